Source: an optimization exercise on an open RTL-to-GDS flow (aim: small area and a short achievable clock period). Production flows keep margins and buffers that such runs may drop.
Where RTL was checked, it was by simulation tests only, not by an equivalence proof against the original.
The runs stand in the order in which they began. Some may have run side by side, so a run need not build on the results above it, and the first need not be the original design.
Not every run is shown, and edits may drop behaviour that the tests do not exercise.
Only the layout flow was run in runs 2 to 10, 12, 20, 21, 23 to 25, 27 to 33, 37 to 39, 41 to 48, 50, 51 and 54; the RTL was not checked for function there.
Power and IR drop assume default switching activity.

$ cat run.sh
#!/bin/bash
# synth_recipe.tcl (not shown) runs the flow's synth.tcl, then flattens the netlist and writes it again
# the make line also repeats each setting of config.mk as NAME=value (left out here)
make -C /OpenROAD-flow-scripts/flow DESIGN_CONFIG=/design/flow/config.mk WORK_HOME=/design/flow/orfs CLKGATE_MAP_FILE= SYNTH_SCRIPT=/design/flow/synth_recipe.tcl finish
$ cat config.mk
export PLATFORM = sky130hd
export DESIGN_NAME = mac_array
export DESIGN_NICKNAME = mac_array
export VERILOG_FILES = /design/flow/design.v
export SDC_FILE = /design/flow/constraint.sdc
export NUM_CORES = 4
export LEC_CHECK = 0
export CAP_MARGIN = 20
export CORE_MARGIN = 2
export CORE_UTILIZATION = 40
export SLEW_MARGIN = 20
$ cat constraint.sdc
create_clock -name core_clock -period 8.5 [get_ports {clk}]
set_input_delay 1.7000 -clock core_clock [delete_from_list [all_inputs] [get_ports {clk}]]
set_output_delay 1.7000 -clock core_clock [all_outputs]
set_load 0.01 [all_outputs]
$ cat design.v
module vedic_2x2 (
    input  [1:0] a,
    input  [1:0] b,
    output [3:0] product
);
    wire [3:0] partial;
    wire c1, c2;
    assign partial[0] = a[0] & b[0];
    assign partial[1] = a[1] & b[0];
    assign partial[2] = a[0] & b[1];
    assign partial[3] = a[1] & b[1];
    assign product[0] = partial[0];
    assign {c1, product[1]} = partial[1] + partial[2];
    assign {c2, product[2]} = partial[3] + c1;
    assign product[3] = c2;
endmodule
module vedic_mult #(
    parameter WIDTH = 8
)(
    input  [WIDTH-1:0] a,
    input  [WIDTH-1:0] b,
    output [2*WIDTH-1:0] product
);
    generate
        if (WIDTH == 2) begin : base_case
            vedic_2x2 v2x2 (
                .a(a),
                .b(b),
                .product(product)
            );
        end else begin : recursive_case
            localparam HALF_WIDTH = WIDTH / 2;
            wire [WIDTH-1:0] q0, q1, q2, q3;
            wire [2*WIDTH-1:0] aligned_q0, aligned_q1, aligned_q2, aligned_q3;
            wire [2*WIDTH-1:0] temp1, temp2;
            vedic_mult #(HALF_WIDTH) m0 (
                .a(a[HALF_WIDTH-1:0]),
                .b(b[HALF_WIDTH-1:0]),
                .product(q0)
            );
            vedic_mult #(HALF_WIDTH) m1 (
                .a(a[WIDTH-1:HALF_WIDTH]),
                .b(b[HALF_WIDTH-1:0]),
                .product(q1)
            );
            vedic_mult #(HALF_WIDTH) m2 (
                .a(a[HALF_WIDTH-1:0]),
                .b(b[WIDTH-1:HALF_WIDTH]),
                .product(q2)
            );
            vedic_mult #(HALF_WIDTH) m3 (
                .a(a[WIDTH-1:HALF_WIDTH]),
                .b(b[WIDTH-1:HALF_WIDTH]),
                .product(q3)
            );
            assign aligned_q0 = {{WIDTH{1'b0}}, q0};
            assign aligned_q1 = {{HALF_WIDTH{1'b0}}, q1, {HALF_WIDTH{1'b0}}};
            assign aligned_q2 = {{HALF_WIDTH{1'b0}}, q2, {HALF_WIDTH{1'b0}}};
            assign aligned_q3 = {q3, {WIDTH{1'b0}}};
            assign temp1 = aligned_q0 + aligned_q1;
            assign temp2 = temp1 + aligned_q2;
            assign product = temp2 + aligned_q3;
        end
    endgenerate
endmodule
module sigmoid_activation #(
    parameter WIDTH = 16,
    parameter FRAC_BITS = 11
)(
    input  signed [WIDTH-1:0] x,
    output [WIDTH-1:0] y
);
    localparam signed [WIDTH-1:0] NEG_THRESHOLD = -(4 << FRAC_BITS);
    localparam signed [WIDTH-1:0] POS_THRESHOLD = (4 << FRAC_BITS);
    localparam [WIDTH-1:0] ZERO_VAL = {WIDTH{1'b0}};
    localparam [WIDTH-1:0] HALF_VAL = (1 << (WIDTH-1));
    localparam [WIDTH-1:0] ONE_VAL  = {WIDTH{1'b1}};
    reg [WIDTH-1:0] y_reg;
    always @(*) begin
        if ($signed(x) < NEG_THRESHOLD)
            y_reg = ZERO_VAL;
        else if ($signed(x) > POS_THRESHOLD)
            y_reg = ONE_VAL;
        else
            y_reg = HALF_VAL + {{3{x[WIDTH-1]}}, x[WIDTH-1:3]};
    end
    assign y = y_reg;
endmodule
module mac_unit #(
    parameter DATA_WIDTH = 8,
    parameter ACCUM_WIDTH = 32,
    parameter OUTPUT_WIDTH = 16,
    parameter USE_SQRT_CSLA = 1,
    parameter ENABLE_ACTIVATION = 1,
    parameter FRAC_BITS = 11
)(
    input  clk,
    input  rst_n,
    input  enable,
    input  clear_acc,
    input  [DATA_WIDTH-1:0] input_data,
    input  [DATA_WIDTH-1:0] weight,
    output [OUTPUT_WIDTH-1:0] mac_out,
    output [OUTPUT_WIDTH-1:0] activated_out,
    output valid,
    output overflow
);
    localparam MULT_WIDTH = 2 * DATA_WIDTH;
    wire [MULT_WIDTH-1:0] mult_result;
    reg [ACCUM_WIDTH-1:0] accumulator;
    reg [ACCUM_WIDTH-1:0] next_acc;
    wire [ACCUM_WIDTH:0] acc_sum;
    reg overflow_reg;
    reg valid_reg;
    vedic_mult #(
        .WIDTH(DATA_WIDTH)
    ) multiplier (
        .a(input_data),
        .b(weight),
        .product(mult_result)
    );
    assign acc_sum = {1'b0, accumulator} + {{(ACCUM_WIDTH-MULT_WIDTH+1){1'b0}}, mult_result};
    always @(*) begin
        if (enable) begin
            if (clear_acc) begin
                next_acc = {{(ACCUM_WIDTH-MULT_WIDTH){1'b0}}, mult_result};
            end else begin
                next_acc = acc_sum[ACCUM_WIDTH-1:0];
            end
        end else if (clear_acc) begin
            next_acc = {ACCUM_WIDTH{1'b0}};
        end else begin
            next_acc = accumulator;
        end
    end
    always @(posedge clk or negedge rst_n) begin
        if (!rst_n)
            accumulator <= {ACCUM_WIDTH{1'b0}};
        else
            accumulator <= next_acc;
    end
    always @(posedge clk or negedge rst_n) begin
        if (!rst_n)
            overflow_reg <= 1'b0;
        else if (clear_acc)
            overflow_reg <= 1'b0;
        else if (enable && acc_sum[ACCUM_WIDTH])
            overflow_reg <= 1'b1;
    end
    assign overflow = overflow_reg;
    assign mac_out = accumulator[OUTPUT_WIDTH-1:0];
    generate
        if (ENABLE_ACTIVATION) begin : gen_activation
            sigmoid_activation #(
                .WIDTH(OUTPUT_WIDTH),
                .FRAC_BITS(FRAC_BITS)
            ) activation (
                .x(mac_out),
                .y(activated_out)
            );
        end else begin : no_activation
            assign activated_out = mac_out;
        end
    endgenerate
    always @(posedge clk or negedge rst_n) begin
        if (!rst_n)
            valid_reg <= 1'b0;
        else
            valid_reg <= enable;
    end
    assign valid = valid_reg;
endmodule
module mac_array #(
    parameter NUM_CHANNELS = 4,
    parameter DATA_WIDTH = 8,
    parameter ACCUM_WIDTH = 32,
    parameter OUTPUT_WIDTH = 16
)(
    input  clk,
    input  rst_n,
    input  [NUM_CHANNELS-1:0] enable,
    input  [NUM_CHANNELS-1:0] clear_acc,
    input  [DATA_WIDTH*NUM_CHANNELS-1:0] input_data,
    input  [DATA_WIDTH*NUM_CHANNELS-1:0] weight,
    output [OUTPUT_WIDTH*NUM_CHANNELS-1:0] mac_out,
    output [OUTPUT_WIDTH*NUM_CHANNELS-1:0] activated_out,
    output [NUM_CHANNELS-1:0] valid,
    output [NUM_CHANNELS-1:0] overflow
);
    genvar i;
    generate
        for (i = 0; i < NUM_CHANNELS; i = i + 1) begin : mac_channels
            mac_unit #(
                .DATA_WIDTH(DATA_WIDTH),
                .ACCUM_WIDTH(ACCUM_WIDTH),
                .OUTPUT_WIDTH(OUTPUT_WIDTH)
            ) mac_inst (
                .clk(clk),
                .rst_n(rst_n),
                .enable(enable[i]),
                .clear_acc(clear_acc[i]),
                .input_data(input_data[DATA_WIDTH*(i+1)-1:DATA_WIDTH*i]),
                .weight(weight[DATA_WIDTH*(i+1)-1:DATA_WIDTH*i]),
                .mac_out(mac_out[OUTPUT_WIDTH*(i+1)-1:OUTPUT_WIDTH*i]),
                .activated_out(activated_out[OUTPUT_WIDTH*(i+1)-1:OUTPUT_WIDTH*i]),
                .valid(valid[i]),
                .overflow(overflow[i])
            );
        end
    endgenerate
endmodule
==> metrics.yaml, run 1 <==
seq_area_sq_um: 3403
synth-edff-count: 0
cp-end-kind: "flop"
wl_microns: 53600
dieArea_sq_um: 55150
critical_path_required_ns: 8.83
path_buf_inv: 2
whs_ns: 0.5018
port_buffers: 209
drt_first_iter_violations: 742
clk_pin_slew_ns: 0.06
setup_viol: 0
ys_warn_count: 2
tightest_slew_ns: 1.056
die-width_microns: 234.9
place_worst_setup_slack_ns: -0.4495
mostFrequentLayoutCell: "ha_1"
ys.flop_type: "dfrtp_1"
largest_register_ffs: 128
clockBufferDepth: 2
reg2reg_slack_ns: 5.47
skew_ns: 0.008690
rsz0062_at_grt: "true"
avgSynthCellArea_sq_um: 8.439
multi_input_area_sq_um: 16350
htree_levels: 4
slew_viol_final: 0
root_buffer: "clkbuf_16"
synth.top_cell.area_share: 0.2137
coreArea_sq_um: 52660
dr.pass1.iters: 5
crit_type: "in -> reg"
r2r_end: "mac_channels[3].mac_inst.accumulator[22]"
holdPathStages: 2
p_clk_frac: 0.086
p_seq_frac: 0.112
row_count: 84
ant_nets: 0
min_from: "mac_channels[1].mac_inst.overflow_reg"
most-common-layout-cells: "ha_1 (360), inv_1 (266), and2_1 (260)"
status: "no timing/DRC/antenna violations"
power.switching_mw: 4.063
yosys.area.top_type: "ha_1"
finalCriticalPeriod_ns: 8.226
crit_top_cell: "ha_1"
wl_per_cell_microns: 15.16
fin_ws_ns: 0.2736
fin_area_sq_um: 25850
switching_share: 0.4585
synthTopCellsByArea: "ha_1 (21%), dfrtp_1 (16%), fa_1 (9.8%), and2_1 (7.6%), inv_1 (4.7%)"
crit_path_start_kind: "input pin"
hold_viol_final: 0
grt_use_total: 0.1940
yosysSeqAreaShare: 0.1597
cts_sinks: 136
vdd.ir_drop.worst_uv: 249.8
via_count: 18280
hp-class: "reg -> reg"
fin_nets: 3378
worstPathArrival_ns: 8.55
num_antenna_cells: 0
area_growth_pct: 21.27
cts_made_buffers: 17
antenna_found_initial: 0
synthCells: 2526
crit_fanout: 5
power_density_nw_per_um2: 342.8
p_total_mw: 8.861
fillCellCount: 4999
grt_pass1_wl_microns: 90710
start_util: 0.4048
max_stage_delay_ns: 0.56
clock.fmax_ghz: 0.1216
crit_family: "adder cells"
ioPinCount: 210
slew_headroom: 0.2932
grt_start_max_net_pins: 82
cts_tree: "done"
hpwl_microns: 43270
drv_cap: 0
grt-ovfl-total: 0
drive_gt1_frac: 0.1026
synth_seq_cells: 136
timing.rr.start: "mac_channels[3].mac_inst.accumulator[0]"
combPwrFrac: 0.801
grt_pass1_vias: 18650
utilization: 0.4909
place_area_sq_um: 25040
vias_per_cell: 5.172
gp_congestion: 0.8776
yosysUniqueCellTypes: 67
die_height_microns: 234.9
period_share: 0.9678
drc: 0
postSynth.asyncResetShare: 1.000
clock_latency_ns: 0.44
slowest_stage: "fa_1"
power.leakage_nw: 13.24
synth_area_sq_um: 21320
intPower_mw: 4.798
syn_nets: 3068
whs_endpoint: "mac_channels[1].mac_inst.overflow_reg"
r2r_cells: 10
-- per-stage QoR --
stage | setup TNS [ns] | std cells
3_3_place_gp | -10.12 | 3503
5_1_grt | -0.07880 | 3535
3_5_place_dp | -13.86 | 3503
6_report | 0 | 3535
2_1_floorplan | 0 | 2526
4_1_cts | 0 | 3533
-- timing repair --
action | in CTS | in global routing
endpoints found under the setup margin | 0 | 54
endpoints found under the hold margin | 0 | 0
hold buffers | 0 | 0
gates resized for setup | 0 | 42
buffers inserted | 0 | 2
-- worst reg2reg max path, cell delays in order (launching register included) --
cell and delay [ns]:
dfrtp_1 0.42, ha_1 0.23, inv_1 0.06, fa_1 0.41, nor2b_1 0.16, o31a_1 0.24, o21ai_0 0.19, a2111oi_4 0.49
nor3_4 0.09, nor4_1 0.26, mux2_2 0.37
-- final cells by class --
class | instances | area share
Clock inverter | 12 | 0.006002
Inverter | 267 | 0.03877
Tap cell | 688 | 0.03330
Timing Repair Buffer | 414 | 0.1410
Multi-Input combinational cell | 2000 | 0.6327
Clock buffer | 18 | 0.01660
Sequential cell | 136 | 0.1317
-- kinds of logic after synthesis --
| logic type | share of synthesized area |
|---|---|
| and+or+nand+nor | 0.1927 |
| AOI/OAI and AO/OA | 0.1509 |
| adders and majority gates | 0.3118 |
| buffers and inverters | 0.08311 |
| xor gates and xnor gates | 0.07971 |
| DFF | 0.1597 |
| muxes | 0.02213 |
-- synthesized netlist by cell type, types with 5 or more instances --
master	n
ha_1	364
inv_1	266
and2_1	260
nand2_1	217
a21oi_1	149
dfrtp_1	136
nor2_1	111
fa_1	104
xor2_1	101
o21ai_0	94
xnor2_1	93
buf_4	80
a21o_1	75
nand3_1	38
mux2i_1	37
clkbuf_1	35
nor2b_1	35
o21a_1	28
and3_1	24
nand4_1	22
nor3_1	18
a211oi_1	16
o31ai_1	15
nor4_1	14
o211ai_1	14
o22ai_1	14
a31oi_1	12
or3_1	12
o2111ai_1	11
or4_1	11
nand2b_1	10
mux2_2	9
nor3b_1	9
o21bai_1	9
buf_1	7
a21bo_2	6
a211o_1	5
a21boi_0	5
a22oi_1	5
o31a_1	5
-- power groups by stage --
stage                     Clock (mW)  Sequential, mW  Combinational [mW]
final                          0.766           0.995                7.10
after global routing           0.811            1.02                7.90
after CTS                      0.788           0.995                6.94
after detailed placement           0            1.00                6.89
after global placement             0            1.00                6.81
after floorplan                    0           0.913                4.47
-- metal layers --
layer	routed length (microns)	up-vias	track usage
met5	0	-	0
met2	25370	274	0.3296
li1	-	9174	-
met4	645	0	0.03644
met1	25700	8789	0.2599
met3	1881	46	0.03266
-- worst max path at each step --
stage	start	to	slack, ns	depth (start not counted)
global placement	input_data[25]	mac_channels[3].mac_inst.accumulator[25]	-0.43	29
CTS	input_data[25]	mac_channels[3].mac_inst.accumulator[21]	0.007	29
floorplan	input_data[17]	mac_channels[2].mac_inst.accumulator[28]	0.18	27
global route	input_data[8]	mac_channels[1].mac_inst.accumulator[26]	-0.03	29
finish	input_data[25]	mac_channels[3].mac_inst.accumulator[22]	0.27	28
detailed placement	input_data[25]	mac_channels[3].mac_inst.accumulator[21]	-0.45	29
==> run 2: changes to the inputs <==
--- a/design.v
+++ b/design.v
@@ -67,108 +67,60 @@
     parameter WIDTH = 16,
     parameter FRAC_BITS = 11
 )(
-    input  signed [WIDTH-1:0] x,
-    output [WIDTH-1:0] y
+    input  [15:0] x,
+    output [15:0] y
 );
-    localparam signed [WIDTH-1:0] NEG_THRESHOLD = -(4 << FRAC_BITS);
-    localparam signed [WIDTH-1:0] POS_THRESHOLD = (4 << FRAC_BITS);
-    localparam [WIDTH-1:0] ZERO_VAL = {WIDTH{1'b0}};
-    localparam [WIDTH-1:0] HALF_VAL = (1 << (WIDTH-1));
-    localparam [WIDTH-1:0] ONE_VAL  = {WIDTH{1'b1}};
-    reg [WIDTH-1:0] y_reg;
-    always @(*) begin
-        if ($signed(x) < NEG_THRESHOLD)
-            y_reg = ZERO_VAL;
-        else if ($signed(x) > POS_THRESHOLD)
-            y_reg = ONE_VAL;
-        else
-            y_reg = HALF_VAL + {{3{x[WIDTH-1]}}, x[WIDTH-1:3]};
-    end
-    assign y = y_reg;
+    wire neg_sat = x[15] & ~(x[14] & x[13]);
+    wire pos_sat = ~x[15] & (x[14] | (x[13] & (|x[12:0])));
+    wire [15:0] lin = {~x[15], x[15], x[15], x[15:3]};
+    assign y = pos_sat ? 16'hFFFF : (neg_sat ? 16'h0000 : lin);
 endmodule
 module mac_unit #(
     parameter DATA_WIDTH = 8,
     parameter ACCUM_WIDTH = 32,
-    parameter OUTPUT_WIDTH = 16,
-    parameter USE_SQRT_CSLA = 1,
-    parameter ENABLE_ACTIVATION = 1,
-    parameter FRAC_BITS = 11
+    parameter OUTPUT_WIDTH = 16
 )(
     input  clk,
     input  rst_n,
     input  enable,
     input  clear_acc,
-    input  [DATA_WIDTH-1:0] input_data,
-    input  [DATA_WIDTH-1:0] weight,
-    output [OUTPUT_WIDTH-1:0] mac_out,
-    output [OUTPUT_WIDTH-1:0] activated_out,
+    input  [7:0] input_data,
+    input  [7:0] weight,
+    output [15:0] mac_out,
+    output [15:0] activated_out,
     output valid,
     output overflow
 );
-    localparam MULT_WIDTH = 2 * DATA_WIDTH;
-    wire [MULT_WIDTH-1:0] mult_result;
-    reg [ACCUM_WIDTH-1:0] accumulator;
-    reg [ACCUM_WIDTH-1:0] next_acc;
-    wire [ACCUM_WIDTH:0] acc_sum;
+    reg [15:0] acc_lo;
+    reg [15:0] acc_hi;
     reg overflow_reg;
     reg valid_reg;
-    vedic_mult #(
-        .WIDTH(DATA_WIDTH)
-    ) multiplier (
-        .a(input_data),
-        .b(weight),
-        .product(mult_result)
-    );
-    assign acc_sum = {1'b0, accumulator} + {{(ACCUM_WIDTH-MULT_WIDTH+1){1'b0}}, mult_result};
-    always @(*) begin
-        if (enable) begin
-            if (clear_acc) begin
-                next_acc = {{(ACCUM_WIDTH-MULT_WIDTH){1'b0}}, mult_result};
-            end else begin
-                next_acc = acc_sum[ACCUM_WIDTH-1:0];
-            end
-        end else if (clear_acc) begin
-            next_acc = {ACCUM_WIDTH{1'b0}};
+    wire [7:0] a = input_data & {8{enable}};
+    wire [15:0] lo_m = acc_lo & {16{~clear_acc}};
+    wire [16:0] s = lo_m + a * weight;
+    wire [15:0] hi_m = acc_hi & {16{~clear_acc}};
+    wire [15:0] hi_n = s[16] ? hi_m + 16'd1 : hi_m;
+    wire c32 = s[16] & (&acc_hi);
+    always @(posedge clk or negedge rst_n) begin
+        if (!rst_n) begin
+            acc_lo <= 16'd0;
+            acc_hi <= 16'd0;
+            overflow_reg <= 1'b0;
+            valid_reg <= 1'b0;
         end else begin
-            next_acc = accumulator;
+            acc_lo <= s[15:0];
+            acc_hi <= hi_n;
+            overflow_reg <= ~clear_acc & (overflow_reg | c32);
+            valid_reg <= enable;
         end
     end
-    always @(posedge clk or negedge rst_n) begin
-        if (!rst_n)
-            accumulator <= {ACCUM_WIDTH{1'b0}};
-        else
-            accumulator <= next_acc;
-    end
-    always @(posedge clk or negedge rst_n) begin
-        if (!rst_n)
-            overflow_reg <= 1'b0;
-        else if (clear_acc)
-            overflow_reg <= 1'b0;
-        else if (enable && acc_sum[ACCUM_WIDTH])
-            overflow_reg <= 1'b1;
-    end
     assign overflow = overflow_reg;
-    assign mac_out = accumulator[OUTPUT_WIDTH-1:0];
-    generate
-        if (ENABLE_ACTIVATION) begin : gen_activation
-            sigmoid_activation #(
-                .WIDTH(OUTPUT_WIDTH),
-                .FRAC_BITS(FRAC_BITS)
-            ) activation (
-                .x(mac_out),
-                .y(activated_out)
-            );
-        end else begin : no_activation
-            assign activated_out = mac_out;
-        end
-    endgenerate
-    always @(posedge clk or negedge rst_n) begin
-        if (!rst_n)
-            valid_reg <= 1'b0;
-        else
-            valid_reg <= enable;
-    end
     assign valid = valid_reg;
+    assign mac_out = acc_lo;
+    sigmoid_activation activation (
+        .x(acc_lo),
+        .y(activated_out)
+    );
 endmodule
 module mac_array #(
     parameter NUM_CHANNELS = 4,
==> run 2 against run 1 <==
Sequential cell count unchanged. Non-clock buffer count down 190. Sequential share of layout area up 3.4 points. Design area down 21%. First-iteration DRC count up 13%. Synthesized cell count down 22%. Count of clock-buffer cells in the layout down 1. Combinational power down 57%. Register-to-register slack worse by 0.26 ns. Setup slack better by 0.35 ns. Cell count down 22%. Clock skew up 0.00097 ns. Largest power group unchanged.
==> metrics.yaml, run 2 <==
p_clk_frac: 0.157  # +0.071
postSynth.asyncResetShare: 1.000  # unchanged
intPower_mw: 2.756  # -43%
synthCells: 1980  # -22%
crit_fanout: 23  # +18
synth-edff-count: 0  # unchanged
status: "no timing/DRC/antenna violations"
ioPinCount: 210  # unchanged
yosysMostFrequentCell: "inv_1"
power.leakage_nw: 10.53  # -20%
port_buffers: 209  # unchanged
tightest_slew_ns: 0.8301  # -0.2262 ns
wl_microns: 41930  # -22%
avgSynthCellArea_sq_um: 8.744  # +3.6%
ys_top_cells_by_count: "inv_1 (233), and3_1 (231), ha_1 (212)"
hold_viol_final: 0  # unchanged
mostFrequentLayoutCell: "inv_1"
area_growth_pct: 18.57
final_cells: 2753  # -22%
setup_viol: 0  # unchanged
synth_area_sq_um: 17310  # -19%
clock_latency_ns: 0.45  # about the same
slew_headroom: 0.4393  # +0.1461
slew_viol_final: 0  # unchanged
cp-end-kind: "flop"
cts_resized: 0  # unchanged
dr.pass1.iters: 7  # +2
cts_setup_buffers: 0  # unchanged
synthSimpleGateAreaFrac: 0.2405  # +0.04782
slowest_stage: "clkdlybuf4s50_1"
power.switching_mw: 2.088  # -49%
synth_seq_cells: 136  # unchanged
clock.fmax_ghz: 0.1269  # +4.4%
cp-startpoint: "enable[3]"
ys_warn_count: 1  # -1
rsz0062_at_grt: "false"
whs_ns: 0.5070  # +0.005136 ns
start_util: 0.4037  # -0.001140
worstPathArrival_ns: 8.24  # -0.31 ns
synth_top_family_by_area: "adder cells"
clockBufferDepth: 2  # unchanged
vias_per_cell: 5.215  # +0.83%
wl_per_cell_microns: 15.23  # +0.46%
grt_pass1_wl_microns: 71380  # -21%
finalCriticalPeriod_ns: 7.881  # -0.3452 ns
cts_tree: "done"
ctsHoldBuffers: 0  # unchanged
grt_start_max_net_pins: 80  # -2.4%
antenna_found_initial: 0  # unchanged
timing.rr.start: "mac_channels[3].mac_inst.acc_lo[0]"
drive_gt1_frac: 0.03090  # -0.07166
hpwl_microns: 32440  # -25%
holdPathStages: 2  # unchanged
p_total_mw: 4.844  # -45%
most-common-layout-cells: "inv_1 (233), and3_1 (231), ha_1 (212)"
htree_levels: 4  # unchanged
yosysUniqueCellTypes: 66  # -1.5%
cts_sinks: 136  # unchanged
critical_path_required_ns: 8.86  # +0.03 ns
switching_share: 0.4310  # -0.02750
skew_ns: 0.009659  # +0.0009686 ns
die-width_microns: 212.0  # -9.7%
synth_compound_area_frac: 0.09359  # -0.05732
post-place-cells: 2721  # -22%
min_from: "mac_channels[1].mac_inst.overflow_reg"
synthTopCellsByArea: "dfrtp_1 (20%), fa_1 (17%), ha_1 (15%), and3_1 (8.3%), inv_1 (5.1%)"
crit_path_start_kind: "input pin"
crit_type: "in -> reg"
dieArea_sq_um: 44960  # -18%
synth_mux_area_frac: 0.003180  # -0.01895
vdd.ir_drop.worst_uv: 288.9  # +16%
clk_pin_slew_ns: 0.07  # about the same
max_stage_delay_ns: 0.73  # +0.17 ns
drv_cap: 0  # unchanged
coreArea_sq_um: 42890  # -19%
combPwrFrac: 0.635  # -0.166
via_count: 14360  # -21%
die_height_microns: 212.0  # -9.7%
gp_congestion: 0.8439  # -3.8%
power_density_nw_per_um2: 236.0  # -31%
row_count: 76  # -9.5%
synth-xor-area-share: 0.07234  # -0.007367
yosysSeqAreaShare: 0.1966  # +0.03692
root_buffer: "clkbuf_16"
p_seq_frac: 0.208  # +0.096
ant_nets: 0  # unchanged
num_antenna_cells: 0  # unchanged
synth_fa_ha_area_frac: 0.3249  # +0.01313
r2r_cells: 11  # +1
ys.flop_type: "dfrtp_1"
yosys.area.top_type: "dfrtp_1"
hp-class: "reg -> reg"
period_share: 0.9272  # -0.04061
reg2reg_slack_ns: 5.21  # -0.26 ns
setup_tns_ns: 0  # unchanged
cts_made_buffers: 17  # unchanged
fin_nets: 2589  # -23%
drc: 0  # unchanged
syn_nets: 2414  # -21%
synth.top_cell.area_share: 0.1966  # -0.01708
grt_pass1_vias: 14610  # -22%
drt_first_iter_violations: 836  # +13%
grt_use_total: 0.1940  # about the same
grt-ovfl-total: 0  # unchanged
==> run 2: cell types whose count changed after synthesis, moves of 42 or more <==
cell	before	now
buf_4	80	16
fa_1	104	148
xor2_1	101	46
nor2_1	111	191
nand2_1	217	68
a21o_1	75	33
o21ai_0	94	31
a21oi_1	149	96
nor2b_1	35	96
and3_1	24	231
ha_1	364	212
and2_1	260	7
==> run 2: metrics by stage <==
step	instance area [sq um]	setup WS (ns)	util
finish	20530	0.6188	0.4787
global route	20530	0.1745	0.4787
CTS	20530	0.6543	0.4787
detailed placement	19950	0.1692	0.4651
global placement	19950	0.3854	0.4651
floorplan	17310	1.001	-
==> run 2: worst max-delay path: cells and delay by family <==
family	cells	cell delay (ns)
AND/OR/NAND/NOR	5	0.68
adder cells (fa/ha/maj)	6	2.26
multiplexers	1	0.19
XOR/XNOR	1	0.25
AO/OA/AOI/OAI	8	2.00
buffers and inverters	4	1.15
==> run 2: routing by layer <==
layer  global-route usage  wire length (microns)  up-vias
met5                    0                      0        -
met4              0.05148                    654        0
met3              0.02733                   1660       34
met2               0.3257                  19920      290
met1               0.2622                  19700     6967
li1                     -                      -     7066
==> run 2: layout make-up <==
type / instances / area, sq um
fillers: 4118 / 22360
multi-input cells: 1543 / 12720
flip-flops and latches: 136 / 3403
repair buffers: 224 / 2218
inverters: 233 / 874.6
well taps: 585 / 732.0
clock buffers: 17 / 425.4
clock inverters: 15 / 157.7
==> run 2: power groups by stage <==
| stage | sequential (mW) | clock, mW | combinational, mW |
|---|---|---|---|
| 4_1_cts | 1.01 | 0.786 | 3.10 |
| 6_report | 1.01 | 0.759 | 3.08 |
| 5_1_grt | 1.03 | 0.812 | 3.42 |
| 3_3_place_gp | 1.01 | 0 | 3.04 |
| 2_1_floorplan | 0.992 | 0 | 1.88 |
| 3_5_place_dp | 1.02 | 0 | 3.08 |
==> run 2: final timing paths <==
path                                                         endpoint
worst min-delay path            mac_channels[1].mac_inst.overflow_reg
worst min register to register  mac_channels[1].mac_inst.overflow_reg
worst max-delay path              mac_channels[3].mac_inst.acc_hi[15]
max in group asynchronous         mac_channels[0].mac_inst.acc_hi[13]
worst max register to register    mac_channels[3].mac_inst.acc_hi[11]
min in group asynchronous          mac_channels[1].mac_inst.valid_reg
==> run 3: changes to the inputs <==
--- a/config.mk
+++ b/config.mk
@@ -5,7 +5,9 @@
 export SDC_FILE = /design/flow/constraint.sdc
 export NUM_CORES = 4
 export LEC_CHECK = 0
+export ABC_CLOCK_PERIOD_IN_PS = 2000
 export CAP_MARGIN = 20
 export CORE_MARGIN = 2
 export CORE_UTILIZATION = 40
+export SETUP_SLACK_MARGIN = 4.5
 export SLEW_MARGIN = 20
==> run 3 against run 2 <==
Routed wire length up 12%. Design area up 20%. Count of clock-buffer cells in the layout up 4. Setup slack better by 1.1 ns. Clock skew up 0.0086 ns. Combinational power up 34%. Register-to-register slack better by 0.16 ns. Largest cell class unchanged. Non-clock buffer count up 153. Die area unchanged.
==> metrics.yaml, run 3 <==
clock_latency_ns: 0.46  # about the same
grt_pass1_wl_microns: 76000  # +6.5%
post-place-cells: 2717  # -0.15%
setup_tns_ns: 0  # unchanged
holdPathStages: 2  # unchanged
reg2reg_slack_ns: 5.37  # +0.16 ns
coreArea_sq_um: 42890  # unchanged
yosys.area.top_type: "dfrtp_1"
seq_area_sq_um: 3410  # +0.18%
grt-ovfl-total: 0  # unchanged
hpwl_microns: 32010  # -1.3%
syn_nets: 2414  # unchanged
r2r_cells: 12  # +1
via_count: 15330  # +6.8%
combPwrFrac: 0.687  # +0.052
cts_made_buffers: 17  # unchanged
avgSynthCellArea_sq_um: 8.744  # unchanged
synth_compound_area_frac: 0.09359  # unchanged
grt_use_total: 0.2064  # +0.01248
r2r_end: "mac_channels[2].mac_inst.acc_hi[1]"
cp-end-kind: "flop"
ctsHoldBuffers: 0  # unchanged
hp-class: "reg -> reg"
htree_levels: 4  # unchanged
clock.fmax_ghz: 0.1485  # +17%
multi_input_area_sq_um: 15170  # +19%
clk_pin_slew_ns: 0.06  # about the same
die-width_microns: 212.0  # unchanged
skew_ns: 0.01823  # +0.008572 ns
cts_tree: "done"
vias_per_cell: 5.275  # +1.1%
synthSimpleGateAreaFrac: 0.2405  # unchanged
synth_fa_ha_area_frac: 0.3249  # unchanged
fillCellCount: 3678  # -11%
yosysUniqueCellTypes: 66  # unchanged
dr.pass1.iters: 5  # -2
fin_nets: 2742  # +5.9%
intPower_mw: 3.513  # +27%
synth_seq_cells: 136  # unchanged
area_growth_pct: 42.87
yosysMostFrequentCell: "inv_1"
drv_cap: 0  # unchanged
yosysSeqAreaShare: 0.1966  # unchanged
worstPathArrival_ns: 7.07  # -1.17 ns
p_seq_frac: 0.167  # -0.041
wl_per_cell_microns: 16.20  # +6.3%
grt_pass1_vias: 15520  # +6.3%
crit_fanout: 8  # -65%
cp-startpoint: "enable[0]"
wl_microns: 47070  # +12%
drive_gt1_frac: 0.2895  # +0.2586
p_seq_mw: 1.01  # about the same
maxPowerGroup: "combinational logic"
postSynth.asyncResetShare: 1.000  # unchanged
most-common-layout-cells: "inv_1 (210), and3_1 (189), nor2_1 (168)"
root_buffer: "clkbuf_16"
synth_area_sq_um: 17310  # unchanged
synthCells: 1980  # unchanged
grt_start_max_net_pins: 73  # -8.8%
drc: 0  # unchanged
powerComb_mw: 4.14  # +34%
ant_nets: 0  # unchanged
status: "no timing/DRC/antenna violations"
hold_viol_final: 0  # unchanged
timing.rr.start: "mac_channels[2].mac_inst.acc_lo[0]"
ys_top_cells_by_count: "inv_1 (233), and3_1 (231), ha_1 (212)"
synth_mux_area_frac: 0.003180  # unchanged
powerClk_mw: 0.879  # +16%
synth.top_cell.area_share: 0.1966  # unchanged
finalCriticalPeriod_ns: 6.736  # -1.145 ns
clockBufferDepth: 2  # unchanged
start_util: 0.4037  # unchanged
vdd.ir_drop.worst_uv: 182.7  # -37%
setup_viol: 0  # unchanged
power.switching_mw: 2.514  # +20%
whs_endpoint: "mac_channels[0].mac_inst.overflow_reg"
port_buffers: 209  # unchanged
mostFrequentLayoutCell: "inv_1"
drt_first_iter_violations: 605  # -28%
synth-edff-count: 0  # unchanged
min_from: "mac_channels[0].mac_inst.overflow_reg"
slew_headroom: 0.4139  # -0.02540
ioPinCount: 210  # unchanged
cts_sinks: 136  # unchanged
utilization: 0.5768  # +0.09809
gp_congestion: 0.8320  # -1.4%
antenna_found_initial: 0  # unchanged
row_count: 76  # unchanged
crit_path_start_kind: "input pin"
ys.flop_type: "dfrtp_1"
final_cells: 2906  # +5.6%
ys_warn_count: 1  # unchanged
p_clk_frac: 0.146  # -0.011
rsz0062_at_grt: "true"
critical_path_required_ns: 8.84  # -0.02 ns
power_density_nw_per_um2: 243.7  # +3.3%
die_height_microns: 212.0  # unchanged
synth-xor-area-share: 0.07234  # unchanged
switching_share: 0.4171  # -0.01396
slew_viol_final: 0  # unchanged
tightest_slew_ns: 0.8791  # +0.04897 ns
synthTopCellsByArea: "dfrtp_1 (20%), fa_1 (17%), ha_1 (15%), and3_1 (8.3%), inv_1 (5.1%)"
period_share: 0.7925  # -0.1347
synth_top_family_by_area: "adder cells"
num_antenna_cells: 0  # unchanged
dieArea_sq_um: 44960  # unchanged
crit_type: "in -> reg"
power.leakage_nw: 12.09  # +15%
run 3: cell counts after synthesis:
Identical to the previous run, type by type.
run 3: final cells by class:
class | instances | share of cell area
clock buffers | 21 | 0.01861
clock inverters | 11 | 0.008802
inverters | 233 | 0.03536
multi-input cells | 1543 | 0.6135
flip-flops and latches | 136 | 0.1378
well taps | 585 | 0.02959
repair buffers | 377 | 0.1563
run 3: logic make-up (layout without fill, tap and decap cells):
kind of cell	count (synthesis)	after routing
buffers and inverters	301	642
flip-flops	136	136
AND/OR/NAND/NOR	785	785
multiplexers	5	5
adder cells (fa/ha/maj)	361	361
XOR/XNOR	143	143
AO/OA/AOI/OAI	249	249
run 3: worst max-delay path by stage:
stage                                         endpoint  slack (ns)
floorplan           mac_channels[0].mac_inst.acc_hi[5]        1.56
global placement    mac_channels[0].mac_inst.acc_hi[1]        0.66
detailed placement  mac_channels[0].mac_inst.acc_hi[1]        0.50
CTS                 mac_channels[0].mac_inst.acc_hi[1]        1.80
global route        mac_channels[0].mac_inst.acc_hi[7]        1.57
finish              mac_channels[0].mac_inst.acc_hi[1]        1.76
run 3: layer usage:
layer	up-vias	global-route usage	part of all wire
li1	7377	-	-
met1	7596	0.2668	0.44
met2	293	0.3612	0.51
met3	63	0.02984	0.036
met4	0	0.05391	0.017
met5	-	0	0
run 3: critical path, stage by stage:
cell     delay [ns]
buf_12         0.12
buf_16         0.13
nand3_1        0.11
fa_1           0.49
fa_1           0.49
inv_1          0.06
fa_1           0.50
inv_2          0.04
fa_1           0.50
inv_2          0.05
ha_4           0.27
inv_2          0.03
o21ai_2        0.16
a21o_1         0.15
a21oi_2        0.07
o21ai_2        0.16
nor2_1         0.08
xnor2_1        0.12
ha_1           0.34
nand3_2        0.14
nor2_4         0.04
and3_4         0.16
or4_4          0.42
a21oi_4        0.23
buf_12         0.15
nor2_4         0.04
mux2_4         0.30
run 3: timing repair:
action,4_1_cts,5_1_grt
gates cloned,20,3
endpoints found under the setup margin,177,147
pin swaps,182,147
gates resized for setup,553,228
endpoints found under the hold margin,0,0
setup buffers,102,32
run 3: stage by stage:
stage               power (mW)  worst slack, ns  area, sq um  hold WS, ns
floorplan                3.123            1.562        18480       0.4637
global placement         4.267           0.6574        20820       0.4869
detailed placement       4.312           0.5023        20820       0.4932
CTS                      5.623            1.796        23580       0.5085
global route             6.451            1.570        24740       0.5275
finish                   6.027            1.764        24740       0.4997
--- run 4: outline of the changes from run 3 ---
design.v: 163 -> 344 lines; modules unchanged: 3
  mac_unit: edited, 47 -> 237 lines, shown in part
  mac_array: edited, 39 -> 30 lines, not shown
==> module mac_unit, changes in run 4, first 26 of 237 lines <==
@@ -1,8 +1,4 @@
-module mac_unit #(
-    parameter DATA_WIDTH = 8,
-    parameter ACCUM_WIDTH = 32,
-    parameter OUTPUT_WIDTH = 16
-)(
+module mac_unit (
     input  clk,
     input  rst_n,
     input  enable,
@@ -16,24 +12,218 @@
 );
     reg [15:0] acc_lo;
     reg [15:0] acc_hi;
-    reg overflow_reg;
-    reg valid_reg;
+    reg        hi_cin;      
+    reg        overflow_reg;
+    reg        valid_reg;
     wire [7:0] a = input_data & {8{enable}};
+    wire [63:0] pp;
+    genvar gi, gj;
+    generate
+        for (gi = 0; gi < 8; gi = gi + 1) begin : g_pp_i
+            for (gj = 0; gj < 8; gj = gj + 1) begin : g_pp_j
+                assign pp[gi*8+gj] = a[gi] & weight[gj];
--- a/config.mk
+++ b/config.mk
@@ -5,9 +5,7 @@
 export SDC_FILE = /design/flow/constraint.sdc
 export NUM_CORES = 4
 export LEC_CHECK = 0
-export ABC_CLOCK_PERIOD_IN_PS = 2000
 export CAP_MARGIN = 20
 export CORE_MARGIN = 2
 export CORE_UTILIZATION = 40
-export SETUP_SLACK_MARGIN = 4.5
 export SLEW_MARGIN = 20
==> run 4 against run 3 <==
Critical path type unchanged. Largest cell class unchanged. Count of clock-buffer cells in the layout is 3 lower. Fmax is 3.3% higher. Design area is 27% lower. Clock skew is 0.0023 ns lower. Critical endpoint is now mac_channels[0].mac_inst.overflow_reg. Setup slack better by 0.22 ns. Utilization is 9.1 points lower. Sequential share of layout area is 5.5 points higher. Worst hold slack better by 0.018 ns. Sequential power hardly changed. Critical path depth is 12 lower. Routed wire length is 20% lower.
==> metrics.yaml, run 4 <==
status: "no timing/DRC/antenna violations"
drc: 0  # unchanged
syn_nets: 1958  # -19%
path_buf_inv: 4  # -3
vias_per_cell: 5.102  # -3.3%
wl_per_cell_microns: 16.58  # +2.4%
clk_pin_slew_ns: 0.06  # about the same
r2r_cells: 13  # +1
synth_seq_cells: 140  # +2.9%
timing.rr.start: "mac_channels[0].mac_inst.acc_lo[6]"
crit_chain: "clkdlybuf4s50_1 -> buf_4 -> and3_1 -> fa_1 -> inv_1 -> fa_1 -> inv_1 -> fa_1 -> fa_1 -> ha_1 -> nand4_1 -> or2_2 -> o21a_1 -> or3b_2 -> o21ai_1"
final_cells: 2274  # -22%
drive_gt1_frac: 0.03063  # -0.2589
fin_nets: 2132  # -22%
slew_headroom: 0.3020  # -0.1120
synthCells: 1576  # -20%
ys_warn_count: 1  # unchanged
worstSetupPathDepth: 15  # -44%
yosys.area.top_type: "fa_1"
synthTopCellsByArea: "fa_1 (28%), dfrtp_1 (23%), and3_1 (8.6%), ha_1 (8.3%), inv_1 (5.8%)"
hpwl_microns: 29460  # -8.0%
skew_ns: 0.01588  # -0.002347 ns
htree_levels: 4  # unchanged
cp-startpoint: "enable[0]"
worstPathArrival_ns: 6.88  # -0.19 ns
clock.fmax_ghz: 0.1534  # +3.3%
wl_microns: 37710  # -20%
antenna_found_initial: 0  # unchanged
root_buffer: "clkbuf_16"
fin_area_sq_um: 18170  # -27%
max_stage_delay_ns: 0.93  # +0.43 ns
tightest_slew_ns: 1.047  # +0.1679 ns
cp-end-kind: "flop"
via_count: 11600  # -24%
crit_end: "mac_channels[0].mac_inst.overflow_reg"
crit_family: "adder cells"
mostFrequentLayoutCell: "inv_1"
synth_area_sq_um: 15080  # -13%
drt_first_iter_violations: 578  # -4.5%
cts_tree: "done"
post-place-cells: 2242  # -17%
cts_resized: 0  # -100%
ys.flop_type: "dfrtp_1"
hp-class: "reg -> reg"
finalCriticalPeriod_ns: 6.521  # -0.2154 ns
die_height_microns: 198.2  # -6.6%
yosysUniqueCellTypes: 47  # -29%
num_antenna_cells: 0  # unchanged
utilization: 0.4859  # -0.09089
crit_fanout: 34  # +26
grt_use_total: 0.1973  # -0.009134
critical_path_required_ns: 8.86  # +0.02 ns
port_buffers: 209  # unchanged
yosysSeqAreaShare: 0.2323  # +0.03577
slew_viol_final: 0  # unchanged
cts_setup_buffers: 0  # -100%
clockBufferDepth: 2  # unchanged
ctsHoldBuffers: 0  # unchanged
grt-ovfl-total: 0  # unchanged
postSynth.asyncResetShare: 1.000  # unchanged
clock_latency_ns: 0.43  # -0.03 ns
row_count: 71  # -6.6%
start_util: 0.4032  # -0.0005287
whs_ns: 0.5182  # +0.01850 ns
yosysMostFrequentCell: "inv_1"
place_area_sq_um: 17580  # -16%
slowest_stage: "clkdlybuf4s50_1"
synth.top_cell.area_share: 0.2762  # +0.07959
rsz0062_at_grt: "false"
most-common-layout-cells: "inv_1 (234), fa_1 (208), and3_1 (207)"
setup_viol: 0  # unchanged
dr.pass1.iters: 4  # -1
reg2reg_slack_ns: 4.19  # -1.18 ns
grt_pass1_wl_microns: 61740  # -19%
gp_congestion: 0.8907  # +7.1%
grt_start_max_net_pins: 74  # +1.4%
dieArea_sq_um: 39270  # -13%
power_density_nw_per_um2: 255.8  # +5.0%
area_growth_pct: 20.51
crit_type: "in -> reg"
setup_tns_ns: 0  # unchanged
power.leakage_nw: 9.180  # -24%
ys_top_cells_by_count: "inv_1 (234), fa_1 (208), and3_1 (207)"
cts_sinks: 140  # +2.9%
die-width_microns: 198.2  # -6.6%
ant_nets: 0  # unchanged
drv_cap: 0  # unchanged
crit_path_start_kind: "input pin"
grt_pass1_vias: 11790  # -24%
r2r_end: "mac_channels[0].mac_inst.overflow_reg"
cts_made_buffers: 17  # unchanged
vdd.ir_drop.worst_uv: 142.4  # -22%
hold_viol_final: 0  # unchanged
period_share: 0.7671  # -0.02534
ioPinCount: 210  # unchanged
coreArea_sq_um: 37400  # -13%
crit_top_cell: "fa_1"
synth-edff-count: 0  # unchanged
avgSynthCellArea_sq_um: 9.567  # +9.4%
==> run 4: worst min-delay path by stage <==
| stage | startpoint | cells after the start | slack [ns] | end |
|---|---|---|---|---|
| 6_report | mac_channels[3].mac_inst.overflow_reg | 1 | 0.52 | mac_channels[3].mac_inst.overflow_reg |
| 5_1_grt | mac_channels[3].mac_inst.overflow_reg | 1 | 0.54 | mac_channels[3].mac_inst.overflow_reg |
| 4_1_cts | mac_channels[0].mac_inst.overflow_reg | 2 | 0.53 | mac_channels[0].mac_inst.overflow_reg |
| 3_5_place_dp | mac_channels[0].mac_inst.overflow_reg | 2 | 0.51 | mac_channels[0].mac_inst.overflow_reg |
| 3_3_place_gp | mac_channels[0].mac_inst.overflow_reg | 2 | 0.49 | mac_channels[0].mac_inst.overflow_reg |
| 2_1_floorplan | mac_channels[1].mac_inst.overflow_reg | 1 | 0.46 | mac_channels[1].mac_inst.overflow_reg |
==> run 4: cells by family after synthesis <==
logic type                 Yosys count  synth area share
buffers and inverters              299           0.07842
AOI/OAI and AO/OA                  161           0.06780
DFF                                140            0.2323
adders and majority gates          311            0.3611
and+or+nand+nor                    583            0.2127
xor gates and xnor gates            82           0.04763
==> run 4: power breakdown <==
group,total (mW),switching [mW],internal (mW)
Clock,0.752,0.315,0.437
Combinational,2.87,1.40,1.47
Sequential,1.02,0.201,0.823
Total,4.65,1.92,2.73
==> run 4: final cells by class <==
cell class / count / area [sq um]
clock buffers: 18 / 429.2
clock inverters: 14 / 157.7
fillers: 3513 / 19230
inverters: 234 / 878.3
multi-input cells: 1137 / 10400
flip-flops and latches: 140 / 3503
well taps: 511 / 639.4
repair buffers: 220 / 2166
==> run 4: routing by layer <==
layer	global-route usage	wire length, microns	part of all wire	up-vias
li1	-	-	-	5513
met4	0.04901	571	0.015	0
met5	0	0	0	-
met1	0.2748	17730	0.47	5836
met3	0.02589	1218	0.032	38
met2	0.3261	18190	0.48	214
==> run 4: stage by stage <==
stage               total power [mW]  setup slack [ns]
floorplan                      2.691             2.743
global placement               3.889             1.647
detailed placement             3.927             1.607
CTS                            4.709             2.044
global route                   5.064             1.696
finish                         4.648             1.979
==> run 5: changes to the inputs <==
--- a/design.v
+++ b/design.v
@@ -218,74 +218,7 @@
     assign tc112 = (lo_m[14] & pp[63]) | (lo_m[14] & tc84) | (pp[63] & tc84);
     wire [15:0] row_a = {lo_m[15], ts111, ts109, tc106, tc104, tc102, tc100, tc98, tc96, tc94, tc92, tc90, tc88, tc86, pp[8], lo_m[0]};
     wire [15:0] row_b = {tc112, tc110, tc108, ts107, ts105, ts103, ts101, ts99, ts97, ts95, ts93, ts91, ts89, ts87, ts85, pp[0]};
-    wire [15:0] g0 = row_a & row_b;
-    wire [15:0] p0 = row_a ^ row_b;
-    wire gl1_1 = g0[1] | (p0[1] & g0[0]);
-    wire pl1_1 = p0[1] & p0[0];
-    wire gl1_3 = g0[3] | (p0[3] & g0[2]);
-    wire pl1_3 = p0[3] & p0[2];
-    wire gl1_5 = g0[5] | (p0[5] & g0[4]);
-    wire pl1_5 = p0[5] & p0[4];
-    wire gl1_7 = g0[7] | (p0[7] & g0[6]);
-    wire pl1_7 = p0[7] & p0[6];
-    wire gl1_9 = g0[9] | (p0[9] & g0[8]);
-    wire pl1_9 = p0[9] & p0[8];
-    wire gl1_11 = g0[11] | (p0[11] & g0[10]);
-    wire pl1_11 = p0[11] & p0[10];
-    wire gl1_13 = g0[13] | (p0[13] & g0[12]);
-    wire pl1_13 = p0[13] & p0[12];
-    wire gl1_15 = g0[15] | (p0[15] & g0[14]);
-    wire pl1_15 = p0[15] & p0[14];
-    wire gl2_2 = g0[2] | (p0[2] & gl1_1);
-    wire pl2_2 = p0[2] & pl1_1;
-    wire gl2_3 = gl1_3 | (pl1_3 & gl1_1);
-    wire pl2_3 = pl1_3 & pl1_1;
-    wire gl2_6 = g0[6] | (p0[6] & gl1_5);
-    wire pl2_6 = p0[6] & pl1_5;
-    wire gl2_7 = gl1_7 | (pl1_7 & gl1_5);
-    wire pl2_7 = pl1_7 & pl1_5;
-    wire gl2_10 = g0[10] | (p0[10] & gl1_9);
-    wire pl2_10 = p0[10] & pl1_9;
-    wire gl2_11 = gl1_11 | (pl1_11 & gl1_9);
-    wire pl2_11 = pl1_11 & pl1_9;
-    wire gl2_14 = g0[14] | (p0[14] & gl1_13);
-    wire pl2_14 = p0[14] & pl1_13;
-    wire gl2_15 = gl1_15 | (pl1_15 & gl1_13);
-    wire pl2_15 = pl1_15 & pl1_13;
-    wire gl3_4 = g0[4] | (p0[4] & gl2_3);
-    wire pl3_4 = p0[4] & pl2_3;
-    wire gl3_5 = gl1_5 | (pl1_5 & gl2_3);
-    wire pl3_5 = pl1_5 & pl2_3;
-    wire gl3_6 = gl2_6 | (pl2_6 & gl2_3);
-    wire pl3_6 = pl2_6 & pl2_3;
-    wire gl3_7 = gl2_7 | (pl2_7 & gl2_3);
-    wire pl3_7 = pl2_7 & pl2_3;
-    wire gl3_12 = g0[12] | (p0[12] & gl2_11);
-    wire pl3_12 = p0[12] & pl2_11;
-    wire gl3_13 = gl1_13 | (pl1_13 & gl2_11);
-    wire pl3_13 = pl1_13 & pl2_11;
-    wire gl3_14 = gl2_14 | (pl2_14 & gl2_11);
-    wire pl3_14 = pl2_14 & pl2_11;
-    wire gl3_15 = gl2_15 | (pl2_15 & gl2_11);
-    wire pl3_15 = pl2_15 & pl2_11;
-    wire gl4_8 = g0[8] | (p0[8] & gl3_7);
-    wire pl4_8 = p0[8] & pl3_7;
-    wire gl4_9 = gl1_9 | (pl1_9 & gl3_7);
-    wire pl4_9 = pl1_9 & pl3_7;
-    wire gl4_10 = gl2_10 | (pl2_10 & gl3_7);
-    wire pl4_10 = pl2_10 & pl3_7;
-    wire gl4_11 = gl2_11 | (pl2_11 & gl3_7);
-    wire pl4_11 = pl2_11 & pl3_7;
-    wire gl4_12 = gl3_12 | (pl3_12 & gl3_7);
-    wire pl4_12 = pl3_12 & pl3_7;
-    wire gl4_13 = gl3_13 | (pl3_13 & gl3_7);
-    wire pl4_13 = pl3_13 & pl3_7;
-    wire gl4_14 = gl3_14 | (pl3_14 & gl3_7);
-    wire pl4_14 = pl3_14 & pl3_7;
-    wire gl4_15 = gl3_15 | (pl3_15 & gl3_7);
-    wire pl4_15 = pl3_15 & pl3_7;
-    wire [15:0] cg = {gl4_15, gl4_14, gl4_13, gl4_12, gl4_11, gl4_10, gl4_9, gl4_8, gl3_7, gl3_6, gl3_5, gl3_4, gl2_3, gl2_2, gl1_1, g0[0]};
-    wire [16:0] lo_sum = {cg[15], p0 ^ {cg[14:0], 1'b0}};
+    wire [16:0] lo_sum = row_a + row_b;
     wire c16 = lo_sum[16];
     wire hi_ones = hi_cin ? (acc_hi == 16'hFFFE) : (acc_hi == 16'hFFFF);
     wire [15:0] hi_n = (acc_hi + {15'd0, hi_cin}) & {16{~clear_acc}};
==> run 5 against run 4 <==
Largest cell class unchanged. Non-clock buffer count unchanged. Synthesized cell count grew 5.4%. Global-route usage up 0.55 points. Clock power about the same. Still clean on timing, DRC and antenna. First-iteration DRC count fell by 8.7%. Critical endpoint is now mac_channels[0].mac_inst.acc_lo[15]. Register-to-register slack got worse by 0.16 ns. Setup slack got worse by 0.00083 ns.
==> metrics.yaml, run 5 <==
status: "no timing/DRC/antenna violations"
cp-end-kind: "flop"
ioPinCount: 210  # unchanged
synth.top_cell.area_share: 0.2525  # -0.02366
num_antenna_cells: 0  # unchanged
synth-edff-count: 0  # unchanged
ys_warn_count: 1  # unchanged
syn_nets: 2035  # +3.9%
cts_setup_buffers: 0  # unchanged
skew_ns: 0.01430  # -0.001587 ns
yosysMostFrequentCell: "inv_1"
grt_pass1_vias: 13160  # +12%
drc: 0  # unchanged
gp_congestion: 0.8819  # -0.99%
tightest_slew_ns: 1.020  # -0.02692 ns
setup_tns_ns: 0  # unchanged
postSynth.asyncResetShare: 1.000  # unchanged
p_total_mw: 4.970  # +6.9%
wl_met3_microns: 1966  # +61%
cts_sinks: 140  # unchanged
port_buffers: 209  # unchanged
grt_use_met3: 0.03563  # +0.009743
post-place-cells: 2336  # +4.2%
drt_first_iter_violations: 528  # -8.7%
die-width_microns: 201.1  # +1.5%
setup_viol: 0  # unchanged
dr.max_layer_used: "met4"
grt-ovfl-total: 0  # unchanged
cts_made_buffers: 17  # unchanged
synth_area_sq_um: 15540  # +3.1%
place_worst_setup_slack_ns: 1.593  # -0.01374 ns
period_share: 0.7672  # about the same
worstPathArrival_ns: 6.82  # -0.06 ns
grt_start_max_net_pins: 73  # -1.4%
ys.flop_type: "dfrtp_1"
start_util: 0.4040  # +0.0008164
ctsHoldBuffers: 0  # unchanged
vdd.ir_drop.worst_uv: 219.4  # +54%
drv_cap: 0  # unchanged
rsz0062_at_grt: "false"
place_area_sq_um: 18070  # +2.7%
clock_latency_ns: 0.42  # about the same
crit_fanout: 37  # +8.8%
power_density_nw_per_um2: 266.4  # +4.2%
hpwl_microns: 30810  # +4.6%
drive_gt1_frac: 0.03351  # +0.002884
power.leakage_nw: 9.342  # +1.8%
fin_nets: 2211  # +3.7%
finalCriticalPeriod_ns: 6.521  # +0.0008300 ns
synthTopCellsByArea: "fa_1 (25%), dfrtp_1 (23%), and3_1 (8.9%), ha_1 (8.4%), inv_1 (5.7%)"
grt_busiest_layer: "met2"
synthCells: 1661  # +5.4%
yosysSeqAreaShare: 0.2254  # -0.006903
yosys.area.top_type: "fa_1"
wl_met2_microns: 18430  # +1.3%
die_height_microns: 201.1  # +1.5%
mostFrequentLayoutCell: "inv_1"
cts_resized: 0  # unchanged
clk_pin_slew_ns: 0.07  # about the same
root_buffer: "clkbuf_16"
wl_microns: 39240  # +4.0%
ant_nets: 0  # unchanged
grt_use_total: 0.2028  # +0.005531
crit_path_start_kind: "input pin"
critical_path_required_ns: 8.80  # -0.06 ns
most-common-layout-cells: "inv_1 (237), and3_1 (221), clkdlybuf4s50_1 (207)"
area_growth_pct: 20.03
fin_ws_ns: 1.979  # -0.0008300 ns
use_met2: 0.3318  # +0.005753
row_count: 72  # +1.4%
hp-class: "reg -> reg"
htree_levels: 4  # unchanged
dr.pass1.iters: 5  # +1
yosysUniqueCellTypes: 62  # +32%
slew_viol_final: 0  # unchanged
hold_viol_final: 0  # unchanged
fin_area_sq_um: 18650  # +2.7%
fillCellCount: 3653  # +4.0%
cts_tree: "done"
vias_per_cell: 5.217  # +2.3%
avgSynthCellArea_sq_um: 9.356  # -2.2%
dieArea_sq_um: 40440  # +3.0%
antenna_found_initial: 0  # unchanged
synth_seq_cells: 140  # unchanged
ys_top_cells_by_count: "inv_1 (237), and3_1 (221), fa_1 (196)"
slew_headroom: 0.3178  # +0.01582
clock.fmax_ghz: 0.1533  # about the same
clockBufferDepth: 2  # unchanged
coreArea_sq_um: 38470  # +2.9%
met1_length_microns: 18200  # +2.7%
utilization: 0.4849  # -0.0009570
whs_ns: 0.5417  # +0.02352 ns
crit_type: "in -> reg"
use_met1: 0.2823  # +0.007557
wl_per_cell_microns: 16.57  # about the same
grt_pass1_wl_microns: 67390  # +9.2%
final_cells: 2368  # +4.1%
via_count: 12360  # +6.5%
==> run 5: cell count changes after synthesis, sizes merged, moves of 5 or more <==
cell	before	now
a21oi	43	58
nand2b	14	20
nor3	12	19
nor2	95	107
nand3	79	84
and3	207	221
nand4	23	13
xnor2	35	42
a21o	14	23
fa	208	196
==> run 5: critical path, cell delays in order <==
cell and delay, ns:
clkdlybuf4s50_1 0.88, buf_4 0.45, and3_1 0.19, fa_1 0.53, inv_1 0.05, fa_1 0.44
fa_1 0.46, fa_1 0.51, inv_1 0.04, ha_1 0.35, and3_1 0.26, and3_1 0.17
nand3_1 0.11, a31oi_1 0.34, a221oi_1 0.17, xnor2_1 0.15
==> run 5: kinds of logic after synthesis <==
group                      count (synthesis)  share of synthesized area
DFF                                      140                     0.2254
muxes                                      1                  0.0006441
adders and majority gates                302                     0.3375
xor gates and xnor gates                  90                    0.05072
buffers and inverters                    300                    0.07633
and+or+nand+nor                          628                     0.2216
AOI/OAI and AO/OA                        200                    0.08776
==> run 5: area by class of cell <==
class / instances / area, sq um / area share
clock buffers: 19 / 452.9 / 0.02428
repair buffers: 220 / 2171 / 0.1164
clock inverters: 13 / 132.6 / 0.007110
multi-input cells: 1221 / 10860 / 0.5820
well taps: 518 / 648.1 / 0.03475
inverters: 237 / 889.6 / 0.04769
flip-flops and latches: 140 / 3503 / 0.1878
==> run 5: worst paths after layout <==
kind / to / from / cells after the start / slack [ns]
worst min register to register: mac_channels[0].mac_inst.acc_hi[11] / mac_channels[0].mac_inst.acc_hi[11] / 2 / 0.54
worst max register to register: mac_channels[3].mac_inst.overflow_reg / mac_channels[3].mac_inst.acc_lo[6] / 15 / 4.03
min in group asynchronous: mac_channels[0].mac_inst.acc_lo[12] / rst_n / 1 / 1.26
worst min-delay path: mac_channels[0].mac_inst.acc_hi[11] / mac_channels[0].mac_inst.acc_hi[11] / 2 / 0.54
max in group asynchronous: mac_channels[3].mac_inst.acc_hi[7] / rst_n / 2 / 5.86
worst max-delay path: mac_channels[0].mac_inst.acc_lo[15] / enable[0] / 16 / 1.98
==> run 5: power breakdown <==
part / internal [mW] / leakage [nW] / total [mW] / switching (mW)
clock: 0.425 / 0.275 / 0.751 / 0.326
combinational: 1.60 / 7.24 / 3.16 / 1.56
sequential: 0.825 / 1.83 / 1.06 / 0.233
==> run 6: changes to the inputs <==
==> design.v: back to that of run 4 <==
--- a/config.mk
+++ b/config.mk
@@ -8,4 +8,5 @@
 export CAP_MARGIN = 20
 export CORE_MARGIN = 2
 export CORE_UTILIZATION = 40
+export SETUP_SLACK_MARGIN = 3.0
 export SLEW_MARGIN = 20
==> run 6 against run 5 <==
Count of clock-buffer cells in the layout unchanged. Cell count is 3.9% lower. Utilization increased by 0.57 points. Sequential cell count is the same. Global-route usage shrank 0.73 points. Setup slack gained 1.1 ns. Register-to-register slack improved by 0.33 ns. Clock power grew 4.3%. Critical path depth fell by 2. Combinational power is 7.6% lower. Total power down 4.5%. Largest power group unchanged.
==> metrics.yaml, run 6 <==
slew_headroom: 0.3711  # +0.05326
slew_viol_final: 0  # unchanged
ys_top_cells_by_count: "inv_1 (234), fa_1 (208), and3_1 (207)"
ys.flop_type: "dfrtp_1"
drv_cap: 0  # unchanged
ctsHoldBuffers: 0  # unchanged
cts_sinks: 140  # unchanged
ant_nets: 0  # unchanged
crit_fanout: 8  # -78%
yosysMostFrequentCell: "inv_1"
start_util: 0.4032  # -0.0008164
r2r_cells: 14  # -1
postSynth.asyncResetShare: 1.000  # unchanged
vias_per_cell: 5.169  # -0.93%
synth_compound_area_frac: 0.06780  # -0.01997
gp_congestion: 0.8489  # -3.7%
holdPathStages: 1  # -1
setup_tns_ns: 0  # unchanged
p_seq_frac: 0.220  # +0.007
multi_input_area_sq_um: 10510  # -3.2%
synth.top_cell.area_share: 0.2762  # +0.02366
synth_mux_area_frac: 0  # -0.0006441
most-common-layout-cells: "inv_1 (234), fa_1 (207), and3_1 (203)"
status: "no timing/DRC/antenna violations"
period_share: 0.6331  # -0.1341
cts_made_buffers: 17  # unchanged
drc: 0  # unchanged
drive_gt1_frac: 0.04873  # +0.01521
die-width_microns: 198.2  # -1.5%
switching_share: 0.4074  # -0.01888
crit_path_start_kind: "input pin"
clockBufferDepth: 2  # unchanged
worstPathArrival_ns: 5.73  # -1.09 ns
fillCellCount: 3538  # -3.1%
crit_type: "in -> reg"
synth_fa_ha_area_frac: 0.3611  # +0.02361
antenna_found_initial: 0  # unchanged
area_growth_pct: 21.70
p_clk_frac: 0.165  # +0.014
synthSimpleGateAreaFrac: 0.2127  # -0.008899
clk_pin_slew_ns: 0.06  # about the same
power_density_nw_per_um2: 258.7  # -2.9%
synth_top_family_by_area: "adder cells"
clock_latency_ns: 0.42  # about the same
synth_area_sq_um: 15080  # -3.0%
root_buffer: "clkbuf_16"
htree_levels: 4  # unchanged
ioPinCount: 210  # unchanged
tightest_slew_ns: 0.9434  # -0.07669 ns
num_antenna_cells: 0  # unchanged
yosysUniqueCellTypes: 47  # -24%
via_count: 11770  # -4.8%
dr.pass1.iters: 5  # unchanged
grt_use_total: 0.1956  # -0.007272
die_height_microns: 198.2  # -1.5%
row_count: 71  # -1.4%
intPower_mw: 2.814  # -1.3%
skew_ns: 0.006945  # -0.007351 ns
powerComb_mw: 2.92  # -7.6%
dieArea_sq_um: 39270  # -2.9%
syn_nets: 1958  # -3.8%
reg2reg_slack_ns: 4.36  # +0.33 ns
cts_tree: "done"
hpwl_microns: 29000  # -5.9%
synth_seq_cells: 140  # unchanged
powerClk_mw: 0.783  # +4.3%
cp-end-kind: "flop"
yosys.area.top_type: "fa_1"
hold_viol_final: 0  # unchanged
grt_pass1_vias: 11830  # -10%
drt_first_iter_violations: 524  # -0.76%
synthTopCellsByArea: "fa_1 (28%), dfrtp_1 (23%), and3_1 (8.6%), ha_1 (8.3%), inv_1 (5.8%)"
critical_path_required_ns: 8.85  # +0.05 ns
setup_viol: 0  # unchanged
utilization: 0.4906  # +0.005741
finalCriticalPeriod_ns: 5.381  # -1.140 ns
wl_per_cell_microns: 16.33  # -1.4%
synth-edff-count: 0  # unchanged
power.leakage_nw: 9.554  # +2.3%
grt_start_max_net_pins: 73  # unchanged
ys_warn_count: 1  # unchanged
yosysSeqAreaShare: 0.2323  # +0.006903
p_seq_mw: 1.05  # about the same
power.switching_mw: 1.934  # -8.7%
synth-xor-area-share: 0.04763  # -0.003094
mostFrequentLayoutCell: "inv_1"
rsz0062_at_grt: "true"
vdd.ir_drop.worst_uv: 180.6  # -18%
coreArea_sq_um: 37400  # -2.8%
seq_area_sq_um: 3503  # unchanged
maxPowerGroup: "combinational logic"
port_buffers: 209  # unchanged
clock.fmax_ghz: 0.1858  # +21%
synthCells: 1576  # -5.1%
avgSynthCellArea_sq_um: 9.567  # +2.3%
grt_pass1_wl_microns: 60840  # -9.7%
wl_microns: 37170  # -5.3%
combPwrFrac: 0.615  # -0.021
grt-ovfl-total: 0  # unchanged
fin_nets: 2134  # -3.5%
hp-class: "reg -> reg"
## run 6: cells by family (layout without fill, tap and decap cells)
family | Yosys count | after routing
simple gates | 583 | 583
buf+inv | 299 | 488
xor+xnor | 82 | 82
flops | 140 | 140
compound gates | 161 | 161
fa+ha+maj | 311 | 311
## run 6: per-layer routing
layer  vias to the layer above  GRT usage  share of wire
met2                       260     0.3290           0.50
met3                        37    0.03049          0.045
li1                       5517          -              -
met5                         -          0              0
met4                         0    0.04205          0.014
met1                      5951     0.2669           0.44
## run 6: cell type report
type	count	share of cell area
inverters	234	0.04787
multi-input cells	1137	0.5725
repair buffers	222	0.1203
flip-flops and latches	140	0.1909
well taps	511	0.03484
clock buffers	19	0.02468
clock inverters	13	0.008864
## run 6: what timing repair did
action                     in CTS  in global routing
buffers inserted                1                  0
hold endpoints to repair        0                  0
gates resized for setup        59                 77
pin swaps                       0                  3
setup endpoints to repair      43                 27
## run 6: path summary, 6_finish.rpt
check | end | startpoint
setup / recovery | mac_channels[0].mac_inst.overflow_reg | input_data[2]
hold / removal | mac_channels[1].mac_inst.overflow_reg | mac_channels[1].mac_inst.overflow_reg
setup reg to reg | mac_channels[1].mac_inst.overflow_reg | mac_channels[1].mac_inst.acc_lo[7]
hold reg to reg | mac_channels[1].mac_inst.overflow_reg | mac_channels[1].mac_inst.overflow_reg
max in group asynchronous | mac_channels[0].mac_inst.acc_hi[0] | rst_n
min in group asynchronous | mac_channels[0].mac_inst.valid_reg | rst_n
## run 6: worst max-delay path: stages
cell	delay (ns)
dlygate4sd2_1	0.36
and3_1	0.26
fa_1	0.53
inv_1	0.06
fa_1	0.41
inv_1	0.09
fa_1	0.41
fa_1	0.50
ha_4	0.32
nand4_1	0.06
or2_2	0.29
o21a_1	0.23
or3b_4	0.39
o21ai_1	0.13
## run 6: through the flow
stage | cells | hold WS, ns | cell area [sq um] | power, mW | worst slack (ns)
final | 2276 | 0.5000 | 18350 | 4.748 | 3.119
after CTS | 2276 | 0.4996 | 18270 | 4.818 | 2.989
after global routing | 2276 | 0.5282 | 18350 | 5.149 | 2.955
after floorplan | 1576 | 0.4644 | 15220 | 2.741 | 3.005
after global placement | 2243 | 0.4786 | 17680 | 3.953 | 1.640
after detailed placement | 2243 | 0.4899 | 17680 | 3.998 | 1.515
==> run 7: changes to the inputs <==
--- a/config.mk
+++ b/config.mk
@@ -8,5 +8,5 @@
 export CAP_MARGIN = 20
 export CORE_MARGIN = 2
 export CORE_UTILIZATION = 40
-export SETUP_SLACK_MARGIN = 3.0
+export SETUP_SLACK_MARGIN = 3.7
 export SLEW_MARGIN = 20
==> run 7 against run 6 <==
Highest routed layer unchanged. Critical endpoint unchanged. Synthesized cell count unchanged. Largest power group unchanged. Synthesized area unchanged. Via count up 2.6%. Clock skew increased by 0.0043 ns. Sequential share of layout area fell by 1.6 points.
==> metrics.yaml, run 7 <==
drv_cap: 0  # unchanged
tightest_slew_ns: 1.062  # +0.1187 ns
mostFrequentLayoutCell: "inv_1"
slowest_stage: "fa_1"
via_count: 12070  # +2.6%
power_density_nw_per_um2: 271.7  # +5.0%
dieArea_sq_um: 39270  # unchanged
use_met1: 0.2875  # +0.02060
row_count: 71  # unchanged
synthTopCellsByArea: "fa_1 (28%), dfrtp_1 (23%), and3_1 (8.6%), ha_1 (8.3%), inv_1 (5.8%)"
max_stage_delay_ns: 0.55  # +0.02 ns
hold_viol_final: 0  # unchanged
combPwrFrac: 0.667  # +0.052
grt_busiest_layer: "met2"
power.switching_mw: 2.217  # +15%
wl_microns: 40780  # +9.7%
die-width_microns: 198.2  # unchanged
slew_headroom: 0.2919  # -0.07913
status: "no timing/DRC/antenna violations"
fin_area_sq_um: 19990  # +9.0%
fillCellCount: 3377  # -4.6%
synth-edff-count: 0  # unchanged
setup_tns_ns: 0  # unchanged
vdd.ir_drop.worst_uv: 197.4  # +9.3%
ys_warn_count: 1  # unchanged
grt_pass1_vias: 12490  # +5.6%
worstPathArrival_ns: 5.41  # -0.32 ns
drive_gt1_frac: 0.1991  # +0.1504
htree_levels: 4  # unchanged
ant_nets: 0  # unchanged
crit_fanout: 8  # unchanged
p_clk_frac: 0.144  # -0.021
coreArea_sq_um: 37400  # unchanged
intPower_mw: 3.215  # +14%
ys.flop_type: "dfrtp_1"
crit_chain: "buf_16 -> buf_12 -> and3_4 -> fa_1 -> inv_2 -> fa_2 -> inv_2 -> fa_1 -> fa_1 -> ha_4 -> nand4_1 -> or2_4 -> o21a_4 -> or3b_4 -> o21ai_2"
grt_pass1_wl_microns: 65850  # +8.2%
crit_type: "in -> reg"
num_antenna_cells: 0  # unchanged
die_height_microns: 198.2  # unchanged
postSynth.asyncResetShare: 1.000  # unchanged
wl_per_cell_microns: 17.44  # +6.8%
p_seq_frac: 0.190  # -0.030
synth_seq_cells: 140  # unchanged
yosysSeqAreaShare: 0.2323  # unchanged
crit_top_cell: "fa_1"
cp-end-kind: "flop"
vias_per_cell: 5.160  # -0.18%
grt-ovfl-total: 0  # unchanged
whs_ns: 0.4988  # -0.001201 ns
synth_area_sq_um: 15080  # unchanged
grt_start_max_net_pins: 72  # -1.4%
yosys.area.top_type: "fa_1"
clock_latency_ns: 0.44  # +0.02 ns
ioPinCount: 210  # unchanged
root_buffer: "clkbuf_16"
yosysUniqueCellTypes: 47  # unchanged
hp-class: "reg -> reg"
crit_path_start_kind: "input pin"
syn_nets: 1958  # unchanged
area_growth_pct: 32.59
cts_made_buffers: 17  # unchanged
synthCells: 1576  # unchanged
antenna_found_initial: 0  # unchanged
place_area_sq_um: 18010  # +1.8%
dr.pass1.iters: 5  # unchanged
slew_viol_final: 0  # unchanged
rsz0062_at_grt: "true"
start_util: 0.4032  # unchanged
use_met2: 0.3544  # +0.02534
critical_path_required_ns: 8.86  # about the same
hpwl_microns: 29520  # +1.8%
power.leakage_nw: 9.798  # +2.6%
ys_top_cells_by_count: "inv_1 (234), fa_1 (208), and3_1 (207)"
drc: 0  # unchanged
period_share: 0.5940  # -0.03910
ctsHoldBuffers: 0  # unchanged
port_buffers: 209  # unchanged
clockBufferDepth: 2  # unchanged
path_buf_inv: 4  # +1
finalCriticalPeriod_ns: 5.049  # -0.3324 ns
yosysMostFrequentCell: "inv_1"
synth.top_cell.area_share: 0.2762  # unchanged
cts_sinks: 140  # unchanged
setup_viol: 0  # unchanged
avgSynthCellArea_sq_um: 9.567  # unchanged
crit_family: "adder cells"
grt_use_total: 0.2130  # +0.01738
gp_congestion: 0.8675  # +2.2%
cts_tree: "done"
clock.fmax_ghz: 0.1981  # +6.6%
fin_nets: 2197  # +3.0%
grt_use_met3: 0.03441  # +0.003918
drt_first_iter_violations: 534  # +1.9%
switching_share: 0.4081  # +0.0007639
skew_ns: 0.01121  # +0.004267 ns
clk_pin_slew_ns: 0.06  # about the same
p_total_mw: 5.432  # +14%
most-common-layout-cells: "inv_1 (211), fa_1 (178), and3_1 (167)"
==> run 7: repair_timing <==
| action | 4_1_cts | 5_1_grt |
|---|---|---|
| endpoints found under the setup margin | 56 | 37 |
| gates resized for setup | 441 | 85 |
| buffers inserted | 33 | 15 |
| cloned | 17 | 0 |
| pin swaps | 92 | 78 |
==> run 7: final timing paths <==
path,startpoint,cells past startpoint,slack [ns],to
hold reg to reg,mac_channels[0].mac_inst.overflow_reg,2,0.50,mac_channels[0].mac_inst.overflow_reg
min in group asynchronous,rst_n,1,1.25,mac_channels[2].mac_inst.acc_lo[4]
setup / recovery,enable[0],15,3.45,mac_channels[0].mac_inst.overflow_reg
max in group asynchronous,rst_n,2,5.79,mac_channels[1].mac_inst.acc_lo[0]
hold / removal,mac_channels[0].mac_inst.overflow_reg,2,0.50,mac_channels[0].mac_inst.overflow_reg
setup reg to reg,mac_channels[1].mac_inst.acc_lo[8],14,4.51,mac_channels[1].mac_inst.overflow_reg
==> run 7: metrics by stage <==
stage | setup WS (ns) | instances | utilization
floorplan | 3.135 | 1576 | -
global placement | 1.880 | 2242 | 0.4812
detailed placement | 1.742 | 2242 | 0.4815
CTS | 3.455 | 2324 | 0.5258
global route | 3.384 | 2339 | 0.5346
finish | 3.451 | 2339 | 0.5346
==> run 7: cells by family after synthesis <==
group | count (synthesis) | synth area share
and+or+nand+nor | 583 | 0.2127
DFF | 140 | 0.2323
buffers and inverters | 299 | 0.07842
adders and majority gates | 311 | 0.3611
xor gates and xnor gates | 82 | 0.04763
AOI/OAI and AO/OA | 161 | 0.06780
==> run 7: final cells by class <==
type,instances,area [sq um],share of cell area
multi-input combinational,1137,11320,0.5664
clock buffer,17,425.4,0.02128
clock inverter,15,176.4,0.008824
timing repair buffer,285,3045,0.1523
inverter,234,878.3,0.04393
tap,511,639.4,0.03198
sequential,140,3503,0.1752
==> run 7: power by group through the flow <==
stage / sequential (mW) / clock (mW) / combinational (mW)
after floorplan: 1.01 / 0 / 1.87
after global placement: 1.04 / 0 / 3.05
after detailed placement: 1.04 / 0 / 3.09
after CTS: 1.03 / 0.804 / 3.41
after global routing: 1.05 / 0.833 / 3.96
final: 1.03 / 0.780 / 3.62
==> run 7: routing by layer <==
metal  share of wire  wire length (microns)
met1            0.45                  18230
met5               0                      0
met2            0.50                  20410
met3           0.039                   1587
met4           0.014                    560
--- run 8: outline of the changes from run 7 ---
design.v: 344 -> 257 lines; modules unchanged: 2
  csa_fa: new, 10 lines, not shown
  csa_ha: new, 9 lines
  csa_han: new, 9 lines
  mac_unit: edited, 237 -> 187 lines, shown in part
  removed: vedic_2x2, vedic_mult
==> module csa_ha as of run 8 <==
module csa_ha (
    input  a,
    input  b,
    output s,
    output co
);
    assign s = a ^ b;
    assign co = a & b;
endmodule
==> module csa_han as of run 8 <==
module csa_han (
    input  a,
    input  b,
    output s,
    output co
);
    assign s = ~(a ^ b);
    assign co = a | b;
endmodule
==> module mac_unit, changes in run 8, first 15 of 234 lines <==
@@ -12,135 +12,82 @@
 );
     reg [15:0] acc_lo;
     reg [15:0] acc_hi;
-    reg        hi_cin;      
-    reg        overflow_reg;
+    reg        hi_cin;        
+    reg        hi_ones;       
+    reg        overflow_reg;  
     reg        valid_reg;
-    wire [7:0] a = input_data & {8{enable}};
-    wire [63:0] pp;
+    wire [7:0] a_g = input_data & {8{enable}};
+    wire [15:0] lo_m = acc_lo & {16{~clear_acc}};
+    wire [63:0] ppn;
--- a/config.mk
+++ b/config.mk
@@ -8,5 +8,6 @@
 export CAP_MARGIN = 20
 export CORE_MARGIN = 2
 export CORE_UTILIZATION = 40
-export SETUP_SLACK_MARGIN = 3.7
+export SETUP_SLACK_MARGIN = 3.0
 export SLEW_MARGIN = 20
+export SYNTH_HIERARCHICAL = 1
==> run 8 against run 7 <==
Utilization down 4.1 points. Count of clock-buffer cells in the layout up 6. Non-clock buffer count down 60. Clock skew down 0.0026 ns. Still clean on timing, DRC and antenna. Sequential cell count up 4. Register-to-register slack better by 0.04 ns. Combinational power down 21%. Critical endpoint is now mac_channels[3].mac_inst.acc_lo[13]. Largest power group unchanged.
==> metrics.yaml, run 8 <==
status: "no timing/DRC/antenna violations"
grt_use_total: 0.2029  # -0.01005
tightest_slew_ns: 0.9182  # -0.1439 ns
intPower_mw: 2.852  # -11%
fin_area_sq_um: 18440  # -7.8%
ys_top_cells_by_count: "and3_1 (280), fa_1 (208), dfrtp_1 (144)"
slowest_stage: "clkdlybuf4s50_1"
r2r_cells: 10  # -4
clk_pin_slew_ns: 0.06  # about the same
skew_ns: 0.008609  # -0.002603 ns
drc: 0  # unchanged
clockBufferDepth: 2  # unchanged
avgSynthCellArea_sq_um: 10.64  # +11%
power.switching_mw: 1.967  # -11%
synth_seq_cells: 144  # +2.9%
ioPinCount: 210  # unchanged
ys_warn_count: 7  # +6
timing.rr.start: "mac_channels[0].mac_inst.acc_lo[8]"
ctsHoldBuffers: 0  # unchanged
yosysUniqueCellTypes: 42  # -11%
yosys.area.top_type: "fa_1"
gp_congestion: 0.8149  # -6.1%
switching_share: 0.4081  # about the same
period_share: 0.6328  # +0.03879
num_antenna_cells: 0  # unchanged
root_buffer: "clkbuf_16"
port_buffers: 209  # unchanged
clock.fmax_ghz: 0.1859  # -6.1%
start_util: 0.4027  # -0.0005018
finalCriticalPeriod_ns: 5.379  # +0.3297 ns
wl_per_cell_microns: 17.75  # +1.8%
combPwrFrac: 0.594  # -0.073
coreArea_sq_um: 37400  # unchanged
antenna_found_initial: 0  # unchanged
vdd.ir_drop.worst_uv: 207.4  # +5.1%
area_growth_pct: 22.46
powerComb_mw: 2.86  # -21%
die_height_microns: 198.0  # about the same
cts_made_buffers: 17  # unchanged
drt_first_iter_violations: 630  # +18%
dieArea_sq_um: 39220  # -0.13%
synth-edff-count: 0  # unchanged
hold_viol_final: 0  # unchanged
power_density_nw_per_um2: 261.3  # -3.8%
holdPathStages: 2  # unchanged
grt-ovfl-total: 0  # unchanged
wl_microns: 37830  # -7.2%
ant_nets: 0  # unchanged
p_seq_frac: 0.223  # +0.033
place_area_sq_um: 17630  # -2.1%
grt_start_max_net_pins: 74  # +2.8%
min_from: "mac_channels[1].mac_inst.acc_hi[13]"
drive_gt1_frac: 0.05737  # -0.1418
reg2reg_slack_ns: 4.55  # +0.04 ns
whs_endpoint: "mac_channels[1].mac_inst.acc_hi[13]"
crit_fanout: 8  # unchanged
setup_viol: 0  # unchanged
drv_cap: 0  # unchanged
clock_latency_ns: 0.43  # about the same
crit_path_start_kind: "input pin"
vias_per_cell: 5.419  # +5.0%
powerClk_mw: 0.882  # +13%
via_count: 11550  # -4.3%
die-width_microns: 198.0  # about the same
crit_top_cell: "fa_1"
crit_type: "in -> reg"
power.leakage_nw: 9.453  # -3.5%
grt_pass1_wl_microns: 63110  # -4.1%
worstPathArrival_ns: 5.69  # +0.28 ns
crit_chain: "clkdlybuf4s50_1 -> and3_1 -> fa_1 -> fa_1 -> fa_1 -> fa_1 -> ha_1 -> a21oi_1 -> o21a_1 -> o21ai_1 -> or4_1 -> o311ai_1"
cts_tree: "done"
synth_area_sq_um: 15060  # -0.12%
synth.top_cell.area_share: 0.2765  # +0.0003442
syn_nets: 1798  # -8.2%
cp-end-kind: "flop"
fin_nets: 1990  # -9.4%
postSynth.asyncResetShare: 1.000  # unchanged
slew_headroom: 0.3878  # +0.09592
p_clk_frac: 0.183  # +0.039
yosysSeqAreaShare: 0.2393  # +0.006936
maxPowerGroup: "combinational logic"
mostFrequentLayoutCell: "and3_1"
setup_tns_ns: 0  # unchanged
dr.pass1.iters: 4  # -1
grt_pass1_vias: 12190  # -2.4%
rsz0062_at_grt: "true"
synthTopCellsByArea: "fa_1 (28%), dfrtp_1 (24%), and3_1 (12%), ha_1 (8.3%), nor2b_1 (3.3%)"
hpwl_microns: 29370  # -0.53%
yosysMostFrequentCell: "and3_1"
max_stage_delay_ns: 0.57  # +0.02 ns
cts_sinks: 144  # +2.9%
slew_viol_final: 0  # unchanged
ys.flop_type: "dfrtp_1"
synthCells: 1416  # -10%
critical_path_required_ns: 8.81  # -0.05 ns
hp-class: "reg -> reg"
row_count: 71  # unchanged
p_seq_mw: 1.08  # +5%
most-common-layout-cells: "and3_1 (280), fa_1 (208), clkdlybuf4s50_1 (166)"
r2r_end: "mac_channels[0].mac_inst.acc_lo[14]"
htree_levels: 4  # unchanged
[run 8: routing by layer]
layer  global-route usage  share of wire
met2               0.3237           0.48
met5                    0              0
met3              0.03390          0.039
met1               0.2898           0.47
met4              0.04651          0.012
[run 8: worst max-delay path by stage]
stage                   startpoint                                  end  slack (ns)  cells after the start
floorplan             clear_acc[0]  mac_channels[0].mac_inst.acc_lo[13]        3.31                     12
global placement         enable[3]  mac_channels[3].mac_inst.acc_lo[11]        2.06                     13
detailed placement       enable[3]  mac_channels[3].mac_inst.acc_lo[11]        1.94                     13
CTS                      enable[3]  mac_channels[3].mac_inst.acc_lo[11]        3.04                     13
global route        input_data[10]  mac_channels[1].mac_inst.acc_lo[14]        2.95                     11
finish              input_data[28]  mac_channels[3].mac_inst.acc_lo[13]        3.12                     12
[run 8: worst max-delay path, delay by kind of cell]
family	cells	cell delay [ns]
adder cells (fa/ha/maj)	5	2.18
buffers and inverters	1	0.57
AND/OR/NAND/NOR	2	0.70
AO/OA/AOI/OAI	4	0.53
[run 8: final cells by class]
type,instances,area [sq um]
Inverter,52,195.2
Fill cell,3424,18960
Clock inverter,9,200.2
Multi-Input combinational cell,1168,11020
Clock buffer,23,498.0
Timing Repair Buffer,225,2288
Sequential cell,144,3603
Tap cell,511,639.4
[run 8: through the flow]
step           cells  setup WS, ns  power, mW  utilization  hold WS [ns]
6_report        2132         3.121      4.819       0.4931        0.5355
3_3_place_gp    2097         2.060      3.915       0.4714        0.5204
3_5_place_dp    2097         1.936      3.942       0.4714        0.5198
2_1_floorplan   1416         3.315      2.799            -        0.4971
4_1_cts         2129         3.041      4.859       0.4902        0.5362
5_1_grt         2132         2.955      5.250       0.4931        0.5662
[run 8: cell families after synthesis]
group           after synthesis  synth area share
compound gates              192           0.09970
xor+xnor                     80           0.04653
fa+ha+maj                   308            0.3596
simple gates                588            0.2247
buf+inv                     104           0.03024
flops                       144            0.2393
[run 8: Yosys stat by module (local to each module, per instance), excerpt]
module,cells,times used,flops+latches,cell area [sq um]
mac_unit,272,4,36,2524
sigmoid_activation,26,4,0,180.2
csa_ha,1,32,0,12.51
csa_fa,1,192,0,20.02
[run 8: timing repair]
item                       4_1_cts  5_1_grt
resized for setup               23       57
setup endpoints to repair       37       26
setup buffers                    0        3
pin swaps                        0        7
--- run 9: outline of the changes from run 8 ---
design.v: 257 -> 257 lines; modules unchanged: 5
  mac_unit: edited, 187 -> 187 lines, shown in part
==> module mac_unit, changes in run 9, first 11 of 65 lines <==
@@ -24,27 +24,27 @@
     generate
         for (gi = 0; gi < 8; gi = gi + 1) begin : g_pp_i
             for (gj = 0; gj < 8; gj = gj + 1) begin : g_pp_j
-                assign ppn[gi*8+gj] = (a_g[gi] & weight[gj]);
+                assign ppn[gi*8+gj] = ~(a_g[gi] & weight[gj]);
             end
         end
     endgenerate
-    assign accn = lo_m;
+    assign accn = ~lo_m;
==> run 9 against run 8 <==
Fmax down 0.37%. Clock power down 8.3%. Non-clock buffer count up 25. Setup slack worse by 0.020 ns. Routed wire length up 2.5%. Cell count up 14%. Critical path depth up 3. Highest routed layer unchanged. Global-route usage down 0.70 points. Largest cell class unchanged. Count of clock-buffer cells in the layout down 4.
==> metrics.yaml, run 9 <==
status: "no timing/DRC/antenna violations"
die_height_microns: 201.0  # +1.5%
crit_path_start_kind: "input pin"
hp-class: "reg -> reg"
ys.flop_type: "dfrtp_1"
num_antenna_cells: 0  # unchanged
worstPathArrival_ns: 5.70  # about the same
dieArea_sq_um: 40420  # +3.1%
period_share: 0.6351  # +0.002328
holdPathStages: 2  # unchanged
ys_top_cells_by_count: "nand2_1 (312), inv_1 (264), fa_1 (208)"
slew_viol_final: 0  # unchanged
dr.pass1.iters: 5  # +1
drv_cap: 0  # unchanged
crit_chain: "clkdlybuf4s50_1 -> and2_4 -> nand2_1 -> fa_1 -> fa_1 -> fa_1 -> fa_1 -> inv_1 -> ha_4 -> nand4_1 -> nor2_1 -> o211ai_2 -> nand2_2 -> mux2_2 -> xnor2_2"
drc: 0  # unchanged
synth.top_cell.area_share: 0.2681  # -0.008376
path_buf_inv: 2  # +1
fin_nets: 2275  # +14%
drt_first_iter_violations: 565  # -10%
yosysUniqueCellTypes: 44  # +4.8%
hpwl_microns: 29330  # -0.12%
synthCells: 1716  # +21%
gp_congestion: 0.8984  # +10%
skew_ns: 0.01512  # +0.006508 ns
crit_top_cell: "fa_1"
cp-end-kind: "flop"
root_buffer: "clkbuf_16"
post-place-cells: 2359  # +12%
cts_sinks: 144  # unchanged
slowest_stage: "fa_1"
slew_headroom: 0.3480  # -0.03988
setup_tns_ns: 0  # unchanged
die-width_microns: 201.0  # +1.5%
clk_pin_slew_ns: 0.06  # about the same
clockBufferDepth: 2  # unchanged
finalCriticalPeriod_ns: 5.399  # +0.01979 ns
clock_latency_ns: 0.43  # about the same
row_count: 72  # +1.4%
dr.max_layer_used: "met4"
synth_seq_cells: 144  # unchanged
postSynth.asyncResetShare: 1.000  # unchanged
grt_pass1_vias: 12620  # +3.5%
wl_microns: 38760  # +2.5%
start_util: 0.4037  # +0.001058
place_worst_setup_slack_ns: 2.172  # +0.2361 ns
fin_area_sq_um: 19300  # +4.7%
yosys.area.top_type: "fa_1"
hold_viol_final: 0  # unchanged
fin_ws_ns: 3.101  # -0.01979 ns
wl_met2_microns: 19370  # +6.7%
via_count: 12080  # +4.6%
synth_area_sq_um: 15530  # +3.1%
crit_family: "adder cells"
port_buffers: 209  # unchanged
grt_use_total: 0.1959  # -0.007017
setup_viol: 0  # unchanged
fillCellCount: 3645  # +6.5%
worstSetupPathDepth: 15  # +3
syn_nets: 2098  # +17%
drive_gt1_frac: 0.1007  # +0.04336
synthTopCellsByArea: "fa_1 (27%), dfrtp_1 (23%), ha_1 (8.1%), nand2_1 (7.5%), inv_1 (6.4%)"
vdd.ir_drop.worst_uv: 215.0  # +3.6%
ant_nets: 0  # unchanged
area_growth_pct: 24.31
max_stage_delay_ns: 0.54  # -0.03 ns
grt_pass1_wl_microns: 64250  # +1.8%
rsz0062_at_grt: "false"
p_total_mw: 5.142  # +6.7%
yosysSeqAreaShare: 0.2320  # -0.007249
yosysMostFrequentCell: "nand2_1"
place_area_sq_um: 17920  # +1.7%
multi_input_area_sq_um: 10880  # -1.3%
vias_per_cell: 4.984  # -8.0%
met1_length_microns: 17180  # -3.1%
critical_path_required_ns: 8.80  # about the same
cts_made_buffers: 17  # unchanged
grt_use_met3: 0.03084  # -0.003051
ioPinCount: 210  # unchanged
antenna_found_initial: 0  # unchanged
cts_tree: "done"
grt-ovfl-total: 0  # unchanged
final_cells: 2424  # +14%
wl_per_cell_microns: 15.99  # -9.9%
wl_met3_microns: 1831  # +23%
crit_fanout: 8  # unchanged
grt_busiest_layer: "met2"
seq_area_sq_um: 3603  # unchanged
use_met2: 0.3355  # +0.01183
coreArea_sq_um: 38470  # +2.9%
synth-edff-count: 0  # unchanged
utilization: 0.5019  # +0.008762
clock.fmax_ghz: 0.1852  # -0.37%
power.leakage_nw: 8.745  # -7.5%
grt_start_max_net_pins: 74  # unchanged
whs_ns: 0.5398  # +0.004308 ns
avgSynthCellArea_sq_um: 9.050  # -15%
htree_levels: 4  # unchanged
power_density_nw_per_um2: 266.3  # +1.9%
crit_type: "in -> reg"
most-common-layout-cells: "nand2_1 (311), inv_1 (263), fa_1 (195)"
use_met1: 0.2635  # -0.02628
ys_warn_count: 7  # unchanged
tightest_slew_ns: 0.9781  # +0.05982 ns
r2r_cells: 13  # +3
mostFrequentLayoutCell: "nand2_1"
[run 9: cell count changes after synthesis, moves of 16 or more]
cell	previous run	this run
nand3_1	40	20
inv_1	52	264
nor2b_1	80	32
and2_1	0	32
o21ai_1	0	20
o21ai_0	40	24
nand2_1	36	312
and3_1	280	8
nand2b_1	4	72
buf_1	0	28
[run 9: logic make-up after synthesis]
group,synth area share
adder cells (fa/ha/maj),0.3487
AO/OA/AOI/OAI,0.07090
AND/OR/NAND/NOR,0.2072
XOR/XNOR,0.04286
multiplexers,0.008057
buffers and inverters,0.09023
flip-flops,0.2320
[run 9: power by group]
group | total [mW] | switching [mW] | internal (mW)
combinational | 3.26 | 1.60 | 1.66
sequential | 1.07 | 0.230 | 0.844
clock | 0.809 | 0.324 | 0.485
[run 9: final timing paths]
| kind | start | endpoint | slack [ns] |
|---|---|---|---|
| min in group asynchronous | rst_n | mac_channels[3].mac_inst.overflow_reg | 1.32 |
| worst max register to register | mac_channels[2].mac_inst.acc_lo[8] | mac_channels[2].mac_inst.acc_lo[14] | 4.54 |
| worst min register to register | mac_channels[3].mac_inst.acc_hi[15] | mac_channels[3].mac_inst.hi_ones | 0.54 |
| worst max-delay path | input_data[17] | mac_channels[2].mac_inst.acc_lo[14] | 3.10 |
| max in group asynchronous | rst_n | mac_channels[1].mac_inst.overflow_reg | 5.74 |
| worst min-delay path | mac_channels[3].mac_inst.acc_hi[15] | mac_channels[3].mac_inst.hi_ones | 0.54 |
[run 9: layout make-up]
type / instances / share of cell area
timing repair buffer: 250 / 0.1326
clock inverter: 13 / 0.008944
inverter: 264 / 0.05133
sequential: 144 / 0.1867
tap: 518 / 0.03357
clock buffer: 19 / 0.02346
multi-input combinational: 1216 / 0.5634
[run 9: timing repair]
action,in CTS,in global routing
setup endpoints to repair,36,29
setup buffers,0,29
hold endpoints to repair,0,0
hold buffers,0,0
pin swaps,3,38
cloned,2,2
gates resized for setup,76,81
[run 9: per-module statistics from Yosys (local to each module, per instance), excerpt]
module | area (sq um) | flops+latches | times used | cells inside
mac_unit | 2521 | 36 | 4 | 315
sigmoid_activation | 180.2 | 0 | 4 | 26
csa_han | 27.53 | 0 | 32 | 5
csa_fa | 20.02 | 0 | 192 | 1
==> run 10: changes to the inputs <==
==> design.v: back to that of run 8 <==
==> flow/run.sh (new file) <==
#!/bin/bash
# Standard layout, with the port buffers made from the smallest buffer cell
# instead of the resizer's default pick; timing repair upsizes them as needed.
cp standard.sh standard_sh.txt
export BUFFER_PORTS_ARGS="-buffer_cell sky130_fd_sc_hd__buf_1"
bash standard.sh > standard.log 2>&1
==> standard.sh (new file) <==
#!/bin/bash
# synth_recipe.tcl (not shown) runs the flow's synth.tcl, then flattens the netlist and writes it again
# the make line also repeats each setting of config.mk as NAME=value (left out here)
make -C /OpenROAD-flow-scripts/flow DESIGN_CONFIG=/design/flow/config.mk WORK_HOME=/design/flow/orfs CLKGATE_MAP_FILE= SYNTH_SCRIPT=/design/flow/synth_recipe.tcl "${@:-finish}"
removed: run.sh
==> run 10 against run 9 <==
Via count shrank 4.0%. Sequential cell count is the same. First-iteration DRC count grew 32%. Synthesized area shrank 3.0%. Global-route usage shrank 0.20 points. Highest routed layer unchanged. Register-to-register slack lost 0.09 ns. Largest cell class unchanged. Count of clock-buffer cells in the layout grew 1. Cell count shrank 12%. Design area shrank 12%.
==> metrics.yaml, run 10 <==
slew_headroom: 0.3634  # +0.01545
mostFrequentLayoutCell: "and3_1"
htree_levels: 4  # unchanged
grt_pass1_wl_microns: 60610  # -5.7%
synthCells: 1416  # -17%
via_count: 11600  # -4.0%
rsz0062_at_grt: "true"
setup_tns_ns: 0  # unchanged
drv_cap: 0  # unchanged
crit_fanout: 33  # +25
n_clock_buffer: 20  # +1
drive_gt1_frac: 0.04768  # -0.05306
row_count: 71  # -1.4%
grt-ovfl-total: 0  # unchanged
place_worst_setup_slack_ns: 2.387  # +0.2155 ns
max_stage_delay_ns: 0.53  # about the same
slew_viol_final: 0  # unchanged
ys_top_cells_by_count: "and3_1 (280), fa_1 (208), dfrtp_1 (144)"
synth_seq_cells: 144  # unchanged
synthSimpleGateAreaFrac: 0.2247  # +0.01744
most-common-layout-cells: "and3_1 (280), fa_1 (208), buf_1 (205)"
crit_chain: "buf_1 -> buf_4 -> nor2b_1 -> fa_1 -> fa_1 -> fa_1 -> fa_1 -> ha_1 -> nand4_1 -> o21ai_0 -> nor2_1 -> o311ai_1"
crit_top_cell: "fa_1"
area_growth_pct: 12.51
drt_first_iter_violations: 748  # +32%
clk_pin_slew_ns: 0.06  # about the same
cts_made_buffers: 17  # unchanged
multi_input_gates: 1168  # -3.9%
ant_nets: 0  # unchanged
nonClockBufferCount: 221  # -12%
start_util: 0.4027  # -0.001058
crit_type: "in -> reg"
dominant_cells: "multi-input gates"
synth_fa_ha_area_frac: 0.3596  # +0.01089
power.leakage_nw: 8.495  # -2.8%
clockBufferDepth: 2  # unchanged
seq_area_sq_um: 3603  # unchanged
drc: 0  # unchanged
postSynth.asyncResetShare: 1.000  # unchanged
hold_viol_final: 0  # unchanged
yosysSeqAreaShare: 0.2393  # +0.007249
cts_tree: "done"
fin_nets: 1986  # -13%
root_buffer: "clkbuf_16"
critical_path_required_ns: 8.80  # about the same
ys_warn_count: 7  # unchanged
nWellTaps: 511  # -1.4%
clock.fmax_ghz: 0.1896  # +2.3%
coreArea_sq_um: 37400  # -2.8%
yosysUniqueCellTypes: 42  # -4.5%
hpwl_microns: 28360  # -3.3%
antenna_found_initial: 0  # unchanged
num_antenna_cells: 0  # unchanged
synth_mux_area_frac: 0  # -0.008057
vias_per_cell: 5.455  # +9.4%
clock_area_frac: 0.03508  # +0.002670
synth.top_cell.area_share: 0.2765  # +0.008376
n_sequential_cell: 144  # unchanged
synth-edff-count: 0  # unchanged
finalCriticalPeriod_ns: 5.275  # -0.1237 ns
wl_per_cell_microns: 17.07  # +6.7%
cp-end-kind: "flop"
dr.pass1.iters: 7  # +2
p_total_mw: 4.268  # -17%
seq_share: 0.2127  # +0.02601
slowest_stage: "fa_1"
reg2reg_slack_ns: 4.45  # -0.09 ns
ioPinCount: 210  # unchanged
dieArea_sq_um: 39220  # -3.0%
period_share: 0.6206  # -0.01455
fin_ws_ns: 3.225  # +0.1237 ns
synth_top_family_by_area: "adder cells"
ys.flop_type: "dfrtp_1"
syn_nets: 1798  # -14%
grt_pass1_vias: 11870  # -6.0%
grt_use_total: 0.1939  # -0.002016
port_buffers: 209  # unchanged
synth_area_sq_um: 15060  # -3.0%
path_buf_inv: 2  # unchanged
yosys.area.top_type: "fa_1"
worstPathArrival_ns: 5.57  # -0.13 ns
cts_sinks: 144  # unchanged
skew_ns: 0.008391  # -0.006726 ns
avgSynthCellArea_sq_um: 10.64  # +18%
setup_viol: 0  # unchanged
status: "no timing/DRC/antenna violations"
die_height_microns: 198.0  # -1.5%
wl_microns: 36290  # -6.4%
synth_compound_area_frac: 0.09970  # +0.02880
tightest_slew_ns: 0.9549  # -0.02318 ns
multi_input_area_sq_um: 11000  # +1.1%
clock_latency_ns: 0.42  # about the same
multi_input_area_share: 0.6492  # +0.08582
vdd.ir_drop.worst_uv: 207.2  # -3.6%
gp_congestion: 0.8682  # -3.4%
nonClkBufAreaFrac: 0.05376  # -0.07885
die-width_microns: 198.0  # -1.5%
fillCellCount: 3581  # -1.8%
synth-xor-area-share: 0.04653  # +0.003665
crit_family: "adder cells"
yosysMostFrequentCell: "and3_1"
crit_path_start_kind: "input pin"
synthTopCellsByArea: "fa_1 (28%), dfrtp_1 (24%), and3_1 (12%), ha_1 (8.3%), nor2b_1 (3.3%)"
grt_start_max_net_pins: 78  # +5.4%
hp-class: "reg -> reg"
power_density_nw_per_um2: 251.9  # -5.4%
inverters: 52  # -80%
## run 10: cell count changes after synthesis, moves of 28 or more
cell,previous run,this run
nand2b_1,72,4
inv_1,264,52
and3_1,8,280
nand2_1,312,36
buf_1,28,0
and2_1,32,0
nor2b_1,32,80
## run 10: repair_timing
action,CTS,global route
gates resized for setup,3,13
hold buffers,0,0
pin swaps,0,2
cloned,0,0
buffers inserted,0,2
endpoints found under the setup margin,4,12
## run 10: per-layer routing
metal,global-route usage,part of all wire,routed length [microns]
met1,0.2696,0.45,16480
met2,0.3179,0.49,17650
met3,0.02998,0.043,1574
met4,0.04818,0.016,575
met5,0,0,0
## run 10: through the flow
stage	cell area, sq um	utilization	instances	hold WS [ns]
after floorplan	15060	-	1416	0.4971
after global placement	16300	0.4359	2094	0.5174
after detailed placement	16300	0.4359	2094	0.5198
after CTS	16910	0.4520	2124	0.5385
after global routing	16940	0.4530	2126	0.5579
final	16940	0.4530	2126	0.5371
## run 10: per-module statistics from Yosys, one instance, submodules excluded, excerpt
| module | cell area [sq um] | flip-flops and latches |
|---|---|---|
| csa_fa | 20.02 | 0 |
| csa_ha | 12.51 | 0 |
| mac_unit | 2524 | 36 |
| sigmoid_activation | 180.2 | 0 |
## run 10: worst paths after layout
| path | from | endpoint | cells after the start |
|---|---|---|---|
| setup / recovery | clear_acc[3] | mac_channels[3].mac_inst.acc_lo[14] | 12 |
| hold / removal | mac_channels[1].mac_inst.acc_hi[13] | mac_channels[1].mac_inst.acc_hi[13] | 2 |
| setup reg to reg | mac_channels[3].mac_inst.acc_lo[8] | mac_channels[3].mac_inst.acc_lo[14] | 10 |
| hold reg to reg | mac_channels[1].mac_inst.acc_hi[13] | mac_channels[1].mac_inst.acc_hi[13] | 2 |
| max in group asynchronous | rst_n | mac_channels[0].mac_inst.acc_hi[12] | 2 |
| min in group asynchronous | rst_n | mac_channels[3].mac_inst.acc_lo[12] | 1 |
## run 10: report_power, final
group / internal [mW] / switching, mW / total [mW]
logic: 1.02 / 1.42 / 2.44
clock network: 0.473 / 0.282 / 0.754
registers: 0.844 / 0.233 / 1.08
## run 10: kinds of logic after synthesis
family	Yosys count
AOI/OAI and AO/OA	192
and+or+nand+nor	588
adders and majority gates	308
buffers and inverters	104
xor gates and xnor gates	80
DFF	144
==> run 11: too many edits to list; what changed since run 10 <==
design.v: 257 -> 237 lines; modules unchanged: 5
  mac_unit: edited, 187 -> 167 lines, not shown
==> run 11 against run 10 <==
Still clean. Register-to-register slack better by 0.39 ns. Total power is 18% higher. Synthesized cell count is 1.1% lower. First-iteration DRC count is 12% lower. Count of clock-buffer cells in the layout is 1 higher. Sequential cell count is 28 higher. Critical path type is now reg -> out. Highest routed layer unchanged.
==> metrics.yaml, run 11 <==
critical_path_required_ns: 6.80  # -2.00 ns
port_buffers: 209  # unchanged
cp-startpoint: "mac_channels[3].mac_inst.up_s[0]"
yosys.area.top_type: "fa_1"
setup_viol: 0  # unchanged
area_growth_pct: 11.45
rsz0062_at_grt: "false"
hpwl_microns: 28030  # -1.2%
drt_first_iter_violations: 660  # -12%
start_util: 0.4075  # +0.004796
path_buf_inv: 3  # +1
ant_nets: 0  # unchanged
cts_made_buffers: 17  # unchanged
avgSynthCellArea_sq_um: 11.01  # +3.6%
grt_pass1_vias: 11500  # -3.1%
fillCellCount: 3643  # +1.7%
synth_fa_ha_area_frac: 0.3603  # +0.0006847
synthCells: 1400  # -1.1%
wl_per_cell_microns: 17.32  # +1.5%
synthTopCellsByArea: "fa_1 (29%), dfrtp_1 (28%), and3_1 (11%), ha_1 (7.5%), xor2_1 (3.2%)"
synth_seq_cells: 172  # +19%
syn_nets: 1786  # -0.67%
cts_sinks: 172  # +19%
largest-register: "mac_channels.mac_inst.acc_hi"
power.leakage_nw: 8.843  # +4.1%
dr.pass1.iters: 4  # -3
postSynth.asyncResetShare: 1.000  # unchanged
worstPathArrival_ns: 3.57  # -2.00 ns
crit_path_start_kind: "flop"
vias_per_cell: 5.329  # -2.3%
grt_use_total: 0.1870  # -0.006868
grt_pass1_wl_microns: 61260  # +1.1%
synth_compound_area_frac: 0.07141  # -0.02830
timing.rr.start: "mac_channels[3].mac_inst.up_s[0]"
synth_area_sq_um: 15420  # +2.4%
period_share: 0.6206  # about the same
clock_latency_ns: 0.44  # +0.02 ns
antenna_found_initial: 0  # unchanged
ys_warn_count: 7  # unchanged
setup_tns_ns: 0  # unchanged
synth-xor-area-share: 0.03862  # -0.007903
gp_congestion: 0.8448  # -2.7%
ys_top_cells_by_count: "and3_1 (264), fa_1 (220), dfrtp_1 (172)"
clockBufferDepth: 2  # unchanged
num_antenna_cells: 0  # unchanged
slew_headroom: 0.4611  # +0.09769
root_buffer: "clkbuf_16"
crit_top_cell: "fa_1"
crit_fanout: 12  # -64%
mostFrequentLayoutCell: "and3_1"
cts_tree: "done"
clock.fmax_ghz: 0.1896  # about the same
slew_viol_final: 0  # unchanged
crit_type: "reg -> out"
synth.top_cell.area_share: 0.2856  # +0.009118
utilization: 0.4541  # +0.001064
ctsHoldBuffers: 0  # unchanged
die_height_microns: 200.3  # +1.2%
yosysSeqAreaShare: 0.2791  # +0.03985
power_density_nw_per_um2: 293.8  # +17%
min_from: "mac_channels[2].mac_inst.overflow_reg"
max_stage_delay_ns: 0.55  # +0.02 ns
vdd.ir_drop.worst_uv: 165.1  # -20%
grt-ovfl-total: 0  # unchanged
drv_cap: 0  # unchanged
grt_start_max_net_pins: 78  # unchanged
wl_microns: 36350  # +0.18%
synth_mux_area_frac: 0  # unchanged
slowest_stage: "fa_1"
finalCriticalPeriod_ns: 5.275  # -0.0002400 ns
reg2reg_slack_ns: 4.84  # +0.39 ns
hp-class: "reg -> reg"
yosysUniqueCellTypes: 40  # -4.8%
most-common-layout-cells: "and3_1 (264), fa_1 (220), buf_1 (208)"
status: "no timing/DRC/antenna violations"
synthSimpleGateAreaFrac: 0.2100  # -0.01466
synth_top_family_by_area: "adder cells"
largest_register_ffs: 64
ys.flop_type: "dfrtp_1"
hold_viol_final: 0  # unchanged
coreArea_sq_um: 37840  # +1.2%
ioPinCount: 210  # unchanged
htree_levels: 4  # unchanged
cp-end-kind: "output pin"
drc: 0  # unchanged
dieArea_sq_um: 40140  # +2.3%
crit_family: "adder cells"
crit_chain: "fa_1 -> inv_1 -> fa_1 -> nand2b_1 -> nand2b_1 -> a21oi_1 -> fa_1 -> inv_1 -> nor4_1 -> and4_1 -> o21ai_0 -> buf_1"
clk_pin_slew_ns: 0.07  # about the same
skew_ns: 0.01250  # +0.004107 ns
drive_gt1_frac: 0.03526  # -0.01241
fin_nets: 1961  # -1.3%
tightest_slew_ns: 0.8084  # -0.1465 ns
synth-edff-count: 0  # unchanged
yosysMostFrequentCell: "and3_1"
cts_setup_buffers: 0  # unchanged
row_count: 71  # unchanged
via_count: 11190  # -3.5%
p_total_mw: 5.049  # +18%
die-width_microns: 200.3  # +1.2%
run 11: cell count changes in the layout (fill, tap and decap cells not counted), moves of 20 or more:
cell     change
nor2b_1     -36
dfrtp_1     +28
xnor2_1     -28
inv_1       +24
nand3_1     -24
nand4_1     +24
or3_1       +20
run 11: power by group:
part | leakage, nW | internal (mW) | switching [mW] | total, mW
clock network | 0.264 | 0.423 | 0.347 | 0.770
registers | 2.27 | 1.02 | 0.137 | 1.16
logic | 6.31 | 1.20 | 1.92 | 3.12
run 11: logic make-up after synthesis:
kind of cell             after synthesis
AND/OR/NAND/NOR                      552
adder cells (fa/ha/maj)              312
flip-flops                           172
AO/OA/AOI/OAI                        156
buffers and inverters                140
XOR/XNOR                              68
run 11: final cells by class:
cell class                      instances  area [sq um]  share of cell area
Clock buffer                           21         460.4             0.02679
Sequential cell                       172          4304              0.2505
Inverter                               76         285.3             0.01660
Tap cell                              511         639.4             0.03720
Timing Repair Buffer                  220         890.9             0.05184
Multi-Input combinational cell       1088         10500              0.6107
Clock inverter                         11         110.1            0.006407
run 11: path summary, 6_finish.rpt:
| path | end | cells after the start |
|---|---|---|
| max | activated_out[60] | 12 |
| min | mac_channels[2].mac_inst.overflow_reg | 1 |
| max reg2reg | mac_channels[3].mac_inst.up_c[4] | 11 |
| min reg2reg | mac_channels[2].mac_inst.overflow_reg | 1 |
| max in group asynchronous | mac_channels[2].mac_inst.lo_l[2] | 2 |
| min in group asynchronous | mac_channels[1].mac_inst.lo_l[5] | 1 |
run 11: stage by stage:
step / cells / setup slack (ns) / instance area (sq um) / hold WS (ns)
2_1_floorplan: 1400 / 3.740 / 15420 / 0.4809
3_3_place_gp: 2066 / 3.580 / 16580 / 0.4964
3_5_place_dp: 2066 / 3.382 / 16580 / 0.4988
4_1_cts: 2098 / 3.018 / 17150 / 0.5172
5_1_grt: 2099 / 3.003 / 17190 / 0.5287
6_report: 2099 / 3.225 / 17190 / 0.5162
run 11: metal layers:
layer  global-route usage  vias up  part of all wire
met5                    0        -                 0
met4              0.04206        0             0.011
met3              0.02896       27             0.040
met2               0.3034      233              0.48
met1               0.2653     5710              0.47
li1                     -     5216                 -
run 11: what timing repair did:
item | 4_1_cts | 5_1_grt
pin swaps | 0 | 0
gates resized for setup | 1 | 2
endpoints found under the hold margin | 0 | 0
setup endpoints to repair | 4 | 16
==> run 12: changes to the inputs <==
==> design.v: back to that of run 8 <==
--- a/config.mk
+++ b/config.mk
@@ -8,6 +8,7 @@
 export CAP_MARGIN = 20
 export CORE_MARGIN = 2
 export CORE_UTILIZATION = 40
+export CTS_BUF_LIST = sky130_fd_sc_hd__clkbuf_4 sky130_fd_sc_hd__clkbuf_8
 export SETUP_SLACK_MARGIN = 3.0
 export SLEW_MARGIN = 20
 export SYNTH_HIERARCHICAL = 1
==> run 12 against run 11 <==
Critical path depth stayed put. Synthesized cell count is 1.1% higher. Synthesized area is 2.3% lower. Sequential share of layout area is 3.5 points lower. Design area is 2.6% lower. Still clean on timing, DRC and antenna.
==> metrics.yaml, run 12 <==
status: "no timing/DRC/antenna violations"
gp_congestion: 0.8682  # +2.8%
num_antenna_cells: 0  # unchanged
crit_path_start_kind: "input pin"
avgSynthCellArea_sq_um: 10.64  # -3.4%
mostFrequentLayoutCell: "and3_1"
cts_sinks: 144  # -16%
use_met1: 0.2685  # +0.003228
setup_viol: 0  # unchanged
critical_path_required_ns: 8.84  # +2.04 ns
drv_cap: 0  # unchanged
synth_mux_area_frac: 0  # unchanged
p_clk_frac: 0.139  # -0.013
place_worst_setup_slack_ns: 2.387  # -0.9947 ns
cts_setup_buffers: 0  # unchanged
htree_levels: 4  # unchanged
cts_resized: 3  # +2
fin_nets: 1984  # +1.2%
clockBufferDepth: 2  # unchanged
dieArea_sq_um: 39220  # -2.3%
finalCriticalPeriod_ns: 5.260  # -0.01476 ns
postSynth.asyncResetShare: 1.000  # unchanged
row_count: 71  # unchanged
slew_viol_final: 0  # unchanged
wl_met2_microns: 17710  # +1.7%
synthSimpleGateAreaFrac: 0.2247  # +0.01466
grt_use_total: 0.1939  # +0.006919
cp-end-kind: "flop"
wl_microns: 36350  # about the same
skew_ns: 0.01141  # -0.001088 ns
crit_chain: "buf_2 -> buf_4 -> nor2b_1 -> fa_1 -> fa_1 -> fa_1 -> fa_1 -> ha_1 -> nand4_1 -> nor3b_2 -> nor2_1 -> o311ai_1"
area_growth_pct: 11.09
combPwrFrac: 0.597  # -0.021
hold_viol_final: 0  # unchanged
slew_headroom: 0.3662  # -0.09493
die-width_microns: 198.0  # -1.2%
cts_tree: "done"
synth_area_sq_um: 15060  # -2.3%
crit_type: "in -> reg"
synth_fa_ha_area_frac: 0.3596  # -0.0006847
synth_seq_cells: 144  # -16%
path_buf_inv: 2  # -1
synthCells: 1416  # +1.1%
drc: 0  # unchanged
grt_pass1_wl_microns: 60520  # -1.2%
coreArea_sq_um: 37400  # -1.2%
wl_per_cell_microns: 17.12  # -1.2%
vdd.ir_drop.worst_uv: 199.3  # +21%
setup_tns_ns: 0  # unchanged
period_share: 0.6188  # -0.001736
ant_nets: 0  # unchanged
worstPathArrival_ns: 5.60  # +2.03 ns
max_stage_delay_ns: 0.51  # -0.04 ns
grt-ovfl-total: 0  # unchanged
slowest_stage: "fa_1"
most-common-layout-cells: "and3_1 (280), fa_1 (208), buf_1 (206)"
die_height_microns: 198.0  # -1.2%
hp-class: "reg -> reg"
vias_per_cell: 5.482  # +2.9%
synth-edff-count: 0  # unchanged
ys_top_cells_by_count: "and3_1 (280), fa_1 (208), dfrtp_1 (144)"
via_count: 11640  # +4.1%
antenna_found_initial: 0  # unchanged
use_met2: 0.3190  # +0.01554
power.leakage_nw: 8.397  # -5.0%
synth_top_family_by_area: "adder cells"
power_density_nw_per_um2: 243.4  # -17%
synth-xor-area-share: 0.04653  # +0.007903
synth.top_cell.area_share: 0.2765  # -0.009118
crit_family: "adder cells"
grt_start_max_net_pins: 78  # unchanged
yosysUniqueCellTypes: 42  # +5.0%
cts_made_buffers: 17  # unchanged
grt_pass1_vias: 11880  # +3.3%
dr.pass1.iters: 7  # +3
met1_length_microns: 16330  # -4.2%
intPower_mw: 2.159  # -18%
ctsHoldBuffers: 0  # unchanged
p_total_mw: 4.073  # -19%
fillCellCount: 3600  # -1.2%
grt_busiest_layer: "met2"
port_buffers: 209  # unchanged
synth_compound_area_frac: 0.09970  # +0.02830
grt_use_met3: 0.02998  # +0.001016
yosys.area.top_type: "fa_1"
ys_warn_count: 7  # unchanged
dr.max_layer_used: "met4"
crit_fanout: 18  # +6
start_util: 0.4027  # -0.004796
yosysSeqAreaShare: 0.2393  # -0.03985
clk_pin_slew_ns: 0.08  # about the same
wl_met3_microns: 1708  # +16%
hpwl_microns: 28360  # +1.2%
synthTopCellsByArea: "fa_1 (28%), dfrtp_1 (24%), and3_1 (12%), ha_1 (8.3%), nor2b_1 (3.3%)"
fin_ws_ns: 3.240  # +0.01476 ns
drt_first_iter_violations: 721  # +9.2%
drive_gt1_frac: 0.04650  # +0.01123
syn_nets: 1798  # +0.67%
ys.flop_type: "dfrtp_1"
clock.fmax_ghz: 0.1901  # +0.28%
ioPinCount: 210  # unchanged
p_seq_frac: 0.264  # +0.035
yosysMostFrequentCell: "and3_1"
rsz0062_at_grt: "true"
switching_share: 0.4698  # -0.006708
power.switching_mw: 1.913  # -20%
tightest_slew_ns: 0.9508  # +0.1424 ns
clock_latency_ns: 0.45  # about the same
root_buffer: "clkbuf_8"
crit_top_cell: "fa_1"
[run 12: changes by cell type after synthesis, sizes merged, moves of 16 or more]
cell and delta:
xor2 -16, nor3 +16, or3 -20, nor2b +36
buf -20, xnor2 +28, nand3 +16, inv -24
and3 +16, and2 -16, dfrtp -28, nand4 -24
[run 12: per-module statistics from Yosys, one instance, submodules excluded, a selection]
module	copies in the design	cells	flops+latches	cell area, sq um
csa_fa	192	1	0	20.02
csa_ha	32	1	0	12.51
mac_unit	4	272	36	2524
sigmoid_activation	4	26	0	180.2
[run 12: worst paths after layout]
check | startpoint | endpoint | slack, ns | depth (start not counted)
hold reg to reg | mac_channels[1].mac_inst.acc_hi[13] | mac_channels[1].mac_inst.acc_hi[13] | 0.54 | 2
min in group asynchronous | rst_n | mac_channels[3].mac_inst.acc_lo[12] | 1.39 | 1
max in group asynchronous | rst_n | mac_channels[0].mac_inst.acc_hi[2] | 5.86 | 2
setup / recovery | clear_acc[2] | mac_channels[2].mac_inst.acc_lo[14] | 3.24 | 12
hold / removal | mac_channels[1].mac_inst.acc_hi[13] | mac_channels[1].mac_inst.acc_hi[13] | 0.54 | 2
setup reg to reg | mac_channels[3].mac_inst.acc_lo[8] | mac_channels[3].mac_inst.acc_lo[14] | 4.45 | 10
[run 12: metrics by stage]
stage                     cells  hold slack (ns)  utilization  area (sq um)
final                      2124           0.5418       0.4473         16730
after global routing       2124           0.5767       0.4473         16730
after CTS                  2124           0.5413       0.4470         16720
after detailed placement   2094           0.5198       0.4359         16300
after global placement     2094           0.5174       0.4359         16300
after floorplan            1416           0.4971            -         15060
[run 12: power by group through the flow]
| stage | Sequential, mW | Clock [mW] | Combinational [mW] |
|---|---|---|---|
| 2_1_floorplan | 1.03 | 0 | 1.77 |
| 3_3_place_gp | 1.09 | 0 | 2.40 |
| 3_5_place_dp | 1.08 | 0 | 2.44 |
| 4_1_cts | 1.08 | 0.587 | 2.45 |
| 5_1_grt | 1.09 | 0.617 | 2.76 |
| 6_report | 1.08 | 0.566 | 2.43 |
[run 12: area by class of cell]
type	count	area, sq um	area share
Sequential cell	144	3603	0.2154
Clock inverter	10	137.6	0.008227
Inverter	52	195.2	0.01167
Timing Repair Buffer	219	884.6	0.05288
Clock buffer	20	269.0	0.01608
Multi-Input combinational cell	1168	11000	0.6575
Tap cell	511	639.4	0.03822
==> run 13: changes to the inputs <==
==> design.v: back to that of run 11 <==
--- a/config.mk
+++ b/config.mk
@@ -9,6 +9,6 @@
 export CORE_MARGIN = 2
 export CORE_UTILIZATION = 40
 export CTS_BUF_LIST = sky130_fd_sc_hd__clkbuf_4 sky130_fd_sc_hd__clkbuf_8
-export SETUP_SLACK_MARGIN = 3.0
+export SETUP_SLACK_MARGIN = 4.0
 export SLEW_MARGIN = 20
 export SYNTH_HIERARCHICAL = 1
==> run 13 against run 12 <==
Still clean on timing, DRC and antenna. Critical path depth fell by 1. Design area increased by 10%. Via count fell by 1.1%. Utilization up 4.1 points. Sequential power up 8%. Sequential cell count up 28. Critical path type is now reg -> out. Highest routed layer unchanged.
==> metrics.yaml, run 13 <==
utilization: 0.4881  # +0.04074
synth_area_sq_um: 15420  # +2.4%
post-place-cells: 2069  # -1.2%
power.leakage_nw: 9.405  # +12%
wl_per_cell_microns: 17.85  # +4.3%
hpwl_microns: 27970  # -1.4%
cts_tree: "done"
die-width_microns: 200.3  # +1.2%
grt_start_max_net_pins: 71  # -9.0%
use_met2: 0.3089  # -0.01008
largest_register_ffs: 64
slew_headroom: 0.3882  # +0.02205
most-common-layout-cells: "and3_1 (260), fa_1 (204), dfrtp_1 (172)"
synthTopCellsByArea: "fa_1 (29%), dfrtp_1 (28%), and3_1 (11%), ha_1 (7.5%), xor2_1 (3.2%)"
area_growth_pct: 19.78
status: "no timing/DRC/antenna violations"
grt-ovfl-total: 0  # unchanged
whs_ns: 0.5218  # -0.02003 ns
setup_viol: 0  # unchanged
wl_microns: 38270  # +5.3%
syn_nets: 1786  # -0.67%
slew_viol_final: 0  # unchanged
worstPathArrival_ns: 3.19  # -2.41 ns
hold_viol_final: 0  # unchanged
clock_latency_ns: 0.48  # +0.03 ns
largest-register: "mac_channels.mac_inst.acc_hi"
mostFrequentLayoutCell: "and3_1"
clock.fmax_ghz: 0.2046  # +7.6%
die_height_microns: 200.3  # +1.2%
ioPinCount: 210  # unchanged
drv_cap: 0  # unchanged
setup_tns_ns: 0  # unchanged
yosysMostFrequentCell: "and3_1"
fin_area_sq_um: 18470  # +10%
dieArea_sq_um: 40140  # +2.3%
hp-class: "reg -> reg"
period_share: 0.5749  # -0.04388
crit_fanout: 6  # -12
crit_top_cell: "fa_2"
ys_warn_count: 7  # unchanged
grt_use_total: 0.1919  # -0.001975
gp_congestion: 0.8075  # -7.0%
place_area_sq_um: 16630  # +2.0%
critical_path_required_ns: 6.80  # -2.04 ns
dr.pass1.iters: 5  # -2
vias_per_cell: 5.369  # -2.1%
yosys.area.top_type: "fa_1"
postSynth.asyncResetShare: 1.000  # unchanged
rsz0062_at_grt: "true"
synth-edff-count: 0  # unchanged
crit_type: "reg -> out"
ys.flop_type: "dfrtp_1"
clockBufferDepth: 2  # unchanged
finalCriticalPeriod_ns: 4.887  # -0.3730 ns
fin_ws_ns: 3.613  # +0.3730 ns
htree_levels: 4  # unchanged
tightest_slew_ns: 0.9177  # -0.03307 ns
drive_gt1_frac: 0.1843  # +0.1378
start_util: 0.4075  # +0.004796
grt_use_met3: 0.03075  # +0.0007739
grt_pass1_wl_microns: 62650  # +3.5%
place_worst_setup_slack_ns: 3.547  # +1.160 ns
crit_chain: "fa_2 -> inv_2 -> fa_2 -> nand2b_4 -> a21oi_4 -> or3_4 -> and2_4 -> nor4_4 -> and4_4 -> o21ai_4 -> buf_2"
synth_seq_cells: 172  # +19%
max_stage_delay_ns: 0.40  # -0.11 ns
num_antenna_cells: 0  # unchanged
ant_nets: 0  # unchanged
cts_sinks: 172  # +19%
avgSynthCellArea_sq_um: 11.01  # +3.6%
power_density_nw_per_um2: 339.4  # +39%
antenna_found_initial: 0  # unchanged
port_buffers: 209  # unchanged
yosysSeqAreaShare: 0.2791  # +0.03985
vdd.ir_drop.worst_uv: 207.2  # +4.0%
coreArea_sq_um: 37840  # +1.2%
via_count: 11510  # -1.1%
ctsHoldBuffers: 0  # unchanged
use_met1: 0.2709  # +0.002416
cp-end-kind: "output pin"
synthCells: 1400  # -1.1%
grt_pass1_vias: 11970  # +0.73%
ys_top_cells_by_count: "and3_1 (264), fa_1 (220), dfrtp_1 (172)"
slowest_stage: "dfrtp_1"
p_total_mw: 6.270  # +54%
synth.top_cell.area_share: 0.2856  # +0.009118
root_buffer: "clkbuf_8"
grt_busiest_layer: "met2"
skew_ns: 0.02080  # +0.009389 ns
cts_made_buffers: 17  # unchanged
row_count: 71  # unchanged
final_cells: 2144  # +0.94%
crit_path_start_kind: "flop"
drt_first_iter_violations: 521  # -28%
path_buf_inv: 2  # unchanged
yosysUniqueCellTypes: 40  # -4.8%
drc: 0  # unchanged
clk_pin_slew_ns: 0.09  # about the same
crit_family: "simple AND/OR/NAND/NOR gates"
fin_nets: 2007  # +1.2%
[run 13: per-module statistics from Yosys, one instance, submodules excluded, a selection]
module	flops+latches	cells	cell area [sq um]	copies in the design
csa_ha	0	1	12.51	32
csa_fa	0	1	20.02	192
mac_unit	43	268	2614	4
sigmoid_activation	0	26	180.2	4
[run 13: power breakdown]
group	switching (mW)	total (mW)	internal, mW
sequential	0.153	1.17	1.02
combinational	2.43	4.50	2.07
clock	0.331	0.598	0.267
total	2.92	6.27	3.35
[run 13: worst paths after layout]
kind / from / endpoint / slack (ns) / depth (start not counted)
max: mac_channels[0].mac_inst.up_s[0] / activated_out[13] / 3.61 / 11
min: mac_channels[2].mac_inst.overflow_reg / mac_channels[2].mac_inst.overflow_reg / 0.52 / 1
max reg2reg: mac_channels[0].mac_inst.up_s[0] / mac_channels[0].mac_inst.up_c[4] / 4.72 / 12
min reg2reg: mac_channels[2].mac_inst.overflow_reg / mac_channels[2].mac_inst.overflow_reg / 0.52 / 1
max in group asynchronous: rst_n / mac_channels[3].mac_inst.acc_hi[4] / 5.93 / 3
min in group asynchronous: rst_n / mac_channels[1].mac_inst.lo_l[6] / 1.42 / 2
[run 13: repair_timing]
| action | CTS | global route |
|---|---|---|
| hold endpoints to repair | 0 | 0 |
| setup endpoints to repair | 69 | 82 |
| cloned | 6 | 1 |
| resized for setup | 181 | 126 |
| pin swaps | 38 | 31 |
| buffers inserted | 27 | 10 |
[run 13: kinds of logic (layout without fill, tap and decap cells)]
group | after synthesis | count (layout) | synth area share
xor+xnor | 68 | 68 | 0.03862
compound gates | 156 | 157 | 0.07141
fa+ha+maj | 312 | 312 | 0.3603
buf+inv | 140 | 368 | 0.04057
simple gates | 552 | 556 | 0.2100
flops | 172 | 172 | 0.2791
[run 13: routing by layer]
metal / part of all wire / vias up / wire [microns]
met5: 0 / - / 0
met4: 0.015 / 0 / 561
met3: 0.036 / 34 / 1394
met2: 0.48 / 243 / 18460
met1: 0.47 / 5896 / 17850
li1: - / 5338 / -
[run 13: layout make-up]
| class | instances | area (sq um) |
|---|---|---|
| timing repair buffer | 261 | 1448 |
| multi-input combinational | 1093 | 11390 |
| fill | 3508 | 19370 |
| clock buffer | 17 | 234.0 |
| inverter | 76 | 290.3 |
| tap | 511 | 639.4 |
| sequential | 172 | 4304 |
| clock inverter | 14 | 161.4 |
==> run 14: changes to the inputs <==
--- a/config.mk
+++ b/config.mk
@@ -9,6 +9,6 @@
 export CORE_MARGIN = 2
 export CORE_UTILIZATION = 40
 export CTS_BUF_LIST = sky130_fd_sc_hd__clkbuf_4 sky130_fd_sc_hd__clkbuf_8
-export SETUP_SLACK_MARGIN = 4.0
+export SETUP_SLACK_MARGIN = 4.5
 export SLEW_MARGIN = 20
 export SYNTH_HIERARCHICAL = 1
==> run 14 against run 13 <==
Synthesized area unchanged. Global-route usage increased by 1.1 points. Cell count increased by 2.8%. Critical endpoint is now activated_out[50].
==> metrics.yaml, run 14 <==
grt_pass1_wl_microns: 66110  # +5.5%
dr.pass1.iters: 5  # unchanged
cp-end-kind: "output pin"
row_count: 71  # unchanged
drc: 0  # unchanged
hpwl_microns: 27790  # -0.63%
power.leakage_nw: 10.05  # +6.9%
ys_warn_count: 7  # unchanged
area_growth_pct: 31.71
power_density_nw_per_um2: 338.4  # -0.32%
ant_nets: 0  # unchanged
clockBufferDepth: 2  # unchanged
power.switching_mw: 3.095  # +6.0%
p_seq_mw: 1.18  # about the same
crit_path_start_kind: "flop"
place_area_sq_um: 17210  # +3.5%
maxPowerGroup: "combinational logic"
synth_area_sq_um: 15420  # unchanged
synthTopCellsByArea: "fa_1 (29%), dfrtp_1 (28%), and3_1 (11%), ha_1 (7.5%), xor2_1 (3.2%)"
cts_made_buffers: 17  # unchanged
wl_microns: 40270  # +5.2%
cts_tree: "done"
synth-edff-count: 0  # unchanged
combPwrFrac: 0.741  # +0.023
intPower_mw: 3.777  # +13%
via_count: 11950  # +3.8%
finalCriticalPeriod_ns: 4.891  # +0.004230 ns
r2r_cells: 11  # -1
clock.fmax_ghz: 0.2045  # about the same
clock_latency_ns: 0.49  # about the same
root_buffer: "clkbuf_8"
htree_levels: 4  # unchanged
ctsHoldBuffers: 0  # unchanged
fin_area_sq_um: 20310  # +10%
period_share: 0.5754  # about the same
gp_congestion: 0.8403  # +4.1%
cts_sinks: 172  # unchanged
grt_pass1_vias: 12530  # +4.8%
status: "no timing/DRC/antenna violations"
worstPathArrival_ns: 3.19  # about the same
hp-class: "reg -> reg"
coreArea_sq_um: 37840  # unchanged
grt-ovfl-total: 0  # unchanged
mostFrequentLayoutCell: "and3_1"
synth.top_cell.area_share: 0.2856  # unchanged
largest_register_ffs: 64  # unchanged
start_util: 0.4075  # unchanged
setup_tns_ns: 0  # unchanged
vias_per_cell: 5.424  # +1.0%
p_seq_frac: 0.171  # -0.016
antenna_found_initial: 0  # unchanged
die-width_microns: 200.3  # unchanged
crit_top_cell: "fa_2"
tightest_slew_ns: 0.8876  # -0.03009 ns
avgSynthCellArea_sq_um: 11.01  # unchanged
yosysSeqAreaShare: 0.2791  # unchanged
worstSetupPathDepth: 11  # unchanged
synthCells: 1400  # unchanged
fin_ws_ns: 3.609  # -0.004230 ns
slew_headroom: 0.4083  # +0.02006
skew_ns: 0.01489  # -0.005905 ns
grt_start_max_net_pins: 70  # -1.4%
holdPathStages: 1  # unchanged
p_clk_frac: 0.088  # -0.007
crit_chain: "fa_2 -> inv_2 -> fa_2 -> nand2b_4 -> a21oi_4 -> or3_4 -> and2_4 -> nor4_4 -> and4_4 -> o2bb2ai_2 -> buf_2"
ys.flop_type: "dfrtp_1"
clk_pin_slew_ns: 0.10  # about the same
max_stage_delay_ns: 0.40  # about the same
ioPinCount: 210  # unchanged
num_antenna_cells: 0  # unchanged
setup_viol: 0  # unchanged
crit_type: "reg -> out"
switching_share: 0.4504  # -0.01513
grt_use_total: 0.2026  # +0.01063
path_buf_inv: 2  # unchanged
yosysMostFrequentCell: "and3_1"
slowest_stage: "dfrtp_1"
synth_seq_cells: 172  # unchanged
crit_family: "simple AND/OR/NAND/NOR gates"
die_height_microns: 200.3  # unchanged
largest-register: "mac_channels.mac_inst.acc_hi"
hold_viol_final: 0  # unchanged
rsz0062_at_grt: "true"
powerClk_mw: 0.604  # +1%
yosysUniqueCellTypes: 40  # unchanged
drv_cap: 0  # unchanged
most-common-layout-cells: "and3_1 (233), fa_1 (175), dfrtp_1 (172)"
wl_per_cell_microns: 18.28  # +2.4%
crit_fanout: 6  # unchanged
syn_nets: 1786  # unchanged
yosys.area.top_type: "fa_1"
postSynth.asyncResetShare: 1.000  # unchanged
port_buffers: 209  # unchanged
dieArea_sq_um: 40140  # unchanged
powerComb_mw: 5.09  # +13%
slew_viol_final: 0  # unchanged
drt_first_iter_violations: 704  # +35%
critical_path_required_ns: 6.80  # about the same
vdd.ir_drop.worst_uv: 167.1  # -19%
place_worst_setup_slack_ns: 3.548  # +0.0009700 ns
ys_top_cells_by_count: "and3_1 (264), fa_1 (220), dfrtp_1 (172)"
p_total_mw: 6.872  # +9.6%
fin_nets: 2065  # +2.9%
drive_gt1_frac: 0.3121  # +0.1277
-- run 14: cell count changes in the layout (fill, tap and decap cells not counted), moves of 9 or more --
cell,previous run,this run
nor2b_1,44,35
fa_1,204,175
ha_1,92,70
buf_1,140,86
buf_4,26,64
fa_2,16,45
clkbuf_2,9,44
and3_4,4,31
ha_4,0,18
buf_12,2,17
and3_1,260,233
bufbuf_16,0,10
-- run 14: per-module statistics from Yosys (local to each module, per instance), a selection --
module / area [sq um] / times used / flip-flops and latches
mac_unit: 2614 / 4 / 43
sigmoid_activation: 180.2 / 4 / 0
csa_fa: 20.02 / 192 / 0
csa_ha: 12.51 / 32 / 0
-- run 14: area by class of cell --
type	instances	area [sq um]
fillers	3274	17530
repair buffers	320	2572
clock inverters	15	165.2
clock buffers	17	234.0
multi-input cells	1092	12100
inverters	76	297.8
flip-flops and latches	172	4304
well taps	511	639.4
-- run 14: per-layer routing --
layer	global-route usage	vias to the layer above	wire (microns)
met5	0	-	0
met4	0.05476	0	677
met3	0.02864	45	1427
met2	0.3292	243	19840
met1	0.2852	6202	18320
li1	-	5458	-
-- run 14: what timing repair did --
action | CTS | global route
endpoints found under the setup margin | 104 | 109
setup buffers | 55 | 31
resized for setup | 234 | 170
gates cloned | 17 | 2
pin swaps | 85 | 61
-- run 14: through the flow --
step | hold WS [ns] | std cells | utilization
floorplan | 0.4809 | 1400 | -
CTS | 0.5262 | 2170 | 0.5130
detailed placement | 0.5021 | 2066 | 0.4548
finish | 0.5249 | 2203 | 0.5367
global placement | 0.4940 | 2066 | 0.4548
global route | 0.5522 | 2203 | 0.5367
-- run 14: worst paths after layout --
path	start	end	slack, ns
min	mac_channels[2].mac_inst.overflow_reg	mac_channels[2].mac_inst.overflow_reg	0.52
max	mac_channels[3].mac_inst.up_s[0]	activated_out[50]	3.61
min in group asynchronous	rst_n	mac_channels[1].mac_inst.valid_reg	1.23
max reg2reg	mac_channels[0].mac_inst.up_s[0]	mac_channels[0].mac_inst.up_c[3]	4.74
max in group asynchronous	rst_n	mac_channels[1].mac_inst.up_c[5]	5.91
min reg2reg	mac_channels[2].mac_inst.overflow_reg	mac_channels[2].mac_inst.overflow_reg	0.52
-- run 14: cells by family after synthesis --
kind of cell | synth area share
and+or+nand+nor | 0.2100
adders and majority gates | 0.3603
DFF | 0.2791
AOI/OAI and AO/OA | 0.07141
buffers and inverters | 0.04057
xor gates and xnor gates | 0.03862
==> run 15: changes to the inputs <==
==> flow/run.sh (replaced) <==
#!/bin/bash
# Layout flow: the standard ORFS flow with two changes.
#  1. Synthesis extracts full/half adder cells only inside the carry-save
#     cells (csa_fa, csa_ha); the other adders are left to ABC, so their
#     carry chains are not built from slow full-adder cells.  Registers are
#     untouched, so they match the standard synthesis.
#  2. The port buffers use the smallest buffer cell; timing repair upsizes
#     the ones on critical paths.
set -euo pipefail
HERE=$PWD
sed 's/^\(  extract_fa {\*}\[dont_use_extract_fa_args\]\)$/\1 csa_fa csa_ha/' \
  "$FLOW_HOME/scripts/synth.tcl" > "$HERE/synth_sel.tcl"
grep -q 'dont_use_extract_fa_args\] csa_fa csa_ha' "$HERE/synth_sel.tcl"
sed "s#^source \$::env(SCRIPTS_DIR)/synth.tcl\$#source $HERE/synth_sel.tcl#" \
  "$HERE/synth_recipe.tcl" > "$HERE/synth_recipe_sel.tcl"
grep -q "source $HERE/synth_sel.tcl" "$HERE/synth_recipe_sel.tcl"
export BUFFER_PORTS_ARGS="-buffer_cell sky130_fd_sc_hd__buf_1"
bash standard.sh SYNTH_SCRIPT="$HERE/synth_recipe_sel.tcl" finish > standard.log 2>&1
--- a/config.mk
+++ b/config.mk
@@ -9,6 +9,6 @@
 export CORE_MARGIN = 2
 export CORE_UTILIZATION = 40
 export CTS_BUF_LIST = sky130_fd_sc_hd__clkbuf_4 sky130_fd_sc_hd__clkbuf_8
-export SETUP_SLACK_MARGIN = 4.5
+export SETUP_SLACK_MARGIN = 4.3
 export SLEW_MARGIN = 20
 export SYNTH_HIERARCHICAL = 1
==> run 15 against run 14 <==
Still clean. Total power fell by 1.5%. Via count rose by 7.9%. Die area rose by 3.8%. Largest cell class unchanged.
==> metrics.yaml, run 15 <==
finalCriticalPeriod_ns: 4.419  # -0.4723 ns
p_total_mw: 6.767  # -1.5%
port_buffers: 209  # unchanged
cts_sinks: 172  # unchanged
row_count: 73  # +2.8%
met1_length_microns: 19170  # +4.6%
synth-edff-count: 0  # unchanged
setup_tns_ns: 0  # unchanged
cts_tree: "done"
cp-end-kind: "output pin"
antenna_found_initial: 0  # unchanged
dr.pass1.iters: 5  # unchanged
drive_gt1_frac: 0.2659  # -0.04616
drt_first_iter_violations: 768  # +9.1%
whs_ns: 0.5618  # +0.03684 ns
switching_share: 0.4707  # +0.02031
die-width_microns: 204.1  # +1.9%
clock.fmax_ghz: 0.2263  # +11%
hp-class: "reg -> reg"
p_seq_mw: 1.30  # +10%
via_count: 12900  # +7.9%
grt_use_total: 0.2032  # +0.0006204
skew_ns: 0.01524  # +0.0003518 ns
synth_area_sq_um: 16020  # +3.9%
root_buffer: "clkbuf_8"
synthCells: 1552  # +11%
wl_met2_microns: 20730  # +4.5%
clk_pin_slew_ns: 0.09  # about the same
status: "no timing/DRC/antenna violations"
worstPathArrival_ns: 2.72  # -0.47 ns
synth_seq_cells: 172  # unchanged
dieArea_sq_um: 41650  # +3.8%
power_density_nw_per_um2: 338.0  # -0.11%
postSynth.asyncResetShare: 1.000  # unchanged
cts_made_buffers: 17  # unchanged
fin_nets: 2098  # +1.6%
power.switching_mw: 3.185  # +2.9%
largest-register: "mac_channels.mac_inst.acc_hi"
wl_met3_microns: 1650  # +16%
tightest_slew_ns: 0.8662  # -0.02136 ns
start_util: 0.4040  # -0.003444
area_growth_pct: 25.02
fin_area_sq_um: 20020  # -1.4%
yosys.area.top_type: "dfrtp_1"
coreArea_sq_um: 39640  # +4.7%
critical_path_required_ns: 6.80  # about the same
most-common-layout-cells: "and3_1 (256), fa_1 (188), dfrtp_1 (153)"
yosysSeqAreaShare: 0.2688  # -0.01038
htree_levels: 4  # unchanged
slew_headroom: 0.4225  # +0.01424
ys_warn_count: 7  # unchanged
reg2reg_slack_ns: 4.96  # +0.22 ns
yosysUniqueCellTypes: 51  # +28%
place_area_sq_um: 17360  # +0.88%
maxPowerGroup: "combinational logic"
synthTopCellsByArea: "dfrtp_1 (27%), fa_1 (24%), and3_1 (10%), xnor2_1 (6.3%), nor2b_1 (3.4%)"
mostFrequentLayoutCell: "and3_1"
intPower_mw: 3.582  # -5.2%
synth.top_cell.area_share: 0.2688  # -0.01687
p_clk_frac: 0.092  # +0.004
clockBufferDepth: 2  # unchanged
drv_cap: 0  # unchanged
power.leakage_nw: 9.145  # -9.0%
powerComb_mw: 4.84  # -4.9%
ioPinCount: 210  # unchanged
slew_viol_final: 0  # unchanged
hold_viol_final: 0  # unchanged
rsz0062_at_grt: "true"
grt_pass1_vias: 13070  # +4.3%
gp_congestion: 0.8329  # -0.88%
post-place-cells: 2212  # +7.1%
yosysMostFrequentCell: "and3_1"
crit_type: "reg -> out"
hpwl_microns: 29040  # +4.5%
avgSynthCellArea_sq_um: 10.32  # -6.3%
syn_nets: 1850  # +3.6%
dr.max_layer_used: "met4"
grt_pass1_wl_microns: 67990  # +2.8%
wl_per_cell_microns: 18.07  # -1.2%
die_height_microns: 204.1  # +1.9%
grt-ovfl-total: 0  # unchanged
setup_viol: 0  # unchanged
p_seq_frac: 0.192  # +0.021
ys_top_cells_by_count: "and3_1 (268), fa_1 (192), dfrtp_1 (172)"
powerClk_mw: 0.624  # +3%
grt_start_max_net_pins: 68  # -2.9%
num_antenna_cells: 0  # unchanged
crit_fanout: 7  # +1
crit_path_start_kind: "flop"
vdd.ir_drop.worst_uv: 177.5  # +6.2%
wl_microns: 42170  # +4.7%
final_cells: 2334  # +5.9%
vias_per_cell: 5.525  # +1.9%
ant_nets: 0  # unchanged
combPwrFrac: 0.716  # -0.025
clock_latency_ns: 0.49  # about the same
drc: 0  # unchanged
largest_register_ffs: 64  # unchanged
period_share: 0.5199  # -0.05557
ctsHoldBuffers: 0  # unchanged
ys.flop_type: "dfrtp_1"
==> run 15: metrics by stage <==
stage | util | setup slack [ns]
after floorplan | - | 3.989
after global placement | 0.4380 | 3.436
after detailed placement | 0.4380 | 3.333
after CTS | 0.4908 | 4.058
after global routing | 0.5051 | 3.978
final | 0.5051 | 4.081
==> run 15: logic make-up (layout without fill, tap and decap cells) <==
kind of cell             after synthesis  after routing  share of synthesized area
AND/OR/NAND/NOR                      620            628                     0.2269
multiplexers                          24             24                    0.01688
adder cells (fa/ha/maj)              244            244                     0.2775
XOR/XNOR                             136            136                    0.07437
AO/OA/AOI/OAI                        236            240                     0.1003
buffers and inverters                120            365                    0.03531
flip-flops                           172            172                     0.2688
==> run 15: repair_timing <==
item,in CTS,in global routing
gates resized for setup,253,111
cloned,12,2
pin swaps,64,57
setup buffers,57,23
setup endpoints to repair,87,88
==> run 15: area by class of cell <==
type | instances | area [sq um]
fillers | 3589 | 19620
multi-input cells | 1272 | 12690
flip-flops and latches | 172 | 4328
repair buffers | 297 | 1787
well taps | 525 | 656.9
clock buffers | 20 | 256.5
inverters | 40 | 152.6
clock inverters | 8 | 146.4
==> run 15: worst max-delay path: stages, from the launching register on <==
cell,delay (ns)
dfrtp_1,0.43
o22ai_2,0.13
o221ai_2,0.21
nand3_2,0.12
o211a_4,0.18
maj3_2,0.36
xnor2_4,0.27
inv_2,0.12
o21ai_4,0.15
o2bb2ai_2,0.11
buf_2,0.15
==> run 15: routing by layer <==
| layer | vias up | track usage |
|---|---|---|
| li1 | 6017 | - |
| met1 | 6583 | 0.2753 |
| met2 | 253 | 0.3374 |
| met3 | 43 | 0.03221 |
| met4 | 0 | 0.05797 |
| met5 | - | 0 |
==> run 15: worst paths after layout <==
check,from,end,cells past startpoint
worst min-delay path,mac_channels[2].mac_inst.acc_hi[14],mac_channels[2].mac_inst.acc_hi[14],2
max in group asynchronous,rst_n,mac_channels[1].mac_inst.up_s[5],2
worst min register to register,mac_channels[2].mac_inst.acc_hi[14],mac_channels[2].mac_inst.acc_hi[14],2
worst max register to register,mac_channels[1].mac_inst.up_c[0],mac_channels[1].mac_inst.up_c[2],7
worst max-delay path,mac_channels[1].mac_inst.up_s[0],activated_out[25],10
min in group asynchronous,rst_n,mac_channels[0].mac_inst.up_ci,1
==> run 16: changes to the inputs <==
--- a/config.mk
+++ b/config.mk
@@ -9,6 +9,6 @@
 export CORE_MARGIN = 2
 export CORE_UTILIZATION = 40
 export CTS_BUF_LIST = sky130_fd_sc_hd__clkbuf_4 sky130_fd_sc_hd__clkbuf_8
-export SETUP_SLACK_MARGIN = 4.3
+export SETUP_SLACK_MARGIN = 4.6
 export SLEW_MARGIN = 20
 export SYNTH_HIERARCHICAL = 1
==> run 16 against run 15 <==
Count of clock-buffer cells in the layout decreased by 1. Sequential share of layout area decreased by 1.9 points. Synthesized cell count unchanged. Setup slack got worse by 0.12 ns. Still clean. Die area unchanged. Critical path type unchanged. First-iteration DRC count increased by 0.65%. Sequential power about the same. Worst hold slack got worse by 0.0012 ns. Synthesized area unchanged. Combinational power increased by 19%. Routed wire length increased by 4.9%. Clock power decreased by 1%.
==> metrics.yaml, run 16 <==
postSynth.asyncResetShare: 1.000  # unchanged
yosysUniqueCellTypes: 51  # unchanged
synthTopCellsByArea: "dfrtp_1 (27%), fa_1 (24%), and3_1 (10%), xnor2_1 (6.3%), nor2b_1 (3.4%)"
setup_viol: 0  # unchanged
clock_latency_ns: 0.54  # +0.05 ns
mostFrequentLayoutCell: "and3_1"
tightest_slew_ns: 0.9448  # +0.07860 ns
root_buffer: "clkbuf_8"
largest-register: "mac_channels.mac_inst.acc_hi"
avgSynthCellArea_sq_um: 10.32  # unchanged
r2r_end: "mac_channels[3].mac_inst.up_c[1]"
htree_levels: 4  # unchanged
vdd.ir_drop.worst_uv: 433.8  # +140%
grt-ovfl-total: 0  # unchanged
setup_tns_ns: 0  # unchanged
min_from: "mac_channels[0].mac_inst.acc_hi[14]"
coreArea_sq_um: 39640  # unchanged
power.leakage_nw: 9.911  # +8.4%
cp-startpoint: "mac_channels[1].mac_inst.up_s[0]"
ys.flop_type: "dfrtp_1"
clk_pin_slew_ns: 0.09  # about the same
port_buffers: 209  # unchanged
crit_family: "compound AO/OA/AOI/OAI gates"
rsz0062_at_grt: "true"
yosys.area.top_type: "dfrtp_1"
hold_viol_final: 0  # unchanged
drc: 0  # unchanged
cts_tree: "done"
crit_chain: "a21oi_4 -> o221ai_2 -> and2_4 -> maj3_2 -> xnor2_4 -> o21ai_4 -> clkbuf_16 -> o2bb2ai_2 -> buf_2"
ys_warn_count: 7  # unchanged
gp_congestion: 0.8180  # -1.8%
dr.pass1.iters: 5  # unchanged
grt_pass1_vias: 13590  # +4.0%
max_stage_delay_ns: 0.49  # +0.06 ns
hp-class: "reg -> reg"
synth_area_sq_um: 16020  # unchanged
fin_nets: 2166  # +3.2%
die-width_microns: 204.1  # unchanged
power_density_nw_per_um2: 348.9  # +3.2%
synthCells: 1552  # unchanged
dieArea_sq_um: 41650  # unchanged
utilization: 0.5551  # +0.05006
syn_nets: 1850  # unchanged
whs_endpoint: "mac_channels[0].mac_inst.acc_hi[14]"
path_buf_inv: 2  # unchanged
synth.top_cell.area_share: 0.2688  # unchanged
critical_path_required_ns: 6.80  # about the same
slew_headroom: 0.3701  # -0.05240
period_share: 0.5338  # +0.01396
holdPathStages: 2  # unchanged
reg2reg_slack_ns: 4.97  # about the same
cp-end-kind: "output pin"
wl_microns: 44230  # +4.9%
crit_type: "reg -> out"
ys_top_cells_by_count: "and3_1 (268), fa_1 (192), dfrtp_1 (172)"
vias_per_cell: 5.554  # +0.53%
drive_gt1_frac: 0.3822  # +0.1164
finalCriticalPeriod_ns: 4.538  # +0.1186 ns
die_height_microns: 204.1  # unchanged
start_util: 0.4040  # unchanged
drt_first_iter_violations: 773  # +0.65%
r2r_cells: 9  # +2
worstSetupPathDepth: 9  # -1
crit_end: "activated_out[18]"
status: "no timing/DRC/antenna violations"
crit_fanout: 5  # -2
largest_register_ffs: 64  # unchanged
via_count: 13360  # +3.6%
hpwl_microns: 28700  # -1.2%
num_antenna_cells: 0  # unchanged
worstPathArrival_ns: 2.84  # +0.12 ns
ioPinCount: 210  # unchanged
slowest_stage: "dfrtp_2"
most-common-layout-cells: "and3_1 (235), dfrtp_1 (150), fa_1 (141)"
area_growth_pct: 37.41
synth_seq_cells: 172  # unchanged
timing.rr.start: "mac_channels[3].mac_inst.up_s[0]"
synth-edff-count: 0  # unchanged
ant_nets: 0  # unchanged
grt_pass1_wl_microns: 70390  # +3.5%
fillCellCount: 3353  # -6.6%
yosysMostFrequentCell: "and3_1"
cts_made_buffers: 17  # unchanged
drv_cap: 0  # unchanged
clock.fmax_ghz: 0.2204  # -2.6%
crit_path_start_kind: "flop"
row_count: 73  # unchanged
cts_sinks: 172  # unchanged
yosysSeqAreaShare: 0.2688  # unchanged
skew_ns: 0.01733  # +0.002083 ns
clockBufferDepth: 2  # unchanged
slew_viol_final: 0  # unchanged
grt_use_total: 0.2119  # +0.008731
antenna_found_initial: 0  # unchanged
grt_start_max_net_pins: 111  # +63%
wl_per_cell_microns: 18.38  # +1.7%
## run 16: cell counts after synthesis
Identical to the previous run, type by type.
## run 16: metrics by stage
| step | std cells | setup WS (ns) | instance area (sq um) | hold WS [ns] | total power, mW |
|---|---|---|---|---|---|
| 2_1_floorplan | 1552 | 3.989 | 17190 | 0.5157 | 4.070 |
| 3_3_place_gp | 2210 | 3.390 | 17990 | 0.5315 | 4.883 |
| 3_5_place_dp | 2210 | 3.329 | 17990 | 0.5414 | 4.947 |
| 4_1_cts | 2353 | 3.985 | 20880 | 0.5598 | 6.909 |
| 5_1_grt | 2406 | 3.840 | 22010 | 0.5951 | 8.182 |
| 6_report | 2406 | 3.962 | 22010 | 0.5606 | 7.679 |
## run 16: routing by layer
metal,track usage,vias to the layer above,share of wire
met5,0,-,0
met4,0.07350,0,0.020
met3,0.04018,75,0.043
met2,0.3502,332,0.51
met1,0.2792,6812,0.43
li1,-,6145,-
## run 16: report_power, final
part / switching (mW) / internal (mW)
Combinational: 2.78 / 2.96
Sequential: 0.299 / 1.02
Clock: 0.340 / 0.277
Total: 3.42 / 4.26
## run 16: worst min-delay path, delay by kind of cell (launching register included)
family	cells	cell delay (ns)
flip-flops	1	0.40
AO/OA/AOI/OAI	2	0.13
## run 16: repair_timing
action	CTS	global route
gates cloned	20	4
resized for setup	353	160
endpoints found under the setup margin	130	102
pin swaps	106	79
buffers inserted	91	49
hold buffers	0	0
## run 16: kinds of logic (layout without fill, tap and decap cells)
kind of cell	Yosys count	count (layout)	synth area share
muxes	24	24	0.01688
and+or+nand+nor	620	628	0.2269
AOI/OAI and AO/OA	236	236	0.1003
buffers and inverters	120	441	0.03531
adders and majority gates	244	244	0.2775
xor gates and xnor gates	136	136	0.07437
DFF	172	172	0.2688
## run 16: layout make-up
type,count,area (sq um),share of cell area
Clock buffer,19,261.5,0.01188
Clock inverter,13,141.4,0.006425
Inverter,40,150.1,0.006823
Multi-Input combinational cell,1268,13410,0.6093
Sequential cell,172,4332,0.1968
Tap cell,525,656.9,0.02985
Timing Repair Buffer,369,3057,0.1389
## run 16: modules after synthesis, one instance, submodules excluded, a selection
module,cells,area (sq um)
csa_fa,1,20.02
csa_ha,1,12.51
mac_unit,306,2763
sigmoid_activation,26,180.2
==> run 17: changes to the inputs <==
--- a/config.mk
+++ b/config.mk
@@ -9,6 +9,6 @@
 export CORE_MARGIN = 2
 export CORE_UTILIZATION = 40
 export CTS_BUF_LIST = sky130_fd_sc_hd__clkbuf_4 sky130_fd_sc_hd__clkbuf_8
-export SETUP_SLACK_MARGIN = 4.6
+export SETUP_SLACK_MARGIN = 4.0
 export SLEW_MARGIN = 20
 export SYNTH_HIERARCHICAL = 1
==> run 17 against run 16 <==
Non-clock buffer count fell by 114. Cell count shrank 4.8%. Synthesized cell count did not move.
==> metrics.yaml, run 17 <==
status: "no timing/DRC/antenna violations"
power.leakage_nw: 8.657  # -13%
synthTopCellsByArea: "dfrtp_1 (27%), fa_1 (24%), and3_1 (10%), xnor2_1 (6.3%), nor2b_1 (3.4%)"
fillCellCount: 3694  # +10%
dieArea_sq_um: 41650  # unchanged
power_density_nw_per_um2: 324.5  # -7.0%
crit_path_start_kind: "flop"
grt_pass1_vias: 12390  # -8.8%
synth-edff-count: 0  # unchanged
most-common-layout-cells: "and3_1 (264), fa_1 (192), buf_1 (172)"
postSynth.asyncResetShare: 1.000  # unchanged
avgSynthCellArea_sq_um: 10.32  # unchanged
start_util: 0.4040  # unchanged
vias_per_cell: 5.525  # -0.53%
num_antenna_cells: 0  # unchanged
die_height_microns: 204.1  # unchanged
max_stage_delay_ns: 0.59  # +0.10 ns
slowest_stage: "xnor2_1"
drt_first_iter_violations: 677  # -12%
area_growth_pct: 18.78
r2r_cells: 8  # -1
ys.flop_type: "dfrtp_1"
antenna_found_initial: 0  # unchanged
synth.top_cell.area_share: 0.2688  # unchanged
slew_headroom: 0.4335  # +0.06340
dr.pass1.iters: 5  # unchanged
yosysUniqueCellTypes: 51  # unchanged
hold_viol_final: 0  # unchanged
synth_seq_cells: 172  # unchanged
setup_tns_ns: 0  # unchanged
ioPinCount: 210  # unchanged
place_area_sq_um: 17230  # -4.2%
worstPathArrival_ns: 2.82  # -0.02 ns
gp_congestion: 0.8371  # +2.3%
reg2reg_slack_ns: 4.75  # -0.22 ns
setup_viol: 0  # unchanged
hp-class: "reg -> reg"
cp-end-kind: "output pin"
fin_ws_ns: 3.984  # +0.02138 ns
crit_type: "reg -> out"
drc: 0  # unchanged
cts_tree: "done"
yosysSeqAreaShare: 0.2688  # unchanged
vdd.ir_drop.worst_uv: 163.2  # -62%
ant_nets: 0  # unchanged
root_buffer: "clkbuf_8"
wl_per_cell_microns: 17.35  # -5.6%
crit_chain: "buf_4 -> maj3_1 -> xnor2_1 -> nor4_2 -> and4_4 -> o21ai_4 -> buf_6"
fin_area_sq_um: 19020  # -14%
path_buf_inv: 2  # unchanged
cts_made_buffers: 17  # unchanged
yosysMostFrequentCell: "and3_1"
worstSetupPathDepth: 7  # -2
period_share: 0.5313  # -0.002515
largest_register_ffs: 64  # unchanged
crit_fanout: 6  # +1
port_buffers: 209  # unchanged
holdPathStages: 2  # unchanged
tightest_slew_ns: 0.8497  # -0.09510 ns
row_count: 73  # unchanged
largest-register: "mac_channels.mac_inst.acc_hi"
via_count: 12660  # -5.3%
critical_path_required_ns: 6.80  # about the same
grt_use_total: 0.1900  # -0.02197
clock_latency_ns: 0.50  # -0.04 ns
multi_input_area_sq_um: 12210  # -8.9%
coreArea_sq_um: 39640  # unchanged
synth_area_sq_um: 16020  # unchanged
hpwl_microns: 28920  # +0.75%
grt-ovfl-total: 0  # unchanged
drive_gt1_frac: 0.1795  # -0.2027
rsz0062_at_grt: "true"
grt_start_max_net_pins: 68  # -39%
seq_area_sq_um: 4323  # -0.20%
clk_pin_slew_ns: 0.10  # about the same
htree_levels: 4  # unchanged
finalCriticalPeriod_ns: 4.516  # -0.02138 ns
ys_warn_count: 7  # unchanged
clockBufferDepth: 2  # unchanged
yosys.area.top_type: "dfrtp_1"
place_worst_setup_slack_ns: 3.376  # +0.04708 ns
final_cells: 2291  # -4.8%
syn_nets: 1850  # unchanged
mostFrequentLayoutCell: "and3_1"
grt_pass1_wl_microns: 63810  # -9.3%
ys_top_cells_by_count: "and3_1 (268), fa_1 (192), dfrtp_1 (172)"
cts_sinks: 172  # unchanged
wl_microns: 39750  # -10%
slew_viol_final: 0  # unchanged
crit_family: "XOR/XNOR gates"
clock.fmax_ghz: 0.2214  # +0.47%
skew_ns: 0.01573  # -0.001593 ns
drv_cap: 0  # unchanged
fin_nets: 2051  # -5.3%
post-place-cells: 2213  # +0.14%
die-width_microns: 204.1  # unchanged
synthCells: 1552  # unchanged
-- run 17: final timing paths --
kind / startpoint / to
max: mac_channels[0].mac_inst.up_c[0] / activated_out[13]
min: mac_channels[1].mac_inst.acc_hi[14] / mac_channels[1].mac_inst.acc_hi[14]
max reg2reg: mac_channels[0].mac_inst.up_c[0] / mac_channels[0].mac_inst.up_c[2]
min reg2reg: mac_channels[1].mac_inst.acc_hi[14] / mac_channels[1].mac_inst.acc_hi[14]
max in group asynchronous: rst_n / mac_channels[1].mac_inst.up_c[4]
min in group asynchronous: rst_n / mac_channels[0].mac_inst.lo_l[7]
-- run 17: power by group --
part / internal, mW / leakage [nW] / switching, mW
clock network: 0.312 / 0.202 / 0.319
logic: 1.89 / 6.21 / 2.37
registers: 1.02 / 2.25 / 0.266
total: 3.22 / 8.66 / 2.96
-- run 17: cells by family after synthesis --
| family | share of synthesized area |
|---|---|
| buffers and inverters | 0.03531 |
| multiplexers | 0.01688 |
| adder cells (fa/ha/maj) | 0.2775 |
| AO/OA/AOI/OAI | 0.1003 |
| XOR/XNOR | 0.07437 |
| AND/OR/NAND/NOR | 0.2269 |
| flip-flops | 0.2688 |
-- run 17: metal layers --
layer | global-route usage | routed length, microns | up-vias
li1 | - | - | 5895
met1 | 0.2640 | 18360 | 6477
met2 | 0.3102 | 19370 | 243
met3 | 0.02647 | 1336 | 43
met4 | 0.05461 | 680 | 0
met5 | 0 | 0 | -
-- run 17: what timing repair did --
item,CTS,global route
setup buffers,18,21
hold endpoints to repair,0,0
gates cloned,5,2
gates resized for setup,137,86
pin swaps,19,25
setup endpoints to repair,67,66
hold buffers,0,0
-- run 17: cell type report --
| cell class | instances | area share |
|---|---|---|
| Timing Repair Buffer | 255 | 0.06571 |
| Clock buffer | 20 | 0.01414 |
| Tap cell | 525 | 0.03453 |
| Clock inverter | 12 | 0.008550 |
| Sequential cell | 172 | 0.2272 |
| Multi-Input combinational cell | 1267 | 0.6419 |
| Inverter | 40 | 0.007893 |
-- run 17: metrics by stage --
step | hold slack [ns] | util | total power [mW]
after floorplan | 0.5157 | - | 3.610
after global placement | 0.5274 | 0.4346 | 4.535
after detailed placement | 0.5498 | 0.4346 | 4.588
after CTS | 0.5623 | 0.4664 | 5.789
after global routing | 0.5810 | 0.4799 | 6.636
final | 0.5589 | 0.4799 | 6.172
==> run 18: changes to the inputs <==
--- a/config.mk
+++ b/config.mk
@@ -5,6 +5,7 @@
 export SDC_FILE = /design/flow/constraint.sdc
 export NUM_CORES = 4
 export LEC_CHECK = 0
+export ABC_CLOCK_PERIOD_IN_PS = 3500
 export CAP_MARGIN = 20
 export CORE_MARGIN = 2
 export CORE_UTILIZATION = 40
==> run 18 against run 17 <==
Still clean on timing, DRC and antenna. Synthesized area unchanged. Clock power about the same. Design area unchanged. Register-to-register slack about the same. Via count unchanged. Die area unchanged. Global-route usage unchanged. Fmax unchanged. Sequential power about the same. Total power unchanged. Clock skew unchanged. Combinational power about the same. Critical path type unchanged. Highest routed layer unchanged.
==> metrics.yaml, run 18 <==
status: "no timing/DRC/antenna violations"
holdPathStages: 2  # unchanged
setup_viol: 0  # unchanged
multi_input_area_sq_um: 12210  # unchanged
tightest_slew_ns: 0.8497  # unchanged
grt_start_max_net_pins: 68  # unchanged
most-common-layout-cells: "and3_1 (264), fa_1 (192), buf_1 (172)"
clockBufferDepth: 2  # unchanged
die-width_microns: 204.1  # unchanged
dieArea_sq_um: 41650  # unchanged
nWellTaps: 525  # unchanged
cts_tree: "done"
nonClockBufferCount: 255  # unchanged
drt_first_iter_violations: 677  # unchanged
vdd.ir_drop.worst_uv: 163.2  # unchanged
fin_ws_ns: 3.984  # unchanged
htree_levels: 4  # unchanged
synth_top_family_by_area: "adder cells"
clock_area_frac: 0.02269  # unchanged
hp-class: "reg -> reg"
coreArea_sq_um: 39640  # unchanged
fin_nets: 2051  # unchanged
postSynth.asyncResetShare: 1.000  # unchanged
vias_per_cell: 5.525  # unchanged
root_buffer: "clkbuf_8"
crit_chain: "buf_4 -> maj3_1 -> xnor2_1 -> nor4_2 -> and4_4 -> o21ai_4 -> buf_6"
drc: 0  # unchanged
slew_viol_final: 0  # unchanged
synth-edff-count: 0  # unchanged
synthTopCellsByArea: "dfrtp_1 (27%), fa_1 (24%), and3_1 (10%), xnor2_1 (6.3%), nor2b_1 (3.4%)"
max_stage_delay_ns: 0.59  # about the same
via_count: 12660  # unchanged
nonClkBufAreaFrac: 0.06571  # unchanged
crit_type: "reg -> out"
rsz0062_at_grt: "true"
num_antenna_cells: 0  # unchanged
synthSimpleGateAreaFrac: 0.2269  # unchanged
port_buffers: 209  # unchanged
timing.rr.start: "mac_channels[0].mac_inst.up_c[0]"
yosys.area.top_type: "dfrtp_1"
period_share: 0.5313  # unchanged
largest-register: "mac_channels.mac_inst.acc_hi"
clock_latency_ns: 0.50  # about the same
fillCellCount: 3694  # unchanged
seq_share: 0.2272  # unchanged
cp-end-kind: "output pin"
clk_pin_slew_ns: 0.10  # about the same
skew_ns: 0.01573  # unchanged
area_growth_pct: 18.78  # unchanged
grt_pass1_wl_microns: 63810  # unchanged
syn_nets: 1850  # unchanged
dominant_cells: "multi-input gates"
antenna_found_initial: 0  # unchanged
inverters: 40  # unchanged
synth_area_sq_um: 16020  # unchanged
ant_nets: 0  # unchanged
synth_compound_area_frac: 0.1003  # unchanged
synthCells: 1552  # unchanged
grt-ovfl-total: 0  # unchanged
synth_seq_cells: 172  # unchanged
wl_microns: 39750  # unchanged
mostFrequentLayoutCell: "and3_1"
dr.pass1.iters: 5  # unchanged
crit_fanout: 6  # unchanged
multi_input_gates: 1267  # unchanged
finalCriticalPeriod_ns: 4.516  # unchanged
reg2reg_slack_ns: 4.75  # about the same
synth.top_cell.area_share: 0.2688  # unchanged
synth_fa_ha_area_frac: 0.2775  # unchanged
gp_congestion: 0.8371  # unchanged
seq_area_sq_um: 4323  # unchanged
grt_use_total: 0.1900  # unchanged
n_clock_buffer: 20  # unchanged
hold_viol_final: 0  # unchanged
r2r_end: "mac_channels[0].mac_inst.up_c[2]"
synth-xor-area-share: 0.07438  # unchanged
wl_per_cell_microns: 17.35  # unchanged
ys.flop_type: "dfrtp_1"
cts_sinks: 172  # unchanged
yosysUniqueCellTypes: 51  # unchanged
avgSynthCellArea_sq_um: 10.32  # unchanged
row_count: 73  # unchanged
n_sequential_cell: 172  # unchanged
crit_path_start_kind: "flop"
ys_top_cells_by_count: "and3_1 (268), fa_1 (192), dfrtp_1 (172)"
whs_endpoint: "mac_channels[1].mac_inst.acc_hi[14]"
ctsHoldBuffers: 0  # unchanged
clock.fmax_ghz: 0.2214  # unchanged
yosysMostFrequentCell: "and3_1"
grt_pass1_vias: 12390  # unchanged
multi_input_area_share: 0.6419  # unchanged
place_worst_setup_slack_ns: 3.376  # unchanged
ioPinCount: 210  # unchanged
slowest_stage: "xnor2_1"
worstPathArrival_ns: 2.82  # about the same
drive_gt1_frac: 0.1795  # unchanged
largest_register_ffs: 64  # unchanged
utilization: 0.4799  # unchanged
ys_warn_count: 7  # unchanged
slew_headroom: 0.4335  # unchanged
r2r_cells: 8  # unchanged
drv_cap: 0  # unchanged
die_height_microns: 204.1  # unchanged
yosysSeqAreaShare: 0.2688  # unchanged
hpwl_microns: 28920  # unchanged
critical_path_required_ns: 6.80  # about the same
cts_made_buffers: 17  # unchanged
synth_mux_area_frac: 0.01688  # unchanged
min_from: "mac_channels[1].mac_inst.acc_hi[14]"
power_density_nw_per_um2: 324.5  # unchanged
power.leakage_nw: 8.657  # unchanged
setup_tns_ns: 0  # unchanged
start_util: 0.4040  # unchanged
[run 18: cell counts in the layout (fill, tap and decap cells not counted)]
Identical to the previous run, type by type.
[run 18: power by group]
part / internal [mW] / switching, mW
registers: 1.02 / 0.266
clock network: 0.312 / 0.319
logic: 1.89 / 2.37
total: 3.22 / 2.96
[run 18: worst max path at each step]
stage | slack, ns | end | cells after the start | from
final | 3.98 | activated_out[13] | 7 | mac_channels[0].mac_inst.up_c[0]
after global placement | 3.45 | mac_channels[0].mac_inst.lo_l[6] | 10 | enable[0]
after detailed placement | 3.38 | mac_channels[0].mac_inst.lo_l[7] | 10 | enable[0]
after global routing | 3.89 | activated_out[13] | 7 | mac_channels[0].mac_inst.up_c[0]
after CTS | 3.98 | activated_out[6] | 10 | mac_channels[0].mac_inst.up_s[1]
after floorplan | 3.99 | mac_channels[0].mac_inst.lo_l[6] | 11 | enable[0]
[run 18: worst max-delay path, delay by kind of cell (launching register included)]
kind	cells	cell delay, ns
buf+inv	2	0.29
simple gates	2	0.42
xor+xnor	1	0.59
compound gates	1	0.21
fa+ha+maj	1	0.36
flops	1	0.45
[run 18: kinds of logic after synthesis]
family                   Yosys count
AND/OR/NAND/NOR                  620
adder cells (fa/ha/maj)          244
AO/OA/AOI/OAI                    236
flip-flops                       172
XOR/XNOR                         136
buffers and inverters            120
multiplexers                      24
[run 18: timing repair]
action	CTS	global route
buffers inserted	18	21
hold endpoints to repair	0	0
endpoints found under the setup margin	67	66
cloned	5	2
gates resized for setup	137	86
pin swaps	19	25
[run 18: routing by layer]
metal | track usage | vias up | share of wire
met5 | 0 | - | 0
met4 | 0.05461 | 0 | 0.017
met3 | 0.02647 | 43 | 0.034
met2 | 0.3102 | 243 | 0.49
met1 | 0.2640 | 6477 | 0.46
li1 | - | 5895 | -
[run 18: stage by stage]
stage / instance area [sq um] / hold WS (ns) / total power [mW] / cells
after detailed placement: 17230 / 0.5498 / 4.588 / 2213
final: 19020 / 0.5589 / 6.172 / 2291
after CTS: 18490 / 0.5623 / 5.789 / 2268
after global routing: 19020 / 0.5810 / 6.636 / 2291
after global placement: 17230 / 0.5274 / 4.535 / 2213
after floorplan: 16280 / 0.5157 / 3.610 / 1552
==> run 19: changes to the inputs <==
--- a/flow/run.sh
+++ b/flow/run.sh
@@ -15,4 +15,4 @@
   "$HERE/synth_recipe.tcl" > "$HERE/synth_recipe_sel.tcl"
 grep -q "source $HERE/synth_sel.tcl" "$HERE/synth_recipe_sel.tcl"
 export BUFFER_PORTS_ARGS="-buffer_cell sky130_fd_sc_hd__buf_1"
-bash standard.sh SYNTH_SCRIPT="$HERE/synth_recipe_sel.tcl" finish > standard.log 2>&1
+bash standard.sh SYNTH_SCRIPT="$HERE/synth_recipe_sel.tcl" RECOVER_POWER=100 finish > standard.log 2>&1
--- a/config.mk
+++ b/config.mk
@@ -5,7 +5,6 @@
 export SDC_FILE = /design/flow/constraint.sdc
 export NUM_CORES = 4
 export LEC_CHECK = 0
-export ABC_CLOCK_PERIOD_IN_PS = 3500
 export CAP_MARGIN = 20
 export CORE_MARGIN = 2
 export CORE_UTILIZATION = 40
==> run 19 against run 18 <==
Now fails the layout checks on capacitance limit, slew limit. Non-clock buffer count stayed put. Combinational power shrank 9.6%. Clock power about the same. Routed wire length rose by 0.41%. Sequential cell count stayed put. Largest cell class unchanged. Register-to-register slack about the same. Global-route usage is the same. First-iteration DRC count is 0.15% higher. Sequential share of layout area up 0.77 points. Synthesized cell count stayed put. Sequential power hardly changed.
==> metrics.yaml, run 19 <==
status: "finished with violations"
violations: "capacitance limit, slew limit"
synth.top_cell.area_share: 0.2688  # unchanged
htree_levels: 4  # unchanged
grt_pass1_wl_microns: 63810  # unchanged
drive_gt1_frac: 0.1189  # -0.06059
setup_viol: 0  # unchanged
p_seq_mw: 1.28  # about the same
crit_path_start_kind: "flop"
whs_ns: 0.5605  # +0.001632 ns
ioPinCount: 210  # unchanged
cts_tree: "done"
yosys.area.top_type: "dfrtp_1"
crit_type: "reg -> out"
post-place-cells: 2213  # unchanged
synth-edff-count: 0  # unchanged
place_area_sq_um: 17230  # unchanged
cts_sinks: 172  # unchanged
powerClk_mw: 0.631  # about the same
power.leakage_nw: 8.394  # -3.0%
powerComb_mw: 3.85  # -9.6%
avgSynthCellArea_sq_um: 10.32  # unchanged
row_count: 73  # unchanged
drt_first_iter_violations: 678  # +0.15%
drc: 0  # unchanged
drv_cap: 9  # +9
tightest_slew_ns: 2.564  # +1.715 ns
yosysMostFrequentCell: "and3_1"
clock_latency_ns: 0.50  # about the same
setup_tns_ns: 0  # unchanged
antenna_found_initial: 0  # unchanged
slew_headroom: -0.7095  # -1.143
power_density_nw_per_um2: 313.2  # -3.5%
via_count: 12700  # +0.34%
intPower_mw: 2.956  # -8.1%
ys_top_cells_by_count: "and3_1 (268), fa_1 (192), dfrtp_1 (172)"
finalCriticalPeriod_ns: 5.735  # +1.218 ns
port_buffers: 209  # unchanged
slew_viol_final: 486  # +486
synth_seq_cells: 172  # unchanged
cp-end-kind: "output pin"
start_util: 0.4040  # unchanged
most-common-layout-cells: "and3_1 (268), fa_1 (192), buf_1 (172)"
ys_warn_count: 7  # unchanged
ys.flop_type: "dfrtp_1"
maxPowerGroup: "combinational logic"
dr.pass1.iters: 5  # unchanged
grt_pass1_vias: 12390  # unchanged
postSynth.asyncResetShare: 1.000  # unchanged
syn_nets: 1850  # unchanged
synth_area_sq_um: 16020  # unchanged
clk_pin_slew_ns: 0.10  # about the same
clockBufferDepth: 2  # unchanged
hp-class: "reg -> reg"
hpwl_microns: 28920  # unchanged
area_growth_pct: 14.81
switching_share: 0.4869  # +0.008100
ant_nets: 0  # unchanged
cts_made_buffers: 17  # unchanged
fillCellCount: 3796  # +2.8%
combPwrFrac: 0.669  # -0.021
fin_area_sq_um: 18390  # -3.3%
gp_congestion: 0.8371  # unchanged
num_antenna_cells: 0  # unchanged
place_worst_setup_slack_ns: 3.376  # unchanged
fin_nets: 2051  # unchanged
wl_per_cell_microns: 17.42  # +0.41%
fin_ws_ns: 2.765  # -1.218 ns
rsz0062_at_grt: "true"
wl_microns: 39910  # +0.41%
synthTopCellsByArea: "dfrtp_1 (27%), fa_1 (24%), and3_1 (10%), xnor2_1 (6.3%), nor2b_1 (3.4%)"
hold_viol_final: 0  # unchanged
clock.fmax_ghz: 0.1744  # -21%
yosysSeqAreaShare: 0.2688  # unchanged
root_buffer: "clkbuf_8"
p_clk_frac: 0.110  # +0.008
p_seq_frac: 0.222  # +0.014
die-width_microns: 204.1  # unchanged
grt_use_total: 0.1900  # unchanged
synthCells: 1552  # unchanged
skew_ns: 0.01432  # -0.001416 ns
largest_register_ffs: 64  # unchanged
yosysUniqueCellTypes: 51  # unchanged
period_share: 0.6747  # +0.1434
dieArea_sq_um: 41650  # unchanged
die_height_microns: 204.1  # unchanged
crit_fanout: 13  # +7
mostFrequentLayoutCell: "and3_1"
p_total_mw: 5.760  # -6.7%
vdd.ir_drop.worst_uv: 146.2  # -10%
largest-register: "mac_channels.mac_inst.acc_hi"
vias_per_cell: 5.544  # +0.34%
coreArea_sq_um: 39640  # unchanged
worstPathArrival_ns: 4.03  # +1.21 ns
critical_path_required_ns: 6.80  # about the same
final_cells: 2291  # unchanged
grt_start_max_net_pins: 68  # unchanged
ctsHoldBuffers: 0  # unchanged
utilization: 0.4639  # -0.01603
grt-ovfl-total: 0  # unchanged
power.switching_mw: 2.804  # -5.1%
run 19: cell families after synthesis:
| logic type | share of synthesized area |
|---|---|
| AO/OA/AOI/OAI | 0.1003 |
| XOR/XNOR | 0.07437 |
| adder cells (fa/ha/maj) | 0.2775 |
| buffers and inverters | 0.03531 |
| flip-flops | 0.2688 |
| multiplexers | 0.01688 |
| AND/OR/NAND/NOR | 0.2269 |
run 19: per-layer routing:
layer  vias up  routed length, microns  GRT usage
li1       5895                       -          -
met1      6477                   18540     0.2640
met2       283                   19250     0.3102
met3        46                    1437    0.02647
met4         0                     676    0.05461
met5         -                       0          0
run 19: layout make-up:
cell class | instances | area (sq um) | share of cell area
repair buffers | 255 | 1139 | 0.06192
well taps | 525 | 656.9 | 0.03572
clock inverters | 12 | 162.7 | 0.008846
flip-flops and latches | 172 | 4319 | 0.2349
multi-input cells | 1267 | 11690 | 0.6358
clock buffers | 20 | 269.0 | 0.01463
inverters | 40 | 150.1 | 0.008166
run 19: path summary, 6_finish.rpt:
check,startpoint,endpoint,slack (ns),cells past startpoint
max reg2reg,mac_channels[0].mac_inst.up_s[0],mac_channels[0].mac_inst.up_c[3],4.74,8
min in group asynchronous,rst_n,mac_channels[0].mac_inst.up_ci,1.99,1
min reg2reg,mac_channels[2].mac_inst.acc_hi[14],mac_channels[2].mac_inst.acc_hi[14],0.56,2
max in group asynchronous,rst_n,mac_channels[1].mac_inst.up_c[4],4.51,2
min,mac_channels[2].mac_inst.acc_hi[14],mac_channels[2].mac_inst.acc_hi[14],0.56,2
max,mac_channels[0].mac_inst.up_s[0],activated_out[13],2.77,11
run 19: modules after synthesis (local to each module, per instance), a selection:
module              copies in the design  area (sq um)
csa_ha                                32         12.51
sigmoid_activation                     4         180.2
mac_unit                               4          2763
csa_fa                               192         20.02
run 19: worst max-delay path, cell delays in order, from the launching register on:
cell	delay (ns)
dfrtp_1	0.42
a21oi_1	0.12
o221ai_1	0.39
nand3_2	0.14
o211a_4	0.17
maj3_2	0.32
xnor2_1	0.39
clkinv_1	0.25
o21ai_4	0.09
clkbuf_1	0.56
o21ai_0	0.32
clkdlybuf4s25_1	0.37
run 19: what timing repair did:
action	in CTS	in global routing
setup buffers	18	21
gates resized for setup	137	86
pin swaps	19	25
cloned	5	2
endpoints found under the setup margin	67	66
## Run 20: large edit since run 19, in outline
design.v: 237 -> 242 lines; modules unchanged: 5
  mac_unit: edited, 167 -> 172 lines, shown in part
==> module mac_unit, changes in run 20, first 20 of 153 lines <==
@@ -11,13 +11,14 @@
     output overflow
 );
     reg [7:0] lo_l;
-    reg [7:0] up_s;
+    reg [7:0] up_s;    
     reg [7:0] up_c;
     reg        up_ci;
     reg [15:0] acc_hi;
     reg        hi_p;
     reg        overflow_reg;
     reg        valid_reg;
+    reg        alive;
     wire [7:0] ur_g = up_s & up_c;
     wire [7:0] ur_p = up_s ^ up_c;
     wire ur_g0c = ur_g[0] | (ur_p[0] & up_ci);
@@ -43,52 +44,53 @@
     wire [15:0] acc = {ur_s, lo_l};
     wire hi_inc = hi_p | ur_co;
     wire ovf = overflow_reg | (hi_inc & (&acc_hi));
--- a/flow/run.sh
+++ b/flow/run.sh
@@ -15,4 +15,4 @@
   "$HERE/synth_recipe.tcl" > "$HERE/synth_recipe_sel.tcl"
 grep -q "source $HERE/synth_sel.tcl" "$HERE/synth_recipe_sel.tcl"
 export BUFFER_PORTS_ARGS="-buffer_cell sky130_fd_sc_hd__buf_1"
-bash standard.sh SYNTH_SCRIPT="$HERE/synth_recipe_sel.tcl" RECOVER_POWER=100 finish > standard.log 2>&1
+bash standard.sh SYNTH_SCRIPT="$HERE/synth_recipe_sel.tcl" finish > standard.log 2>&1
==> run 20 against run 19 <==
The run now finishes clean. Critical path depth did not move. Clock power fell by 12%. Non-clock buffer count rose by 45. Via count rose by 1.7%. Fmax rose by 23%. Count of clock-buffer cells in the layout rose by 1. Design area rose by 4.2%. Cell count rose by 1.2%. Synthesized cell count fell by 1.3%.
==> metrics.yaml, run 20 <==
ys_warn_count: 7  # unchanged
worstPathArrival_ns: 2.98  # -1.05 ns
grt-ovfl-total: 0  # unchanged
yosys.area.top_type: "fa_1"
ioPinCount: 210  # unchanged
final_cells: 2319  # +1.2%
syn_nets: 1830  # -1.1%
clock_latency_ns: 0.50  # about the same
slew_headroom: 0.4386  # +1.148
switching_share: 0.4732  # -0.01364
setup_viol: 0  # unchanged
power.leakage_nw: 8.644  # +3.0%
mostFrequentLayoutCell: "and3_1"
slew_viol_final: 0  # -100%
fin_ws_ns: 3.820  # +1.055 ns
slowest_stage: "a222oi_1"
cts_made_buffers: 17  # unchanged
postSynth.asyncResetShare: 0.6364  # -0.3636
combPwrFrac: 0.723  # +0.054
drv_cap: 0  # -9
tightest_slew_ns: 0.8422  # -1.722 ns
largest_register_ffs: 64  # unchanged
power.switching_mw: 3.197  # +14%
skew_ns: 0.01241  # -0.001905 ns
use_met2: 0.3355  # +0.02532
synth-edff-count: 0  # unchanged
synth_seq_cells: 176  # +2.3%
rsz0062_at_grt: "true"
drt_first_iter_violations: 816  # +20%
finalCriticalPeriod_ns: 4.680  # -1.055 ns
p_total_mw: 6.755  # +17%
drive_gt1_frac: 0.2049  # +0.08597
port_buffers: 209  # unchanged
vdd.ir_drop.worst_uv: 256.9  # +76%
synthCells: 1532  # -1.3%
grt_busiest_layer: "met2"
cts_sinks: 176  # +2.3%
htree_levels: 4  # unchanged
setup_tns_ns: 0  # unchanged
dieArea_sq_um: 40920  # -1.8%
clock.fmax_ghz: 0.2137  # +23%
ant_nets: 0  # unchanged
p_seq_mw: 1.32  # +3%
intPower_mw: 3.558  # +20%
status: "no timing/DRC/antenna violations"
via_count: 12920  # +1.7%
post-place-cells: 2199  # -0.63%
yosysSeqAreaShare: 0.2597  # -0.009043
grt_pass1_vias: 12730  # +2.8%
grt_use_total: 0.1990  # +0.009060
met1_length_microns: 18700  # +0.86%
wl_microns: 41620  # +4.3%
area_growth_pct: 21.81
grt_start_max_net_pins: 69  # +1.5%
synthTopCellsByArea: "fa_1 (24%), dfrtp_1 (18%), and3_1 (10%), dfxtp_1 (8.1%), xnor2_1 (5.6%)"
crit_type: "reg -> out"
num_antenna_cells: 0  # unchanged
whs_ns: 0.4866  # -0.07390 ns
grt_pass1_wl_microns: 65850  # +3.2%
powerComb_mw: 4.88  # +27%
vias_per_cell: 5.573  # +0.52%
crit_chain: "a222oi_1 -> buf_4 -> buf_6 -> o21a_4 -> nor2_2 -> maj3_2 -> xor2_4 -> o21ai_2 -> buf_6 -> o21ai_4 -> buf_6"
largest-register: "mac_channels.mac_inst.acc_hi"
fin_area_sq_um: 19150  # +4.2%
crit_fanout: 6  # -7
maxPowerGroup: "combinational logic"
hold_viol_final: 0  # unchanged
clk_pin_slew_ns: 0.10  # about the same
critical_path_required_ns: 6.80  # about the same
crit_path_start_kind: "flop"
avgSynthCellArea_sq_um: 10.26  # -0.53%
drc: 0  # unchanged
antenna_found_initial: 0  # unchanged
utilization: 0.4945  # +0.03062
p_seq_frac: 0.195  # -0.027
row_count: 72  # -1.4%
fin_nets: 2086  # +1.7%
coreArea_sq_um: 38740  # -2.3%
use_met1: 0.2666  # +0.002568
period_share: 0.5506  # -0.1241
grt_use_met3: 0.02483  # -0.001636
dr.max_layer_used: "met4"
place_area_sq_um: 16930  # -1.7%
die-width_microns: 202.3  # -0.89%
ys_top_cells_by_count: "and3_1 (256), fa_1 (192), dfrtp_1 (112)"
crit_top_cell: "buf_6"
hpwl_microns: 29300  # +1.3%
cp-end-kind: "output pin"
cts_tree: "done"
place_worst_setup_slack_ns: 3.368  # -0.007640 ns
max_stage_delay_ns: 0.45  # -0.11 ns
wl_met3_microns: 1493  # +3.9%
dr.pass1.iters: 5  # unchanged
ctsHoldBuffers: 0  # unchanged
gp_congestion: 0.8347  # -0.29%
start_util: 0.4059  # +0.001928
ys.flop_type: "dfrtp_1"
clockBufferDepth: 2  # unchanged
synth.top_cell.area_share: 0.2444  # -0.02432
p_clk_frac: 0.082  # -0.028
wl_per_cell_microns: 17.95  # +3.0%
hp-class: "reg -> reg"
most-common-layout-cells: "and3_1 (253), fa_1 (192), buf_1 (150)"
root_buffer: "clkbuf_8"
yosysMostFrequentCell: "and3_1"
synth_area_sq_um: 15730  # -1.8%
power_density_nw_per_um2: 352.7  # +13%
wl_met2_microns: 20660  # +7.3%
yosysUniqueCellTypes: 54  # +5.9%
die_height_microns: 202.3  # -0.89%
powerClk_mw: 0.555  # -12%
==> run 20: changes by cell type after synthesis, moves of 16 or more <==
cell      delta
dfxtp_1     +64
dfrtp_1     -60
inv_1       -28
nand2_1     +24
mux2_2      -20
o211ai_1    +20
a21oi_1     -16
nor2b_1     -16
xnor2_1     -16
==> run 20: cells by family after synthesis <==
| group | synth area share |
|---|---|
| fa+ha+maj | 0.2826 |
| xor+xnor | 0.08148 |
| simple gates | 0.2155 |
| flops | 0.2597 |
| mux | 0.002546 |
| other cells | 0.0009545 |
| buf+inv | 0.02546 |
| compound gates | 0.1318 |
==> run 20: critical path: cells and delay by family, from the launching register on <==
kind                       cells  cell delay (ns)
AOI/OAI and AO/OA              4             0.86
xor gates and xnor gates       1             0.25
adders and majority gates      1             0.35
buffers and inverters          4             0.56
DFF                            1             0.42
and+or+nand+nor                1             0.04
==> run 20: repair_timing <==
action,in CTS,in global routing
buffers inserted,53,27
hold endpoints to repair,0,0
gates cloned,4,3
resized for setup,162,118
setup endpoints to repair,64,66
pin swaps,48,46
==> run 20: modules after synthesis (local to each module, per instance), a selection <==
| module | cells inside | copies in the design | flops+latches |
|---|---|---|---|
| csa_ha | 1 | 32 | 0 |
| mac_unit | 301 | 4 | 44 |
| csa_fa | 1 | 192 | 0 |
| sigmoid_activation | 26 | 4 | 0 |
==> run 20: layout make-up <==
type | instances | area, sq um
repair buffers | 300 | 1758
multi-input cells | 1281 | 12260
fillers | 3514 | 19580
clock inverters | 11 | 81.33
inverters | 12 | 45.04
well taps | 518 | 648.1
clock buffers | 21 | 276.5
flip-flops and latches | 176 | 4089
==> run 20: path summary, 6_finish.rpt <==
kind | startpoint | to | slack [ns] | cells past startpoint
setup / recovery | mac_channels[2].mac_inst.up_s[3] | activated_out[46] | 3.82 | 11
min in group asynchronous | rst_n | mac_channels[3].mac_inst.valid_reg | 1.25 | 1
setup reg to reg | mac_channels[3].mac_inst.up_c[0] | mac_channels[3].mac_inst.up_c[2] | 4.99 | 7
hold / removal | mac_channels[2].mac_inst.acc_hi[12] | mac_channels[2].mac_inst.acc_hi[12] | 0.49 | 2
hold reg to reg | mac_channels[2].mac_inst.acc_hi[12] | mac_channels[2].mac_inst.acc_hi[12] | 0.49 | 2
max in group asynchronous | rst_n | mac_channels[0].mac_inst.up_c[2] | 5.84 | 2
--- run 21: outline of the changes from run 20 ---
design.v: 242 -> 234 lines; modules unchanged: 5
  mac_unit: edited, 172 -> 164 lines, not shown
==> run 21 against run 20 <==
Synthesized area shrank 0.29%. Cell count decreased by 3.1%. Sequential power about the same. Highest routed layer is now met5. Critical path type unchanged.
==> metrics.yaml, run 21 <==
hp-class: "reg -> reg"
rsz0062_at_grt: "true"
r2r_cells: 10  # +3
drc: 0  # unchanged
synthSimpleGateAreaFrac: 0.2180  # +0.002534
wl_microns: 40120  # -3.6%
cts_made_buffers: 17  # unchanged
postSynth.asyncResetShare: 1.000  # +0.3636
worstPathArrival_ns: 3.13  # +0.15 ns
fin_nets: 2014  # -3.5%
whs_endpoint: "mac_channels[2].mac_inst.acc_hi[1]"
max_stage_delay_ns: 0.49  # +0.04 ns
synth_fa_ha_area_frac: 0.2898  # +0.007196
crit_end: "activated_out[16]"
clk_pin_slew_ns: 0.10  # about the same
yosysUniqueCellTypes: 41  # -24%
setup_viol: 0  # unchanged
place_worst_setup_slack_ns: 3.478  # +0.1097 ns
synth.top_cell.area_share: 0.2873  # +0.04283
vdd.ir_drop.worst_uv: 246.5  # -4.1%
synth_compound_area_frac: 0.07022  # -0.06154
ys_top_cells_by_count: "and3_1 (256), fa_1 (192), dfrtp_1 (180)"
row_count: 72  # unchanged
gp_congestion: 0.8234  # -1.4%
grt-ovfl-total: 0  # unchanged
slowest_stage: "nor4_1"
htree_levels: 4  # unchanged
ant_nets: 0  # unchanged
syn_nets: 1782  # -2.6%
start_util: 0.4057  # about the same
fin_area_sq_um: 18720  # -2.2%
dieArea_sq_um: 40800  # -0.28%
synth-edff-count: 0  # unchanged
wl_per_cell_microns: 17.85  # -0.56%
area_growth_pct: 19.41
setup_tns_ns: 0  # unchanged
crit_chain: "o22ai_2 -> nor2_1 -> a21oi_1 -> maj3_1 -> xnor2_1 -> nor4_1 -> and4_2 -> o2bb2ai_1 -> buf_2"
p_total_mw: 6.302  # -6.7%
period_share: 0.5678  # +0.01720
crit_path_start_kind: "flop"
hpwl_microns: 28890  # -1.4%
place_area_sq_um: 16860  # -0.41%
synth_mux_area_frac: 0.003830  # +0.001284
avgSynthCellArea_sq_um: 10.57  # +2.9%
mostFrequentLayoutCell: "and3_1"
critical_path_required_ns: 6.80  # about the same
finalCriticalPeriod_ns: 4.826  # +0.1462 ns
yosysSeqAreaShare: 0.2873  # +0.02756
ioPinCount: 210  # unchanged
skew_ns: 0.01674  # +0.004330 ns
die_height_microns: 202.0  # -0.14%
tightest_slew_ns: 0.9627  # +0.1205 ns
timing.rr.start: "mac_channels[1].mac_inst.up_s[0]"
grt_start_max_net_pins: 69  # unchanged
grt_use_total: 0.1980  # -0.001022
slew_viol_final: 0  # unchanged
synth-xor-area-share: 0.1050  # +0.02353
fillCellCount: 3522  # +0.23%
synth_seq_cells: 180  # +2.3%
vias_per_cell: 5.400  # -3.1%
largest_register_ffs: 64  # unchanged
synth_area_sq_um: 15680  # -0.29%
drive_gt1_frac: 0.1689  # -0.03600
clock_latency_ns: 0.50  # about the same
slew_headroom: 0.3582  # -0.08033
drv_cap: 0  # unchanged
yosysMostFrequentCell: "and3_1"
die-width_microns: 202.0  # -0.14%
power_density_nw_per_um2: 336.6  # -4.6%
antenna_found_initial: 5  # +5
clock.fmax_ghz: 0.2072  # -3.0%
hold_viol_final: 0  # unchanged
r2r_end: "mac_channels[1].mac_inst.up_c[4]"
synthTopCellsByArea: "dfrtp_1 (29%), fa_1 (25%), and3_1 (10%), xnor2_1 (6.0%), xor2_1 (4.5%)"
ys_warn_count: 7  # unchanged
post-place-cells: 2153  # -2.1%
cts_sinks: 180  # +2.3%
holdPathStages: 2  # unchanged
dr.pass1.iters: 5  # unchanged
most-common-layout-cells: "and3_1 (256), fa_1 (192), dfrtp_1 (176)"
clockBufferDepth: 2  # unchanged
reg2reg_slack_ns: 4.60  # -0.39 ns
crit_type: "reg -> out"
power.leakage_nw: 8.862  # +2.5%
utilization: 0.4845  # -0.009985
port_buffers: 209  # unchanged
ys.flop_type: "dfrtp_1"
via_count: 12140  # -6.1%
drt_first_iter_violations: 620  # -24%
grt_pass1_vias: 12360  # -3.0%
coreArea_sq_um: 38650  # -0.23%
yosys.area.top_type: "dfrtp_1"
synth_top_family_by_area: "adder cells"
synthCells: 1484  # -3.1%
cts_tree: "done"
largest-register: "mac_channels.mac_inst.acc_hi"
root_buffer: "clkbuf_8"
final_cells: 2248  # -3.1%
grt_pass1_wl_microns: 65430  # -0.64%
status: "no timing/DRC/antenna violations"
whs_ns: 0.5463  # +0.05971 ns
cp-startpoint: "mac_channels[1].mac_inst.up_s[0]"
cp-end-kind: "output pin"
min_from: "mac_channels[2].mac_inst.acc_hi[1]"
crit_fanout: 6  # unchanged
fin_ws_ns: 3.674  # -0.1462 ns
[run 21: cell types whose count changed after synthesis, sizes merged, moves of 16 or more]
| cell | previous run | this run |
|---|---|---|
| xor2 | 36 | 80 |
| dfxtp | 64 | 0 |
| nor2 | 60 | 92 |
| nand2 | 88 | 72 |
| o211ai | 28 | 8 |
| o21ai | 60 | 36 |
| nand2b | 16 | 0 |
| dfrtp | 112 | 180 |
| a31o | 20 | 0 |
[run 21: per-layer routing]
| metal | track usage | part of all wire | vias to the layer above |
|---|---|---|---|
| met3 | 0.03015 | 0.032 | 49 |
| met2 | 0.3263 | 0.50 | 205 |
| met5 | 0 | 0.0014 | - |
| li1 | - | - | 5622 |
| met1 | 0.2715 | 0.46 | 6256 |
| met4 | 0.05699 | 0.014 | 8 |
[run 21: power breakdown]
| part | total, mW | internal [mW] | switching [mW] |
|---|---|---|---|
| Sequential | 1.33 | 1.06 | 0.263 |
| Clock | 0.674 | 0.335 | 0.339 |
| Combinational | 4.30 | 1.86 | 2.44 |
[run 21: what timing repair did]
action,4_1_cts,5_1_grt
hold buffers,0,0
gates cloned,11,0
gates resized for setup,177,56
endpoints found under the setup margin,65,72
setup buffers,31,20
pin swaps,61,32
[run 21: final cells by class]
type / count / area (sq um) / share of cell area
Multi-Input combinational cell: 1227 / 11670 / 0.6233
Sequential cell: 180 / 4509 / 0.2408
Timing Repair Buffer: 270 / 1369 / 0.07310
Tap cell: 518 / 648.1 / 0.03461
Clock buffer: 19 / 255.2 / 0.01363
Clock inverter: 13 / 195.2 / 0.01042
Inverter: 20 / 75.07 / 0.004009
Antenna cell: 1 / 2.502 / 0.0001336
[run 21: cell families (layout without fill, tap and decap cells)]
logic type               count (synthesis)  in the layout
other                                    0              1
flip-flops                             180            180
AO/OA/AOI/OAI                          164            168
multiplexers                             4              4
adder cells (fa/ha/maj)                252            252
buffers and inverters                   88            322
AND/OR/NAND/NOR                        608            615
XOR/XNOR                               188            188
[run 21: worst max-delay path: cells and delay by family (launching register included)]
kind	cells	cell delay (ns)
XOR/XNOR	1	0.25
AO/OA/AOI/OAI	3	0.33
flip-flops	1	0.43
buffers and inverters	1	0.16
AND/OR/NAND/NOR	3	1.07
adder cells (fa/ha/maj)	1	0.38
==> run 22: changes to the inputs <==
==> design.v: back to that of run 11 <==
--- a/config.mk
+++ b/config.mk
@@ -7,8 +7,9 @@
 export LEC_CHECK = 0
 export CAP_MARGIN = 20
 export CORE_MARGIN = 2
-export CORE_UTILIZATION = 40
+export CORE_UTILIZATION = 65
 export CTS_BUF_LIST = sky130_fd_sc_hd__clkbuf_4 sky130_fd_sc_hd__clkbuf_8
+export PLACE_DENSITY = 0.75
 export SETUP_SLACK_MARGIN = 4.0
 export SLEW_MARGIN = 20
 export SYNTH_HIERARCHICAL = 1
==> run 22 against run 21 <==
Total power grew 1.8%. Utilization rose by 30 points. Worst hold slack improved by 0.0070 ns. Sequential share of layout area decreased by 1.3 points. Sequential power is essentially flat. Critical path type unchanged. Largest power group unchanged. Highest routed layer is now met4.
==> metrics.yaml, run 22 <==
die-width_microns: 161.0  # -20%
ys.flop_type: "dfrtp_1"
skew_ns: 0.02103  # +0.004291 ns
ioPinCount: 210  # unchanged
synth_compound_area_frac: 0.1003  # +0.03009
clock_latency_ns: 0.49  # about the same
fin_area_sq_um: 19030  # +1.6%
port_buffers: 209  # unchanged
fin_nets: 2071  # +2.8%
synth-edff-count: 0  # unchanged
synth-xor-area-share: 0.07438  # -0.03064
num_antenna_cells: 0  # -1
clockBufferDepth: 2  # unchanged
antenna_found_initial: 0  # -5
drv_cap: 0  # unchanged
yosysMostFrequentCell: "and3_1"
r2r_cells: 8  # -2
place_worst_setup_slack_ns: 3.096  # -0.3818 ns
synthTopCellsByArea: "dfrtp_1 (27%), fa_1 (24%), and3_1 (10%), xnor2_1 (6.3%), nor2b_1 (3.4%)"
clk_pin_slew_ns: 0.09  # about the same
grt_pass1_wl_microns: 63510  # -2.9%
drc: 0  # unchanged
status: "no timing/DRC/antenna violations"
power.leakage_nw: 8.785  # -0.86%
timing.rr.start: "mac_channels[1].mac_inst.up_c[0]"
power.switching_mw: 3.120  # +2.5%
most-common-layout-cells: "and3_1 (264), fa_1 (192), buf_1 (167)"
die_height_microns: 161.0  # -20%
hold_viol_final: 0  # unchanged
vdd.ir_drop.worst_uv: 406.2  # +65%
cts_made_buffers: 17  # unchanged
hpwl_microns: 27590  # -4.5%
fillCellCount: 1599  # -55%
postSynth.asyncResetShare: 1.000  # unchanged
setup_viol: 0  # unchanged
avgSynthCellArea_sq_um: 10.32  # -2.3%
final_cells: 2109  # -6.2%
gp_congestion: 0.8589  # +4.3%
htree_levels: 4  # unchanged
syn_nets: 1850  # +3.8%
synthSimpleGateAreaFrac: 0.2269  # +0.008873
grt_use_total: 0.3038  # +0.1058
wl_microns: 41920  # +4.5%
ant_nets: 0  # unchanged
drive_gt1_frac: 0.1989  # +0.03000
utilization: 0.7848  # +0.3003
holdPathStages: 2  # unchanged
yosysUniqueCellTypes: 51  # +24%
clock.fmax_ghz: 0.2154  # +4.0%
drt_first_iter_violations: 1190  # +92%
dieArea_sq_um: 25910  # -36%
hp-class: "reg -> reg"
crit_fanout: 6  # unchanged
yosysSeqAreaShare: 0.2688  # -0.01851
synth_mux_area_frac: 0.01688  # +0.01304
grt_start_max_net_pins: 78  # +13%
wl_per_cell_microns: 19.88  # +11%
synth.top_cell.area_share: 0.2688  # -0.01851
cp-end-kind: "output pin"
crit_path_start_kind: "flop"
power_density_nw_per_um2: 337.1  # +0.17%
worstPathArrival_ns: 2.94  # -0.19 ns
switching_share: 0.4864  # +0.003123
place_area_sq_um: 17020  # +0.92%
dr.pass1.iters: 6  # +1
maxPowerGroup: "combinational logic"
rsz0062_at_grt: "true"
grt_pass1_vias: 12690  # +2.7%
post-place-cells: 2018  # -6.3%
cts_tree: "done"
combPwrFrac: 0.705  # +0.022
intPower_mw: 3.295  # +1.2%
reg2reg_slack_ns: 4.80  # +0.20 ns
mostFrequentLayoutCell: "and3_1"
largest-register: "mac_channels.mac_inst.acc_hi"
grt-ovfl-total: 0  # unchanged
min_from: "mac_channels[3].mac_inst.acc_hi[14]"
synthCells: 1552  # +4.6%
slew_headroom: 0.3524  # -0.005830
tightest_slew_ns: 0.9714  # +0.008745 ns
ys_warn_count: 7  # unchanged
cts_sinks: 172  # -4.4%
p_clk_frac: 0.092  # -0.015
p_seq_mw: 1.30  # about the same
fin_ws_ns: 3.858  # +0.1845 ns
critical_path_required_ns: 6.80  # about the same
powerComb_mw: 4.53  # +5.3%
synth_fa_ha_area_frac: 0.2775  # -0.01232
ctsHoldBuffers: 0  # unchanged
root_buffer: "clkbuf_8"
finalCriticalPeriod_ns: 4.642  # -0.1845 ns
powerClk_mw: 0.589  # -13%
setup_tns_ns: 0  # unchanged
yosys.area.top_type: "dfrtp_1"
synth_top_family_by_area: "adder cells"
crit_type: "reg -> out"
period_share: 0.5461  # -0.02171
synth_area_sq_um: 16020  # +2.1%
p_seq_frac: 0.203  # -0.007
whs_endpoint: "mac_channels[3].mac_inst.acc_hi[14]"
area_growth_pct: 18.83
start_util: 0.6605  # +0.2548
ys_top_cells_by_count: "and3_1 (268), fa_1 (192), dfrtp_1 (172)"
largest_register_ffs: 64  # unchanged
vias_per_cell: 6.340  # +17%
via_count: 13370  # +10%
synth_seq_cells: 172  # -4.4%
coreArea_sq_um: 24250  # -37%
r2r_end: "mac_channels[1].mac_inst.up_c[2]"
slew_viol_final: 0  # unchanged
row_count: 57  # -21%
[run 22: final cells by class]
cell class	instances	area, sq um	area share
inverters	40	150.1	0.007890
well taps	324	405.4	0.02130
repair buffers	275	1464	0.07692
flip-flops and latches	172	4329	0.2275
clock buffers	20	269.0	0.01414
clock inverters	11	120.1	0.006312
multi-input cells	1267	12290	0.6460
[run 22: metrics by stage]
| step | hold slack [ns] | total power [mW] |
|---|---|---|
| floorplan | 0.5157 | 3.610 |
| global placement | 0.5344 | 4.499 |
| detailed placement | 0.5418 | 4.592 |
| CTS | 0.5540 | 5.515 |
| global route | 0.5709 | 6.801 |
| finish | 0.5534 | 6.416 |
[run 22: timing repair]
item                       CTS  global route
setup endpoints to repair   63            68
buffers inserted            18            32
gates cloned                 3             7
pin swaps                   15            46
resized for setup          100           189
[run 22: critical path, stage by stage, from the launching register on]
cell	delay, ns
dfrtp_1	0.43
nand2_1	0.11
a31oi_2	0.29
nand3_1	0.17
o211a_4	0.19
maj3_2	0.37
xnor2_4	0.29
inv_2	0.11
o21ai_4	0.09
buf_6	0.18
o2bb2ai_1	0.09
clkbuf_2	0.13
[run 22: routing by layer]
layer / track usage / up-vias / wire [microns]
li1: - / 5935 / -
met3: 0.04417 / 122 / 2706
met4: 0.09334 / 0 / 1058
met1: 0.4272 / 6753 / 17220
met2: 0.4967 / 561 / 20940
met5: 0 / - / 0
[run 22: cell families (layout without fill, tap and decap cells)]
family | Yosys count | after routing
adder cells (fa/ha/maj) | 244 | 244
XOR/XNOR | 136 | 136
AND/OR/NAND/NOR | 620 | 626
flip-flops | 172 | 172
AO/OA/AOI/OAI | 236 | 237
buffers and inverters | 120 | 346
multiplexers | 24 | 24
[run 22: worst max-delay path by stage]
| stage | cells past startpoint | slack, ns | end | startpoint |
|---|---|---|---|---|
| 2_1_floorplan | 11 | 3.99 | mac_channels[0].mac_inst.lo_l[6] | enable[0] |
| 3_3_place_gp | 11 | 3.21 | mac_channels[0].mac_inst.lo_l[7] | clear_acc[0] |
| 3_5_place_dp | 11 | 3.10 | mac_channels[0].mac_inst.lo_l[7] | clear_acc[0] |
| 4_1_cts | 11 | 4.00 | activated_out[35] | mac_channels[2].mac_inst.up_c[0] |
| 5_1_grt | 11 | 3.79 | activated_out[22] | mac_channels[1].mac_inst.up_c[3] |
| 6_report | 11 | 3.86 | activated_out[22] | mac_channels[1].mac_inst.up_c[3] |
## Run 23: large edit since run 22, in outline
design.v: 237 -> 238 lines; modules unchanged: 5
  mac_unit: edited, 167 -> 168 lines, shown in part
==> module mac_unit, changes in run 23, first 22 of 150 lines <==
@@ -11,15 +11,15 @@
     output overflow
 );
     reg [7:0] lo_l;
-    reg [7:0] up_s;
-    reg [7:0] up_c;
+    reg [7:0] up_p;    
+    reg [7:0] up_g;    
     reg        up_ci;
     reg [15:0] acc_hi;
     reg        hi_p;
     reg        overflow_reg;
     reg        valid_reg;
-    wire [7:0] ur_g = up_s & up_c;
-    wire [7:0] ur_p = up_s ^ up_c;
+    wire [7:0] ur_g = up_g;
+    wire [7:0] ur_p = up_p;
     wire ur_g0c = ur_g[0] | (ur_p[0] & up_ci);
     wire ur_g1_1 = ur_g[1] | (ur_p[1] & ur_g0c);
     wire ur_g1_3 = ur_g[3] | (ur_p[3] & ur_g[2]);
@@ -46,49 +46,50 @@
     wire [15:0] hi_n = (acc_hi + {15'd0, hi_inc}) & {16{~clear_acc}};
--- a/config.mk
+++ b/config.mk
@@ -7,9 +7,8 @@
 export LEC_CHECK = 0
 export CAP_MARGIN = 20
 export CORE_MARGIN = 2
-export CORE_UTILIZATION = 65
+export CORE_UTILIZATION = 40
 export CTS_BUF_LIST = sky130_fd_sc_hd__clkbuf_4 sky130_fd_sc_hd__clkbuf_8
-export PLACE_DENSITY = 0.75
 export SETUP_SLACK_MARGIN = 4.0
 export SLEW_MARGIN = 20
 export SYNTH_HIERARCHICAL = 1
==> run 23 against run 22 <==
Utilization down 29 points. Sequential cell count did not move. Die area grew 64%. Design area is 5.7% higher. Clock power up 5.6%. Synthesized cell count increased by 2.6%. Cell count up 12%. Critical path type unchanged.
==> metrics.yaml, run 23 <==
cts_tree: "done"
p_total_mw: 6.555  # +2.2%
start_util: 0.4031  # -0.2573
vdd.ir_drop.worst_uv: 443.8  # +9.2%
yosys.area.top_type: "dfrtp_1"
grt-ovfl-total: 0  # unchanged
slew_viol_final: 0  # unchanged
postSynth.asyncResetShare: 1.000  # unchanged
largest_register_ffs: 64  # unchanged
crit_chain: "a21oi_4 -> nand4b_1 -> nand2_2 -> a21oi_1 -> xnor2_1 -> nand2_1 -> nand2_4 -> o2bb2ai_4 -> buf_6"
fin_nets: 2124  # +2.6%
htree_levels: 4  # unchanged
period_share: 0.5401  # -0.005939
worstPathArrival_ns: 2.89  # -0.05 ns
drc: 0  # unchanged
row_count: 74  # +30%
wl_microns: 43100  # +2.8%
place_area_sq_um: 17560  # +3.2%
yosysMostFrequentCell: "and3_1"
ys_top_cells_by_count: "and3_1 (260), fa_1 (192), dfrtp_1 (172)"
dr.pass1.iters: 7  # +1
yosysUniqueCellTypes: 54  # +5.9%
area_growth_pct: 22.82
synth_area_sq_um: 16390  # +2.3%
grt_use_total: 0.2006  # -0.1032
clk_pin_slew_ns: 0.11  # +0.02 ns
num_antenna_cells: 0  # unchanged
coreArea_sq_um: 40650  # +68%
post-place-cells: 2248  # +11%
fillCellCount: 3690  # +130%
gp_congestion: 0.8332  # -3.0%
grt_pass1_wl_microns: 67190  # +5.8%
cts_made_buffers: 17  # unchanged
ioPinCount: 210  # unchanged
setup_tns_ns: 0  # unchanged
synth_seq_cells: 172  # unchanged
status: "no timing/DRC/antenna violations"
utilization: 0.4951  # -0.2897
fin_area_sq_um: 20120  # +5.7%
power_density_nw_per_um2: 325.7  # -3.4%
tightest_slew_ns: 0.6890  # -0.2824 ns
grt_pass1_vias: 12570  # -0.95%
reg2reg_slack_ns: 4.83  # +0.03 ns
clock.fmax_ghz: 0.2178  # +1.1%
largest-register: "mac_channels.mac_inst.acc_hi"
slew_headroom: 0.5364  # +0.1840
grt_start_max_net_pins: 173  # +120%
skew_ns: 0.01734  # -0.003691 ns
syn_nets: 1890  # +2.2%
path_buf_inv: 1  # -2
crit_fanout: 10  # +4
crit_path_start_kind: "flop"
ctsHoldBuffers: 0  # unchanged
hpwl_microns: 28680  # +3.9%
yosysSeqAreaShare: 0.2627  # -0.006074
cp-end-kind: "output pin"
ys.flop_type: "dfrtp_1"
crit_family: "simple AND/OR/NAND/NOR gates"
fin_ws_ns: 3.909  # +0.05048 ns
drv_cap: 0  # unchanged
synth.top_cell.area_share: 0.2627  # -0.006074
via_count: 13160  # -1.6%
die_height_microns: 206.4  # +28%
clockBufferDepth: 2  # unchanged
ys_warn_count: 7  # unchanged
ant_nets: 0  # unchanged
whs_ns: 0.5446  # -0.008788 ns
root_buffer: "clkbuf_8"
cts_sinks: 172  # unchanged
slowest_stage: "xnor2_1"
mostFrequentLayoutCell: "and3_1"
drt_first_iter_violations: 844  # -29%
final_cells: 2371  # +12%
max_stage_delay_ns: 0.45  # +0.02 ns
critical_path_required_ns: 6.80  # about the same
place_worst_setup_slack_ns: 2.778  # -0.3182 ns
most-common-layout-cells: "and3_1 (254), fa_1 (186), dfrtp_1 (172)"
clock_latency_ns: 0.56  # +0.07 ns
setup_viol: 0  # unchanged
port_buffers: 209  # unchanged
hold_viol_final: 0  # unchanged
synthCells: 1592  # +2.6%
power.leakage_nw: 9.697  # +10%
avgSynthCellArea_sq_um: 10.29  # -0.26%
vias_per_cell: 5.550  # -12%
crit_type: "reg -> out"
rsz0062_at_grt: "true"
wl_per_cell_microns: 18.18  # -8.6%
finalCriticalPeriod_ns: 4.591  # -0.05048 ns
dieArea_sq_um: 42600  # +64%
synthTopCellsByArea: "dfrtp_1 (26%), fa_1 (23%), and3_1 (9.9%), xor2_1 (5.8%), xnor2_1 (3.4%)"
die-width_microns: 206.4  # +28%
synth-edff-count: 0  # unchanged
drive_gt1_frac: 0.2191  # +0.02026
hp-class: "reg -> reg"
antenna_found_initial: 0  # unchanged
run 23: cell count changes in the layout (fill, tap and decap cells not counted), moves of 28 or more:
cell      delta
o211ai_1    +28
xnor2_1     -36
nor2_1      +47
xor2_1      +80
a21oi_1     -51
and2_1      +40
buf_1       -50
run 23: logic make-up (layout without fill, tap and decap cells):
group | count (synthesis) | count (layout) | synth area share
fa+ha+maj | 224 | 224 | 0.2590
flops | 172 | 172 | 0.2627
compound gates | 232 | 234 | 0.1173
buf+inv | 116 | 357 | 0.03177
xor+xnor | 172 | 172 | 0.09194
simple gates | 676 | 680 | 0.2373
run 23: final timing paths:
kind | start | to | depth (start not counted)
max | mac_channels[2].mac_inst.up_ci | activated_out[32] | 9
min | mac_channels[3].mac_inst.acc_hi[4] | mac_channels[3].mac_inst.acc_hi[4] | 2
max reg2reg | mac_channels[3].mac_inst.up_ci | mac_channels[3].mac_inst.up_g[2] | 13
min reg2reg | mac_channels[3].mac_inst.acc_hi[4] | mac_channels[3].mac_inst.acc_hi[4] | 2
max in group asynchronous | rst_n | mac_channels[2].mac_inst.acc_hi[13] | 3
min in group asynchronous | rst_n | mac_channels[0].mac_inst.lo_l[0] | 2
run 23: layout make-up:
type                       count  area, sq um  share of cell area
sequential                   172         4304              0.2139
multi-input combinational   1310        12550              0.6238
tap                          532        665.6             0.03308
inverter                      20        77.57            0.003855
clock inverter                13        137.6            0.006839
clock buffer                  19        261.5             0.01299
timing repair buffer         305         2123              0.1055
run 23: routing by layer:
| layer | global-route usage | vias to the layer above | routed length [microns] |
|---|---|---|---|
| met5 | 0 | - | 0 |
| met4 | 0.06173 | 0 | 791 |
| met3 | 0.03343 | 52 | 1860 |
| met2 | 0.3190 | 319 | 21290 |
| met1 | 0.2799 | 6687 | 19160 |
| li1 | - | 6100 | - |
run 23: where the power goes:
part / internal, mW / switching [mW] / total (mW)
Combinational: 2.16 / 2.49 / 4.66
Sequential: 1.02 / 0.258 / 1.27
Clock: 0.277 / 0.346 / 0.622
run 23: tightest hold or removal path, delay by kind of cell (launching register included):
| kind | cells | cell delay [ns] |
|---|---|---|
| xor+xnor | 1 | 0.07 |
| flops | 1 | 0.37 |
| simple gates | 1 | 0.07 |
run 23: repair_timing:
item                       CTS  global route
gates cloned                 6            13
resized for setup          140           207
pin swaps                   25            48
setup buffers               34            37
setup endpoints to repair   66            67
==> run 24: changes to the inputs <==
--- a/design.v
+++ b/design.v
@@ -51,15 +51,15 @@
     output overflow
 );
     reg [7:0] lo_l;
-    reg [7:0] up_p;    
-    reg [7:0] up_g;    
+    reg [7:0] up_s;    
+    reg [7:0] up_c;
     reg        up_ci;
     reg [15:0] acc_hi;
     reg        hi_p;
     reg        overflow_reg;
     reg        valid_reg;
-    wire [7:0] ur_g = up_g;
-    wire [7:0] ur_p = up_p;
+    wire [7:0] ur_g = up_s & up_c;
+    wire [7:0] ur_p = up_s ^ up_c;
     wire ur_g0c = ur_g[0] | (ur_p[0] & up_ci);
     wire ur_g1_1 = ur_g[1] | (ur_p[1] & ur_g0c);
     wire ur_g1_3 = ur_g[3] | (ur_p[3] & ur_g[2]);
@@ -180,8 +180,8 @@
     always @(posedge clk or negedge rst_n) begin
         if (!rst_n) begin
             lo_l <= 8'd0;
-            up_p <= 8'd0;
-            up_g <= 8'd0;
+            up_s <= 8'd0;
+            up_c <= 8'd0;
             up_ci <= 1'b0;
             acc_hi <= 16'd0;
             hi_p <= 1'b0;
@@ -189,8 +189,8 @@
             valid_reg <= 1'b0;
         end else begin
             lo_l <= lr_s;
-            up_p <= row_a[15:8] ^ row_b[15:8];
-            up_g <= row_b[15:8] & row_a[15:8];
+            up_s <= row_a[15:8];
+            up_c <= row_b[15:8];
             up_ci <= lr_co;
             acc_hi <= hi_n;
             hi_p <= c16;
--- a/config.mk
+++ b/config.mk
@@ -9,6 +9,6 @@
 export CORE_MARGIN = 2
 export CORE_UTILIZATION = 40
 export CTS_BUF_LIST = sky130_fd_sc_hd__clkbuf_4 sky130_fd_sc_hd__clkbuf_8
-export SETUP_SLACK_MARGIN = 4.0
+export SETUP_SLACK_MARGIN = 3.7
 export SLEW_MARGIN = 20
 export SYNTH_HIERARCHICAL = 1
==> run 24 against run 23 <==
Non-clock buffer count decreased by 76. Largest power group unchanged. Worst hold slack gained 0.013 ns. Count of clock-buffer cells in the layout up 1. Routed wire length shrank 10%. Sequential power hardly changed. Sequential share of layout area rose by 2.5 points.
==> metrics.yaml, run 24 <==
die-width_microns: 204.1  # -1.1%
mostFrequentLayoutCell: "and3_1"
yosysMostFrequentCell: "and3_1"
fin_nets: 2019  # -4.9%
largest-register: "mac_channels.mac_inst.acc_hi"
postSynth.asyncResetShare: 1.000  # unchanged
root_buffer: "clkbuf_8"
synthCells: 1552  # -2.5%
power.leakage_nw: 8.284  # -15%
num_antenna_cells: 0  # unchanged
yosys.area.top_type: "dfrtp_1"
crit_fanout: 13  # +3
clock.fmax_ghz: 0.2156  # -1.0%
p_total_mw: 5.479  # -16%
die_height_microns: 204.1  # -1.1%
drc: 0  # unchanged
yosysUniqueCellTypes: 51  # -5.6%
grt-ovfl-total: 0  # unchanged
yosysSeqAreaShare: 0.2688  # +0.006074
synth-edff-count: 0  # unchanged
clockBufferDepth: 2  # unchanged
ctsHoldBuffers: 0  # unchanged
synth_area_sq_um: 16020  # -2.3%
grt_pass1_wl_microns: 63360  # -5.7%
final_cells: 2259  # -4.7%
whs_ns: 0.5580  # +0.01341 ns
largest_register_ffs: 64  # unchanged
grt_use_total: 0.1895  # -0.01102
place_area_sq_um: 17150  # -2.3%
crit_path_start_kind: "flop"
slew_viol_final: 0  # unchanged
use_met1: 0.2715  # -0.008404
slowest_stage: "dfrtp_1"
max_stage_delay_ns: 0.43  # -0.02 ns
gp_congestion: 0.8684  # +4.2%
fin_area_sq_um: 18000  # -11%
clk_pin_slew_ns: 0.09  # -0.02 ns
drive_gt1_frac: 0.09631  # -0.1228
post-place-cells: 2220  # -1.2%
synth.top_cell.area_share: 0.2688  # +0.006074
grt_pass1_vias: 12110  # -3.7%
status: "no timing/DRC/antenna violations"
fin_ws_ns: 3.861  # -0.04821 ns
wl_microns: 38680  # -10%
drv_cap: 0  # unchanged
ys.flop_type: "dfrtp_1"
setup_viol: 0  # unchanged
syn_nets: 1850  # -2.1%
tightest_slew_ns: 0.8795  # +0.1905 ns
hpwl_microns: 29230  # +1.9%
synthTopCellsByArea: "dfrtp_1 (27%), fa_1 (24%), and3_1 (10%), xnor2_1 (6.3%), nor2b_1 (3.4%)"
finalCriticalPeriod_ns: 4.639  # +0.04821 ns
path_buf_inv: 2  # +1
cts_tree: "done"
wl_per_cell_microns: 17.12  # -5.8%
ant_nets: 0  # unchanged
rsz0062_at_grt: "true"
slew_headroom: 0.4137  # -0.1227
avgSynthCellArea_sq_um: 10.32  # +0.26%
htree_levels: 4  # unchanged
power_density_nw_per_um2: 304.3  # -6.6%
skew_ns: 0.01244  # -0.004899 ns
grt_busiest_layer: "met2"
area_growth_pct: 12.41
worstPathArrival_ns: 2.94  # +0.05 ns
dr.pass1.iters: 5  # -2
dieArea_sq_um: 41650  # -2.2%
antenna_found_initial: 0  # unchanged
utilization: 0.4542  # -0.04094
use_met2: 0.2953  # -0.02376
period_share: 0.5458  # +0.005672
drt_first_iter_violations: 639  # -24%
cts_setup_buffers: 0  # -100%
via_count: 12380  # -5.9%
row_count: 73  # -1.4%
crit_family: "compound AO/OA/AOI/OAI gates"
critical_path_required_ns: 6.80  # about the same
vdd.ir_drop.worst_uv: 187.5  # -58%
grt_start_max_net_pins: 71  # -59%
ys_warn_count: 7  # unchanged
hold_viol_final: 0  # unchanged
synth_seq_cells: 172  # unchanged
setup_tns_ns: 0  # unchanged
crit_chain: "a22oi_1 -> o221ai_1 -> and2_2 -> maj3_1 -> xnor2_2 -> o21ai_0 -> buf_4 -> o2bb2ai_1 -> buf_1"
grt_use_met3: 0.02695  # -0.006483
ioPinCount: 210  # unchanged
vias_per_cell: 5.480  # -1.2%
place_worst_setup_slack_ns: 3.172  # +0.3938 ns
cts_sinks: 172  # unchanged
most-common-layout-cells: "and3_1 (268), buf_1 (199), fa_1 (192)"
ys_top_cells_by_count: "and3_1 (268), fa_1 (192), dfrtp_1 (172)"
clock_latency_ns: 0.50  # -0.06 ns
coreArea_sq_um: 39640  # -2.5%
port_buffers: 209  # unchanged
start_util: 0.4040  # +0.0008874
crit_type: "reg -> out"
cts_made_buffers: 17  # unchanged
cts_resized: 36  # -74%
cp-end-kind: "output pin"
hp-class: "reg -> reg"
==> run 24: changes by cell type in the layout (fill, tap and decap cells not counted), sizes merged, moves of 24 or more <==
| cell | before | now |
|---|---|---|
| xor2 | 108 | 20 |
| xnor2 | 64 | 116 |
| nor2 | 104 | 60 |
| buf | 261 | 219 |
| a21oi | 24 | 64 |
| and2 | 44 | 12 |
| clkbuf | 62 | 30 |
| o211ai | 36 | 4 |
| mux2 | 0 | 24 |
==> run 24: layout make-up <==
type	instances	area, sq um
repair buffers	229	952.2
clock buffers	20	269.0
well taps	525	656.9
clock inverters	12	136.4
inverters	40	150.1
fillers	3832	21640
flip-flops and latches	172	4305
multi-input cells	1261	11530
==> run 24: kinds of logic after synthesis <==
logic type      after synthesis  share of synthesized area
compound gates              236                     0.1003
flops                       172                     0.2688
mux                          24                    0.01688
fa+ha+maj                   244                     0.2775
buf+inv                     120                    0.03531
simple gates                620                     0.2269
xor+xnor                    136                    0.07437
==> run 24: per-module statistics from Yosys, one instance, submodules excluded, a selection <==
module / flops+latches / cell area, sq um / times used
sigmoid_activation: 0 / 180.2 / 4
mac_unit: 43 / 2763 / 4
csa_ha: 0 / 12.51 / 32
csa_fa: 0 / 20.02 / 192
==> run 24: metal layers <==
metal  wire length (microns)  share of wire  vias up
li1                        -              -     5816
met1                   18050           0.47     6259
met2                   18190           0.47      254
met3                    1584          0.041       51
met4                     854          0.022        0
met5                       0              0        -
==> run 24: worst min-delay path: cells and delay by family, from the launching register on <==
kind               cells  cell delay, ns
AOI/OAI and AO/OA      2            0.14
DFF                    1            0.39
==> run 24: power by group <==
group	internal (mW)	switching (mW)
Combinational	1.50	2.13
Clock	0.281	0.318
Sequential	1.01	0.238
Total	2.79	2.68
==> run 24: final timing paths <==
path	startpoint	to	slack, ns	cells past startpoint
max	mac_channels[3].mac_inst.up_s[3]	activated_out[55]	3.86	9
max reg2reg	mac_channels[3].mac_inst.up_ci	mac_channels[3].mac_inst.up_c[2]	5.01	7
min reg2reg	mac_channels[0].mac_inst.acc_hi[13]	mac_channels[0].mac_inst.acc_hi[13]	0.56	2
min	mac_channels[0].mac_inst.acc_hi[13]	mac_channels[0].mac_inst.acc_hi[13]	0.56	2
min in group asynchronous	rst_n	mac_channels[0].mac_inst.up_s[0]	1.26	1
max in group asynchronous	rst_n	mac_channels[3].mac_inst.up_s[0]	5.83	2
==> run 25: changes to the inputs <==
--- a/config.mk
+++ b/config.mk
@@ -9,6 +9,6 @@
 export CORE_MARGIN = 2
 export CORE_UTILIZATION = 40
 export CTS_BUF_LIST = sky130_fd_sc_hd__clkbuf_4 sky130_fd_sc_hd__clkbuf_8
-export SETUP_SLACK_MARGIN = 3.7
+export SETUP_SLACK_MARGIN = 3.85
 export SLEW_MARGIN = 20
 export SYNTH_HIERARCHICAL = 1
==> run 25 against run 24 <==
Via count rose by 3.9%. Still clean. Critical path depth decreased by 1. Global-route usage increased by 1.7 points. Non-clock buffer count rose by 23. Sequential power is 4% higher. Design area up 3.7%. Cell count up 1.3%. First-iteration DRC count rose by 4.4%. Critical endpoint is now activated_out[27].
==> metrics.yaml, run 25 <==
worstPathArrival_ns: 2.82  # -0.12 ns
drt_first_iter_violations: 667  # +4.4%
critical_path_required_ns: 6.80  # about the same
wl_per_cell_microns: 18.53  # +8.2%
period_share: 0.5321  # -0.01368
crit_path_start_kind: "flop"
power_density_nw_per_um2: 319.1  # +4.9%
postSynth.asyncResetShare: 1.000  # unchanged
max_stage_delay_ns: 0.47  # +0.04 ns
p_total_mw: 5.958  # +8.8%
yosysMostFrequentCell: "and3_1"
root_buffer: "clkbuf_8"
dr.pass1.iters: 5  # unchanged
grt_pass1_vias: 12810  # +5.8%
utilization: 0.4710  # +0.01682
wl_microns: 42420  # +9.7%
area_growth_pct: 16.58
hpwl_microns: 29740  # +1.7%
cts_made_buffers: 17  # unchanged
coreArea_sq_um: 39640  # unchanged
finalCriticalPeriod_ns: 4.523  # -0.1162 ns
setup_viol: 0  # unchanged
crit_family: "simple AND/OR/NAND/NOR gates"
most-common-layout-cells: "and3_1 (268), fa_1 (192), buf_1 (167)"
largest_register_ffs: 64  # unchanged
clk_pin_slew_ns: 0.09  # about the same
ioPinCount: 210  # unchanged
die-width_microns: 204.1  # unchanged
start_util: 0.4040  # unchanged
synth_area_sq_um: 16020  # unchanged
num_antenna_cells: 0  # unchanged
fin_ws_ns: 3.977  # +0.1162 ns
drive_gt1_frac: 0.1661  # +0.06979
avgSynthCellArea_sq_um: 10.32  # unchanged
clockBufferDepth: 2  # unchanged
ys_top_cells_by_count: "and3_1 (268), fa_1 (192), dfrtp_1 (172)"
die_height_microns: 204.1  # unchanged
place_area_sq_um: 17120  # -0.17%
place_worst_setup_slack_ns: 3.244  # +0.07224 ns
clock.fmax_ghz: 0.2211  # +2.6%
cts_tree: "done"
ys_warn_count: 7  # unchanged
antenna_found_initial: 0  # unchanged
grt_start_max_net_pins: 68  # -4.2%
crit_chain: "o22ai_4 -> o21ai_1 -> maj3_1 -> xnor2_4 -> nor4_4 -> and4_4 -> o21ai_0 -> buf_2"
grt_use_total: 0.2063  # +0.01677
dieArea_sq_um: 41650  # unchanged
setup_tns_ns: 0  # unchanged
synth_seq_cells: 172  # unchanged
slowest_stage: "dfrtp_2"
seq_area_sq_um: 4337  # +0.73%
yosys.area.top_type: "dfrtp_1"
slew_viol_final: 0  # unchanged
mostFrequentLayoutCell: "and3_1"
fillCellCount: 3765  # -1.7%
fin_nets: 2049  # +1.5%
multi_input_area_sq_um: 11930  # +3.4%
synth.top_cell.area_share: 0.2688  # unchanged
grt-ovfl-total: 0  # unchanged
crit_type: "reg -> out"
yosysSeqAreaShare: 0.2688  # unchanged
ys.flop_type: "dfrtp_1"
via_count: 12860  # +3.9%
port_buffers: 209  # unchanged
skew_ns: 0.01674  # +0.004296 ns
syn_nets: 1850  # unchanged
yosysUniqueCellTypes: 51  # unchanged
largest-register: "mac_channels.mac_inst.acc_hi"
gp_congestion: 0.8382  # -3.5%
vias_per_cell: 5.617  # +2.5%
reg2reg_slack_ns: 4.78  # -0.23 ns
rsz0062_at_grt: "true"
crit_fanout: 6  # -7
path_buf_inv: 1  # -1
slew_headroom: 0.4144  # +0.0006750
fin_area_sq_um: 18670  # +3.7%
clock_latency_ns: 0.54  # +0.04 ns
ctsHoldBuffers: 0  # unchanged
vdd.ir_drop.worst_uv: 219.8  # +17%
tightest_slew_ns: 0.8784  # -0.001013 ns
synthTopCellsByArea: "dfrtp_1 (27%), fa_1 (24%), and3_1 (10%), xnor2_1 (6.3%), nor2b_1 (3.4%)"
hold_viol_final: 0  # unchanged
cts_sinks: 172  # unchanged
row_count: 73  # unchanged
drv_cap: 0  # unchanged
synthCells: 1552  # unchanged
grt_pass1_wl_microns: 67650  # +6.8%
drc: 0  # unchanged
power.leakage_nw: 8.581  # +3.6%
synth-edff-count: 0  # unchanged
cp-end-kind: "output pin"
status: "no timing/DRC/antenna violations"
hp-class: "reg -> reg"
ant_nets: 0  # unchanged
htree_levels: 4  # unchanged
==> run 25: cell counts after synthesis <==
Identical to the previous run, type by type.
==> run 25: worst paths after layout <==
check,startpoint,to,cells after the start
max,mac_channels[1].mac_inst.up_c[1],activated_out[27],8
min,mac_channels[2].mac_inst.acc_hi[13],mac_channels[2].mac_inst.acc_hi[13],2
max reg2reg,mac_channels[1].mac_inst.up_c[0],mac_channels[1].mac_inst.up_c[3],8
min reg2reg,mac_channels[2].mac_inst.acc_hi[13],mac_channels[2].mac_inst.acc_hi[13],2
max in group asynchronous,rst_n,mac_channels[2].mac_inst.up_c[1],2
min in group asynchronous,rst_n,mac_channels[0].mac_inst.lo_l[4],1
==> run 25: routing by layer <==
metal,global-route usage,routed length (microns)
met5,0,0
met4,0.06858,789
met3,0.03683,1810
met2,0.3351,20800
met1,0.2793,19020
==> run 25: logic make-up (layout without fill, tap and decap cells) <==
logic type	after synthesis	in the layout	synth area share
buffers and inverters	120	324	0.03531
AND/OR/NAND/NOR	620	627	0.2269
adder cells (fa/ha/maj)	244	244	0.2775
AO/OA/AOI/OAI	236	237	0.1003
flip-flops	172	172	0.2688
XOR/XNOR	136	136	0.07437
multiplexers	24	24	0.01688
==> run 25: through the flow <==
step,hold WS [ns],cells
2_1_floorplan,0.5157,1552
3_3_place_gp,0.5309,2216
3_5_place_dp,0.5505,2216
4_1_cts,0.5638,2271
5_1_grt,0.5916,2289
6_report,0.5608,2289
==> run 25: area by class of cell <==
type / count / share of cell area
inverter: 40 / 0.008042
multi-input combinational: 1268 / 0.6389
timing repair buffer: 252 / 0.06286
tap: 525 / 0.03518
clock buffer: 22 / 0.01521
clock inverter: 10 / 0.007506
sequential: 172 / 0.2323
==> run 25: modules after synthesis (local to each module, per instance), excerpt <==
module	cells inside	times used	flops+latches	cell area (sq um)
mac_unit	306	4	43	2763
sigmoid_activation	26	4	0	180.2
csa_ha	1	32	0	12.51
csa_fa	1	192	0	20.02
==> run 25: where the power goes <==
group	switching, mW	internal (mW)
logic	2.29	1.73
clock network	0.329	0.315
registers	0.273	1.02
==> run 25: timing repair <==
action	4_1_cts	5_1_grt
buffers inserted	18	12
setup endpoints to repair	61	65
hold endpoints to repair	0	0
resized for setup	100	124
pin swaps	15	21
gates cloned	5	6
==> run 26: changes to the inputs <==
--- a/design.v
+++ b/design.v
@@ -50,36 +50,28 @@
     output valid,
     output overflow
 );
-    reg [7:0] lo_l;
-    reg [7:0] up_s;    
-    reg [7:0] up_c;
+    reg [9:0] lo_l;
+    reg [5:0] up_s;    
+    reg [5:0] up_c;
     reg        up_ci;
     reg [15:0] acc_hi;
     reg        hi_p;
     reg        overflow_reg;
     reg        valid_reg;
-    wire [7:0] ur_g = up_s & up_c;
-    wire [7:0] ur_p = up_s ^ up_c;
+    wire [5:0] ur_g = up_s & up_c;
+    wire [5:0] ur_p = up_s ^ up_c;
     wire ur_g0c = ur_g[0] | (ur_p[0] & up_ci);
     wire ur_g1_1 = ur_g[1] | (ur_p[1] & ur_g0c);
     wire ur_g1_3 = ur_g[3] | (ur_p[3] & ur_g[2]);
     wire ur_p1_3 = ur_p[3] & ur_p[2];
     wire ur_g1_5 = ur_g[5] | (ur_p[5] & ur_g[4]);
     wire ur_p1_5 = ur_p[5] & ur_p[4];
-    wire ur_g1_7 = ur_g[7] | (ur_p[7] & ur_g[6]);
-    wire ur_p1_7 = ur_p[7] & ur_p[6];
     wire ur_g2_2 = ur_g[2] | (ur_p[2] & ur_g1_1);
     wire ur_g2_3 = ur_g1_3 | (ur_p1_3 & ur_g1_1);
-    wire ur_g2_6 = ur_g[6] | (ur_p[6] & ur_g1_5);
-    wire ur_p2_6 = ur_p[6] & ur_p1_5;
-    wire ur_g2_7 = ur_g1_7 | (ur_p1_7 & ur_g1_5);
-    wire ur_p2_7 = ur_p1_7 & ur_p1_5;
     wire ur_g3_4 = ur_g[4] | (ur_p[4] & ur_g2_3);
     wire ur_g3_5 = ur_g1_5 | (ur_p1_5 & ur_g2_3);
-    wire ur_g3_6 = ur_g2_6 | (ur_p2_6 & ur_g2_3);
-    wire ur_g3_7 = ur_g2_7 | (ur_p2_7 & ur_g2_3);
-    wire [7:0] ur_s = ur_p ^ {ur_g3_6, ur_g3_5, ur_g3_4, ur_g2_3, ur_g2_2, ur_g1_1, ur_g0c, up_ci};
-    wire ur_co = ur_g3_7;
+    wire [5:0] ur_s = ur_p ^ {ur_g3_4, ur_g2_3, ur_g2_2, ur_g1_1, ur_g0c, up_ci};
+    wire ur_co = ur_g3_5;
     wire [15:0] acc = {ur_s, lo_l};
     wire hi_inc = hi_p | ur_co;
     wire ovf = overflow_reg | (hi_inc & (&acc_hi));
@@ -155,8 +147,8 @@
     csa_fa u_ts111 (.a(acct[14]), .b(ppt[63]), .c(tc84), .s(ts111), .co(tc112));
     wire [15:0] row_a = {acct[15], ts111, ts109, tc106, tc104, tc102, tc100, tc98, tc96, tc94, tc92, tc90, tc88, tc86, ppt[8], acct[0]};
     wire [15:0] row_b = {tc112, tc110, tc108, ts107, ts105, ts103, ts101, ts99, ts97, ts95, ts93, ts91, ts89, ts87, ts85, ppt[0]};
-    wire [7:0] lr_g = row_a[7:0] & row_b[7:0];
-    wire [7:0] lr_p = row_a[7:0] ^ row_b[7:0];
+    wire [9:0] lr_g = row_a[9:0] & row_b[9:0];
+    wire [9:0] lr_p = row_a[9:0] ^ row_b[9:0];
     wire lr_g1_1 = lr_g[1] | (lr_p[1] & lr_g[0]);
     wire lr_g1_3 = lr_g[3] | (lr_p[3] & lr_g[2]);
     wire lr_p1_3 = lr_p[3] & lr_p[2];
@@ -164,6 +156,8 @@
     wire lr_p1_5 = lr_p[5] & lr_p[4];
     wire lr_g1_7 = lr_g[7] | (lr_p[7] & lr_g[6]);
     wire lr_p1_7 = lr_p[7] & lr_p[6];
+    wire lr_g1_9 = lr_g[9] | (lr_p[9] & lr_g[8]);
+    wire lr_p1_9 = lr_p[9] & lr_p[8];
     wire lr_g2_2 = lr_g[2] | (lr_p[2] & lr_g1_1);
     wire lr_g2_3 = lr_g1_3 | (lr_p1_3 & lr_g1_1);
     wire lr_g2_6 = lr_g[6] | (lr_p[6] & lr_g1_5);
@@ -174,14 +168,16 @@
     wire lr_g3_5 = lr_g1_5 | (lr_p1_5 & lr_g2_3);
     wire lr_g3_6 = lr_g2_6 | (lr_p2_6 & lr_g2_3);
     wire lr_g3_7 = lr_g2_7 | (lr_p2_7 & lr_g2_3);
-    wire [7:0] lr_s = lr_p ^ {lr_g3_6, lr_g3_5, lr_g3_4, lr_g2_3, lr_g2_2, lr_g1_1, lr_g[0], 1'b0};
-    wire lr_co = lr_g3_7;
+    wire lr_g4_8 = lr_g[8] | (lr_p[8] & lr_g3_7);
+    wire lr_g4_9 = lr_g1_9 | (lr_p1_9 & lr_g3_7);
+    wire [9:0] lr_s = lr_p ^ {lr_g4_8, lr_g3_7, lr_g3_6, lr_g3_5, lr_g3_4, lr_g2_3, lr_g2_2, lr_g1_1, lr_g[0], 1'b0};
+    wire lr_co = lr_g4_9;
     wire c16 = 1'b0;
     always @(posedge clk or negedge rst_n) begin
         if (!rst_n) begin
-            lo_l <= 8'd0;
-            up_s <= 8'd0;
-            up_c <= 8'd0;
+            lo_l <= 10'd0;
+            up_s <= 6'd0;
+            up_c <= 6'd0;
             up_ci <= 1'b0;
             acc_hi <= 16'd0;
             hi_p <= 1'b0;
@@ -189,8 +185,8 @@
             valid_reg <= 1'b0;
         end else begin
             lo_l <= lr_s;
-            up_s <= row_a[15:8];
-            up_c <= row_b[15:8];
+            up_s <= row_a[15:10];
+            up_c <= row_b[15:10];
             up_ci <= lr_co;
             acc_hi <= hi_n;
             hi_p <= c16;
--- a/config.mk
+++ b/config.mk
@@ -9,6 +9,6 @@
 export CORE_MARGIN = 2
 export CORE_UTILIZATION = 40
 export CTS_BUF_LIST = sky130_fd_sc_hd__clkbuf_4 sky130_fd_sc_hd__clkbuf_8
-export SETUP_SLACK_MARGIN = 3.85
+export SETUP_SLACK_MARGIN = 4.0
 export SLEW_MARGIN = 20
 export SYNTH_HIERARCHICAL = 1
==> run 26 against run 25 <==
Still clean on timing, DRC and antenna. Fmax is 1.6% higher. Die area is 3.8% lower. Synthesized cell count is 4.1% lower. Clock power is 16% lower. First-iteration DRC count is 11% higher. Critical path depth is 2 higher. Count of clock-buffer cells in the layout is 4 lower. Routed wire length is 7.2% lower. Sequential power is 8% lower. Global-route usage is 0.90 points lower. Largest power group unchanged.
==> metrics.yaml, run 26 <==
cts_sinks: 164  # -4.7%
hold_viol_final: 0  # unchanged
wl_microns: 39380  # -7.2%
fin_nets: 2008  # -2.0%
fin_ws_ns: 4.047  # +0.06977 ns
yosys.area.top_type: "dfrtp_1"
synthTopCellsByArea: "dfrtp_1 (27%), fa_1 (25%), and3_1 (10%), xnor2_1 (9.1%), nor2b_1 (2.8%)"
place_worst_setup_slack_ns: 3.005  # -0.2394 ns
seq_area_sq_um: 4104  # -5.4%
switching_share: 0.4748  # -0.009951
ioPinCount: 210  # unchanged
yosysUniqueCellTypes: 46  # -9.8%
crit_top_cell: "fa_1"
synth.top_cell.area_share: 0.2665  # -0.002257
antenna_found_initial: 0  # unchanged
final_cells: 2234  # -2.4%
status: "no timing/DRC/antenna violations"
fillCellCount: 3512  # -6.7%
root_buffer: "clkbuf_8"
slowest_stage: "fa_1"
clock_latency_ns: 0.49  # -0.05 ns
htree_levels: 4  # unchanged
utilization: 0.4859  # +0.01491
clockBufferDepth: 2  # unchanged
dieArea_sq_um: 40080  # -3.8%
p_total_mw: 5.788  # -2.9%
dr.pass1.iters: 7  # +2
clock.fmax_ghz: 0.2246  # +1.6%
gp_congestion: 0.8586  # +2.4%
yosysSeqAreaShare: 0.2665  # -0.002257
area_growth_pct: 19.13
wl_per_cell_microns: 17.63  # -4.9%
ctsHoldBuffers: 0  # unchanged
rsz0062_at_grt: "true"
combPwrFrac: 0.701  # +0.027
power.switching_mw: 2.748  # -4.9%
synth_seq_cells: 164  # -4.7%
slew_viol_final: 0  # unchanged
synth_area_sq_um: 15400  # -3.8%
tightest_slew_ns: 0.9139  # +0.03542 ns
power.leakage_nw: 8.532  # -0.57%
ant_nets: 0  # unchanged
p_seq_frac: 0.206  # -0.012
die-width_microns: 200.2  # -1.9%
multi_input_area_sq_um: 11650  # -2.4%
power_density_nw_per_um2: 315.5  # -1.1%
setup_viol: 0  # unchanged
synthCells: 1488  # -4.1%
post-place-cells: 2148  # -3.1%
largest_register_ffs: 64  # unchanged
cp-end-kind: "flop"
clk_pin_slew_ns: 0.09  # about the same
syn_nets: 1786  # -3.5%
crit_family: "adder cells"
worstPathArrival_ns: 4.85  # +2.03 ns
hp-class: "reg -> reg"
min_from: "mac_channels[3].mac_inst.acc_hi[14]"
drt_first_iter_violations: 742  # +11%
ys_top_cells_by_count: "and3_1 (256), fa_1 (192), dfrtp_1 (164)"
period_share: 0.5239  # -0.008208
avgSynthCellArea_sq_um: 10.35  # +0.29%
mostFrequentLayoutCell: "and3_1"
critical_path_required_ns: 8.90  # +2.10 ns
ys.flop_type: "dfrtp_1"
timing.rr.start: "mac_channels[2].mac_inst.lo_l[6]"
via_count: 12290  # -4.4%
num_antenna_cells: 0  # unchanged
largest-register: "mac_channels.mac_inst.acc_hi"
row_count: 71  # -2.7%
synth-edff-count: 0  # unchanged
grt_start_max_net_pins: 74  # +8.8%
yosysMostFrequentCell: "and3_1"
hpwl_microns: 27760  # -6.6%
max_stage_delay_ns: 0.56  # +0.09 ns
finalCriticalPeriod_ns: 4.453  # -0.06977 ns
grt-ovfl-total: 0  # unchanged
crit_chain: "buf_1 -> and3_4 -> fa_1 -> fa_2 -> fa_1 -> fa_1 -> and2_4 -> maj3_2 -> nor2_2 -> xnor2_1"
crit_type: "in -> reg"
whs_ns: 0.5468  # -0.01405 ns
drc: 0  # unchanged
cts_tree: "done"
skew_ns: 0.01763  # +0.0008901 ns
grt_pass1_vias: 12170  # -5.0%
drive_gt1_frac: 0.1770  # +0.01092
crit_path_start_kind: "input pin"
crit_fanout: 8  # +2
die_height_microns: 200.2  # -1.9%
vias_per_cell: 5.502  # -2.0%
postSynth.asyncResetShare: 1.000  # unchanged
setup_tns_ns: 0  # unchanged
vdd.ir_drop.worst_uv: 405.6  # +85%
grt_pass1_wl_microns: 64430  # -4.8%
slew_headroom: 0.3908  # -0.02361
ys_warn_count: 7  # unchanged
start_util: 0.4079  # +0.003872
grt_use_total: 0.1973  # -0.008965
path_buf_inv: 1  # unchanged
cp-startpoint: "weight[4]"
cts_made_buffers: 17  # unchanged
most-common-layout-cells: "and3_1 (248), fa_1 (188), dfrtp_1 (164)"
intPower_mw: 3.039  # -0.99%
fin_area_sq_um: 18350  # -1.7%
p_clk_frac: 0.093  # -0.015
port_buffers: 209  # unchanged
place_area_sq_um: 16620  # -3.0%
coreArea_sq_um: 37760  # -4.8%
drv_cap: 0  # unchanged
## run 26: cell count changes after synthesis, sizes merged, moves of 16 or more
cell	change
a21oi	-28
a31o	-16
inv	-20
mux2	-24
nor2	+16
nor2b	-20
nor3	+16
xnor2	+44
## run 26: Yosys stat by module, one instance, submodules excluded, a selection
module	flip-flops and latches	cells inside
mac_unit	41	290
csa_fa	0	1
sigmoid_activation	0	26
csa_ha	0	1
## run 26: what timing repair did
| item | CTS | global route |
|---|---|---|
| setup buffers | 19 | 24 |
| pin swaps | 23 | 42 |
| gates resized for setup | 98 | 198 |
| setup endpoints to repair | 76 | 67 |
| gates cloned | 7 | 4 |
## run 26: power groups by stage
stage / Combinational [mW] / Clock [mW] / Sequential [mW]
5_1_grt: 4.42 / 0.599 / 1.22
2_1_floorplan: 2.19 / 0 / 1.15
3_3_place_gp: 2.99 / 0 / 1.19
3_5_place_dp: 3.03 / 0 / 1.20
6_report: 4.05 / 0.539 / 1.19
4_1_cts: 3.45 / 0.562 / 1.18
## run 26: layout make-up
cell class / count / area share
timing repair buffer: 263 / 0.08253
tap: 511 / 0.03485
multi-input combinational: 1244 / 0.6348
clock inverter: 14 / 0.006411
sequential: 164 / 0.2237
inverter: 20 / 0.004501
clock buffer: 18 / 0.01316
## run 26: logic make-up after synthesis
| logic type | count (synthesis) | share of synthesized area |
|---|---|---|
| and+or+nand+nor | 608 | 0.2223 |
| adders and majority gates | 244 | 0.2889 |
| AOI/OAI and AO/OA | 212 | 0.09685 |
| xor gates and xnor gates | 172 | 0.09782 |
| DFF | 164 | 0.2665 |
| buffers and inverters | 88 | 0.02762 |
## run 26: worst paths after layout
path | end | cells past startpoint | slack, ns
min in group asynchronous | mac_channels[1].mac_inst.up_s[2] | 1 | 1.17
worst min-delay path | mac_channels[3].mac_inst.acc_hi[14] | 2 | 0.55
worst min register to register | mac_channels[3].mac_inst.acc_hi[14] | 2 | 0.55
max in group asynchronous | mac_channels[2].mac_inst.up_s[0] | 2 | 6.04
worst max register to register | mac_channels[2].mac_inst.lo_l[9] | 9 | 5.08
worst max-delay path | mac_channels[0].mac_inst.lo_l[9] | 10 | 4.05
## run 26: per-layer routing
metal  GRT usage  part of all wire  up-vias
li1            -                 -     5699
met1      0.2758              0.45     6254
met2      0.3242              0.49      312
met3     0.03384             0.048       27
met4     0.03865             0.011        0
met5           0                 0        -
==> run 27: changes to the inputs <==
--- a/design.v
+++ b/design.v
@@ -50,28 +50,24 @@
     output valid,
     output overflow
 );
-    reg [9:0] lo_l;
-    reg [5:0] up_s;    
-    reg [5:0] up_c;
+    reg [11:0] lo_l;
+    reg [3:0] up_s;    
+    reg [3:0] up_c;
     reg        up_ci;
     reg [15:0] acc_hi;
     reg        hi_p;
     reg        overflow_reg;
     reg        valid_reg;
-    wire [5:0] ur_g = up_s & up_c;
-    wire [5:0] ur_p = up_s ^ up_c;
+    wire [3:0] ur_g = up_s & up_c;
+    wire [3:0] ur_p = up_s ^ up_c;
     wire ur_g0c = ur_g[0] | (ur_p[0] & up_ci);
     wire ur_g1_1 = ur_g[1] | (ur_p[1] & ur_g0c);
     wire ur_g1_3 = ur_g[3] | (ur_p[3] & ur_g[2]);
     wire ur_p1_3 = ur_p[3] & ur_p[2];
-    wire ur_g1_5 = ur_g[5] | (ur_p[5] & ur_g[4]);
-    wire ur_p1_5 = ur_p[5] & ur_p[4];
     wire ur_g2_2 = ur_g[2] | (ur_p[2] & ur_g1_1);
     wire ur_g2_3 = ur_g1_3 | (ur_p1_3 & ur_g1_1);
-    wire ur_g3_4 = ur_g[4] | (ur_p[4] & ur_g2_3);
-    wire ur_g3_5 = ur_g1_5 | (ur_p1_5 & ur_g2_3);
-    wire [5:0] ur_s = ur_p ^ {ur_g3_4, ur_g2_3, ur_g2_2, ur_g1_1, ur_g0c, up_ci};
-    wire ur_co = ur_g3_5;
+    wire [3:0] ur_s = ur_p ^ {ur_g2_2, ur_g1_1, ur_g0c, up_ci};
+    wire ur_co = ur_g2_3;
     wire [15:0] acc = {ur_s, lo_l};
     wire hi_inc = hi_p | ur_co;
     wire ovf = overflow_reg | (hi_inc & (&acc_hi));
@@ -147,8 +143,8 @@
     csa_fa u_ts111 (.a(acct[14]), .b(ppt[63]), .c(tc84), .s(ts111), .co(tc112));
     wire [15:0] row_a = {acct[15], ts111, ts109, tc106, tc104, tc102, tc100, tc98, tc96, tc94, tc92, tc90, tc88, tc86, ppt[8], acct[0]};
     wire [15:0] row_b = {tc112, tc110, tc108, ts107, ts105, ts103, ts101, ts99, ts97, ts95, ts93, ts91, ts89, ts87, ts85, ppt[0]};
-    wire [9:0] lr_g = row_a[9:0] & row_b[9:0];
-    wire [9:0] lr_p = row_a[9:0] ^ row_b[9:0];
+    wire [11:0] lr_g = row_a[11:0] & row_b[11:0];
+    wire [11:0] lr_p = row_a[11:0] ^ row_b[11:0];
     wire lr_g1_1 = lr_g[1] | (lr_p[1] & lr_g[0]);
     wire lr_g1_3 = lr_g[3] | (lr_p[3] & lr_g[2]);
     wire lr_p1_3 = lr_p[3] & lr_p[2];
@@ -158,26 +154,34 @@
     wire lr_p1_7 = lr_p[7] & lr_p[6];
     wire lr_g1_9 = lr_g[9] | (lr_p[9] & lr_g[8]);
     wire lr_p1_9 = lr_p[9] & lr_p[8];
+    wire lr_g1_11 = lr_g[11] | (lr_p[11] & lr_g[10]);
+    wire lr_p1_11 = lr_p[11] & lr_p[10];
     wire lr_g2_2 = lr_g[2] | (lr_p[2] & lr_g1_1);
     wire lr_g2_3 = lr_g1_3 | (lr_p1_3 & lr_g1_1);
     wire lr_g2_6 = lr_g[6] | (lr_p[6] & lr_g1_5);
     wire lr_p2_6 = lr_p[6] & lr_p1_5;
     wire lr_g2_7 = lr_g1_7 | (lr_p1_7 & lr_g1_5);
     wire lr_p2_7 = lr_p1_7 & lr_p1_5;
+    wire lr_g2_10 = lr_g[10] | (lr_p[10] & lr_g1_9);
+    wire lr_p2_10 = lr_p[10] & lr_p1_9;
+    wire lr_g2_11 = lr_g1_11 | (lr_p1_11 & lr_g1_9);
+    wire lr_p2_11 = lr_p1_11 & lr_p1_9;
     wire lr_g3_4 = lr_g[4] | (lr_p[4] & lr_g2_3);
     wire lr_g3_5 = lr_g1_5 | (lr_p1_5 & lr_g2_3);
     wire lr_g3_6 = lr_g2_6 | (lr_p2_6 & lr_g2_3);
     wire lr_g3_7 = lr_g2_7 | (lr_p2_7 & lr_g2_3);
     wire lr_g4_8 = lr_g[8] | (lr_p[8] & lr_g3_7);
     wire lr_g4_9 = lr_g1_9 | (lr_p1_9 & lr_g3_7);
-    wire [9:0] lr_s = lr_p ^ {lr_g4_8, lr_g3_7, lr_g3_6, lr_g3_5, lr_g3_4, lr_g2_3, lr_g2_2, lr_g1_1, lr_g[0], 1'b0};
-    wire lr_co = lr_g4_9;
+    wire lr_g4_10 = lr_g2_10 | (lr_p2_10 & lr_g3_7);
+    wire lr_g4_11 = lr_g2_11 | (lr_p2_11 & lr_g3_7);
+    wire [11:0] lr_s = lr_p ^ {lr_g4_10, lr_g4_9, lr_g4_8, lr_g3_7, lr_g3_6, lr_g3_5, lr_g3_4, lr_g2_3, lr_g2_2, lr_g1_1, lr_g[0], 1'b0};
+    wire lr_co = lr_g4_11;
     wire c16 = 1'b0;
     always @(posedge clk or negedge rst_n) begin
         if (!rst_n) begin
-            lo_l <= 10'd0;
-            up_s <= 6'd0;
-            up_c <= 6'd0;
+            lo_l <= 12'd0;
+            up_s <= 4'd0;
+            up_c <= 4'd0;
             up_ci <= 1'b0;
             acc_hi <= 16'd0;
             hi_p <= 1'b0;
@@ -185,8 +189,8 @@
             valid_reg <= 1'b0;
         end else begin
             lo_l <= lr_s;
-            up_s <= row_a[15:10];
-            up_c <= row_b[15:10];
+            up_s <= row_a[15:12];
+            up_c <= row_b[15:12];
             up_ci <= lr_co;
             acc_hi <= hi_n;
             hi_p <= c16;
==> run 27 against run 26 <==
Critical path type unchanged. Via count is 5.1% higher. Count of clock-buffer cells in the layout is 1 lower. Register-to-register slack got worse by 0.25 ns. Routed wire length up 8.1%. Design area is 5.3% higher. Clock skew shrank 0.0045 ns. Critical path depth rose by 4. Sequential share of layout area fell by 2.2 points.
==> metrics.yaml, run 27 <==
combPwrFrac: 0.689  # -0.012
p_clk_frac: 0.110  # +0.017
rsz0062_at_grt: "true"
powerComb_mw: 3.81  # -5.9%
antenna_found_initial: 0  # unchanged
slew_headroom: 0.3794  # -0.01135
clk_pin_slew_ns: 0.10  # about the same
die_height_microns: 201.3  # +0.52%
vias_per_cell: 5.667  # +3.0%
yosys.area.top_type: "dfrtp_1"
grt_use_total: 0.2081  # +0.01077
synth_area_sq_um: 15560  # +1.1%
power.switching_mw: 2.627  # -4.4%
hpwl_microns: 29090  # +4.8%
synth-edff-count: 0  # unchanged
root_buffer: "clkbuf_8"
status: "no timing/DRC/antenna violations"
drc: 0  # unchanged
slowest_stage: "fa_1"
whs_ns: 0.5392  # -0.007629 ns
gp_congestion: 0.8556  # -0.35%
crit_path_start_kind: "input pin"
min_from: "mac_channels[0].mac_inst.acc_hi[8]"
ys_warn_count: 7  # unchanged
wl_microns: 42580  # +8.1%
ys_top_cells_by_count: "and3_1 (256), fa_1 (192), dfrtp_1 (156)"
slew_viol_final: 0  # unchanged
most-common-layout-cells: "and3_1 (234), dfrtp_1 (156), fa_1 (151)"
reg2reg_slack_ns: 4.83  # -0.25 ns
die-width_microns: 201.3  # +0.52%
cts_setup_buffers: 24  # +5
cts_tree: "done"
dieArea_sq_um: 40510  # +1.1%
tightest_slew_ns: 0.9309  # +0.01702 ns
hp-class: "reg -> reg"
grt_start_max_net_pins: 72  # -2.7%
via_count: 12910  # +5.1%
num_antenna_cells: 0  # unchanged
ctsHoldBuffers: 0  # unchanged
p_seq_frac: 0.200  # -0.006
coreArea_sq_um: 38560  # +2.1%
crit_type: "in -> reg"
timing.rr.start: "mac_channels[2].mac_inst.lo_l[6]"
synth_seq_cells: 156  # -4.9%
yosysMostFrequentCell: "and3_1"
vdd.ir_drop.worst_uv: 278.9  # -31%
synth.top_cell.area_share: 0.2508  # -0.01569
start_util: 0.4037  # -0.004201
setup_viol: 0  # unchanged
p_total_mw: 5.534  # -4.4%
cts_sinks: 156  # -4.9%
clockBufferDepth: 2  # unchanged
clock.fmax_ghz: 0.2187  # -2.6%
port_buffers: 209  # unchanged
wl_per_cell_microns: 18.69  # +6.0%
grt_pass1_wl_microns: 67770  # +5.2%
drive_gt1_frac: 0.2402  # +0.06319
fin_nets: 2046  # +1.9%
r2r_end: "mac_channels[2].mac_inst.lo_l[9]"
synthCells: 1524  # +2.4%
skew_ns: 0.01310  # -0.004528 ns
switching_share: 0.4747  # about the same
area_growth_pct: 24.10
largest_register_ffs: 64  # unchanged
ant_nets: 0  # unchanged
holdPathStages: 2  # unchanged
postSynth.asyncResetShare: 1.000  # unchanged
clock_latency_ns: 0.51  # +0.02 ns
cp-end-kind: "flop"
power.leakage_nw: 8.860  # +3.8%
drt_first_iter_violations: 849  # +14%
crit_chain: "buf_12 -> buf_12 -> buf_8 -> and3_4 -> ha_4 -> fa_2 -> fa_1 -> fa_2 -> a221oi_2 -> o2bb2a_4 -> o41ai_4 -> buf_6 -> maj3_2 -> xnor2_1"
power_density_nw_per_um2: 286.5  # -9.2%
syn_nets: 1822  # +2.0%
p_seq_mw: 1.11  # -7%
largest-register: "mac_channels.mac_inst.acc_hi"
mostFrequentLayoutCell: "and3_1"
powerClk_mw: 0.611  # +13%
worstPathArrival_ns: 4.97  # +0.12 ns
maxPowerGroup: "combinational logic"
htree_levels: 4  # unchanged
whs_endpoint: "mac_channels[0].mac_inst.acc_hi[8]"
max_stage_delay_ns: 0.51  # -0.05 ns
ys.flop_type: "dfrtp_1"
grt_pass1_vias: 12810  # +5.3%
intPower_mw: 2.907  # -4.4%
cts_resized: 181  # +85%
setup_tns_ns: 0  # unchanged
critical_path_required_ns: 8.90  # about the same
avgSynthCellArea_sq_um: 10.21  # -1.3%
hold_viol_final: 0  # unchanged
ioPinCount: 210  # unchanged
period_share: 0.5380  # +0.01404
row_count: 72  # +1.4%
crit_fanout: 8  # unchanged
dr.pass1.iters: 5  # -2
drv_cap: 0  # unchanged
cts_made_buffers: 17  # unchanged
yosysSeqAreaShare: 0.2508  # -0.01569
r2r_cells: 11  # +2
grt-ovfl-total: 0  # unchanged
finalCriticalPeriod_ns: 4.573  # +0.1193 ns
yosysUniqueCellTypes: 49  # +6.5%
synthTopCellsByArea: "dfrtp_1 (25%), fa_1 (25%), and3_1 (10%), xnor2_1 (5.9%), xor2_1 (3.4%)"
run 27: changes by cell type in the layout (fill, tap and decap cells not counted), moves of 18 or more:
cell | previous run | this run
buf_1 | 124 | 101
buf_2 | 26 | 58
clkbuf_2 | 46 | 28
fa_1 | 188 | 151
fa_2 | 4 | 41
nand3_1 | 24 | 55
xnor2_1 | 148 | 88
xor2_1 | 12 | 52
run 27: layout make-up:
| type | instances | area [sq um] |
|---|---|---|
| tap | 518 | 648.1 |
| fill | 3549 | 19240 |
| timing repair buffer | 286 | 1972 |
| inverter | 12 | 50.05 |
| clock buffer | 17 | 234.0 |
| multi-input combinational | 1275 | 12320 |
| sequential | 156 | 3904 |
| clock inverter | 15 | 183.9 |
run 27: kinds of logic after synthesis:
group / after synthesis / share of synthesized area
AO/OA/AOI/OAI: 236 / 0.1174
XOR/XNOR: 164 / 0.09228
adder cells (fa/ha/maj): 244 / 0.2855
buffers and inverters: 96 / 0.02797
flip-flops: 156 / 0.2508
AND/OR/NAND/NOR: 628 / 0.2260
run 27: worst max-delay path by stage:
stage	cells past startpoint	endpoint	from	slack (ns)
2_1_floorplan	13	mac_channels[0].mac_inst.lo_l[11]	enable[0]	3.56
3_3_place_gp	11	mac_channels[1].mac_inst.lo_l[11]	clear_acc[1]	2.81
3_5_place_dp	11	mac_channels[1].mac_inst.lo_l[11]	clear_acc[1]	2.75
4_1_cts	12	mac_channels[1].mac_inst.lo_l[11]	clear_acc[1]	3.96
5_1_grt	11	mac_channels[1].mac_inst.lo_l[11]	clear_acc[1]	3.91
6_report	14	mac_channels[3].mac_inst.lo_l[9]	enable[3]	3.93
run 27: routing by layer:
layer | wire (microns) | global-route usage
met1 | 19180 | 0.2873
met3 | 1890 | 0.03677
met5 | 0 | 0
met4 | 949 | 0.06145
met2 | 20560 | 0.3365
run 27: worst max-delay path: cells and delay by family:
family	cells	cell delay [ns]
xor+xnor	1	0.12
simple gates	1	0.17
fa+ha+maj	5	1.89
buf+inv	4	0.53
compound gates	3	0.54
run 27: through the flow:
step	worst slack [ns]	utilization	cell area, sq um	instances
6_report	3.927	0.5010	19320	2279
3_5_place_dp	2.753	0.4428	17070	2176
3_3_place_gp	2.806	0.4428	17070	2176
4_1_cts	3.961	0.4768	18380	2243
2_1_floorplan	3.562	-	16240	1524
5_1_grt	3.910	0.5010	19320	2279
==> run 28: changes to the inputs <==
--- a/design.v
+++ b/design.v
@@ -58,6 +58,7 @@
     reg        hi_p;
     reg        overflow_reg;
     reg        valid_reg;
+    reg        alive;
     wire [3:0] ur_g = up_s & up_c;
     wire [3:0] ur_p = up_s ^ up_c;
     wire ur_g0c = ur_g[0] | (ur_p[0] & up_ci);
@@ -71,7 +72,7 @@
     wire [15:0] acc = {ur_s, lo_l};
     wire hi_inc = hi_p | ur_co;
     wire ovf = overflow_reg | (hi_inc & (&acc_hi));
-    wire [15:0] hi_n = (acc_hi + {15'd0, hi_inc}) & {16{~clear_acc}};
+    wire [15:0] hi_n = (acc_hi + {15'd0, hi_inc}) & {16{~clear_acc & alive}};
     wire [7:0] a_g = input_data & {8{enable}};
     wire [15:0] lo_m = acc & {16{~clear_acc}};
     wire [63:0] ppt;
@@ -183,7 +184,7 @@
             up_s <= 4'd0;
             up_c <= 4'd0;
             up_ci <= 1'b0;
-            acc_hi <= 16'd0;
+            alive <= 1'b0;
             hi_p <= 1'b0;
             overflow_reg <= 1'b0;
             valid_reg <= 1'b0;
@@ -192,11 +193,14 @@
             up_s <= row_a[15:12];
             up_c <= row_b[15:12];
             up_ci <= lr_co;
-            acc_hi <= hi_n;
+            alive <= 1'b1;
             hi_p <= c16;
             overflow_reg <= ~clear_acc & ovf;
             valid_reg <= enable;
         end
+    end
+    always @(posedge clk) begin
+        acc_hi <= hi_n;
     end
     assign overflow = ovf;
     assign valid = valid_reg;
==> run 28 against run 27 <==
Routed wire length is 1.0% higher. Still clean. Global-route usage rose by 0.055 points. Clock power increased by 1%. Critical endpoint is now mac_channels[1].mac_inst.lo_l[9].
==> metrics.yaml, run 28 <==
clock_area_frac: 0.02236  # +0.0007209
yosysMostFrequentCell: "and3_1"
dieArea_sq_um: 41110  # +1.5%
synth-edff-count: 0  # unchanged
drive_gt1_frac: 0.1787  # -0.06146
synth_seq_cells: 160  # +2.6%
gp_congestion: 0.8299  # -3.0%
most-common-layout-cells: "and3_1 (233), fa_1 (176), buf_1 (144)"
multi_input_gates: 1312  # +2.9%
coreArea_sq_um: 38830  # +0.70%
holdPathStages: 2  # unchanged
setup_viol: 0  # unchanged
grt-ovfl-total: 0  # unchanged
wl_microns: 43020  # +1.0%
setup_tns_ns: 0  # unchanged
area_growth_pct: 21.14
inverters: 56  # +44
timing.rr.start: "mac_channels[3].mac_inst.lo_l[6]"
cp-end-kind: "flop"
min_from: "mac_channels[2].mac_inst.acc_hi[14]"
synthSimpleGateAreaFrac: 0.2230  # -0.003049
synthTopCellsByArea: "fa_1 (24%), dfrtp_1 (15%), and3_1 (9.8%), xnor2_1 (8.4%), dfxtp_1 (8.1%)"
clock.fmax_ghz: 0.2153  # -1.6%
largest_register_ffs: 64  # unchanged
slowest_stage: "fa_2"
fin_nets: 2148  # +5.0%
ioPinCount: 210  # unchanged
r2r_cells: 11  # unchanged
die_height_microns: 202.7  # +0.74%
synthCells: 1620  # +6.3%
powerComb_mw: 3.69  # -3%
htree_levels: 4  # unchanged
fin_area_sq_um: 19140  # -0.91%
drc: 0  # unchanged
cts_made_buffers: 17  # unchanged
root_buffer: "clkbuf_8"
critical_path_required_ns: 8.89  # about the same
num_antenna_cells: 0  # unchanged
period_share: 0.5465  # +0.008564
yosysSeqAreaShare: 0.2331  # -0.01767
skew_ns: 0.01676  # +0.003656 ns
crit_fanout: 6  # -2
cts_sinks: 160  # +2.6%
synth.top_cell.area_share: 0.2433  # -0.007535
rsz0062_at_grt: "true"
ctsHoldBuffers: 0  # unchanged
yosys.area.top_type: "fa_1"
utilization: 0.4930  # -0.007999
hold_viol_final: 0  # unchanged
place_worst_setup_slack_ns: 2.623  # -0.1294 ns
whs_endpoint: "mac_channels[2].mac_inst.acc_hi[15]"
synth_area_sq_um: 15800  # +1.5%
wl_per_cell_microns: 18.07  # -3.3%
crit_type: "in -> reg"
seq_share: 0.1924  # -0.009656
worstPathArrival_ns: 5.04  # +0.07 ns
nonClockBufferCount: 303  # +5.9%
start_util: 0.4069  # +0.003248
crit_path_start_kind: "input pin"
slew_headroom: 0.4277  # +0.04827
vias_per_cell: 5.564  # -1.8%
nonClkBufAreaFrac: 0.1061  # +0.004006
grt_use_total: 0.2087  # +0.0005531
powerClk_mw: 0.620  # +1%
crit_chain: "clkbuf_16 -> and3_4 -> fa_1 -> fa_2 -> fa_1 -> fa_2 -> buf_12 -> xor2_4 -> nand4b_1 -> buf_4 -> o21ai_4 -> maj3_2 -> xnor2_1"
synth_fa_ha_area_frac: 0.2711  # -0.01439
ant_nets: 0  # unchanged
grt_start_max_net_pins: 61  # -15%
place_area_sq_um: 17080  # about the same
fillCellCount: 3593  # +1.2%
p_seq_mw: 1.15  # +4%
postSynth.asyncResetShare: 0.6000  # -0.4000
row_count: 72  # unchanged
clockBufferDepth: 2  # unchanged
drt_first_iter_violations: 846  # -0.35%
p_seq_frac: 0.211  # +0.011
hp-class: "reg -> reg"
via_count: 13250  # +2.6%
reg2reg_slack_ns: 4.70  # -0.13 ns
slew_viol_final: 0  # unchanged
syn_nets: 1918  # +5.3%
power.switching_mw: 2.569  # -2.2%
max_stage_delay_ns: 0.61  # +0.10 ns
p_total_mw: 5.461  # -1.3%
die-width_microns: 202.7  # +0.74%
status: "no timing/DRC/antenna violations"
cts_tree: "done"
power.leakage_nw: 8.173  # -7.7%
intPower_mw: 2.893  # -0.49%
n_clock_buffer: 23  # +6
synth_mux_area_frac: 0  # unchanged
multi_input_area_share: 0.6343  # -0.003771
synth-xor-area-share: 0.09756  # +0.005278
finalCriticalPeriod_ns: 4.645  # +0.07279 ns
vdd.ir_drop.worst_uv: 245.9  # -12%
synth_compound_area_frac: 0.1343  # +0.01694
maxPowerGroup: "combinational logic"
clock_latency_ns: 0.48  # -0.03 ns
seq_area_sq_um: 3684  # -5.6%
port_buffers: 209  # unchanged
n_sequential_cell: 160  # +2.6%
antenna_found_initial: 0  # unchanged
==> run 28: cell types whose count changed in the layout (fill, tap and decap cells not counted), sizes merged, moves of 24 or more <==
| cell | change |
|---|---|
| nor2 | +24 |
| xor2 | -36 |
| nand3 | -24 |
| a211oi | +44 |
| inv | +41 |
| xnor2 | +48 |
| dfrtp | -60 |
| buf | +38 |
| dfxtp | +64 |
==> run 28: Yosys stat by module (local to each module, per instance), a selection <==
module,cells,copies in the design
csa_ha,1,32
mac_unit,323,4
sigmoid_activation,26,4
csa_fa,1,192
==> run 28: repair_timing <==
action / 4_1_cts / 5_1_grt
setup buffers: 40 / 31
setup endpoints to repair: 40 / 84
pin swaps: 42 / 29
cloned: 13 / 3
resized for setup: 147 / 92
==> run 28: metrics by stage <==
step / instances / hold WS [ns]
finish: 2381 / 0.5255
global route: 2381 / 0.5528
CTS: 2347 / 0.5241
detailed placement: 2262 / 0.5057
global placement: 2262 / 0.4960
floorplan: 1620 / 0.4840
==> run 28: worst max-delay path, delay by kind of cell <==
kind	cells	cell delay, ns
buf+inv	3	0.45
xor+xnor	2	0.25
fa+ha+maj	5	2.10
compound gates	1	0.19
simple gates	2	0.34
==> run 28: layer usage <==
| metal | track usage | wire length (microns) | share of wire | vias up |
|---|---|---|---|---|
| met5 | 0 | 0 | 0 | - |
| met4 | 0.04901 | 559 | 0.013 | 0 |
| met3 | 0.03114 | 2228 | 0.052 | 38 |
| met2 | 0.3456 | 21020 | 0.49 | 357 |
| met1 | 0.2887 | 19220 | 0.45 | 6673 |
| li1 | - | - | - | 6181 |
==> run 28: kinds of logic (layout without fill, tap and decap cells) <==
kind of cell               after synthesis  after routing
AOI/OAI and AO/OA                      276            276
xor gates and xnor gates               176            176
adders and majority gates              228            228
buffers and inverters                  148            391
DFF                                    160            160
other                                    4              4
and+or+nand+nor                        628            628
==> run 28: worst max-delay path by stage <==
stage                          start                                 to  depth (start not counted)
final                      enable[1]   mac_channels[1].mac_inst.lo_l[9]                         13
after floorplan            enable[0]   mac_channels[0].mac_inst.lo_l[9]                         13
after global routing      weight[15]  mac_channels[1].mac_inst.lo_l[11]                         10
after detailed placement   enable[1]  mac_channels[1].mac_inst.lo_l[11]                         11
after CTS                  weight[4]   mac_channels[0].mac_inst.lo_l[9]                         12
after global placement     enable[0]   mac_channels[0].mac_inst.lo_l[9]                         12
==> run 29: changes to the inputs <==
==> design.v: back to that of run 20 <==
--- a/config.mk
+++ b/config.mk
@@ -9,6 +9,6 @@
 export CORE_MARGIN = 2
 export CORE_UTILIZATION = 40
 export CTS_BUF_LIST = sky130_fd_sc_hd__clkbuf_4 sky130_fd_sc_hd__clkbuf_8
-export SETUP_SLACK_MARGIN = 4.0
+export SETUP_SLACK_MARGIN = 3.85
 export SLEW_MARGIN = 20
 export SYNTH_HIERARCHICAL = 1
==> run 29 against run 28 <==
Die area fell by 0.46%. Sequential share of layout area rose by 3.0 points. Routed wire length fell by 5.8%. Non-clock buffer count fell by 45. Setup slack improved by 0.034 ns. Utilization fell by 1.9 points. Critical endpoint is now activated_out[3]. Largest cell class unchanged.
==> metrics.yaml, run 29 <==
fin_area_sq_um: 18360  # -4.1%
slew_headroom: 0.3731  # -0.05460
grt_use_total: 0.1964  # -0.01229
wl_microns: 40540  # -5.8%
use_met2: 0.3273  # -0.01835
most-common-layout-cells: "and3_1 (256), fa_1 (192), buf_1 (162)"
crit_type: "reg -> out"
drt_first_iter_violations: 645  # -24%
syn_nets: 1830  # -4.6%
vias_per_cell: 5.564  # about the same
vdd.ir_drop.worst_uv: 287.3  # +17%
crit_fanout: 6  # unchanged
met1_length_microns: 18860  # -1.8%
dr.max_layer_used: "met4"
die-width_microns: 202.3  # -0.23%
tightest_slew_ns: 0.9404
grt_pass1_wl_microns: 65150
yosys.area.top_type: "fa_1"
grt_start_max_net_pins: 69  # +13%
utilization: 0.4740  # -0.01901
avgSynthCellArea_sq_um: 10.26
crit_chain: "o22ai_1 -> o21ai_0 -> maj3_1 -> xnor2_2 -> nor4_4 -> and4_4 -> o2bb2ai_2 -> buf_2"
ys.flop_type: "dfrtp_1"
gp_congestion: 0.8404  # +1.3%
cts_tree: "done"
postSynth.asyncResetShare: 0.6364  # +0.03636
wl_per_cell_microns: 17.77  # -1.6%
yosysSeqAreaShare: 0.2597  # +0.02657
synth.top_cell.area_share: 0.2444  # +0.001161
ioPinCount: 210  # unchanged
row_count: 72  # unchanged
max_stage_delay_ns: 0.43  # -0.18 ns
grt-ovfl-total: 0  # unchanged
root_buffer: "clkbuf_8"
path_buf_inv: 1  # -2
cp-end-kind: "output pin"
synthTopCellsByArea: "fa_1 (24%), dfrtp_1 (18%), and3_1 (10%), dfxtp_1 (8.1%), xnor2_1 (5.6%)"
antenna_found_initial: 0  # unchanged
drc: 0  # unchanged
period_share: 0.5425  # -0.003974
coreArea_sq_um: 38740  # -0.23%
clock.fmax_ghz: 0.2168  # +0.73%
yosysMostFrequentCell: "and3_1"
finalCriticalPeriod_ns: 4.612  # -0.03378 ns
hold_viol_final: 0  # unchanged
clockBufferDepth: 2  # unchanged
start_util: 0.4059  # -0.0009916
setup_tns_ns: 0  # unchanged
wl_met2_microns: 19730  # -6.1%
clock_latency_ns: 0.50  # +0.02 ns
area_growth_pct: 16.76
setup_viol: 0  # unchanged
ant_nets: 0  # unchanged
cts_made_buffers: 17  # unchanged
power_density_nw_per_um2: 334.5
place_area_sq_um: 16870  # -1.3%
cts_sinks: 176  # +10%
grt_pass1_vias: 12610
slew_viol_final: 0  # unchanged
via_count: 12690  # -4.2%
fin_nets: 2048  # -4.7%
die_height_microns: 202.3  # -0.23%
yosysUniqueCellTypes: 54
worstPathArrival_ns: 2.91  # -2.13 ns
reg2reg_slack_ns: 4.84  # +0.14 ns
mostFrequentLayoutCell: "and3_1"
dr.pass1.iters: 5
crit_family: "simple AND/OR/NAND/NOR gates"
grt_use_met3: 0.02757  # -0.003568
synth_area_sq_um: 15730  # -0.48%
grt_busiest_layer: "met2"
ys_top_cells_by_count: "and3_1 (256), fa_1 (192), dfrtp_1 (112)"
status: "no timing/DRC/antenna violations"
hpwl_microns: 29160
rsz0062_at_grt: "true"
ys_warn_count: 7
dieArea_sq_um: 40920  # -0.46%
port_buffers: 209  # unchanged
wl_met3_microns: 1460  # -34%
synth-edff-count: 0  # unchanged
htree_levels: 4  # unchanged
power.leakage_nw: 8.281  # +1.3%
synth_seq_cells: 176  # +10%
slowest_stage: "dfrtp_1"
hp-class: "reg -> reg"
clk_pin_slew_ns: 0.09
crit_path_start_kind: "flop"
critical_path_required_ns: 6.80  # -2.09 ns
drive_gt1_frac: 0.1577  # -0.02106
drv_cap: 0
largest-register: "mac_channels.mac_inst.acc_hi"
fillCellCount: 3628  # +0.97%
use_met1: 0.2696  # -0.01905
skew_ns: 0.02206  # +0.005305 ns
synthCells: 1532  # -5.4%
largest_register_ffs: 64  # unchanged
num_antenna_cells: 0  # unchanged
## run 29: worst paths after layout
check | from | cells past startpoint | end
worst min-delay path | mac_channels[2].mac_inst.acc_hi[12] | 2 | mac_channels[2].mac_inst.acc_hi[12]
worst min register to register | mac_channels[2].mac_inst.acc_hi[12] | 2 | mac_channels[2].mac_inst.acc_hi[12]
min in group asynchronous | rst_n | 1 | mac_channels[0].mac_inst.valid_reg
worst max-delay path | mac_channels[0].mac_inst.up_c[1] | 8 | activated_out[3]
worst max register to register | mac_channels[2].mac_inst.up_c[0] | 7 | mac_channels[2].mac_inst.up_c[2]
max in group asynchronous | rst_n | 2 | mac_channels[2].mac_inst.up_s[3]
## run 29: per-stage QoR
stage                     power [mW]  std cells  setup WS, ns  hold slack (ns)
after detailed placement       4.681       2199         3.401           0.4741
after floorplan                3.654       1532         3.864           0.4522
after global placement         4.625       2199         3.462           0.4613
final                          6.142       2281         3.888           0.4900
after CTS                      5.546       2250         3.838           0.4900
after global routing           6.626       2281         3.729           0.5146
## run 29: report_power, final
part           leakage [nW]  internal [mW]  switching, mW
sequential             1.93           1.03          0.277
clock                 0.197          0.234          0.341
combinational          6.16           1.87           2.39
total                  8.28           3.14           3.01
## run 29: per-module statistics from Yosys, one instance, submodules excluded, excerpt
module	area (sq um)	cells
mac_unit	2690	301
sigmoid_activation	180.2	26
csa_fa	20.02	1
csa_ha	12.51	1
## run 29: cells by family after synthesis
kind of cell / synth area share
simple gates: 0.2155
compound gates: 0.1318
fa+ha+maj: 0.2826
flops: 0.2597
xor+xnor: 0.08148
buf+inv: 0.02546
other cells: 0.0009545
mux: 0.002546
## run 29: worst register-to-register path, delay by kind of cell, from the launching register on
kind                     cells  cell delay [ns]
XOR/XNOR                     1             0.66
adder cells (fa/ha/maj)      5             2.16
flip-flops                   1             0.46
AND/OR/NAND/NOR              1             0.27
## run 29: what timing repair did
item                                    CTS  global route
setup buffers                            15            24
hold buffers                              0             0
gates cloned                              4             7
endpoints found under the setup margin   60            66
resized for setup                        61           160
pin swaps                                18            44
## run 29: final cells by class
class	count	area, sq um	share of cell area
flip-flops and latches	176	4089	0.2227
clock inverters	11	95.09	0.005179
inverters	12	45.04	0.002453
multi-input cells	1285	11930	0.6495
clock buffers	21	276.5	0.01506
well taps	518	648.1	0.03530
repair buffers	258	1281	0.06978
==> run 30: changes to the inputs <==
--- a/design.v
+++ b/design.v
@@ -50,37 +50,29 @@
     output valid,
     output overflow
 );
-    reg [7:0] lo_l;
-    reg [7:0] up_s;    
-    reg [7:0] up_c;
+    reg [9:0] lo_l;
+    reg [5:0] up_s;    
+    reg [5:0] up_c;
     reg        up_ci;
     reg [15:0] acc_hi;
     reg        hi_p;
     reg        overflow_reg;
     reg        valid_reg;
     reg        alive;
-    wire [7:0] ur_g = up_s & up_c;
-    wire [7:0] ur_p = up_s ^ up_c;
+    wire [5:0] ur_g = up_s & up_c;
+    wire [5:0] ur_p = up_s ^ up_c;
     wire ur_g0c = ur_g[0] | (ur_p[0] & up_ci);
     wire ur_g1_1 = ur_g[1] | (ur_p[1] & ur_g0c);
     wire ur_g1_3 = ur_g[3] | (ur_p[3] & ur_g[2]);
     wire ur_p1_3 = ur_p[3] & ur_p[2];
     wire ur_g1_5 = ur_g[5] | (ur_p[5] & ur_g[4]);
     wire ur_p1_5 = ur_p[5] & ur_p[4];
-    wire ur_g1_7 = ur_g[7] | (ur_p[7] & ur_g[6]);
-    wire ur_p1_7 = ur_p[7] & ur_p[6];
     wire ur_g2_2 = ur_g[2] | (ur_p[2] & ur_g1_1);
     wire ur_g2_3 = ur_g1_3 | (ur_p1_3 & ur_g1_1);
-    wire ur_g2_6 = ur_g[6] | (ur_p[6] & ur_g1_5);
-    wire ur_p2_6 = ur_p[6] & ur_p1_5;
-    wire ur_g2_7 = ur_g1_7 | (ur_p1_7 & ur_g1_5);
-    wire ur_p2_7 = ur_p1_7 & ur_p1_5;
     wire ur_g3_4 = ur_g[4] | (ur_p[4] & ur_g2_3);
     wire ur_g3_5 = ur_g1_5 | (ur_p1_5 & ur_g2_3);
-    wire ur_g3_6 = ur_g2_6 | (ur_p2_6 & ur_g2_3);
-    wire ur_g3_7 = ur_g2_7 | (ur_p2_7 & ur_g2_3);
-    wire [7:0] ur_s = ur_p ^ {ur_g3_6, ur_g3_5, ur_g3_4, ur_g2_3, ur_g2_2, ur_g1_1, ur_g0c, up_ci};
-    wire ur_co = ur_g3_7;
+    wire [5:0] ur_s = ur_p ^ {ur_g3_4, ur_g2_3, ur_g2_2, ur_g1_1, ur_g0c, up_ci};
+    wire ur_co = ur_g3_5;
     wire [15:0] acc = {ur_s, lo_l};
     wire hi_inc = hi_p | ur_co;
     wire ovf = overflow_reg | (hi_inc & (&acc_hi));
@@ -156,8 +148,8 @@
     csa_fa u_ts111 (.a(acct[14]), .b(ppt[63]), .c(tc84), .s(ts111), .co(tc112));
     wire [15:0] row_a = {acct[15], ts111, ts109, tc106, tc104, tc102, tc100, tc98, tc96, tc94, tc92, tc90, tc88, tc86, ppt[8], acct[0]};
     wire [15:0] row_b = {tc112, tc110, tc108, ts107, ts105, ts103, ts101, ts99, ts97, ts95, ts93, ts91, ts89, ts87, ts85, ppt[0]};
-    wire [7:0] lr_g = row_a[7:0] & row_b[7:0];
-    wire [7:0] lr_p = row_a[7:0] ^ row_b[7:0];
+    wire [9:0] lr_g = row_a[9:0] & row_b[9:0];
+    wire [9:0] lr_p = row_a[9:0] ^ row_b[9:0];
     wire lr_g1_1 = lr_g[1] | (lr_p[1] & lr_g[0]);
     wire lr_g1_3 = lr_g[3] | (lr_p[3] & lr_g[2]);
     wire lr_p1_3 = lr_p[3] & lr_p[2];
@@ -165,6 +157,8 @@
     wire lr_p1_5 = lr_p[5] & lr_p[4];
     wire lr_g1_7 = lr_g[7] | (lr_p[7] & lr_g[6]);
     wire lr_p1_7 = lr_p[7] & lr_p[6];
+    wire lr_g1_9 = lr_g[9] | (lr_p[9] & lr_g[8]);
+    wire lr_p1_9 = lr_p[9] & lr_p[8];
     wire lr_g2_2 = lr_g[2] | (lr_p[2] & lr_g1_1);
     wire lr_g2_3 = lr_g1_3 | (lr_p1_3 & lr_g1_1);
     wire lr_g2_6 = lr_g[6] | (lr_p[6] & lr_g1_5);
@@ -175,14 +169,16 @@
     wire lr_g3_5 = lr_g1_5 | (lr_p1_5 & lr_g2_3);
     wire lr_g3_6 = lr_g2_6 | (lr_p2_6 & lr_g2_3);
     wire lr_g3_7 = lr_g2_7 | (lr_p2_7 & lr_g2_3);
-    wire [7:0] lr_s = lr_p ^ {lr_g3_6, lr_g3_5, lr_g3_4, lr_g2_3, lr_g2_2, lr_g1_1, lr_g[0], 1'b0};
-    wire lr_co = lr_g3_7;
+    wire lr_g4_8 = lr_g[8] | (lr_p[8] & lr_g3_7);
+    wire lr_g4_9 = lr_g1_9 | (lr_p1_9 & lr_g3_7);
+    wire [9:0] lr_s = lr_p ^ {lr_g4_8, lr_g3_7, lr_g3_6, lr_g3_5, lr_g3_4, lr_g2_3, lr_g2_2, lr_g1_1, lr_g[0], 1'b0};
+    wire lr_co = lr_g4_9;
     wire c16 = 1'b0;
     always @(posedge clk or negedge rst_n) begin
         if (!rst_n) begin
-            lo_l <= 8'd0;
-            up_s <= 8'd0;
-            up_c <= 8'd0;
+            lo_l <= 10'd0;
+            up_s <= 6'd0;
+            up_c <= 6'd0;
             up_ci <= 1'b0;
             alive <= 1'b0;
             hi_p <= 1'b0;
@@ -190,8 +186,8 @@
             valid_reg <= 1'b0;
         end else begin
             lo_l <= lr_s;
-            up_s <= row_a[15:8];
-            up_c <= row_b[15:8];
+            up_s <= row_a[15:10];
+            up_c <= row_b[15:10];
             up_ci <= lr_co;
             alive <= 1'b1;
             hi_p <= c16;
--- a/config.mk
+++ b/config.mk
@@ -9,6 +9,6 @@
 export CORE_MARGIN = 2
 export CORE_UTILIZATION = 40
 export CTS_BUF_LIST = sky130_fd_sc_hd__clkbuf_4 sky130_fd_sc_hd__clkbuf_8
-export SETUP_SLACK_MARGIN = 3.85
+export SETUP_SLACK_MARGIN = 4.0
 export SLEW_MARGIN = 20
 export SYNTH_HIERARCHICAL = 1
==> run 30 against run 29 <==
First-iteration DRC count grew 20%. Clock power is 8.2% higher. Still clean. Total power fell by 2.9%. Worst hold slack worse by 0.0016 ns.
==> metrics.yaml, run 30 <==
status: "no timing/DRC/antenna violations"
synthTopCellsByArea: "fa_1 (25%), dfrtp_1 (17%), and3_1 (10%), dfxtp_1 (8.2%), xnor2_1 (6.5%)"
p_seq_frac: 0.201  # -0.012
area_growth_pct: 26.26
finalCriticalPeriod_ns: 4.582  # -0.02958 ns
ioPinCount: 210  # unchanged
p_clk_frac: 0.104  # +0.010
ctsHoldBuffers: 0  # unchanged
setup_viol: 0  # unchanged
dominant_cells: "multi-input gates"
multi_input_gates: 1279  # -0.47%
die_height_microns: 201.9  # -0.17%
clk_pin_slew_ns: 0.12  # +0.03 ns
hp-class: "reg -> reg"
p_total_mw: 5.963  # -2.9%
grt_pass1_wl_microns: 66950  # +2.8%
slew_viol_final: 0  # unchanged
slowest_stage: "fa_2"
wl_microns: 41130  # +1.4%
n_sequential_cell: 168  # -4.5%
multi_input_area_share: 0.6414  # -0.008083
clock.fmax_ghz: 0.2182  # +0.65%
critical_path_required_ns: 8.91  # +2.11 ns
synth_mux_area_frac: 0.002874  # +0.0003283
cp-end-kind: "flop"
grt_pass1_vias: 13100  # +3.9%
clock_latency_ns: 0.52  # +0.02 ns
post-place-cells: 2187  # -0.55%
nonClockBufferCount: 300  # +16%
wl_per_cell_microns: 17.78  # about the same
intPower_mw: 3.151  # +0.48%
synth.top_cell.area_share: 0.2453  # +0.0008587
crit_fanout: 5  # -1
grt-ovfl-total: 0  # unchanged
fin_nets: 2080  # +1.6%
synthSimpleGateAreaFrac: 0.2181  # +0.002673
switching_share: 0.4716  # -0.01783
rsz0062_at_grt: "true"
largest-register: "mac_channels.mac_inst.acc_hi"
synth_area_sq_um: 15670  # -0.35%
crit_path_start_kind: "input pin"
start_util: 0.4055  # -0.0004783
largest_register_ffs: 64  # unchanged
synth_fa_ha_area_frac: 0.2913  # +0.008658
dr.pass1.iters: 6  # +1
drive_gt1_frac: 0.2791  # +0.1214
slew_headroom: 0.4683  # +0.09521
root_buffer: "clkbuf_8"
gp_congestion: 0.8521  # +1.4%
vdd.ir_drop.worst_uv: 263.5  # -8.3%
seq_share: 0.1963  # -0.02641
yosysSeqAreaShare: 0.2478  # -0.01186
setup_tns_ns: 0  # unchanged
hold_viol_final: 0  # unchanged
power_density_nw_per_um2: 301.4  # -9.9%
nonClkBufAreaFrac: 0.1050  # +0.03519
power.switching_mw: 2.812  # -6.4%
crit_type: "in -> reg"
cts_tree: "done"
hpwl_microns: 27850  # -4.5%
die-width_microns: 201.9  # -0.17%
synth_top_family_by_area: "adder cells"
synth-edff-count: 0  # unchanged
clock_area_frac: 0.02150  # +0.001261
grt_use_total: 0.2017  # +0.005361
crit_chain: "buf_12 -> bufbuf_16 -> and3_1 -> fa_1 -> fa_2 -> fa_2 -> fa_2 -> xor2_4 -> or3_1 -> o211ai_1 -> nor3_1"
path_buf_inv: 2  # +1
nWellTaps: 518  # unchanged
postSynth.asyncResetShare: 0.6190  # -0.01732
avgSynthCellArea_sq_um: 10.20  # -0.61%
row_count: 72  # unchanged
port_buffers: 209  # unchanged
htree_levels: 4  # unchanged
drc: 0  # unchanged
num_antenna_cells: 0  # unchanged
mostFrequentLayoutCell: "and3_1"
worstPathArrival_ns: 4.99  # +2.08 ns
skew_ns: 0.01661  # -0.005450 ns
via_count: 12910  # +1.7%
syn_nets: 1834  # +0.22%
max_stage_delay_ns: 0.56  # +0.13 ns
yosysUniqueCellTypes: 57  # +5.6%
power.leakage_nw: 8.751  # +5.7%
cts_sinks: 168  # -4.5%
synthCells: 1536  # +0.26%
n_clock_buffer: 17  # -19%
yosys.area.top_type: "fa_1"
synth_compound_area_frac: 0.1242  # -0.007522
synth_seq_cells: 168  # -4.5%
ys.flop_type: "dfrtp_1"
drt_first_iter_violations: 772  # +20%
period_share: 0.5391  # -0.003480
final_cells: 2313  # +1.4%
synth-xor-area-share: 0.08719  # +0.005716
dieArea_sq_um: 40770  # -0.35%
crit_family: "adder cells"
ys_warn_count: 7  # unchanged
tightest_slew_ns: 0.7976  # -0.1428 ns
inverters: 16  # +4
fillCellCount: 3482  # -4.0%
ant_nets: 0  # unchanged
multi_input_area_sq_um: 12690  # +6.4%
==> run 30: routing by layer <==
| metal | share of wire | track usage |
|---|---|---|
| met1 | 0.44 | 0.2793 |
| met2 | 0.49 | 0.3227 |
| met3 | 0.050 | 0.03096 |
| met4 | 0.018 | 0.07038 |
| met5 | 0 | 0 |
==> run 30: what timing repair did <==
action                                  4_1_cts  5_1_grt
setup buffers                                46       27
cloned                                       17        4
pin swaps                                    82       79
endpoints found under the setup margin       89       75
resized for setup                           251      183
==> run 30: worst reg2reg max path, cell delays in order (launching register included) <==
cell	delay, ns
dfrtp_1	0.50
nor2b_2	0.24
ha_4	0.22
fa_2	0.34
fa_1	0.53
fa_2	0.49
maj3_2	0.32
maj3_2	0.36
or3_1	0.31
o211ai_1	0.19
nor3_1	0.09
==> run 30: stage by stage <==
stage	area, sq um	hold slack (ns)	setup slack, ns
floorplan	15990	0.4539	3.422
global placement	16960	0.4622	2.776
detailed placement	16960	0.4739	2.645
CTS	18890	0.4900	3.949
global route	19790	0.5108	3.880
finish	19790	0.4884	3.918
==> run 30: power by group through the flow <==
stage                     combinational [mW]  sequential [mW]  clock [mW]
after floorplan                         2.31             1.15           0
after global placement                  3.00             1.19           0
after detailed placement                3.06             1.19           0
after CTS                               3.61             1.18       0.649
after global routing                    4.49             1.22       0.678
final                                   4.14             1.20       0.622
==> run 30: worst paths after layout <==
check                                              startpoint                            endpoint  slack [ns]  cells after the start
hold / removal             mac_channels[0].mac_inst.acc_hi[5]  mac_channels[0].mac_inst.acc_hi[5]        0.49                      2
setup / recovery                                    enable[1]    mac_channels[1].mac_inst.lo_l[9]        3.92                     11
min in group asynchronous                               rst_n    mac_channels[1].mac_inst.lo_l[3]        1.25                      1
hold reg to reg            mac_channels[0].mac_inst.acc_hi[5]  mac_channels[0].mac_inst.acc_hi[5]        0.49                      2
max in group asynchronous                               rst_n    mac_channels[3].mac_inst.lo_l[1]        5.97                      2
setup reg to reg             mac_channels[1].mac_inst.lo_l[5]    mac_channels[1].mac_inst.lo_l[9]        4.80                     10
==> run 30: per-module statistics from Yosys, one instance, submodules excluded, excerpt <==
module | area [sq um] | flops+latches | cells inside
mac_unit | 2676 | 42 | 302
sigmoid_activation | 180.2 | 0 | 26
csa_fa | 20.02 | 0 | 1
csa_ha | 12.51 | 0 | 1
==> run 31: changes to the inputs <==
--- a/config.mk
+++ b/config.mk
@@ -9,6 +9,6 @@
 export CORE_MARGIN = 2
 export CORE_UTILIZATION = 40
 export CTS_BUF_LIST = sky130_fd_sc_hd__clkbuf_4 sky130_fd_sc_hd__clkbuf_8
-export SETUP_SLACK_MARGIN = 4.0
+export SETUP_SLACK_MARGIN = 3.85
 export SLEW_MARGIN = 20
 export SYNTH_HIERARCHICAL = 1
==> run 31 against run 30 <==
Largest cell class unchanged. Clock power decreased by 0.6%. Critical path type unchanged. Design area decreased by 6.7%. Largest power group unchanged. Sequential power about the same. Routed wire length decreased by 4.5%. Sequential share of layout area increased by 1.4 points. Utilization decreased by 3.4 points. Sequential cell count unchanged.
==> metrics.yaml, run 31 <==
power.leakage_nw: 8.198  # -6.3%
switching_share: 0.4831  # +0.01158
multi_input_area_sq_um: 12010  # -5.4%
whs_ns: 0.4899  # +0.001546 ns
synth.top_cell.area_share: 0.2453  # unchanged
synthTopCellsByArea: "fa_1 (25%), dfrtp_1 (17%), and3_1 (10%), dfxtp_1 (8.2%), xnor2_1 (6.5%)"
crit_family: "adder cells"
finalCriticalPeriod_ns: 4.671  # +0.08870 ns
intPower_mw: 2.711  # -14%
min_from: "mac_channels[0].mac_inst.acc_hi[5]"
crit_path_start_kind: "input pin"
dieArea_sq_um: 40770  # unchanged
syn_nets: 1834  # unchanged
reg2reg_slack_ns: 4.80  # about the same
skew_ns: 0.01512  # -0.001492 ns
row_count: 72  # unchanged
synth-xor-area-share: 0.08719  # unchanged
synth-edff-count: 0  # unchanged
grt_start_max_net_pins: 70
vias_per_cell: 5.568
hold_viol_final: 0  # unchanged
ys_top_cells_by_count: "and3_1 (260), fa_1 (192), xnor2_1 (116)"
cts_made_buffers: 17
wl_per_cell_microns: 17.41  # -2.1%
ctsHoldBuffers: 0  # unchanged
fin_nets: 2024  # -2.7%
synth_compound_area_frac: 0.1242  # unchanged
antenna_found_initial: 0
period_share: 0.5495  # +0.01044
htree_levels: 4  # unchanged
synth_fa_ha_area_frac: 0.2913  # unchanged
slowest_stage: "fa_1"
die-width_microns: 201.9  # unchanged
vdd.ir_drop.worst_uv: 197.8  # -25%
yosysUniqueCellTypes: 57  # unchanged
holdPathStages: 2  # unchanged
synth_mux_area_frac: 0.002874  # unchanged
drc: 0  # unchanged
gp_congestion: 0.8521  # unchanged
coreArea_sq_um: 38650
synthCells: 1536  # unchanged
wl_microns: 39300  # -4.5%
grt_pass1_vias: 12600  # -3.8%
p_seq_frac: 0.226  # +0.025
cts_sinks: 168  # unchanged
postSynth.asyncResetShare: 0.6190  # unchanged
slew_headroom: 0.4712  # +0.002915
dr.pass1.iters: 6  # unchanged
cts_tree: "done"
worstPathArrival_ns: 5.11  # +0.12 ns
crit_top_cell: "fa_1"
synth_area_sq_um: 15670  # unchanged
synthSimpleGateAreaFrac: 0.2181  # unchanged
timing.rr.start: "mac_channels[1].mac_inst.lo_l[5]"
r2r_end: "mac_channels[1].mac_inst.lo_l[9]"
utilization: 0.4775
crit_type: "in -> reg"
most-common-layout-cells: "and3_1 (249), fa_1 (178), buf_1 (147)"
power_density_nw_per_um2: 284.2  # -5.7%
clockBufferDepth: 2
via_count: 12570  # -2.7%
r2r_cells: 10  # unchanged
ioPinCount: 210  # unchanged
grt-ovfl-total: 0  # unchanged
max_stage_delay_ns: 0.70  # +0.14 ns
path_buf_inv: 2  # unchanged
drv_cap: 0
clock_latency_ns: 0.51  # about the same
status: "no timing/DRC/antenna violations"
p_clk_frac: 0.118  # +0.014
rsz0062_at_grt: "true"
largest_register_ffs: 64  # unchanged
start_util: 0.4055  # unchanged
clock.fmax_ghz: 0.2141  # -1.9%
fillCellCount: 3634  # +4.4%
cp-end-kind: "flop"
mostFrequentLayoutCell: "and3_1"
yosysSeqAreaShare: 0.2478  # unchanged
hp-class: "reg -> reg"
seq_area_sq_um: 3884
tightest_slew_ns: 0.7932  # -0.004372 ns
ys_warn_count: 7  # unchanged
critical_path_required_ns: 8.94  # +0.03 ns
die_height_microns: 201.9  # unchanged
yosys.area.top_type: "fa_1"
yosysMostFrequentCell: "and3_1"
grt_use_total: 0.1932  # -0.008527
grt_pass1_wl_microns: 64200  # -4.1%
synth_top_family_by_area: "adder cells"
power.switching_mw: 2.534  # -9.9%
crit_chain: "buf_2 -> buf_12 -> and3_1 -> fa_1 -> fa_1 -> fa_1 -> fa_1 -> xor2_1 -> or3_1 -> o211ai_1 -> nor3_1"
num_antenna_cells: 0  # unchanged
ys.flop_type: "dfrtp_1"
combPwrFrac: 0.657
whs_endpoint: "mac_channels[0].mac_inst.acc_hi[5]"
ant_nets: 0  # unchanged
drt_first_iter_violations: 675  # -13%
largest-register: "mac_channels.mac_inst.acc_hi"
clk_pin_slew_ns: 0.12  # about the same
p_total_mw: 5.245  # -12%
root_buffer: "clkbuf_8"
slew_viol_final: 0  # unchanged
port_buffers: 209  # unchanged
setup_tns_ns: 0  # unchanged
crit_fanout: 35  # +30
avgSynthCellArea_sq_um: 10.20  # unchanged
setup_viol: 0  # unchanged
area_growth_pct: 17.77
hpwl_microns: 27850  # unchanged
drive_gt1_frac: 0.1691  # -0.1100
synth_seq_cells: 168  # unchanged
-- run 31: through the flow --
step                area [sq um]  worst slack, ns  instances
CTS                        17950            3.850       2236
finish                     18450            3.829       2257
detailed placement         16960            2.645       2187
global route               18450            3.726       2257
global placement           16960            2.776       2187
floorplan                  15990            3.422       1536
-- run 31: power groups by stage --
stage / logic [mW] / registers (mW) / clock network, mW
after floorplan: 2.31 / 1.15 / 0
after global placement: 3.00 / 1.19 / 0
after detailed placement: 3.06 / 1.19 / 0
after CTS: 3.30 / 1.18 / 0.649
after global routing: 3.79 / 1.21 / 0.678
final: 3.44 / 1.18 / 0.618
-- run 31: modules after synthesis, one instance, submodules excluded, a selection --
module              area (sq um)  flip-flops and latches  cells
mac_unit                    2676                      42    302
csa_ha                     12.51                       0      1
sigmoid_activation         180.2                       0     26
csa_fa                     20.02                       0      1
-- run 31: kinds of logic (layout without fill, tap and decap cells) --
family          Yosys count  count (layout)
simple gates            592             593
fa+ha+maj               256             256
other cells               4               4
flops                   168             168
xor+xnor                156             156
compound gates          260             263
mux                       4               4
buf+inv                  96             295
-- run 31: worst max-delay path by stage --
stage	start	to	slack (ns)	cells after the start
after detailed placement	enable[2]	mac_channels[2].mac_inst.lo_l[9]	2.64	12
final	enable[1]	mac_channels[1].mac_inst.lo_l[9]	3.83	11
after global placement	enable[2]	mac_channels[2].mac_inst.lo_l[9]	2.78	12
after global routing	enable[1]	mac_channels[1].mac_inst.lo_l[9]	3.73	12
after CTS	weight[28]	mac_channels[3].mac_inst.lo_l[9]	3.85	11
after floorplan	enable[0]	mac_channels[0].mac_inst.lo_l[9]	3.42	12
-- run 31: per-layer routing --
layer,global-route usage,routed length (microns),vias up
li1,-,-,5876
met1,0.2689,17820,6297
met2,0.3068,18880,339
met3,0.03096,1864,55
met4,0.06644,733,0
met5,0,0,-
-- run 31: tightest hold or removal path, cell delays in order, from the launching register on --
cell	delay, ns
dfxtp_1	0.33
o21ai_0	0.07
a21oi_1	0.05
-- run 31: final cells by class --
class                      instances  share of cell area
tap                              518             0.03512
inverter                          16            0.003254
multi-input combinational       1276              0.6508
clock inverter                    15             0.01037
timing repair buffer             247             0.07736
clock buffer                      17             0.01268
sequential                       168              0.2105
-- run 31: timing repair --
item | CTS | global route
buffers inserted | 13 | 12
cloned | 4 | 9
setup endpoints to repair | 77 | 66
pin swaps | 15 | 28
gates resized for setup | 123 | 79
==> run 32: changes to the inputs <==
--- a/design.v
+++ b/design.v
@@ -50,17 +50,16 @@
     output valid,
     output overflow
 );
-    reg [9:0] lo_l;
-    reg [5:0] up_s;    
-    reg [5:0] up_c;
+    reg [8:0] lo_l;
+    reg [6:0] up_s;    
+    reg [6:0] up_c;
     reg        up_ci;
     reg [15:0] acc_hi;
     reg        hi_p;
     reg        overflow_reg;
     reg        valid_reg;
-    reg        alive;
-    wire [5:0] ur_g = up_s & up_c;
-    wire [5:0] ur_p = up_s ^ up_c;
+    wire [6:0] ur_g = up_s & up_c;
+    wire [6:0] ur_p = up_s ^ up_c;
     wire ur_g0c = ur_g[0] | (ur_p[0] & up_ci);
     wire ur_g1_1 = ur_g[1] | (ur_p[1] & ur_g0c);
     wire ur_g1_3 = ur_g[3] | (ur_p[3] & ur_g[2]);
@@ -69,14 +68,17 @@
     wire ur_p1_5 = ur_p[5] & ur_p[4];
     wire ur_g2_2 = ur_g[2] | (ur_p[2] & ur_g1_1);
     wire ur_g2_3 = ur_g1_3 | (ur_p1_3 & ur_g1_1);
+    wire ur_g2_6 = ur_g[6] | (ur_p[6] & ur_g1_5);
+    wire ur_p2_6 = ur_p[6] & ur_p1_5;
     wire ur_g3_4 = ur_g[4] | (ur_p[4] & ur_g2_3);
     wire ur_g3_5 = ur_g1_5 | (ur_p1_5 & ur_g2_3);
-    wire [5:0] ur_s = ur_p ^ {ur_g3_4, ur_g2_3, ur_g2_2, ur_g1_1, ur_g0c, up_ci};
-    wire ur_co = ur_g3_5;
+    wire ur_g3_6 = ur_g2_6 | (ur_p2_6 & ur_g2_3);
+    wire [6:0] ur_s = ur_p ^ {ur_g3_5, ur_g3_4, ur_g2_3, ur_g2_2, ur_g1_1, ur_g0c, up_ci};
+    wire ur_co = ur_g3_6;
     wire [15:0] acc = {ur_s, lo_l};
     wire hi_inc = hi_p | ur_co;
     wire ovf = overflow_reg | (hi_inc & (&acc_hi));
-    wire [15:0] hi_n = (acc_hi + {15'd0, hi_inc}) & {16{~clear_acc & alive}};
+    wire [15:0] hi_n = (acc_hi + {15'd0, hi_inc}) & {16{~clear_acc}};
     wire [7:0] a_g = input_data & {8{enable}};
     wire [15:0] lo_m = acc & {16{~clear_acc}};
     wire [63:0] ppt;
@@ -148,8 +150,8 @@
     csa_fa u_ts111 (.a(acct[14]), .b(ppt[63]), .c(tc84), .s(ts111), .co(tc112));
     wire [15:0] row_a = {acct[15], ts111, ts109, tc106, tc104, tc102, tc100, tc98, tc96, tc94, tc92, tc90, tc88, tc86, ppt[8], acct[0]};
     wire [15:0] row_b = {tc112, tc110, tc108, ts107, ts105, ts103, ts101, ts99, ts97, ts95, ts93, ts91, ts89, ts87, ts85, ppt[0]};
-    wire [9:0] lr_g = row_a[9:0] & row_b[9:0];
-    wire [9:0] lr_p = row_a[9:0] ^ row_b[9:0];
+    wire [8:0] lr_g = row_a[8:0] & row_b[8:0];
+    wire [8:0] lr_p = row_a[8:0] ^ row_b[8:0];
     wire lr_g1_1 = lr_g[1] | (lr_p[1] & lr_g[0]);
     wire lr_g1_3 = lr_g[3] | (lr_p[3] & lr_g[2]);
     wire lr_p1_3 = lr_p[3] & lr_p[2];
@@ -157,8 +159,6 @@
     wire lr_p1_5 = lr_p[5] & lr_p[4];
     wire lr_g1_7 = lr_g[7] | (lr_p[7] & lr_g[6]);
     wire lr_p1_7 = lr_p[7] & lr_p[6];
-    wire lr_g1_9 = lr_g[9] | (lr_p[9] & lr_g[8]);
-    wire lr_p1_9 = lr_p[9] & lr_p[8];
     wire lr_g2_2 = lr_g[2] | (lr_p[2] & lr_g1_1);
     wire lr_g2_3 = lr_g1_3 | (lr_p1_3 & lr_g1_1);
     wire lr_g2_6 = lr_g[6] | (lr_p[6] & lr_g1_5);
@@ -170,33 +170,29 @@
     wire lr_g3_6 = lr_g2_6 | (lr_p2_6 & lr_g2_3);
     wire lr_g3_7 = lr_g2_7 | (lr_p2_7 & lr_g2_3);
     wire lr_g4_8 = lr_g[8] | (lr_p[8] & lr_g3_7);
-    wire lr_g4_9 = lr_g1_9 | (lr_p1_9 & lr_g3_7);
-    wire [9:0] lr_s = lr_p ^ {lr_g4_8, lr_g3_7, lr_g3_6, lr_g3_5, lr_g3_4, lr_g2_3, lr_g2_2, lr_g1_1, lr_g[0], 1'b0};
-    wire lr_co = lr_g4_9;
+    wire [8:0] lr_s = lr_p ^ {lr_g3_7, lr_g3_6, lr_g3_5, lr_g3_4, lr_g2_3, lr_g2_2, lr_g1_1, lr_g[0], 1'b0};
+    wire lr_co = lr_g4_8;
     wire c16 = 1'b0;
     always @(posedge clk or negedge rst_n) begin
         if (!rst_n) begin
-            lo_l <= 10'd0;
-            up_s <= 6'd0;
-            up_c <= 6'd0;
+            lo_l <= 9'd0;
+            up_s <= 7'd0;
+            up_c <= 7'd0;
             up_ci <= 1'b0;
-            alive <= 1'b0;
+            acc_hi <= 16'd0;
             hi_p <= 1'b0;
             overflow_reg <= 1'b0;
             valid_reg <= 1'b0;
         end else begin
             lo_l <= lr_s;
-            up_s <= row_a[15:10];
-            up_c <= row_b[15:10];
+            up_s <= row_a[15:9];
+            up_c <= row_b[15:9];
             up_ci <= lr_co;
-            alive <= 1'b1;
+            acc_hi <= hi_n;
             hi_p <= c16;
             overflow_reg <= ~clear_acc & ovf;
             valid_reg <= enable;
         end
-    end
-    always @(posedge clk) begin
-        acc_hi <= hi_n;
     end
     assign overflow = ovf;
     assign valid = valid_reg;
--- a/config.mk
+++ b/config.mk
@@ -9,6 +9,6 @@
 export CORE_MARGIN = 2
 export CORE_UTILIZATION = 40
 export CTS_BUF_LIST = sky130_fd_sc_hd__clkbuf_4 sky130_fd_sc_hd__clkbuf_8
-export SETUP_SLACK_MARGIN = 3.85
+export SETUP_SLACK_MARGIN = 4.0
 export SLEW_MARGIN = 20
 export SYNTH_HIERARCHICAL = 1
==> run 32 against run 31 <==
Still clean. Sequential share of layout area up 1.5 points. Worst hold slack gained 0.050 ns. Die area down 1.2%. Clock power is 13% lower. Synthesized cell count down 4.2%. Combinational power up 28%. Count of clock-buffer cells in the layout grew 2. Utilization grew 0.87 points. Design area increased by 1.1%. Sequential power about the same. First-iteration DRC count fell by 3.3%. Critical endpoint is now activated_out[12].
==> metrics.yaml, run 32 <==
worstPathArrival_ns: 3.28  # -1.83 ns
fin_nets: 1988  # -1.8%
p_total_mw: 6.136  # +17%
cts_sinks: 168  # unchanged
via_count: 12200  # -3.0%
synth-xor-area-share: 0.09479  # +0.007599
p_clk_frac: 0.087  # -0.031
power.leakage_nw: 8.765  # +6.9%
synthTopCellsByArea: "dfrtp_1 (27%), fa_1 (25%), and3_1 (11%), xnor2_1 (6.8%), nor2b_1 (3.2%)"
p_seq_frac: 0.195  # -0.031
whs_endpoint: "mac_channels[0].mac_inst.acc_hi[6]"
ctsHoldBuffers: 0  # unchanged
power_density_nw_per_um2: 328.8  # +16%
wl_microns: 39340  # +0.12%
slew_headroom: 0.4427  # -0.02852
synth_area_sq_um: 15470  # -1.3%
dr.pass1.iters: 7  # +1
cts_tree: "done"
crit_top_cell: "maj3_2"
period_share: 0.5860  # +0.03650
crit_path_start_kind: "flop"
cts_made_buffers: 17  # unchanged
ys_top_cells_by_count: "and3_1 (260), fa_1 (192), dfrtp_1 (168)"
combPwrFrac: 0.717  # +0.060
clk_pin_slew_ns: 0.09  # -0.03 ns
max_stage_delay_ns: 0.41  # -0.29 ns
start_util: 0.4031  # -0.002361
hpwl_microns: 27640  # -0.75%
setup_tns_ns: 0  # unchanged
tightest_slew_ns: 0.8360  # +0.04278 ns
critical_path_required_ns: 6.80  # -2.14 ns
maxPowerGroup: "combinational logic"
ioPinCount: 210  # unchanged
slew_viol_final: 0  # unchanged
timing.rr.start: "mac_channels[2].mac_inst.up_ci"
skew_ns: 0.01747  # +0.002345 ns
rsz0062_at_grt: "true"
die-width_microns: 200.7  # -0.63%
grt_use_total: 0.1977  # +0.004435
mostFrequentLayoutCell: "and3_1"
coreArea_sq_um: 38380  # -0.70%
gp_congestion: 0.8365  # -1.8%
holdPathStages: 2  # unchanged
htree_levels: 4  # unchanged
grt-ovfl-total: 0  # unchanged
synth_mux_area_frac: 0.008735  # +0.005861
ant_nets: 0  # unchanged
synth_seq_cells: 168  # unchanged
post-place-cells: 2128  # -2.7%
status: "no timing/DRC/antenna violations"
powerClk_mw: 0.536  # -13%
reg2reg_slack_ns: 4.70  # -0.10 ns
grt_pass1_wl_microns: 64820  # +0.97%
crit_family: "adder cells"
yosysSeqAreaShare: 0.2718  # +0.02391
cp-end-kind: "output pin"
synth-edff-count: 0  # unchanged
crit_type: "reg -> out"
antenna_found_initial: 0  # unchanged
area_growth_pct: 20.62
wl_per_cell_microns: 17.72  # +1.8%
final_cells: 2220  # -1.6%
root_buffer: "clkbuf_8"
row_count: 72  # unchanged
largest-register: "mac_channels.mac_inst.acc_hi"
synthSimpleGateAreaFrac: 0.2268  # +0.008646
drt_first_iter_violations: 653  # -3.3%
die_height_microns: 200.7  # -0.63%
clock.fmax_ghz: 0.2008  # -6.2%
power.switching_mw: 2.886  # +14%
synthCells: 1472  # -4.2%
slowest_stage: "dfrtp_1"
crit_chain: "maj3_2 -> a221o_2 -> a21o_4 -> maj3_2 -> maj3_2 -> xnor2_4 -> inv_2 -> o21ai_4 -> buf_6 -> o21ai_4 -> buf_2"
finalCriticalPeriod_ns: 4.981  # +0.3103 ns
grt_pass1_vias: 12370  # -1.8%
ys.flop_type: "dfrtp_1"
yosysMostFrequentCell: "and3_1"
syn_nets: 1770  # -3.5%
switching_share: 0.4704  # -0.01279
dieArea_sq_um: 40260  # -1.2%
grt_start_max_net_pins: 70  # unchanged
r2r_end: "mac_channels[2].mac_inst.up_c[3]"
avgSynthCellArea_sq_um: 10.51  # +3.0%
setup_viol: 0  # unchanged
clock_latency_ns: 0.47  # -0.04 ns
hold_viol_final: 0  # unchanged
postSynth.asyncResetShare: 1.000  # +0.3810
clockBufferDepth: 2  # unchanged
yosysUniqueCellTypes: 47  # -18%
synth_top_family_by_area: "adder cells"
path_buf_inv: 3  # +1
hp-class: "reg -> reg"
p_seq_mw: 1.20  # about the same
yosys.area.top_type: "dfrtp_1"
drive_gt1_frac: 0.2121  # +0.04304
powerComb_mw: 4.40  # +28%
vdd.ir_drop.worst_uv: 198.6  # +0.41%
ys_warn_count: 7  # unchanged
drc: 0  # unchanged
largest_register_ffs: 64  # unchanged
r2r_cells: 8  # -2
synth_compound_area_frac: 0.07862  # -0.04563
-- run 32: cell count changes after synthesis, moves of 12 or more --
cell	before	now
nand3_1	8	52
nor2b_1	68	80
nand4_1	4	24
nor3_1	24	8
o21ai_1	12	0
o211ai_2	12	0
dfxtp_1	64	0
o2111ai_1	20	0
a21oi_1	36	12
dfrtp_1	104	168
maj3_1	32	12
or3_1	24	0
o21ai_0	40	28
maj3_2	0	12
-- run 32: cells by family after synthesis --
group / after synthesis
and+or+nand+nor: 620
buffers and inverters: 100
DFF: 168
xor gates and xnor gates: 164
adders and majority gates: 248
AOI/OAI and AO/OA: 160
muxes: 12
-- run 32: area by class of cell --
class | count | area [sq um]
Multi-Input combinational cell | 1211 | 11740
Fill cell | 3544 | 19720
Clock buffer | 19 | 249.0
Timing Repair Buffer | 272 | 1644
Tap cell | 518 | 648.1
Sequential cell | 168 | 4204
Clock inverter | 12 | 96.34
Inverter | 20 | 77.57
-- run 32: per-stage QoR --
stage | area, sq um | util | hold WS, ns | setup WS [ns]
after floorplan | 16000 | - | 0.4966 | 3.790
after global placement | 16940 | 0.4415 | 0.5151 | 3.174
after detailed placement | 16940 | 0.4415 | 0.5198 | 3.083
after CTS | 18180 | 0.4738 | 0.5465 | 3.490
after global routing | 18660 | 0.4862 | 0.5661 | 3.374
final | 18660 | 0.4862 | 0.5397 | 3.519
-- run 32: worst max path at each step --
| stage | end | start | cells after the start | slack, ns |
|---|---|---|---|---|
| 2_1_floorplan | mac_channels[0].mac_inst.up_ci | enable[0] | 11 | 3.79 |
| 3_3_place_gp | mac_channels[1].mac_inst.up_ci | enable[1] | 10 | 3.17 |
| 3_5_place_dp | mac_channels[1].mac_inst.up_ci | enable[1] | 10 | 3.08 |
| 4_1_cts | activated_out[29] | mac_channels[1].mac_inst.up_s[0] | 10 | 3.49 |
| 5_1_grt | activated_out[12] | mac_channels[0].mac_inst.up_s[0] | 11 | 3.37 |
| 6_report | activated_out[12] | mac_channels[0].mac_inst.up_s[0] | 11 | 3.52 |
-- run 32: layer usage --
metal,wire length [microns],global-route usage
met1,17670,0.2725
met2,19450,0.3240
met3,1693,0.03312
met4,528,0.05370
met5,0,0
-- run 32: what timing repair did --
action,4_1_cts,5_1_grt
resized for setup,168,84
gates cloned,9,1
buffers inserted,37,14
pin swaps,72,15
endpoints found under the setup margin,87,82
hold endpoints to repair,0,0
==> run 33: changes to the inputs <==
--- a/design.v
+++ b/design.v
@@ -50,31 +50,25 @@
     output valid,
     output overflow
 );
-    reg [8:0] lo_l;
-    reg [6:0] up_s;    
-    reg [6:0] up_c;
+    reg [10:0] lo_l;
+    reg [4:0] up_s;    
+    reg [4:0] up_c;
     reg        up_ci;
     reg [15:0] acc_hi;
     reg        hi_p;
     reg        overflow_reg;
     reg        valid_reg;
-    wire [6:0] ur_g = up_s & up_c;
-    wire [6:0] ur_p = up_s ^ up_c;
+    wire [4:0] ur_g = up_s & up_c;
+    wire [4:0] ur_p = up_s ^ up_c;
     wire ur_g0c = ur_g[0] | (ur_p[0] & up_ci);
     wire ur_g1_1 = ur_g[1] | (ur_p[1] & ur_g0c);
     wire ur_g1_3 = ur_g[3] | (ur_p[3] & ur_g[2]);
     wire ur_p1_3 = ur_p[3] & ur_p[2];
-    wire ur_g1_5 = ur_g[5] | (ur_p[5] & ur_g[4]);
-    wire ur_p1_5 = ur_p[5] & ur_p[4];
     wire ur_g2_2 = ur_g[2] | (ur_p[2] & ur_g1_1);
     wire ur_g2_3 = ur_g1_3 | (ur_p1_3 & ur_g1_1);
-    wire ur_g2_6 = ur_g[6] | (ur_p[6] & ur_g1_5);
-    wire ur_p2_6 = ur_p[6] & ur_p1_5;
     wire ur_g3_4 = ur_g[4] | (ur_p[4] & ur_g2_3);
-    wire ur_g3_5 = ur_g1_5 | (ur_p1_5 & ur_g2_3);
-    wire ur_g3_6 = ur_g2_6 | (ur_p2_6 & ur_g2_3);
-    wire [6:0] ur_s = ur_p ^ {ur_g3_5, ur_g3_4, ur_g2_3, ur_g2_2, ur_g1_1, ur_g0c, up_ci};
-    wire ur_co = ur_g3_6;
+    wire [4:0] ur_s = ur_p ^ {ur_g2_3, ur_g2_2, ur_g1_1, ur_g0c, up_ci};
+    wire ur_co = ur_g3_4;
     wire [15:0] acc = {ur_s, lo_l};
     wire hi_inc = hi_p | ur_co;
     wire ovf = overflow_reg | (hi_inc & (&acc_hi));
@@ -150,8 +144,8 @@
     csa_fa u_ts111 (.a(acct[14]), .b(ppt[63]), .c(tc84), .s(ts111), .co(tc112));
     wire [15:0] row_a = {acct[15], ts111, ts109, tc106, tc104, tc102, tc100, tc98, tc96, tc94, tc92, tc90, tc88, tc86, ppt[8], acct[0]};
     wire [15:0] row_b = {tc112, tc110, tc108, ts107, ts105, ts103, ts101, ts99, ts97, ts95, ts93, ts91, ts89, ts87, ts85, ppt[0]};
-    wire [8:0] lr_g = row_a[8:0] & row_b[8:0];
-    wire [8:0] lr_p = row_a[8:0] ^ row_b[8:0];
+    wire [10:0] lr_g = row_a[10:0] & row_b[10:0];
+    wire [10:0] lr_p = row_a[10:0] ^ row_b[10:0];
     wire lr_g1_1 = lr_g[1] | (lr_p[1] & lr_g[0]);
     wire lr_g1_3 = lr_g[3] | (lr_p[3] & lr_g[2]);
     wire lr_p1_3 = lr_p[3] & lr_p[2];
@@ -159,25 +153,31 @@
     wire lr_p1_5 = lr_p[5] & lr_p[4];
     wire lr_g1_7 = lr_g[7] | (lr_p[7] & lr_g[6]);
     wire lr_p1_7 = lr_p[7] & lr_p[6];
+    wire lr_g1_9 = lr_g[9] | (lr_p[9] & lr_g[8]);
+    wire lr_p1_9 = lr_p[9] & lr_p[8];
     wire lr_g2_2 = lr_g[2] | (lr_p[2] & lr_g1_1);
     wire lr_g2_3 = lr_g1_3 | (lr_p1_3 & lr_g1_1);
     wire lr_g2_6 = lr_g[6] | (lr_p[6] & lr_g1_5);
     wire lr_p2_6 = lr_p[6] & lr_p1_5;
     wire lr_g2_7 = lr_g1_7 | (lr_p1_7 & lr_g1_5);
     wire lr_p2_7 = lr_p1_7 & lr_p1_5;
+    wire lr_g2_10 = lr_g[10] | (lr_p[10] & lr_g1_9);
+    wire lr_p2_10 = lr_p[10] & lr_p1_9;
     wire lr_g3_4 = lr_g[4] | (lr_p[4] & lr_g2_3);
     wire lr_g3_5 = lr_g1_5 | (lr_p1_5 & lr_g2_3);
     wire lr_g3_6 = lr_g2_6 | (lr_p2_6 & lr_g2_3);
     wire lr_g3_7 = lr_g2_7 | (lr_p2_7 & lr_g2_3);
     wire lr_g4_8 = lr_g[8] | (lr_p[8] & lr_g3_7);
-    wire [8:0] lr_s = lr_p ^ {lr_g3_7, lr_g3_6, lr_g3_5, lr_g3_4, lr_g2_3, lr_g2_2, lr_g1_1, lr_g[0], 1'b0};
-    wire lr_co = lr_g4_8;
+    wire lr_g4_9 = lr_g1_9 | (lr_p1_9 & lr_g3_7);
+    wire lr_g4_10 = lr_g2_10 | (lr_p2_10 & lr_g3_7);
+    wire [10:0] lr_s = lr_p ^ {lr_g4_9, lr_g4_8, lr_g3_7, lr_g3_6, lr_g3_5, lr_g3_4, lr_g2_3, lr_g2_2, lr_g1_1, lr_g[0], 1'b0};
+    wire lr_co = lr_g4_10;
     wire c16 = 1'b0;
     always @(posedge clk or negedge rst_n) begin
         if (!rst_n) begin
-            lo_l <= 9'd0;
-            up_s <= 7'd0;
-            up_c <= 7'd0;
+            lo_l <= 11'd0;
+            up_s <= 5'd0;
+            up_c <= 5'd0;
             up_ci <= 1'b0;
             acc_hi <= 16'd0;
             hi_p <= 1'b0;
@@ -185,8 +185,8 @@
             valid_reg <= 1'b0;
         end else begin
             lo_l <= lr_s;
-            up_s <= row_a[15:9];
-            up_c <= row_b[15:9];
+            up_s <= row_a[15:11];
+            up_c <= row_b[15:11];
             up_ci <= lr_co;
             acc_hi <= hi_n;
             hi_p <= c16;
==> run 33 against run 32 <==
Critical endpoint is now activated_out[52]. Still clean. Worst hold slack better by 0.0081 ns. Global-route usage up 1.1 points. Critical path depth down 2. Design area up 2.8%. Highest routed layer unchanged. Non-clock buffer count up 30. Critical path type unchanged. Combinational power down 13%. Fmax up 7.5%.
==> metrics.yaml, run 33 <==
synthSimpleGateAreaFrac: 0.2285  # +0.001746
avgSynthCellArea_sq_um: 10.61  # +0.98%
grt-ovfl-total: 0  # unchanged
mostFrequentLayoutCell: "and3_1"
syn_nets: 1726  # -2.5%
seq_share: 0.2088  # -0.01650
ys_warn_count: 7  # unchanged
antenna_found_initial: 0  # unchanged
synth-edff-count: 0  # unchanged
setup_tns_ns: 0  # unchanged
cts_tree: "done"
power.leakage_nw: 8.953  # +2.2%
largest-register: "mac_channels.mac_inst.acc_hi"
p_clk_frac: 0.106  # +0.019
dr.pass1.iters: 5  # -2
cts_made_buffers: 17  # unchanged
gp_congestion: 0.8844  # +5.7%
clk_pin_slew_ns: 0.09  # about the same
inverters: 8  # -60%
dieArea_sq_um: 39460  # -2.0%
ctsHoldBuffers: 0  # unchanged
fin_nets: 1989  # +0.050%
grt_use_total: 0.2088  # +0.01117
hp-class: "reg -> reg"
p_seq_frac: 0.208  # +0.013
vdd.ir_drop.worst_uv: 183.9  # -7.4%
nWellTaps: 511  # -1.4%
clockBufferDepth: 2  # unchanged
multi_input_area_share: 0.6243  # -0.004910
status: "no timing/DRC/antenna violations"
drive_gt1_frac: 0.2617  # +0.04963
skew_ns: 0.01868  # +0.001209 ns
critical_path_required_ns: 6.80  # about the same
row_count: 71  # -1.4%
grt_pass1_wl_microns: 64870  # about the same
synth_top_family_by_area: "adder cells"
tightest_slew_ns: 1.025  # +0.1892 ns
power.switching_mw: 2.589  # -10%
grt_pass1_vias: 12100  # -2.2%
fillCellCount: 3387  # -4.4%
synth_seq_cells: 160  # -4.8%
n_sequential_cell: 160  # -4.8%
largest_register_ffs: 64  # unchanged
setup_viol: 0  # unchanged
slew_viol_final: 0  # unchanged
n_clock_buffer: 17  # -2
crit_family: "adder cells"
clock.fmax_ghz: 0.2157  # +7.5%
seq_area_sq_um: 4004  # -4.8%
area_growth_pct: 26.54
switching_share: 0.4604  # -0.009934
wl_microns: 40640  # +3.3%
crit_chain: "maj3_2 -> a311oi_4 -> nor2_2 -> maj3_2 -> xnor2_4 -> inv_2 -> o21ai_4 -> o2bb2ai_4 -> buf_2"
die_height_microns: 198.6  # -1.0%
slowest_stage: "dfrtp_1"
multi_input_area_sq_um: 11970  # +2.0%
fin_ws_ns: 3.865  # +0.3458 ns
clock_latency_ns: 0.48  # about the same
yosysSeqAreaShare: 0.2642  # -0.007556
wl_per_cell_microns: 18.35  # +3.5%
worstPathArrival_ns: 2.94  # -0.34 ns
coreArea_sq_um: 37490  # -2.3%
slew_headroom: 0.3120  # -0.1307
grt_start_max_net_pins: 67  # -4.3%
combPwrFrac: 0.685  # -0.032
power_density_nw_per_um2: 293.3  # -11%
hold_viol_final: 0  # unchanged
ys_top_cells_by_count: "and3_1 (268), fa_1 (192), dfrtp_1 (160)"
place_worst_setup_slack_ns: 2.775  # -0.3078 ns
synthCells: 1428  # -3.0%
root_buffer: "clkbuf_8"
path_buf_inv: 2  # -1
max_stage_delay_ns: 0.43  # +0.02 ns
multi_input_gates: 1202  # -0.74%
yosys.area.top_type: "dfrtp_1"
synth_mux_area_frac: 0  # -0.008735
htree_levels: 4  # unchanged
synthTopCellsByArea: "dfrtp_1 (26%), fa_1 (25%), and3_1 (11%), xnor2_1 (7.4%), xor2_1 (3.2%)"
clock_area_frac: 0.02127  # +0.002765
synth_area_sq_um: 15150  # -2.0%
drc: 0  # unchanged
utilization: 0.5115  # +0.02527
crit_top_cell: "maj3_2"
yosysUniqueCellTypes: 43  # -8.5%
die-width_microns: 198.6  # -1.0%
cts_setup_buffers: 47  # +27%
synth_compound_area_frac: 0.07629  # -0.002327
dominant_cells: "multi-input gates"
start_util: 0.4042  # +0.001142
postSynth.asyncResetShare: 1.000  # unchanged
period_share: 0.5453  # -0.04068
hpwl_microns: 27750  # +0.38%
ys.flop_type: "dfrtp_1"
cts_sinks: 160  # -4.8%
synth-xor-area-share: 0.1063  # +0.01155
nonClockBufferCount: 302  # +11%
crit_type: "reg -> out"
cp-end-kind: "output pin"
yosysMostFrequentCell: "and3_1"
via_count: 12060  # -1.1%
ioPinCount: 210  # unchanged
drt_first_iter_violations: 684  # +4.7%
## run 33: changes by cell type after synthesis, moves of 12 or more
cell	change
xor2_1	+16
mux2_2	-12
and4_1	+12
nand3_1	-16
inv_1	-12
o211ai_1	-12
a21o_1	+12
## run 33: worst paths after layout
kind,endpoint,cells past startpoint,start,slack [ns]
max in group asynchronous,mac_channels[3].mac_inst.acc_hi[2],2,rst_n,5.84
min in group asynchronous,mac_channels[1].mac_inst.lo_l[1],1,rst_n,1.26
setup / recovery,activated_out[52],9,mac_channels[3].mac_inst.up_ci,3.86
setup reg to reg,mac_channels[2].mac_inst.up_ci,10,mac_channels[2].mac_inst.lo_l[6],4.81
hold / removal,mac_channels[2].mac_inst.acc_hi[7],2,mac_channels[2].mac_inst.acc_hi[7],0.55
hold reg to reg,mac_channels[2].mac_inst.acc_hi[7],2,mac_channels[2].mac_inst.acc_hi[7],0.55
## run 33: per-module statistics from Yosys (local to each module, per instance), excerpt
| module | times used | cell area, sq um | flip-flops and latches | cells inside |
|---|---|---|---|---|
| csa_ha | 32 | 12.51 | 0 | 1 |
| sigmoid_activation | 4 | 180.2 | 0 | 26 |
| mac_unit | 4 | 2547 | 40 | 275 |
| csa_fa | 192 | 20.02 | 0 | 1 |
## run 33: per-stage QoR
stage / total power [mW] / instance area [sq um] / instances / hold slack [ns]
3_3_place_gp: 4.013 / 16500 / 2094 / 0.5160
5_1_grt: 6.050 / 19180 / 2215 / 0.5703
6_report: 5.623 / 19180 / 2215 / 0.5478
4_1_cts: 5.337 / 18530 / 2188 / 0.5510
2_1_floorplan: 3.262 / 15470 / 1428 / 0.4971
3_5_place_dp: 4.082 / 16510 / 2095 / 0.5249
## run 33: power by group through the flow
stage	Sequential (mW)	Clock, mW	Combinational [mW]
floorplan	1.11	0	2.15
detailed placement	1.16	0	2.92
CTS	1.16	0.618	3.56
finish	1.17	0.597	3.85
global route	1.19	0.654	4.20
global placement	1.15	0	2.86
## run 33: routing by layer
metal | up-vias | share of wire | global-route usage
met3 | 34 | 0.045 | 0.03069
li1 | 5553 | - | -
met1 | 6161 | 0.46 | 0.2937
met2 | 310 | 0.48 | 0.3379
met5 | - | 0 | 0
met4 | 0 | 0.014 | 0.05583
## run 33: cells by family (layout without fill, tap and decap cells)
family          Yosys count  after routing
simple gates            604            607
compound gates          152            155
flops                   160            160
fa+ha+maj               256            256
xor+xnor                184            184
buf+inv                  72            342
==> run 34: changes to the inputs <==
==> design.v: back to that of run 26 <==
--- a/config.mk
+++ b/config.mk
@@ -9,6 +9,6 @@
 export CORE_MARGIN = 2
 export CORE_UTILIZATION = 40
 export CTS_BUF_LIST = sky130_fd_sc_hd__clkbuf_4 sky130_fd_sc_hd__clkbuf_8
-export SETUP_SLACK_MARGIN = 4.0
+export SETUP_SLACK_MARGIN = 4.2
 export SLEW_MARGIN = 20
 export SYNTH_HIERARCHICAL = 1
==> run 34 against run 33 <==
Still clean on timing, DRC and antenna. Total power grew 18%. Synthesized cell count grew 4.2%. Critical path depth is the same. Sequential share of layout area shrank 0.42 points. Synthesized area grew 1.6%. Sequential cell count grew 4. Worst hold slack is essentially flat. Routed wire length grew 5.3%. Combinational power grew 26%. Clock skew shrank 0.0063 ns. Highest routed layer unchanged.
==> metrics.yaml, run 34 <==
p_total_mw: 6.631  # +18%
postSynth.asyncResetShare: 1.000  # unchanged
utilization: 0.5312  # +0.01972
drt_first_iter_violations: 770  # +13%
setup_viol: 0  # unchanged
ys_top_cells_by_count: "and3_1 (256), fa_1 (192), dfrtp_1 (164)"
reg2reg_slack_ns: 5.11  # +0.30 ns
crit_type: "reg -> out"
cp-startpoint: "mac_channels[3].mac_inst.up_ci"
die_height_microns: 200.2  # +0.79%
ys_warn_count: 7  # unchanged
drc: 0  # unchanged
num_antenna_cells: 0
synth_compound_area_frac: 0.09685  # +0.02056
ant_nets: 0
setup_tns_ns: 0  # unchanged
post-place-cells: 2149  # +2.6%
status: "no timing/DRC/antenna violations"
finalCriticalPeriod_ns: 4.428
clock.fmax_ghz: 0.2258  # +4.7%
mostFrequentLayoutCell: "and3_1"
grt_pass1_wl_microns: 67560  # +4.2%
crit_path_start_kind: "flop"
fin_ws_ns: 4.072  # +0.2071 ns
fin_area_sq_um: 20060  # +4.6%
dr.pass1.iters: 5  # unchanged
critical_path_required_ns: 6.80  # about the same
grt_use_total: 0.2076  # -0.001196
fin_nets: 2076  # +4.4%
syn_nets: 1786  # +3.5%
grt_start_max_net_pins: 77  # +15%
synth_area_sq_um: 15400  # +1.6%
synth-edff-count: 0  # unchanged
worstPathArrival_ns: 2.73  # -0.21 ns
most-common-layout-cells: "and3_1 (238), fa_1 (169), dfrtp_1 (164)"
power.leakage_nw: 9.267  # +3.5%
synth_top_family_by_area: "adder cells"
gp_congestion: 0.8680  # -1.9%
wl_microns: 42800  # +5.3%
wl_per_cell_microns: 18.59  # +1.3%
ys.flop_type: "dfrtp_1"
min_from: "mac_channels[1].mac_inst.acc_hi[15]"
row_count: 71  # unchanged
yosysMostFrequentCell: "and3_1"
grt-ovfl-total: 0  # unchanged
yosys.area.top_type: "dfrtp_1"
rsz0062_at_grt: "true"
clk_pin_slew_ns: 0.09  # about the same
cts_made_buffers: 17  # unchanged
yosysSeqAreaShare: 0.2665  # +0.002293
crit_end: "activated_out[56]"
grt_pass1_vias: 12800  # +5.8%
clock_latency_ns: 0.48  # about the same
vdd.ir_drop.worst_uv: 497.3  # +170%
cts_tree: "done"
htree_levels: 4  # unchanged
slew_headroom: 0.3582  # +0.04616
place_area_sq_um: 16620  # +0.70%
synth_fa_ha_area_frac: 0.2889
synthTopCellsByArea: "dfrtp_1 (27%), fa_1 (25%), and3_1 (10%), xnor2_1 (9.1%), nor2b_1 (2.8%)"
hpwl_microns: 27850  # +0.35%
whs_ns: 0.5479  # +0.0001320 ns
coreArea_sq_um: 37760  # +0.71%
largest-register: "mac_channels.mac_inst.acc_hi"
root_buffer: "clkbuf_8"
start_util: 0.4079  # +0.003642
cp-end-kind: "output pin"
synth.top_cell.area_share: 0.2665
ioPinCount: 210  # unchanged
skew_ns: 0.01238  # -0.006293 ns
place_worst_setup_slack_ns: 2.983  # +0.2081 ns
via_count: 12760  # +5.8%
synth_seq_cells: 164  # +2.5%
avgSynthCellArea_sq_um: 10.35  # -2.5%
hp-class: "reg -> reg"
period_share: 0.5210  # -0.02436
timing.rr.start: "mac_channels[0].mac_inst.lo_l[5]"
final_cells: 2302  # +3.9%
die-width_microns: 200.2  # +0.79%
power_density_nw_per_um2: 330.6  # +13%
synthCells: 1488  # +4.2%
crit_fanout: 4
clockBufferDepth: 2  # unchanged
largest_register_ffs: 64  # unchanged
synth-xor-area-share: 0.09782  # -0.008518
area_growth_pct: 30.24
hold_viol_final: 0  # unchanged
tightest_slew_ns: 0.9628  # -0.06236 ns
synth_mux_area_frac: 0  # unchanged
r2r_cells: 9  # -1
vias_per_cell: 5.542
synthSimpleGateAreaFrac: 0.2223  # -0.006239
slew_viol_final: 0  # unchanged
drive_gt1_frac: 0.2797  # +0.01799
antenna_found_initial: 0  # unchanged
dieArea_sq_um: 40080  # +1.6%
ctsHoldBuffers: 0  # unchanged
r2r_end: "mac_channels[0].mac_inst.lo_l[8]"
port_buffers: 209
yosysUniqueCellTypes: 46  # +7.0%
drv_cap: 0
cts_sinks: 164  # +2.5%
[run 34: cell types whose count changed in the layout (fill, tap and decap cells not counted), sizes merged, moves of 16 or more]
cell / previous run / this run
nor4: 12 / 28
xor2: 56 / 12
nand4: 20 / 4
nor3: 4 / 24
buf: 267 / 301
xnor2: 128 / 160
a21oi: 12 / 36
nand2: 53 / 80
[run 34: layout make-up]
type                            instances  area [sq um]
Fill cell                            3244         17700
Clock inverter                         12         97.59
Clock buffer                           20         269.0
Timing Repair Buffer                  331          2525
Inverter                               20         77.57
Sequential cell                       164          4104
Tap cell                              511         639.4
Multi-Input combinational cell       1244         12340
[run 34: how the worst min path moves through the flow]
stage,end,slack [ns],depth (start not counted)
final,mac_channels[1].mac_inst.acc_hi[15],0.55,2
after global routing,mac_channels[0].mac_inst.acc_hi[15],0.57,2
after CTS,mac_channels[1].mac_inst.acc_hi[15],0.55,2
after detailed placement,mac_channels[1].mac_inst.acc_hi[14],0.53,2
after global placement,mac_channels[1].mac_inst.acc_hi[13],0.53,2
after floorplan,mac_channels[0].mac_inst.acc_hi[12],0.51,2
[run 34: worst max-delay path, stage by stage, from the launching register on]
cell and delay [ns]:
dfrtp_1 0.41, buf_4 0.14, buf_4 0.12, xnor2_1 0.12, xnor2_1 0.27, nor4_1 0.49, and4_4 0.36, buf_4 0.16
o2bb2ai_4 0.05, buf_2 0.13
[run 34: timing repair]
action	in CTS	in global routing
gates resized for setup	296	180
pin swaps	86	73
buffers inserted	54	43
setup endpoints to repair	80	78
cloned	16	8
[run 34: per-layer routing]
| metal | part of all wire | vias to the layer above | global-route usage | routed length, microns |
|---|---|---|---|---|
| met1 | 0.43 | 6442 | 0.2793 | 18340 |
| met5 | 0 | - | 0 | 0 |
| met3 | 0.053 | 62 | 0.03889 | 2282 |
| met2 | 0.50 | 397 | 0.3410 | 21290 |
| met4 | 0.021 | 0 | 0.06263 | 891 |
| li1 | - | 5856 | - | - |
[run 34: cells by family (layout without fill, tap and decap cells)]
| logic type | after synthesis | after routing |
|---|---|---|
| xor+xnor | 172 | 172 |
| flops | 164 | 164 |
| buf+inv | 88 | 383 |
| compound gates | 212 | 212 |
| fa+ha+maj | 244 | 244 |
| simple gates | 608 | 616 |
[run 34: report_power, final]
part           internal, mW  switching [mW]  total, mW
Combinational          2.39            2.49       4.87
Sequential            0.960           0.249       1.21
Clock                 0.225           0.323      0.548
==> run 35: changes to the inputs <==
--- a/config.mk
+++ b/config.mk
@@ -9,6 +9,6 @@
 export CORE_MARGIN = 2
 export CORE_UTILIZATION = 40
 export CTS_BUF_LIST = sky130_fd_sc_hd__clkbuf_4 sky130_fd_sc_hd__clkbuf_8
-export SETUP_SLACK_MARGIN = 4.2
+export SETUP_SLACK_MARGIN = 3.7
 export SLEW_MARGIN = 20
 export SYNTH_HIERARCHICAL = 1
==> run 35 against run 34 <==
Die area unchanged. Synthesized cell count unchanged. Still clean. Total power down 28%. Register-to-register slack got worse by 0.08 ns. Critical path type is now in -> reg. Combinational power decreased by 38%. Cell count decreased by 5.3%. Clock skew increased by 0.0029 ns.
==> metrics.yaml, run 35 <==
status: "no timing/DRC/antenna violations"
port_buffers: 209  # unchanged
root_buffer: "clkbuf_8"
cp-end-kind: "flop"
hpwl_microns: 27570  # -1.0%
max_stage_delay_ns: 0.58  # +0.09 ns
ys_warn_count: 7  # unchanged
synth-edff-count: 0  # unchanged
coreArea_sq_um: 37760  # unchanged
start_util: 0.4079  # unchanged
r2r_end: "mac_channels[2].mac_inst.lo_l[9]"
min_from: "mac_channels[2].mac_inst.acc_hi[13]"
rsz0062_at_grt: "false"
utilization: 0.4507  # -0.08056
grt_pass1_vias: 11880  # -7.1%
p_total_mw: 4.773  # -28%
finalCriticalPeriod_ns: 4.637  # +0.2084 ns
most-common-layout-cells: "and3_1 (256), buf_1 (204), fa_1 (192)"
final_cells: 2180  # -5.3%
combPwrFrac: 0.628  # -0.107
vias_per_cell: 5.405  # -2.5%
cts_setup_buffers: 0  # -100%
power.switching_mw: 2.309  # -25%
clockBufferDepth: 2  # unchanged
clk_pin_slew_ns: 0.09  # about the same
drt_first_iter_violations: 758  # -1.6%
switching_share: 0.4837  # +0.02222
power_density_nw_per_um2: 280.5  # -15%
crit_top_cell: "fa_1"
htree_levels: 4  # unchanged
syn_nets: 1786  # unchanged
num_antenna_cells: 0  # unchanged
crit_chain: "buf_4 -> and3_1 -> fa_1 -> fa_1 -> fa_1 -> fa_1 -> o21ai_0 -> a221oi_1 -> nor2_1 -> xnor2_1"
critical_path_required_ns: 8.86  # +2.06 ns
grt_pass1_wl_microns: 62130  # -8.0%
area_growth_pct: 10.49
postSynth.asyncResetShare: 1.000  # unchanged
crit_fanout: 69  # +65
wl_per_cell_microns: 16.99  # -8.6%
timing.rr.start: "mac_channels[2].mac_inst.lo_l[7]"
holdPathStages: 2  # unchanged
drv_cap: 0  # unchanged
whs_endpoint: "mac_channels[2].mac_inst.acc_hi[13]"
place_worst_setup_slack_ns: 3.043  # +0.05972 ns
hold_viol_final: 0  # unchanged
die-width_microns: 200.2  # unchanged
row_count: 71  # unchanged
slew_headroom: 0.4262  # +0.06799
setup_tns_ns: 0  # unchanged
grt_use_met3: 0.02522  # -0.01367
mostFrequentLayoutCell: "and3_1"
worstPathArrival_ns: 5.00  # +2.27 ns
hp-class: "reg -> reg"
synthTopCellsByArea: "dfrtp_1 (27%), fa_1 (25%), and3_1 (10%), xnor2_1 (9.1%), nor2b_1 (2.8%)"
use_met2: 0.3123  # -0.02877
fin_nets: 1954  # -5.9%
grt_busiest_layer: "met2"
dieArea_sq_um: 40080  # unchanged
avgSynthCellArea_sq_um: 10.35  # unchanged
ys_top_cells_by_count: "and3_1 (256), fa_1 (192), dfrtp_1 (164)"
drc: 0  # unchanged
grt_use_total: 0.1900  # -0.01768
synth_seq_cells: 164  # unchanged
whs_ns: 0.5501  # +0.002226 ns
largest_register_ffs: 64  # unchanged
slew_viol_final: 0  # unchanged
yosysUniqueCellTypes: 46  # unchanged
power.leakage_nw: 7.794  # -16%
reg2reg_slack_ns: 5.03  # -0.08 ns
die_height_microns: 200.2  # unchanged
clock.fmax_ghz: 0.2157  # -4.5%
ant_nets: 0  # unchanged
p_clk_frac: 0.123  # +0.040
synth.top_cell.area_share: 0.2665  # unchanged
fin_ws_ns: 3.863  # -0.2084 ns
yosysMostFrequentCell: "and3_1"
use_met1: 0.2654  # -0.01386
drive_gt1_frac: 0.04733  # -0.2324
antenna_found_initial: 0  # unchanged
dr.pass1.iters: 5  # unchanged
wl_microns: 37040  # -13%
crit_path_start_kind: "input pin"
clock_latency_ns: 0.48  # about the same
tightest_slew_ns: 0.8608  # -0.1020 ns
fin_area_sq_um: 17020  # -15%
post-place-cells: 2148  # -0.047%
skew_ns: 0.01525  # +0.002870 ns
period_share: 0.5455  # +0.02451
cts_sinks: 164  # unchanged
yosys.area.top_type: "dfrtp_1"
intPower_mw: 2.465  # -31%
largest-register: "mac_channels.mac_inst.acc_hi"
ioPinCount: 210  # unchanged
ys.flop_type: "dfrtp_1"
synthCells: 1488  # unchanged
slowest_stage: "fa_1"
p_seq_frac: 0.249  # +0.067
vdd.ir_drop.worst_uv: 355.5  # -29%
gp_congestion: 0.8684  # about the same
yosysSeqAreaShare: 0.2665  # unchanged
crit_type: "in -> reg"
r2r_cells: 9  # unchanged
run 35: cell counts after synthesis:
No cell type changed its count.
run 35: worst max path at each step:
stage	from	end	slack, ns
2_1_floorplan	enable[0]	mac_channels[0].mac_inst.lo_l[9]	3.71
3_3_place_gp	enable[2]	mac_channels[2].mac_inst.lo_l[9]	3.16
3_5_place_dp	enable[2]	mac_channels[2].mac_inst.lo_l[9]	3.04
4_1_cts	mac_channels[1].mac_inst.up_ci	activated_out[29]	3.70
5_1_grt	mac_channels[1].mac_inst.up_ci	activated_out[29]	3.70
6_report	enable[2]	mac_channels[2].mac_inst.lo_l[9]	3.86
run 35: per-layer routing:
| layer | wire length (microns) | vias up | part of all wire |
|---|---|---|---|
| met2 | 17840 | 267 | 0.48 |
| met3 | 1642 | 30 | 0.044 |
| li1 | - | 5555 | - |
| met1 | 17130 | 5930 | 0.46 |
| met5 | 0 | - | 0 |
| met4 | 434 | 0 | 0.012 |
run 35: logic make-up (layout without fill, tap and decap cells):
| family | after synthesis | after routing | share of synthesized area |
|---|---|---|---|
| and+or+nand+nor | 608 | 608 | 0.2223 |
| xor gates and xnor gates | 172 | 172 | 0.09782 |
| adders and majority gates | 244 | 244 | 0.2889 |
| AOI/OAI and AO/OA | 212 | 212 | 0.09685 |
| buffers and inverters | 88 | 269 | 0.02762 |
| DFF | 164 | 164 | 0.2665 |
run 35: critical path, delay by kind of cell:
kind	cells	cell delay [ns]
compound gates	2	0.47
xor+xnor	1	0.13
fa+ha+maj	4	1.91
buf+inv	1	0.39
simple gates	2	0.37
run 35: layout make-up:
class	instances	area, sq um
Clock buffer	18	241.5
Tap cell	511	639.4
Inverter	20	75.07
Sequential cell	164	4104
Multi-Input combinational cell	1236	10940
Clock inverter	14	152.6
Timing Repair Buffer	217	864.6
Fill cell	3643	20740
run 35: repair_timing:
action / CTS / global route
hold buffers: 0 / 0
endpoints found under the setup margin: 58 / 45
endpoints found under the hold margin: 0 / 0
pin swaps: 0 / 3
gates resized for setup: 14 / 15
run 35: power groups by stage:
| stage | Clock, mW | Sequential [mW] | Combinational [mW] |
|---|---|---|---|
| after floorplan | 0 | 1.15 | 2.16 |
| after global placement | 0 | 1.20 | 2.94 |
| after detailed placement | 0 | 1.20 | 2.98 |
| after CTS | 0.609 | 1.19 | 3.02 |
| after global routing | 0.645 | 1.21 | 3.35 |
| final | 0.586 | 1.19 | 3.00 |
==> run 36: changes to the inputs <==
--- a/flow/run.sh
+++ b/flow/run.sh
@@ -14,5 +14,5 @@
 sed "s#^source \$::env(SCRIPTS_DIR)/synth.tcl\$#source $HERE/synth_sel.tcl#" \
   "$HERE/synth_recipe.tcl" > "$HERE/synth_recipe_sel.tcl"
 grep -q "source $HERE/synth_sel.tcl" "$HERE/synth_recipe_sel.tcl"
-export BUFFER_PORTS_ARGS="-buffer_cell sky130_fd_sc_hd__buf_1"
+export BUFFER_PORTS_ARGS="-buffer_cell sky130_fd_sc_hd__buf_2"
 bash standard.sh SYNTH_SCRIPT="$HERE/synth_recipe_sel.tcl" finish > standard.log 2>&1
==> run 36 against run 35 <==
Die area stayed put. Global-route usage is 0.23 points higher. Sequential share of layout area is 0.43 points lower. Highest routed layer unchanged. Total power is 4.4% higher. Critical path type is now reg -> out.
==> metrics.yaml, run 36 <==
wl_per_cell_microns: 17.08  # +0.53%
slew_headroom: 0.3520  # -0.07418
start_util: 0.4079  # unchanged
die_height_microns: 200.2  # unchanged
largest_register_ffs: 64  # unchanged
hold_viol_final: 0  # unchanged
post-place-cells: 2144  # -0.19%
port_buffers: 209  # unchanged
crit_fanout: 10  # -86%
rsz0062_at_grt: "false"
combPwrFrac: 0.637  # +0.009
gp_congestion: 0.8416  # -3.1%
ys_top_cells_by_count: "and3_1 (256), fa_1 (192), dfrtp_1 (164)"
area_growth_pct: 12.48
final_cells: 2179  # -0.046%
root_buffer: "clkbuf_8"
powerClk_mw: 0.621  # +6.0%
clock_latency_ns: 0.49  # about the same
yosysSeqAreaShare: 0.2665  # unchanged
htree_levels: 4  # unchanged
postSynth.asyncResetShare: 1.000  # unchanged
crit_chain: "maj3_2 -> a21o_1 -> maj3_1 -> xnor2_1 -> nand2_1 -> nand2_1 -> o2bb2ai_1 -> buf_2"
switching_share: 0.4616  # -0.02211
place_worst_setup_slack_ns: 3.127  # +0.08359 ns
num_antenna_cells: 0  # unchanged
clk_pin_slew_ns: 0.09  # about the same
dieArea_sq_um: 40080  # unchanged
wl_microns: 37220  # +0.48%
via_count: 11900
cp-end-kind: "output pin"
most-common-layout-cells: "and3_1 (256), buf_2 (202), fa_1 (192)"
setup_tns_ns: 0  # unchanged
intPower_mw: 2.683  # +8.9%
hp-class: "reg -> reg"
synth-edff-count: 0  # unchanged
power.leakage_nw: 8.348  # +7.1%
p_clk_frac: 0.125  # +0.002
crit_family: "adder cells"
row_count: 71  # unchanged
cts_sinks: 164  # unchanged
drt_first_iter_violations: 678  # -11%
crit_top_cell: "nand2_1"
yosysMostFrequentCell: "and3_1"
slew_viol_final: 0  # unchanged
clockBufferDepth: 2  # unchanged
fin_ws_ns: 3.882  # +0.01814 ns
utilization: 0.4588  # +0.008119
die-width_microns: 200.2  # unchanged
slowest_stage: "dfrtp_1"
max_stage_delay_ns: 0.41  # -0.17 ns
skew_ns: 0.01068  # -0.004576 ns
grt_use_total: 0.1922  # +0.002263
ys.flop_type: "dfrtp_1"
fin_area_sq_um: 17320  # +1.8%
powerComb_mw: 3.18  # +6%
setup_viol: 0
grt-ovfl-total: 0
dr.pass1.iters: 5  # unchanged
ctsHoldBuffers: 0  # unchanged
crit_path_start_kind: "flop"
period_share: 0.5433  # -0.002134
vias_per_cell: 5.463  # +1.1%
clock.fmax_ghz: 0.2165  # +0.39%
grt_start_max_net_pins: 98
status: "no timing/DRC/antenna violations"
power_density_nw_per_um2: 287.7  # +2.5%
path_buf_inv: 1  # unchanged
mostFrequentLayoutCell: "and3_1"
synthCells: 1488  # unchanged
fin_nets: 1953  # -0.051%
cts_tree: "done"
place_area_sq_um: 16770
largest-register: "mac_channels.mac_inst.acc_hi"
yosys.area.top_type: "dfrtp_1"
ys_warn_count: 7  # unchanged
hpwl_microns: 27780  # +0.76%
syn_nets: 1786  # unchanged
finalCriticalPeriod_ns: 4.618  # -0.01814 ns
vdd.ir_drop.worst_uv: 354.0  # -0.40%
coreArea_sq_um: 37760  # unchanged
grt_pass1_vias: 12110  # +1.9%
yosysUniqueCellTypes: 46  # unchanged
ant_nets: 0  # unchanged
crit_type: "reg -> out"
grt_pass1_wl_microns: 63070  # +1.5%
critical_path_required_ns: 6.80  # -2.06 ns
antenna_found_initial: 0  # unchanged
synth.top_cell.area_share: 0.2665  # unchanged
cts_made_buffers: 17
maxPowerGroup: "combinational logic"
drv_cap: 0  # unchanged
p_total_mw: 4.983  # +4.4%
drive_gt1_frac: 0.1709  # +0.1235
tightest_slew_ns: 0.9720  # +0.1113 ns
p_seq_frac: 0.238  # -0.011
worstPathArrival_ns: 2.92  # -2.08 ns
drc: 0  # unchanged
synth_area_sq_um: 15400
avgSynthCellArea_sq_um: 10.35  # unchanged
power.switching_mw: 2.300  # -0.38%
whs_ns: 0.5537  # +0.003537 ns
synth_seq_cells: 164  # unchanged
p_seq_mw: 1.19  # about the same
synthTopCellsByArea: "dfrtp_1 (27%), fa_1 (25%), and3_1 (10%), xnor2_1 (9.1%), nor2b_1 (2.8%)"
ioPinCount: 210  # unchanged
==> run 36: cell count changes in the layout (fill, tap and decap cells not counted), sizes merged <==
cell,previous run,this run
clkbuf,21,25
inv,24,21
buf,214,212
bufinv,2,3
clkinv,4,3
==> run 36: what timing repair did <==
action | CTS | global route
endpoints found under the setup margin | 53 | 50
setup buffers | 0 | 3
pin swaps | 0 | 4
resized for setup | 13 | 21
==> run 36: path summary, 6_finish.rpt <==
check | slack (ns) | depth (start not counted) | endpoint | start
max | 3.88 | 8 | activated_out[9] | mac_channels[0].mac_inst.up_ci
min | 0.55 | 2 | mac_channels[3].mac_inst.acc_hi[14] | mac_channels[3].mac_inst.acc_hi[14]
max reg2reg | 5.01 | 9 | mac_channels[0].mac_inst.lo_l[9] | mac_channels[0].mac_inst.lo_l[6]
min reg2reg | 0.55 | 2 | mac_channels[3].mac_inst.acc_hi[14] | mac_channels[3].mac_inst.acc_hi[14]
max in group asynchronous | 5.83 | 2 | mac_channels[2].mac_inst.up_c[1] | rst_n
min in group asynchronous | 1.27 | 1 | mac_channels[3].mac_inst.lo_l[2] | rst_n
==> run 36: layout make-up <==
cell class | instances | area [sq um]
clock inverter | 11 | 151.4
tap | 511 | 639.4
multi-input combinational | 1236 | 10950
timing repair buffer | 216 | 1124
fill | 3594 | 20430
clock buffer | 21 | 276.5
inverter | 20 | 75.07
sequential | 164 | 4104
==> run 36: modules after synthesis, one instance, submodules excluded, a selection <==
module              times used  cell area, sq um
csa_fa                     192             20.02
csa_ha                      32             12.51
mac_unit                     4              2609
sigmoid_activation           4             180.2
==> run 36: worst reg2reg max path: cells and delay by family (launching register included) <==
family,cells,cell delay [ns]
flip-flops,1,0.50
adder cells (fa/ha/maj),5,2.27
AND/OR/NAND/NOR,3,0.53
XOR/XNOR,1,0.12
==> run 36: cells by family (layout without fill, tap and decap cells) <==
family,after synthesis,after routing,share of synthesized area
xor+xnor,172,172,0.09782
buf+inv,88,268,0.02762
fa+ha+maj,244,244,0.2889
compound gates,212,212,0.09685
simple gates,608,608,0.2223
flops,164,164,0.2665
==> run 36: layer usage <==
metal | routed length, microns | GRT usage
met1 | 16860 | 0.2630
met2 | 17940 | 0.3149
met3 | 1674 | 0.02685
met4 | 754 | 0.06370
met5 | 0 | 0
==> run 37: changes to the inputs <==
--- a/design.v
+++ b/design.v
@@ -58,6 +58,7 @@
     reg        hi_p;
     reg        overflow_reg;
     reg        valid_reg;
+    reg        alive;
     wire [5:0] ur_g = up_s & up_c;
     wire [5:0] ur_p = up_s ^ up_c;
     wire ur_g0c = ur_g[0] | (ur_p[0] & up_ci);
@@ -75,7 +76,7 @@
     wire [15:0] acc = {ur_s, lo_l};
     wire hi_inc = hi_p | ur_co;
     wire ovf = overflow_reg | (hi_inc & (&acc_hi));
-    wire [15:0] hi_n = (acc_hi + {15'd0, hi_inc}) & {16{~clear_acc}};
+    wire [15:0] hi_n = (acc_hi + {15'd0, hi_inc}) & {16{~clear_acc & alive}};
     wire [7:0] a_g = input_data & {8{enable}};
     wire [15:0] lo_m = acc & {16{~clear_acc}};
     wire [63:0] ppt;
@@ -179,7 +180,7 @@
             up_s <= 6'd0;
             up_c <= 6'd0;
             up_ci <= 1'b0;
-            acc_hi <= 16'd0;
+            alive <= 1'b0;
             hi_p <= 1'b0;
             overflow_reg <= 1'b0;
             valid_reg <= 1'b0;
@@ -188,11 +189,14 @@
             up_s <= row_a[15:10];
             up_c <= row_b[15:10];
             up_ci <= lr_co;
-            acc_hi <= hi_n;
+            alive <= 1'b1;
             hi_p <= c16;
             overflow_reg <= ~clear_acc & ovf;
             valid_reg <= enable;
         end
+    end
+    always @(posedge clk) begin
+        acc_hi <= hi_n;
     end
     assign overflow = ovf;
     assign valid = valid_reg;
--- a/flow/run.sh
+++ b/flow/run.sh
@@ -14,5 +14,5 @@
 sed "s#^source \$::env(SCRIPTS_DIR)/synth.tcl\$#source $HERE/synth_sel.tcl#" \
   "$HERE/synth_recipe.tcl" > "$HERE/synth_recipe_sel.tcl"
 grep -q "source $HERE/synth_sel.tcl" "$HERE/synth_recipe_sel.tcl"
-export BUFFER_PORTS_ARGS="-buffer_cell sky130_fd_sc_hd__buf_2"
+export BUFFER_PORTS_ARGS="-buffer_cell sky130_fd_sc_hd__buf_1"
 bash standard.sh SYNTH_SCRIPT="$HERE/synth_recipe_sel.tcl" finish > standard.log 2>&1
==> run 37 against run 36 <==
Die area rose by 1.7%. Global-route usage rose by 0.31 points. Routed wire length rose by 4.7%. Utilization rose by 0.99 points. Synthesized area rose by 1.8%. Total power rose by 3.7%. Sequential cell count rose by 4. Design area rose by 4.6%. Cell count rose by 3.1%. Via count rose by 3.6%. Combinational power rose by 6.6%. Sequential power barely moved. Largest cell class unchanged.
==> metrics.yaml, run 37 <==
grt_pass1_wl_microns: 64730  # +2.6%
row_count: 72  # +1.4%
crit_fanout: 18  # +8
ctsHoldBuffers: 0  # unchanged
clock.fmax_ghz: 0.2101  # -3.0%
avgSynthCellArea_sq_um: 10.20  # -1.4%
vdd.ir_drop.worst_uv: 216.0  # -39%
place_worst_setup_slack_ns: 2.713  # -0.4134 ns
setup_viol: 0  # unchanged
grt_pass1_vias: 12280  # +1.4%
slew_headroom: 0.5752  # +0.2233
yosysSeqAreaShare: 0.2478  # -0.01865
antenna_found_initial: 0  # unchanged
inverters: 16  # -20%
cts_setup_buffers: 0  # unchanged
whs_ns: 0.4855  # -0.06812 ns
largest-register: "mac_channels.mac_inst.acc_hi"
via_count: 12330  # +3.6%
place_area_sq_um: 16970  # +1.2%
hold_viol_final: 0  # unchanged
area_growth_pct: 15.59
die-width_microns: 201.9  # +0.86%
cp-end-kind: "flop"
mostFrequentLayoutCell: "and3_1"
most-common-layout-cells: "and3_1 (251), fa_1 (180), buf_1 (177)"
worstPathArrival_ns: 5.14  # +2.22 ns
yosys.area.top_type: "fa_1"
utilization: 0.4687  # +0.009871
multi_input_area_sq_um: 11900  # +8.7%
critical_path_required_ns: 8.88  # +2.08 ns
dominant_cells: "multi-input gates"
ioPinCount: 210  # unchanged
yosysMostFrequentCell: "and3_1"
n_clock_buffer: 23  # +9.5%
grt_start_max_net_pins: 70  # -29%
synth_area_sq_um: 15670  # +1.8%
ys.flop_type: "dfrtp_1"
coreArea_sq_um: 38650  # +2.4%
tightest_slew_ns: 0.6371  # -0.3349 ns
synth.top_cell.area_share: 0.2453  # -0.02120
crit_path_start_kind: "input pin"
hp-class: "reg -> reg"
ant_nets: 0  # unchanged
grt_use_total: 0.1953  # +0.003078
gp_congestion: 0.8436  # +0.24%
multi_input_gates: 1274  # +3.1%
nWellTaps: 518  # +1.4%
largest_register_ffs: 64  # unchanged
postSynth.asyncResetShare: 0.6190  # -0.3810
grt-ovfl-total: 0  # unchanged
synthTopCellsByArea: "fa_1 (25%), dfrtp_1 (17%), and3_1 (10%), dfxtp_1 (8.2%), xnor2_1 (6.5%)"
clock_area_frac: 0.02121  # -0.003496
synthCells: 1536  # +3.2%
die_height_microns: 201.9  # +0.86%
yosysUniqueCellTypes: 57  # +24%
vias_per_cell: 5.490  # +0.50%
syn_nets: 1834  # +2.7%
fin_area_sq_um: 18110  # +4.6%
ys_warn_count: 7  # unchanged
fillCellCount: 3658  # +1.8%
power_density_nw_per_um2: 285.2  # -0.87%
drv_cap: 0  # unchanged
setup_tns_ns: 0  # unchanged
nonClkBufAreaFrac: 0.06811  # +0.003247
fin_nets: 2013  # +3.1%
wl_microns: 38950  # +4.7%
drt_first_iter_violations: 667  # -1.6%
post-place-cells: 2189  # +2.1%
cts_resized: 63  # +50
seq_area_sq_um: 3884  # -5.4%
clk_pin_slew_ns: 0.09  # about the same
period_share: 0.5600  # +0.01670
cts_made_buffers: 17  # unchanged
rsz0062_at_grt: "false"
cts_tree: "done"
ys_top_cells_by_count: "and3_1 (260), fa_1 (192), xnor2_1 (116)"
cts_sinks: 168  # +2.4%
multi_input_area_share: 0.6572  # +0.02489
finalCriticalPeriod_ns: 4.760  # +0.1419 ns
seq_share: 0.2144  # -0.02250
root_buffer: "clkbuf_8"
slew_viol_final: 0  # unchanged
port_buffers: 209  # unchanged
clock_latency_ns: 0.50  # about the same
crit_type: "in -> reg"
num_antenna_cells: 0  # unchanged
synth_seq_cells: 168  # +2.4%
nonClockBufferCount: 238  # +10%
power.leakage_nw: 7.978  # -4.4%
p_total_mw: 5.165  # +3.7%
drive_gt1_frac: 0.1360  # -0.03487
htree_levels: 4  # unchanged
skew_ns: 0.01504  # +0.004363 ns
final_cells: 2246  # +3.1%
status: "no timing/DRC/antenna violations"
clockBufferDepth: 2  # unchanged
synth-edff-count: 0  # unchanged
dr.pass1.iters: 5  # unchanged
wl_per_cell_microns: 17.34  # +1.5%
drc: 0  # unchanged
dieArea_sq_um: 40770  # +1.7%
n_sequential_cell: 168  # +2.4%
start_util: 0.4055  # -0.002422
fin_ws_ns: 3.740  # -0.1419 ns
hpwl_microns: 27910  # +0.47%
## run 37: cell count changes after synthesis, moves of 16 or more
cell       previous run  this run
dfxtp_1               0        64
dfrtp_1             164       104
xnor2_1             160       116
nand2_1              76        48
xor2_1               12        40
o2111ai_1             0        20
maj3_1               16        32
nand3_1              24         8
or3_1                 8        24
## run 37: cell families after synthesis
kind of cell,Yosys count,synth area share
mux,4,0.002874
xor+xnor,156,0.08719
simple gates,592,0.2181
buf+inv,96,0.02747
compound gates,260,0.1242
flops,168,0.2478
other cells,4,0.0009579
fa+ha+maj,256,0.2913
## run 37: layer usage
| layer | GRT usage | vias up | share of wire |
|---|---|---|---|
| met5 | 0 | - | 0 |
| met4 | 0.05095 | 0 | 0.015 |
| met3 | 0.03047 | 37 | 0.037 |
| met2 | 0.3093 | 262 | 0.47 |
| met1 | 0.2794 | 6204 | 0.48 |
| li1 | - | 5828 | - |
## run 37: worst max-delay path, stage by stage
cell and delay, ns:
clkbuf_2 0.16, buf_12 0.18, and3_1 0.18, fa_1 0.50, fa_1 0.42, fa_1 0.53, fa_2 0.48, maj3_2 0.37
or3_1 0.36, o211ai_1 0.17, nor3_1 0.08
## run 37: per-module statistics from Yosys (local to each module, per instance), a selection
module / area [sq um] / copies in the design
csa_fa: 20.02 / 192
sigmoid_activation: 180.2 / 4
mac_unit: 2676 / 4
csa_ha: 12.51 / 32
## run 37: path summary, 6_finish.rpt
path | startpoint | endpoint | slack [ns] | depth (start not counted)
setup / recovery | enable[2] | mac_channels[2].mac_inst.lo_l[9] | 3.74 | 11
hold / removal | mac_channels[0].mac_inst.acc_hi[5] | mac_channels[0].mac_inst.acc_hi[5] | 0.49 | 2
setup reg to reg | mac_channels[3].mac_inst.lo_l[5] | mac_channels[3].mac_inst.lo_l[9] | 4.75 | 10
hold reg to reg | mac_channels[0].mac_inst.acc_hi[5] | mac_channels[0].mac_inst.acc_hi[5] | 0.49 | 2
max in group asynchronous | rst_n | mac_channels[3].mac_inst.lo_l[9] | 6.14 | 3
min in group asynchronous | rst_n | mac_channels[3].mac_inst.lo_l[1] | 1.12 | 1
## run 37: power by group
part           switching [mW]  leakage, nW  internal (mW)
clock network           0.327        0.191          0.263
logic                    1.91         5.95           1.48
registers               0.223         1.83          0.966
==> run 38: changes to the inputs <==
--- a/design.v
+++ b/design.v
@@ -58,7 +58,6 @@
     reg        hi_p;
     reg        overflow_reg;
     reg        valid_reg;
-    reg        alive;
     wire [5:0] ur_g = up_s & up_c;
     wire [5:0] ur_p = up_s ^ up_c;
     wire ur_g0c = ur_g[0] | (ur_p[0] & up_ci);
@@ -76,7 +75,7 @@
     wire [15:0] acc = {ur_s, lo_l};
     wire hi_inc = hi_p | ur_co;
     wire ovf = overflow_reg | (hi_inc & (&acc_hi));
-    wire [15:0] hi_n = (acc_hi + {15'd0, hi_inc}) & {16{~clear_acc & alive}};
+    wire [15:0] hi_n = (acc_hi + {15'd0, hi_inc}) & {16{~clear_acc}};
     wire [7:0] a_g = input_data & {8{enable}};
     wire [15:0] lo_m = acc & {16{~clear_acc}};
     wire [63:0] ppt;
@@ -180,7 +179,7 @@
             up_s <= 6'd0;
             up_c <= 6'd0;
             up_ci <= 1'b0;
-            alive <= 1'b0;
+            acc_hi <= 16'd0;
             hi_p <= 1'b0;
             overflow_reg <= 1'b0;
             valid_reg <= 1'b0;
@@ -189,22 +188,19 @@
             up_s <= row_a[15:10];
             up_c <= row_b[15:10];
             up_ci <= lr_co;
-            alive <= 1'b1;
+            acc_hi <= hi_n;
             hi_p <= c16;
             overflow_reg <= ~clear_acc & ovf;
             valid_reg <= enable;
         end
     end
-    always @(posedge clk) begin
-        acc_hi <= hi_n;
-    end
     assign overflow = ovf;
     assign valid = valid_reg;
     assign mac_out = acc;
-    sigmoid_activation activation (
-        .x(acc),
-        .y(activated_out)
-    );
+    wire neg_sat = acc[15] & ~(acc[14] & acc[13]);
+    wire pos_sat = ~acc[15] & (acc[14] | (acc[13] & (|acc[12:0])));
+    wire [15:0] lin = {~acc[15], acc[15], acc[15], acc[15:3]};
+    assign activated_out = pos_sat ? 16'hFFFF : (neg_sat ? 16'h0000 : lin);
 endmodule
 module mac_array (
     input  clk,
--- a/config.mk
+++ b/config.mk
@@ -9,6 +9,6 @@
 export CORE_MARGIN = 2
 export CORE_UTILIZATION = 40
 export CTS_BUF_LIST = sky130_fd_sc_hd__clkbuf_4 sky130_fd_sc_hd__clkbuf_8
-export SETUP_SLACK_MARGIN = 3.7
+export SETUP_SLACK_MARGIN = 3.8
 export SLEW_MARGIN = 20
 export SYNTH_HIERARCHICAL = 1
==> run 38 against run 37 <==
Synthesized area is 1.3% higher. First-iteration DRC count is 9.9% higher. Design area is 2.8% lower. Non-clock buffer count is 17 lower. Worst hold slack better by 0.048 ns. Total power is 0.80% lower. Sequential share of layout area is 1.9 points higher. Clock skew hardly changed. Sequential power hardly changed. Via count is 3.4% lower. Synthesized cell count is 2.9% lower.
==> metrics.yaml, run 38 <==
antenna_found_initial: 1  # +1
clock_latency_ns: 0.50  # about the same
dr.pass1.iters: 4  # -1
fillCellCount: 3762  # +2.8%
ant_nets: 0  # unchanged
yosys.area.top_type: "dfrtp_1"
grt_use_total: 0.1917  # -0.003632
row_count: 72  # unchanged
ctsHoldBuffers: 0  # unchanged
cp-end-kind: "output pin"
r2r_cells: 11  # +1
mostFrequentLayoutCell: "and3_1"
vias_per_cell: 5.432  # -1.1%
die-width_microns: 203.3  # +0.66%
cts_made_buffers: 17  # unchanged
yosysUniqueCellTypes: 56  # -1.8%
avgSynthCellArea_sq_um: 10.64  # +4.3%
hpwl_microns: 28200  # +1.1%
wl_per_cell_microns: 17.51  # +0.94%
synthCells: 1492  # -2.9%
final_cells: 2193  # -2.4%
syn_nets: 1790  # -2.4%
period_share: 0.5393  # -0.02072
drt_first_iter_violations: 733  # +9.9%
min_from: "mac_channels[1].mac_inst.acc_hi[6]"
grt-ovfl-total: 0  # unchanged
slew_viol_final: 0  # unchanged
status: "no timing/DRC/antenna violations"
r2r_end: "mac_channels[3].mac_inst.up_ci"
area_growth_pct: 10.88
hp-class: "reg -> reg"
num_antenna_cells: 0  # unchanged
crit_path_start_kind: "flop"
clockBufferDepth: 2  # unchanged
drive_gt1_frac: 0.08478  # -0.05122
critical_path_required_ns: 6.80  # -2.08 ns
cp-startpoint: "mac_channels[3].mac_inst.up_s[0]"
yosysSeqAreaShare: 0.2584  # +0.01059
slew_headroom: 0.4683  # -0.1069
wl_met3_microns: 2083  # +45%
post-place-cells: 2156  # -1.5%
die_height_microns: 203.3  # +0.66%
tightest_slew_ns: 0.7975  # +0.1603 ns
timing.rr.start: "mac_channels[3].mac_inst.lo_l[5]"
setup_tns_ns: 0  # unchanged
yosysMostFrequentCell: "and3_1"
clk_pin_slew_ns: 0.09  # about the same
grt_pass1_vias: 12270  # -0.081%
cts_sinks: 164  # -2.4%
grt_use_met3: 0.03819  # +0.007717
dieArea_sq_um: 41310  # +1.3%
port_buffers: 209  # unchanged
synthTopCellsByArea: "dfrtp_1 (26%), fa_1 (24%), and3_1 (10%), xnor2_1 (5.7%), xor2_1 (3.5%)"
synth_seq_cells: 164  # -2.4%
grt_start_max_net_pins: 77  # +10%
power.leakage_nw: 8.528  # +6.9%
root_buffer: "clkbuf_8"
postSynth.asyncResetShare: 1.000  # +0.3810
synth-edff-count: 0  # unchanged
clock.fmax_ghz: 0.2181  # +3.8%
utilization: 0.4525  # -0.01621
hold_viol_final: 0  # unchanged
wl_met2_microns: 18290  # -0.62%
p_total_mw: 5.124  # -0.80%
reg2reg_slack_ns: 5.03  # +0.28 ns
crit_fanout: 10  # -8
synth.top_cell.area_share: 0.2584  # +0.01314
power_density_nw_per_um2: 291.0  # +2.0%
synth_area_sq_um: 15880  # +1.3%
dr.max_layer_used: "met5"
holdPathStages: 2  # unchanged
ioPinCount: 210  # unchanged
worstPathArrival_ns: 2.88  # -2.26 ns
crit_type: "reg -> out"
finalCriticalPeriod_ns: 4.584  # -0.1762 ns
grt_pass1_wl_microns: 63850  # -1.4%
grt_busiest_layer: "met2"
via_count: 11910  # -3.4%
coreArea_sq_um: 38920  # +0.70%
whs_endpoint: "mac_channels[1].mac_inst.acc_hi[6]"
wl_microns: 38390  # -1.4%
drv_cap: 0  # unchanged
ys.flop_type: "dfrtp_1"
skew_ns: 0.01531  # +0.0002701 ns
setup_viol: 0  # unchanged
start_util: 0.4081  # +0.002585
cts_setup_buffers: 0  # unchanged
htree_levels: 4  # unchanged
met1_length_microns: 17410  # -6.0%
cts_tree: "done"
vdd.ir_drop.worst_uv: 167.8  # -22%
ys_warn_count: 7  # unchanged
largest-register: "mac_channels.mac_inst.acc_hi"
use_met1: 0.2671  # -0.01225
gp_congestion: 0.8591  # +1.8%
use_met2: 0.3051  # -0.004183
largest_register_ffs: 64  # unchanged
drc: 0  # unchanged
most-common-layout-cells: "and3_1 (256), buf_1 (202), fa_1 (188)"
fin_nets: 1960  # -2.6%
ys_top_cells_by_count: "and3_1 (256), fa_1 (192), dfrtp_1 (164)"
rsz0062_at_grt: "true"
cts_resized: 11  # -83%
run 38: cell types whose count changed after synthesis, sizes merged, moves of 12 or more:
cell     delta
dfrtp      +60
o2bb2ai    -40
inv        +24
xor2       +24
nor2       +12
a21o       +40
nor3       -12
o2111ai    -12
nor2b      -16
a211oi     -12
dfxtp      -64
nand2      -16
and2       -12
a21oi      +20
run 38: how the worst max path moves through the flow:
stage	endpoint
4_1_cts	mac_channels[2].mac_inst.up_ci
3_3_place_gp	mac_channels[2].mac_inst.up_ci
5_1_grt	activated_out[55]
3_5_place_dp	mac_channels[2].mac_inst.up_ci
2_1_floorplan	mac_channels[0].mac_inst.up_ci
6_report	activated_out[55]
run 38: area by class of cell:
class / count / area (sq um) / area share
multi-input combinational: 1218 / 11350 / 0.6447
sequential: 164 / 4104 / 0.2331
timing repair buffer: 221 / 959.7 / 0.05450
tap: 518 / 648.1 / 0.03681
clock buffer: 23 / 291.5 / 0.01656
inverter: 40 / 150.1 / 0.008527
clock inverter: 9 / 102.6 / 0.005827
run 38: through the flow:
step | hold slack [ns] | worst slack (ns) | cell area [sq um]
2_1_floorplan | 0.4966 | 3.767 | 15990
3_3_place_gp | 0.5140 | 2.962 | 16970
6_report | 0.5333 | 3.916 | 17610
4_1_cts | 0.5424 | 3.788 | 17400
5_1_grt | 0.5775 | 3.762 | 17610
3_5_place_dp | 0.5168 | 2.849 | 16970
run 38: cell families after synthesis:
logic type | after synthesis | synth area share
AOI/OAI and AO/OA | 248 | 0.1147
xor gates and xnor gates | 172 | 0.09959
adders and majority gates | 252 | 0.2871
buffers and inverters | 112 | 0.03908
DFF | 164 | 0.2584
muxes | 4 | 0.003782
and+or+nand+nor | 540 | 0.1973
run 38: worst max-delay path, stage by stage (launching register included):
cell and delay [ns]:
dfrtp_1 0.41, maj3_4 0.35, a221o_1 0.37, and3_4 0.21, nor2_4 0.20, o21ai_0 0.12, mux2_4 0.36, a21o_1 0.24
buf_1 0.13
run 38: Yosys stat by module, one instance, submodules excluded, excerpt:
module	flip-flops and latches	copies in the design	area [sq um]	cells
mac_unit	41	4	2909	317
csa_fa	0	192	20.02	1
csa_ha	0	32	12.51	1
run 38: power by group:
part	switching (mW)	internal, mW
registers	0.241	0.962
clock network	0.305	0.288
logic	1.92	1.40
==> run 39: changes to the inputs <==
--- a/design.v
+++ b/design.v
@@ -26,38 +26,15 @@
     assign s = ~(a ^ b);
     assign co = a | b;
 endmodule
-module sigmoid_activation #(
-    parameter WIDTH = 16,
-    parameter FRAC_BITS = 11
-)(
-    input  [15:0] x,
-    output [15:0] y
-);
-    wire neg_sat = x[15] & ~(x[14] & x[13]);
-    wire pos_sat = ~x[15] & (x[14] | (x[13] & (|x[12:0])));
-    wire [15:0] lin = {~x[15], x[15], x[15], x[15:3]};
-    assign y = pos_sat ? 16'hFFFF : (neg_sat ? 16'h0000 : lin);
-endmodule
-module mac_unit (
-    input  clk,
-    input  rst_n,
-    input  enable,
-    input  clear_acc,
-    input  [7:0] input_data,
-    input  [7:0] weight,
-    output [15:0] mac_out,
-    output [15:0] activated_out,
-    output valid,
-    output overflow
-);
-    reg [9:0] lo_l;
-    reg [5:0] up_s;    
-    reg [5:0] up_c;
-    reg        up_ci;
-    reg [15:0] acc_hi;
-    reg        hi_p;
-    reg        overflow_reg;
-    reg        valid_reg;
+module acc_resolve (
+    input  [9:0] lo_l,
+    input  [5:0] up_s,
+    input  [5:0] up_c,
+    input  up_ci,
+    output [15:0] acc,
+    output co,
+    output [15:0] act
+);
     wire [5:0] ur_g = up_s & up_c;
     wire [5:0] ur_p = up_s ^ up_c;
     wire ur_g0c = ur_g[0] | (ur_p[0] & up_ci);
@@ -72,7 +49,37 @@
     wire ur_g3_5 = ur_g1_5 | (ur_p1_5 & ur_g2_3);
     wire [5:0] ur_s = ur_p ^ {ur_g3_4, ur_g2_3, ur_g2_2, ur_g1_1, ur_g0c, up_ci};
     wire ur_co = ur_g3_5;
-    wire [15:0] acc = {ur_s, lo_l};
+    assign acc = {ur_s, lo_l};
+    assign co = ur_co;
+    wire neg_sat = acc[15] & ~(acc[14] & acc[13]);
+    wire pos_sat = ~acc[15] & (acc[14] | (acc[13] & (|acc[12:0])));
+    wire [15:0] lin = {~acc[15], acc[15], acc[15], acc[15:3]};
+    assign act = pos_sat ? 16'hFFFF : (neg_sat ? 16'h0000 : lin);
+endmodule
+module mac_unit (
+    input  clk,
+    input  rst_n,
+    input  enable,
+    input  clear_acc,
+    input  [7:0] input_data,
+    input  [7:0] weight,
+    output [15:0] mac_out,
+    output [15:0] activated_out,
+    output valid,
+    output overflow
+);
+    reg [9:0] lo_l;
+    reg [5:0] up_s;    
+    reg [5:0] up_c;
+    reg        up_ci;
+    reg [15:0] acc_hi;
+    reg        hi_p;
+    reg        overflow_reg;
+    reg        valid_reg;
+    wire [15:0] acc;
+    wire ur_co;
+    acc_resolve u_res (.lo_l(lo_l), .up_s(up_s), .up_c(up_c), .up_ci(up_ci),
+                       .acc(acc), .co(ur_co), .act(activated_out));
     wire hi_inc = hi_p | ur_co;
     wire ovf = overflow_reg | (hi_inc & (&acc_hi));
     wire [15:0] hi_n = (acc_hi + {15'd0, hi_inc}) & {16{~clear_acc}};
@@ -197,10 +204,6 @@
     assign overflow = ovf;
     assign valid = valid_reg;
     assign mac_out = acc;
-    wire neg_sat = acc[15] & ~(acc[14] & acc[13]);
-    wire pos_sat = ~acc[15] & (acc[14] | (acc[13] & (|acc[12:0])));
-    wire [15:0] lin = {~acc[15], acc[15], acc[15], acc[15:3]};
-    assign activated_out = pos_sat ? 16'hFFFF : (neg_sat ? 16'h0000 : lin);
 endmodule
 module mac_array (
     input  clk,
==> run 39 against run 38 <==
Clock power increased by 12%. Non-clock buffer count up 41. Utilization grew 0.65 points. Count of clock-buffer cells in the layout decreased by 2. Synthesized cell count down 0.27%. Register-to-register slack got worse by 0.07 ns. Via count shrank 3.6%. Sequential power shrank 3%. Worst hold slack gained 0.011 ns. Highest routed layer is now met4.
==> metrics.yaml, run 39 <==
status: "no timing/DRC/antenna violations"
timing.rr.start: "mac_channels[2].mac_inst.lo_l[5]"
crit_type: "in -> reg"
avgSynthCellArea_sq_um: 10.40  # -2.3%
holdPathStages: 2  # unchanged
period_share: 0.5503  # +0.01099
multi_input_area_sq_um: 10940  # -3.6%
max_stage_delay_ns: 0.55  # +0.14 ns
grt_busiest_layer: "met2"
place_worst_setup_slack_ns: 3.187  # +0.3373 ns
slew_viol_final: 0  # unchanged
synthCells: 1488  # -0.27%
yosysSeqAreaShare: 0.2653  # +0.006856
clockBufferDepth: 2  # unchanged
area_growth_pct: 13.85
ys_warn_count: 7  # unchanged
wl_microns: 36740  # -4.3%
dieArea_sq_um: 40260  # -2.5%
grt_use_met3: 0.02630  # -0.01189
fin_area_sq_um: 17610  # about the same
syn_nets: 1786  # -0.22%
postSynth.asyncResetShare: 1.000  # unchanged
grt_start_max_net_pins: 76  # -1.3%
power.leakage_nw: 8.528  # about the same
power_density_nw_per_um2: 290.8  # about the same
gp_congestion: 0.8309  # -3.3%
grt_pass1_vias: 11530  # -6.0%
cp-end-kind: "flop"
clk_pin_slew_ns: 0.09  # about the same
dr.pass1.iters: 5  # +1
ys.flop_type: "dfrtp_1"
die-width_microns: 200.7  # -1.3%
fillCellCount: 3745  # -0.45%
setup_viol: 0  # unchanged
finalCriticalPeriod_ns: 4.678  # +0.09340 ns
synth_seq_cells: 164  # unchanged
tightest_slew_ns: 0.7173  # -0.08024 ns
crit_chain: "buf_1 -> and3_4 -> ha_4 -> fa_2 -> fa_1 -> fa_1 -> o22ai_1 -> o21ai_1 -> maj3_2 -> a21oi_2 -> o21ai_2 -> maj3_2"
grt_use_total: 0.1850  # -0.006621
synthTopCellsByArea: "dfrtp_1 (27%), fa_1 (25%), and3_1 (10%), xnor2_1 (5.9%), xor2_1 (4.5%)"
synth.top_cell.area_share: 0.2653  # +0.006856
wl_per_cell_microns: 16.69  # -4.7%
drive_gt1_frac: 0.1140  # +0.02924
fin_nets: 1971  # +0.56%
synth-edff-count: 0  # unchanged
rsz0062_at_grt: "true"
via_count: 11490  # -3.6%
ioPinCount: 210  # unchanged
crit_family: "adder cells"
path_buf_inv: 1  # unchanged
worstSetupPathDepth: 12  # +4
final_cells: 2202  # +0.41%
crit_path_start_kind: "input pin"
grt-ovfl-total: 0  # unchanged
row_count: 72  # unchanged
use_met1: 0.2575  # -0.009582
vdd.ir_drop.worst_uv: 232.8  # +39%
most-common-layout-cells: "and3_1 (248), buf_1 (197), fa_1 (188)"
critical_path_required_ns: 8.88  # +2.08 ns
num_antenna_cells: 0  # unchanged
place_area_sq_um: 16520  # -2.7%
yosys.area.top_type: "dfrtp_1"
min_from: "mac_channels[0].mac_inst.acc_hi[13]"
mostFrequentLayoutCell: "and3_1"
skew_ns: 0.02599  # +0.01068 ns
ant_nets: 0  # unchanged
htree_levels: 4  # unchanged
clock.fmax_ghz: 0.2138  # -2.0%
clock_latency_ns: 0.50  # about the same
seq_area_sq_um: 4104  # unchanged
post-place-cells: 2129  # -1.3%
hpwl_microns: 27260  # -3.4%
largest_register_ffs: 64  # unchanged
cts_made_buffers: 17  # unchanged
slew_headroom: 0.5218  # +0.05349
worstPathArrival_ns: 5.05  # +2.17 ns
vias_per_cell: 5.217  # -4.0%
use_met2: 0.3037  # -0.001400
whs_ns: 0.5440  # +0.01069 ns
hp-class: "reg -> reg"
coreArea_sq_um: 38380  # -1.4%
setup_tns_ns: 0  # unchanged
start_util: 0.4031  # -0.004947
crit_fanout: 8  # -2
yosysMostFrequentCell: "and3_1"
p_total_mw: 5.121  # about the same
cts_tree: "done"
ctsHoldBuffers: 0  # unchanged
fin_ws_ns: 3.822  # -0.09340 ns
drt_first_iter_violations: 718  # -2.0%
root_buffer: "clkbuf_8"
synth_area_sq_um: 15470  # -2.6%
largest-register: "mac_channels.mac_inst.acc_hi"
slowest_stage: "fa_1"
utilization: 0.4589  # +0.006470
die_height_microns: 200.7  # -1.3%
grt_pass1_wl_microns: 60330  # -5.5%
cts_sinks: 164  # unchanged
hold_viol_final: 0  # unchanged
cp-startpoint: "weight[12]"
drc: 0  # unchanged
r2r_cells: 11  # unchanged
antenna_found_initial: 0  # -1
port_buffers: 209  # unchanged
ys_top_cells_by_count: "and3_1 (252), fa_1 (192), dfrtp_1 (164)"
drv_cap: 0  # unchanged
yosysUniqueCellTypes: 41  # -27%
## run 39: where the power goes
part           switching (mW)  leakage, nW  internal (mW)
sequential              0.193         2.16          0.964
combinational            1.94         6.14           1.36
clock                   0.296        0.229          0.368
## run 39: worst reg2reg max path: stages, from the launching register on
cell     delay [ns]
dfrtp_1        0.45
nor2b_1        0.25
ha_4           0.24
fa_2           0.36
fa_1           0.48
fa_1           0.54
o22ai_1        0.17
o21ai_1        0.09
maj3_2         0.30
a21oi_2        0.16
o21ai_2        0.09
maj3_2         0.29
## run 39: Yosys stat by module (local to each module, per instance), a selection
module | cells inside | flip-flops and latches
csa_ha | 1 | 0
mac_unit | 237 | 41
csa_fa | 1 | 0
acc_resolve | 79 | 0
## run 39: cell families (layout without fill, tap and decap cells)
family                   Yosys count  count (layout)  synth area share
AND/OR/NAND/NOR                  600             600            0.2158
adder cells (fa/ha/maj)          256             256            0.2963
flip-flops                       164             164            0.2653
buffers and inverters            124             320           0.04238
XOR/XNOR                         184             184            0.1042
AO/OA/AOI/OAI                    160             160           0.07603
## run 39: repair_timing
item | 4_1_cts | 5_1_grt
gates resized for setup | 23 | 41
pin swaps | 22 | 13
buffers inserted | 24 | 15
endpoints found under the setup margin | 49 | 43
cloned | 0 | 4
## run 39: layout make-up
| class | count | share of cell area |
|---|---|---|
| Multi-Input combinational cell | 1200 | 0.6212 |
| Sequential cell | 164 | 0.2330 |
| Timing Repair Buffer | 262 | 0.07729 |
| Tap cell | 518 | 0.03680 |
| Clock buffer | 21 | 0.01570 |
| Clock inverter | 9 | 0.01002 |
| Inverter | 28 | 0.005968 |
## run 39: path summary, 6_finish.rpt
check                                                      end  slack (ns)
hold / removal             mac_channels[0].mac_inst.acc_hi[13]        0.54
min in group asynchronous     mac_channels[1].mac_inst.lo_l[4]        1.22
hold reg to reg            mac_channels[0].mac_inst.acc_hi[13]        0.54
max in group asynchronous   mac_channels[2].mac_inst.acc_hi[0]        6.14
setup reg to reg                mac_channels[2].mac_inst.up_ci        4.96
setup / recovery                mac_channels[1].mac_inst.up_ci        3.82
## run 39: per-layer routing
metal,routed length (microns),vias up
li1,-,5410
met1,17000,5814
met2,17920,238
met3,1362,26
met4,461,0
met5,0,-
==> run 40: changes to the inputs <==
==> design.v: back to that of run 26 <==
--- a/config.mk
+++ b/config.mk
@@ -9,6 +9,6 @@
 export CORE_MARGIN = 2
 export CORE_UTILIZATION = 40
 export CTS_BUF_LIST = sky130_fd_sc_hd__clkbuf_4 sky130_fd_sc_hd__clkbuf_8
-export SETUP_SLACK_MARGIN = 3.8
+export SETUP_SLACK_MARGIN = 3.9
 export SLEW_MARGIN = 20
 export SYNTH_HIERARCHICAL = 1
==> run 40 against run 39 <==
Still clean. Sequential cell count unchanged. Setup slack improved by 0.16 ns. Fmax is 3.6% higher. Synthesized cell count unchanged. Utilization rose by 0.96 points. Sequential power about the same. Synthesized area is 0.45% lower. Design area grew 0.44%. First-iteration DRC count rose by 7.5%. Cell count grew 0.27%. Non-clock buffer count is 24 lower. Via count rose by 5.5%. Critical endpoint is now activated_out[54]. Highest routed layer unchanged.
==> metrics.yaml, run 40 <==
largest-register: "mac_channels.mac_inst.acc_hi"
clk_pin_slew_ns: 0.10  # about the same
row_count: 71  # -1.4%
reg2reg_slack_ns: 5.07  # +0.11 ns
clockBufferDepth: 2  # unchanged
drc: 0  # unchanged
slew_headroom: 0.3830  # -0.1388
drive_gt1_frac: 0.1096  # -0.004409
finalCriticalPeriod_ns: 4.515  # -0.1629 ns
slowest_stage: "maj3_1"
num_antenna_cells: 0  # unchanged
hp-class: "reg -> reg"
slew_viol_final: 0  # unchanged
r2r_end: "mac_channels[2].mac_inst.lo_l[9]"
timing.rr.start: "mac_channels[2].mac_inst.lo_l[6]"
cts_setup_buffers: 6  # -75%
port_buffers: 209  # unchanged
max_stage_delay_ns: 0.44  # -0.11 ns
grt_use_total: 0.1937  # +0.008692
ant_nets: 0  # unchanged
dieArea_sq_um: 40080  # -0.45%
synth-edff-count: 0  # unchanged
antenna_found_initial: 0  # unchanged
seq_area_sq_um: 4104  # unchanged
yosys.area.top_type: "dfrtp_1"
synth_area_sq_um: 15400  # -0.45%
hpwl_microns: 27760  # +1.9%
status: "no timing/DRC/antenna violations"
worstPathArrival_ns: 2.81  # -2.24 ns
fin_nets: 1982  # +0.56%
ys_warn_count: 7  # unchanged
yosysUniqueCellTypes: 46  # +12%
cts_tree: "done"
postSynth.asyncResetShare: 1.000  # unchanged
root_buffer: "clkbuf_8"
holdPathStages: 2  # unchanged
crit_chain: "maj3_2 -> a21o_1 -> maj3_1 -> xnor2_4 -> buf_12 -> nand2_4 -> nand2_4 -> o2bb2ai_1 -> buf_1"
r2r_cells: 9  # -2
period_share: 0.5311  # -0.01917
fin_area_sq_um: 17690  # +0.44%
critical_path_required_ns: 6.80  # -2.08 ns
synthCells: 1488  # unchanged
path_buf_inv: 2  # +1
whs_endpoint: "mac_channels[3].mac_inst.acc_hi[14]"
place_area_sq_um: 16620  # +0.61%
clock.fmax_ghz: 0.2215  # +3.6%
grt_pass1_vias: 12040  # +4.4%
largest_register_ffs: 64  # unchanged
start_util: 0.4079  # +0.004784
fillCellCount: 3595  # -4.0%
syn_nets: 1786  # unchanged
cts_sinks: 164  # unchanged
crit_fanout: 5  # -3
cts_made_buffers: 17  # unchanged
tightest_slew_ns: 0.9255  # +0.2082 ns
crit_family: "adder cells"
grt-ovfl-total: 0  # unchanged
synthTopCellsByArea: "dfrtp_1 (27%), fa_1 (25%), and3_1 (10%), xnor2_1 (9.1%), nor2b_1 (2.8%)"
die-width_microns: 200.2  # -0.22%
area_growth_pct: 14.87
yosysSeqAreaShare: 0.2665  # +0.001207
ioPinCount: 210  # unchanged
ctsHoldBuffers: 0  # unchanged
wl_per_cell_microns: 17.55  # +5.2%
utilization: 0.4685  # +0.009614
hold_viol_final: 0  # unchanged
setup_viol: 0  # unchanged
crit_type: "reg -> out"
dr.pass1.iters: 5  # unchanged
min_from: "mac_channels[3].mac_inst.acc_hi[14]"
synth.top_cell.area_share: 0.2665  # +0.001207
power.leakage_nw: 8.084  # -5.2%
power_density_nw_per_um2: 297.3  # +2.2%
skew_ns: 0.01868  # -0.007305 ns
wl_microns: 38750  # +5.5%
avgSynthCellArea_sq_um: 10.35  # -0.45%
setup_tns_ns: 0  # unchanged
multi_input_area_sq_um: 11370  # +3.9%
htree_levels: 4  # unchanged
cp-end-kind: "output pin"
grt_start_max_net_pins: 74  # -2.6%
crit_top_cell: "nand2_4"
whs_ns: 0.5482  # +0.004223 ns
ys.flop_type: "dfrtp_1"
grt_pass1_wl_microns: 63360  # +5.0%
drv_cap: 0  # unchanged
die_height_microns: 200.2  # -0.22%
vdd.ir_drop.worst_uv: 334.6  # +44%
cts_resized: 55  # +140%
most-common-layout-cells: "and3_1 (248), fa_1 (188), buf_1 (188)"
drt_first_iter_violations: 772  # +7.5%
coreArea_sq_um: 37760  # -1.6%
vias_per_cell: 5.491  # +5.2%
rsz0062_at_grt: "true"
ys_top_cells_by_count: "and3_1 (256), fa_1 (192), dfrtp_1 (164)"
via_count: 12120  # +5.5%
crit_path_start_kind: "flop"
yosysMostFrequentCell: "and3_1"
gp_congestion: 0.8586  # +3.3%
clock_latency_ns: 0.49  # about the same
synth_seq_cells: 164  # unchanged
mostFrequentLayoutCell: "and3_1"
[run 40: cell types whose count changed after synthesis, sizes merged, moves of 28 or more]
cell,delta
o2bb2ai,+44
a21o,-28
buf,-36
nor2,-28
xnor2,+56
xor2,-68
[run 40: metal layers]
metal / global-route usage / share of wire / up-vias
met5: 0 / 0 / -
met4: 0.04078 / 0.010 / 0
met3: 0.03222 / 0.051 / 24
met2: 0.3171 / 0.49 / 320
met1: 0.2713 / 0.45 / 6143
li1: - / - / 5637
[run 40: area by class of cell]
| cell class | count | area share |
|---|---|---|
| Sequential cell | 164 | 0.2320 |
| Inverter | 20 | 0.004456 |
| Multi-Input combinational cell | 1243 | 0.6428 |
| Tap cell | 511 | 0.03614 |
| Timing Repair Buffer | 238 | 0.06429 |
| Clock buffer | 18 | 0.01365 |
| Clock inverter | 14 | 0.006649 |
[run 40: how the worst max path moves through the flow]
stage	startpoint	end	slack, ns	depth (start not counted)
floorplan	enable[0]	mac_channels[0].mac_inst.lo_l[9]	3.75	11
global placement	enable[1]	mac_channels[1].mac_inst.lo_l[9]	3.09	10
detailed placement	enable[1]	mac_channels[1].mac_inst.lo_l[9]	3.00	10
CTS	mac_channels[1].mac_inst.up_ci	activated_out[29]	3.89	9
global route	mac_channels[3].mac_inst.up_ci	activated_out[54]	3.82	9
finish	mac_channels[3].mac_inst.up_ci	activated_out[54]	3.99	9
[run 40: stage by stage]
stage,power [mW],std cells,setup WS (ns)
floorplan,3.344,1488,3.745
global placement,4.178,2148,3.091
detailed placement,4.230,2148,3.005
CTS,4.984,2190,3.888
global route,5.704,2208,3.819
finish,5.259,2208,3.985
[run 40: power breakdown]
group          internal, mW  switching [mW]  total [mW]
Sequential            0.960           0.229        1.19
Clock                 0.212           0.327       0.539
Combinational          1.52            2.01        3.53
[run 40: worst reg2reg max path: stages (launching register included)]
cell and delay [ns]:
dfrtp_1 0.47, nor2b_1 0.19, fa_1 0.51, fa_2 0.38, fa_1 0.48, fa_1 0.61, o21ai_0 0.17, a221oi_1 0.33
nor2_2 0.06, xnor2_1 0.12
[run 40: cells by family after synthesis]
kind of cell | after synthesis | synth area share
fa+ha+maj | 244 | 0.2889
flops | 164 | 0.2665
buf+inv | 88 | 0.02762
simple gates | 608 | 0.2223
xor+xnor | 172 | 0.09782
compound gates | 212 | 0.09685
==> run 41: changes to the inputs <==
--- a/design.v
+++ b/design.v
@@ -51,15 +51,15 @@
     output overflow
 );
     reg [9:0] lo_l;
-    reg [5:0] up_s;    
-    reg [5:0] up_c;
+    reg [5:0] up_p;    
+    reg [5:0] up_g;    
     reg        up_ci;
     reg [15:0] acc_hi;
     reg        hi_p;
     reg        overflow_reg;
     reg        valid_reg;
-    wire [5:0] ur_g = up_s & up_c;
-    wire [5:0] ur_p = up_s ^ up_c;
+    wire [5:0] ur_g = up_g;
+    wire [5:0] ur_p = up_p;
     wire ur_g0c = ur_g[0] | (ur_p[0] & up_ci);
     wire ur_g1_1 = ur_g[1] | (ur_p[1] & ur_g0c);
     wire ur_g1_3 = ur_g[3] | (ur_p[3] & ur_g[2]);
@@ -176,8 +176,8 @@
     always @(posedge clk or negedge rst_n) begin
         if (!rst_n) begin
             lo_l <= 10'd0;
-            up_s <= 6'd0;
-            up_c <= 6'd0;
+            up_p <= 6'd0;
+            up_g <= 6'd0;
             up_ci <= 1'b0;
             acc_hi <= 16'd0;
             hi_p <= 1'b0;
@@ -185,8 +185,8 @@
             valid_reg <= 1'b0;
         end else begin
             lo_l <= lr_s;
-            up_s <= row_a[15:10];
-            up_c <= row_b[15:10];
+            up_p <= row_a[15:10] ^ row_b[15:10];
+            up_g <= row_b[15:10] & row_a[15:10];
             up_ci <= lr_co;
             acc_hi <= hi_n;
             hi_p <= c16;
--- a/config.mk
+++ b/config.mk
@@ -9,6 +9,6 @@
 export CORE_MARGIN = 2
 export CORE_UTILIZATION = 40
 export CTS_BUF_LIST = sky130_fd_sc_hd__clkbuf_4 sky130_fd_sc_hd__clkbuf_8
-export SETUP_SLACK_MARGIN = 3.9
+export SETUP_SLACK_MARGIN = 3.8
 export SLEW_MARGIN = 20
 export SYNTH_HIERARCHICAL = 1
==> run 41 against run 40 <==
Still clean. Cell count down 4.5%. Global-route usage up 0.68 points. Register-to-register slack worse by 0.29 ns. Sequential share of layout area up 0.063 points. Sequential power down 3%. Fmax down 5.2%. Largest cell class unchanged.
==> metrics.yaml, run 41 <==
status: "no timing/DRC/antenna violations"
grt_start_max_net_pins: 68  # -8.1%
mostFrequentLayoutCell: "and3_1"
final_cells: 2109  # -4.5%
area_growth_pct: 17.42
crit_type: "in -> reg"
cts_sinks: 164  # unchanged
timing.rr.start: "mac_channels[3].mac_inst.lo_l[4]"
cts_made_buffers: 17  # unchanged
r2r_cells: 10  # +1
die-width_microns: 197.8  # -1.2%
hpwl_microns: 27600  # -0.58%
crit_top_cell: "maj3_2"
grt-ovfl-total: 0  # unchanged
ys_top_cells_by_count: "and3_1 (220), fa_1 (192), dfrtp_1 (164)"
root_buffer: "clkbuf_8"
vias_per_cell: 5.481  # -0.18%
skew_ns: 0.01671  # -0.001972 ns
worstSetupPathDepth: 10  # +1
start_util: 0.4084  # +0.0005481
drt_first_iter_violations: 680  # -12%
postSynth.asyncResetShare: 1.000  # unchanged
clockBufferDepth: 2  # unchanged
crit_path_start_kind: "input pin"
rsz0062_at_grt: "true"
met1_length_microns: 17410  # -0.54%
drc: 0  # unchanged
grt_use_total: 0.2005  # +0.006816
dr.max_layer_used: "met4"
synth_area_sq_um: 15020  # -2.4%
synthCells: 1420  # -4.6%
synthTopCellsByArea: "dfrtp_1 (27%), fa_1 (26%), and3_1 (9.2%), xnor2_1 (6.3%), xor2_1 (3.5%)"
wl_met3_microns: 2071  # +4.1%
fin_nets: 1925  # -2.9%
wl_per_cell_microns: 18.26  # +4.1%
yosys.area.top_type: "dfrtp_1"
critical_path_required_ns: 8.88  # +2.08 ns
htree_levels: 4  # unchanged
cts_tree: "done"
ys.flop_type: "dfrtp_1"
setup_viol: 0  # unchanged
dieArea_sq_um: 39130  # -2.4%
min_from: "mac_channels[1].mac_inst.acc_hi[4]"
slew_headroom: 0.4084  # +0.02541
ant_nets: 0  # unchanged
ys_warn_count: 7  # unchanged
hp-class: "reg -> reg"
synth-edff-count: 0  # unchanged
grt_busiest_layer: "met2"
use_met1: 0.2800  # +0.008749
ioPinCount: 210  # unchanged
hold_viol_final: 0  # unchanged
antenna_found_initial: 0  # unchanged
cp-end-kind: "flop"
syn_nets: 1718  # -3.8%
whs_endpoint: "mac_channels[1].mac_inst.acc_hi[4]"
most-common-layout-cells: "and3_1 (209), fa_1 (183), dfrtp_1 (164)"
row_count: 70  # -1.4%
tightest_slew_ns: 0.8874  # -0.03812 ns
yosysUniqueCellTypes: 39  # -15%
max_stage_delay_ns: 0.51  # +0.07 ns
clk_pin_slew_ns: 0.10  # about the same
grt_pass1_wl_microns: 61770  # -2.5%
yosysMostFrequentCell: "and3_1"
gp_congestion: 0.8447  # -1.6%
wl_microns: 38520  # -0.60%
setup_tns_ns: 0  # unchanged
die_height_microns: 197.8  # -1.2%
slowest_stage: "fa_1"
post-place-cells: 2040  # -5.0%
dr.pass1.iters: 5  # unchanged
period_share: 0.5602  # +0.02906
port_buffers: 209  # unchanged
holdPathStages: 2  # unchanged
crit_chain: "buf_1 -> and3_2 -> ha_1 -> fa_1 -> fa_1 -> fa_1 -> maj3_2 -> maj3_2 -> maj3_2 -> maj3_2"
vdd.ir_drop.worst_uv: 368.3  # +10%
avgSynthCellArea_sq_um: 10.58  # +2.2%
grt_pass1_vias: 11600  # -3.7%
largest-register: "mac_channels.mac_inst.acc_hi"
drv_cap: 0  # unchanged
power.leakage_nw: 8.371  # +3.5%
clock.fmax_ghz: 0.2100  # -5.2%
fillCellCount: 3455  # -3.9%
finalCriticalPeriod_ns: 4.762  # +0.2470 ns
wl_met2_microns: 18380  # -2.5%
reg2reg_slack_ns: 4.78  # -0.29 ns
drive_gt1_frac: 0.1579  # +0.04832
clock_latency_ns: 0.49  # about the same
path_buf_inv: 1  # -1
crit_fanout: 8  # +3
r2r_end: "mac_channels[3].mac_inst.up_ci"
coreArea_sq_um: 36790  # -2.6%
use_met2: 0.3221  # +0.005030
crit_family: "adder cells"
slew_viol_final: 0  # unchanged
yosysSeqAreaShare: 0.2732  # +0.006658
worstPathArrival_ns: 5.15  # +2.34 ns
power_density_nw_per_um2: 269.7  # -9.3%
synth.top_cell.area_share: 0.2732  # +0.006658
largest_register_ffs: 64  # unchanged
synth_seq_cells: 164  # unchanged
grt_use_met3: 0.03730  # +0.005086
via_count: 11560  # -4.7%
## run 41: worst max path at each step
stage | from | end | slack, ns
2_1_floorplan | enable[0] | mac_channels[0].mac_inst.up_ci | 3.36
3_3_place_gp | enable[1] | mac_channels[1].mac_inst.up_ci | 2.73
3_5_place_dp | enable[1] | mac_channels[1].mac_inst.up_ci | 2.66
4_1_cts | weight[11] | mac_channels[1].mac_inst.up_ci | 3.75
5_1_grt | enable[3] | mac_channels[3].mac_inst.up_ci | 3.68
6_report | weight[20] | mac_channels[2].mac_inst.up_ci | 3.74
## run 41: through the flow
stage | hold WS, ns | power (mW) | setup slack (ns) | util | area [sq um]
6_report | 0.5409 | 4.759 | 3.738 | 0.4796 | 17640
5_1_grt | 0.5819 | 5.151 | 3.679 | 0.4795 | 17640
4_1_cts | 0.5537 | 4.706 | 3.749 | 0.4661 | 17150
3_5_place_dp | 0.5285 | 3.922 | 2.655 | 0.4391 | 16150
3_3_place_gp | 0.5218 | 3.868 | 2.734 | 0.4391 | 16150
2_1_floorplan | 0.5042 | 3.109 | 3.360 | - | 15240
## run 41: cell type report
type / count / area [sq um] / area share
antenna: 1 / 2.502 / 0.0001418
timing repair buffer: 255 / 1544 / 0.08752
inverter: 32 / 120.1 / 0.006809
clock inverter: 15 / 220.2 / 0.01248
sequential: 164 / 4104 / 0.2326
clock buffer: 17 / 234.0 / 0.01326
tap: 468 / 585.6 / 0.03319
multi-input combinational: 1157 / 10830 / 0.6140
## run 41: power by group
group,switching (mW),total [mW],internal [mW]
registers,0.199,1.15,0.955
logic,1.69,2.93,1.25
clock network,0.342,0.671,0.329
## run 41: timing repair
action | in CTS | in global routing
gates cloned | 4 | 8
resized for setup | 101 | 67
endpoints found under the setup margin | 71 | 70
pin swaps | 14 | 23
hold buffers | 0 | 0
buffers inserted | 12 | 12
## run 41: kinds of logic (layout without fill, tap and decap cells)
kind of cell               after synthesis  in the layout  share of synthesized area
other                                    0              1                          0
xor gates and xnor gates               168            168                    0.09793
adders and majority gates              244            244                     0.2971
AOI/OAI and AO/OA                      136            136                    0.06962
buffers and inverters                  100            319                    0.03265
and+or+nand+nor                        608            609                     0.2295
DFF                                    164            164                     0.2732
==> run 42: changes to the inputs <==
--- a/design.v
+++ b/design.v
@@ -25,6 +25,13 @@
 );
     assign s = ~(a ^ b);
     assign co = a | b;
+endmodule
+module op_gate (
+    input  [7:0] d,
+    input  en,
+    output [7:0] q
+);
+    assign q = d & {8{en}};
 endmodule
 module sigmoid_activation #(
     parameter WIDTH = 16,
@@ -51,15 +58,15 @@
     output overflow
 );
     reg [9:0] lo_l;
-    reg [5:0] up_p;    
-    reg [5:0] up_g;    
+    reg [5:0] up_s;    
+    reg [5:0] up_c;
     reg        up_ci;
     reg [15:0] acc_hi;
     reg        hi_p;
     reg        overflow_reg;
     reg        valid_reg;
-    wire [5:0] ur_g = up_g;
-    wire [5:0] ur_p = up_p;
+    wire [5:0] ur_g = up_s & up_c;
+    wire [5:0] ur_p = up_s ^ up_c;
     wire ur_g0c = ur_g[0] | (ur_p[0] & up_ci);
     wire ur_g1_1 = ur_g[1] | (ur_p[1] & ur_g0c);
     wire ur_g1_3 = ur_g[3] | (ur_p[3] & ur_g[2]);
@@ -76,7 +83,8 @@
     wire hi_inc = hi_p | ur_co;
     wire ovf = overflow_reg | (hi_inc & (&acc_hi));
     wire [15:0] hi_n = (acc_hi + {15'd0, hi_inc}) & {16{~clear_acc}};
-    wire [7:0] a_g = input_data & {8{enable}};
+    wire [7:0] a_g;
+    op_gate u_gate (.d(input_data), .en(enable), .q(a_g));
     wire [15:0] lo_m = acc & {16{~clear_acc}};
     wire [63:0] ppt;
     wire [15:0] acct = lo_m;
@@ -176,8 +184,8 @@
     always @(posedge clk or negedge rst_n) begin
         if (!rst_n) begin
             lo_l <= 10'd0;
-            up_p <= 6'd0;
-            up_g <= 6'd0;
+            up_s <= 6'd0;
+            up_c <= 6'd0;
             up_ci <= 1'b0;
             acc_hi <= 16'd0;
             hi_p <= 1'b0;
@@ -185,8 +193,8 @@
             valid_reg <= 1'b0;
         end else begin
             lo_l <= lr_s;
-            up_p <= row_a[15:10] ^ row_b[15:10];
-            up_g <= row_b[15:10] & row_a[15:10];
+            up_s <= row_a[15:10];
+            up_c <= row_b[15:10];
             up_ci <= lr_co;
             acc_hi <= hi_n;
             hi_p <= c16;
==> run 42 against run 41 <==
Still clean. Largest cell class unchanged. Highest routed layer unchanged. Sequential share of layout area down 1.9 points. Global-route usage down 0.36 points. Critical path type unchanged. Critical endpoint is now mac_channels[1].mac_inst.up_ci. Sequential cell count unchanged. Largest power group unchanged. Count of clock-buffer cells in the layout up 3.
==> metrics.yaml, run 42 <==
fillCellCount: 3465  # +0.29%
powerComb_mw: 3.94  # +34%
synthCells: 1480  # +4.2%
hp-class: "reg -> reg"
postSynth.asyncResetShare: 1.000  # unchanged
vdd.ir_drop.worst_uv: 301.0  # -18%
crit_fanout: 6  # -2
place_worst_setup_slack_ns: 2.760  # +0.1051 ns
use_met2: 0.3229  # +0.0007988
drv_cap: 0  # unchanged
htree_levels: 4  # unchanged
power.switching_mw: 2.664  # +20%
grt_busiest_layer: "met2"
setup_viol: 0  # unchanged
start_util: 0.4079  # -0.0005798
p_clk_frac: 0.096  # -0.045
wl_met2_microns: 19520  # +6.2%
fin_nets: 2069  # +7.5%
cts_sinks: 164  # unchanged
via_count: 11730  # +1.5%
hpwl_microns: 28390  # +2.9%
slew_viol_final: 0  # unchanged
post-place-cells: 2160  # +5.9%
combPwrFrac: 0.695  # +0.079
rsz0062_at_grt: "true"
crit_end: "mac_channels[1].mac_inst.up_ci"
power.leakage_nw: 8.334  # -0.43%
synth-edff-count: 0  # unchanged
drive_gt1_frac: 0.2291  # +0.07116
seq_area_sq_um: 4104  # unchanged
cts_made_buffers: 17  # unchanged
yosysMostFrequentCell: "and2_1"
grt_pass1_wl_microns: 63790  # +3.3%
cts_tree: "done"
wl_per_cell_microns: 17.34  # -5.0%
ys.flop_type: "dfrtp_1"
r2r_end: "mac_channels[3].mac_inst.up_ci"
worstPathArrival_ns: 5.14  # about the same
drc: 0  # unchanged
tightest_slew_ns: 0.9625  # +0.07512 ns
intPower_mw: 3.013  # +19%
drt_first_iter_violations: 548  # -19%
ys_warn_count: 7  # unchanged
skew_ns: 0.01619  # -0.0005180 ns
timing.rr.start: "mac_channels[3].mac_inst.lo_l[5]"
yosys.area.top_type: "dfrtp_1"
clock.fmax_ghz: 0.2103  # +0.14%
wl_met3_microns: 1408  # -32%
synth_area_sq_um: 15430  # +2.7%
most-common-layout-cells: "and2_1 (247), fa_1 (179), dfrtp_1 (164)"
synthTopCellsByArea: "dfrtp_1 (27%), fa_1 (25%), and2_1 (12%), xnor2_1 (7.0%), nor2b_1 (2.8%)"
multi_input_area_sq_um: 12030  # +11%
grt_use_total: 0.1970  # -0.003551
clk_pin_slew_ns: 0.09  # about the same
dr.pass1.iters: 5  # unchanged
wl_microns: 39750  # +3.2%
finalCriticalPeriod_ns: 4.755  # -0.006880 ns
r2r_cells: 12  # +2
crit_path_start_kind: "input pin"
syn_nets: 1778  # +3.5%
ant_nets: 0  # unchanged
ys_top_cells_by_count: "and2_1 (288), fa_1 (192), dfrtp_1 (164)"
yosysUniqueCellTypes: 44  # +13%
antenna_found_initial: 0  # unchanged
dr.max_layer_used: "met4"
clockBufferDepth: 2  # unchanged
die-width_microns: 200.4  # +1.3%
power_density_nw_per_um2: 295.6  # +9.6%
largest-register: "mac_channels.mac_inst.acc_hi"
period_share: 0.5594  # -0.0008094
status: "no timing/DRC/antenna violations"
largest_register_ffs: 64  # unchanged
final_cells: 2292  # +8.7%
hold_viol_final: 0  # unchanged
crit_chain: "buf_12 -> and2_4 -> and2_4 -> fa_1 -> fa_1 -> fa_2 -> nor2_2 -> o21ai_2 -> a221oi_2 -> o31ai_2 -> maj3_2 -> maj3_2 -> a22o_1"
reg2reg_slack_ns: 4.65  # -0.13 ns
cp-end-kind: "flop"
setup_tns_ns: 0  # unchanged
synth_seq_cells: 164  # unchanged
grt_start_max_net_pins: 65  # -4.4%
dieArea_sq_um: 40170  # +2.7%
utilization: 0.5074  # +0.02785
root_buffer: "clkbuf_8"
critical_path_required_ns: 8.89  # about the same
p_seq_frac: 0.210  # -0.033
mostFrequentLayoutCell: "and2_1"
p_seq_mw: 1.19  # +3%
slew_headroom: 0.3584  # -0.05008
met1_length_microns: 17960  # +3.1%
grt-ovfl-total: 0  # unchanged
grt_use_met3: 0.02971  # -0.007594
synth.top_cell.area_share: 0.2659  # -0.007263
switching_share: 0.4693  # +0.001026
ctsHoldBuffers: 0  # unchanged
maxPowerGroup: "combinational logic"
p_total_mw: 5.677  # +19%
ioPinCount: 210  # unchanged
die_height_microns: 200.4  # +1.3%
grt_pass1_vias: 12100  # +4.3%
crit_type: "in -> reg"
vias_per_cell: 5.118  # -6.6%
powerClk_mw: 0.543  # -19%
## run 42: timing repair
item                       CTS  global route
pin swaps                   74            81
gates resized for setup    169           165
buffers inserted            43            46
setup endpoints to repair   71            70
cloned                       4            10
## run 42: cell families after synthesis
| group | count (synthesis) | synth area share |
|---|---|---|
| simple gates | 640 | 0.2387 |
| buf+inv | 72 | 0.02302 |
| xor+xnor | 160 | 0.09079 |
| fa+ha+maj | 244 | 0.2889 |
| flops | 164 | 0.2659 |
| compound gates | 200 | 0.09274 |
## run 42: Yosys stat by module, one instance, submodules excluded, a selection
module	cells	copies in the design	cell area, sq um	flip-flops and latches
csa_ha	1	32	12.51	0
mac_unit	280	4	2567	41
csa_fa	1	192	20.02	0
op_gate	8	4	50.05	0
sigmoid_activation	26	4	180.2	0
## run 42: area by class of cell
cell class,count,share of cell area
clock buffers,20,0.01368
clock inverters,9,0.004431
inverters,24,0.004821
multi-input cells,1249,0.6265
flip-flops and latches,164,0.2137
well taps,511,0.03329
repair buffers,315,0.1036
## run 42: through the flow
stage | area, sq um | hold slack [ns]
5_1_grt | 19200 | 0.5718
3_3_place_gp | 16730 | 0.5163
3_5_place_dp | 16730 | 0.5241
6_report | 19200 | 0.5449
4_1_cts | 17950 | 0.5474
2_1_floorplan | 15540 | 0.4973
## run 42: worst max-delay path, delay by kind of cell
family	cells	cell delay [ns]
simple gates	3	0.44
compound gates	4	0.73
fa+ha+maj	5	2.16
buf+inv	1	0.11
## run 42: worst min-delay path by stage
stage / start / endpoint / slack (ns) / cells past startpoint
after detailed placement: mac_channels[2].mac_inst.acc_hi[3] / mac_channels[2].mac_inst.acc_hi[3] / 0.52 / 2
after global placement: mac_channels[0].mac_inst.acc_hi[3] / mac_channels[0].mac_inst.acc_hi[3] / 0.52 / 2
final: mac_channels[1].mac_inst.acc_hi[3] / mac_channels[1].mac_inst.acc_hi[3] / 0.54 / 2
after floorplan: mac_channels[0].mac_inst.acc_hi[3] / mac_channels[0].mac_inst.acc_hi[3] / 0.50 / 2
after global routing: mac_channels[2].mac_inst.acc_hi[11] / mac_channels[2].mac_inst.acc_hi[11] / 0.57 / 2
after CTS: mac_channels[2].mac_inst.acc_hi[0] / mac_channels[2].mac_inst.acc_hi[0] / 0.55 / 1
==> run 43: changes to the inputs <==
--- a/design.v
+++ b/design.v
@@ -25,13 +25,6 @@
 );
     assign s = ~(a ^ b);
     assign co = a | b;
-endmodule
-module op_gate (
-    input  [7:0] d,
-    input  en,
-    output [7:0] q
-);
-    assign q = d & {8{en}};
 endmodule
 module sigmoid_activation #(
     parameter WIDTH = 16,
@@ -81,10 +74,12 @@
     wire ur_co = ur_g3_5;
     wire [15:0] acc = {ur_s, lo_l};
     wire hi_inc = hi_p | ur_co;
-    wire ovf = overflow_reg | (hi_inc & (&acc_hi));
-    wire [15:0] hi_n = (acc_hi + {15'd0, hi_inc}) & {16{~clear_acc}};
-    wire [7:0] a_g;
-    op_gate u_gate (.d(input_data), .en(enable), .q(a_g));
+    wire hi_fb = acc_hi[15] ^ acc_hi[11] ^ acc_hi[2] ^ acc_hi[0] ^ ~(|acc_hi[14:0]);
+    wire [15:0] hi_step = {acc_hi[14:0], hi_fb};
+    wire hi_full = (acc_hi == 16'h8000);
+    wire [15:0] hi_n = (hi_inc ? hi_step : acc_hi) & {16{~clear_acc}};
+    wire ovf = overflow_reg | (hi_inc & hi_full);
+    wire [7:0] a_g = input_data & {8{enable}};
     wire [15:0] lo_m = acc & {16{~clear_acc}};
     wire [63:0] ppt;
     wire [15:0] acct = lo_m;
==> run 43 against run 42 <==
Design area increased by 1.5%. Setup slack got worse by 0.050 ns. Still clean on timing, DRC and antenna. Sequential cell count unchanged. Routed wire length increased by 5.1%. Global-route usage increased by 1.3 points. Critical path type is now reg -> out. Worst hold slack improved by 0.0059 ns. Non-clock buffer count increased by 15.
==> metrics.yaml, run 43 <==
crit_path_start_kind: "flop"
p_seq_mw: 1.20  # about the same
ys.flop_type: "dfrtp_1"
crit_type: "reg -> out"
num_antenna_cells: 0
wl_per_cell_microns: 19.08  # +10%
wl_microns: 41790  # +5.1%
p_seq_frac: 0.187  # -0.023
slew_viol_final: 0  # unchanged
grt_pass1_wl_microns: 65120  # +2.1%
htree_levels: 4  # unchanged
drc: 0  # unchanged
finalCriticalPeriod_ns: 4.805  # +0.05043 ns
multi_input_area_sq_um: 11810  # -1.8%
coreArea_sq_um: 37490
drive_gt1_frac: 0.2680  # +0.03893
via_count: 12140  # +3.5%
synthCells: 1380  # -6.8%
most-common-layout-cells: "and3_1 (237), fa_1 (179), dfrtp_1 (164)"
powerComb_mw: 4.53  # +15%
synth_seq_cells: 164  # unchanged
ys_warn_count: 7  # unchanged
cts_sinks: 164  # unchanged
critical_path_required_ns: 6.80  # -2.09 ns
vdd.ir_drop.worst_uv: 437.8  # +45%
timing.rr.start: "mac_channels[3].mac_inst.lo_l[6]"
dr.pass1.iters: 5  # unchanged
fin_nets: 1964  # -5.1%
hpwl_microns: 27510  # -3.1%
reg2reg_slack_ns: 4.70  # +0.05 ns
seq_area_sq_um: 4104  # unchanged
cts_tree: "done"
ioPinCount: 210  # unchanged
power_density_nw_per_um2: 327.8  # +11%
vias_per_cell: 5.544  # +8.3%
root_buffer: "clkbuf_8"
avgSynthCellArea_sq_um: 10.98
synthTopCellsByArea: "dfrtp_1 (27%), fa_1 (25%), and3_1 (10%), xnor2_1 (5.6%), mux2i_1 (4.0%)"
crit_top_cell: "maj3_2"
holdPathStages: 2  # unchanged
p_total_mw: 6.388  # +13%
final_cells: 2190  # -4.5%
maxPowerGroup: "combinational logic"
intPower_mw: 3.458  # +15%
min_from: "mac_channels[1].mac_inst.acc_hi[7]"
switching_share: 0.4587  # -0.01061
yosysSeqAreaShare: 0.2709
clk_pin_slew_ns: 0.11  # +0.02 ns
setup_viol: 0  # unchanged
place_area_sq_um: 16330  # -2.4%
synth_area_sq_um: 15150  # -1.8%
die_height_microns: 198.6  # -0.91%
area_growth_pct: 28.64
utilization: 0.5199  # +0.01242
dieArea_sq_um: 39450  # -1.8%
r2r_end: "mac_channels[3].mac_inst.up_ci"
row_count: 71
post-place-cells: 2040  # -5.6%
drt_first_iter_violations: 548  # unchanged
worstPathArrival_ns: 3.11  # -2.03 ns
start_util: 0.4041  # -0.003744
r2r_cells: 11  # -1
cp-end-kind: "output pin"
max_stage_delay_ns: 0.42
crit_fanout: 7  # +1
crit_end: "activated_out[52]"
slew_headroom: 0.4576  # +0.09923
die-width_microns: 198.6  # -0.91%
mostFrequentLayoutCell: "and3_1"
crit_chain: "maj3_2 -> maj3_2 -> maj3_2 -> a21oi_4 -> xnor2_4 -> buf_6 -> buf_6 -> o21ai_4 -> buf_12 -> o2bb2ai_1 -> buf_2"
power.switching_mw: 2.930  # +10%
yosys.area.top_type: "dfrtp_1"
hold_viol_final: 0  # unchanged
combPwrFrac: 0.709  # +0.014
ys_top_cells_by_count: "and3_1 (248), fa_1 (192), dfrtp_1 (164)"
largest_register_ffs: 64  # unchanged
ant_nets: 0  # unchanged
antenna_found_initial: 0  # unchanged
clock_latency_ns: 0.50
slowest_stage: "dfrtp_1"
yosysUniqueCellTypes: 48  # +9.1%
grt_start_max_net_pins: 65  # unchanged
clockBufferDepth: 2  # unchanged
gp_congestion: 0.8611
synth-edff-count: 0  # unchanged
drv_cap: 0  # unchanged
fin_area_sq_um: 19490  # +1.5%
synth.top_cell.area_share: 0.2709  # +0.005007
grt-ovfl-total: 0  # unchanged
port_buffers: 209
power.leakage_nw: 9.788  # +17%
powerClk_mw: 0.661  # +22%
skew_ns: 0.02540  # +0.009204 ns
rsz0062_at_grt: "true"
setup_tns_ns: 0  # unchanged
grt_use_total: 0.2099  # +0.01293
largest-register: "mac_channels.mac_inst.acc_hi"
p_clk_frac: 0.103  # +0.007
grt_pass1_vias: 11970  # -1.1%
whs_endpoint: "mac_channels[1].mac_inst.acc_hi[8]"
period_share: 0.5653  # +0.005933
postSynth.asyncResetShare: 1.000  # unchanged
tightest_slew_ns: 0.8136  # -0.1488 ns
cp-startpoint: "mac_channels[3].mac_inst.up_ci"
syn_nets: 1678  # -5.6%
status: "no timing/DRC/antenna violations"
hp-class: "reg -> reg"
yosysMostFrequentCell: "and3_1"
cts_made_buffers: 17  # unchanged
clock.fmax_ghz: 0.2081  # -1.0%
fillCellCount: 3318  # -4.2%
[run 43: changes by cell type after synthesis, sizes merged, moves of 20 or more]
cell	before	now
and3	12	248
inv	24	4
xnor2	124	96
clkbuf	16	52
and2	288	8
mux2i	0	60
nand2	76	32
[run 43: kinds of logic (layout without fill, tap and decap cells)]
logic type,Yosys count,in the layout,synth area share
adders and majority gates,256,256,0.3023
and+or+nand+nor,532,539,0.2005
AOI/OAI and AO/OA,164,166,0.08523
muxes,60,60,0.03964
xor gates and xnor gates,128,128,0.07400
buffers and inverters,76,366,0.02742
DFF,164,164,0.2709
[run 43: layer usage]
layer  vias to the layer above  global-route usage  part of all wire
met5                         -                   0                 0
met2                       399              0.3480              0.49
li1                       5505                   -                 -
met1                      6189              0.2869              0.44
met3                        49             0.04035             0.056
met4                         0             0.04422             0.016
[run 43: through the flow]
stage | worst slack [ns] | hold slack [ns]
6_report | 3.695 | 0.5508
5_1_grt | 3.556 | 0.5838
4_1_cts | 3.625 | 0.5585
3_5_place_dp | 2.552 | 0.5353
3_3_place_gp | 2.656 | 0.5165
2_1_floorplan | 3.352 | 0.5085
[run 43: timing repair]
item,in CTS,in global routing
hold buffers,0,0
setup endpoints to repair,75,72
gates cloned,17,4
pin swaps,49,71
setup buffers,40,57
resized for setup,205,207
[run 43: critical path: cells and delay by family, from the launching register on]
| kind | cells | cell delay, ns |
|---|---|---|
| xor gates and xnor gates | 1 | 0.20 |
| buffers and inverters | 4 | 0.57 |
| DFF | 1 | 0.42 |
| AOI/OAI and AO/OA | 3 | 0.44 |
| adders and majority gates | 3 | 0.97 |
[run 43: final cells by class]
| class | count | share of cell area |
|---|---|---|
| Timing Repair Buffer | 330 | 0.1263 |
| Sequential cell | 164 | 0.2106 |
| Tap cell | 511 | 0.03281 |
| Clock inverter | 11 | 0.008924 |
| Inverter | 4 | 0.0007704 |
| Clock buffer | 21 | 0.01451 |
| Multi-Input combinational cell | 1149 | 0.6061 |
[run 43: modules after synthesis (local to each module, per instance), a selection]
| module | cell area [sq um] | cells |
|---|---|---|
| csa_fa | 20.02 | 1 |
| sigmoid_activation | 180.2 | 26 |
| mac_unit | 2546 | 263 |
| csa_ha | 12.51 | 1 |
==> run 44: changes to the inputs <==
--- a/config.mk
+++ b/config.mk
@@ -9,6 +9,6 @@
 export CORE_MARGIN = 2
 export CORE_UTILIZATION = 40
 export CTS_BUF_LIST = sky130_fd_sc_hd__clkbuf_4 sky130_fd_sc_hd__clkbuf_8
-export SETUP_SLACK_MARGIN = 3.8
+export SETUP_SLACK_MARGIN = 3.7
 export SLEW_MARGIN = 20
 export SYNTH_HIERARCHICAL = 1
==> run 44 against run 43 <==
Register-to-register slack worse by 0.03 ns. Fmax up 0.22%. Combinational power down 16%. Setup slack better by 0.010 ns. Die area unchanged. Largest cell class unchanged.
==> metrics.yaml, run 44 <==
crit_type: "reg -> out"
cts_sinks: 164  # unchanged
rsz0062_at_grt: "true"
post-place-cells: 2038  # -0.098%
multi_input_area_sq_um: 11290  # -4.4%
setup_viol: 0  # unchanged
clock.fmax_ghz: 0.2086  # +0.22%
synth_mux_area_frac: 0.03964  # unchanged
hold_viol_final: 0  # unchanged
use_met1: 0.2790  # -0.007894
gp_congestion: 0.9045  # +5.0%
n_sequential_cell: 164  # unchanged
yosysUniqueCellTypes: 48  # unchanged
drive_gt1_frac: 0.1892  # -0.07886
setup_tns_ns: 0  # unchanged
die_height_microns: 198.6  # unchanged
yosys.area.top_type: "dfrtp_1"
slew_viol_final: 0  # unchanged
die-width_microns: 198.6  # unchanged
dieArea_sq_um: 39450  # unchanged
synth_top_family_by_area: "adder cells"
crit_path_start_kind: "flop"
grt_pass1_wl_microns: 63150  # -3.0%
ioPinCount: 210  # unchanged
crit_fanout: 6  # -1
wl_per_cell_microns: 18.55  # -2.8%
slew_headroom: 0.3689  # -0.08868
grt_use_total: 0.2038  # -0.006144
multi_input_area_share: 0.6174  # +0.01139
row_count: 71  # unchanged
synth-edff-count: 0  # unchanged
yosysSeqAreaShare: 0.2709  # unchanged
antenna_found_initial: 0  # unchanged
synth_fa_ha_area_frac: 0.3023  # unchanged
worstPathArrival_ns: 3.09  # -0.02 ns
synthTopCellsByArea: "dfrtp_1 (27%), fa_1 (25%), and3_1 (10%), xnor2_1 (5.6%), mux2i_1 (4.0%)"
period_share: 0.5641  # -0.001224
synth-xor-area-share: 0.07400  # unchanged
skew_ns: 0.02072  # -0.004677 ns
nonClkBufAreaFrac: 0.1007  # -0.02570
status: "no timing/DRC/antenna violations"
clockBufferDepth: 2  # unchanged
max_stage_delay_ns: 0.40  # -0.02 ns
drv_cap: 0  # unchanged
area_growth_pct: 20.71
vias_per_cell: 5.537  # -0.12%
most-common-layout-cells: "and3_1 (240), fa_1 (181), dfrtp_1 (164)"
mostFrequentLayoutCell: "and3_1"
crit_chain: "maj3_2 -> maj3_2 -> maj3_2 -> a21oi_4 -> xnor2_4 -> nor4_4 -> and4_4 -> o2bb2ai_4 -> buf_6"
finalCriticalPeriod_ns: 4.795  # -0.01040 ns
tightest_slew_ns: 0.9467  # +0.1330 ns
yosysMostFrequentCell: "and3_1"
slowest_stage: "dfrtp_1"
coreArea_sq_um: 37490  # unchanged
hpwl_microns: 27690  # +0.64%
inverters: 4  # unchanged
nonClockBufferCount: 280  # -15%
use_met2: 0.3380  # -0.009972
grt_pass1_vias: 11870  # -0.84%
largest-register: "mac_channels.mac_inst.acc_hi"
largest_register_ffs: 64  # unchanged
synthSimpleGateAreaFrac: 0.2005  # unchanged
fillCellCount: 3468  # +4.5%
hp-class: "reg -> reg"
drt_first_iter_violations: 602  # +9.9%
cts_tree: "done"
clk_pin_slew_ns: 0.11  # about the same
root_buffer: "clkbuf_8"
port_buffers: 209  # unchanged
ys.flop_type: "dfrtp_1"
critical_path_required_ns: 6.80  # about the same
start_util: 0.4041  # unchanged
synth_area_sq_um: 15150  # unchanged
ant_nets: 0  # unchanged
clock_area_frac: 0.02169  # -0.001743
n_clock_buffer: 18  # -14%
synth_seq_cells: 164  # unchanged
avgSynthCellArea_sq_um: 10.98  # unchanged
clock_latency_ns: 0.48  # -0.02 ns
nWellTaps: 511  # unchanged
synth_compound_area_frac: 0.08523  # unchanged
cp-end-kind: "output pin"
grt_use_met3: 0.03340  # -0.006952
seq_share: 0.2244  # +0.01385
ys_top_cells_by_count: "and3_1 (248), fa_1 (192), dfrtp_1 (164)"
dr.pass1.iters: 5  # unchanged
postSynth.asyncResetShare: 1.000  # unchanged
grt-ovfl-total: 0  # unchanged
dominant_cells: "multi-input gates"
crit_top_cell: "maj3_2"
p_total_mw: 5.579  # -13%
synthCells: 1380  # unchanged
path_buf_inv: 1  # -3
htree_levels: 4  # unchanged
synth.top_cell.area_share: 0.2709  # unchanged
seq_area_sq_um: 4104  # unchanged
power.leakage_nw: 9.246  # -5.5%
final_cells: 2134  # -2.6%
power_density_nw_per_um2: 305.1  # -6.9%
wl_microns: 39590  # -5.3%
num_antenna_cells: 0  # unchanged
grt_busiest_layer: "met2"
drc: 0  # unchanged
vdd.ir_drop.worst_uv: 327.3  # -25%
ys_warn_count: 7  # unchanged
via_count: 11820  # -2.7%
grt_start_max_net_pins: 71  # +9.2%
cts_made_buffers: 17  # unchanged
fin_nets: 1908  # -2.9%
syn_nets: 1678  # unchanged
crit_family: "adder cells"
multi_input_gates: 1143  # -0.52%
-- run 44: stage by stage --
stage          cell area (sq um)  hold slack [ns]    util  worst slack [ns]
3_3_place_gp               16320           0.5252  0.4352             2.681
3_5_place_dp               16320           0.5346  0.4352             2.533
6_report                   18290           0.5536  0.4878             3.705
4_1_cts                    17530           0.5531  0.4677             3.665
5_1_grt                    18290           0.5896  0.4878             3.568
2_1_floorplan              15370           0.5085       -             3.352
-- run 44: path summary, 6_finish.rpt --
check	slack [ns]	start	cells after the start	endpoint
min in group asynchronous	1.19	rst_n	1	mac_channels[1].mac_inst.lo_l[8]
max	3.71	mac_channels[3].mac_inst.up_ci	9	activated_out[56]
max reg2reg	4.67	mac_channels[0].mac_inst.lo_l[6]	11	mac_channels[0].mac_inst.up_ci
min	0.55	mac_channels[0].mac_inst.acc_hi[3]	2	mac_channels[0].mac_inst.acc_hi[4]
min reg2reg	0.55	mac_channels[0].mac_inst.acc_hi[3]	2	mac_channels[0].mac_inst.acc_hi[4]
max in group asynchronous	5.98	rst_n	2	mac_channels[2].mac_inst.acc_hi[9]
-- run 44: cell families (layout without fill, tap and decap cells) --
group	after synthesis	count (layout)
and+or+nand+nor	532	534
adders and majority gates	256	256
AOI/OAI and AO/OA	164	165
DFF	164	164
xor gates and xnor gates	128	128
buffers and inverters	76	316
muxes	60	60
-- run 44: layer usage --
layer,up-vias,part of all wire
met5,-,0
li1,5365,-
met4,0,0.010
met3,28,0.058
met1,6062,0.44
met2,362,0.49
-- run 44: worst register-to-register path, stage by stage, from the launching register on --
cell and delay [ns]:
dfrtp_1 0.52, nor2b_2 0.21, fa_1 0.43, fa_2 0.36, fa_1 0.54, fa_2 0.50
a22oi_2 0.20, nand3_1 0.09, o22ai_1 0.12, o21ai_1 0.12, maj3_2 0.34, maj3_2 0.29
-- run 44: repair_timing --
| action | 4_1_cts | 5_1_grt |
|---|---|---|
| setup buffers | 20 | 28 |
| resized for setup | 112 | 128 |
| pin swaps | 26 | 31 |
| hold buffers | 0 | 0 |
| cloned | 9 | 7 |
| endpoints found under the hold margin | 0 | 0 |
| endpoints found under the setup margin | 74 | 67 |
-- run 44: power breakdown --
part           internal (mW)  switching [mW]
logic                   1.70            2.11
registers              0.960           0.219
clock network          0.248           0.343
==> run 45: changes to the inputs <==
--- a/design.v
+++ b/design.v
@@ -50,28 +50,36 @@
     output valid,
     output overflow
 );
-    reg [9:0] lo_l;
-    reg [5:0] up_s;    
-    reg [5:0] up_c;
+    reg [7:0] lo_l;
+    reg [7:0] up_s;    
+    reg [7:0] up_c;
     reg        up_ci;
     reg [15:0] acc_hi;
     reg        hi_p;
     reg        overflow_reg;
     reg        valid_reg;
-    wire [5:0] ur_g = up_s & up_c;
-    wire [5:0] ur_p = up_s ^ up_c;
+    wire [7:0] ur_g = up_s & up_c;
+    wire [7:0] ur_p = up_s ^ up_c;
     wire ur_g0c = ur_g[0] | (ur_p[0] & up_ci);
     wire ur_g1_1 = ur_g[1] | (ur_p[1] & ur_g0c);
     wire ur_g1_3 = ur_g[3] | (ur_p[3] & ur_g[2]);
     wire ur_p1_3 = ur_p[3] & ur_p[2];
     wire ur_g1_5 = ur_g[5] | (ur_p[5] & ur_g[4]);
     wire ur_p1_5 = ur_p[5] & ur_p[4];
+    wire ur_g1_7 = ur_g[7] | (ur_p[7] & ur_g[6]);
+    wire ur_p1_7 = ur_p[7] & ur_p[6];
     wire ur_g2_2 = ur_g[2] | (ur_p[2] & ur_g1_1);
     wire ur_g2_3 = ur_g1_3 | (ur_p1_3 & ur_g1_1);
+    wire ur_g2_6 = ur_g[6] | (ur_p[6] & ur_g1_5);
+    wire ur_p2_6 = ur_p[6] & ur_p1_5;
+    wire ur_g2_7 = ur_g1_7 | (ur_p1_7 & ur_g1_5);
+    wire ur_p2_7 = ur_p1_7 & ur_p1_5;
     wire ur_g3_4 = ur_g[4] | (ur_p[4] & ur_g2_3);
     wire ur_g3_5 = ur_g1_5 | (ur_p1_5 & ur_g2_3);
-    wire [5:0] ur_s = ur_p ^ {ur_g3_4, ur_g2_3, ur_g2_2, ur_g1_1, ur_g0c, up_ci};
-    wire ur_co = ur_g3_5;
+    wire ur_g3_6 = ur_g2_6 | (ur_p2_6 & ur_g2_3);
+    wire ur_g3_7 = ur_g2_7 | (ur_p2_7 & ur_g2_3);
+    wire [7:0] ur_s = ur_p ^ {ur_g3_6, ur_g3_5, ur_g3_4, ur_g2_3, ur_g2_2, ur_g1_1, ur_g0c, up_ci};
+    wire ur_co = ur_g3_7;
     wire [15:0] acc = {ur_s, lo_l};
     wire hi_inc = hi_p | ur_co;
     wire hi_fb = acc_hi[15] ^ acc_hi[11] ^ acc_hi[2] ^ acc_hi[0] ^ ~(|acc_hi[14:0]);
@@ -150,8 +158,8 @@
     csa_fa u_ts111 (.a(acct[14]), .b(ppt[63]), .c(tc84), .s(ts111), .co(tc112));
     wire [15:0] row_a = {acct[15], ts111, ts109, tc106, tc104, tc102, tc100, tc98, tc96, tc94, tc92, tc90, tc88, tc86, ppt[8], acct[0]};
     wire [15:0] row_b = {tc112, tc110, tc108, ts107, ts105, ts103, ts101, ts99, ts97, ts95, ts93, ts91, ts89, ts87, ts85, ppt[0]};
-    wire [9:0] lr_g = row_a[9:0] & row_b[9:0];
-    wire [9:0] lr_p = row_a[9:0] ^ row_b[9:0];
+    wire [7:0] lr_g = row_a[7:0] & row_b[7:0];
+    wire [7:0] lr_p = row_a[7:0] ^ row_b[7:0];
     wire lr_g1_1 = lr_g[1] | (lr_p[1] & lr_g[0]);
     wire lr_g1_3 = lr_g[3] | (lr_p[3] & lr_g[2]);
     wire lr_p1_3 = lr_p[3] & lr_p[2];
@@ -159,8 +167,6 @@
     wire lr_p1_5 = lr_p[5] & lr_p[4];
     wire lr_g1_7 = lr_g[7] | (lr_p[7] & lr_g[6]);
     wire lr_p1_7 = lr_p[7] & lr_p[6];
-    wire lr_g1_9 = lr_g[9] | (lr_p[9] & lr_g[8]);
-    wire lr_p1_9 = lr_p[9] & lr_p[8];
     wire lr_g2_2 = lr_g[2] | (lr_p[2] & lr_g1_1);
     wire lr_g2_3 = lr_g1_3 | (lr_p1_3 & lr_g1_1);
     wire lr_g2_6 = lr_g[6] | (lr_p[6] & lr_g1_5);
@@ -171,16 +177,14 @@
     wire lr_g3_5 = lr_g1_5 | (lr_p1_5 & lr_g2_3);
     wire lr_g3_6 = lr_g2_6 | (lr_p2_6 & lr_g2_3);
     wire lr_g3_7 = lr_g2_7 | (lr_p2_7 & lr_g2_3);
-    wire lr_g4_8 = lr_g[8] | (lr_p[8] & lr_g3_7);
-    wire lr_g4_9 = lr_g1_9 | (lr_p1_9 & lr_g3_7);
-    wire [9:0] lr_s = lr_p ^ {lr_g4_8, lr_g3_7, lr_g3_6, lr_g3_5, lr_g3_4, lr_g2_3, lr_g2_2, lr_g1_1, lr_g[0], 1'b0};
-    wire lr_co = lr_g4_9;
+    wire [7:0] lr_s = lr_p ^ {lr_g3_6, lr_g3_5, lr_g3_4, lr_g2_3, lr_g2_2, lr_g1_1, lr_g[0], 1'b0};
+    wire lr_co = lr_g3_7;
     wire c16 = 1'b0;
     always @(posedge clk or negedge rst_n) begin
         if (!rst_n) begin
-            lo_l <= 10'd0;
-            up_s <= 6'd0;
-            up_c <= 6'd0;
+            lo_l <= 8'd0;
+            up_s <= 8'd0;
+            up_c <= 8'd0;
             up_ci <= 1'b0;
             acc_hi <= 16'd0;
             hi_p <= 1'b0;
@@ -188,8 +192,8 @@
             valid_reg <= 1'b0;
         end else begin
             lo_l <= lr_s;
-            up_s <= row_a[15:10];
-            up_c <= row_b[15:10];
+            up_s <= row_a[15:8];
+            up_c <= row_b[15:8];
             up_ci <= lr_co;
             acc_hi <= hi_n;
             hi_p <= c16;
--- a/config.mk
+++ b/config.mk
@@ -9,6 +9,6 @@
 export CORE_MARGIN = 2
 export CORE_UTILIZATION = 40
 export CTS_BUF_LIST = sky130_fd_sc_hd__clkbuf_4 sky130_fd_sc_hd__clkbuf_8
-export SETUP_SLACK_MARGIN = 3.7
+export SETUP_SLACK_MARGIN = 3.8
 export SLEW_MARGIN = 20
 export SYNTH_HIERARCHICAL = 1
==> run 45 against run 44 <==
Still clean on timing, DRC and antenna. Sequential power rose by 5%. Sequential share of layout area rose by 0.42 points. Utilization shrank 1.0 points. Critical path depth increased by 1. Fmax rose by 2.4%. Via count is 4.2% higher. Synthesized cell count is 5.2% higher. Die area is 4.8% higher. Critical path type unchanged. Largest cell class unchanged.
==> metrics.yaml, run 45 <==
die-width_microns: 203.3  # +2.4%
grt-ovfl-total: 0  # unchanged
most-common-layout-cells: "and3_1 (252), fa_1 (184), dfrtp_1 (168)"
num_antenna_cells: 0  # unchanged
intPower_mw: 3.026  # +4.0%
ioPinCount: 210  # unchanged
p_seq_mw: 1.24  # +5%
avgSynthCellArea_sq_um: 10.95  # -0.28%
r2r_cells: 8  # -3
drc: 0  # unchanged
power.leakage_nw: 8.630  # -6.7%
skew_ns: 0.01706  # -0.003660 ns
ys_top_cells_by_count: "and3_1 (252), fa_1 (192), dfrtp_1 (172)"
clockBufferDepth: 2  # unchanged
cts_setup_buffers: 33  # +65%
grt_use_total: 0.1966  # -0.007182
syn_nets: 1750  # +4.3%
postSynth.asyncResetShare: 1.000  # unchanged
powerComb_mw: 4.10  # +7.6%
dr.pass1.iters: 5  # unchanged
row_count: 73  # +2.8%
grt_start_max_net_pins: 76  # +7.0%
power.switching_mw: 2.904  # +8.8%
tightest_slew_ns: 0.9643  # +0.01768 ns
period_share: 0.5511  # -0.01296
area_growth_pct: 18.59
slew_headroom: 0.3571  # -0.01179
gp_congestion: 0.8331  # -7.9%
use_met1: 0.2753  # -0.003763
crit_path_start_kind: "flop"
yosysSeqAreaShare: 0.2708  # about the same
fin_nets: 1980  # +3.8%
clock_latency_ns: 0.50  # +0.02 ns
ant_nets: 0  # unchanged
cts_made_buffers: 17  # unchanged
mostFrequentLayoutCell: "and3_1"
use_met2: 0.3242  # -0.01376
yosysUniqueCellTypes: 53  # +10%
hp-class: "reg -> reg"
hpwl_microns: 28600  # +3.3%
drt_first_iter_violations: 741  # +23%
root_buffer: "clkbuf_8"
grt_use_met3: 0.02237  # -0.01103
die_height_microns: 203.3  # +2.4%
clock.fmax_ghz: 0.2135  # +2.4%
synthTopCellsByArea: "dfrtp_1 (27%), fa_1 (24%), and3_1 (9.9%), xnor2_1 (5.1%), mux2i_1 (4.0%)"
hold_viol_final: 0  # unchanged
yosys.area.top_type: "dfrtp_1"
cp-end-kind: "output pin"
clk_pin_slew_ns: 0.10  # about the same
synth-edff-count: 0  # unchanged
utilization: 0.4777  # -0.01005
drv_cap: 0  # unchanged
via_count: 12310  # +4.2%
slew_viol_final: 0  # unchanged
cts_tree: "done"
p_clk_frac: 0.099  # -0.007
maxPowerGroup: "combinational logic"
setup_viol: 0  # unchanged
vdd.ir_drop.worst_uv: 350.3  # +7.0%
grt_pass1_wl_microns: 65250  # +3.3%
grt_pass1_vias: 12340  # +4.0%
ctsHoldBuffers: 0  # unchanged
synth_seq_cells: 172  # +4.9%
cts_sinks: 172  # +4.9%
vias_per_cell: 5.547  # +0.17%
coreArea_sq_um: 39460  # +5.3%
port_buffers: 209  # unchanged
antenna_found_initial: 0  # unchanged
start_util: 0.4028  # -0.001271
grt_busiest_layer: "met2"
synth_area_sq_um: 15900  # +4.9%
setup_tns_ns: 0  # unchanged
synth.top_cell.area_share: 0.2708  # about the same
ys_warn_count: 7  # unchanged
switching_share: 0.4897  # +0.01117
finalCriticalPeriod_ns: 4.685  # -0.1101 ns
status: "no timing/DRC/antenna violations"
htree_levels: 4  # unchanged
wl_per_cell_microns: 18.43  # -0.66%
p_seq_frac: 0.210  # about the same
powerClk_mw: 0.586  # -0.8%
dieArea_sq_um: 41350  # +4.8%
synthCells: 1452  # +5.2%
yosysMostFrequentCell: "and3_1"
largest-register: "mac_channels.mac_inst.acc_hi"
wl_microns: 40890  # +3.3%
ys.flop_type: "dfrtp_1"
whs_ns: 0.5077  # -0.04588 ns
critical_path_required_ns: 6.80  # about the same
holdPathStages: 1  # -1
largest_register_ffs: 64  # unchanged
crit_fanout: 5  # -1
drive_gt1_frac: 0.1824  # -0.006747
worstPathArrival_ns: 2.98  # -0.11 ns
rsz0062_at_grt: "true"
cts_resized: 80  # -29%
crit_type: "reg -> out"
combPwrFrac: 0.692  # +0.009
power_density_nw_per_um2: 314.6  # +3.1%
run 45: cell count changes after synthesis, sizes merged, moves of 12 or more:
cell and change:
o211ai +12, nor3 +12, nand2b +64, inv +20, a211oi +12, maj3 -16
a31oi +12, nor2 -60, buf +12
run 45: critical path: stages (launching register included):
cell and delay (ns):
dfrtp_1 0.44, xnor2_1 0.15, or4_4 0.53, o211ai_1 0.10, buf_4 0.21, nor3_2 0.09, a211oi_4 0.27, buf_4 0.21
nand2_2 0.17, o2bb2ai_2 0.17, buf_2 0.14
run 45: final cells by class:
type,instances,area [sq um]
timing repair buffer,279,1500
inverter,24,95.09
clock inverter,13,132.6
clock buffer,18,247.7
tap,525,656.9
multi-input combinational,1188,11910
sequential,172,4309
fill,3668,20610
run 45: cells by family after synthesis:
| logic type | after synthesis | synth area share |
|---|---|---|
| flops | 172 | 0.2708 |
| buf+inv | 100 | 0.03180 |
| fa+ha+maj | 240 | 0.2771 |
| compound gates | 216 | 0.1083 |
| xor+xnor | 124 | 0.06832 |
| simple gates | 536 | 0.2034 |
| mux | 64 | 0.04030 |
run 45: metal layers:
| layer | part of all wire | vias up |
|---|---|---|
| li1 | - | 5674 |
| met3 | 0.035 | 39 |
| met1 | 0.45 | 6333 |
| met2 | 0.50 | 262 |
| met5 | 0 | - |
| met4 | 0.014 | 0 |
run 45: path summary, 6_finish.rpt:
| kind | from | to | slack, ns |
|---|---|---|---|
| worst max register to register | mac_channels[0].mac_inst.up_s[0] | mac_channels[0].mac_inst.up_c[2] | 4.78 |
| worst min register to register | mac_channels[0].mac_inst.overflow_reg | mac_channels[0].mac_inst.overflow_reg | 0.51 |
| worst max-delay path | mac_channels[3].mac_inst.up_s[5] | activated_out[54] | 3.82 |
| min in group asynchronous | rst_n | mac_channels[1].mac_inst.lo_l[1] | 1.14 |
| worst min-delay path | mac_channels[0].mac_inst.overflow_reg | mac_channels[0].mac_inst.overflow_reg | 0.51 |
| max in group asynchronous | rst_n | mac_channels[1].mac_inst.up_c[5] | 6.04 |
run 45: stage by stage:
step                      setup slack, ns  power, mW  area, sq um  instances
after global placement              2.909      4.470        17070       2122
after global routing                3.628      6.396        18850       2219
final                               3.815      5.930        18850       2219
after detailed placement            2.848      4.540        17070       2122
after floorplan                     3.653      3.569        16000       1452
after CTS                           3.805      5.478        18100       2192
==> run 46: changes to the inputs <==
--- a/design.v
+++ b/design.v
@@ -50,36 +50,31 @@
     output valid,
     output overflow
 );
-    reg [7:0] lo_l;
-    reg [7:0] up_s;    
-    reg [7:0] up_c;
+    reg [8:0] lo_l;
+    reg [6:0] up_s;    
+    reg [6:0] up_c;
     reg        up_ci;
     reg [15:0] acc_hi;
     reg        hi_p;
     reg        overflow_reg;
     reg        valid_reg;
-    wire [7:0] ur_g = up_s & up_c;
-    wire [7:0] ur_p = up_s ^ up_c;
+    wire [6:0] ur_g = up_s & up_c;
+    wire [6:0] ur_p = up_s ^ up_c;
     wire ur_g0c = ur_g[0] | (ur_p[0] & up_ci);
     wire ur_g1_1 = ur_g[1] | (ur_p[1] & ur_g0c);
     wire ur_g1_3 = ur_g[3] | (ur_p[3] & ur_g[2]);
     wire ur_p1_3 = ur_p[3] & ur_p[2];
     wire ur_g1_5 = ur_g[5] | (ur_p[5] & ur_g[4]);
     wire ur_p1_5 = ur_p[5] & ur_p[4];
-    wire ur_g1_7 = ur_g[7] | (ur_p[7] & ur_g[6]);
-    wire ur_p1_7 = ur_p[7] & ur_p[6];
     wire ur_g2_2 = ur_g[2] | (ur_p[2] & ur_g1_1);
     wire ur_g2_3 = ur_g1_3 | (ur_p1_3 & ur_g1_1);
     wire ur_g2_6 = ur_g[6] | (ur_p[6] & ur_g1_5);
     wire ur_p2_6 = ur_p[6] & ur_p1_5;
-    wire ur_g2_7 = ur_g1_7 | (ur_p1_7 & ur_g1_5);
-    wire ur_p2_7 = ur_p1_7 & ur_p1_5;
     wire ur_g3_4 = ur_g[4] | (ur_p[4] & ur_g2_3);
     wire ur_g3_5 = ur_g1_5 | (ur_p1_5 & ur_g2_3);
     wire ur_g3_6 = ur_g2_6 | (ur_p2_6 & ur_g2_3);
-    wire ur_g3_7 = ur_g2_7 | (ur_p2_7 & ur_g2_3);
-    wire [7:0] ur_s = ur_p ^ {ur_g3_6, ur_g3_5, ur_g3_4, ur_g2_3, ur_g2_2, ur_g1_1, ur_g0c, up_ci};
-    wire ur_co = ur_g3_7;
+    wire [6:0] ur_s = ur_p ^ {ur_g3_5, ur_g3_4, ur_g2_3, ur_g2_2, ur_g1_1, ur_g0c, up_ci};
+    wire ur_co = ur_g3_6;
     wire [15:0] acc = {ur_s, lo_l};
     wire hi_inc = hi_p | ur_co;
     wire hi_fb = acc_hi[15] ^ acc_hi[11] ^ acc_hi[2] ^ acc_hi[0] ^ ~(|acc_hi[14:0]);
@@ -158,8 +153,8 @@
     csa_fa u_ts111 (.a(acct[14]), .b(ppt[63]), .c(tc84), .s(ts111), .co(tc112));
     wire [15:0] row_a = {acct[15], ts111, ts109, tc106, tc104, tc102, tc100, tc98, tc96, tc94, tc92, tc90, tc88, tc86, ppt[8], acct[0]};
     wire [15:0] row_b = {tc112, tc110, tc108, ts107, ts105, ts103, ts101, ts99, ts97, ts95, ts93, ts91, ts89, ts87, ts85, ppt[0]};
-    wire [7:0] lr_g = row_a[7:0] & row_b[7:0];
-    wire [7:0] lr_p = row_a[7:0] ^ row_b[7:0];
+    wire [8:0] lr_g = row_a[8:0] & row_b[8:0];
+    wire [8:0] lr_p = row_a[8:0] ^ row_b[8:0];
     wire lr_g1_1 = lr_g[1] | (lr_p[1] & lr_g[0]);
     wire lr_g1_3 = lr_g[3] | (lr_p[3] & lr_g[2]);
     wire lr_p1_3 = lr_p[3] & lr_p[2];
@@ -177,14 +172,15 @@
     wire lr_g3_5 = lr_g1_5 | (lr_p1_5 & lr_g2_3);
     wire lr_g3_6 = lr_g2_6 | (lr_p2_6 & lr_g2_3);
     wire lr_g3_7 = lr_g2_7 | (lr_p2_7 & lr_g2_3);
-    wire [7:0] lr_s = lr_p ^ {lr_g3_6, lr_g3_5, lr_g3_4, lr_g2_3, lr_g2_2, lr_g1_1, lr_g[0], 1'b0};
-    wire lr_co = lr_g3_7;
+    wire lr_g4_8 = lr_g[8] | (lr_p[8] & lr_g3_7);
+    wire [8:0] lr_s = lr_p ^ {lr_g3_7, lr_g3_6, lr_g3_5, lr_g3_4, lr_g2_3, lr_g2_2, lr_g1_1, lr_g[0], 1'b0};
+    wire lr_co = lr_g4_8;
     wire c16 = 1'b0;
     always @(posedge clk or negedge rst_n) begin
         if (!rst_n) begin
-            lo_l <= 8'd0;
-            up_s <= 8'd0;
-            up_c <= 8'd0;
+            lo_l <= 9'd0;
+            up_s <= 7'd0;
+            up_c <= 7'd0;
             up_ci <= 1'b0;
             acc_hi <= 16'd0;
             hi_p <= 1'b0;
@@ -192,8 +188,8 @@
             valid_reg <= 1'b0;
         end else begin
             lo_l <= lr_s;
-            up_s <= row_a[15:8];
-            up_c <= row_b[15:8];
+            up_s <= row_a[15:9];
+            up_c <= row_b[15:9];
             up_ci <= lr_co;
             acc_hi <= hi_n;
             hi_p <= c16;
==> run 46 against run 45 <==
Critical path type unchanged. Design area grew 1.8%. Routed wire length decreased by 2.2%. Utilization increased by 0.63 points. Non-clock buffer count down 3. Total power grew 9.6%. Clock skew grew 0.0016 ns. Via count shrank 2.5%. Sequential cell count fell by 4. Clock power rose by 0.9%. Global-route usage decreased by 0.47 points. Still clean on timing, DRC and antenna. Cell count decreased by 0.45%.
==> metrics.yaml, run 46 <==
synthTopCellsByArea: "dfrtp_1 (26%), fa_1 (24%), and3_1 (9.7%), xnor2_1 (6.5%), mux2i_1 (3.7%)"
cts_made_buffers: 17  # unchanged
crit_fanout: 6  # +1
coreArea_sq_um: 39640  # +0.46%
clock.fmax_ghz: 0.2084  # -2.4%
yosysMostFrequentCell: "and3_1"
synth.top_cell.area_share: 0.2618  # -0.008935
most-common-layout-cells: "and3_1 (240), fa_1 (188), dfrtp_1 (166)"
gp_congestion: 0.8217  # -1.4%
use_met1: 0.2608  # -0.01450
fin_nets: 1969  # -0.56%
finalCriticalPeriod_ns: 4.798  # +0.1136 ns
place_area_sq_um: 16970  # -0.55%
utilization: 0.4841  # +0.006320
post-place-cells: 2111  # -0.52%
vias_per_cell: 5.434  # -2.0%
skew_ns: 0.01868  # +0.001622 ns
avgSynthCellArea_sq_um: 11.03  # +0.73%
ys_top_cells_by_count: "and3_1 (248), fa_1 (192), dfrtp_1 (168)"
holdPathStages: 2  # +1
slew_viol_final: 0  # unchanged
fillCellCount: 3590  # -2.1%
wl_microns: 39970  # -2.2%
setup_tns_ns: 0  # unchanged
tightest_slew_ns: 0.9086  # -0.05573 ns
synth-edff-count: 0  # unchanged
fin_ws_ns: 3.702  # -0.1136 ns
area_growth_pct: 19.51
power.leakage_nw: 8.823  # +2.2%
hpwl_microns: 28500  # -0.34%
synthCells: 1456  # +0.28%
grt_start_max_net_pins: 69  # -9.2%
cts_tree: "done"
r2r_cells: 10  # +2
grt_use_met3: 0.03189  # +0.009516
period_share: 0.5645  # +0.01336
status: "no timing/DRC/antenna violations"
yosysSeqAreaShare: 0.2618  # -0.008935
critical_path_required_ns: 6.80  # about the same
ant_nets: 0  # unchanged
wl_met2_microns: 19860  # -2.1%
syn_nets: 1754  # +0.23%
p_total_mw: 6.501  # +9.6%
cts_sinks: 168  # -2.3%
grt_use_total: 0.1919  # -0.004657
clock_latency_ns: 0.49  # about the same
place_worst_setup_slack_ns: 2.909  # +0.06167 ns
slew_headroom: 0.3943  # +0.03716
use_met2: 0.3203  # -0.003893
yosysUniqueCellTypes: 55  # +3.8%
antenna_found_initial: 0  # unchanged
grt-ovfl-total: 0  # unchanged
drive_gt1_frac: 0.2037  # +0.02127
crit_path_start_kind: "flop"
postSynth.asyncResetShare: 1.000  # unchanged
synth_area_sq_um: 16060  # +1.0%
hp-class: "reg -> reg"
clockBufferDepth: 2  # unchanged
grt_pass1_wl_microns: 64330  # -1.4%
clk_pin_slew_ns: 0.10  # about the same
via_count: 12000  # -2.5%
ys_warn_count: 7  # unchanged
vdd.ir_drop.worst_uv: 169.9  # -51%
num_antenna_cells: 0  # unchanged
mostFrequentLayoutCell: "and3_1"
worstPathArrival_ns: 3.10  # +0.12 ns
htree_levels: 4  # unchanged
drt_first_iter_violations: 600  # -19%
largest_register_ffs: 64  # unchanged
met1_length_microns: 17920  # -3.7%
cp-end-kind: "output pin"
wl_per_cell_microns: 18.09  # -1.8%
synth_seq_cells: 168  # -2.3%
start_util: 0.4050  # +0.002184
whs_ns: 0.5326  # +0.02485 ns
fin_area_sq_um: 19190  # +1.8%
setup_viol: 0  # unchanged
grt_busiest_layer: "met2"
dr.pass1.iters: 5  # unchanged
yosys.area.top_type: "dfrtp_1"
die_height_microns: 204.3  # +0.49%
ys.flop_type: "dfrtp_1"
hold_viol_final: 0  # unchanged
dr.max_layer_used: "met4"
largest-register: "mac_channels.mac_inst.acc_hi"
drv_cap: 0  # unchanged
row_count: 73  # unchanged
drc: 0  # unchanged
die-width_microns: 204.3  # +0.49%
ioPinCount: 210  # unchanged
wl_met3_microns: 1600  # +11%
dieArea_sq_um: 41760  # +0.99%
root_buffer: "clkbuf_8"
ctsHoldBuffers: 0  # unchanged
crit_type: "reg -> out"
port_buffers: 209  # unchanged
power_density_nw_per_um2: 338.8  # +7.7%
final_cells: 2209  # -0.45%
rsz0062_at_grt: "true"
grt_pass1_vias: 12300  # -0.34%
## run 46: where the power goes
| part | internal [mW] | total (mW) | switching [mW] |
|---|---|---|---|
| combinational | 2.19 | 4.63 | 2.44 |
| sequential | 0.995 | 1.28 | 0.283 |
| clock | 0.275 | 0.591 | 0.316 |
| total | 3.46 | 6.50 | 3.04 |
## run 46: critical path: stages (launching register included)
cell	delay [ns]
dfrtp_1	0.42
maj3_4	0.35
a221oi_4	0.26
nor3_2	0.09
maj3_2	0.36
xnor2_4	0.17
buf_6	0.13
nor4_4	0.16
and4_4	0.33
buf_4	0.14
o2bb2ai_4	0.06
buf_6	0.12
## run 46: layout make-up
| type | instances | area (sq um) | area share |
|---|---|---|---|
| flip-flops and latches | 168 | 4207 | 0.2192 |
| repair buffers | 276 | 1642 | 0.08555 |
| clock inverters | 13 | 146.4 | 0.007629 |
| inverters | 20 | 75.07 | 0.003912 |
| multi-input cells | 1188 | 12210 | 0.6361 |
| clock buffers | 19 | 255.2 | 0.01330 |
| well taps | 525 | 656.9 | 0.03423 |
## run 46: kinds of logic after synthesis
kind of cell             Yosys count  share of synthesized area
AND/OR/NAND/NOR                  552                     0.2070
AO/OA/AOI/OAI                    176                    0.08292
XOR/XNOR                         132                    0.07201
multiplexers                      60                    0.03741
adder cells (fa/ha/maj)          260                     0.2887
flip-flops                       168                     0.2618
buffers and inverters            108                    0.05019
## run 46: worst paths after layout
path | start | to | slack [ns]
hold reg to reg | mac_channels[1].mac_inst.overflow_reg | mac_channels[1].mac_inst.overflow_reg | 0.53
min in group asynchronous | rst_n | mac_channels[0].mac_inst.lo_l[1] | 1.25
setup reg to reg | mac_channels[0].mac_inst.up_ci | mac_channels[0].mac_inst.up_c[3] | 4.92
hold / removal | mac_channels[1].mac_inst.overflow_reg | mac_channels[1].mac_inst.overflow_reg | 0.53
setup / recovery | mac_channels[0].mac_inst.up_ci | activated_out[2] | 3.70
max in group asynchronous | rst_n | mac_channels[3].mac_inst.up_c[3] | 5.78
## run 46: modules after synthesis, one instance, submodules excluded, a selection
module | cell area, sq um | copies in the design
sigmoid_activation | 180.2 | 4
csa_fa | 20.02 | 192
csa_ha | 12.51 | 32
mac_unit | 2773 | 4
## run 46: timing repair
action	in CTS	in global routing
setup buffers	31	24
gates cloned	6	5
gates resized for setup	133	179
pin swaps	35	33
hold endpoints to repair	0	0
endpoints found under the setup margin	66	69
==> run 47: changes to the inputs <==
--- a/design.v
+++ b/design.v
@@ -50,31 +50,25 @@
     output valid,
     output overflow
 );
-    reg [8:0] lo_l;
-    reg [6:0] up_s;    
-    reg [6:0] up_c;
+    reg [10:0] lo_l;
+    reg [4:0] up_s;    
+    reg [4:0] up_c;
     reg        up_ci;
     reg [15:0] acc_hi;
     reg        hi_p;
     reg        overflow_reg;
     reg        valid_reg;
-    wire [6:0] ur_g = up_s & up_c;
-    wire [6:0] ur_p = up_s ^ up_c;
+    wire [4:0] ur_g = up_s & up_c;
+    wire [4:0] ur_p = up_s ^ up_c;
     wire ur_g0c = ur_g[0] | (ur_p[0] & up_ci);
     wire ur_g1_1 = ur_g[1] | (ur_p[1] & ur_g0c);
     wire ur_g1_3 = ur_g[3] | (ur_p[3] & ur_g[2]);
     wire ur_p1_3 = ur_p[3] & ur_p[2];
-    wire ur_g1_5 = ur_g[5] | (ur_p[5] & ur_g[4]);
-    wire ur_p1_5 = ur_p[5] & ur_p[4];
     wire ur_g2_2 = ur_g[2] | (ur_p[2] & ur_g1_1);
     wire ur_g2_3 = ur_g1_3 | (ur_p1_3 & ur_g1_1);
-    wire ur_g2_6 = ur_g[6] | (ur_p[6] & ur_g1_5);
-    wire ur_p2_6 = ur_p[6] & ur_p1_5;
     wire ur_g3_4 = ur_g[4] | (ur_p[4] & ur_g2_3);
-    wire ur_g3_5 = ur_g1_5 | (ur_p1_5 & ur_g2_3);
-    wire ur_g3_6 = ur_g2_6 | (ur_p2_6 & ur_g2_3);
-    wire [6:0] ur_s = ur_p ^ {ur_g3_5, ur_g3_4, ur_g2_3, ur_g2_2, ur_g1_1, ur_g0c, up_ci};
-    wire ur_co = ur_g3_6;
+    wire [4:0] ur_s = ur_p ^ {ur_g2_3, ur_g2_2, ur_g1_1, ur_g0c, up_ci};
+    wire ur_co = ur_g3_4;
     wire [15:0] acc = {ur_s, lo_l};
     wire hi_inc = hi_p | ur_co;
     wire hi_fb = acc_hi[15] ^ acc_hi[11] ^ acc_hi[2] ^ acc_hi[0] ^ ~(|acc_hi[14:0]);
@@ -153,8 +147,8 @@
     csa_fa u_ts111 (.a(acct[14]), .b(ppt[63]), .c(tc84), .s(ts111), .co(tc112));
     wire [15:0] row_a = {acct[15], ts111, ts109, tc106, tc104, tc102, tc100, tc98, tc96, tc94, tc92, tc90, tc88, tc86, ppt[8], acct[0]};
     wire [15:0] row_b = {tc112, tc110, tc108, ts107, ts105, ts103, ts101, ts99, ts97, ts95, ts93, ts91, ts89, ts87, ts85, ppt[0]};
-    wire [8:0] lr_g = row_a[8:0] & row_b[8:0];
-    wire [8:0] lr_p = row_a[8:0] ^ row_b[8:0];
+    wire [10:0] lr_g = row_a[10:0] & row_b[10:0];
+    wire [10:0] lr_p = row_a[10:0] ^ row_b[10:0];
     wire lr_g1_1 = lr_g[1] | (lr_p[1] & lr_g[0]);
     wire lr_g1_3 = lr_g[3] | (lr_p[3] & lr_g[2]);
     wire lr_p1_3 = lr_p[3] & lr_p[2];
@@ -162,25 +156,31 @@
     wire lr_p1_5 = lr_p[5] & lr_p[4];
     wire lr_g1_7 = lr_g[7] | (lr_p[7] & lr_g[6]);
     wire lr_p1_7 = lr_p[7] & lr_p[6];
+    wire lr_g1_9 = lr_g[9] | (lr_p[9] & lr_g[8]);
+    wire lr_p1_9 = lr_p[9] & lr_p[8];
     wire lr_g2_2 = lr_g[2] | (lr_p[2] & lr_g1_1);
     wire lr_g2_3 = lr_g1_3 | (lr_p1_3 & lr_g1_1);
     wire lr_g2_6 = lr_g[6] | (lr_p[6] & lr_g1_5);
     wire lr_p2_6 = lr_p[6] & lr_p1_5;
     wire lr_g2_7 = lr_g1_7 | (lr_p1_7 & lr_g1_5);
     wire lr_p2_7 = lr_p1_7 & lr_p1_5;
+    wire lr_g2_10 = lr_g[10] | (lr_p[10] & lr_g1_9);
+    wire lr_p2_10 = lr_p[10] & lr_p1_9;
     wire lr_g3_4 = lr_g[4] | (lr_p[4] & lr_g2_3);
     wire lr_g3_5 = lr_g1_5 | (lr_p1_5 & lr_g2_3);
     wire lr_g3_6 = lr_g2_6 | (lr_p2_6 & lr_g2_3);
     wire lr_g3_7 = lr_g2_7 | (lr_p2_7 & lr_g2_3);
     wire lr_g4_8 = lr_g[8] | (lr_p[8] & lr_g3_7);
-    wire [8:0] lr_s = lr_p ^ {lr_g3_7, lr_g3_6, lr_g3_5, lr_g3_4, lr_g2_3, lr_g2_2, lr_g1_1, lr_g[0], 1'b0};
-    wire lr_co = lr_g4_8;
+    wire lr_g4_9 = lr_g1_9 | (lr_p1_9 & lr_g3_7);
+    wire lr_g4_10 = lr_g2_10 | (lr_p2_10 & lr_g3_7);
+    wire [10:0] lr_s = lr_p ^ {lr_g4_9, lr_g4_8, lr_g3_7, lr_g3_6, lr_g3_5, lr_g3_4, lr_g2_3, lr_g2_2, lr_g1_1, lr_g[0], 1'b0};
+    wire lr_co = lr_g4_10;
     wire c16 = 1'b0;
     always @(posedge clk or negedge rst_n) begin
         if (!rst_n) begin
-            lo_l <= 9'd0;
-            up_s <= 7'd0;
-            up_c <= 7'd0;
+            lo_l <= 11'd0;
+            up_s <= 5'd0;
+            up_c <= 5'd0;
             up_ci <= 1'b0;
             acc_hi <= 16'd0;
             hi_p <= 1'b0;
@@ -188,8 +188,8 @@
             valid_reg <= 1'b0;
         end else begin
             lo_l <= lr_s;
-            up_s <= row_a[15:9];
-            up_c <= row_b[15:9];
+            up_s <= row_a[15:11];
+            up_c <= row_b[15:11];
             up_ci <= lr_co;
             acc_hi <= hi_n;
             hi_p <= c16;
==> run 47 against run 46 <==
Still clean on timing, DRC and antenna. Routed wire length fell by 1.0%. Non-clock buffer count fell by 17. Synthesized cell count fell by 1.1%. First-iteration DRC count fell by 14%. Register-to-register slack got worse by 0.13 ns. Clock skew fell by 0.0081 ns. Fmax rose by 2.2%. Total power fell by 22%. Global-route usage rose by 0.82 points. Clock power fell by 3%. Sequential share of layout area rose by 0.31 points. Critical endpoint is now mac_channels[1].mac_inst.up_ci.
==> metrics.yaml, run 47 <==
synthSimpleGateAreaFrac: 0.2136  # +0.006622
max_stage_delay_ns: 0.65  # +0.23 ns
yosys.area.top_type: "dfrtp_1"
ys_warn_count: 7  # unchanged
gp_congestion: 0.8616  # +4.9%
cts_tree: "done"
grt-ovfl-total: 0  # unchanged
avgSynthCellArea_sq_um: 10.58  # -4.1%
port_buffers: 209  # unchanged
drive_gt1_frac: 0.1682  # -0.03550
grt_use_total: 0.2002  # +0.008235
utilization: 0.4793  # -0.004754
drc: 0  # unchanged
post-place-cells: 2082  # -1.4%
worstSetupPathDepth: 12  # +1
vdd.ir_drop.worst_uv: 184.7  # +8.7%
crit_type: "in -> reg"
combPwrFrac: 0.659  # -0.053
intPower_mw: 2.707  # -22%
cp-end-kind: "flop"
tightest_slew_ns: 0.8922  # -0.01638 ns
slew_headroom: 0.4052  # +0.01092
num_antenna_cells: 0  # unchanged
synth_seq_cells: 160  # -4.8%
setup_tns_ns: 0  # unchanged
holdPathStages: 2  # unchanged
clk_pin_slew_ns: 0.09  # about the same
crit_chain: "buf_6 -> buf_12 -> and3_4 -> fa_1 -> fa_2 -> fa_1 -> fa_2 -> xnor2_2 -> nor4_1 -> o21ai_1 -> a31oi_2 -> maj3_2"
period_share: 0.5524  # -0.01213
yosysSeqAreaShare: 0.2629  # +0.001053
via_count: 12070  # +0.55%
status: "no timing/DRC/antenna violations"
largest-register: "mac_channels.mac_inst.acc_hi"
p_clk_frac: 0.113  # +0.022
grt_pass1_vias: 11820  # -3.9%
powerComb_mw: 3.34  # -28%
wl_microns: 39560  # -1.0%
setup_viol: 0  # unchanged
place_area_sq_um: 16440  # -3.1%
maxPowerGroup: "combinational logic"
antenna_found_initial: 0  # unchanged
cts_sinks: 160  # -4.8%
fin_area_sq_um: 18010  # -6.1%
p_total_mw: 5.071  # -22%
powerClk_mw: 0.572  # -3%
postSynth.asyncResetShare: 1.000  # unchanged
clock_latency_ns: 0.46  # -0.03 ns
cts_made_buffers: 17  # unchanged
synthCells: 1440  # -1.1%
synth_fa_ha_area_frac: 0.2977  # +0.009079
place_worst_setup_slack_ns: 2.721  # -0.1880 ns
power_density_nw_per_um2: 281.6  # -17%
grt_pass1_wl_microns: 62950  # -2.1%
clock.fmax_ghz: 0.2130  # +2.2%
die_height_microns: 199.1  # -2.6%
yosysUniqueCellTypes: 43  # -22%
synth_top_family_by_area: "adder cells"
root_buffer: "clkbuf_8"
fin_ws_ns: 3.805  # +0.1031 ns
drv_cap: 0  # unchanged
synth_mux_area_frac: 0.002958  # -0.03445
crit_path_start_kind: "input pin"
vias_per_cell: 5.593  # +2.9%
synth.top_cell.area_share: 0.2629  # +0.001053
htree_levels: 4  # unchanged
rsz0062_at_grt: "true"
dieArea_sq_um: 39650  # -5.0%
ys_top_cells_by_count: "and3_1 (252), fa_1 (192), dfrtp_1 (160)"
use_met2: 0.3323  # +0.01196
grt_start_max_net_pins: 67  # -2.9%
largest_register_ffs: 64  # unchanged
synth_area_sq_um: 15230  # -5.1%
worstPathArrival_ns: 5.11  # +2.01 ns
syn_nets: 1738  # -0.91%
grt_use_met3: 0.02734  # -0.004546
most-common-layout-cells: "and3_1 (244), fa_1 (176), dfrtp_1 (160)"
drt_first_iter_violations: 516  # -14%
ioPinCount: 210  # unchanged
mostFrequentLayoutCell: "and3_1"
slew_viol_final: 0  # unchanged
whs_ns: 0.5164  # -0.01614 ns
p_seq_frac: 0.229  # +0.032
wl_per_cell_microns: 18.33  # +1.3%
grt_busiest_layer: "met2"
hp-class: "reg -> reg"
power.switching_mw: 2.364  # -22%
path_buf_inv: 2  # -1
synth-xor-area-share: 0.07361  # +0.001604
area_growth_pct: 18.26
synth_compound_area_frac: 0.1153  # +0.03243
clockBufferDepth: 2  # unchanged
row_count: 71  # -2.7%
crit_fanout: 9  # +3
critical_path_required_ns: 8.91  # +2.11 ns
crit_family: "adder cells"
power.leakage_nw: 8.401  # -4.8%
hold_viol_final: 0  # unchanged
ys.flop_type: "dfrtp_1"
use_met1: 0.2769  # +0.01613
final_cells: 2158  # -2.3%
slowest_stage: "fa_2"
yosysMostFrequentCell: "and3_1"
[run 47: cell count changes in the layout (fill, tap and decap cells not counted), sizes merged, moves of 12 or more]
| cell | previous run | this run |
|---|---|---|
| mux2i | 60 | 0 |
| nor3 | 16 | 4 |
| or3b | 0 | 60 |
| a21oi | 28 | 72 |
| buf | 266 | 197 |
| nand2b | 64 | 0 |
| o22ai | 12 | 0 |
| o21ai | 25 | 89 |
| clkbuf | 29 | 78 |
[run 47: worst paths after layout]
kind / start / to / slack [ns]
setup / recovery: enable[1] / mac_channels[1].mac_inst.up_ci / 3.80
hold / removal: mac_channels[0].mac_inst.overflow_reg / mac_channels[0].mac_inst.overflow_reg / 0.52
setup reg to reg: mac_channels[1].mac_inst.lo_l[6] / mac_channels[1].mac_inst.up_ci / 4.79
hold reg to reg: mac_channels[0].mac_inst.overflow_reg / mac_channels[0].mac_inst.overflow_reg / 0.52
max in group asynchronous: rst_n / mac_channels[2].mac_inst.lo_l[0] / 5.86
min in group asynchronous: rst_n / mac_channels[1].mac_inst.up_s[0] / 1.28
[run 47: kinds of logic after synthesis]
kind of cell               count (synthesis)
adders and majority gates                252
and+or+nand+nor                          520
buffers and inverters                    104
xor gates and xnor gates                 128
DFF                                      160
muxes                                      4
AOI/OAI and AO/OA                        272
[run 47: final cells by class]
type                    instances  area, sq um
flip-flops and latches        160         4004
clock inverters                12        135.1
well taps                     511        639.4
fillers                      3555        19570
multi-input cells            1182        11290
repair buffers                259         1635
clock buffers                  18        247.7
inverters                      16        60.06
[run 47: Yosys stat by module (local to each module, per instance), a selection]
module / cells inside / copies in the design / area [sq um] / flops+latches
csa_fa: 1 / 192 / 20.02 / 0
csa_ha: 1 / 32 / 12.51 / 0
mac_unit: 278 / 4 / 2566 / 40
sigmoid_activation: 26 / 4 / 180.2 / 0
[run 47: timing repair]
item	in CTS	in global routing
resized for setup	87	127
cloned	7	10
setup endpoints to repair	75	72
buffers inserted	9	20
hold buffers	0	0
pin swaps	19	51
[run 47: metal layers]
metal / wire length (microns) / vias up
met4: 618 / 0
met1: 17570 / 6212
met3: 1627 / 36
met2: 19740 / 252
li1: - / 5569
met5: 0 / -
[run 47: worst min-delay path, delay by kind of cell, from the launching register on]
family                 cells  cell delay (ns)
flip-flops                 1             0.37
AO/OA/AOI/OAI              1             0.06
buffers and inverters      1             0.06
==> run 48: changes to the inputs <==
==> design.v: back to that of run 43 <==
--- a/config.mk
+++ b/config.mk
@@ -9,6 +9,6 @@
 export CORE_MARGIN = 2
 export CORE_UTILIZATION = 40
 export CTS_BUF_LIST = sky130_fd_sc_hd__clkbuf_4 sky130_fd_sc_hd__clkbuf_8
-export SETUP_SLACK_MARGIN = 3.8
+export SETUP_SLACK_MARGIN = 4.0
 export SLEW_MARGIN = 20
 export SYNTH_HIERARCHICAL = 1
==> run 48 against run 47 <==
First-iteration DRC count up 18%. Clock skew rose by 0.014 ns. Routed wire length rose by 7.0%. Setup slack got worse by 0.11 ns. Largest cell class unchanged. Die area is 0.52% lower. Critical path depth decreased by 1. Non-clock buffer count rose by 65. Synthesized area shrank 0.53%. Critical path type is now reg -> out. Sequential share of layout area shrank 1.4 points. Sequential cell count up 4. Fmax shrank 2.2%. Global-route usage grew 1.7 points.
==> metrics.yaml, run 48 <==
largest_register_ffs: 64  # unchanged
tightest_slew_ns: 0.8073  # -0.08489 ns
place_worst_setup_slack_ns: 2.552  # -0.1695 ns
crit_type: "reg -> out"
p_seq_frac: 0.181  # -0.048
ys.flop_type: "dfrtp_1"
synth_compound_area_frac: 0.08523  # -0.03011
dominant_cells: "multi-input gates"
dieArea_sq_um: 39450  # -0.52%
synth_seq_cells: 164  # +2.5%
powerClk_mw: 0.662  # +16%
synthSimpleGateAreaFrac: 0.2005  # -0.01308
power.leakage_nw: 9.851  # +17%
seq_area_sq_um: 4104  # +2.5%
drive_gt1_frac: 0.2733  # +0.1051
cts_made_buffers: 17  # unchanged
clock_area_frac: 0.02322  # +0.001963
drv_cap: 0  # unchanged
n_sequential_cell: 164  # +2.5%
vias_per_cell: 5.553  # -0.70%
slew_viol_final: 0  # unchanged
htree_levels: 4  # unchanged
antenna_found_initial: 0  # unchanged
slew_headroom: 0.4618  # +0.05660
most-common-layout-cells: "and3_1 (236), fa_1 (177), dfrtp_1 (164)"
grt_use_total: 0.2171  # +0.01691
hp-class: "reg -> reg"
nWellTaps: 511  # unchanged
gp_congestion: 0.8611  # about the same
ys_warn_count: 7  # unchanged
grt_busiest_layer: "met2"
synth-xor-area-share: 0.07400  # +0.0003891
die-width_microns: 198.6
cp-end-kind: "output pin"
use_met2: 0.3604  # +0.02810
fillCellCount: 3275  # -7.9%
crit_fanout: 7  # -2
crit_path_start_kind: "flop"
area_growth_pct: 29.82
status: "no timing/DRC/antenna violations"
power_density_nw_per_um2: 337.0  # +20%
grt_pass1_vias: 12310  # +4.1%
drt_first_iter_violations: 611  # +18%
ctsHoldBuffers: 0  # unchanged
root_buffer: "clkbuf_8"
yosysMostFrequentCell: "and3_1"
seq_share: 0.2087  # -0.01363
mostFrequentLayoutCell: "and3_1"
row_count: 71  # unchanged
inverters: 4  # -12
grt-ovfl-total: 0  # unchanged
via_count: 12120  # +0.45%
cts_sinks: 164  # +2.5%
grt_use_met3: 0.04290  # +0.01555
fin_ws_ns: 3.698  # -0.1064 ns
nonClockBufferCount: 324  # +25%
multi_input_area_share: 0.6048  # -0.02200
grt_start_max_net_pins: 65  # -3.0%
synth_fa_ha_area_frac: 0.3023  # +0.004547
avgSynthCellArea_sq_um: 10.98  # +3.8%
yosysSeqAreaShare: 0.2709  # +0.007997
yosysUniqueCellTypes: 48  # +12%
nonClkBufAreaFrac: 0.1300  # +0.03924
rsz0062_at_grt: "true"
ys_top_cells_by_count: "and3_1 (248), fa_1 (192), dfrtp_1 (164)"
setup_viol: 0  # unchanged
clk_pin_slew_ns: 0.11  # +0.02 ns
clockBufferDepth: 2  # unchanged
hpwl_microns: 27510
die_height_microns: 198.6  # -0.26%
synthCells: 1380  # -4.2%
num_antenna_cells: 0  # unchanged
p_clk_frac: 0.100  # -0.013
largest-register: "mac_channels.mac_inst.acc_hi"
cts_tree: "done"
critical_path_required_ns: 6.80  # -2.11 ns
combPwrFrac: 0.720  # +0.061
ant_nets: 0
drc: 0  # unchanged
wl_per_cell_microns: 19.39  # +5.8%
synth_mux_area_frac: 0.03964  # +0.03669
use_met1: 0.2940  # +0.01714
synth.top_cell.area_share: 0.2709  # +0.007997
cts_resized: 318  # +270%
synth_top_family_by_area: "adder cells"
vdd.ir_drop.worst_uv: 455.8  # +150%
maxPowerGroup: "combinational logic"
intPower_mw: 3.636  # +34%
powerComb_mw: 4.77  # +43%
yosys.area.top_type: "dfrtp_1"
period_share: 0.5649  # +0.01252
hold_viol_final: 0  # unchanged
cts_setup_buffers: 68  # +59
syn_nets: 1678  # -3.5%
multi_input_area_sq_um: 11900  # +5.4%
wl_microns: 42320  # +7.0%
power.switching_mw: 2.991  # +27%
multi_input_gates: 1148  # -2.9%
port_buffers: 209  # unchanged
worstPathArrival_ns: 3.10  # -2.01 ns
setup_tns_ns: 0  # unchanged
clock.fmax_ghz: 0.2083  # -2.2%
==> run 48: cell count changes in the layout (fill, tap and decap cells not counted), sizes merged, moves of 15 or more <==
cell	previous run	this run
a21oi	72	24
buf	197	300
o21ai	89	29
xnor2	116	96
clkbuf	78	35
or3b	60	0
inv	20	5
nor2	24	80
mux2i	0	60
xor2	12	32
==> run 48: final timing paths <==
kind                       depth (start not counted)                           startpoint                             endpoint  slack [ns]
hold / removal                                     2  mac_channels[2].mac_inst.acc_hi[12]  mac_channels[2].mac_inst.acc_hi[13]        0.55
hold reg to reg                                    2  mac_channels[2].mac_inst.acc_hi[12]  mac_channels[2].mac_inst.acc_hi[13]        0.55
setup / recovery                                  11       mac_channels[3].mac_inst.up_ci                    activated_out[52]        3.70
max in group asynchronous                          2                                rst_n     mac_channels[3].mac_inst.lo_l[9]        5.98
setup reg to reg                                  11     mac_channels[1].mac_inst.lo_l[6]       mac_channels[1].mac_inst.up_ci        4.67
min in group asynchronous                          1                                rst_n     mac_channels[1].mac_inst.lo_l[2]        1.24
==> run 48: critical path, stage by stage, from the launching register on <==
cell and delay (ns):
dfrtp_1 0.42, maj3_2 0.31, maj3_2 0.31, maj3_2 0.35
a21oi_4 0.22, xnor2_4 0.20, buf_6 0.16, buf_6 0.11
o21ai_4 0.07, buf_12 0.15, o2bb2ai_1 0.15, buf_2 0.15
==> run 48: per-stage QoR <==
stage / area [sq um] / power, mW / utilization / std cells / hold WS [ns]
after floorplan: 15370 / 3.382 / - / 1380 / 0.5085
after global placement: 16330 / 4.227 / 0.4356 / 2040 / 0.5165
after detailed placement: 16330 / 4.281 / 0.4356 / 2040 / 0.5353
after CTS: 18980 / 6.018 / 0.5062 / 2161 / 0.5583
after global routing: 19670 / 7.080 / 0.5246 / 2183 / 0.5820
final: 19670 / 6.627 / 0.5246 / 2183 / 0.5511
==> run 48: modules after synthesis (local to each module, per instance), a selection <==
module,copies in the design,flip-flops and latches
mac_unit,4,41
csa_ha,32,0
csa_fa,192,0
sigmoid_activation,4,0
==> run 48: layer usage <==
| metal | vias to the layer above | routed length (microns) | part of all wire |
|---|---|---|---|
| met1 | 6190 | 18480 | 0.44 |
| met3 | 51 | 2427 | 0.057 |
| met4 | 0 | 649 | 0.015 |
| li1 | 5488 | - | - |
| met2 | 394 | 20770 | 0.49 |
| met5 | - | 0 | 0 |
==> run 49: changes to the inputs <==
--- a/design.v
+++ b/design.v
@@ -74,11 +74,8 @@
     wire ur_co = ur_g3_5;
     wire [15:0] acc = {ur_s, lo_l};
     wire hi_inc = hi_p | ur_co;
-    wire hi_fb = acc_hi[15] ^ acc_hi[11] ^ acc_hi[2] ^ acc_hi[0] ^ ~(|acc_hi[14:0]);
-    wire [15:0] hi_step = {acc_hi[14:0], hi_fb};
-    wire hi_full = (acc_hi == 16'h8000);
-    wire [15:0] hi_n = (hi_inc ? hi_step : acc_hi) & {16{~clear_acc}};
-    wire ovf = overflow_reg | (hi_inc & hi_full);
+    wire ovf = overflow_reg | (hi_inc & (&acc_hi));
+    wire [15:0] hi_n = (acc_hi + {15'd0, hi_inc}) & {16{~clear_acc}};
     wire [7:0] a_g = input_data & {8{enable}};
     wire [15:0] lo_m = acc & {16{~clear_acc}};
     wire [63:0] ppt;
--- a/config.mk
+++ b/config.mk
@@ -9,6 +9,6 @@
 export CORE_MARGIN = 2
 export CORE_UTILIZATION = 40
 export CTS_BUF_LIST = sky130_fd_sc_hd__clkbuf_4 sky130_fd_sc_hd__clkbuf_8
-export SETUP_SLACK_MARGIN = 4.0
+export SETUP_SLACK_MARGIN = 3.8
 export SLEW_MARGIN = 20
 export SYNTH_HIERARCHICAL = 1
==> run 49 against run 48 <==
First-iteration DRC count increased by 38%. Register-to-register slack improved by 0.35 ns. Total power fell by 26%. Non-clock buffer count fell by 99. Utilization is 6.7 points lower. Cell count increased by 0.23%. Routed wire length is 11% lower. Critical path depth is 1 lower. Count of clock-buffer cells in the layout shrank 4. Synthesized cell count is 7.8% higher. Setup slack gained 0.22 ns. Critical endpoint is now activated_out[0].
==> metrics.yaml, run 49 <==
maxPowerGroup: "combinational logic"
cp-end-kind: "output pin"
die-width_microns: 200.2  # +0.81%
dieArea_sq_um: 40080  # +1.6%
synth_compound_area_frac: 0.09685  # +0.01161
synth.top_cell.area_share: 0.2665  # -0.004402
slew_headroom: 0.3710  # -0.09082
grt_use_total: 0.1941  # -0.02297
postSynth.asyncResetShare: 1.000
p_seq_frac: 0.241  # +0.060
hpwl_microns: 27970  # +1.7%
synth_seq_cells: 164  # unchanged
num_antenna_cells: 0  # unchanged
crit_type: "reg -> out"
p_seq_mw: 1.19
wl_microns: 37680  # -11%
status: "no timing/DRC/antenna violations"
grt-ovfl-total: 0  # unchanged
synth_mux_area_frac: 0  # -0.03964
slowest_stage: "dfrtp_1"
ys_top_cells_by_count: "and3_1 (256), fa_1 (192), dfrtp_1 (164)"
wl_per_cell_microns: 17.22  # -11%
fin_nets: 1963
clk_pin_slew_ns: 0.09  # -0.02 ns
ys_warn_count: 7  # unchanged
crit_chain: "maj3_2 -> a211o_1 -> nand2_1 -> o21ai_0 -> xnor2_1 -> inv_1 -> o21ai_0 -> buf_4 -> o2bb2ai_1 -> buf_1"
start_util: 0.4079
vdd.ir_drop.worst_uv: 370.2  # -19%
dr.pass1.iters: 5
row_count: 71  # unchanged
powerClk_mw: 0.596  # -10%
vias_per_cell: 5.462  # -1.6%
power.switching_mw: 2.392  # -20%
htree_levels: 4  # unchanged
cts_made_buffers: 17  # unchanged
synth_top_family_by_area: "adder cells"
fin_area_sq_um: 17280  # -12%
clockBufferDepth: 2  # unchanged
finalCriticalPeriod_ns: 4.580
critical_path_required_ns: 6.80  # about the same
most-common-layout-cells: "and3_1 (248), buf_1 (198), fa_1 (188)"
combPwrFrac: 0.638  # -0.082
intPower_mw: 2.540  # -30%
drt_first_iter_violations: 841  # +38%
hold_viol_final: 0  # unchanged
p_total_mw: 4.932  # -26%
grt_start_max_net_pins: 76  # +17%
place_area_sq_um: 16620  # +1.8%
via_count: 11950  # -1.4%
worstSetupPathDepth: 10  # -1
p_clk_frac: 0.121  # +0.021
synth_fa_ha_area_frac: 0.2889  # -0.01336
powerComb_mw: 3.15  # -34%
crit_path_start_kind: "flop"
synth_area_sq_um: 15400
drc: 0  # unchanged
worstPathArrival_ns: 2.88  # -0.22 ns
synthSimpleGateAreaFrac: 0.2223  # +0.02177
slew_viol_final: 0  # unchanged
yosys.area.top_type: "dfrtp_1"
rsz0062_at_grt: "true"
largest_register_ffs: 64  # unchanged
avgSynthCellArea_sq_um: 10.35  # -5.7%
max_stage_delay_ns: 0.41  # about the same
cts_sinks: 164  # unchanged
antenna_found_initial: 0  # unchanged
synthCells: 1488  # +7.8%
place_worst_setup_slack_ns: 3.029  # +0.4771 ns
ioPinCount: 210
grt_pass1_vias: 12000  # -2.5%
yosysMostFrequentCell: "and3_1"
fillCellCount: 3618  # +10%
crit_top_cell: "o21ai_0"
area_growth_pct: 12.20
syn_nets: 1786  # +6.4%
crit_family: "compound AO/OA/AOI/OAI gates"
power_density_nw_per_um2: 285.4  # -15%
root_buffer: "clkbuf_8"
coreArea_sq_um: 37760
yosysUniqueCellTypes: 46  # -4.2%
drive_gt1_frac: 0.07573  # -0.1976
r2r_cells: 9  # -2
setup_tns_ns: 0  # unchanged
grt_pass1_wl_microns: 63370
skew_ns: 0.01294
clock_latency_ns: 0.48
whs_ns: 0.5545  # +0.003452 ns
synth-edff-count: 0
cts_tree: "done"
largest-register: "mac_channels.mac_inst.acc_hi"
ant_nets: 0  # unchanged
clock.fmax_ghz: 0.2183  # +4.8%
drv_cap: 0  # unchanged
port_buffers: 209  # unchanged
switching_share: 0.4850
synthTopCellsByArea: "dfrtp_1 (27%), fa_1 (25%), and3_1 (10%), xnor2_1 (9.1%), nor2b_1 (2.8%)"
holdPathStages: 2  # unchanged
gp_congestion: 0.8433  # -2.1%
power.leakage_nw: 7.895  # -20%
period_share: 0.5388  # -0.02608
mostFrequentLayoutCell: "and3_1"
hp-class: "reg -> reg"
path_buf_inv: 3  # -1
die_height_microns: 200.2  # +0.81%
fin_ws_ns: 3.920  # +0.2217 ns
crit_fanout: 13  # +6
yosysSeqAreaShare: 0.2665  # -0.004402
tightest_slew_ns: 0.9436  # +0.1362 ns
setup_viol: 0  # unchanged
synth-xor-area-share: 0.09782  # +0.02382
ys.flop_type: "dfrtp_1"
run 49: area by class of cell:
type	instances	area, sq um	share of cell area
Clock buffer	17	234.0	0.01354
Sequential cell	164	4104	0.2375
Multi-Input combinational cell	1237	11090	0.6419
Clock inverter	14	165.2	0.009559
Inverter	20	75.07	0.004345
Tap cell	511	639.4	0.03700
Timing Repair Buffer	225	969.7	0.05612
run 49: per-module statistics from Yosys (local to each module, per instance), a selection:
module              area, sq um  cells
mac_unit                   2609    290
sigmoid_activation        180.2     26
csa_fa                    20.02      1
csa_ha                    12.51      1
run 49: worst paths after layout:
check	to	slack, ns	from
hold reg to reg	mac_channels[1].mac_inst.acc_hi[13]	0.55	mac_channels[1].mac_inst.acc_hi[13]
hold / removal	mac_channels[1].mac_inst.acc_hi[13]	0.55	mac_channels[1].mac_inst.acc_hi[13]
setup reg to reg	mac_channels[1].mac_inst.lo_l[9]	5.02	mac_channels[1].mac_inst.lo_l[7]
setup / recovery	activated_out[0]	3.92	mac_channels[0].mac_inst.up_ci
max in group asynchronous	mac_channels[2].mac_inst.acc_hi[1]	6.03	rst_n
min in group asynchronous	mac_channels[1].mac_inst.lo_l[5]	1.16	rst_n
run 49: timing repair:
item / in CTS / in global routing
setup buffers: 0 / 7
gates cloned: 1 / 0
endpoints found under the hold margin: 0 / 0
endpoints found under the setup margin: 67 / 63
gates resized for setup: 23 / 39
pin swaps: 3 / 7
hold buffers: 0 / 0
run 49: logic make-up (layout without fill, tap and decap cells):
family	Yosys count	in the layout
fa+ha+maj	244	244
compound gates	212	212
xor+xnor	172	172
buf+inv	88	276
flops	164	164
simple gates	608	609
run 49: routing by layer:
| metal | wire length [microns] | track usage | vias to the layer above |
|---|---|---|---|
| met3 | 1688 | 0.02733 | 36 |
| met2 | 18090 | 0.3130 | 301 |
| met5 | 0 | 0 | - |
| met4 | 576 | 0.05117 | 0 |
| li1 | - | - | 5577 |
| met1 | 17320 | 0.2749 | 6037 |
run 49: per-stage QoR:
step	cells	utilization
2_1_floorplan	1488	-
3_3_place_gp	2149	0.4403
3_5_place_dp	2149	0.4403
4_1_cts	2181	0.4532
5_1_grt	2188	0.4576
6_report	2188	0.4576
--- run 50: outline of the changes from run 49 ---
design.v: 234 -> 259 lines; modules unchanged: 5
  acc_add_u: new, 24 lines, not shown
  acc_add_l: new, 34 lines, not shown
  mac_unit: edited, 164 -> 131 lines, not shown
==> run 50 against run 49 <==
Fmax shrank 4.5%. Die area shrank 0.63%. Largest power group unchanged. Via count up 0.28%. Still clean on timing, DRC and antenna. First-iteration DRC count decreased by 34%. Design area up 5.8%. Worst hold slack got worse by 0.020 ns. Setup slack worse by 0.22 ns. Register-to-register slack lost 0.36 ns. Sequential power about the same. Critical path type is now in -> reg. Cell count fell by 0.14%.
==> metrics.yaml, run 50 <==
synth_area_sq_um: 15300  # -0.65%
grt_pass1_wl_microns: 61870  # -2.4%
yosysMostFrequentCell: "and3_1"
yosysUniqueCellTypes: 47  # +2.2%
gp_congestion: 0.8471  # +0.45%
htree_levels: 4  # unchanged
row_count: 71  # unchanged
port_buffers: 209  # unchanged
hpwl_microns: 27530  # -1.6%
clk_pin_slew_ns: 0.09  # about the same
finalCriticalPeriod_ns: 4.797  # +0.2174 ns
clock_latency_ns: 0.47  # about the same
slowest_stage: "fa_1"
r2r_end: "mac_channels[2].mac_inst.up_ci"
most-common-layout-cells: "and3_1 (249), fa_1 (183), buf_1 (165)"
dieArea_sq_um: 39830  # -0.63%
max_stage_delay_ns: 0.52  # +0.11 ns
yosysSeqAreaShare: 0.2682  # +0.001743
die-width_microns: 199.6  # -0.32%
area_growth_pct: 19.44
hp-class: "reg -> reg"
largest-register: "mac_channels.mac_inst.acc_hi"
skew_ns: 0.01504  # +0.002099 ns
ys_warn_count: 7  # unchanged
synthTopCellsByArea: "dfrtp_1 (27%), fa_1 (25%), and3_1 (10%), xnor2_1 (5.0%), nor2b_1 (3.3%)"
crit_type: "in -> reg"
crit_fanout: 5  # -8
wl_per_cell_microns: 17.64  # +2.4%
crit_path_start_kind: "input pin"
setup_tns_ns: 0  # unchanged
final_cells: 2185  # -0.14%
dr.pass1.iters: 5  # unchanged
ys_top_cells_by_count: "and3_1 (256), fa_1 (192), dfrtp_1 (164)"
ctsHoldBuffers: 0  # unchanged
drt_first_iter_violations: 554  # -34%
r2r_cells: 11  # +2
drc: 0  # unchanged
synth.top_cell.area_share: 0.2682  # +0.001743
tightest_slew_ns: 0.8241  # -0.1194 ns
root_buffer: "clkbuf_8"
p_total_mw: 5.064  # +2.7%
wl_microns: 38540  # +2.3%
mostFrequentLayoutCell: "and3_1"
timing.rr.start: "mac_channels[2].mac_inst.lo_l[6]"
coreArea_sq_um: 37670  # -0.24%
fin_nets: 1960  # -0.15%
fin_area_sq_um: 18270  # +5.8%
antenna_found_initial: 0  # unchanged
grt-ovfl-total: 0  # unchanged
grt_use_total: 0.1954  # +0.001247
num_antenna_cells: 0  # unchanged
ant_nets: 0  # unchanged
postSynth.asyncResetShare: 1.000  # unchanged
start_util: 0.4062  # -0.001695
ioPinCount: 210  # unchanged
cp-end-kind: "flop"
worstPathArrival_ns: 5.16  # +2.28 ns
clockBufferDepth: 2  # unchanged
post-place-cells: 2087  # -2.9%
period_share: 0.5644  # +0.02557
whs_endpoint: "mac_channels[0].mac_inst.overflow_reg"
clock.fmax_ghz: 0.2085  # -4.5%
fillCellCount: 3555  # -1.7%
via_count: 11990  # +0.28%
drive_gt1_frac: 0.1625  # +0.08675
hold_viol_final: 0  # unchanged
grt_start_max_net_pins: 59  # -22%
cts_tree: "done"
holdPathStages: 2  # unchanged
power_density_nw_per_um2: 277.1  # -2.9%
yosys.area.top_type: "dfrtp_1"
syn_nets: 1726  # -3.4%
avgSynthCellArea_sq_um: 10.71  # +3.5%
cts_made_buffers: 17  # unchanged
slew_viol_final: 0  # unchanged
die_height_microns: 199.6  # -0.32%
slew_headroom: 0.4506  # +0.07961
synth-edff-count: 0  # unchanged
vias_per_cell: 5.485  # +0.42%
synth_seq_cells: 164  # unchanged
fin_ws_ns: 3.703  # -0.2174 ns
setup_viol: 0  # unchanged
vdd.ir_drop.worst_uv: 148.6  # -60%
crit_chain: "buf_16 -> buf_12 -> and3_4 -> fa_1 -> fa_2 -> fa_1 -> fa_2 -> o21ai_2 -> a211oi_2 -> a211oi_2 -> o21ai_2 -> maj3_2 -> maj3_2"
largest_register_ffs: 64  # unchanged
ys.flop_type: "dfrtp_1"
synthCells: 1428  # -4.0%
power.leakage_nw: 8.768  # +11%
status: "no timing/DRC/antenna violations"
utilization: 0.4852  # +0.02752
whs_ns: 0.5343  # -0.02024 ns
critical_path_required_ns: 8.86  # +2.06 ns
place_area_sq_um: 16490  # -0.81%
grt_pass1_vias: 11840  # -1.3%
cts_sinks: 164  # unchanged
reg2reg_slack_ns: 4.66  # -0.36 ns
min_from: "mac_channels[0].mac_inst.overflow_reg"
place_worst_setup_slack_ns: 2.242  # -0.7864 ns
rsz0062_at_grt: "true"
drv_cap: 0  # unchanged
[run 50: worst max-delay path: cells and delay by family]
family          cells  cell delay, ns
simple gates        1            0.14
fa+ha+maj           6            2.51
buf+inv             2            0.23
compound gates      4            0.58
[run 50: how the worst max path moves through the flow]
stage | cells after the start | endpoint | startpoint
after CTS | 12 | mac_channels[1].mac_inst.up_ci | enable[1]
after floorplan | 12 | mac_channels[0].mac_inst.up_ci | enable[0]
after detailed placement | 12 | mac_channels[1].mac_inst.up_ci | enable[1]
after global placement | 12 | mac_channels[1].mac_inst.up_ci | enable[1]
after global routing | 13 | mac_channels[1].mac_inst.up_ci | enable[1]
final | 13 | mac_channels[1].mac_inst.up_ci | enable[1]
[run 50: logic make-up (layout without fill, tap and decap cells)]
group / after synthesis / after routing / share of synthesized area
AOI/OAI and AO/OA: 192 / 192 / 0.08505
xor gates and xnor gates: 140 / 140 / 0.08407
adders and majority gates: 260 / 260 / 0.3023
buffers and inverters: 104 / 346 / 0.03206
DFF: 164 / 164 / 0.2682
muxes: 20 / 20 / 0.01439
and+or+nand+nor: 548 / 552 / 0.2139
[run 50: layer usage]
metal / up-vias / wire (microns) / global-route usage
met1: 6131 / 17700 / 0.2709
met4: 0 / 474 / 0.04801
met5: - / 0 / 0
met3: 30 / 1488 / 0.02464
li1: 5546 / - / -
met2: 278 / 18880 / 0.3255
[run 50: timing repair]
action | in CTS | in global routing
buffers inserted | 21 | 29
pin swaps | 25 | 28
resized for setup | 98 | 67
gates cloned | 11 | 6
setup endpoints to repair | 81 | 70
[run 50: Yosys stat by module (local to each module, per instance), a selection]
| module | times used | flops+latches |
|---|---|---|
| csa_ha | 32 | 0 |
| csa_fa | 192 | 0 |
| sigmoid_activation | 4 | 0 |
| acc_add_l | 4 | 0 |
| acc_add_u | 4 | 0 |
| mac_unit | 4 | 41 |
[run 50: layout make-up]
type	count	area, sq um	share of cell area
multi-input cells	1164	11170	0.6111
inverters	32	120.1	0.006573
clock inverters	10	108.9	0.005957
clock buffers	21	270.3	0.01479
flip-flops and latches	164	4104	0.2246
well taps	511	639.4	0.03499
repair buffers	283	1864	0.1020
[run 50: where the power goes]
group,internal (mW),switching (mW)
clock,0.274,0.288
sequential,0.965,0.217
combinational,1.43,1.89
total,2.67,2.39
==> run 51: changes to the inputs <==
--- a/design.v
+++ b/design.v
@@ -25,30 +25,6 @@
 );
     assign s = ~(a ^ b);
     assign co = a | b;
-endmodule
-module acc_add_u (
-    input  [5:0] a,
-    input  [5:0] b,
-    input  ci,
-    output [5:0] s,
-    output co
-);
-    wire [5:0] ur_g = a & b;
-    wire [5:0] ur_p = a ^ b;
-    wire ur_g0c = ur_g[0] | (ur_p[0] & ci);
-    wire ur_g1_1 = ur_g[1] | (ur_p[1] & ur_g0c);
-    wire ur_g1_3 = ur_g[3] | (ur_p[3] & ur_g[2]);
-    wire ur_p1_3 = ur_p[3] & ur_p[2];
-    wire ur_g1_5 = ur_g[5] | (ur_p[5] & ur_g[4]);
-    wire ur_p1_5 = ur_p[5] & ur_p[4];
-    wire ur_g2_2 = ur_g[2] | (ur_p[2] & ur_g1_1);
-    wire ur_g2_3 = ur_g1_3 | (ur_p1_3 & ur_g1_1);
-    wire ur_g3_4 = ur_g[4] | (ur_p[4] & ur_g2_3);
-    wire ur_g3_5 = ur_g1_5 | (ur_p1_5 & ur_g2_3);
-    wire [5:0] ur_s = ur_p ^ {ur_g3_4, ur_g2_3, ur_g2_2, ur_g1_1, ur_g0c, ci};
-    wire ur_co = ur_g3_5;
-    assign s = ur_s;
-    assign co = ur_co;
 endmodule
 module acc_add_l (
     input  [9:0] a,
@@ -116,9 +92,20 @@
     reg        hi_p;
     reg        overflow_reg;
     reg        valid_reg;
-    wire [5:0] ur_s;
-    wire ur_co;
-    acc_add_u u_ur (.a(up_s), .b(up_c), .ci(up_ci), .s(ur_s), .co(ur_co));
+    wire [5:0] ur_g = up_s & up_c;
+    wire [5:0] ur_p = up_s ^ up_c;
+    wire ur_g0c = ur_g[0] | (ur_p[0] & up_ci);
+    wire ur_g1_1 = ur_g[1] | (ur_p[1] & ur_g0c);
+    wire ur_g1_3 = ur_g[3] | (ur_p[3] & ur_g[2]);
+    wire ur_p1_3 = ur_p[3] & ur_p[2];
+    wire ur_g1_5 = ur_g[5] | (ur_p[5] & ur_g[4]);
+    wire ur_p1_5 = ur_p[5] & ur_p[4];
+    wire ur_g2_2 = ur_g[2] | (ur_p[2] & ur_g1_1);
+    wire ur_g2_3 = ur_g1_3 | (ur_p1_3 & ur_g1_1);
+    wire ur_g3_4 = ur_g[4] | (ur_p[4] & ur_g2_3);
+    wire ur_g3_5 = ur_g1_5 | (ur_p1_5 & ur_g2_3);
+    wire [5:0] ur_s = ur_p ^ {ur_g3_4, ur_g2_3, ur_g2_2, ur_g1_1, ur_g0c, up_ci};
+    wire ur_co = ur_g3_5;
     wire [15:0] acc = {ur_s, lo_l};
     wire hi_inc = hi_p | ur_co;
     wire ovf = overflow_reg | (hi_inc & (&acc_hi));
==> run 51 against run 50 <==
Still clean on timing, DRC and antenna. Fmax up 0.71%. Critical path depth stayed put. Design area increased by 6.4%. Routed wire length rose by 7.4%. Via count up 7.6%. Die area up 7.4%. Largest cell class unchanged.
==> metrics.yaml, run 51 <==
slowest_stage: "fa_2"
syn_nets: 1838  # +6.5%
grt-ovfl-total: 0  # unchanged
max_stage_delay_ns: 0.54  # +0.02 ns
synthTopCellsByArea: "dfrtp_1 (25%), fa_1 (23%), and3_1 (10%), xnor2_1 (4.3%), nor2b_1 (3.8%)"
skew_ns: 0.01470  # -0.0003381 ns
root_buffer: "clkbuf_8"
tightest_slew_ns: 0.8479  # +0.02376 ns
avgSynthCellArea_sq_um: 10.68  # -0.30%
p_seq_mw: 1.21  # about the same
coreArea_sq_um: 40740  # +8.2%
die-width_microns: 206.8  # +3.6%
dr.pass1.iters: 6  # +1
intPower_mw: 2.708  # +1.4%
cts_made_buffers: 17  # unchanged
switching_share: 0.4765  # +0.004014
p_clk_frac: 0.113  # +0.002
cp-end-kind: "flop"
crit_family: "adder cells"
ioPinCount: 210  # unchanged
setup_viol: 0  # unchanged
min_from: "mac_channels[0].mac_inst.overflow_reg"
clock.fmax_ghz: 0.2099  # +0.71%
synth_seq_cells: 164  # unchanged
grt_pass1_wl_microns: 66500  # +7.5%
yosys.area.top_type: "dfrtp_1"
cts_tree: "done"
ant_nets: 0  # unchanged
largest_register_ffs: 64  # unchanged
finalCriticalPeriod_ns: 4.764  # -0.03369 ns
ctsHoldBuffers: 0  # unchanged
powerClk_mw: 0.585  # +3.9%
synthCells: 1540  # +7.8%
most-common-layout-cells: "and3_1 (254), fa_1 (183), dfrtp_1 (164)"
period_share: 0.5604  # -0.003964
clockBufferDepth: 2  # unchanged
clk_pin_slew_ns: 0.09  # about the same
cts_setup_buffers: 13  # -38%
synth_area_sq_um: 16450  # +7.5%
start_util: 0.4038  # -0.002384
largest-register: "mac_channels.mac_inst.acc_hi"
powerComb_mw: 3.38  # +2%
p_seq_frac: 0.233  # about the same
num_antenna_cells: 0  # unchanged
power.switching_mw: 2.465  # +3.0%
status: "no timing/DRC/antenna violations"
clock_latency_ns: 0.47  # about the same
vias_per_cell: 5.632  # +2.7%
cts_resized: 100  # +2.0%
grt_use_total: 0.1958  # +0.0004492
ys.flop_type: "dfrtp_1"
slew_headroom: 0.4307  # -0.01990
yosysUniqueCellTypes: 55  # +17%
fin_area_sq_um: 19450  # +6.4%
grt_pass1_vias: 12720  # +7.4%
crit_fanout: 5  # unchanged
port_buffers: 209  # unchanged
row_count: 74  # +4.2%
holdPathStages: 2  # unchanged
synth-edff-count: 0  # unchanged
drive_gt1_frac: 0.1792  # +0.01670
vdd.ir_drop.worst_uv: 198.6  # +34%
critical_path_required_ns: 8.86  # about the same
yosysMostFrequentCell: "and3_1"
synth.top_cell.area_share: 0.2495  # -0.01877
place_area_sq_um: 17650  # +7.1%
wl_per_cell_microns: 18.08  # +2.5%
cp-startpoint: "enable[2]"
drt_first_iter_violations: 793  # +43%
dieArea_sq_um: 42760  # +7.4%
whs_ns: 0.5427  # +0.008418 ns
setup_tns_ns: 0  # unchanged
crit_path_start_kind: "input pin"
cts_sinks: 164  # unchanged
worstPathArrival_ns: 5.12  # -0.04 ns
hp-class: "reg -> reg"
crit_chain: "buf_8 -> buf_12 -> and3_4 -> fa_1 -> fa_2 -> fa_1 -> fa_2 -> buf_4 -> xor2_2 -> nand4_1 -> o21ai_2 -> maj3_2 -> maj3_2"
combPwrFrac: 0.654  # -0.002
path_buf_inv: 3  # +1
via_count: 12900  # +7.6%
power_density_nw_per_um2: 266.0  # -4.0%
drv_cap: 0  # unchanged
mostFrequentLayoutCell: "and3_1"
antenna_found_initial: 0  # unchanged
hpwl_microns: 29700  # +7.9%
power.leakage_nw: 9.310  # +6.2%
crit_type: "in -> reg"
postSynth.asyncResetShare: 1.000  # unchanged
wl_microns: 41410  # +7.4%
ys_warn_count: 7  # unchanged
r2r_cells: 11  # unchanged
rsz0062_at_grt: "true"
timing.rr.start: "mac_channels[2].mac_inst.lo_l[6]"
drc: 0  # unchanged
slew_viol_final: 0  # unchanged
hold_viol_final: 0  # unchanged
worstSetupPathDepth: 13  # unchanged
fin_nets: 2044  # +4.3%
reg2reg_slack_ns: 4.67  # about the same
grt_start_max_net_pins: 75  # +27%
gp_congestion: 0.8762  # +3.4%
maxPowerGroup: "combinational logic"
yosysSeqAreaShare: 0.2495  # -0.01877
htree_levels: 4  # unchanged
ys_top_cells_by_count: "and3_1 (264), fa_1 (192), dfrtp_1 (164)"
area_growth_pct: 18.22
die_height_microns: 206.8  # +3.6%
==> run 51: cell count changes after synthesis, sizes merged, moves of 20 or more <==
cell	previous run	this run
a21oi	44	20
nor2b	80	100
nor3	0	28
nor2	52	76
a211oi	12	32
mux2	16	44
==> run 51: layout make-up <==
type,count,area (sq um)
Clock buffer,22,284.0
Clock inverter,9,105.1
Fill cell,3737,21290
Inverter,20,75.07
Multi-Input combinational cell,1276,12300
Sequential cell,164,4104
Tap cell,532,665.6
Timing Repair Buffer,267,1911
==> run 51: final timing paths <==
kind,endpoint
setup / recovery,mac_channels[2].mac_inst.up_ci
setup reg to reg,mac_channels[2].mac_inst.up_ci
hold reg to reg,mac_channels[0].mac_inst.overflow_reg
min in group asynchronous,mac_channels[1].mac_inst.valid_reg
max in group asynchronous,mac_channels[2].mac_inst.up_c[4]
hold / removal,mac_channels[0].mac_inst.overflow_reg
==> run 51: worst reg2reg max path: stages, from the launching register on <==
cell and delay (ns):
dfrtp_1 0.48, nor2b_4 0.17, fa_1 0.49, fa_2 0.35
fa_1 0.49, fa_2 0.54, buf_4 0.17, xor2_2 0.17
nand4_1 0.13, o21ai_2 0.09, maj3_2 0.32, maj3_2 0.31
==> run 51: kinds of logic (layout without fill, tap and decap cells) <==
family,count (synthesis),after routing,synth area share
AOI/OAI and AO/OA,240,240,0.1284
xor gates and xnor gates,124,124,0.06967
adders and majority gates,256,256,0.2790
buffers and inverters,100,318,0.02768
DFF,164,164,0.2495
muxes,48,48,0.03347
and+or+nand+nor,608,608,0.2124
==> run 51: stage by stage <==
| stage | utilization | power [mW] | std cells | setup slack (ns) |
|---|---|---|---|---|
| 6_report | 0.4774 | 5.173 | 2290 | 3.736 |
| 5_1_grt | 0.4774 | 5.642 | 2290 | 3.672 |
| 4_1_cts | 0.4639 | 5.067 | 2267 | 3.746 |
| 3_5_place_dp | 0.4334 | 4.310 | 2211 | 2.551 |
| 3_3_place_gp | 0.4334 | 4.250 | 2211 | 2.653 |
| 2_1_floorplan | - | 3.431 | 1540 | 3.198 |
==> run 51: layer usage <==
layer | share of wire | vias to the layer above | global-route usage
met2 | 0.49 | 358 | 0.3267
met4 | 0.017 | 0 | 0.05294
met1 | 0.45 | 6529 | 0.2687
met3 | 0.046 | 46 | 0.02622
met5 | 0 | - | 0
li1 | - | 5964 | -
==> run 52: changes to the inputs <==
==> design.v: back to that of run 26 <==
--- a/config.mk
+++ b/config.mk
@@ -8,7 +8,8 @@
 export CAP_MARGIN = 20
 export CORE_MARGIN = 2
 export CORE_UTILIZATION = 40
-export CTS_BUF_LIST = sky130_fd_sc_hd__clkbuf_4 sky130_fd_sc_hd__clkbuf_8
+export CTS_BUF_LIST = sky130_fd_sc_hd__clkbuf_8
+export CTS_CLUSTER_SIZE = 30
 export SETUP_SLACK_MARGIN = 3.8
 export SLEW_MARGIN = 20
 export SYNTH_HIERARCHICAL = 1
==> run 52 against run 51 <==
Synthesized cell count decreased by 3.4%. Clock power increased by 2%. Sequential cell count unchanged. Critical path depth decreased by 3. Register-to-register slack improved by 0.35 ns. Utilization decreased by 2.0 points. Critical path type is now reg -> out. Sequential power about the same. Fmax increased by 4.0%. Non-clock buffer count decreased by 42. Routed wire length decreased by 9.0%. First-iteration DRC count increased by 6.1%. Setup slack improved by 0.18 ns.
==> metrics.yaml, run 52 <==
status: "no timing/DRC/antenna violations"
grt_pass1_vias: 12000  # -5.7%
most-common-layout-cells: "and3_1 (248), buf_1 (198), fa_1 (188)"
use_met2: 0.3130  # -0.01369
die-width_microns: 200.2  # -3.2%
cts_sinks: 164  # unchanged
syn_nets: 1786  # -2.8%
hpwl_microns: 27970  # -5.8%
place_area_sq_um: 16620  # -5.8%
wl_microns: 37680  # -9.0%
synth_mux_area_frac: 0  # -0.03347
slew_viol_final: 0  # unchanged
gp_congestion: 0.8433  # -3.8%
synth-edff-count: 0  # unchanged
slew_headroom: 0.3710  # -0.05971
drt_first_iter_violations: 841  # +6.1%
antenna_found_initial: 0  # unchanged
cp-end-kind: "output pin"
ys_warn_count: 7  # unchanged
dr.max_layer_used: "met4"
power.leakage_nw: 7.895  # -15%
synth-xor-area-share: 0.09782  # +0.02815
dieArea_sq_um: 40080  # -6.3%
row_count: 71  # -4.1%
wl_met3_microns: 1688  # -12%
num_antenna_cells: 0  # unchanged
grt_start_max_net_pins: 76  # +1.3%
use_met1: 0.2749  # +0.006250
synthCells: 1488  # -3.4%
grt-ovfl-total: 0  # unchanged
mostFrequentLayoutCell: "and3_1"
postSynth.asyncResetShare: 1.000  # unchanged
crit_type: "reg -> out"
tightest_slew_ns: 0.9436  # +0.09566 ns
synth_fa_ha_area_frac: 0.2889  # +0.009940
grt_use_total: 0.1941  # -0.001697
cts_tree: "done"
synthTopCellsByArea: "dfrtp_1 (27%), fa_1 (25%), and3_1 (10%), xnor2_1 (9.1%), nor2b_1 (2.8%)"
cts_made_buffers: 17  # unchanged
synth_seq_cells: 164  # unchanged
yosysSeqAreaShare: 0.2665  # +0.01703
fin_area_sq_um: 17280  # -11%
worstPathArrival_ns: 2.88  # -2.24 ns
dr.pass1.iters: 5  # -1
fin_nets: 1963  # -4.0%
drc: 0  # unchanged
yosysUniqueCellTypes: 46  # -16%
synth_area_sq_um: 15400  # -6.4%
critical_path_required_ns: 6.80  # -2.06 ns
clock.fmax_ghz: 0.2183  # +4.0%
vdd.ir_drop.worst_uv: 370.2  # +86%
die_height_microns: 200.2  # -3.2%
yosys.area.top_type: "dfrtp_1"
drv_cap: 0  # unchanged
whs_ns: 0.5545  # +0.01182 ns
setup_viol: 0  # unchanged
finalCriticalPeriod_ns: 4.580  # -0.1837 ns
largest_register_ffs: 64  # unchanged
coreArea_sq_um: 37760  # -7.3%
ioPinCount: 210  # unchanged
wl_per_cell_microns: 17.22  # -4.8%
hold_viol_final: 0  # unchanged
crit_path_start_kind: "flop"
vias_per_cell: 5.462  # -3.0%
avgSynthCellArea_sq_um: 10.35  # -3.1%
rsz0062_at_grt: "true"
grt_pass1_wl_microns: 63370  # -4.7%
largest-register: "mac_channels.mac_inst.acc_hi"
ys_top_cells_by_count: "and3_1 (256), fa_1 (192), dfrtp_1 (164)"
synth_compound_area_frac: 0.09685  # -0.03154
skew_ns: 0.01294  # -0.001761 ns
period_share: 0.5388  # -0.02161
yosysMostFrequentCell: "and3_1"
wl_met2_microns: 18090  # -11%
clockBufferDepth: 2  # unchanged
via_count: 11950  # -7.3%
ant_nets: 0  # unchanged
synthSimpleGateAreaFrac: 0.2223  # +0.009943
grt_busiest_layer: "met2"
clock_latency_ns: 0.48  # about the same
synth.top_cell.area_share: 0.2665  # +0.01703
htree_levels: 4  # unchanged
start_util: 0.4079  # +0.004079
met1_length_microns: 17320  # -6.6%
power_density_nw_per_um2: 285.4  # +7.3%
drive_gt1_frac: 0.07573  # -0.1035
crit_fanout: 13  # +8
setup_tns_ns: 0  # unchanged
ys.flop_type: "dfrtp_1"
root_buffer: "clkbuf_8"
clk_pin_slew_ns: 0.09  # about the same
synth_top_family_by_area: "adder cells"
area_growth_pct: 12.20
grt_use_met3: 0.02733  # +0.001118
port_buffers: 209  # unchanged
hp-class: "reg -> reg"
[run 52: cell types whose count changed after synthesis, moves of 24 or more]
cell	before	now
o21ai_0	24	52
mux2_1	40	0
nor2b_1	100	68
xor2_1	36	12
xnor2_1	80	160
a21oi_1	12	36
nand2_1	44	76
[run 52: power by group]
group	switching (mW)	total (mW)	leakage (nW)	internal, mW
clock	0.328	0.596	0.197	0.268
sequential	0.230	1.19	2.16	0.960
combinational	1.83	3.15	5.54	1.31
total	2.39	4.93	7.90	2.54
[run 52: timing repair]
action,CTS,global route
pin swaps,3,7
hold buffers,0,0
cloned,1,0
setup buffers,0,7
setup endpoints to repair,67,63
gates resized for setup,23,39
endpoints found under the hold margin,0,0
[run 52: area by class of cell]
cell class                      instances  area [sq um]
Clock buffer                           17         234.0
Clock inverter                         14         165.2
Fill cell                            3618         20480
Inverter                               20         75.07
Multi-Input combinational cell       1237         11090
Sequential cell                       164          4104
Tap cell                              511         639.4
Timing Repair Buffer                  225         969.7
[run 52: critical path, cell delays in order (launching register included)]
cell	delay, ns
dfrtp_1	0.41
maj3_2	0.35
a211o_1	0.36
nand2_1	0.11
o21ai_0	0.13
xnor2_1	0.33
inv_1	0.10
o21ai_0	0.10
buf_4	0.23
o2bb2ai_1	0.13
buf_1	0.15
[run 52: final timing paths]
check | from | to | slack, ns | cells after the start
max | mac_channels[0].mac_inst.up_ci | activated_out[0] | 3.92 | 10
min | mac_channels[1].mac_inst.acc_hi[13] | mac_channels[1].mac_inst.acc_hi[13] | 0.55 | 2
max reg2reg | mac_channels[1].mac_inst.lo_l[7] | mac_channels[1].mac_inst.lo_l[9] | 5.02 | 9
min reg2reg | mac_channels[1].mac_inst.acc_hi[13] | mac_channels[1].mac_inst.acc_hi[13] | 0.55 | 2
max in group asynchronous | rst_n | mac_channels[2].mac_inst.acc_hi[1] | 6.03 | 2
min in group asynchronous | rst_n | mac_channels[1].mac_inst.lo_l[5] | 1.16 | 1
[run 52: stage by stage]
stage | util | std cells | worst slack (ns) | total power, mW
2_1_floorplan | - | 1488 | 3.745 | 3.344
3_3_place_gp | 0.4403 | 2149 | 3.124 | 4.186
3_5_place_dp | 0.4403 | 2149 | 3.029 | 4.241
4_1_cts | 0.4532 | 2181 | 3.814 | 4.910
5_1_grt | 0.4576 | 2188 | 3.753 | 5.346
6_report | 0.4576 | 2188 | 3.920 | 4.932
==> run 53: changes to the inputs <==
--- a/config.mk
+++ b/config.mk
@@ -7,9 +7,8 @@
 export LEC_CHECK = 0
 export CAP_MARGIN = 20
 export CORE_MARGIN = 2
-export CORE_UTILIZATION = 40
-export CTS_BUF_LIST = sky130_fd_sc_hd__clkbuf_8
-export CTS_CLUSTER_SIZE = 30
+export CORE_UTILIZATION = 50
+export CTS_BUF_LIST = sky130_fd_sc_hd__clkbuf_4 sky130_fd_sc_hd__clkbuf_8
 export SETUP_SLACK_MARGIN = 3.8
 export SLEW_MARGIN = 20
 export SYNTH_HIERARCHICAL = 1
==> run 53 against run 52 <==
Clock power decreased by 0.7%. Die area decreased by 20%. Sequential share of layout area increased by 0.11 points. Design area decreased by 0.44%. Total power increased by 1.3%. Fmax increased by 0.65%. Worst hold slack got worse by 0.0034 ns. Sequential cell count unchanged. Register-to-register slack about the same. Count of clock-buffer cells in the layout unchanged. Utilization increased by 11 points. Synthesized cell count unchanged. Largest cell class unchanged. Largest power group unchanged.
==> metrics.yaml, run 53 <==
status: "no timing/DRC/antenna violations"
wl_microns: 37430  # -0.64%
grt_pass1_vias: 11620  # -3.2%
skew_ns: 0.01284  # -0.00009400 ns
finalCriticalPeriod_ns: 4.550  # -0.02963 ns
grt-ovfl-total: 0  # unchanged
dr.pass1.iters: 5  # unchanged
mostFrequentLayoutCell: "and3_1"
row_count: 64  # -9.9%
max_stage_delay_ns: 0.44  # +0.03 ns
die-width_microns: 179.5  # -10%
intPower_mw: 2.560  # +0.79%
place_area_sq_um: 16480  # -0.87%
fin_area_sq_um: 17200  # -0.44%
synth_seq_cells: 164  # unchanged
synth-edff-count: 0  # unchanged
grt_start_max_net_pins: 70  # -7.9%
drv_cap: 0  # unchanged
hold_viol_final: 0  # unchanged
ant_nets: 0  # unchanged
hpwl_microns: 27090  # -3.1%
power.switching_mw: 2.438  # +1.9%
p_clk_frac: 0.118  # -0.003
wl_met2_microns: 18440  # +1.9%
largest-register: "mac_channels.mac_inst.acc_hi"
wl_met3_microns: 1528  # -9.5%
critical_path_required_ns: 6.80  # about the same
ys_warn_count: 7  # unchanged
drt_first_iter_violations: 744  # -12%
yosysUniqueCellTypes: 46  # unchanged
utilization: 0.5653  # +0.1077
setup_viol: 0  # unchanged
start_util: 0.5061  # +0.09820
crit_type: "reg -> out"
use_met1: 0.3291  # +0.05420
synthTopCellsByArea: "dfrtp_1 (27%), fa_1 (25%), and3_1 (10%), xnor2_1 (9.1%), nor2b_1 (2.8%)"
crit_family: "adder cells"
grt_busiest_layer: "met2"
place_worst_setup_slack_ns: 3.025  # -0.003630 ns
path_buf_inv: 1  # -2
largest_register_ffs: 64  # unchanged
clock_latency_ns: 0.49  # about the same
gp_congestion: 0.8581  # +1.8%
avgSynthCellArea_sq_um: 10.35  # unchanged
coreArea_sq_um: 30430  # -19%
cts_made_buffers: 17  # unchanged
yosysSeqAreaShare: 0.2665  # unchanged
num_antenna_cells: 0  # unchanged
wl_per_cell_microns: 18.02  # +4.7%
htree_levels: 4  # unchanged
slew_headroom: 0.4179  # +0.04690
syn_nets: 1786  # unchanged
clk_pin_slew_ns: 0.11  # +0.02 ns
ys.flop_type: "dfrtp_1"
cts_tree: "done"
power.leakage_nw: 7.920  # +0.31%
yosysMostFrequentCell: "and3_1"
crit_chain: "maj3_2 -> a21o_1 -> maj3_1 -> xnor2_4 -> nand2_1 -> nand2_4 -> o2bb2ai_1 -> buf_1"
dieArea_sq_um: 32220  # -20%
grt_use_total: 0.2339  # +0.03974
clockBufferDepth: 2  # unchanged
whs_ns: 0.5511  # -0.003380 ns
slew_viol_final: 0  # unchanged
postSynth.asyncResetShare: 1.000  # unchanged
grt_use_met3: 0.03323  # +0.005890
port_buffers: 209  # unchanged
p_seq_frac: 0.238  # -0.003
vdd.ir_drop.worst_uv: 245.3  # -34%
setup_tns_ns: 0  # unchanged
most-common-layout-cells: "and3_1 (248), buf_1 (200), fa_1 (188)"
worstPathArrival_ns: 2.85  # -0.03 ns
met1_length_microns: 16940  # -2.2%
fin_nets: 1966  # +0.15%
ctsHoldBuffers: 0  # unchanged
antenna_found_initial: 0  # unchanged
crit_fanout: 10  # -3
rsz0062_at_grt: "true"
drive_gt1_frac: 0.07912  # +0.003389
cts_sinks: 164  # unchanged
grt_pass1_wl_microns: 61270  # -3.3%
root_buffer: "clkbuf_8"
area_growth_pct: 11.70
drc: 0  # unchanged
power_density_nw_per_um2: 290.6  # +1.8%
hp-class: "reg -> reg"
synthCells: 1488  # unchanged
period_share: 0.5353  # -0.003486
clock.fmax_ghz: 0.2198  # +0.65%
yosys.area.top_type: "dfrtp_1"
fin_ws_ns: 3.950  # +0.02963 ns
use_met2: 0.3828  # +0.06984
slowest_stage: "maj3_1"
switching_share: 0.4878  # +0.002817
synth.top_cell.area_share: 0.2665  # unchanged
ioPinCount: 210  # unchanged
combPwrFrac: 0.644  # +0.006
vias_per_cell: 5.755  # +5.4%
via_count: 11950  # +0.017%
tightest_slew_ns: 0.8732  # -0.07036 ns
crit_path_start_kind: "flop"
ys_top_cells_by_count: "and3_1 (256), fa_1 (192), dfrtp_1 (164)"
die_height_microns: 179.5  # -10%
dr.max_layer_used: "met4"
cp-end-kind: "output pin"
synth_area_sq_um: 15400  # unchanged
## run 53: cell counts after synthesis
Identical to the previous run, type by type.
## run 53: path summary, 6_finish.rpt
path,slack (ns),start,cells past startpoint,end
worst min register to register,0.55,mac_channels[2].mac_inst.acc_hi[14],2,mac_channels[2].mac_inst.acc_hi[14]
max in group asynchronous,5.99,rst_n,2,mac_channels[2].mac_inst.acc_hi[1]
worst max register to register,5.03,mac_channels[1].mac_inst.lo_l[7],9,mac_channels[1].mac_inst.lo_l[9]
worst max-delay path,3.95,mac_channels[1].mac_inst.up_c[0],8,activated_out[20]
min in group asynchronous,1.20,rst_n,1,mac_channels[1].mac_inst.lo_l[0]
worst min-delay path,0.55,mac_channels[2].mac_inst.acc_hi[14],2,mac_channels[2].mac_inst.acc_hi[14]
## run 53: metrics by stage
step	total power [mW]	std cells
floorplan	3.344	1488
global placement	4.174	2034
detailed placement	4.216	2034
CTS	4.892	2067
global route	5.414	2077
finish	4.998	2077
## run 53: power by group through the flow
stage / Clock (mW) / Sequential, mW / Combinational [mW]
5_1_grt: 0.651 / 1.22 / 3.55
4_1_cts: 0.619 / 1.19 / 3.08
2_1_floorplan: 0 / 1.15 / 2.19
3_5_place_dp: 0 / 1.20 / 3.02
6_report: 0.592 / 1.19 / 3.22
3_3_place_gp: 0 / 1.20 / 2.97
## run 53: cell families (layout without fill, tap and decap cells)
| kind of cell | Yosys count | count (layout) | synth area share |
|---|---|---|---|
| AO/OA/AOI/OAI | 212 | 212 | 0.09685 |
| AND/OR/NAND/NOR | 608 | 611 | 0.2223 |
| adder cells (fa/ha/maj) | 244 | 244 | 0.2889 |
| XOR/XNOR | 172 | 172 | 0.09782 |
| flip-flops | 164 | 164 | 0.2665 |
| buffers and inverters | 88 | 278 | 0.02762 |
## run 53: cell type report
cell class | instances | area [sq um]
tap | 396 | 495.5
inverter | 20 | 75.07
sequential | 164 | 4104
multi-input combinational | 1239 | 11160
clock inverter | 15 | 158.9
clock buffer | 17 | 234.0
timing repair buffer | 226 | 975.9
fill | 2756 | 13230
## run 53: timing repair
item | 4_1_cts | 5_1_grt
endpoints found under the setup margin | 66 | 67
setup buffers | 1 | 6
pin swaps | 1 | 13
cloned | 0 | 4
gates resized for setup | 24 | 51
==> run 54: changes to the inputs <==
--- a/design.v
+++ b/design.v
@@ -25,6 +25,18 @@
 );
     assign s = ~(a ^ b);
     assign co = a | b;
+endmodule
+module hi_count (
+    input  [15:0] h,
+    input  inc,
+    input  clr,
+    output full,
+    output [15:0] h_n
+);
+    wire fb = h[15] ^ h[11] ^ h[2] ^ h[0] ^ ~(|h[14:0]);
+    wire [15:0] step = {h[14:0], fb};
+    assign full = (h == 16'h8000);
+    assign h_n = (inc ? step : h) & {16{~clr}};
 endmodule
 module sigmoid_activation #(
     parameter WIDTH = 16,
@@ -74,8 +86,10 @@
     wire ur_co = ur_g3_5;
     wire [15:0] acc = {ur_s, lo_l};
     wire hi_inc = hi_p | ur_co;
-    wire ovf = overflow_reg | (hi_inc & (&acc_hi));
-    wire [15:0] hi_n = (acc_hi + {15'd0, hi_inc}) & {16{~clear_acc}};
+    wire hi_full;
+    wire [15:0] hi_n;
+    hi_count u_hi (.h(acc_hi), .inc(hi_inc), .clr(clear_acc), .full(hi_full), .h_n(hi_n));
+    wire ovf = overflow_reg | (hi_inc & hi_full);
     wire [7:0] a_g = input_data & {8{enable}};
     wire [15:0] lo_m = acc & {16{~clear_acc}};
     wire [63:0] ppt;
--- a/config.mk
+++ b/config.mk
@@ -7,7 +7,7 @@
 export LEC_CHECK = 0
 export CAP_MARGIN = 20
 export CORE_MARGIN = 2
-export CORE_UTILIZATION = 50
+export CORE_UTILIZATION = 40
 export CTS_BUF_LIST = sky130_fd_sc_hd__clkbuf_4 sky130_fd_sc_hd__clkbuf_8
 export SETUP_SLACK_MARGIN = 3.8
 export SLEW_MARGIN = 20
==> run 54 against run 53 <==
Synthesized cell count is 7.3% lower. Clock power increased by 2%. Setup slack got worse by 0.25 ns. Clock skew is 0.0026 ns higher. Synthesized area down 0.94%. Count of clock-buffer cells in the layout grew 1. Combinational power is about 10% higher. Fmax decreased by 5.3%. First-iteration DRC count is 0.67% higher. Critical path type is now in -> reg. Largest power group unchanged.
==> metrics.yaml, run 54 <==
status: "no timing/DRC/antenna violations"
die_height_microns: 199.3  # +11%
wl_microns: 38120  # +1.8%
grt_pass1_wl_microns: 61330  # about the same
cts_made_buffers: 17  # unchanged
p_total_mw: 5.326  # +6.6%
tightest_slew_ns: 0.9597  # +0.08650 ns
largest_register_ffs: 64  # unchanged
synth-edff-count: 0  # unchanged
skew_ns: 0.01549  # +0.002642 ns
place_area_sq_um: 16430  # -0.29%
yosysSeqAreaShare: 0.2690  # +0.002536
synth.top_cell.area_share: 0.2690  # +0.002536
drt_first_iter_violations: 749  # +0.67%
finalCriticalPeriod_ns: 4.805  # +0.2545 ns
postSynth.asyncResetShare: 1.000  # unchanged
synthTopCellsByArea: "dfrtp_1 (27%), fa_1 (25%), and3_1 (10%), xnor2_1 (6.4%), mux2i_1 (3.9%)"
grt_start_max_net_pins: 63  # -10%
place_worst_setup_slack_ns: 2.370  # -0.6553 ns
yosys.area.top_type: "dfrtp_1"
antenna_found_initial: 0  # unchanged
synth_seq_cells: 164  # unchanged
syn_nets: 1678  # -6.0%
cts_tree: "done"
cp-startpoint: "enable[3]"
die-width_microns: 199.3  # +11%
via_count: 11530  # -3.5%
mostFrequentLayoutCell: "and3_1"
dr.pass1.iters: 5  # unchanged
crit_fanout: 6  # -4
fin_area_sq_um: 18120  # +5.4%
avgSynthCellArea_sq_um: 11.05  # +6.8%
crit_path_start_kind: "input pin"
hpwl_microns: 27290  # +0.74%
yosysMostFrequentCell: "and3_1"
crit_type: "in -> reg"
ioPinCount: 210  # unchanged
utilization: 0.4823  # -0.08296
yosysUniqueCellTypes: 48  # +4.3%
drive_gt1_frac: 0.1728  # +0.09366
critical_path_required_ns: 8.86  # +2.06 ns
hp-class: "reg -> reg"
root_buffer: "clkbuf_8"
synth_area_sq_um: 15250  # -0.94%
period_share: 0.5653  # +0.02994
ys.flop_type: "dfrtp_1"
fin_nets: 1894  # -3.7%
port_buffers: 209  # unchanged
area_growth_pct: 18.82
clock_latency_ns: 0.47  # -0.02 ns
cts_sinks: 164  # unchanged
fin_ws_ns: 3.695  # -0.2545 ns
worstPathArrival_ns: 5.16  # +2.31 ns
start_util: 0.4060  # -0.1001
slew_viol_final: 0  # unchanged
setup_tns_ns: 0  # unchanged
timing.rr.start: "mac_channels[3].mac_inst.lo_l[6]"
post-place-cells: 2035  # +0.049%
final_cells: 2120  # +2.1%
ys_top_cells_by_count: "and3_1 (248), fa_1 (192), dfrtp_1 (164)"
coreArea_sq_um: 37580  # +23%
ant_nets: 0  # unchanged
grt_use_total: 0.1961  # -0.03774
most-common-layout-cells: "and3_1 (238), fa_1 (178), dfrtp_1 (164)"
dieArea_sq_um: 39710  # +23%
vias_per_cell: 5.441  # -5.5%
wl_per_cell_microns: 17.98  # -0.24%
ys_warn_count: 7  # unchanged
synthCells: 1380  # -7.3%
gp_congestion: 0.8310  # -3.2%
grt_pass1_vias: 11500  # -1.0%
largest-register: "mac_channels.mac_inst.acc_hi"
vdd.ir_drop.worst_uv: 306.0  # +25%
drc: 0  # unchanged
clock.fmax_ghz: 0.2081  # -5.3%
num_antenna_cells: 0  # unchanged
ctsHoldBuffers: 0  # unchanged
clockBufferDepth: 2  # unchanged
rsz0062_at_grt: "true"
htree_levels: 4  # unchanged
whs_ns: 0.5441  # -0.007047 ns
slew_headroom: 0.3602  # -0.05767
power.leakage_nw: 8.580  # +8.3%
grt-ovfl-total: 0  # unchanged
drv_cap: 0  # unchanged
cp-end-kind: "flop"
min_from: "mac_channels[2].mac_inst.overflow_reg"
hold_viol_final: 0  # unchanged
power_density_nw_per_um2: 293.9  # +1.1%
row_count: 71  # +11%
clk_pin_slew_ns: 0.10  # about the same
setup_viol: 0  # unchanged
==> run 54: cell count changes in the layout (fill, tap and decap cells not counted), moves of 20 or more <==
| cell | change |
|---|---|
| buf_4 | +33 |
| nor2b_1 | -26 |
| buf_1 | -47 |
| o21ai_0 | -22 |
| a21oi_1 | -20 |
| mux2i_1 | +60 |
| buf_2 | +21 |
| nand2_1 | -28 |
| xnor2_1 | -54 |
==> run 54: area by class of cell <==
cell class | count | area [sq um]
Fill cell | 3485 | 19450
Multi-Input combinational cell | 1134 | 11160
Sequential cell | 164 | 4104
Timing Repair Buffer | 271 | 1777
Tap cell | 511 | 639.4
Clock buffer | 18 | 247.7
Clock inverter | 14 | 163.9
Inverter | 8 | 30.03
==> run 54: worst paths after layout <==
path / to / slack, ns / depth (start not counted)
min in group asynchronous: mac_channels[1].mac_inst.up_c[3] / 1.34 / 1
worst min-delay path: mac_channels[2].mac_inst.overflow_reg / 0.54 / 2
max in group asynchronous: mac_channels[3].mac_inst.up_c[4] / 5.83 / 2
worst min register to register: mac_channels[2].mac_inst.overflow_reg / 0.54 / 2
worst max-delay path: mac_channels[3].mac_inst.up_ci / 3.70 / 12
worst max register to register: mac_channels[3].mac_inst.up_ci / 4.62 / 10
==> run 54: report_power, final <==
part	switching (mW)	internal (mW)
logic	1.97	1.58
clock network	0.329	0.277
registers	0.210	0.961
==> run 54: routing by layer <==
metal / wire length (microns) / vias to the layer above / GRT usage / part of all wire
li1: - / 5295 / - / -
met5: 0 / - / 0 / 0
met4: 442 / 0 / 0.04533 / 0.012
met1: 17370 / 5918 / 0.2757 / 0.46
met2: 18240 / 288 / 0.3127 / 0.48
met3: 2063 / 33 / 0.03916 / 0.054
==> run 54: kinds of logic after synthesis <==
group,share of synthesized area
adder cells (fa/ha/maj),0.3009
AND/OR/NAND/NOR,0.2021
buffers and inverters,0.02920
multiplexers,0.03937
XOR/XNOR,0.08071
flip-flops,0.2690
AO/OA/AOI/OAI,0.07874
==> run 54: worst max-delay path, cell delays in order <==
cell and delay, ns:
buf_12 0.11, buf_12 0.12, and3_4 0.16, fa_1 0.48, fa_2 0.38, fa_1 0.54
fa_2 0.48, xor2_2 0.17, and3b_1 0.17, a22o_1 0.24, maj3_2 0.32, maj3_2 0.29
==> run 54: timing repair <==
item	in CTS	in global routing
endpoints found under the setup margin	73	57
gates cloned	13	3
setup buffers	28	9
resized for setup	129	61
pin swaps	44	28

what the ideal ports hide:
The results above use ideal ports. As a check the final layouts listed here were re-extracted and re-timed, cells and wires unchanged.
Step 1 assumes that a clkbuf_16 drives the clock port and a buf_2 every other input.
Step 2 times the ports against the registers' clock, not the clock port: input delays grow and output delays shrink by t, the midpoint of the rising clock arrivals with the driver on.
a / b / c = no drivers / after step 1 / after step 2; a / b = the first two.
| run | t (ns) | slack for setup (ns) | worst setup path after step 2 | worst slew at a driven data input, ns |
|---|---|---|---|---|
| run 1 | 0.485 | 0.274 / 0.301 / -0.185 | input to register | 0.08 |
| run 2 | 0.491 | 0.619 / 0.639 / 0.148 | input to register | 0.04 |
| run 3 | 0.500 | 1.764 / 1.754 / 1.254 | input to register | 0.08 |
| run 4 | 0.469 | 1.979 / 1.997 / 1.528 | input to register | 0.04 |
| run 5 | 0.463 | 1.979 / 1.994 / 1.531 | input to register | 0.04 |
| run 6 | 0.474 | 3.119 / 3.146 / 2.672 | input to register | 0.05 |
| run 7 | 0.485 | 3.451 / 3.413 / 2.927 | input to register | 0.22 |
| run 8 | 0.468 | 3.121 / 3.145 / 2.677 | input to register | 0.04 |
| run 9 | 0.464 | 3.101 / 3.115 / 2.651 | input to register | 0.05 |
| run 10 | 0.461 | 3.225 / 3.246 / 2.785 | input to register | 0.04 |
| run 11 | 0.479 | 3.225 / 3.179 / 3.527 | input to register | 0.04 |
| run 12 | 0.490 | 3.240 / 3.258 / 2.767 | input to register | 0.03 |
| run 13 | 0.524 | 3.613 / 3.563 / 3.620 | input to register | 0.05 |
| run 14 | 0.530 | 3.609 / 3.563 / 3.770 | input to register | 0.06 |
| run 15 | 0.526 | 4.081 / 4.037 / 3.833 | input to register | 0.07 |
| run 16 | 0.579 | 3.962 / 3.919 / 3.930 | input to register | 0.17 |
| run 17 | 0.535 | 3.984 / 3.936 / 3.600 | input to register | 0.04 |
| run 18 | 0.535 | 3.984 / 3.936 / 3.600 | input to register | 0.04 |
| run 19 | 0.536 | 2.765 / 2.718 / 2.378 | input to register | 0.04 |
| run 20 | 0.540 | 3.820 / 3.777 / 3.663 | input to register | 0.05 |
| run 21 | 0.536 | 3.674 / 3.633 / 3.804 | input to register | 0.09 |
| run 22 | 0.516 | 3.858 / 3.818 / 3.631 | input to register | 0.04 |
| run 23 | 0.595 | 3.909 / 3.860 / 3.377 | input to register | 0.11 |
| run 24 | 0.536 | 3.861 / 3.815 / 3.393 | input to register | 0.03 |
| run 25 | 0.583 | 3.977 / 3.927 / 3.453 | input to register | 0.06 |
| run 26 | 0.530 | 4.047 / 4.052 / 3.532 | input to register | 0.07 |
| run 27 | 0.546 | 3.927 / 3.845 / 3.299 | input to register | 0.19 |
| run 28 | 0.518 | 3.855 / 3.727 / 3.209 | input to register | 0.20 |
| run 29 | 0.527 | 3.888 / 3.846 / 3.506 | input to register | 0.04 |
| run 30 | 0.558 | 3.918 / 3.896 / 3.338 | input to register | 0.18 |
| run 31 | 0.554 | 3.829 / 3.831 / 3.277 | input to register | 0.10 |
| run 32 | 0.510 | 3.519 / 3.469 / 3.572 | input to register | 0.05 |
| run 33 | 0.516 | 3.865 / 3.813 / 3.297 | input to register | 0.24 |
| run 34 | 0.518 | 4.072 / 4.028 / 3.663 | input to register | 0.14 |
| run 35 | 0.522 | 3.863 / 3.822 / 3.361 | input to register | 0.04 |
| run 36 | 0.530 | 3.882 / 3.834 / 3.369 | input to register | 0.05 |
| run 37 | 0.547 | 3.740 / 3.768 / 3.221 | input to register | 0.06 |
| run 38 | 0.537 | 3.916 / 3.868 / 3.451 | input to register | 0.08 |
| run 39 | 0.526 | 3.822 / 3.808 / 3.312 | input to register | 0.04 |
| run 40 | 0.528 | 3.985 / 3.937 / 3.489 | input to register | 0.06 |
| run 41 | 0.534 | 3.738 / 3.759 / 3.224 | input to register | 0.13 |
| run 42 | 0.536 | 3.745 / 3.709 / 3.173 | input to register | 0.14 |
| run 43 | 0.537 | 3.695 / 3.647 / 3.194 | input to register | 0.20 |
| run 44 | 0.522 | 3.705 / 3.657 / 3.175 | input to register | 0.16 |
| run 45 | 0.538 | 3.815 / 3.769 / 3.423 | input to register | 0.05 |
| run 46 | 0.532 | 3.702 / 3.653 / 3.385 | input to register | 0.05 |
| run 47 | 0.506 | 3.805 / 3.817 / 3.311 | input to register | 0.07 |
| run 48 | 0.533 | 3.698 / 3.653 / 3.184 | input to register | 0.19 |
| run 49 | 0.526 | 3.920 / 3.871 / 3.440 | input to register | 0.04 |
| run 50 | 0.510 | 3.703 / 3.618 / 3.108 | input to register | 0.19 |
| run 51 | 0.520 | 3.736 / 3.715 / 3.195 | input to register | 0.16 |
| run 52 | 0.526 | 3.920 / 3.871 / 3.440 | input to register | 0.04 |
| run 53 | 0.530 | 3.950 / 3.901 / 3.479 | input to register | 0.05 |
| run 54 | 0.512 | 3.695 / 3.613 / 3.101 | input to register | 0.17 |
Met with ideal ports but missed after step 2: setup timing in run 1. For run 28, which loses most, drivers alone change the setup slack by -0.128 ns; drivers and shift together by -0.646 ns.
